From an optimization exercise on the open Yosys and OpenROAD flow, aimed at small area and a short achievable clock period; shortcuts taken in it are not production practice. Function was checked by simulation only, so behaviour that the tests miss may differ from the original. Order is by start time. A run may have started before the one above it ended, and the first run may already hold edits. The series may have gaps, and a smaller design here may also do less where the tests do not look. Power figures rest on the tool's default switching activity, not on a simulated workload.

`flow/config.mk`:
```
export PLATFORM = sky130hd
export DESIGN_NAME = mkRouterCore
export DESIGN_NICKNAME = mkRouterCore
export VERILOG_FILES = /design/flow/design.v
export SDC_FILE = /design/flow/constraint.sdc
export NUM_CORES = 4
export LEC_CHECK = 0
export CAP_MARGIN = 40
export CORE_MARGIN = 2
export CORE_UTILIZATION = 40
export SLEW_MARGIN = 40
```
`flow/constraint.sdc`:
```
create_clock -name core_clock -period 12.0 [get_ports {CLK}]
set_input_delay 2.4000 -clock core_clock [delete_from_list [all_inputs] [get_ports {CLK}]]
set_output_delay 2.4000 -clock core_clock [all_outputs]
set_load 0.01 [all_outputs]
```
`flow/design.v`:
```
module module_gen_grant_carry(gen_grant_carry_c,
			      gen_grant_carry_r,
			      gen_grant_carry_p,
			      gen_grant_carry);
  input  gen_grant_carry_c;
  input  gen_grant_carry_r;
  input  gen_grant_carry_p;
  output [1 : 0] gen_grant_carry;
  wire [1 : 0] gen_grant_carry;
  assign gen_grant_carry =
	     { gen_grant_carry_r && (gen_grant_carry_c || gen_grant_carry_p),
	       !gen_grant_carry_r &&
	       (gen_grant_carry_c || gen_grant_carry_p) } ;
endmodule   
module module_outport_encoder(outport_encoder_vec,
			      outport_encoder);
  input  [4 : 0] outport_encoder_vec;
  output [3 : 0] outport_encoder;
  wire [3 : 0] outport_encoder;
  assign outport_encoder =
	     { outport_encoder_vec[0] || outport_encoder_vec[1] ||
	       outport_encoder_vec[2] ||
	       outport_encoder_vec[3] ||
	       outport_encoder_vec[4],
	       outport_encoder_vec[0] ?
		 3'd0 :
		 (outport_encoder_vec[1] ?
		    3'd1 :
		    (outport_encoder_vec[2] ?
		       3'd2 :
		       (outport_encoder_vec[3] ? 3'd3 : 3'd4))) } ;
endmodule   
module RegFile_1port(CLK, rst_n,
               ADDR_IN, D_IN, WE,
               ADDR_OUT, D_OUT
               );
   parameter                   data_width = 1;
   parameter                   addr_width = 1;
   parameter                   depth = 1<<addr_width;
   input                       CLK;
   input                       rst_n;
   input [addr_width - 1 : 0]  ADDR_IN;
   input [data_width - 1 : 0]  D_IN;
   input                       WE;
   input [addr_width - 1 : 0]  ADDR_OUT;
   output [data_width - 1 : 0] D_OUT;
   reg [data_width - 1 : 0]    arr[0 : depth-1];
   always@(posedge CLK)
     begin
        if (WE)
          arr[ADDR_IN] <=  D_IN;
     end  
   assign D_OUT  = arr[ADDR_OUT ];
endmodule
module mkInputVCQueues(CLK,
		       RST_N,
		       enq_fifo_in,
		       enq_data_in,
		       EN_enq,
		       deq_fifo_out,
		       EN_deq,
		       deq,
		       notEmpty,
		       notFull);
  input  CLK;
  input  RST_N;
  input  enq_fifo_in;
  input  [69 : 0] enq_data_in;
  input  EN_enq;
  input  deq_fifo_out;
  input  EN_deq;
  output [69 : 0] deq;
  output [1 : 0] notEmpty;
  output [1 : 0] notFull;
  wire [69 : 0] deq;
  wire [1 : 0] notEmpty, notFull;
  wire [2 : 0] inputVCQueues_ifc_mf_ifc_new_head_S_wget,
	       inputVCQueues_ifc_mf_ifc_new_tail_S_wget;
  wire [1 : 0] inputVCQueues_ifc_mf_ifc_rdFIFO_S_wget,
	       inputVCQueues_ifc_mf_ifc_wrFIFO_S_wget;
  reg [2 : 0] inputVCQueues_ifc_mf_ifc_heads;
  wire [2 : 0] inputVCQueues_ifc_mf_ifc_heads_S_D_IN;
  wire inputVCQueues_ifc_mf_ifc_heads_S_EN;
  reg [2 : 0] inputVCQueues_ifc_mf_ifc_heads_1;
  wire [2 : 0] inputVCQueues_ifc_mf_ifc_heads_1_S_D_IN;
  wire inputVCQueues_ifc_mf_ifc_heads_1_S_EN;
  reg inputVCQueues_ifc_mf_ifc_not_empty;
  wire inputVCQueues_ifc_mf_ifc_not_empty_S_D_IN,
       inputVCQueues_ifc_mf_ifc_not_empty_S_EN;
  reg inputVCQueues_ifc_mf_ifc_not_empty_1;
  wire inputVCQueues_ifc_mf_ifc_not_empty_1_S_D_IN,
       inputVCQueues_ifc_mf_ifc_not_empty_1_S_EN;
  reg inputVCQueues_ifc_mf_ifc_not_full;
  wire inputVCQueues_ifc_mf_ifc_not_full_S_D_IN,
       inputVCQueues_ifc_mf_ifc_not_full_S_EN;
  reg inputVCQueues_ifc_mf_ifc_not_full_1;
  wire inputVCQueues_ifc_mf_ifc_not_full_1_S_D_IN,
       inputVCQueues_ifc_mf_ifc_not_full_1_S_EN;
  reg [2 : 0] inputVCQueues_ifc_mf_ifc_tails;
  wire [2 : 0] inputVCQueues_ifc_mf_ifc_tails_S_D_IN;
  wire inputVCQueues_ifc_mf_ifc_tails_S_EN;
  reg [2 : 0] inputVCQueues_ifc_mf_ifc_tails_1;
  wire [2 : 0] inputVCQueues_ifc_mf_ifc_tails_1_S_D_IN;
  wire inputVCQueues_ifc_mf_ifc_tails_1_S_EN;
  wire [69 : 0] inputVCQueues_ifc_mf_ifc_fifoMem_S_D_IN,
		inputVCQueues_ifc_mf_ifc_fifoMem_S_D_OUT;
  wire [3 : 0] inputVCQueues_ifc_mf_ifc_fifoMem_S_ADDR_IN,
	       inputVCQueues_ifc_mf_ifc_fifoMem_S_ADDR_OUT;
  wire inputVCQueues_ifc_mf_ifc_fifoMem_S_WE;
  wire [2 : 0] fifoRdPtr__h4011,
	       fifoWrPtr__h3541,
	       x__h2438,
	       x__h3030,
	       y__h2439,
	       y__h3031;
  wire IF_deq_fifo_out_THEN_NOT_inputVCQueues_ifc_mf__ETC___d89,
       IF_enq_fifo_in_THEN_NOT_inputVCQueues_ifc_mf_i_ETC___d88,
       IF_inputVCQueues_ifc_mf_ifc_new_head_whas__8_T_ETC___d58,
       IF_inputVCQueues_ifc_mf_ifc_new_tail_whas_THEN_ETC___d36,
       NOT_inputVCQueues_ifc_mf_ifc_rdFIFO_whas__2_3__ETC___d38,
       NOT_inputVCQueues_ifc_mf_ifc_rdFIFO_whas__2_3__ETC___d41,
       NOT_inputVCQueues_ifc_mf_ifc_rdFIFO_whas__2_3__ETC___d43,
       NOT_inputVCQueues_ifc_mf_ifc_wrFIFO_whas_5_OR__ETC___d60,
       NOT_inputVCQueues_ifc_mf_ifc_wrFIFO_whas_5_OR__ETC___d63,
       NOT_inputVCQueues_ifc_mf_ifc_wrFIFO_whas_5_OR__ETC___d65,
       inputVCQueues_ifc_mf_ifc_rdFIFO_whas__2_AND_in_ETC___d52,
       inputVCQueues_ifc_mf_ifc_rdFIFO_whas__2_AND_in_ETC___d54,
       inputVCQueues_ifc_mf_ifc_wrFIFO_whas_AND_input_ETC___d30,
       inputVCQueues_ifc_mf_ifc_wrFIFO_whas_AND_input_ETC___d32;
  assign deq = inputVCQueues_ifc_mf_ifc_fifoMem_S_D_OUT ;
  assign notEmpty =
	     { inputVCQueues_ifc_mf_ifc_not_empty_1,
	       inputVCQueues_ifc_mf_ifc_not_empty } ;
  assign notFull =
	     { inputVCQueues_ifc_mf_ifc_not_full_1,
	       inputVCQueues_ifc_mf_ifc_not_full } ;
  RegFile_1port #(   32'd70,
		     32'd4) inputVCQueues_ifc_mf_ifc_fifoMem(.CLK(CLK),
									  .rst_n(RST_N),
									  .ADDR_IN(inputVCQueues_ifc_mf_ifc_fifoMem_S_ADDR_IN),
									  .ADDR_OUT(inputVCQueues_ifc_mf_ifc_fifoMem_S_ADDR_OUT),
									  .D_IN(inputVCQueues_ifc_mf_ifc_fifoMem_S_D_IN),
									  .WE(inputVCQueues_ifc_mf_ifc_fifoMem_S_WE),
									  .D_OUT(inputVCQueues_ifc_mf_ifc_fifoMem_S_D_OUT));
  assign inputVCQueues_ifc_mf_ifc_wrFIFO_S_wget = { 1'd1, enq_fifo_in } ;
  assign inputVCQueues_ifc_mf_ifc_rdFIFO_S_wget = { 1'd1, deq_fifo_out } ;
  assign inputVCQueues_ifc_mf_ifc_new_tail_S_wget = fifoWrPtr__h3541 + 3'd1 ;
  assign inputVCQueues_ifc_mf_ifc_new_head_S_wget = fifoRdPtr__h4011 + 3'd1 ;
  assign inputVCQueues_ifc_mf_ifc_heads_S_D_IN = x__h3030 ;
  assign inputVCQueues_ifc_mf_ifc_heads_S_EN =
	     EN_deq && inputVCQueues_ifc_mf_ifc_rdFIFO_S_wget[1] &&
	     !inputVCQueues_ifc_mf_ifc_rdFIFO_S_wget[0] ;
  assign inputVCQueues_ifc_mf_ifc_heads_1_S_D_IN = x__h3030 ;
  assign inputVCQueues_ifc_mf_ifc_heads_1_S_EN =
	     EN_deq && inputVCQueues_ifc_mf_ifc_rdFIFO_S_wget[1] &&
	     inputVCQueues_ifc_mf_ifc_rdFIFO_S_wget[0] ;
  assign inputVCQueues_ifc_mf_ifc_not_empty_S_D_IN =
	     inputVCQueues_ifc_mf_ifc_wrFIFO_whas_AND_input_ETC___d32 ;
  assign inputVCQueues_ifc_mf_ifc_not_empty_S_EN =
	     inputVCQueues_ifc_mf_ifc_wrFIFO_whas_AND_input_ETC___d32 ||
	     EN_deq && inputVCQueues_ifc_mf_ifc_rdFIFO_S_wget[1] &&
	     NOT_inputVCQueues_ifc_mf_ifc_wrFIFO_whas_5_OR__ETC___d63 ;
  assign inputVCQueues_ifc_mf_ifc_not_empty_1_S_D_IN =
	     inputVCQueues_ifc_mf_ifc_wrFIFO_whas_AND_input_ETC___d30 ;
  assign inputVCQueues_ifc_mf_ifc_not_empty_1_S_EN =
	     inputVCQueues_ifc_mf_ifc_wrFIFO_whas_AND_input_ETC___d30 ||
	     EN_deq && inputVCQueues_ifc_mf_ifc_rdFIFO_S_wget[1] &&
	     NOT_inputVCQueues_ifc_mf_ifc_wrFIFO_whas_5_OR__ETC___d60 ;
  assign inputVCQueues_ifc_mf_ifc_not_full_S_D_IN =
	     !EN_enq || !inputVCQueues_ifc_mf_ifc_wrFIFO_S_wget[1] ||
	     !NOT_inputVCQueues_ifc_mf_ifc_rdFIFO_whas__2_3__ETC___d41 ;
  assign inputVCQueues_ifc_mf_ifc_not_full_S_EN =
	     EN_enq && inputVCQueues_ifc_mf_ifc_wrFIFO_S_wget[1] &&
	     NOT_inputVCQueues_ifc_mf_ifc_rdFIFO_whas__2_3__ETC___d41 ||
	     inputVCQueues_ifc_mf_ifc_rdFIFO_whas__2_AND_in_ETC___d54 ;
  assign inputVCQueues_ifc_mf_ifc_not_full_1_S_D_IN =
	     !EN_enq || !inputVCQueues_ifc_mf_ifc_wrFIFO_S_wget[1] ||
	     !NOT_inputVCQueues_ifc_mf_ifc_rdFIFO_whas__2_3__ETC___d38 ;
  assign inputVCQueues_ifc_mf_ifc_not_full_1_S_EN =
	     EN_enq && inputVCQueues_ifc_mf_ifc_wrFIFO_S_wget[1] &&
	     NOT_inputVCQueues_ifc_mf_ifc_rdFIFO_whas__2_3__ETC___d38 ||
	     inputVCQueues_ifc_mf_ifc_rdFIFO_whas__2_AND_in_ETC___d52 ;
  assign inputVCQueues_ifc_mf_ifc_tails_S_D_IN = x__h2438 ;
  assign inputVCQueues_ifc_mf_ifc_tails_S_EN =
	     EN_enq && inputVCQueues_ifc_mf_ifc_wrFIFO_S_wget[1] &&
	     !inputVCQueues_ifc_mf_ifc_wrFIFO_S_wget[0] ;
  assign inputVCQueues_ifc_mf_ifc_tails_1_S_D_IN = x__h2438 ;
  assign inputVCQueues_ifc_mf_ifc_tails_1_S_EN =
	     EN_enq && inputVCQueues_ifc_mf_ifc_wrFIFO_S_wget[1] &&
	     inputVCQueues_ifc_mf_ifc_wrFIFO_S_wget[0] ;
  assign inputVCQueues_ifc_mf_ifc_fifoMem_S_ADDR_IN =
	     { enq_fifo_in, fifoWrPtr__h3541 } ;
  assign inputVCQueues_ifc_mf_ifc_fifoMem_S_ADDR_OUT =
	     { deq_fifo_out, fifoRdPtr__h4011 } ;
  assign inputVCQueues_ifc_mf_ifc_fifoMem_S_D_IN = enq_data_in ;
  assign inputVCQueues_ifc_mf_ifc_fifoMem_S_WE = EN_enq ;
  assign IF_deq_fifo_out_THEN_NOT_inputVCQueues_ifc_mf__ETC___d89 =
	     deq_fifo_out ?
	       !inputVCQueues_ifc_mf_ifc_not_empty_1 :
	       !inputVCQueues_ifc_mf_ifc_not_empty ;
  assign IF_enq_fifo_in_THEN_NOT_inputVCQueues_ifc_mf_i_ETC___d88 =
	     enq_fifo_in ?
	       !inputVCQueues_ifc_mf_ifc_not_full_1 :
	       !inputVCQueues_ifc_mf_ifc_not_full ;
  assign IF_inputVCQueues_ifc_mf_ifc_new_head_whas__8_T_ETC___d58 =
	     x__h3030 == y__h3031 ;
  assign IF_inputVCQueues_ifc_mf_ifc_new_tail_whas_THEN_ETC___d36 =
	     x__h2438 == y__h2439 ;
  assign NOT_inputVCQueues_ifc_mf_ifc_rdFIFO_whas__2_3__ETC___d38 =
	     (!EN_deq || !inputVCQueues_ifc_mf_ifc_rdFIFO_S_wget[1] ||
	      inputVCQueues_ifc_mf_ifc_wrFIFO_S_wget[0] !=
	      inputVCQueues_ifc_mf_ifc_rdFIFO_S_wget[0]) &&
	     IF_inputVCQueues_ifc_mf_ifc_new_tail_whas_THEN_ETC___d36 &&
	     inputVCQueues_ifc_mf_ifc_wrFIFO_S_wget[0] ;
  assign NOT_inputVCQueues_ifc_mf_ifc_rdFIFO_whas__2_3__ETC___d41 =
	     (!EN_deq || !inputVCQueues_ifc_mf_ifc_rdFIFO_S_wget[1] ||
	      inputVCQueues_ifc_mf_ifc_wrFIFO_S_wget[0] !=
	      inputVCQueues_ifc_mf_ifc_rdFIFO_S_wget[0]) &&
	     IF_inputVCQueues_ifc_mf_ifc_new_tail_whas_THEN_ETC___d36 &&
	     !inputVCQueues_ifc_mf_ifc_wrFIFO_S_wget[0] ;
  assign NOT_inputVCQueues_ifc_mf_ifc_rdFIFO_whas__2_3__ETC___d43 =
	     (!EN_deq || !inputVCQueues_ifc_mf_ifc_rdFIFO_S_wget[1] ||
	      inputVCQueues_ifc_mf_ifc_wrFIFO_S_wget[0] !=
	      inputVCQueues_ifc_mf_ifc_rdFIFO_S_wget[0]) &&
	     IF_inputVCQueues_ifc_mf_ifc_new_tail_whas_THEN_ETC___d36 ;
  assign NOT_inputVCQueues_ifc_mf_ifc_wrFIFO_whas_5_OR__ETC___d60 =
	     (!EN_enq || !inputVCQueues_ifc_mf_ifc_wrFIFO_S_wget[1] ||
	      inputVCQueues_ifc_mf_ifc_rdFIFO_S_wget[0] !=
	      inputVCQueues_ifc_mf_ifc_wrFIFO_S_wget[0]) &&
	     IF_inputVCQueues_ifc_mf_ifc_new_head_whas__8_T_ETC___d58 &&
	     inputVCQueues_ifc_mf_ifc_rdFIFO_S_wget[0] ;
  assign NOT_inputVCQueues_ifc_mf_ifc_wrFIFO_whas_5_OR__ETC___d63 =
	     (!EN_enq || !inputVCQueues_ifc_mf_ifc_wrFIFO_S_wget[1] ||
	      inputVCQueues_ifc_mf_ifc_rdFIFO_S_wget[0] !=
	      inputVCQueues_ifc_mf_ifc_wrFIFO_S_wget[0]) &&
	     IF_inputVCQueues_ifc_mf_ifc_new_head_whas__8_T_ETC___d58 &&
	     !inputVCQueues_ifc_mf_ifc_rdFIFO_S_wget[0] ;
  assign NOT_inputVCQueues_ifc_mf_ifc_wrFIFO_whas_5_OR__ETC___d65 =
	     (!EN_enq || !inputVCQueues_ifc_mf_ifc_wrFIFO_S_wget[1] ||
	      inputVCQueues_ifc_mf_ifc_rdFIFO_S_wget[0] !=
	      inputVCQueues_ifc_mf_ifc_wrFIFO_S_wget[0]) &&
	     IF_inputVCQueues_ifc_mf_ifc_new_head_whas__8_T_ETC___d58 ;
  assign fifoRdPtr__h4011 =
	     deq_fifo_out ?
	       inputVCQueues_ifc_mf_ifc_heads_1 :
	       inputVCQueues_ifc_mf_ifc_heads ;
  assign fifoWrPtr__h3541 =
	     enq_fifo_in ?
	       inputVCQueues_ifc_mf_ifc_tails_1 :
	       inputVCQueues_ifc_mf_ifc_tails ;
  assign inputVCQueues_ifc_mf_ifc_rdFIFO_whas__2_AND_in_ETC___d52 =
	     EN_deq && inputVCQueues_ifc_mf_ifc_rdFIFO_S_wget[1] &&
	     (!EN_enq || !inputVCQueues_ifc_mf_ifc_wrFIFO_S_wget[1] ||
	      inputVCQueues_ifc_mf_ifc_rdFIFO_S_wget[0] !=
	      inputVCQueues_ifc_mf_ifc_wrFIFO_S_wget[0]) &&
	     inputVCQueues_ifc_mf_ifc_rdFIFO_S_wget[0] ;
  assign inputVCQueues_ifc_mf_ifc_rdFIFO_whas__2_AND_in_ETC___d54 =
	     EN_deq && inputVCQueues_ifc_mf_ifc_rdFIFO_S_wget[1] &&
	     (!EN_enq || !inputVCQueues_ifc_mf_ifc_wrFIFO_S_wget[1] ||
	      inputVCQueues_ifc_mf_ifc_rdFIFO_S_wget[0] !=
	      inputVCQueues_ifc_mf_ifc_wrFIFO_S_wget[0]) &&
	     !inputVCQueues_ifc_mf_ifc_rdFIFO_S_wget[0] ;
  assign inputVCQueues_ifc_mf_ifc_wrFIFO_whas_AND_input_ETC___d30 =
	     EN_enq && inputVCQueues_ifc_mf_ifc_wrFIFO_S_wget[1] &&
	     (!EN_deq || !inputVCQueues_ifc_mf_ifc_rdFIFO_S_wget[1] ||
	      inputVCQueues_ifc_mf_ifc_wrFIFO_S_wget[0] !=
	      inputVCQueues_ifc_mf_ifc_rdFIFO_S_wget[0]) &&
	     inputVCQueues_ifc_mf_ifc_wrFIFO_S_wget[0] ;
  assign inputVCQueues_ifc_mf_ifc_wrFIFO_whas_AND_input_ETC___d32 =
	     EN_enq && inputVCQueues_ifc_mf_ifc_wrFIFO_S_wget[1] &&
	     (!EN_deq || !inputVCQueues_ifc_mf_ifc_rdFIFO_S_wget[1] ||
	      inputVCQueues_ifc_mf_ifc_wrFIFO_S_wget[0] !=
	      inputVCQueues_ifc_mf_ifc_rdFIFO_S_wget[0]) &&
	     !inputVCQueues_ifc_mf_ifc_wrFIFO_S_wget[0] ;
  assign x__h2438 = EN_enq ? inputVCQueues_ifc_mf_ifc_new_tail_S_wget : 3'd0 ;
  assign x__h3030 = EN_deq ? inputVCQueues_ifc_mf_ifc_new_head_S_wget : 3'd0 ;
  assign y__h2439 =
	     inputVCQueues_ifc_mf_ifc_wrFIFO_S_wget[0] ?
	       inputVCQueues_ifc_mf_ifc_heads_1 :
	       inputVCQueues_ifc_mf_ifc_heads ;
  assign y__h3031 =
	     inputVCQueues_ifc_mf_ifc_rdFIFO_S_wget[0] ?
	       inputVCQueues_ifc_mf_ifc_tails_1 :
	       inputVCQueues_ifc_mf_ifc_tails ;
  always@(posedge CLK)
  begin
    if (!RST_N)
      begin
        inputVCQueues_ifc_mf_ifc_heads <=  3'd0;
	inputVCQueues_ifc_mf_ifc_heads_1 <=  3'd0;
	inputVCQueues_ifc_mf_ifc_not_empty <=  1'd0;
	inputVCQueues_ifc_mf_ifc_not_empty_1 <=  1'd0;
	inputVCQueues_ifc_mf_ifc_not_full <=  1'd1;
	inputVCQueues_ifc_mf_ifc_not_full_1 <=  1'd1;
	inputVCQueues_ifc_mf_ifc_tails <=  3'd0;
	inputVCQueues_ifc_mf_ifc_tails_1 <=  3'd0;
      end
    else
      begin
        if (inputVCQueues_ifc_mf_ifc_heads_S_EN)
	  inputVCQueues_ifc_mf_ifc_heads <= 
	      inputVCQueues_ifc_mf_ifc_heads_S_D_IN;
	if (inputVCQueues_ifc_mf_ifc_heads_1_S_EN)
	  inputVCQueues_ifc_mf_ifc_heads_1 <= 
	      inputVCQueues_ifc_mf_ifc_heads_1_S_D_IN;
	if (inputVCQueues_ifc_mf_ifc_not_empty_S_EN)
	  inputVCQueues_ifc_mf_ifc_not_empty <= 
	      inputVCQueues_ifc_mf_ifc_not_empty_S_D_IN;
	if (inputVCQueues_ifc_mf_ifc_not_empty_1_S_EN)
	  inputVCQueues_ifc_mf_ifc_not_empty_1 <= 
	      inputVCQueues_ifc_mf_ifc_not_empty_1_S_D_IN;
	if (inputVCQueues_ifc_mf_ifc_not_full_S_EN)
	  inputVCQueues_ifc_mf_ifc_not_full <= 
	      inputVCQueues_ifc_mf_ifc_not_full_S_D_IN;
	if (inputVCQueues_ifc_mf_ifc_not_full_1_S_EN)
	  inputVCQueues_ifc_mf_ifc_not_full_1 <= 
	      inputVCQueues_ifc_mf_ifc_not_full_1_S_D_IN;
	if (inputVCQueues_ifc_mf_ifc_tails_S_EN)
	  inputVCQueues_ifc_mf_ifc_tails <= 
	      inputVCQueues_ifc_mf_ifc_tails_S_D_IN;
	if (inputVCQueues_ifc_mf_ifc_tails_1_S_EN)
	  inputVCQueues_ifc_mf_ifc_tails_1 <= 
	      inputVCQueues_ifc_mf_ifc_tails_1_S_D_IN;
      end
  end
  endmodule   
module mkOutPortFIFO(CLK,
		     RST_N,
		     enq_sendData,
		     EN_enq,
		     RDY_enq,
		     EN_deq,
		     RDY_deq,
		     first,
		     RDY_first,
		     notFull,
		     RDY_notFull,
		     notEmpty,
		     RDY_notEmpty,
		     count,
		     RDY_count,
		     EN_clear,
		     RDY_clear);
  input  CLK;
  input  RST_N;
  input  [2 : 0] enq_sendData;
  input  EN_enq;
  output RDY_enq;
  input  EN_deq;
  output RDY_deq;
  output [2 : 0] first;
  output RDY_first;
  output notFull;
  output RDY_notFull;
  output notEmpty;
  output RDY_notEmpty;
  output [3 : 0] count;
  output RDY_count;
  input  EN_clear;
  output RDY_clear;
  reg [2 : 0] first;
  wire [3 : 0] count;
  wire RDY_clear,
       RDY_count,
       RDY_deq,
       RDY_enq,
       RDY_first,
       RDY_notEmpty,
       RDY_notFull,
       notEmpty,
       notFull;
  reg outPortFIFO_ifc_fifo_almost_full;
  wire outPortFIFO_ifc_fifo_almost_full_S_D_IN,
       outPortFIFO_ifc_fifo_almost_full_S_EN;
  reg [63 : 0] outPortFIFO_ifc_fifo_deq_cnt;
  wire [63 : 0] outPortFIFO_ifc_fifo_deq_cnt_S_D_IN;
  wire outPortFIFO_ifc_fifo_deq_cnt_S_EN;
  reg outPortFIFO_ifc_fifo_empty;
  wire outPortFIFO_ifc_fifo_empty_S_D_IN, outPortFIFO_ifc_fifo_empty_S_EN;
  reg [63 : 0] outPortFIFO_ifc_fifo_enq_cnt;
  wire [63 : 0] outPortFIFO_ifc_fifo_enq_cnt_S_D_IN;
  wire outPortFIFO_ifc_fifo_enq_cnt_S_EN;
  reg outPortFIFO_ifc_fifo_full;
  wire outPortFIFO_ifc_fifo_full_S_D_IN, outPortFIFO_ifc_fifo_full_S_EN;
  reg [2 : 0] outPortFIFO_ifc_fifo_head;
  wire [2 : 0] outPortFIFO_ifc_fifo_head_S_D_IN;
  wire outPortFIFO_ifc_fifo_head_S_EN;
  reg [2 : 0] outPortFIFO_ifc_fifo_mem;
  wire [2 : 0] outPortFIFO_ifc_fifo_mem_S_D_IN;
  wire outPortFIFO_ifc_fifo_mem_S_EN;
  reg [2 : 0] outPortFIFO_ifc_fifo_mem_1;
  wire [2 : 0] outPortFIFO_ifc_fifo_mem_1_S_D_IN;
  wire outPortFIFO_ifc_fifo_mem_1_S_EN;
  reg [2 : 0] outPortFIFO_ifc_fifo_mem_2;
  wire [2 : 0] outPortFIFO_ifc_fifo_mem_2_S_D_IN;
  wire outPortFIFO_ifc_fifo_mem_2_S_EN;
  reg [2 : 0] outPortFIFO_ifc_fifo_mem_3;
  wire [2 : 0] outPortFIFO_ifc_fifo_mem_3_S_D_IN;
  wire outPortFIFO_ifc_fifo_mem_3_S_EN;
  reg [2 : 0] outPortFIFO_ifc_fifo_mem_4;
  wire [2 : 0] outPortFIFO_ifc_fifo_mem_4_S_D_IN;
  wire outPortFIFO_ifc_fifo_mem_4_S_EN;
  reg [2 : 0] outPortFIFO_ifc_fifo_mem_5;
  wire [2 : 0] outPortFIFO_ifc_fifo_mem_5_S_D_IN;
  wire outPortFIFO_ifc_fifo_mem_5_S_EN;
  reg [2 : 0] outPortFIFO_ifc_fifo_mem_6;
  wire [2 : 0] outPortFIFO_ifc_fifo_mem_6_S_D_IN;
  wire outPortFIFO_ifc_fifo_mem_6_S_EN;
  reg [2 : 0] outPortFIFO_ifc_fifo_mem_7;
  wire [2 : 0] outPortFIFO_ifc_fifo_mem_7_S_D_IN;
  wire outPortFIFO_ifc_fifo_mem_7_S_EN;
  reg [3 : 0] outPortFIFO_ifc_fifo_size_cnt;
  wire [3 : 0] outPortFIFO_ifc_fifo_size_cnt_S_D_IN;
  wire outPortFIFO_ifc_fifo_size_cnt_S_EN;
  reg [2 : 0] outPortFIFO_ifc_fifo_tail;
  wire [2 : 0] outPortFIFO_ifc_fifo_tail_S_D_IN;
  wire outPortFIFO_ifc_fifo_tail_S_EN;
  wire WILL_FIRE_RL_outPortFIFO_ifc_fifo_continuousAssert;
  wire [63 : 0] x__h1275, x__h2099;
  wire [3 : 0] IF_outPortFIFO_ifc_fifo_w_deq_whas_AND_outPort_ETC___d48,
	       IF_outPortFIFO_ifc_fifo_w_deq_whas_THEN_outPor_ETC___d47;
  wire [2 : 0] outPortFIFO_ifc_fifo_head_PLUS_1___d110,
	       outPortFIFO_ifc_fifo_tail_PLUS_1___d111;
  wire IF_outPortFIFO_ifc_fifo_w_deq_whas_AND_outPort_ETC___d115,
       IF_outPortFIFO_ifc_fifo_w_deq_whas_AND_outPort_ETC___d33,
       IF_outPortFIFO_ifc_fifo_w_deq_whas_AND_outPort_ETC___d41,
       IF_outPortFIFO_ifc_fifo_w_deq_whas_THEN_outPor_ETC___d32,
       IF_outPortFIFO_ifc_fifo_w_deq_whas_THEN_outPor_ETC___d40,
       IF_outPortFIFO_ifc_fifo_w_enq_whas_THEN_outPor_ETC___d23,
       IF_outPortFIFO_ifc_fifo_w_enq_whas_THEN_outPor_ETC___d31,
       outPortFIFO_ifc_fifo_empty_6_EQ_outPortFIFO_if_ETC___d82;
  assign RDY_enq = 1'd1 ;
  assign RDY_deq = 1'd1 ;
  always@(outPortFIFO_ifc_fifo_head or
	  outPortFIFO_ifc_fifo_mem_7 or
	  outPortFIFO_ifc_fifo_mem or
	  outPortFIFO_ifc_fifo_mem_1 or
	  outPortFIFO_ifc_fifo_mem_2 or
	  outPortFIFO_ifc_fifo_mem_3 or
	  outPortFIFO_ifc_fifo_mem_4 or
	  outPortFIFO_ifc_fifo_mem_5 or outPortFIFO_ifc_fifo_mem_6)
  begin
    case (outPortFIFO_ifc_fifo_head)
      3'd0: first = outPortFIFO_ifc_fifo_mem;
      3'd1: first = outPortFIFO_ifc_fifo_mem_1;
      3'd2: first = outPortFIFO_ifc_fifo_mem_2;
      3'd3: first = outPortFIFO_ifc_fifo_mem_3;
      3'd4: first = outPortFIFO_ifc_fifo_mem_4;
      3'd5: first = outPortFIFO_ifc_fifo_mem_5;
      3'd6: first = outPortFIFO_ifc_fifo_mem_6;
      3'd7: first = outPortFIFO_ifc_fifo_mem_7;
    endcase
  end
  assign RDY_first = 1'd1 ;
  assign notFull = !outPortFIFO_ifc_fifo_full ;
  assign RDY_notFull = 1'd1 ;
  assign notEmpty = !outPortFIFO_ifc_fifo_empty ;
  assign RDY_notEmpty = 1'd1 ;
  assign count = outPortFIFO_ifc_fifo_size_cnt ;
  assign RDY_count = 1'd1 ;
  assign RDY_clear = 1'd1 ;
  assign WILL_FIRE_RL_outPortFIFO_ifc_fifo_continuousAssert =
	     outPortFIFO_ifc_fifo_empty &&
	     outPortFIFO_ifc_fifo_enq_cnt != outPortFIFO_ifc_fifo_deq_cnt ;
  assign outPortFIFO_ifc_fifo_almost_full_S_D_IN =
	     !EN_clear &&
	     (IF_outPortFIFO_ifc_fifo_w_deq_whas_AND_outPort_ETC___d33 ||
	      IF_outPortFIFO_ifc_fifo_w_deq_whas_AND_outPort_ETC___d115) ;
  assign outPortFIFO_ifc_fifo_almost_full_S_EN = 1'd1 ;
  assign outPortFIFO_ifc_fifo_deq_cnt_S_D_IN = EN_clear ? 64'd0 : x__h1275 ;
  assign outPortFIFO_ifc_fifo_deq_cnt_S_EN = EN_clear || EN_deq ;
  assign outPortFIFO_ifc_fifo_empty_S_D_IN =
	     EN_clear ||
	     IF_outPortFIFO_ifc_fifo_w_deq_whas_AND_outPort_ETC___d41 ;
  assign outPortFIFO_ifc_fifo_empty_S_EN = 1'd1 ;
  assign outPortFIFO_ifc_fifo_enq_cnt_S_D_IN = EN_clear ? 64'd0 : x__h2099 ;
  assign outPortFIFO_ifc_fifo_enq_cnt_S_EN = EN_clear || EN_enq ;
  assign outPortFIFO_ifc_fifo_full_S_D_IN =
	     !EN_clear &&
	     IF_outPortFIFO_ifc_fifo_w_deq_whas_AND_outPort_ETC___d115 ;
  assign outPortFIFO_ifc_fifo_full_S_EN = 1'd1 ;
  assign outPortFIFO_ifc_fifo_head_S_D_IN =
	     EN_clear ? 3'd0 : outPortFIFO_ifc_fifo_head_PLUS_1___d110 ;
  assign outPortFIFO_ifc_fifo_head_S_EN = EN_clear || EN_deq ;
  assign outPortFIFO_ifc_fifo_mem_S_D_IN = enq_sendData ;
  assign outPortFIFO_ifc_fifo_mem_S_EN =
	     !EN_clear && EN_enq && outPortFIFO_ifc_fifo_tail == 3'd0 ;
  assign outPortFIFO_ifc_fifo_mem_1_S_D_IN = enq_sendData ;
  assign outPortFIFO_ifc_fifo_mem_1_S_EN =
	     !EN_clear && EN_enq && outPortFIFO_ifc_fifo_tail == 3'd1 ;
  assign outPortFIFO_ifc_fifo_mem_2_S_D_IN = enq_sendData ;
  assign outPortFIFO_ifc_fifo_mem_2_S_EN =
	     !EN_clear && EN_enq && outPortFIFO_ifc_fifo_tail == 3'd2 ;
  assign outPortFIFO_ifc_fifo_mem_3_S_D_IN = enq_sendData ;
  assign outPortFIFO_ifc_fifo_mem_3_S_EN =
	     !EN_clear && EN_enq && outPortFIFO_ifc_fifo_tail == 3'd3 ;
  assign outPortFIFO_ifc_fifo_mem_4_S_D_IN = enq_sendData ;
  assign outPortFIFO_ifc_fifo_mem_4_S_EN =
	     !EN_clear && EN_enq && outPortFIFO_ifc_fifo_tail == 3'd4 ;
  assign outPortFIFO_ifc_fifo_mem_5_S_D_IN = enq_sendData ;
  assign outPortFIFO_ifc_fifo_mem_5_S_EN =
	     !EN_clear && EN_enq && outPortFIFO_ifc_fifo_tail == 3'd5 ;
  assign outPortFIFO_ifc_fifo_mem_6_S_D_IN = enq_sendData ;
  assign outPortFIFO_ifc_fifo_mem_6_S_EN =
	     !EN_clear && EN_enq && outPortFIFO_ifc_fifo_tail == 3'd6 ;
  assign outPortFIFO_ifc_fifo_mem_7_S_D_IN = enq_sendData ;
  assign outPortFIFO_ifc_fifo_mem_7_S_EN =
	     !EN_clear && EN_enq && outPortFIFO_ifc_fifo_tail == 3'd7 ;
  assign outPortFIFO_ifc_fifo_size_cnt_S_D_IN =
	     EN_clear ?
	       4'd0 :
	       IF_outPortFIFO_ifc_fifo_w_deq_whas_AND_outPort_ETC___d48 ;
  assign outPortFIFO_ifc_fifo_size_cnt_S_EN = 1'd1 ;
  assign outPortFIFO_ifc_fifo_tail_S_D_IN =
	     EN_clear ? 3'd0 : outPortFIFO_ifc_fifo_tail_PLUS_1___d111 ;
  assign outPortFIFO_ifc_fifo_tail_S_EN = EN_clear || EN_enq ;
  assign IF_outPortFIFO_ifc_fifo_w_deq_whas_AND_outPort_ETC___d115 =
	     (EN_deq && EN_enq) ?
	       outPortFIFO_ifc_fifo_full :
	       !EN_deq &&
	       IF_outPortFIFO_ifc_fifo_w_enq_whas_THEN_outPor_ETC___d23 ;
  assign IF_outPortFIFO_ifc_fifo_w_deq_whas_AND_outPort_ETC___d33 =
	     (EN_deq && EN_enq) ?
	       outPortFIFO_ifc_fifo_almost_full :
	       IF_outPortFIFO_ifc_fifo_w_deq_whas_THEN_outPor_ETC___d32 ;
  assign IF_outPortFIFO_ifc_fifo_w_deq_whas_AND_outPort_ETC___d41 =
	     (EN_deq && EN_enq) ?
	       outPortFIFO_ifc_fifo_empty :
	       IF_outPortFIFO_ifc_fifo_w_deq_whas_THEN_outPor_ETC___d40 ;
  assign IF_outPortFIFO_ifc_fifo_w_deq_whas_AND_outPort_ETC___d48 =
	     (EN_deq && EN_enq) ?
	       outPortFIFO_ifc_fifo_size_cnt :
	       IF_outPortFIFO_ifc_fifo_w_deq_whas_THEN_outPor_ETC___d47 ;
  assign IF_outPortFIFO_ifc_fifo_w_deq_whas_THEN_outPor_ETC___d32 =
	     EN_deq ?
	       outPortFIFO_ifc_fifo_tail == outPortFIFO_ifc_fifo_head :
	       IF_outPortFIFO_ifc_fifo_w_enq_whas_THEN_outPor_ETC___d31 ;
  assign IF_outPortFIFO_ifc_fifo_w_deq_whas_THEN_outPor_ETC___d40 =
	     EN_deq ?
	       outPortFIFO_ifc_fifo_head_PLUS_1___d110 ==
	       outPortFIFO_ifc_fifo_tail :
	       !EN_enq && outPortFIFO_ifc_fifo_empty ;
  assign IF_outPortFIFO_ifc_fifo_w_deq_whas_THEN_outPor_ETC___d47 =
	     EN_deq ?
	       outPortFIFO_ifc_fifo_size_cnt - 4'd1 :
	       (EN_enq ?
		  outPortFIFO_ifc_fifo_size_cnt + 4'd1 :
		  outPortFIFO_ifc_fifo_size_cnt) ;
  assign IF_outPortFIFO_ifc_fifo_w_enq_whas_THEN_outPor_ETC___d23 =
	     EN_enq ?
	       outPortFIFO_ifc_fifo_tail_PLUS_1___d111 ==
	       outPortFIFO_ifc_fifo_head :
	       outPortFIFO_ifc_fifo_full ;
  assign IF_outPortFIFO_ifc_fifo_w_enq_whas_THEN_outPor_ETC___d31 =
	     EN_enq ?
	       outPortFIFO_ifc_fifo_tail + 3'd2 == outPortFIFO_ifc_fifo_head :
	       outPortFIFO_ifc_fifo_almost_full ;
  assign outPortFIFO_ifc_fifo_empty_6_EQ_outPortFIFO_if_ETC___d82 =
	     outPortFIFO_ifc_fifo_empty ==
	     (outPortFIFO_ifc_fifo_head == outPortFIFO_ifc_fifo_tail &&
	      !outPortFIFO_ifc_fifo_full) ;
  assign outPortFIFO_ifc_fifo_head_PLUS_1___d110 =
	     outPortFIFO_ifc_fifo_head + 3'd1 ;
  assign outPortFIFO_ifc_fifo_tail_PLUS_1___d111 =
	     outPortFIFO_ifc_fifo_tail + 3'd1 ;
  assign x__h1275 = outPortFIFO_ifc_fifo_deq_cnt + 64'd1 ;
  assign x__h2099 = outPortFIFO_ifc_fifo_enq_cnt + 64'd1 ;
  always@(posedge CLK)
  begin
    if (!RST_N)
      begin
        outPortFIFO_ifc_fifo_almost_full <=  1'd0;
	outPortFIFO_ifc_fifo_deq_cnt <=  64'd0;
	outPortFIFO_ifc_fifo_empty <=  1'd1;
	outPortFIFO_ifc_fifo_enq_cnt <=  64'd0;
	outPortFIFO_ifc_fifo_full <=  1'd0;
	outPortFIFO_ifc_fifo_head <=  3'd0;
	outPortFIFO_ifc_fifo_mem <=  3'd0;
	outPortFIFO_ifc_fifo_mem_1 <=  3'd0;
	outPortFIFO_ifc_fifo_mem_2 <=  3'd0;
	outPortFIFO_ifc_fifo_mem_3 <=  3'd0;
	outPortFIFO_ifc_fifo_mem_4 <=  3'd0;
	outPortFIFO_ifc_fifo_mem_5 <=  3'd0;
	outPortFIFO_ifc_fifo_mem_6 <=  3'd0;
	outPortFIFO_ifc_fifo_mem_7 <=  3'd0;
	outPortFIFO_ifc_fifo_size_cnt <=  4'd0;
	outPortFIFO_ifc_fifo_tail <=  3'd0;
      end
    else
      begin
        if (outPortFIFO_ifc_fifo_almost_full_S_EN)
	  outPortFIFO_ifc_fifo_almost_full <= 
	      outPortFIFO_ifc_fifo_almost_full_S_D_IN;
	if (outPortFIFO_ifc_fifo_deq_cnt_S_EN)
	  outPortFIFO_ifc_fifo_deq_cnt <= 
	      outPortFIFO_ifc_fifo_deq_cnt_S_D_IN;
	if (outPortFIFO_ifc_fifo_empty_S_EN)
	  outPortFIFO_ifc_fifo_empty <= 
	      outPortFIFO_ifc_fifo_empty_S_D_IN;
	if (outPortFIFO_ifc_fifo_enq_cnt_S_EN)
	  outPortFIFO_ifc_fifo_enq_cnt <= 
	      outPortFIFO_ifc_fifo_enq_cnt_S_D_IN;
	if (outPortFIFO_ifc_fifo_full_S_EN)
	  outPortFIFO_ifc_fifo_full <= 
	      outPortFIFO_ifc_fifo_full_S_D_IN;
	if (outPortFIFO_ifc_fifo_head_S_EN)
	  outPortFIFO_ifc_fifo_head <= 
	      outPortFIFO_ifc_fifo_head_S_D_IN;
	if (outPortFIFO_ifc_fifo_mem_S_EN)
	  outPortFIFO_ifc_fifo_mem <= 
	      outPortFIFO_ifc_fifo_mem_S_D_IN;
	if (outPortFIFO_ifc_fifo_mem_1_S_EN)
	  outPortFIFO_ifc_fifo_mem_1 <= 
	      outPortFIFO_ifc_fifo_mem_1_S_D_IN;
	if (outPortFIFO_ifc_fifo_mem_2_S_EN)
	  outPortFIFO_ifc_fifo_mem_2 <= 
	      outPortFIFO_ifc_fifo_mem_2_S_D_IN;
	if (outPortFIFO_ifc_fifo_mem_3_S_EN)
	  outPortFIFO_ifc_fifo_mem_3 <= 
	      outPortFIFO_ifc_fifo_mem_3_S_D_IN;
	if (outPortFIFO_ifc_fifo_mem_4_S_EN)
	  outPortFIFO_ifc_fifo_mem_4 <= 
	      outPortFIFO_ifc_fifo_mem_4_S_D_IN;
	if (outPortFIFO_ifc_fifo_mem_5_S_EN)
	  outPortFIFO_ifc_fifo_mem_5 <= 
	      outPortFIFO_ifc_fifo_mem_5_S_D_IN;
	if (outPortFIFO_ifc_fifo_mem_6_S_EN)
	  outPortFIFO_ifc_fifo_mem_6 <= 
	      outPortFIFO_ifc_fifo_mem_6_S_D_IN;
	if (outPortFIFO_ifc_fifo_mem_7_S_EN)
	  outPortFIFO_ifc_fifo_mem_7 <= 
	      outPortFIFO_ifc_fifo_mem_7_S_D_IN;
	if (outPortFIFO_ifc_fifo_size_cnt_S_EN)
	  outPortFIFO_ifc_fifo_size_cnt <= 
	      outPortFIFO_ifc_fifo_size_cnt_S_D_IN;
	if (outPortFIFO_ifc_fifo_tail_S_EN)
	  outPortFIFO_ifc_fifo_tail <= 
	      outPortFIFO_ifc_fifo_tail_S_D_IN;
      end
  end
  endmodule   
module mkRouterInputArbitersRoundRobin(CLK,
				       RST_N,
				       input_arbs_0_select_requests,
				       input_arbs_0_select,
				       EN_input_arbs_0_next,
				       input_arbs_1_select_requests,
				       input_arbs_1_select,
				       EN_input_arbs_1_next,
				       input_arbs_2_select_requests,
				       input_arbs_2_select,
				       EN_input_arbs_2_next,
				       input_arbs_3_select_requests,
				       input_arbs_3_select,
				       EN_input_arbs_3_next,
				       input_arbs_4_select_requests,
				       input_arbs_4_select,
				       EN_input_arbs_4_next);
  input  CLK;
  input  RST_N;
  input  [4 : 0] input_arbs_0_select_requests;
  output [4 : 0] input_arbs_0_select;
  input  EN_input_arbs_0_next;
  input  [4 : 0] input_arbs_1_select_requests;
  output [4 : 0] input_arbs_1_select;
  input  EN_input_arbs_1_next;
  input  [4 : 0] input_arbs_2_select_requests;
  output [4 : 0] input_arbs_2_select;
  input  EN_input_arbs_2_next;
  input  [4 : 0] input_arbs_3_select_requests;
  output [4 : 0] input_arbs_3_select;
  input  EN_input_arbs_3_next;
  input  [4 : 0] input_arbs_4_select_requests;
  output [4 : 0] input_arbs_4_select;
  input  EN_input_arbs_4_next;
  wire [4 : 0] input_arbs_0_select,
	       input_arbs_1_select,
	       input_arbs_2_select,
	       input_arbs_3_select,
	       input_arbs_4_select;
  reg [4 : 0] ias_0_token;
  wire [4 : 0] ias_0_token_S_D_IN;
  wire ias_0_token_S_EN;
  reg [4 : 0] ias_1_token;
  wire [4 : 0] ias_1_token_S_D_IN;
  wire ias_1_token_S_EN;
  reg [4 : 0] ias_2_token;
  wire [4 : 0] ias_2_token_S_D_IN;
  wire ias_2_token_S_EN;
  reg [4 : 0] ias_3_token;
  wire [4 : 0] ias_3_token_S_D_IN;
  wire ias_3_token_S_EN;
  reg [4 : 0] ias_4_token;
  wire [4 : 0] ias_4_token_S_D_IN;
  wire ias_4_token_S_EN;
  wire [1 : 0] ab__h12572,
	       ab__h12587,
	       ab__h12602,
	       ab__h12617,
	       ab__h12632,
	       ab__h14013,
	       ab__h14460,
	       ab__h14853,
	       ab__h15197,
	       ab__h15492,
	       ab__h19612,
	       ab__h19627,
	       ab__h19642,
	       ab__h19657,
	       ab__h19672,
	       ab__h21053,
	       ab__h21500,
	       ab__h21893,
	       ab__h22237,
	       ab__h22532,
	       ab__h26652,
	       ab__h26667,
	       ab__h26682,
	       ab__h26697,
	       ab__h26712,
	       ab__h28093,
	       ab__h28540,
	       ab__h28933,
	       ab__h29277,
	       ab__h29572,
	       ab__h33692,
	       ab__h33707,
	       ab__h33722,
	       ab__h33737,
	       ab__h33752,
	       ab__h35133,
	       ab__h35580,
	       ab__h35973,
	       ab__h36317,
	       ab__h36612,
	       ab__h5532,
	       ab__h5547,
	       ab__h5562,
	       ab__h5577,
	       ab__h5592,
	       ab__h6973,
	       ab__h7420,
	       ab__h7813,
	       ab__h8157,
	       ab__h8452;
  wire NOT_gen_grant_carry_00_BIT_1_01_14_AND_NOT_gen_ETC___d328,
       NOT_gen_grant_carry_00_BIT_1_01_14_AND_NOT_gen_ETC___d348,
       NOT_gen_grant_carry_0_BIT_1_1_04_AND_NOT_gen_g_ETC___d118,
       NOT_gen_grant_carry_0_BIT_1_1_04_AND_NOT_gen_g_ETC___d138,
       NOT_gen_grant_carry_0_BIT_1_1_4_AND_NOT_gen_gr_ETC___d48,
       NOT_gen_grant_carry_0_BIT_1_1_4_AND_NOT_gen_gr_ETC___d68,
       NOT_gen_grant_carry_22_BIT_1_54_60_AND_NOT_gen_ETC___d276,
       NOT_gen_grant_carry_26_BIT_1_47_51_AND_NOT_gen_ETC___d267,
       NOT_gen_grant_carry_2_BIT_1_14_20_AND_NOT_gen__ETC___d136,
       NOT_gen_grant_carry_2_BIT_1_4_0_AND_NOT_gen_gr_ETC___d66,
       NOT_gen_grant_carry_30_BIT_1_31_44_AND_NOT_gen_ETC___d258,
       NOT_gen_grant_carry_30_BIT_1_31_44_AND_NOT_gen_ETC___d278,
       NOT_gen_grant_carry_52_BIT_1_84_90_AND_NOT_gen_ETC___d206,
       NOT_gen_grant_carry_56_BIT_1_77_81_AND_NOT_gen_ETC___d197,
       NOT_gen_grant_carry_60_BIT_1_61_74_AND_NOT_gen_ETC___d188,
       NOT_gen_grant_carry_60_BIT_1_61_74_AND_NOT_gen_ETC___d208,
       NOT_gen_grant_carry_6_BIT_1_07_11_AND_NOT_gen__ETC___d127,
       NOT_gen_grant_carry_6_BIT_1_7_1_AND_NOT_gen_gr_ETC___d57,
       NOT_gen_grant_carry_92_BIT_1_24_30_AND_NOT_gen_ETC___d346,
       NOT_gen_grant_carry_96_BIT_1_17_21_AND_NOT_gen_ETC___d337,
       ab_BIT_0___h13184,
       ab_BIT_0___h13291,
       ab_BIT_0___h13398,
       ab_BIT_0___h13505,
       ab_BIT_0___h14084,
       ab_BIT_0___h14220,
       ab_BIT_0___h14613,
       ab_BIT_0___h14957,
       ab_BIT_0___h15252,
       ab_BIT_0___h20224,
       ab_BIT_0___h20331,
       ab_BIT_0___h20438,
       ab_BIT_0___h20545,
       ab_BIT_0___h21124,
       ab_BIT_0___h21260,
       ab_BIT_0___h21653,
       ab_BIT_0___h21997,
       ab_BIT_0___h22292,
       ab_BIT_0___h27264,
       ab_BIT_0___h27371,
       ab_BIT_0___h27478,
       ab_BIT_0___h27585,
       ab_BIT_0___h28164,
       ab_BIT_0___h28300,
       ab_BIT_0___h28693,
       ab_BIT_0___h29037,
       ab_BIT_0___h29332,
       ab_BIT_0___h34304,
       ab_BIT_0___h34411,
       ab_BIT_0___h34518,
       ab_BIT_0___h34625,
       ab_BIT_0___h35204,
       ab_BIT_0___h35340,
       ab_BIT_0___h35733,
       ab_BIT_0___h36077,
       ab_BIT_0___h36372,
       ab_BIT_0___h6144,
       ab_BIT_0___h6251,
       ab_BIT_0___h6358,
       ab_BIT_0___h6465,
       ab_BIT_0___h7044,
       ab_BIT_0___h7180,
       ab_BIT_0___h7573,
       ab_BIT_0___h7917,
       ab_BIT_0___h8212,
       ias_0_token_BIT_0___h6142,
       ias_0_token_BIT_1___h6249,
       ias_0_token_BIT_2___h6356,
       ias_0_token_BIT_3___h6463,
       ias_0_token_BIT_4___h6570,
       ias_1_token_BIT_0___h13182,
       ias_1_token_BIT_1___h13289,
       ias_1_token_BIT_2___h13396,
       ias_1_token_BIT_3___h13503,
       ias_1_token_BIT_4___h13610,
       ias_2_token_BIT_0___h20222,
       ias_2_token_BIT_1___h20329,
       ias_2_token_BIT_2___h20436,
       ias_2_token_BIT_3___h20543,
       ias_2_token_BIT_4___h20650,
       ias_3_token_BIT_0___h27262,
       ias_3_token_BIT_1___h27369,
       ias_3_token_BIT_2___h27476,
       ias_3_token_BIT_3___h27583,
       ias_3_token_BIT_4___h27690,
       ias_4_token_BIT_0___h34302,
       ias_4_token_BIT_1___h34409,
       ias_4_token_BIT_2___h34516,
       ias_4_token_BIT_3___h34623,
       ias_4_token_BIT_4___h34730;
  assign input_arbs_0_select =
	     { ab__h5532[1] || ab__h6973[1],
	       !ab__h5532[1] && !ab__h6973[1] &&
	       (ab__h5547[1] || ab__h7420[1]),
	       NOT_gen_grant_carry_0_BIT_1_1_4_AND_NOT_gen_gr_ETC___d48,
	       !ab__h5532[1] && !ab__h6973[1] &&
	       NOT_gen_grant_carry_6_BIT_1_7_1_AND_NOT_gen_gr_ETC___d57,
	       NOT_gen_grant_carry_0_BIT_1_1_4_AND_NOT_gen_gr_ETC___d68 } ;
  assign input_arbs_1_select =
	     { ab__h12572[1] || ab__h14013[1],
	       !ab__h12572[1] && !ab__h14013[1] &&
	       (ab__h12587[1] || ab__h14460[1]),
	       NOT_gen_grant_carry_0_BIT_1_1_04_AND_NOT_gen_g_ETC___d118,
	       !ab__h12572[1] && !ab__h14013[1] &&
	       NOT_gen_grant_carry_6_BIT_1_07_11_AND_NOT_gen__ETC___d127,
	       NOT_gen_grant_carry_0_BIT_1_1_04_AND_NOT_gen_g_ETC___d138 } ;
  assign input_arbs_2_select =
	     { ab__h19612[1] || ab__h21053[1],
	       !ab__h19612[1] && !ab__h21053[1] &&
	       (ab__h19627[1] || ab__h21500[1]),
	       NOT_gen_grant_carry_60_BIT_1_61_74_AND_NOT_gen_ETC___d188,
	       !ab__h19612[1] && !ab__h21053[1] &&
	       NOT_gen_grant_carry_56_BIT_1_77_81_AND_NOT_gen_ETC___d197,
	       NOT_gen_grant_carry_60_BIT_1_61_74_AND_NOT_gen_ETC___d208 } ;
  assign input_arbs_3_select =
	     { ab__h26652[1] || ab__h28093[1],
	       !ab__h26652[1] && !ab__h28093[1] &&
	       (ab__h26667[1] || ab__h28540[1]),
	       NOT_gen_grant_carry_30_BIT_1_31_44_AND_NOT_gen_ETC___d258,
	       !ab__h26652[1] && !ab__h28093[1] &&
	       NOT_gen_grant_carry_26_BIT_1_47_51_AND_NOT_gen_ETC___d267,
	       NOT_gen_grant_carry_30_BIT_1_31_44_AND_NOT_gen_ETC___d278 } ;
  assign input_arbs_4_select =
	     { ab__h33692[1] || ab__h35133[1],
	       !ab__h33692[1] && !ab__h35133[1] &&
	       (ab__h33707[1] || ab__h35580[1]),
	       NOT_gen_grant_carry_00_BIT_1_01_14_AND_NOT_gen_ETC___d328,
	       !ab__h33692[1] && !ab__h35133[1] &&
	       NOT_gen_grant_carry_96_BIT_1_17_21_AND_NOT_gen_ETC___d337,
	       NOT_gen_grant_carry_00_BIT_1_01_14_AND_NOT_gen_ETC___d348 } ;
  assign ias_0_token_S_D_IN = { ias_0_token[0], ias_0_token[4:1] } ;
  assign ias_0_token_S_EN = EN_input_arbs_0_next ;
  assign ias_1_token_S_D_IN = { ias_1_token[0], ias_1_token[4:1] } ;
  assign ias_1_token_S_EN = EN_input_arbs_1_next ;
  assign ias_2_token_S_D_IN = { ias_2_token[0], ias_2_token[4:1] } ;
  assign ias_2_token_S_EN = EN_input_arbs_2_next ;
  assign ias_3_token_S_D_IN = { ias_3_token[0], ias_3_token[4:1] } ;
  assign ias_3_token_S_EN = EN_input_arbs_3_next ;
  assign ias_4_token_S_D_IN = { ias_4_token[0], ias_4_token[4:1] } ;
  assign ias_4_token_S_EN = EN_input_arbs_4_next ;
  module_gen_grant_carry instance_gen_grant_carry_45(.gen_grant_carry_c(1'd0),
						     .gen_grant_carry_r(input_arbs_0_select_requests[0]),
						     .gen_grant_carry_p(ias_0_token_BIT_0___h6142),
						     .gen_grant_carry(ab__h5592));
  module_gen_grant_carry instance_gen_grant_carry_1(.gen_grant_carry_c(ab_BIT_0___h6144),
						    .gen_grant_carry_r(input_arbs_0_select_requests[1]),
						    .gen_grant_carry_p(ias_0_token_BIT_1___h6249),
						    .gen_grant_carry(ab__h5577));
  module_gen_grant_carry instance_gen_grant_carry_0(.gen_grant_carry_c(ab_BIT_0___h6251),
						    .gen_grant_carry_r(input_arbs_0_select_requests[2]),
						    .gen_grant_carry_p(ias_0_token_BIT_2___h6356),
						    .gen_grant_carry(ab__h5562));
  module_gen_grant_carry instance_gen_grant_carry_2(.gen_grant_carry_c(ab_BIT_0___h6358),
						    .gen_grant_carry_r(input_arbs_0_select_requests[3]),
						    .gen_grant_carry_p(ias_0_token_BIT_3___h6463),
						    .gen_grant_carry(ab__h5547));
  module_gen_grant_carry instance_gen_grant_carry_3(.gen_grant_carry_c(ab_BIT_0___h6465),
						    .gen_grant_carry_r(input_arbs_0_select_requests[4]),
						    .gen_grant_carry_p(ias_0_token_BIT_4___h6570),
						    .gen_grant_carry(ab__h5532));
  module_gen_grant_carry instance_gen_grant_carry_4(.gen_grant_carry_c(ab_BIT_0___h7044),
						    .gen_grant_carry_r(input_arbs_0_select_requests[0]),
						    .gen_grant_carry_p(ias_0_token_BIT_0___h6142),
						    .gen_grant_carry(ab__h8452));
  module_gen_grant_carry instance_gen_grant_carry_5(.gen_grant_carry_c(ab_BIT_0___h8212),
						    .gen_grant_carry_r(input_arbs_0_select_requests[1]),
						    .gen_grant_carry_p(ias_0_token_BIT_1___h6249),
						    .gen_grant_carry(ab__h8157));
  module_gen_grant_carry instance_gen_grant_carry_6(.gen_grant_carry_c(ab_BIT_0___h7917),
						    .gen_grant_carry_r(input_arbs_0_select_requests[2]),
						    .gen_grant_carry_p(ias_0_token_BIT_2___h6356),
						    .gen_grant_carry(ab__h7813));
  module_gen_grant_carry instance_gen_grant_carry_7(.gen_grant_carry_c(ab_BIT_0___h7573),
						    .gen_grant_carry_r(input_arbs_0_select_requests[3]),
						    .gen_grant_carry_p(ias_0_token_BIT_3___h6463),
						    .gen_grant_carry(ab__h7420));
  module_gen_grant_carry instance_gen_grant_carry_8(.gen_grant_carry_c(ab_BIT_0___h7180),
						    .gen_grant_carry_r(input_arbs_0_select_requests[4]),
						    .gen_grant_carry_p(ias_0_token_BIT_4___h6570),
						    .gen_grant_carry(ab__h6973));
  module_gen_grant_carry instance_gen_grant_carry_46(.gen_grant_carry_c(1'd0),
						     .gen_grant_carry_r(input_arbs_1_select_requests[0]),
						     .gen_grant_carry_p(ias_1_token_BIT_0___h13182),
						     .gen_grant_carry(ab__h12632));
  module_gen_grant_carry instance_gen_grant_carry_9(.gen_grant_carry_c(ab_BIT_0___h13184),
						    .gen_grant_carry_r(input_arbs_1_select_requests[1]),
						    .gen_grant_carry_p(ias_1_token_BIT_1___h13289),
						    .gen_grant_carry(ab__h12617));
  module_gen_grant_carry instance_gen_grant_carry_10(.gen_grant_carry_c(ab_BIT_0___h13291),
						     .gen_grant_carry_r(input_arbs_1_select_requests[2]),
						     .gen_grant_carry_p(ias_1_token_BIT_2___h13396),
						     .gen_grant_carry(ab__h12602));
  module_gen_grant_carry instance_gen_grant_carry_11(.gen_grant_carry_c(ab_BIT_0___h13398),
						     .gen_grant_carry_r(input_arbs_1_select_requests[3]),
						     .gen_grant_carry_p(ias_1_token_BIT_3___h13503),
						     .gen_grant_carry(ab__h12587));
  module_gen_grant_carry instance_gen_grant_carry_12(.gen_grant_carry_c(ab_BIT_0___h13505),
						     .gen_grant_carry_r(input_arbs_1_select_requests[4]),
						     .gen_grant_carry_p(ias_1_token_BIT_4___h13610),
						     .gen_grant_carry(ab__h12572));
  module_gen_grant_carry instance_gen_grant_carry_13(.gen_grant_carry_c(ab_BIT_0___h14084),
						     .gen_grant_carry_r(input_arbs_1_select_requests[0]),
						     .gen_grant_carry_p(ias_1_token_BIT_0___h13182),
						     .gen_grant_carry(ab__h15492));
  module_gen_grant_carry instance_gen_grant_carry_14(.gen_grant_carry_c(ab_BIT_0___h15252),
						     .gen_grant_carry_r(input_arbs_1_select_requests[1]),
						     .gen_grant_carry_p(ias_1_token_BIT_1___h13289),
						     .gen_grant_carry(ab__h15197));
  module_gen_grant_carry instance_gen_grant_carry_15(.gen_grant_carry_c(ab_BIT_0___h14957),
						     .gen_grant_carry_r(input_arbs_1_select_requests[2]),
						     .gen_grant_carry_p(ias_1_token_BIT_2___h13396),
						     .gen_grant_carry(ab__h14853));
  module_gen_grant_carry instance_gen_grant_carry_16(.gen_grant_carry_c(ab_BIT_0___h14613),
						     .gen_grant_carry_r(input_arbs_1_select_requests[3]),
						     .gen_grant_carry_p(ias_1_token_BIT_3___h13503),
						     .gen_grant_carry(ab__h14460));
  module_gen_grant_carry instance_gen_grant_carry_17(.gen_grant_carry_c(ab_BIT_0___h14220),
						     .gen_grant_carry_r(input_arbs_1_select_requests[4]),
						     .gen_grant_carry_p(ias_1_token_BIT_4___h13610),
						     .gen_grant_carry(ab__h14013));
  module_gen_grant_carry instance_gen_grant_carry_47(.gen_grant_carry_c(1'd0),
						     .gen_grant_carry_r(input_arbs_2_select_requests[0]),
						     .gen_grant_carry_p(ias_2_token_BIT_0___h20222),
						     .gen_grant_carry(ab__h19672));
  module_gen_grant_carry instance_gen_grant_carry_18(.gen_grant_carry_c(ab_BIT_0___h20224),
						     .gen_grant_carry_r(input_arbs_2_select_requests[1]),
						     .gen_grant_carry_p(ias_2_token_BIT_1___h20329),
						     .gen_grant_carry(ab__h19657));
  module_gen_grant_carry instance_gen_grant_carry_19(.gen_grant_carry_c(ab_BIT_0___h20331),
						     .gen_grant_carry_r(input_arbs_2_select_requests[2]),
						     .gen_grant_carry_p(ias_2_token_BIT_2___h20436),
						     .gen_grant_carry(ab__h19642));
  module_gen_grant_carry instance_gen_grant_carry_20(.gen_grant_carry_c(ab_BIT_0___h20438),
						     .gen_grant_carry_r(input_arbs_2_select_requests[3]),
						     .gen_grant_carry_p(ias_2_token_BIT_3___h20543),
						     .gen_grant_carry(ab__h19627));
  module_gen_grant_carry instance_gen_grant_carry_21(.gen_grant_carry_c(ab_BIT_0___h20545),
						     .gen_grant_carry_r(input_arbs_2_select_requests[4]),
						     .gen_grant_carry_p(ias_2_token_BIT_4___h20650),
						     .gen_grant_carry(ab__h19612));
  module_gen_grant_carry instance_gen_grant_carry_22(.gen_grant_carry_c(ab_BIT_0___h21124),
						     .gen_grant_carry_r(input_arbs_2_select_requests[0]),
						     .gen_grant_carry_p(ias_2_token_BIT_0___h20222),
						     .gen_grant_carry(ab__h22532));
  module_gen_grant_carry instance_gen_grant_carry_23(.gen_grant_carry_c(ab_BIT_0___h22292),
						     .gen_grant_carry_r(input_arbs_2_select_requests[1]),
						     .gen_grant_carry_p(ias_2_token_BIT_1___h20329),
						     .gen_grant_carry(ab__h22237));
  module_gen_grant_carry instance_gen_grant_carry_24(.gen_grant_carry_c(ab_BIT_0___h21997),
						     .gen_grant_carry_r(input_arbs_2_select_requests[2]),
						     .gen_grant_carry_p(ias_2_token_BIT_2___h20436),
						     .gen_grant_carry(ab__h21893));
  module_gen_grant_carry instance_gen_grant_carry_25(.gen_grant_carry_c(ab_BIT_0___h21653),
						     .gen_grant_carry_r(input_arbs_2_select_requests[3]),
						     .gen_grant_carry_p(ias_2_token_BIT_3___h20543),
						     .gen_grant_carry(ab__h21500));
  module_gen_grant_carry instance_gen_grant_carry_26(.gen_grant_carry_c(ab_BIT_0___h21260),
						     .gen_grant_carry_r(input_arbs_2_select_requests[4]),
						     .gen_grant_carry_p(ias_2_token_BIT_4___h20650),
						     .gen_grant_carry(ab__h21053));
  module_gen_grant_carry instance_gen_grant_carry_48(.gen_grant_carry_c(1'd0),
						     .gen_grant_carry_r(input_arbs_3_select_requests[0]),
						     .gen_grant_carry_p(ias_3_token_BIT_0___h27262),
						     .gen_grant_carry(ab__h26712));
  module_gen_grant_carry instance_gen_grant_carry_27(.gen_grant_carry_c(ab_BIT_0___h27264),
						     .gen_grant_carry_r(input_arbs_3_select_requests[1]),
						     .gen_grant_carry_p(ias_3_token_BIT_1___h27369),
						     .gen_grant_carry(ab__h26697));
  module_gen_grant_carry instance_gen_grant_carry_28(.gen_grant_carry_c(ab_BIT_0___h27371),
						     .gen_grant_carry_r(input_arbs_3_select_requests[2]),
						     .gen_grant_carry_p(ias_3_token_BIT_2___h27476),
						     .gen_grant_carry(ab__h26682));
  module_gen_grant_carry instance_gen_grant_carry_29(.gen_grant_carry_c(ab_BIT_0___h27478),
						     .gen_grant_carry_r(input_arbs_3_select_requests[3]),
						     .gen_grant_carry_p(ias_3_token_BIT_3___h27583),
						     .gen_grant_carry(ab__h26667));
  module_gen_grant_carry instance_gen_grant_carry_30(.gen_grant_carry_c(ab_BIT_0___h27585),
						     .gen_grant_carry_r(input_arbs_3_select_requests[4]),
						     .gen_grant_carry_p(ias_3_token_BIT_4___h27690),
						     .gen_grant_carry(ab__h26652));
  module_gen_grant_carry instance_gen_grant_carry_31(.gen_grant_carry_c(ab_BIT_0___h28164),
						     .gen_grant_carry_r(input_arbs_3_select_requests[0]),
						     .gen_grant_carry_p(ias_3_token_BIT_0___h27262),
						     .gen_grant_carry(ab__h29572));
  module_gen_grant_carry instance_gen_grant_carry_32(.gen_grant_carry_c(ab_BIT_0___h29332),
						     .gen_grant_carry_r(input_arbs_3_select_requests[1]),
						     .gen_grant_carry_p(ias_3_token_BIT_1___h27369),
						     .gen_grant_carry(ab__h29277));
  module_gen_grant_carry instance_gen_grant_carry_33(.gen_grant_carry_c(ab_BIT_0___h29037),
						     .gen_grant_carry_r(input_arbs_3_select_requests[2]),
						     .gen_grant_carry_p(ias_3_token_BIT_2___h27476),
						     .gen_grant_carry(ab__h28933));
  module_gen_grant_carry instance_gen_grant_carry_34(.gen_grant_carry_c(ab_BIT_0___h28693),
						     .gen_grant_carry_r(input_arbs_3_select_requests[3]),
						     .gen_grant_carry_p(ias_3_token_BIT_3___h27583),
						     .gen_grant_carry(ab__h28540));
  module_gen_grant_carry instance_gen_grant_carry_35(.gen_grant_carry_c(ab_BIT_0___h28300),
						     .gen_grant_carry_r(input_arbs_3_select_requests[4]),
						     .gen_grant_carry_p(ias_3_token_BIT_4___h27690),
						     .gen_grant_carry(ab__h28093));
  module_gen_grant_carry instance_gen_grant_carry_49(.gen_grant_carry_c(1'd0),
						     .gen_grant_carry_r(input_arbs_4_select_requests[0]),
						     .gen_grant_carry_p(ias_4_token_BIT_0___h34302),
						     .gen_grant_carry(ab__h33752));
  module_gen_grant_carry instance_gen_grant_carry_36(.gen_grant_carry_c(ab_BIT_0___h34304),
						     .gen_grant_carry_r(input_arbs_4_select_requests[1]),
						     .gen_grant_carry_p(ias_4_token_BIT_1___h34409),
						     .gen_grant_carry(ab__h33737));
  module_gen_grant_carry instance_gen_grant_carry_37(.gen_grant_carry_c(ab_BIT_0___h34411),
						     .gen_grant_carry_r(input_arbs_4_select_requests[2]),
						     .gen_grant_carry_p(ias_4_token_BIT_2___h34516),
						     .gen_grant_carry(ab__h33722));
  module_gen_grant_carry instance_gen_grant_carry_38(.gen_grant_carry_c(ab_BIT_0___h34518),
						     .gen_grant_carry_r(input_arbs_4_select_requests[3]),
						     .gen_grant_carry_p(ias_4_token_BIT_3___h34623),
						     .gen_grant_carry(ab__h33707));
  module_gen_grant_carry instance_gen_grant_carry_39(.gen_grant_carry_c(ab_BIT_0___h34625),
						     .gen_grant_carry_r(input_arbs_4_select_requests[4]),
						     .gen_grant_carry_p(ias_4_token_BIT_4___h34730),
						     .gen_grant_carry(ab__h33692));
  module_gen_grant_carry instance_gen_grant_carry_40(.gen_grant_carry_c(ab_BIT_0___h35204),
						     .gen_grant_carry_r(input_arbs_4_select_requests[0]),
						     .gen_grant_carry_p(ias_4_token_BIT_0___h34302),
						     .gen_grant_carry(ab__h36612));
  module_gen_grant_carry instance_gen_grant_carry_41(.gen_grant_carry_c(ab_BIT_0___h36372),
						     .gen_grant_carry_r(input_arbs_4_select_requests[1]),
						     .gen_grant_carry_p(ias_4_token_BIT_1___h34409),
						     .gen_grant_carry(ab__h36317));
  module_gen_grant_carry instance_gen_grant_carry_42(.gen_grant_carry_c(ab_BIT_0___h36077),
						     .gen_grant_carry_r(input_arbs_4_select_requests[2]),
						     .gen_grant_carry_p(ias_4_token_BIT_2___h34516),
						     .gen_grant_carry(ab__h35973));
  module_gen_grant_carry instance_gen_grant_carry_43(.gen_grant_carry_c(ab_BIT_0___h35733),
						     .gen_grant_carry_r(input_arbs_4_select_requests[3]),
						     .gen_grant_carry_p(ias_4_token_BIT_3___h34623),
						     .gen_grant_carry(ab__h35580));
  module_gen_grant_carry instance_gen_grant_carry_44(.gen_grant_carry_c(ab_BIT_0___h35340),
						     .gen_grant_carry_r(input_arbs_4_select_requests[4]),
						     .gen_grant_carry_p(ias_4_token_BIT_4___h34730),
						     .gen_grant_carry(ab__h35133));
  assign NOT_gen_grant_carry_00_BIT_1_01_14_AND_NOT_gen_ETC___d328 =
	     !ab__h33692[1] && !ab__h35133[1] && !ab__h33707[1] &&
	     !ab__h35580[1] &&
	     (ab__h33722[1] || ab__h35973[1]) ;
  assign NOT_gen_grant_carry_00_BIT_1_01_14_AND_NOT_gen_ETC___d348 =
	     !ab__h33692[1] && !ab__h35133[1] && !ab__h33707[1] &&
	     !ab__h35580[1] &&
	     NOT_gen_grant_carry_92_BIT_1_24_30_AND_NOT_gen_ETC___d346 ;
  assign NOT_gen_grant_carry_0_BIT_1_1_04_AND_NOT_gen_g_ETC___d118 =
	     !ab__h12572[1] && !ab__h14013[1] && !ab__h12587[1] &&
	     !ab__h14460[1] &&
	     (ab__h12602[1] || ab__h14853[1]) ;
  assign NOT_gen_grant_carry_0_BIT_1_1_04_AND_NOT_gen_g_ETC___d138 =
	     !ab__h12572[1] && !ab__h14013[1] && !ab__h12587[1] &&
	     !ab__h14460[1] &&
	     NOT_gen_grant_carry_2_BIT_1_14_20_AND_NOT_gen__ETC___d136 ;
  assign NOT_gen_grant_carry_0_BIT_1_1_4_AND_NOT_gen_gr_ETC___d48 =
	     !ab__h5532[1] && !ab__h6973[1] && !ab__h5547[1] &&
	     !ab__h7420[1] &&
	     (ab__h5562[1] || ab__h7813[1]) ;
  assign NOT_gen_grant_carry_0_BIT_1_1_4_AND_NOT_gen_gr_ETC___d68 =
	     !ab__h5532[1] && !ab__h6973[1] && !ab__h5547[1] &&
	     !ab__h7420[1] &&
	     NOT_gen_grant_carry_2_BIT_1_4_0_AND_NOT_gen_gr_ETC___d66 ;
  assign NOT_gen_grant_carry_22_BIT_1_54_60_AND_NOT_gen_ETC___d276 =
	     !ab__h26682[1] && !ab__h28933[1] && !ab__h26697[1] &&
	     !ab__h29277[1] &&
	     (ab__h26712[1] || ab__h29572[1]) ;
  assign NOT_gen_grant_carry_26_BIT_1_47_51_AND_NOT_gen_ETC___d267 =
	     !ab__h26667[1] && !ab__h28540[1] && !ab__h26682[1] &&
	     !ab__h28933[1] &&
	     (ab__h26697[1] || ab__h29277[1]) ;
  assign NOT_gen_grant_carry_2_BIT_1_14_20_AND_NOT_gen__ETC___d136 =
	     !ab__h12602[1] && !ab__h14853[1] && !ab__h12617[1] &&
	     !ab__h15197[1] &&
	     (ab__h12632[1] || ab__h15492[1]) ;
  assign NOT_gen_grant_carry_2_BIT_1_4_0_AND_NOT_gen_gr_ETC___d66 =
	     !ab__h5562[1] && !ab__h7813[1] && !ab__h5577[1] &&
	     !ab__h8157[1] &&
	     (ab__h5592[1] || ab__h8452[1]) ;
  assign NOT_gen_grant_carry_30_BIT_1_31_44_AND_NOT_gen_ETC___d258 =
	     !ab__h26652[1] && !ab__h28093[1] && !ab__h26667[1] &&
	     !ab__h28540[1] &&
	     (ab__h26682[1] || ab__h28933[1]) ;
  assign NOT_gen_grant_carry_30_BIT_1_31_44_AND_NOT_gen_ETC___d278 =
	     !ab__h26652[1] && !ab__h28093[1] && !ab__h26667[1] &&
	     !ab__h28540[1] &&
	     NOT_gen_grant_carry_22_BIT_1_54_60_AND_NOT_gen_ETC___d276 ;
  assign NOT_gen_grant_carry_52_BIT_1_84_90_AND_NOT_gen_ETC___d206 =
	     !ab__h19642[1] && !ab__h21893[1] && !ab__h19657[1] &&
	     !ab__h22237[1] &&
	     (ab__h19672[1] || ab__h22532[1]) ;
  assign NOT_gen_grant_carry_56_BIT_1_77_81_AND_NOT_gen_ETC___d197 =
	     !ab__h19627[1] && !ab__h21500[1] && !ab__h19642[1] &&
	     !ab__h21893[1] &&
	     (ab__h19657[1] || ab__h22237[1]) ;
  assign NOT_gen_grant_carry_60_BIT_1_61_74_AND_NOT_gen_ETC___d188 =
	     !ab__h19612[1] && !ab__h21053[1] && !ab__h19627[1] &&
	     !ab__h21500[1] &&
	     (ab__h19642[1] || ab__h21893[1]) ;
  assign NOT_gen_grant_carry_60_BIT_1_61_74_AND_NOT_gen_ETC___d208 =
	     !ab__h19612[1] && !ab__h21053[1] && !ab__h19627[1] &&
	     !ab__h21500[1] &&
	     NOT_gen_grant_carry_52_BIT_1_84_90_AND_NOT_gen_ETC___d206 ;
  assign NOT_gen_grant_carry_6_BIT_1_07_11_AND_NOT_gen__ETC___d127 =
	     !ab__h12587[1] && !ab__h14460[1] && !ab__h12602[1] &&
	     !ab__h14853[1] &&
	     (ab__h12617[1] || ab__h15197[1]) ;
  assign NOT_gen_grant_carry_6_BIT_1_7_1_AND_NOT_gen_gr_ETC___d57 =
	     !ab__h5547[1] && !ab__h7420[1] && !ab__h5562[1] &&
	     !ab__h7813[1] &&
	     (ab__h5577[1] || ab__h8157[1]) ;
  assign NOT_gen_grant_carry_92_BIT_1_24_30_AND_NOT_gen_ETC___d346 =
	     !ab__h33722[1] && !ab__h35973[1] && !ab__h33737[1] &&
	     !ab__h36317[1] &&
	     (ab__h33752[1] || ab__h36612[1]) ;
  assign NOT_gen_grant_carry_96_BIT_1_17_21_AND_NOT_gen_ETC___d337 =
	     !ab__h33707[1] && !ab__h35580[1] && !ab__h33722[1] &&
	     !ab__h35973[1] &&
	     (ab__h33737[1] || ab__h36317[1]) ;
  assign ab_BIT_0___h13184 = ab__h12632[0] ;
  assign ab_BIT_0___h13291 = ab__h12617[0] ;
  assign ab_BIT_0___h13398 = ab__h12602[0] ;
  assign ab_BIT_0___h13505 = ab__h12587[0] ;
  assign ab_BIT_0___h14084 = ab__h12572[0] ;
  assign ab_BIT_0___h14220 = ab__h14460[0] ;
  assign ab_BIT_0___h14613 = ab__h14853[0] ;
  assign ab_BIT_0___h14957 = ab__h15197[0] ;
  assign ab_BIT_0___h15252 = ab__h15492[0] ;
  assign ab_BIT_0___h20224 = ab__h19672[0] ;
  assign ab_BIT_0___h20331 = ab__h19657[0] ;
  assign ab_BIT_0___h20438 = ab__h19642[0] ;
  assign ab_BIT_0___h20545 = ab__h19627[0] ;
  assign ab_BIT_0___h21124 = ab__h19612[0] ;
  assign ab_BIT_0___h21260 = ab__h21500[0] ;
  assign ab_BIT_0___h21653 = ab__h21893[0] ;
  assign ab_BIT_0___h21997 = ab__h22237[0] ;
  assign ab_BIT_0___h22292 = ab__h22532[0] ;
  assign ab_BIT_0___h27264 = ab__h26712[0] ;
  assign ab_BIT_0___h27371 = ab__h26697[0] ;
  assign ab_BIT_0___h27478 = ab__h26682[0] ;
  assign ab_BIT_0___h27585 = ab__h26667[0] ;
  assign ab_BIT_0___h28164 = ab__h26652[0] ;
  assign ab_BIT_0___h28300 = ab__h28540[0] ;
  assign ab_BIT_0___h28693 = ab__h28933[0] ;
  assign ab_BIT_0___h29037 = ab__h29277[0] ;
  assign ab_BIT_0___h29332 = ab__h29572[0] ;
  assign ab_BIT_0___h34304 = ab__h33752[0] ;
  assign ab_BIT_0___h34411 = ab__h33737[0] ;
  assign ab_BIT_0___h34518 = ab__h33722[0] ;
  assign ab_BIT_0___h34625 = ab__h33707[0] ;
  assign ab_BIT_0___h35204 = ab__h33692[0] ;
  assign ab_BIT_0___h35340 = ab__h35580[0] ;
  assign ab_BIT_0___h35733 = ab__h35973[0] ;
  assign ab_BIT_0___h36077 = ab__h36317[0] ;
  assign ab_BIT_0___h36372 = ab__h36612[0] ;
  assign ab_BIT_0___h6144 = ab__h5592[0] ;
  assign ab_BIT_0___h6251 = ab__h5577[0] ;
  assign ab_BIT_0___h6358 = ab__h5562[0] ;
  assign ab_BIT_0___h6465 = ab__h5547[0] ;
  assign ab_BIT_0___h7044 = ab__h5532[0] ;
  assign ab_BIT_0___h7180 = ab__h7420[0] ;
  assign ab_BIT_0___h7573 = ab__h7813[0] ;
  assign ab_BIT_0___h7917 = ab__h8157[0] ;
  assign ab_BIT_0___h8212 = ab__h8452[0] ;
  assign ias_0_token_BIT_0___h6142 = ias_0_token[0] ;
  assign ias_0_token_BIT_1___h6249 = ias_0_token[1] ;
  assign ias_0_token_BIT_2___h6356 = ias_0_token[2] ;
  assign ias_0_token_BIT_3___h6463 = ias_0_token[3] ;
  assign ias_0_token_BIT_4___h6570 = ias_0_token[4] ;
  assign ias_1_token_BIT_0___h13182 = ias_1_token[0] ;
  assign ias_1_token_BIT_1___h13289 = ias_1_token[1] ;
  assign ias_1_token_BIT_2___h13396 = ias_1_token[2] ;
  assign ias_1_token_BIT_3___h13503 = ias_1_token[3] ;
  assign ias_1_token_BIT_4___h13610 = ias_1_token[4] ;
  assign ias_2_token_BIT_0___h20222 = ias_2_token[0] ;
  assign ias_2_token_BIT_1___h20329 = ias_2_token[1] ;
  assign ias_2_token_BIT_2___h20436 = ias_2_token[2] ;
  assign ias_2_token_BIT_3___h20543 = ias_2_token[3] ;
  assign ias_2_token_BIT_4___h20650 = ias_2_token[4] ;
  assign ias_3_token_BIT_0___h27262 = ias_3_token[0] ;
  assign ias_3_token_BIT_1___h27369 = ias_3_token[1] ;
  assign ias_3_token_BIT_2___h27476 = ias_3_token[2] ;
  assign ias_3_token_BIT_3___h27583 = ias_3_token[3] ;
  assign ias_3_token_BIT_4___h27690 = ias_3_token[4] ;
  assign ias_4_token_BIT_0___h34302 = ias_4_token[0] ;
  assign ias_4_token_BIT_1___h34409 = ias_4_token[1] ;
  assign ias_4_token_BIT_2___h34516 = ias_4_token[2] ;
  assign ias_4_token_BIT_3___h34623 = ias_4_token[3] ;
  assign ias_4_token_BIT_4___h34730 = ias_4_token[4] ;
  always@(posedge CLK)
  begin
    if (!RST_N)
      begin
        ias_0_token <=  5'd1;
	ias_1_token <=  5'd2;
	ias_2_token <=  5'd4;
	ias_3_token <=  5'd8;
	ias_4_token <=  5'd16;
      end
    else
      begin
        if (ias_0_token_S_EN)
	  ias_0_token <=  ias_0_token_S_D_IN;
	if (ias_1_token_S_EN)
	  ias_1_token <=  ias_1_token_S_D_IN;
	if (ias_2_token_S_EN)
	  ias_2_token <=  ias_2_token_S_D_IN;
	if (ias_3_token_S_EN)
	  ias_3_token <=  ias_3_token_S_D_IN;
	if (ias_4_token_S_EN)
	  ias_4_token <=  ias_4_token_S_D_IN;
      end
  end
endmodule   
module mkRouterOutputArbitersRoundRobin(CLK,
					RST_N,
					output_arbs_0_select_requests,
					output_arbs_0_select,
					EN_output_arbs_0_next,
					output_arbs_1_select_requests,
					output_arbs_1_select,
					EN_output_arbs_1_next,
					output_arbs_2_select_requests,
					output_arbs_2_select,
					EN_output_arbs_2_next,
					output_arbs_3_select_requests,
					output_arbs_3_select,
					EN_output_arbs_3_next,
					output_arbs_4_select_requests,
					output_arbs_4_select,
					EN_output_arbs_4_next);
  input  CLK;
  input  RST_N;
  input  [4 : 0] output_arbs_0_select_requests;
  output [4 : 0] output_arbs_0_select;
  input  EN_output_arbs_0_next;
  input  [4 : 0] output_arbs_1_select_requests;
  output [4 : 0] output_arbs_1_select;
  input  EN_output_arbs_1_next;
  input  [4 : 0] output_arbs_2_select_requests;
  output [4 : 0] output_arbs_2_select;
  input  EN_output_arbs_2_next;
  input  [4 : 0] output_arbs_3_select_requests;
  output [4 : 0] output_arbs_3_select;
  input  EN_output_arbs_3_next;
  input  [4 : 0] output_arbs_4_select_requests;
  output [4 : 0] output_arbs_4_select;
  input  EN_output_arbs_4_next;
  wire [4 : 0] output_arbs_0_select,
	       output_arbs_1_select,
	       output_arbs_2_select,
	       output_arbs_3_select,
	       output_arbs_4_select;
  reg [4 : 0] oas_0_token;
  wire [4 : 0] oas_0_token_S_D_IN;
  wire oas_0_token_S_EN;
  reg [4 : 0] oas_1_token;
  wire [4 : 0] oas_1_token_S_D_IN;
  wire oas_1_token_S_EN;
  reg [4 : 0] oas_2_token;
  wire [4 : 0] oas_2_token_S_D_IN;
  wire oas_2_token_S_EN;
  reg [4 : 0] oas_3_token;
  wire [4 : 0] oas_3_token_S_D_IN;
  wire oas_3_token_S_EN;
  reg [4 : 0] oas_4_token;
  wire [4 : 0] oas_4_token_S_D_IN;
  wire oas_4_token_S_EN;
  wire [1 : 0] ab__h12572,
	       ab__h12587,
	       ab__h12602,
	       ab__h12617,
	       ab__h12632,
	       ab__h14013,
	       ab__h14460,
	       ab__h14853,
	       ab__h15197,
	       ab__h15492,
	       ab__h19612,
	       ab__h19627,
	       ab__h19642,
	       ab__h19657,
	       ab__h19672,
	       ab__h21053,
	       ab__h21500,
	       ab__h21893,
	       ab__h22237,
	       ab__h22532,
	       ab__h26652,
	       ab__h26667,
	       ab__h26682,
	       ab__h26697,
	       ab__h26712,
	       ab__h28093,
	       ab__h28540,
	       ab__h28933,
	       ab__h29277,
	       ab__h29572,
	       ab__h33692,
	       ab__h33707,
	       ab__h33722,
	       ab__h33737,
	       ab__h33752,
	       ab__h35133,
	       ab__h35580,
	       ab__h35973,
	       ab__h36317,
	       ab__h36612,
	       ab__h5532,
	       ab__h5547,
	       ab__h5562,
	       ab__h5577,
	       ab__h5592,
	       ab__h6973,
	       ab__h7420,
	       ab__h7813,
	       ab__h8157,
	       ab__h8452;
  wire NOT_gen_grant_carry_00_BIT_1_01_14_AND_NOT_gen_ETC___d328,
       NOT_gen_grant_carry_00_BIT_1_01_14_AND_NOT_gen_ETC___d348,
       NOT_gen_grant_carry_0_BIT_1_1_04_AND_NOT_gen_g_ETC___d118,
       NOT_gen_grant_carry_0_BIT_1_1_04_AND_NOT_gen_g_ETC___d138,
       NOT_gen_grant_carry_0_BIT_1_1_4_AND_NOT_gen_gr_ETC___d48,
       NOT_gen_grant_carry_0_BIT_1_1_4_AND_NOT_gen_gr_ETC___d68,
       NOT_gen_grant_carry_22_BIT_1_54_60_AND_NOT_gen_ETC___d276,
       NOT_gen_grant_carry_26_BIT_1_47_51_AND_NOT_gen_ETC___d267,
       NOT_gen_grant_carry_2_BIT_1_14_20_AND_NOT_gen__ETC___d136,
       NOT_gen_grant_carry_2_BIT_1_4_0_AND_NOT_gen_gr_ETC___d66,
       NOT_gen_grant_carry_30_BIT_1_31_44_AND_NOT_gen_ETC___d258,
       NOT_gen_grant_carry_30_BIT_1_31_44_AND_NOT_gen_ETC___d278,
       NOT_gen_grant_carry_52_BIT_1_84_90_AND_NOT_gen_ETC___d206,
       NOT_gen_grant_carry_56_BIT_1_77_81_AND_NOT_gen_ETC___d197,
       NOT_gen_grant_carry_60_BIT_1_61_74_AND_NOT_gen_ETC___d188,
       NOT_gen_grant_carry_60_BIT_1_61_74_AND_NOT_gen_ETC___d208,
       NOT_gen_grant_carry_6_BIT_1_07_11_AND_NOT_gen__ETC___d127,
       NOT_gen_grant_carry_6_BIT_1_7_1_AND_NOT_gen_gr_ETC___d57,
       NOT_gen_grant_carry_92_BIT_1_24_30_AND_NOT_gen_ETC___d346,
       NOT_gen_grant_carry_96_BIT_1_17_21_AND_NOT_gen_ETC___d337,
       ab_BIT_0___h13184,
       ab_BIT_0___h13291,
       ab_BIT_0___h13398,
       ab_BIT_0___h13505,
       ab_BIT_0___h14084,
       ab_BIT_0___h14220,
       ab_BIT_0___h14613,
       ab_BIT_0___h14957,
       ab_BIT_0___h15252,
       ab_BIT_0___h20224,
       ab_BIT_0___h20331,
       ab_BIT_0___h20438,
       ab_BIT_0___h20545,
       ab_BIT_0___h21124,
       ab_BIT_0___h21260,
       ab_BIT_0___h21653,
       ab_BIT_0___h21997,
       ab_BIT_0___h22292,
       ab_BIT_0___h27264,
       ab_BIT_0___h27371,
       ab_BIT_0___h27478,
       ab_BIT_0___h27585,
       ab_BIT_0___h28164,
       ab_BIT_0___h28300,
       ab_BIT_0___h28693,
       ab_BIT_0___h29037,
       ab_BIT_0___h29332,
       ab_BIT_0___h34304,
       ab_BIT_0___h34411,
       ab_BIT_0___h34518,
       ab_BIT_0___h34625,
       ab_BIT_0___h35204,
       ab_BIT_0___h35340,
       ab_BIT_0___h35733,
       ab_BIT_0___h36077,
       ab_BIT_0___h36372,
       ab_BIT_0___h6144,
       ab_BIT_0___h6251,
       ab_BIT_0___h6358,
       ab_BIT_0___h6465,
       ab_BIT_0___h7044,
       ab_BIT_0___h7180,
       ab_BIT_0___h7573,
       ab_BIT_0___h7917,
       ab_BIT_0___h8212,
       oas_0_token_BIT_0___h6142,
       oas_0_token_BIT_1___h6249,
       oas_0_token_BIT_2___h6356,
       oas_0_token_BIT_3___h6463,
       oas_0_token_BIT_4___h6570,
       oas_1_token_BIT_0___h13182,
       oas_1_token_BIT_1___h13289,
       oas_1_token_BIT_2___h13396,
       oas_1_token_BIT_3___h13503,
       oas_1_token_BIT_4___h13610,
       oas_2_token_BIT_0___h20222,
       oas_2_token_BIT_1___h20329,
       oas_2_token_BIT_2___h20436,
       oas_2_token_BIT_3___h20543,
       oas_2_token_BIT_4___h20650,
       oas_3_token_BIT_0___h27262,
       oas_3_token_BIT_1___h27369,
       oas_3_token_BIT_2___h27476,
       oas_3_token_BIT_3___h27583,
       oas_3_token_BIT_4___h27690,
       oas_4_token_BIT_0___h34302,
       oas_4_token_BIT_1___h34409,
       oas_4_token_BIT_2___h34516,
       oas_4_token_BIT_3___h34623,
       oas_4_token_BIT_4___h34730;
  assign output_arbs_0_select =
	     { ab__h5532[1] || ab__h6973[1],
	       !ab__h5532[1] && !ab__h6973[1] &&
	       (ab__h5547[1] || ab__h7420[1]),
	       NOT_gen_grant_carry_0_BIT_1_1_4_AND_NOT_gen_gr_ETC___d48,
	       !ab__h5532[1] && !ab__h6973[1] &&
	       NOT_gen_grant_carry_6_BIT_1_7_1_AND_NOT_gen_gr_ETC___d57,
	       NOT_gen_grant_carry_0_BIT_1_1_4_AND_NOT_gen_gr_ETC___d68 } ;
  assign output_arbs_1_select =
	     { ab__h12572[1] || ab__h14013[1],
	       !ab__h12572[1] && !ab__h14013[1] &&
	       (ab__h12587[1] || ab__h14460[1]),
	       NOT_gen_grant_carry_0_BIT_1_1_04_AND_NOT_gen_g_ETC___d118,
	       !ab__h12572[1] && !ab__h14013[1] &&
	       NOT_gen_grant_carry_6_BIT_1_07_11_AND_NOT_gen__ETC___d127,
	       NOT_gen_grant_carry_0_BIT_1_1_04_AND_NOT_gen_g_ETC___d138 } ;
  assign output_arbs_2_select =
	     { ab__h19612[1] || ab__h21053[1],
	       !ab__h19612[1] && !ab__h21053[1] &&
	       (ab__h19627[1] || ab__h21500[1]),
	       NOT_gen_grant_carry_60_BIT_1_61_74_AND_NOT_gen_ETC___d188,
	       !ab__h19612[1] && !ab__h21053[1] &&
	       NOT_gen_grant_carry_56_BIT_1_77_81_AND_NOT_gen_ETC___d197,
	       NOT_gen_grant_carry_60_BIT_1_61_74_AND_NOT_gen_ETC___d208 } ;
  assign output_arbs_3_select =
	     { ab__h26652[1] || ab__h28093[1],
	       !ab__h26652[1] && !ab__h28093[1] &&
	       (ab__h26667[1] || ab__h28540[1]),
	       NOT_gen_grant_carry_30_BIT_1_31_44_AND_NOT_gen_ETC___d258,
	       !ab__h26652[1] && !ab__h28093[1] &&
	       NOT_gen_grant_carry_26_BIT_1_47_51_AND_NOT_gen_ETC___d267,
	       NOT_gen_grant_carry_30_BIT_1_31_44_AND_NOT_gen_ETC___d278 } ;
  assign output_arbs_4_select =
	     { ab__h33692[1] || ab__h35133[1],
	       !ab__h33692[1] && !ab__h35133[1] &&
	       (ab__h33707[1] || ab__h35580[1]),
	       NOT_gen_grant_carry_00_BIT_1_01_14_AND_NOT_gen_ETC___d328,
	       !ab__h33692[1] && !ab__h35133[1] &&
	       NOT_gen_grant_carry_96_BIT_1_17_21_AND_NOT_gen_ETC___d337,
	       NOT_gen_grant_carry_00_BIT_1_01_14_AND_NOT_gen_ETC___d348 } ;
  assign oas_0_token_S_D_IN = { oas_0_token[0], oas_0_token[4:1] } ;
  assign oas_0_token_S_EN = EN_output_arbs_0_next ;
  assign oas_1_token_S_D_IN = { oas_1_token[0], oas_1_token[4:1] } ;
  assign oas_1_token_S_EN = EN_output_arbs_1_next ;
  assign oas_2_token_S_D_IN = { oas_2_token[0], oas_2_token[4:1] } ;
  assign oas_2_token_S_EN = EN_output_arbs_2_next ;
  assign oas_3_token_S_D_IN = { oas_3_token[0], oas_3_token[4:1] } ;
  assign oas_3_token_S_EN = EN_output_arbs_3_next ;
  assign oas_4_token_S_D_IN = { oas_4_token[0], oas_4_token[4:1] } ;
  assign oas_4_token_S_EN = EN_output_arbs_4_next ;
  module_gen_grant_carry instance_gen_grant_carry_45(.gen_grant_carry_c(1'd0),
						     .gen_grant_carry_r(output_arbs_0_select_requests[0]),
						     .gen_grant_carry_p(oas_0_token_BIT_0___h6142),
						     .gen_grant_carry(ab__h5592));
  module_gen_grant_carry instance_gen_grant_carry_1(.gen_grant_carry_c(ab_BIT_0___h6144),
						    .gen_grant_carry_r(output_arbs_0_select_requests[1]),
						    .gen_grant_carry_p(oas_0_token_BIT_1___h6249),
						    .gen_grant_carry(ab__h5577));
  module_gen_grant_carry instance_gen_grant_carry_0(.gen_grant_carry_c(ab_BIT_0___h6251),
						    .gen_grant_carry_r(output_arbs_0_select_requests[2]),
						    .gen_grant_carry_p(oas_0_token_BIT_2___h6356),
						    .gen_grant_carry(ab__h5562));
  module_gen_grant_carry instance_gen_grant_carry_2(.gen_grant_carry_c(ab_BIT_0___h6358),
						    .gen_grant_carry_r(output_arbs_0_select_requests[3]),
						    .gen_grant_carry_p(oas_0_token_BIT_3___h6463),
						    .gen_grant_carry(ab__h5547));
  module_gen_grant_carry instance_gen_grant_carry_3(.gen_grant_carry_c(ab_BIT_0___h6465),
						    .gen_grant_carry_r(output_arbs_0_select_requests[4]),
						    .gen_grant_carry_p(oas_0_token_BIT_4___h6570),
						    .gen_grant_carry(ab__h5532));
  module_gen_grant_carry instance_gen_grant_carry_4(.gen_grant_carry_c(ab_BIT_0___h7044),
						    .gen_grant_carry_r(output_arbs_0_select_requests[0]),
						    .gen_grant_carry_p(oas_0_token_BIT_0___h6142),
						    .gen_grant_carry(ab__h8452));
  module_gen_grant_carry instance_gen_grant_carry_5(.gen_grant_carry_c(ab_BIT_0___h8212),
						    .gen_grant_carry_r(output_arbs_0_select_requests[1]),
						    .gen_grant_carry_p(oas_0_token_BIT_1___h6249),
						    .gen_grant_carry(ab__h8157));
  module_gen_grant_carry instance_gen_grant_carry_6(.gen_grant_carry_c(ab_BIT_0___h7917),
						    .gen_grant_carry_r(output_arbs_0_select_requests[2]),
						    .gen_grant_carry_p(oas_0_token_BIT_2___h6356),
						    .gen_grant_carry(ab__h7813));
  module_gen_grant_carry instance_gen_grant_carry_7(.gen_grant_carry_c(ab_BIT_0___h7573),
						    .gen_grant_carry_r(output_arbs_0_select_requests[3]),
						    .gen_grant_carry_p(oas_0_token_BIT_3___h6463),
						    .gen_grant_carry(ab__h7420));
  module_gen_grant_carry instance_gen_grant_carry_8(.gen_grant_carry_c(ab_BIT_0___h7180),
						    .gen_grant_carry_r(output_arbs_0_select_requests[4]),
						    .gen_grant_carry_p(oas_0_token_BIT_4___h6570),
						    .gen_grant_carry(ab__h6973));
  module_gen_grant_carry instance_gen_grant_carry_46(.gen_grant_carry_c(1'd0),
						     .gen_grant_carry_r(output_arbs_1_select_requests[0]),
						     .gen_grant_carry_p(oas_1_token_BIT_0___h13182),
						     .gen_grant_carry(ab__h12632));
  module_gen_grant_carry instance_gen_grant_carry_9(.gen_grant_carry_c(ab_BIT_0___h13184),
						    .gen_grant_carry_r(output_arbs_1_select_requests[1]),
						    .gen_grant_carry_p(oas_1_token_BIT_1___h13289),
						    .gen_grant_carry(ab__h12617));
  module_gen_grant_carry instance_gen_grant_carry_10(.gen_grant_carry_c(ab_BIT_0___h13291),
						     .gen_grant_carry_r(output_arbs_1_select_requests[2]),
						     .gen_grant_carry_p(oas_1_token_BIT_2___h13396),
						     .gen_grant_carry(ab__h12602));
  module_gen_grant_carry instance_gen_grant_carry_11(.gen_grant_carry_c(ab_BIT_0___h13398),
						     .gen_grant_carry_r(output_arbs_1_select_requests[3]),
						     .gen_grant_carry_p(oas_1_token_BIT_3___h13503),
						     .gen_grant_carry(ab__h12587));
  module_gen_grant_carry instance_gen_grant_carry_12(.gen_grant_carry_c(ab_BIT_0___h13505),
						     .gen_grant_carry_r(output_arbs_1_select_requests[4]),
						     .gen_grant_carry_p(oas_1_token_BIT_4___h13610),
						     .gen_grant_carry(ab__h12572));
  module_gen_grant_carry instance_gen_grant_carry_13(.gen_grant_carry_c(ab_BIT_0___h14084),
						     .gen_grant_carry_r(output_arbs_1_select_requests[0]),
						     .gen_grant_carry_p(oas_1_token_BIT_0___h13182),
						     .gen_grant_carry(ab__h15492));
  module_gen_grant_carry instance_gen_grant_carry_14(.gen_grant_carry_c(ab_BIT_0___h15252),
						     .gen_grant_carry_r(output_arbs_1_select_requests[1]),
						     .gen_grant_carry_p(oas_1_token_BIT_1___h13289),
						     .gen_grant_carry(ab__h15197));
  module_gen_grant_carry instance_gen_grant_carry_15(.gen_grant_carry_c(ab_BIT_0___h14957),
						     .gen_grant_carry_r(output_arbs_1_select_requests[2]),
						     .gen_grant_carry_p(oas_1_token_BIT_2___h13396),
						     .gen_grant_carry(ab__h14853));
  module_gen_grant_carry instance_gen_grant_carry_16(.gen_grant_carry_c(ab_BIT_0___h14613),
						     .gen_grant_carry_r(output_arbs_1_select_requests[3]),
						     .gen_grant_carry_p(oas_1_token_BIT_3___h13503),
						     .gen_grant_carry(ab__h14460));
  module_gen_grant_carry instance_gen_grant_carry_17(.gen_grant_carry_c(ab_BIT_0___h14220),
						     .gen_grant_carry_r(output_arbs_1_select_requests[4]),
						     .gen_grant_carry_p(oas_1_token_BIT_4___h13610),
						     .gen_grant_carry(ab__h14013));
  module_gen_grant_carry instance_gen_grant_carry_47(.gen_grant_carry_c(1'd0),
						     .gen_grant_carry_r(output_arbs_2_select_requests[0]),
						     .gen_grant_carry_p(oas_2_token_BIT_0___h20222),
						     .gen_grant_carry(ab__h19672));
  module_gen_grant_carry instance_gen_grant_carry_18(.gen_grant_carry_c(ab_BIT_0___h20224),
						     .gen_grant_carry_r(output_arbs_2_select_requests[1]),
						     .gen_grant_carry_p(oas_2_token_BIT_1___h20329),
						     .gen_grant_carry(ab__h19657));
  module_gen_grant_carry instance_gen_grant_carry_19(.gen_grant_carry_c(ab_BIT_0___h20331),
						     .gen_grant_carry_r(output_arbs_2_select_requests[2]),
						     .gen_grant_carry_p(oas_2_token_BIT_2___h20436),
						     .gen_grant_carry(ab__h19642));
  module_gen_grant_carry instance_gen_grant_carry_20(.gen_grant_carry_c(ab_BIT_0___h20438),
						     .gen_grant_carry_r(output_arbs_2_select_requests[3]),
						     .gen_grant_carry_p(oas_2_token_BIT_3___h20543),
						     .gen_grant_carry(ab__h19627));
  module_gen_grant_carry instance_gen_grant_carry_21(.gen_grant_carry_c(ab_BIT_0___h20545),
						     .gen_grant_carry_r(output_arbs_2_select_requests[4]),
						     .gen_grant_carry_p(oas_2_token_BIT_4___h20650),
						     .gen_grant_carry(ab__h19612));
  module_gen_grant_carry instance_gen_grant_carry_22(.gen_grant_carry_c(ab_BIT_0___h21124),
						     .gen_grant_carry_r(output_arbs_2_select_requests[0]),
						     .gen_grant_carry_p(oas_2_token_BIT_0___h20222),
						     .gen_grant_carry(ab__h22532));
  module_gen_grant_carry instance_gen_grant_carry_23(.gen_grant_carry_c(ab_BIT_0___h22292),
						     .gen_grant_carry_r(output_arbs_2_select_requests[1]),
						     .gen_grant_carry_p(oas_2_token_BIT_1___h20329),
						     .gen_grant_carry(ab__h22237));
  module_gen_grant_carry instance_gen_grant_carry_24(.gen_grant_carry_c(ab_BIT_0___h21997),
						     .gen_grant_carry_r(output_arbs_2_select_requests[2]),
						     .gen_grant_carry_p(oas_2_token_BIT_2___h20436),
						     .gen_grant_carry(ab__h21893));
  module_gen_grant_carry instance_gen_grant_carry_25(.gen_grant_carry_c(ab_BIT_0___h21653),
						     .gen_grant_carry_r(output_arbs_2_select_requests[3]),
						     .gen_grant_carry_p(oas_2_token_BIT_3___h20543),
						     .gen_grant_carry(ab__h21500));
  module_gen_grant_carry instance_gen_grant_carry_26(.gen_grant_carry_c(ab_BIT_0___h21260),
						     .gen_grant_carry_r(output_arbs_2_select_requests[4]),
						     .gen_grant_carry_p(oas_2_token_BIT_4___h20650),
						     .gen_grant_carry(ab__h21053));
  module_gen_grant_carry instance_gen_grant_carry_48(.gen_grant_carry_c(1'd0),
						     .gen_grant_carry_r(output_arbs_3_select_requests[0]),
						     .gen_grant_carry_p(oas_3_token_BIT_0___h27262),
						     .gen_grant_carry(ab__h26712));
  module_gen_grant_carry instance_gen_grant_carry_27(.gen_grant_carry_c(ab_BIT_0___h27264),
						     .gen_grant_carry_r(output_arbs_3_select_requests[1]),
						     .gen_grant_carry_p(oas_3_token_BIT_1___h27369),
						     .gen_grant_carry(ab__h26697));
  module_gen_grant_carry instance_gen_grant_carry_28(.gen_grant_carry_c(ab_BIT_0___h27371),
						     .gen_grant_carry_r(output_arbs_3_select_requests[2]),
						     .gen_grant_carry_p(oas_3_token_BIT_2___h27476),
						     .gen_grant_carry(ab__h26682));
  module_gen_grant_carry instance_gen_grant_carry_29(.gen_grant_carry_c(ab_BIT_0___h27478),
						     .gen_grant_carry_r(output_arbs_3_select_requests[3]),
						     .gen_grant_carry_p(oas_3_token_BIT_3___h27583),
						     .gen_grant_carry(ab__h26667));
  module_gen_grant_carry instance_gen_grant_carry_30(.gen_grant_carry_c(ab_BIT_0___h27585),
						     .gen_grant_carry_r(output_arbs_3_select_requests[4]),
						     .gen_grant_carry_p(oas_3_token_BIT_4___h27690),
						     .gen_grant_carry(ab__h26652));
  module_gen_grant_carry instance_gen_grant_carry_31(.gen_grant_carry_c(ab_BIT_0___h28164),
						     .gen_grant_carry_r(output_arbs_3_select_requests[0]),
						     .gen_grant_carry_p(oas_3_token_BIT_0___h27262),
						     .gen_grant_carry(ab__h29572));
  module_gen_grant_carry instance_gen_grant_carry_32(.gen_grant_carry_c(ab_BIT_0___h29332),
						     .gen_grant_carry_r(output_arbs_3_select_requests[1]),
						     .gen_grant_carry_p(oas_3_token_BIT_1___h27369),
						     .gen_grant_carry(ab__h29277));
  module_gen_grant_carry instance_gen_grant_carry_33(.gen_grant_carry_c(ab_BIT_0___h29037),
						     .gen_grant_carry_r(output_arbs_3_select_requests[2]),
						     .gen_grant_carry_p(oas_3_token_BIT_2___h27476),
						     .gen_grant_carry(ab__h28933));
  module_gen_grant_carry instance_gen_grant_carry_34(.gen_grant_carry_c(ab_BIT_0___h28693),
						     .gen_grant_carry_r(output_arbs_3_select_requests[3]),
						     .gen_grant_carry_p(oas_3_token_BIT_3___h27583),
						     .gen_grant_carry(ab__h28540));
  module_gen_grant_carry instance_gen_grant_carry_35(.gen_grant_carry_c(ab_BIT_0___h28300),
						     .gen_grant_carry_r(output_arbs_3_select_requests[4]),
						     .gen_grant_carry_p(oas_3_token_BIT_4___h27690),
						     .gen_grant_carry(ab__h28093));
  module_gen_grant_carry instance_gen_grant_carry_49(.gen_grant_carry_c(1'd0),
						     .gen_grant_carry_r(output_arbs_4_select_requests[0]),
						     .gen_grant_carry_p(oas_4_token_BIT_0___h34302),
						     .gen_grant_carry(ab__h33752));
  module_gen_grant_carry instance_gen_grant_carry_36(.gen_grant_carry_c(ab_BIT_0___h34304),
						     .gen_grant_carry_r(output_arbs_4_select_requests[1]),
						     .gen_grant_carry_p(oas_4_token_BIT_1___h34409),
						     .gen_grant_carry(ab__h33737));
  module_gen_grant_carry instance_gen_grant_carry_37(.gen_grant_carry_c(ab_BIT_0___h34411),
						     .gen_grant_carry_r(output_arbs_4_select_requests[2]),
						     .gen_grant_carry_p(oas_4_token_BIT_2___h34516),
						     .gen_grant_carry(ab__h33722));
  module_gen_grant_carry instance_gen_grant_carry_38(.gen_grant_carry_c(ab_BIT_0___h34518),
						     .gen_grant_carry_r(output_arbs_4_select_requests[3]),
						     .gen_grant_carry_p(oas_4_token_BIT_3___h34623),
						     .gen_grant_carry(ab__h33707));
  module_gen_grant_carry instance_gen_grant_carry_39(.gen_grant_carry_c(ab_BIT_0___h34625),
						     .gen_grant_carry_r(output_arbs_4_select_requests[4]),
						     .gen_grant_carry_p(oas_4_token_BIT_4___h34730),
						     .gen_grant_carry(ab__h33692));
  module_gen_grant_carry instance_gen_grant_carry_40(.gen_grant_carry_c(ab_BIT_0___h35204),
						     .gen_grant_carry_r(output_arbs_4_select_requests[0]),
						     .gen_grant_carry_p(oas_4_token_BIT_0___h34302),
						     .gen_grant_carry(ab__h36612));
  module_gen_grant_carry instance_gen_grant_carry_41(.gen_grant_carry_c(ab_BIT_0___h36372),
						     .gen_grant_carry_r(output_arbs_4_select_requests[1]),
						     .gen_grant_carry_p(oas_4_token_BIT_1___h34409),
						     .gen_grant_carry(ab__h36317));
  module_gen_grant_carry instance_gen_grant_carry_42(.gen_grant_carry_c(ab_BIT_0___h36077),
						     .gen_grant_carry_r(output_arbs_4_select_requests[2]),
						     .gen_grant_carry_p(oas_4_token_BIT_2___h34516),
						     .gen_grant_carry(ab__h35973));
  module_gen_grant_carry instance_gen_grant_carry_43(.gen_grant_carry_c(ab_BIT_0___h35733),
						     .gen_grant_carry_r(output_arbs_4_select_requests[3]),
						     .gen_grant_carry_p(oas_4_token_BIT_3___h34623),
						     .gen_grant_carry(ab__h35580));
  module_gen_grant_carry instance_gen_grant_carry_44(.gen_grant_carry_c(ab_BIT_0___h35340),
						     .gen_grant_carry_r(output_arbs_4_select_requests[4]),
						     .gen_grant_carry_p(oas_4_token_BIT_4___h34730),
						     .gen_grant_carry(ab__h35133));
  assign NOT_gen_grant_carry_00_BIT_1_01_14_AND_NOT_gen_ETC___d328 =
	     !ab__h33692[1] && !ab__h35133[1] && !ab__h33707[1] &&
	     !ab__h35580[1] &&
	     (ab__h33722[1] || ab__h35973[1]) ;
  assign NOT_gen_grant_carry_00_BIT_1_01_14_AND_NOT_gen_ETC___d348 =
	     !ab__h33692[1] && !ab__h35133[1] && !ab__h33707[1] &&
	     !ab__h35580[1] &&
	     NOT_gen_grant_carry_92_BIT_1_24_30_AND_NOT_gen_ETC___d346 ;
  assign NOT_gen_grant_carry_0_BIT_1_1_04_AND_NOT_gen_g_ETC___d118 =
	     !ab__h12572[1] && !ab__h14013[1] && !ab__h12587[1] &&
	     !ab__h14460[1] &&
	     (ab__h12602[1] || ab__h14853[1]) ;
  assign NOT_gen_grant_carry_0_BIT_1_1_04_AND_NOT_gen_g_ETC___d138 =
	     !ab__h12572[1] && !ab__h14013[1] && !ab__h12587[1] &&
	     !ab__h14460[1] &&
	     NOT_gen_grant_carry_2_BIT_1_14_20_AND_NOT_gen__ETC___d136 ;
  assign NOT_gen_grant_carry_0_BIT_1_1_4_AND_NOT_gen_gr_ETC___d48 =
	     !ab__h5532[1] && !ab__h6973[1] && !ab__h5547[1] &&
	     !ab__h7420[1] &&
	     (ab__h5562[1] || ab__h7813[1]) ;
  assign NOT_gen_grant_carry_0_BIT_1_1_4_AND_NOT_gen_gr_ETC___d68 =
	     !ab__h5532[1] && !ab__h6973[1] && !ab__h5547[1] &&
	     !ab__h7420[1] &&
	     NOT_gen_grant_carry_2_BIT_1_4_0_AND_NOT_gen_gr_ETC___d66 ;
  assign NOT_gen_grant_carry_22_BIT_1_54_60_AND_NOT_gen_ETC___d276 =
	     !ab__h26682[1] && !ab__h28933[1] && !ab__h26697[1] &&
	     !ab__h29277[1] &&
	     (ab__h26712[1] || ab__h29572[1]) ;
  assign NOT_gen_grant_carry_26_BIT_1_47_51_AND_NOT_gen_ETC___d267 =
	     !ab__h26667[1] && !ab__h28540[1] && !ab__h26682[1] &&
	     !ab__h28933[1] &&
	     (ab__h26697[1] || ab__h29277[1]) ;
  assign NOT_gen_grant_carry_2_BIT_1_14_20_AND_NOT_gen__ETC___d136 =
	     !ab__h12602[1] && !ab__h14853[1] && !ab__h12617[1] &&
	     !ab__h15197[1] &&
	     (ab__h12632[1] || ab__h15492[1]) ;
  assign NOT_gen_grant_carry_2_BIT_1_4_0_AND_NOT_gen_gr_ETC___d66 =
	     !ab__h5562[1] && !ab__h7813[1] && !ab__h5577[1] &&
	     !ab__h8157[1] &&
	     (ab__h5592[1] || ab__h8452[1]) ;
  assign NOT_gen_grant_carry_30_BIT_1_31_44_AND_NOT_gen_ETC___d258 =
	     !ab__h26652[1] && !ab__h28093[1] && !ab__h26667[1] &&
	     !ab__h28540[1] &&
	     (ab__h26682[1] || ab__h28933[1]) ;
  assign NOT_gen_grant_carry_30_BIT_1_31_44_AND_NOT_gen_ETC___d278 =
	     !ab__h26652[1] && !ab__h28093[1] && !ab__h26667[1] &&
	     !ab__h28540[1] &&
	     NOT_gen_grant_carry_22_BIT_1_54_60_AND_NOT_gen_ETC___d276 ;
  assign NOT_gen_grant_carry_52_BIT_1_84_90_AND_NOT_gen_ETC___d206 =
	     !ab__h19642[1] && !ab__h21893[1] && !ab__h19657[1] &&
	     !ab__h22237[1] &&
	     (ab__h19672[1] || ab__h22532[1]) ;
  assign NOT_gen_grant_carry_56_BIT_1_77_81_AND_NOT_gen_ETC___d197 =
	     !ab__h19627[1] && !ab__h21500[1] && !ab__h19642[1] &&
	     !ab__h21893[1] &&
	     (ab__h19657[1] || ab__h22237[1]) ;
  assign NOT_gen_grant_carry_60_BIT_1_61_74_AND_NOT_gen_ETC___d188 =
	     !ab__h19612[1] && !ab__h21053[1] && !ab__h19627[1] &&
	     !ab__h21500[1] &&
	     (ab__h19642[1] || ab__h21893[1]) ;
  assign NOT_gen_grant_carry_60_BIT_1_61_74_AND_NOT_gen_ETC___d208 =
	     !ab__h19612[1] && !ab__h21053[1] && !ab__h19627[1] &&
	     !ab__h21500[1] &&
	     NOT_gen_grant_carry_52_BIT_1_84_90_AND_NOT_gen_ETC___d206 ;
  assign NOT_gen_grant_carry_6_BIT_1_07_11_AND_NOT_gen__ETC___d127 =
	     !ab__h12587[1] && !ab__h14460[1] && !ab__h12602[1] &&
	     !ab__h14853[1] &&
	     (ab__h12617[1] || ab__h15197[1]) ;
  assign NOT_gen_grant_carry_6_BIT_1_7_1_AND_NOT_gen_gr_ETC___d57 =
	     !ab__h5547[1] && !ab__h7420[1] && !ab__h5562[1] &&
	     !ab__h7813[1] &&
	     (ab__h5577[1] || ab__h8157[1]) ;
  assign NOT_gen_grant_carry_92_BIT_1_24_30_AND_NOT_gen_ETC___d346 =
	     !ab__h33722[1] && !ab__h35973[1] && !ab__h33737[1] &&
	     !ab__h36317[1] &&
	     (ab__h33752[1] || ab__h36612[1]) ;
  assign NOT_gen_grant_carry_96_BIT_1_17_21_AND_NOT_gen_ETC___d337 =
	     !ab__h33707[1] && !ab__h35580[1] && !ab__h33722[1] &&
	     !ab__h35973[1] &&
	     (ab__h33737[1] || ab__h36317[1]) ;
  assign ab_BIT_0___h13184 = ab__h12632[0] ;
  assign ab_BIT_0___h13291 = ab__h12617[0] ;
  assign ab_BIT_0___h13398 = ab__h12602[0] ;
  assign ab_BIT_0___h13505 = ab__h12587[0] ;
  assign ab_BIT_0___h14084 = ab__h12572[0] ;
  assign ab_BIT_0___h14220 = ab__h14460[0] ;
  assign ab_BIT_0___h14613 = ab__h14853[0] ;
  assign ab_BIT_0___h14957 = ab__h15197[0] ;
  assign ab_BIT_0___h15252 = ab__h15492[0] ;
  assign ab_BIT_0___h20224 = ab__h19672[0] ;
  assign ab_BIT_0___h20331 = ab__h19657[0] ;
  assign ab_BIT_0___h20438 = ab__h19642[0] ;
  assign ab_BIT_0___h20545 = ab__h19627[0] ;
  assign ab_BIT_0___h21124 = ab__h19612[0] ;
  assign ab_BIT_0___h21260 = ab__h21500[0] ;
  assign ab_BIT_0___h21653 = ab__h21893[0] ;
  assign ab_BIT_0___h21997 = ab__h22237[0] ;
  assign ab_BIT_0___h22292 = ab__h22532[0] ;
  assign ab_BIT_0___h27264 = ab__h26712[0] ;
  assign ab_BIT_0___h27371 = ab__h26697[0] ;
  assign ab_BIT_0___h27478 = ab__h26682[0] ;
  assign ab_BIT_0___h27585 = ab__h26667[0] ;
  assign ab_BIT_0___h28164 = ab__h26652[0] ;
  assign ab_BIT_0___h28300 = ab__h28540[0] ;
  assign ab_BIT_0___h28693 = ab__h28933[0] ;
  assign ab_BIT_0___h29037 = ab__h29277[0] ;
  assign ab_BIT_0___h29332 = ab__h29572[0] ;
  assign ab_BIT_0___h34304 = ab__h33752[0] ;
  assign ab_BIT_0___h34411 = ab__h33737[0] ;
  assign ab_BIT_0___h34518 = ab__h33722[0] ;
  assign ab_BIT_0___h34625 = ab__h33707[0] ;
  assign ab_BIT_0___h35204 = ab__h33692[0] ;
  assign ab_BIT_0___h35340 = ab__h35580[0] ;
  assign ab_BIT_0___h35733 = ab__h35973[0] ;
  assign ab_BIT_0___h36077 = ab__h36317[0] ;
  assign ab_BIT_0___h36372 = ab__h36612[0] ;
  assign ab_BIT_0___h6144 = ab__h5592[0] ;
  assign ab_BIT_0___h6251 = ab__h5577[0] ;
  assign ab_BIT_0___h6358 = ab__h5562[0] ;
  assign ab_BIT_0___h6465 = ab__h5547[0] ;
  assign ab_BIT_0___h7044 = ab__h5532[0] ;
  assign ab_BIT_0___h7180 = ab__h7420[0] ;
  assign ab_BIT_0___h7573 = ab__h7813[0] ;
  assign ab_BIT_0___h7917 = ab__h8157[0] ;
  assign ab_BIT_0___h8212 = ab__h8452[0] ;
  assign oas_0_token_BIT_0___h6142 = oas_0_token[0] ;
  assign oas_0_token_BIT_1___h6249 = oas_0_token[1] ;
  assign oas_0_token_BIT_2___h6356 = oas_0_token[2] ;
  assign oas_0_token_BIT_3___h6463 = oas_0_token[3] ;
  assign oas_0_token_BIT_4___h6570 = oas_0_token[4] ;
  assign oas_1_token_BIT_0___h13182 = oas_1_token[0] ;
  assign oas_1_token_BIT_1___h13289 = oas_1_token[1] ;
  assign oas_1_token_BIT_2___h13396 = oas_1_token[2] ;
  assign oas_1_token_BIT_3___h13503 = oas_1_token[3] ;
  assign oas_1_token_BIT_4___h13610 = oas_1_token[4] ;
  assign oas_2_token_BIT_0___h20222 = oas_2_token[0] ;
  assign oas_2_token_BIT_1___h20329 = oas_2_token[1] ;
  assign oas_2_token_BIT_2___h20436 = oas_2_token[2] ;
  assign oas_2_token_BIT_3___h20543 = oas_2_token[3] ;
  assign oas_2_token_BIT_4___h20650 = oas_2_token[4] ;
  assign oas_3_token_BIT_0___h27262 = oas_3_token[0] ;
  assign oas_3_token_BIT_1___h27369 = oas_3_token[1] ;
  assign oas_3_token_BIT_2___h27476 = oas_3_token[2] ;
  assign oas_3_token_BIT_3___h27583 = oas_3_token[3] ;
  assign oas_3_token_BIT_4___h27690 = oas_3_token[4] ;
  assign oas_4_token_BIT_0___h34302 = oas_4_token[0] ;
  assign oas_4_token_BIT_1___h34409 = oas_4_token[1] ;
  assign oas_4_token_BIT_2___h34516 = oas_4_token[2] ;
  assign oas_4_token_BIT_3___h34623 = oas_4_token[3] ;
  assign oas_4_token_BIT_4___h34730 = oas_4_token[4] ;
  always@(posedge CLK)
  begin
    if (!RST_N)
      begin
        oas_0_token <=  5'd1;
	oas_1_token <=  5'd2;
	oas_2_token <=  5'd4;
	oas_3_token <=  5'd8;
	oas_4_token <=  5'd16;
      end
    else
      begin
        if (oas_0_token_S_EN)
	  oas_0_token <=  oas_0_token_S_D_IN;
	if (oas_1_token_S_EN)
	  oas_1_token <=  oas_1_token_S_D_IN;
	if (oas_2_token_S_EN)
	  oas_2_token <=  oas_2_token_S_D_IN;
	if (oas_3_token_S_EN)
	  oas_3_token <=  oas_3_token_S_D_IN;
	if (oas_4_token_S_EN)
	  oas_4_token <=  oas_4_token_S_D_IN;
      end
  end
endmodule   
module mkSepRouterAllocator(pipeline,
			    CLK,
			    RST_N,
			    allocate_alloc_input,
			    EN_allocate,
			    allocate,
			    EN_next);
  input  pipeline;
  input  CLK;
  input  RST_N;
  input  [24 : 0] allocate_alloc_input;
  input  EN_allocate;
  output [24 : 0] allocate;
  input  EN_next;
  wire [24 : 0] allocate;
  reg as_inputArbGrants_reg_0;
  wire as_inputArbGrants_reg_0_S_D_IN, as_inputArbGrants_reg_0_S_EN;
  reg as_inputArbGrants_reg_0_1;
  wire as_inputArbGrants_reg_0_1_S_D_IN, as_inputArbGrants_reg_0_1_S_EN;
  reg as_inputArbGrants_reg_0_2;
  wire as_inputArbGrants_reg_0_2_S_D_IN, as_inputArbGrants_reg_0_2_S_EN;
  reg as_inputArbGrants_reg_0_3;
  wire as_inputArbGrants_reg_0_3_S_D_IN, as_inputArbGrants_reg_0_3_S_EN;
  reg as_inputArbGrants_reg_0_4;
  wire as_inputArbGrants_reg_0_4_S_D_IN, as_inputArbGrants_reg_0_4_S_EN;
  reg as_inputArbGrants_reg_1;
  wire as_inputArbGrants_reg_1_S_D_IN, as_inputArbGrants_reg_1_S_EN;
  reg as_inputArbGrants_reg_1_1;
  wire as_inputArbGrants_reg_1_1_S_D_IN, as_inputArbGrants_reg_1_1_S_EN;
  reg as_inputArbGrants_reg_1_2;
  wire as_inputArbGrants_reg_1_2_S_D_IN, as_inputArbGrants_reg_1_2_S_EN;
  reg as_inputArbGrants_reg_1_3;
  wire as_inputArbGrants_reg_1_3_S_D_IN, as_inputArbGrants_reg_1_3_S_EN;
  reg as_inputArbGrants_reg_1_4;
  wire as_inputArbGrants_reg_1_4_S_D_IN, as_inputArbGrants_reg_1_4_S_EN;
  reg as_inputArbGrants_reg_2;
  wire as_inputArbGrants_reg_2_S_D_IN, as_inputArbGrants_reg_2_S_EN;
  reg as_inputArbGrants_reg_2_1;
  wire as_inputArbGrants_reg_2_1_S_D_IN, as_inputArbGrants_reg_2_1_S_EN;
  reg as_inputArbGrants_reg_2_2;
  wire as_inputArbGrants_reg_2_2_S_D_IN, as_inputArbGrants_reg_2_2_S_EN;
  reg as_inputArbGrants_reg_2_3;
  wire as_inputArbGrants_reg_2_3_S_D_IN, as_inputArbGrants_reg_2_3_S_EN;
  reg as_inputArbGrants_reg_2_4;
  wire as_inputArbGrants_reg_2_4_S_D_IN, as_inputArbGrants_reg_2_4_S_EN;
  reg as_inputArbGrants_reg_3;
  wire as_inputArbGrants_reg_3_S_D_IN, as_inputArbGrants_reg_3_S_EN;
  reg as_inputArbGrants_reg_3_1;
  wire as_inputArbGrants_reg_3_1_S_D_IN, as_inputArbGrants_reg_3_1_S_EN;
  reg as_inputArbGrants_reg_3_2;
  wire as_inputArbGrants_reg_3_2_S_D_IN, as_inputArbGrants_reg_3_2_S_EN;
  reg as_inputArbGrants_reg_3_3;
  wire as_inputArbGrants_reg_3_3_S_D_IN, as_inputArbGrants_reg_3_3_S_EN;
  reg as_inputArbGrants_reg_3_4;
  wire as_inputArbGrants_reg_3_4_S_D_IN, as_inputArbGrants_reg_3_4_S_EN;
  reg as_inputArbGrants_reg_4;
  wire as_inputArbGrants_reg_4_S_D_IN, as_inputArbGrants_reg_4_S_EN;
  reg as_inputArbGrants_reg_4_1;
  wire as_inputArbGrants_reg_4_1_S_D_IN, as_inputArbGrants_reg_4_1_S_EN;
  reg as_inputArbGrants_reg_4_2;
  wire as_inputArbGrants_reg_4_2_S_D_IN, as_inputArbGrants_reg_4_2_S_EN;
  reg as_inputArbGrants_reg_4_3;
  wire as_inputArbGrants_reg_4_3_S_D_IN, as_inputArbGrants_reg_4_3_S_EN;
  reg as_inputArbGrants_reg_4_4;
  wire as_inputArbGrants_reg_4_4_S_D_IN, as_inputArbGrants_reg_4_4_S_EN;
  wire [4 : 0] inputArbs_S_input_arbs_0_select,
	       inputArbs_S_input_arbs_0_select_requests,
	       inputArbs_S_input_arbs_1_select,
	       inputArbs_S_input_arbs_1_select_requests,
	       inputArbs_S_input_arbs_2_select,
	       inputArbs_S_input_arbs_2_select_requests,
	       inputArbs_S_input_arbs_3_select,
	       inputArbs_S_input_arbs_3_select_requests,
	       inputArbs_S_input_arbs_4_select,
	       inputArbs_S_input_arbs_4_select_requests;
  wire inputArbs_S_EN_input_arbs_0_next,
       inputArbs_S_EN_input_arbs_1_next,
       inputArbs_S_EN_input_arbs_2_next,
       inputArbs_S_EN_input_arbs_3_next,
       inputArbs_S_EN_input_arbs_4_next;
  wire [4 : 0] outputArbs_S_output_arbs_0_select,
	       outputArbs_S_output_arbs_0_select_requests,
	       outputArbs_S_output_arbs_1_select,
	       outputArbs_S_output_arbs_1_select_requests,
	       outputArbs_S_output_arbs_2_select,
	       outputArbs_S_output_arbs_2_select_requests,
	       outputArbs_S_output_arbs_3_select,
	       outputArbs_S_output_arbs_3_select_requests,
	       outputArbs_S_output_arbs_4_select,
	       outputArbs_S_output_arbs_4_select_requests;
  wire outputArbs_S_EN_output_arbs_0_next,
       outputArbs_S_EN_output_arbs_1_next,
       outputArbs_S_EN_output_arbs_2_next,
       outputArbs_S_EN_output_arbs_3_next,
       outputArbs_S_EN_output_arbs_4_next;
  assign allocate =
	     { outputArbs_S_output_arbs_4_select[4],
	       outputArbs_S_output_arbs_3_select[4],
	       outputArbs_S_output_arbs_2_select[4],
	       outputArbs_S_output_arbs_1_select[4],
	       outputArbs_S_output_arbs_0_select[4],
	       outputArbs_S_output_arbs_4_select[3],
	       outputArbs_S_output_arbs_3_select[3],
	       outputArbs_S_output_arbs_2_select[3],
	       outputArbs_S_output_arbs_1_select[3],
	       outputArbs_S_output_arbs_0_select[3],
	       outputArbs_S_output_arbs_4_select[2],
	       outputArbs_S_output_arbs_3_select[2],
	       outputArbs_S_output_arbs_2_select[2],
	       outputArbs_S_output_arbs_1_select[2],
	       outputArbs_S_output_arbs_0_select[2],
	       outputArbs_S_output_arbs_4_select[1],
	       outputArbs_S_output_arbs_3_select[1],
	       outputArbs_S_output_arbs_2_select[1],
	       outputArbs_S_output_arbs_1_select[1],
	       outputArbs_S_output_arbs_0_select[1],
	       outputArbs_S_output_arbs_4_select[0],
	       outputArbs_S_output_arbs_3_select[0],
	       outputArbs_S_output_arbs_2_select[0],
	       outputArbs_S_output_arbs_1_select[0],
	       outputArbs_S_output_arbs_0_select[0] } ;
  mkRouterInputArbitersRoundRobin inputArbs(.CLK(CLK),
					    .RST_N(RST_N),
					    .input_arbs_0_select_requests(inputArbs_S_input_arbs_0_select_requests),
					    .input_arbs_1_select_requests(inputArbs_S_input_arbs_1_select_requests),
					    .input_arbs_2_select_requests(inputArbs_S_input_arbs_2_select_requests),
					    .input_arbs_3_select_requests(inputArbs_S_input_arbs_3_select_requests),
					    .input_arbs_4_select_requests(inputArbs_S_input_arbs_4_select_requests),
					    .EN_input_arbs_0_next(inputArbs_S_EN_input_arbs_0_next),
					    .EN_input_arbs_1_next(inputArbs_S_EN_input_arbs_1_next),
					    .EN_input_arbs_2_next(inputArbs_S_EN_input_arbs_2_next),
					    .EN_input_arbs_3_next(inputArbs_S_EN_input_arbs_3_next),
					    .EN_input_arbs_4_next(inputArbs_S_EN_input_arbs_4_next),
					    .input_arbs_0_select(inputArbs_S_input_arbs_0_select),
					    .input_arbs_1_select(inputArbs_S_input_arbs_1_select),
					    .input_arbs_2_select(inputArbs_S_input_arbs_2_select),
					    .input_arbs_3_select(inputArbs_S_input_arbs_3_select),
					    .input_arbs_4_select(inputArbs_S_input_arbs_4_select));
  mkRouterOutputArbitersRoundRobin outputArbs(.CLK(CLK),
					      .RST_N(RST_N),
					      .output_arbs_0_select_requests(outputArbs_S_output_arbs_0_select_requests),
					      .output_arbs_1_select_requests(outputArbs_S_output_arbs_1_select_requests),
					      .output_arbs_2_select_requests(outputArbs_S_output_arbs_2_select_requests),
					      .output_arbs_3_select_requests(outputArbs_S_output_arbs_3_select_requests),
					      .output_arbs_4_select_requests(outputArbs_S_output_arbs_4_select_requests),
					      .EN_output_arbs_0_next(outputArbs_S_EN_output_arbs_0_next),
					      .EN_output_arbs_1_next(outputArbs_S_EN_output_arbs_1_next),
					      .EN_output_arbs_2_next(outputArbs_S_EN_output_arbs_2_next),
					      .EN_output_arbs_3_next(outputArbs_S_EN_output_arbs_3_next),
					      .EN_output_arbs_4_next(outputArbs_S_EN_output_arbs_4_next),
					      .output_arbs_0_select(outputArbs_S_output_arbs_0_select),
					      .output_arbs_1_select(outputArbs_S_output_arbs_1_select),
					      .output_arbs_2_select(outputArbs_S_output_arbs_2_select),
					      .output_arbs_3_select(outputArbs_S_output_arbs_3_select),
					      .output_arbs_4_select(outputArbs_S_output_arbs_4_select));
  assign as_inputArbGrants_reg_0_S_D_IN = inputArbs_S_input_arbs_0_select[0] ;
  assign as_inputArbGrants_reg_0_S_EN = EN_allocate && pipeline ;
  assign as_inputArbGrants_reg_0_1_S_D_IN = inputArbs_S_input_arbs_0_select[1] ;
  assign as_inputArbGrants_reg_0_1_S_EN = EN_allocate && pipeline ;
  assign as_inputArbGrants_reg_0_2_S_D_IN = inputArbs_S_input_arbs_0_select[2] ;
  assign as_inputArbGrants_reg_0_2_S_EN = EN_allocate && pipeline ;
  assign as_inputArbGrants_reg_0_3_S_D_IN = inputArbs_S_input_arbs_0_select[3] ;
  assign as_inputArbGrants_reg_0_3_S_EN = EN_allocate && pipeline ;
  assign as_inputArbGrants_reg_0_4_S_D_IN = inputArbs_S_input_arbs_0_select[4] ;
  assign as_inputArbGrants_reg_0_4_S_EN = EN_allocate && pipeline ;
  assign as_inputArbGrants_reg_1_S_D_IN = inputArbs_S_input_arbs_1_select[0] ;
  assign as_inputArbGrants_reg_1_S_EN = EN_allocate && pipeline ;
  assign as_inputArbGrants_reg_1_1_S_D_IN = inputArbs_S_input_arbs_1_select[1] ;
  assign as_inputArbGrants_reg_1_1_S_EN = EN_allocate && pipeline ;
  assign as_inputArbGrants_reg_1_2_S_D_IN = inputArbs_S_input_arbs_1_select[2] ;
  assign as_inputArbGrants_reg_1_2_S_EN = EN_allocate && pipeline ;
  assign as_inputArbGrants_reg_1_3_S_D_IN = inputArbs_S_input_arbs_1_select[3] ;
  assign as_inputArbGrants_reg_1_3_S_EN = EN_allocate && pipeline ;
  assign as_inputArbGrants_reg_1_4_S_D_IN = inputArbs_S_input_arbs_1_select[4] ;
  assign as_inputArbGrants_reg_1_4_S_EN = EN_allocate && pipeline ;
  assign as_inputArbGrants_reg_2_S_D_IN = inputArbs_S_input_arbs_2_select[0] ;
  assign as_inputArbGrants_reg_2_S_EN = EN_allocate && pipeline ;
  assign as_inputArbGrants_reg_2_1_S_D_IN = inputArbs_S_input_arbs_2_select[1] ;
  assign as_inputArbGrants_reg_2_1_S_EN = EN_allocate && pipeline ;
  assign as_inputArbGrants_reg_2_2_S_D_IN = inputArbs_S_input_arbs_2_select[2] ;
  assign as_inputArbGrants_reg_2_2_S_EN = EN_allocate && pipeline ;
  assign as_inputArbGrants_reg_2_3_S_D_IN = inputArbs_S_input_arbs_2_select[3] ;
  assign as_inputArbGrants_reg_2_3_S_EN = EN_allocate && pipeline ;
  assign as_inputArbGrants_reg_2_4_S_D_IN = inputArbs_S_input_arbs_2_select[4] ;
  assign as_inputArbGrants_reg_2_4_S_EN = EN_allocate && pipeline ;
  assign as_inputArbGrants_reg_3_S_D_IN = inputArbs_S_input_arbs_3_select[0] ;
  assign as_inputArbGrants_reg_3_S_EN = EN_allocate && pipeline ;
  assign as_inputArbGrants_reg_3_1_S_D_IN = inputArbs_S_input_arbs_3_select[1] ;
  assign as_inputArbGrants_reg_3_1_S_EN = EN_allocate && pipeline ;
  assign as_inputArbGrants_reg_3_2_S_D_IN = inputArbs_S_input_arbs_3_select[2] ;
  assign as_inputArbGrants_reg_3_2_S_EN = EN_allocate && pipeline ;
  assign as_inputArbGrants_reg_3_3_S_D_IN = inputArbs_S_input_arbs_3_select[3] ;
  assign as_inputArbGrants_reg_3_3_S_EN = EN_allocate && pipeline ;
  assign as_inputArbGrants_reg_3_4_S_D_IN = inputArbs_S_input_arbs_3_select[4] ;
  assign as_inputArbGrants_reg_3_4_S_EN = EN_allocate && pipeline ;
  assign as_inputArbGrants_reg_4_S_D_IN = inputArbs_S_input_arbs_4_select[0] ;
  assign as_inputArbGrants_reg_4_S_EN = EN_allocate && pipeline ;
  assign as_inputArbGrants_reg_4_1_S_D_IN = inputArbs_S_input_arbs_4_select[1] ;
  assign as_inputArbGrants_reg_4_1_S_EN = EN_allocate && pipeline ;
  assign as_inputArbGrants_reg_4_2_S_D_IN = inputArbs_S_input_arbs_4_select[2] ;
  assign as_inputArbGrants_reg_4_2_S_EN = EN_allocate && pipeline ;
  assign as_inputArbGrants_reg_4_3_S_D_IN = inputArbs_S_input_arbs_4_select[3] ;
  assign as_inputArbGrants_reg_4_3_S_EN = EN_allocate && pipeline ;
  assign as_inputArbGrants_reg_4_4_S_D_IN = inputArbs_S_input_arbs_4_select[4] ;
  assign as_inputArbGrants_reg_4_4_S_EN = EN_allocate && pipeline ;
  assign inputArbs_S_input_arbs_0_select_requests = allocate_alloc_input[4:0] ;
  assign inputArbs_S_input_arbs_1_select_requests = allocate_alloc_input[9:5] ;
  assign inputArbs_S_input_arbs_2_select_requests =
	     allocate_alloc_input[14:10] ;
  assign inputArbs_S_input_arbs_3_select_requests =
	     allocate_alloc_input[19:15] ;
  assign inputArbs_S_input_arbs_4_select_requests =
	     allocate_alloc_input[24:20] ;
  assign inputArbs_S_EN_input_arbs_0_next = EN_next ;
  assign inputArbs_S_EN_input_arbs_1_next = EN_next ;
  assign inputArbs_S_EN_input_arbs_2_next = EN_next ;
  assign inputArbs_S_EN_input_arbs_3_next = EN_next ;
  assign inputArbs_S_EN_input_arbs_4_next = EN_next ;
  assign outputArbs_S_output_arbs_0_select_requests =
	     pipeline ?
	       { as_inputArbGrants_reg_4,
		 as_inputArbGrants_reg_3,
		 as_inputArbGrants_reg_2,
		 as_inputArbGrants_reg_1,
		 as_inputArbGrants_reg_0 } :
	       { inputArbs_S_input_arbs_4_select[0],
		 inputArbs_S_input_arbs_3_select[0],
		 inputArbs_S_input_arbs_2_select[0],
		 inputArbs_S_input_arbs_1_select[0],
		 inputArbs_S_input_arbs_0_select[0] } ;
  assign outputArbs_S_output_arbs_1_select_requests =
	     pipeline ?
	       { as_inputArbGrants_reg_4_1,
		 as_inputArbGrants_reg_3_1,
		 as_inputArbGrants_reg_2_1,
		 as_inputArbGrants_reg_1_1,
		 as_inputArbGrants_reg_0_1 } :
	       { inputArbs_S_input_arbs_4_select[1],
		 inputArbs_S_input_arbs_3_select[1],
		 inputArbs_S_input_arbs_2_select[1],
		 inputArbs_S_input_arbs_1_select[1],
		 inputArbs_S_input_arbs_0_select[1] } ;
  assign outputArbs_S_output_arbs_2_select_requests =
	     pipeline ?
	       { as_inputArbGrants_reg_4_2,
		 as_inputArbGrants_reg_3_2,
		 as_inputArbGrants_reg_2_2,
		 as_inputArbGrants_reg_1_2,
		 as_inputArbGrants_reg_0_2 } :
	       { inputArbs_S_input_arbs_4_select[2],
		 inputArbs_S_input_arbs_3_select[2],
		 inputArbs_S_input_arbs_2_select[2],
		 inputArbs_S_input_arbs_1_select[2],
		 inputArbs_S_input_arbs_0_select[2] } ;
  assign outputArbs_S_output_arbs_3_select_requests =
	     pipeline ?
	       { as_inputArbGrants_reg_4_3,
		 as_inputArbGrants_reg_3_3,
		 as_inputArbGrants_reg_2_3,
		 as_inputArbGrants_reg_1_3,
		 as_inputArbGrants_reg_0_3 } :
	       { inputArbs_S_input_arbs_4_select[3],
		 inputArbs_S_input_arbs_3_select[3],
		 inputArbs_S_input_arbs_2_select[3],
		 inputArbs_S_input_arbs_1_select[3],
		 inputArbs_S_input_arbs_0_select[3] } ;
  assign outputArbs_S_output_arbs_4_select_requests =
	     pipeline ?
	       { as_inputArbGrants_reg_4_4,
		 as_inputArbGrants_reg_3_4,
		 as_inputArbGrants_reg_2_4,
		 as_inputArbGrants_reg_1_4,
		 as_inputArbGrants_reg_0_4 } :
	       { inputArbs_S_input_arbs_4_select[4],
		 inputArbs_S_input_arbs_3_select[4],
		 inputArbs_S_input_arbs_2_select[4],
		 inputArbs_S_input_arbs_1_select[4],
		 inputArbs_S_input_arbs_0_select[4] } ;
  assign outputArbs_S_EN_output_arbs_0_next = EN_next ;
  assign outputArbs_S_EN_output_arbs_1_next = EN_next ;
  assign outputArbs_S_EN_output_arbs_2_next = EN_next ;
  assign outputArbs_S_EN_output_arbs_3_next = EN_next ;
  assign outputArbs_S_EN_output_arbs_4_next = EN_next ;
  always@(posedge CLK)
  begin
    if (!RST_N)
      begin
        as_inputArbGrants_reg_0 <=  1'd0;
	as_inputArbGrants_reg_0_1 <=  1'd0;
	as_inputArbGrants_reg_0_2 <=  1'd0;
	as_inputArbGrants_reg_0_3 <=  1'd0;
	as_inputArbGrants_reg_0_4 <=  1'd0;
	as_inputArbGrants_reg_1 <=  1'd0;
	as_inputArbGrants_reg_1_1 <=  1'd0;
	as_inputArbGrants_reg_1_2 <=  1'd0;
	as_inputArbGrants_reg_1_3 <=  1'd0;
	as_inputArbGrants_reg_1_4 <=  1'd0;
	as_inputArbGrants_reg_2 <=  1'd0;
	as_inputArbGrants_reg_2_1 <=  1'd0;
	as_inputArbGrants_reg_2_2 <=  1'd0;
	as_inputArbGrants_reg_2_3 <=  1'd0;
	as_inputArbGrants_reg_2_4 <=  1'd0;
	as_inputArbGrants_reg_3 <=  1'd0;
	as_inputArbGrants_reg_3_1 <=  1'd0;
	as_inputArbGrants_reg_3_2 <=  1'd0;
	as_inputArbGrants_reg_3_3 <=  1'd0;
	as_inputArbGrants_reg_3_4 <=  1'd0;
	as_inputArbGrants_reg_4 <=  1'd0;
	as_inputArbGrants_reg_4_1 <=  1'd0;
	as_inputArbGrants_reg_4_2 <=  1'd0;
	as_inputArbGrants_reg_4_3 <=  1'd0;
	as_inputArbGrants_reg_4_4 <=  1'd0;
      end
    else
      begin
        if (as_inputArbGrants_reg_0_S_EN)
	  as_inputArbGrants_reg_0 <= 
	      as_inputArbGrants_reg_0_S_D_IN;
	if (as_inputArbGrants_reg_0_1_S_EN)
	  as_inputArbGrants_reg_0_1 <= 
	      as_inputArbGrants_reg_0_1_S_D_IN;
	if (as_inputArbGrants_reg_0_2_S_EN)
	  as_inputArbGrants_reg_0_2 <= 
	      as_inputArbGrants_reg_0_2_S_D_IN;
	if (as_inputArbGrants_reg_0_3_S_EN)
	  as_inputArbGrants_reg_0_3 <= 
	      as_inputArbGrants_reg_0_3_S_D_IN;
	if (as_inputArbGrants_reg_0_4_S_EN)
	  as_inputArbGrants_reg_0_4 <= 
	      as_inputArbGrants_reg_0_4_S_D_IN;
	if (as_inputArbGrants_reg_1_S_EN)
	  as_inputArbGrants_reg_1 <= 
	      as_inputArbGrants_reg_1_S_D_IN;
	if (as_inputArbGrants_reg_1_1_S_EN)
	  as_inputArbGrants_reg_1_1 <= 
	      as_inputArbGrants_reg_1_1_S_D_IN;
	if (as_inputArbGrants_reg_1_2_S_EN)
	  as_inputArbGrants_reg_1_2 <= 
	      as_inputArbGrants_reg_1_2_S_D_IN;
	if (as_inputArbGrants_reg_1_3_S_EN)
	  as_inputArbGrants_reg_1_3 <= 
	      as_inputArbGrants_reg_1_3_S_D_IN;
	if (as_inputArbGrants_reg_1_4_S_EN)
	  as_inputArbGrants_reg_1_4 <= 
	      as_inputArbGrants_reg_1_4_S_D_IN;
	if (as_inputArbGrants_reg_2_S_EN)
	  as_inputArbGrants_reg_2 <= 
	      as_inputArbGrants_reg_2_S_D_IN;
	if (as_inputArbGrants_reg_2_1_S_EN)
	  as_inputArbGrants_reg_2_1 <= 
	      as_inputArbGrants_reg_2_1_S_D_IN;
	if (as_inputArbGrants_reg_2_2_S_EN)
	  as_inputArbGrants_reg_2_2 <= 
	      as_inputArbGrants_reg_2_2_S_D_IN;
	if (as_inputArbGrants_reg_2_3_S_EN)
	  as_inputArbGrants_reg_2_3 <= 
	      as_inputArbGrants_reg_2_3_S_D_IN;
	if (as_inputArbGrants_reg_2_4_S_EN)
	  as_inputArbGrants_reg_2_4 <= 
	      as_inputArbGrants_reg_2_4_S_D_IN;
	if (as_inputArbGrants_reg_3_S_EN)
	  as_inputArbGrants_reg_3 <= 
	      as_inputArbGrants_reg_3_S_D_IN;
	if (as_inputArbGrants_reg_3_1_S_EN)
	  as_inputArbGrants_reg_3_1 <= 
	      as_inputArbGrants_reg_3_1_S_D_IN;
	if (as_inputArbGrants_reg_3_2_S_EN)
	  as_inputArbGrants_reg_3_2 <= 
	      as_inputArbGrants_reg_3_2_S_D_IN;
	if (as_inputArbGrants_reg_3_3_S_EN)
	  as_inputArbGrants_reg_3_3 <= 
	      as_inputArbGrants_reg_3_3_S_D_IN;
	if (as_inputArbGrants_reg_3_4_S_EN)
	  as_inputArbGrants_reg_3_4 <= 
	      as_inputArbGrants_reg_3_4_S_D_IN;
	if (as_inputArbGrants_reg_4_S_EN)
	  as_inputArbGrants_reg_4 <= 
	      as_inputArbGrants_reg_4_S_D_IN;
	if (as_inputArbGrants_reg_4_1_S_EN)
	  as_inputArbGrants_reg_4_1 <= 
	      as_inputArbGrants_reg_4_1_S_D_IN;
	if (as_inputArbGrants_reg_4_2_S_EN)
	  as_inputArbGrants_reg_4_2 <= 
	      as_inputArbGrants_reg_4_2_S_D_IN;
	if (as_inputArbGrants_reg_4_3_S_EN)
	  as_inputArbGrants_reg_4_3 <= 
	      as_inputArbGrants_reg_4_3_S_D_IN;
	if (as_inputArbGrants_reg_4_4_S_EN)
	  as_inputArbGrants_reg_4_4 <= 
	      as_inputArbGrants_reg_4_4_S_D_IN;
      end
  end
endmodule   
module mkRouterCore(CLK,
		    RST_N,
		    in_ports_0_putRoutedFlit_flit_in,
		    EN_in_ports_0_putRoutedFlit,
		    EN_in_ports_0_getCredits,
		    in_ports_0_getCredits,
		    in_ports_1_putRoutedFlit_flit_in,
		    EN_in_ports_1_putRoutedFlit,
		    EN_in_ports_1_getCredits,
		    in_ports_1_getCredits,
		    in_ports_2_putRoutedFlit_flit_in,
		    EN_in_ports_2_putRoutedFlit,
		    EN_in_ports_2_getCredits,
		    in_ports_2_getCredits,
		    in_ports_3_putRoutedFlit_flit_in,
		    EN_in_ports_3_putRoutedFlit,
		    EN_in_ports_3_getCredits,
		    in_ports_3_getCredits,
		    in_ports_4_putRoutedFlit_flit_in,
		    EN_in_ports_4_putRoutedFlit,
		    EN_in_ports_4_getCredits,
		    in_ports_4_getCredits,
		    EN_out_ports_0_getFlit,
		    out_ports_0_getFlit,
		    out_ports_0_putCredits_cr_in,
		    EN_out_ports_0_putCredits,
		    EN_out_ports_1_getFlit,
		    out_ports_1_getFlit,
		    out_ports_1_putCredits_cr_in,
		    EN_out_ports_1_putCredits,
		    EN_out_ports_2_getFlit,
		    out_ports_2_getFlit,
		    out_ports_2_putCredits_cr_in,
		    EN_out_ports_2_putCredits,
		    EN_out_ports_3_getFlit,
		    out_ports_3_getFlit,
		    out_ports_3_putCredits_cr_in,
		    EN_out_ports_3_putCredits,
		    EN_out_ports_4_getFlit,
		    out_ports_4_getFlit,
		    out_ports_4_putCredits_cr_in,
		    EN_out_ports_4_putCredits);
  input  CLK;
  input  RST_N;
  input  [73 : 0] in_ports_0_putRoutedFlit_flit_in;
  input  EN_in_ports_0_putRoutedFlit;
  input  EN_in_ports_0_getCredits;
  output [1 : 0] in_ports_0_getCredits;
  input  [73 : 0] in_ports_1_putRoutedFlit_flit_in;
  input  EN_in_ports_1_putRoutedFlit;
  input  EN_in_ports_1_getCredits;
  output [1 : 0] in_ports_1_getCredits;
  input  [73 : 0] in_ports_2_putRoutedFlit_flit_in;
  input  EN_in_ports_2_putRoutedFlit;
  input  EN_in_ports_2_getCredits;
  output [1 : 0] in_ports_2_getCredits;
  input  [73 : 0] in_ports_3_putRoutedFlit_flit_in;
  input  EN_in_ports_3_putRoutedFlit;
  input  EN_in_ports_3_getCredits;
  output [1 : 0] in_ports_3_getCredits;
  input  [73 : 0] in_ports_4_putRoutedFlit_flit_in;
  input  EN_in_ports_4_putRoutedFlit;
  input  EN_in_ports_4_getCredits;
  output [1 : 0] in_ports_4_getCredits;
  input  EN_out_ports_0_getFlit;
  output [70 : 0] out_ports_0_getFlit;
  input  [1 : 0] out_ports_0_putCredits_cr_in;
  input  EN_out_ports_0_putCredits;
  input  EN_out_ports_1_getFlit;
  output [70 : 0] out_ports_1_getFlit;
  input  [1 : 0] out_ports_1_putCredits_cr_in;
  input  EN_out_ports_1_putCredits;
  input  EN_out_ports_2_getFlit;
  output [70 : 0] out_ports_2_getFlit;
  input  [1 : 0] out_ports_2_putCredits_cr_in;
  input  EN_out_ports_2_putCredits;
  input  EN_out_ports_3_getFlit;
  output [70 : 0] out_ports_3_getFlit;
  input  [1 : 0] out_ports_3_putCredits_cr_in;
  input  EN_out_ports_3_putCredits;
  input  EN_out_ports_4_getFlit;
  output [70 : 0] out_ports_4_getFlit;
  input  [1 : 0] out_ports_4_putCredits_cr_in;
  input  EN_out_ports_4_putCredits;
  wire [70 : 0] out_ports_0_getFlit,
		out_ports_1_getFlit,
		out_ports_2_getFlit,
		out_ports_3_getFlit,
		out_ports_4_getFlit;
  wire [1 : 0] in_ports_0_getCredits,
	       in_ports_1_getCredits,
	       in_ports_2_getCredits,
	       in_ports_3_getCredits,
	       in_ports_4_getCredits;
  wire [70 : 0] hasFlitsToSend_perIn_S_wget,
		hasFlitsToSend_perIn_1_S_wget,
		hasFlitsToSend_perIn_2_S_wget,
		hasFlitsToSend_perIn_3_S_wget,
		hasFlitsToSend_perIn_4_S_wget;
  wire credits_clear_0_S_whas,
       credits_clear_0_1_S_whas,
       credits_clear_1_S_whas,
       credits_clear_1_1_S_whas,
       credits_clear_2_S_whas,
       credits_clear_2_1_S_whas,
       credits_clear_3_S_whas,
       credits_clear_3_1_S_whas,
       credits_clear_4_S_whas,
       credits_clear_4_1_S_whas,
       credits_set_0_S_whas,
       credits_set_0_1_S_whas,
       credits_set_1_S_whas,
       credits_set_1_1_S_whas,
       credits_set_2_S_whas,
       credits_set_2_1_S_whas,
       credits_set_3_S_whas,
       credits_set_3_1_S_whas,
       credits_set_4_S_whas,
       credits_set_4_1_S_whas;
  reg [1 : 0] activeVC_perIn_reg;
  wire [1 : 0] activeVC_perIn_reg_S_D_IN;
  wire activeVC_perIn_reg_S_EN;
  reg [1 : 0] activeVC_perIn_reg_1;
  wire [1 : 0] activeVC_perIn_reg_1_S_D_IN;
  wire activeVC_perIn_reg_1_S_EN;
  reg [1 : 0] activeVC_perIn_reg_2;
  wire [1 : 0] activeVC_perIn_reg_2_S_D_IN;
  wire activeVC_perIn_reg_2_S_EN;
  reg [1 : 0] activeVC_perIn_reg_3;
  wire [1 : 0] activeVC_perIn_reg_3_S_D_IN;
  wire activeVC_perIn_reg_3_S_EN;
  reg [1 : 0] activeVC_perIn_reg_4;
  wire [1 : 0] activeVC_perIn_reg_4_S_D_IN;
  wire activeVC_perIn_reg_4_S_EN;
  reg [3 : 0] credits_0;
  wire [3 : 0] credits_0_S_D_IN;
  wire credits_0_S_EN;
  reg [3 : 0] credits_0_1;
  wire [3 : 0] credits_0_1_S_D_IN;
  wire credits_0_1_S_EN;
  reg [3 : 0] credits_1;
  wire [3 : 0] credits_1_S_D_IN;
  wire credits_1_S_EN;
  reg [3 : 0] credits_1_1;
  wire [3 : 0] credits_1_1_S_D_IN;
  wire credits_1_1_S_EN;
  reg [3 : 0] credits_2;
  wire [3 : 0] credits_2_S_D_IN;
  wire credits_2_S_EN;
  reg [3 : 0] credits_2_1;
  wire [3 : 0] credits_2_1_S_D_IN;
  wire credits_2_1_S_EN;
  reg [3 : 0] credits_3;
  wire [3 : 0] credits_3_S_D_IN;
  wire credits_3_S_EN;
  reg [3 : 0] credits_3_1;
  wire [3 : 0] credits_3_1_S_D_IN;
  wire credits_3_1_S_EN;
  reg [3 : 0] credits_4;
  wire [3 : 0] credits_4_S_D_IN;
  wire credits_4_S_EN;
  reg [3 : 0] credits_4_1;
  wire [3 : 0] credits_4_1_S_D_IN;
  wire credits_4_1_S_EN;
  reg [2 : 0] inPortVL_0;
  wire [2 : 0] inPortVL_0_S_D_IN;
  wire inPortVL_0_S_EN;
  reg [2 : 0] inPortVL_0_1;
  wire [2 : 0] inPortVL_0_1_S_D_IN;
  wire inPortVL_0_1_S_EN;
  reg [2 : 0] inPortVL_1;
  wire [2 : 0] inPortVL_1_S_D_IN;
  wire inPortVL_1_S_EN;
  reg [2 : 0] inPortVL_1_1;
  wire [2 : 0] inPortVL_1_1_S_D_IN;
  wire inPortVL_1_1_S_EN;
  reg [2 : 0] inPortVL_2;
  wire [2 : 0] inPortVL_2_S_D_IN;
  wire inPortVL_2_S_EN;
  reg [2 : 0] inPortVL_2_1;
  wire [2 : 0] inPortVL_2_1_S_D_IN;
  wire inPortVL_2_1_S_EN;
  reg [2 : 0] inPortVL_3;
  wire [2 : 0] inPortVL_3_S_D_IN;
  wire inPortVL_3_S_EN;
  reg [2 : 0] inPortVL_3_1;
  wire [2 : 0] inPortVL_3_1_S_D_IN;
  wire inPortVL_3_1_S_EN;
  reg [2 : 0] inPortVL_4;
  wire [2 : 0] inPortVL_4_S_D_IN;
  wire inPortVL_4_S_EN;
  reg [2 : 0] inPortVL_4_1;
  wire [2 : 0] inPortVL_4_1_S_D_IN;
  wire inPortVL_4_1_S_EN;
  reg lockedVL_0;
  wire lockedVL_0_S_D_IN, lockedVL_0_S_EN;
  reg lockedVL_0_1;
  wire lockedVL_0_1_S_D_IN, lockedVL_0_1_S_EN;
  reg lockedVL_1;
  wire lockedVL_1_S_D_IN, lockedVL_1_S_EN;
  reg lockedVL_1_1;
  wire lockedVL_1_1_S_D_IN, lockedVL_1_1_S_EN;
  reg lockedVL_2;
  wire lockedVL_2_S_D_IN, lockedVL_2_S_EN;
  reg lockedVL_2_1;
  wire lockedVL_2_1_S_D_IN, lockedVL_2_1_S_EN;
  reg lockedVL_3;
  wire lockedVL_3_S_D_IN, lockedVL_3_S_EN;
  reg lockedVL_3_1;
  wire lockedVL_3_1_S_D_IN, lockedVL_3_1_S_EN;
  reg lockedVL_4;
  wire lockedVL_4_S_D_IN, lockedVL_4_S_EN;
  reg lockedVL_4_1;
  wire lockedVL_4_1_S_D_IN, lockedVL_4_1_S_EN;
  reg selectedIO_reg_0;
  wire selectedIO_reg_0_S_D_IN, selectedIO_reg_0_S_EN;
  reg selectedIO_reg_0_1;
  wire selectedIO_reg_0_1_S_D_IN, selectedIO_reg_0_1_S_EN;
  reg selectedIO_reg_0_2;
  wire selectedIO_reg_0_2_S_D_IN, selectedIO_reg_0_2_S_EN;
  reg selectedIO_reg_0_3;
  wire selectedIO_reg_0_3_S_D_IN, selectedIO_reg_0_3_S_EN;
  reg selectedIO_reg_0_4;
  wire selectedIO_reg_0_4_S_D_IN, selectedIO_reg_0_4_S_EN;
  reg selectedIO_reg_1;
  wire selectedIO_reg_1_S_D_IN, selectedIO_reg_1_S_EN;
  reg selectedIO_reg_1_1;
  wire selectedIO_reg_1_1_S_D_IN, selectedIO_reg_1_1_S_EN;
  reg selectedIO_reg_1_2;
  wire selectedIO_reg_1_2_S_D_IN, selectedIO_reg_1_2_S_EN;
  reg selectedIO_reg_1_3;
  wire selectedIO_reg_1_3_S_D_IN, selectedIO_reg_1_3_S_EN;
  reg selectedIO_reg_1_4;
  wire selectedIO_reg_1_4_S_D_IN, selectedIO_reg_1_4_S_EN;
  reg selectedIO_reg_2;
  wire selectedIO_reg_2_S_D_IN, selectedIO_reg_2_S_EN;
  reg selectedIO_reg_2_1;
  wire selectedIO_reg_2_1_S_D_IN, selectedIO_reg_2_1_S_EN;
  reg selectedIO_reg_2_2;
  wire selectedIO_reg_2_2_S_D_IN, selectedIO_reg_2_2_S_EN;
  reg selectedIO_reg_2_3;
  wire selectedIO_reg_2_3_S_D_IN, selectedIO_reg_2_3_S_EN;
  reg selectedIO_reg_2_4;
  wire selectedIO_reg_2_4_S_D_IN, selectedIO_reg_2_4_S_EN;
  reg selectedIO_reg_3;
  wire selectedIO_reg_3_S_D_IN, selectedIO_reg_3_S_EN;
  reg selectedIO_reg_3_1;
  wire selectedIO_reg_3_1_S_D_IN, selectedIO_reg_3_1_S_EN;
  reg selectedIO_reg_3_2;
  wire selectedIO_reg_3_2_S_D_IN, selectedIO_reg_3_2_S_EN;
  reg selectedIO_reg_3_3;
  wire selectedIO_reg_3_3_S_D_IN, selectedIO_reg_3_3_S_EN;
  reg selectedIO_reg_3_4;
  wire selectedIO_reg_3_4_S_D_IN, selectedIO_reg_3_4_S_EN;
  reg selectedIO_reg_4;
  wire selectedIO_reg_4_S_D_IN, selectedIO_reg_4_S_EN;
  reg selectedIO_reg_4_1;
  wire selectedIO_reg_4_1_S_D_IN, selectedIO_reg_4_1_S_EN;
  reg selectedIO_reg_4_2;
  wire selectedIO_reg_4_2_S_D_IN, selectedIO_reg_4_2_S_EN;
  reg selectedIO_reg_4_3;
  wire selectedIO_reg_4_3_S_D_IN, selectedIO_reg_4_3_S_EN;
  reg selectedIO_reg_4_4;
  wire selectedIO_reg_4_4_S_D_IN, selectedIO_reg_4_4_S_EN;
  wire [69 : 0] flitBuffers_S_deq, flitBuffers_S_enq_data_in;
  wire [1 : 0] flitBuffers_S_notEmpty;
  wire flitBuffers_S_EN_deq,
       flitBuffers_S_EN_enq,
       flitBuffers_S_deq_fifo_out,
       flitBuffers_S_enq_fifo_in;
  wire [69 : 0] flitBuffers_1_S_deq, flitBuffers_1_S_enq_data_in;
  wire [1 : 0] flitBuffers_1_S_notEmpty;
  wire flitBuffers_1_S_EN_deq,
       flitBuffers_1_S_EN_enq,
       flitBuffers_1_S_deq_fifo_out,
       flitBuffers_1_S_enq_fifo_in;
  wire [69 : 0] flitBuffers_2_S_deq, flitBuffers_2_S_enq_data_in;
  wire [1 : 0] flitBuffers_2_S_notEmpty;
  wire flitBuffers_2_S_EN_deq,
       flitBuffers_2_S_EN_enq,
       flitBuffers_2_S_deq_fifo_out,
       flitBuffers_2_S_enq_fifo_in;
  wire [69 : 0] flitBuffers_3_S_deq, flitBuffers_3_S_enq_data_in;
  wire [1 : 0] flitBuffers_3_S_notEmpty;
  wire flitBuffers_3_S_EN_deq,
       flitBuffers_3_S_EN_enq,
       flitBuffers_3_S_deq_fifo_out,
       flitBuffers_3_S_enq_fifo_in;
  wire [69 : 0] flitBuffers_4_S_deq, flitBuffers_4_S_enq_data_in;
  wire [1 : 0] flitBuffers_4_S_notEmpty;
  wire flitBuffers_4_S_EN_deq,
       flitBuffers_4_S_EN_enq,
       flitBuffers_4_S_deq_fifo_out,
       flitBuffers_4_S_enq_fifo_in;
  wire [2 : 0] outPortFIFOs_0_S_enq_sendData, outPortFIFOs_0_S_first;
  wire outPortFIFOs_0_S_EN_clear, outPortFIFOs_0_S_EN_deq, outPortFIFOs_0_S_EN_enq;
  wire [2 : 0] outPortFIFOs_0_1_S_enq_sendData, outPortFIFOs_0_1_S_first;
  wire outPortFIFOs_0_1_S_EN_clear,
       outPortFIFOs_0_1_S_EN_deq,
       outPortFIFOs_0_1_S_EN_enq;
  wire [2 : 0] outPortFIFOs_1_S_enq_sendData, outPortFIFOs_1_S_first;
  wire outPortFIFOs_1_S_EN_clear, outPortFIFOs_1_S_EN_deq, outPortFIFOs_1_S_EN_enq;
  wire [2 : 0] outPortFIFOs_1_1_S_enq_sendData, outPortFIFOs_1_1_S_first;
  wire outPortFIFOs_1_1_S_EN_clear,
       outPortFIFOs_1_1_S_EN_deq,
       outPortFIFOs_1_1_S_EN_enq;
  wire [2 : 0] outPortFIFOs_2_S_enq_sendData, outPortFIFOs_2_S_first;
  wire outPortFIFOs_2_S_EN_clear, outPortFIFOs_2_S_EN_deq, outPortFIFOs_2_S_EN_enq;
  wire [2 : 0] outPortFIFOs_2_1_S_enq_sendData, outPortFIFOs_2_1_S_first;
  wire outPortFIFOs_2_1_S_EN_clear,
       outPortFIFOs_2_1_S_EN_deq,
       outPortFIFOs_2_1_S_EN_enq;
  wire [2 : 0] outPortFIFOs_3_S_enq_sendData, outPortFIFOs_3_S_first;
  wire outPortFIFOs_3_S_EN_clear, outPortFIFOs_3_S_EN_deq, outPortFIFOs_3_S_EN_enq;
  wire [2 : 0] outPortFIFOs_3_1_S_enq_sendData, outPortFIFOs_3_1_S_first;
  wire outPortFIFOs_3_1_S_EN_clear,
       outPortFIFOs_3_1_S_EN_deq,
       outPortFIFOs_3_1_S_EN_enq;
  wire [2 : 0] outPortFIFOs_4_S_enq_sendData, outPortFIFOs_4_S_first;
  wire outPortFIFOs_4_S_EN_clear, outPortFIFOs_4_S_EN_deq, outPortFIFOs_4_S_EN_enq;
  wire [2 : 0] outPortFIFOs_4_1_S_enq_sendData, outPortFIFOs_4_1_S_first;
  wire outPortFIFOs_4_1_S_EN_clear,
       outPortFIFOs_4_1_S_EN_deq,
       outPortFIFOs_4_1_S_EN_enq;
  wire [24 : 0] routerAlloc_S_allocate, routerAlloc_S_allocate_alloc_input;
  wire routerAlloc_S_EN_allocate, routerAlloc_S_EN_next;
  reg [69 : 0] IF_IF_outport_encoder_00_BIT_3_01_THEN_IF_outp_ETC___d1540,
	       IF_IF_outport_encoder_00_BIT_3_01_THEN_IF_outp_ETC___d1541,
	       IF_IF_outport_encoder_00_BIT_3_01_THEN_IF_outp_ETC___d1542,
	       IF_IF_outport_encoder_00_BIT_3_01_THEN_IF_outp_ETC___d1543;
  reg [3 : 0] CASE_outPortFIFOs_0_1first_credits_4_1_0_cred_ETC__q10,
	      CASE_outPortFIFOs_0first_credits_4_0_credits__ETC__q1,
	      CASE_outPortFIFOs_1_1first_credits_4_1_0_cred_ETC__q9,
	      CASE_outPortFIFOs_1first_credits_4_0_credits__ETC__q2,
	      CASE_outPortFIFOs_2_1first_credits_4_1_0_cred_ETC__q8,
	      CASE_outPortFIFOs_2first_credits_4_0_credits__ETC__q3,
	      CASE_outPortFIFOs_3_1first_credits_4_1_0_cred_ETC__q7,
	      CASE_outPortFIFOs_3first_credits_4_0_credits__ETC__q4,
	      CASE_outPortFIFOs_4_1first_credits_4_1_0_cred_ETC__q6,
	      CASE_outPortFIFOs_4first_credits_4_0_credits__ETC__q5;
  reg CASE_active_in0337_NOT_hasFlitsToSend_perIn_4_ETC__q13,
      CASE_active_in0337_hasFlitsToSend_perIn_4wget_ETC__q14,
      CASE_active_in2080_NOT_hasFlitsToSend_perIn_4_ETC__q15,
      CASE_active_in2080_hasFlitsToSend_perIn_4wget_ETC__q16,
      CASE_active_in3823_NOT_hasFlitsToSend_perIn_4_ETC__q17,
      CASE_active_in3823_hasFlitsToSend_perIn_4wget_ETC__q18,
      CASE_active_in8594_NOT_hasFlitsToSend_perIn_4_ETC__q11,
      CASE_active_in8594_hasFlitsToSend_perIn_4wget_ETC__q12,
      IF_IF_outport_encoder_00_BIT_3_01_THEN_IF_outp_ETC___d1029,
      IF_IF_outport_encoder_00_BIT_3_01_THEN_IF_outp_ETC___d1108,
      IF_IF_outport_encoder_00_BIT_3_01_THEN_IF_outp_ETC___d1187,
      IF_IF_outport_encoder_00_BIT_3_01_THEN_IF_outp_ETC___d1562,
      IF_IF_outport_encoder_00_BIT_3_01_THEN_IF_outp_ETC___d1565,
      IF_IF_outport_encoder_00_BIT_3_01_THEN_IF_outp_ETC___d1568,
      IF_IF_outport_encoder_00_BIT_3_01_THEN_IF_outp_ETC___d1571,
      IF_IF_outport_encoder_00_BIT_3_01_THEN_IF_outp_ETC___d950;
  wire [69 : 0] IF_IF_outport_encoder_00_BIT_3_01_THEN_NOT_out_ETC___d1539,
		IF_IF_outport_encoder_00_BIT_3_01_THEN_NOT_out_ETC___d876;
  wire [4 : 0] IF_IF_outPortFIFOs_0_first__90_EQ_0_91_THEN_cr_ETC___d230,
	       IF_IF_outPortFIFOs_1_first__46_EQ_0_47_THEN_cr_ETC___d186,
	       IF_IF_outPortFIFOs_2_first__01_EQ_0_02_THEN_cr_ETC___d141,
	       IF_IF_outPortFIFOs_3_first__7_EQ_0_8_THEN_cred_ETC___d97,
	       IF_IF_outPortFIFOs_4_first_EQ_0_THEN_credits_0_ETC___d53,
	       IF_flitBuffers_1_notEmpty__44_BIT_0_45_THEN_IF_ETC___d187,
	       IF_flitBuffers_2_notEmpty__9_BIT_0_00_THEN_IF__ETC___d142,
	       IF_flitBuffers_3_notEmpty__5_BIT_0_6_THEN_IF_I_ETC___d98,
	       IF_flitBuffers_4_notEmpty_BIT_0_THEN_IF_IF_out_ETC___d54,
	       IF_flitBuffers_notEmpty__88_BIT_0_89_THEN_IF_I_ETC___d231;
  wire [3 : 0] credits_0_1_read__3_PLUS_1___d1235,
	       credits_0_read_PLUS_1___d1234,
	       credits_1_1_read__5_PLUS_1___d1237,
	       credits_1_read_PLUS_1___d1236,
	       credits_2_1_read__7_PLUS_1___d1239,
	       credits_2_read_PLUS_1___d1238,
	       credits_3_1_read__9_PLUS_1___d1241,
	       credits_3_read__1_PLUS_1___d1240,
	       credits_4_1_read__1_PLUS_1___d1243,
	       credits_4_read__3_PLUS_1___d1242,
	       outport_encoder___d1472,
	       outport_encoder___d1473,
	       outport_encoder___d1474,
	       outport_encoder___d1475,
	       outport_encoder___d1476,
	       x__h42741,
	       x__h43471,
	       x__h44414,
	       x__h45144,
	       x__h46087,
	       x__h46817,
	       x__h47760,
	       x__h48490,
	       x__h49433,
	       x__h50163;
  wire [2 : 0] IF_outport_encoder_07_BIT_3_08_THEN_IF_outport_ETC___d1230,
	       IF_outport_encoder_07_BIT_3_08_THEN_IF_outport_ETC___d1231,
	       IF_outport_encoder_07_BIT_3_08_THEN_IF_outport_ETC___d1232,
	       IF_outport_encoder_07_BIT_3_08_THEN_IF_outport_ETC___d1233,
	       IF_outport_encoder_38_BIT_3_39_THEN_IF_outport_ETC___d1226,
	       IF_outport_encoder_38_BIT_3_39_THEN_IF_outport_ETC___d1227,
	       IF_outport_encoder_38_BIT_3_39_THEN_IF_outport_ETC___d1228,
	       IF_outport_encoder_38_BIT_3_39_THEN_IF_outport_ETC___d1229,
	       IF_outport_encoder_69_BIT_3_70_THEN_IF_outport_ETC___d1222,
	       IF_outport_encoder_69_BIT_3_70_THEN_IF_outport_ETC___d1223,
	       IF_outport_encoder_69_BIT_3_70_THEN_IF_outport_ETC___d1224,
	       IF_outport_encoder_69_BIT_3_70_THEN_IF_outport_ETC___d1225,
	       active_in__h58594,
	       active_in__h60337,
	       active_in__h62080,
	       active_in__h63823;
  wire IF_IF_outport_encoder_00_BIT_3_01_THEN_NOT_out_ETC___d1559,
       IF_IF_outport_encoder_00_BIT_3_01_THEN_NOT_out_ETC___d822,
       IF_IF_outport_encoder_00_BIT_3_01_THEN_NOT_out_ETC___d823,
       IF_IF_outport_encoder_00_BIT_3_01_THEN_NOT_out_ETC___d824,
       IF_IF_outport_encoder_00_BIT_3_01_THEN_NOT_out_ETC___d840,
       IF_IF_outport_encoder_00_BIT_3_01_THEN_NOT_out_ETC___d848,
       IF_IF_outport_encoder_00_BIT_3_01_THEN_NOT_out_ETC___d858,
       IF_IF_outport_encoder_00_BIT_3_01_THEN_NOT_out_ETC___d859,
       IF_IF_outport_encoder_00_BIT_3_01_THEN_NOT_out_ETC___d860,
       IF_IF_outport_encoder_00_BIT_3_01_THEN_NOT_out_ETC___d861,
       IF_outport_encoder_00_BIT_3_01_THEN_NOT_outpor_ETC___d1409,
       IF_outport_encoder_00_BIT_3_01_THEN_NOT_outpor_ETC___d1450,
       IF_outport_encoder_00_BIT_3_01_THEN_NOT_outpor_ETC___d1451,
       IF_outport_encoder_00_BIT_3_01_THEN_NOT_outpor_ETC___d1452,
       IF_outport_encoder_00_BIT_3_01_THEN_outport_en_ETC___d1017,
       IF_outport_encoder_00_BIT_3_01_THEN_outport_en_ETC___d1023,
       IF_outport_encoder_00_BIT_3_01_THEN_outport_en_ETC___d1096,
       IF_outport_encoder_00_BIT_3_01_THEN_outport_en_ETC___d1102,
       IF_outport_encoder_00_BIT_3_01_THEN_outport_en_ETC___d1175,
       IF_outport_encoder_00_BIT_3_01_THEN_outport_en_ETC___d1181,
       IF_outport_encoder_00_BIT_3_01_THEN_outport_en_ETC___d1408,
       IF_outport_encoder_00_BIT_3_01_THEN_outport_en_ETC___d1418,
       IF_outport_encoder_00_BIT_3_01_THEN_outport_en_ETC___d1420,
       IF_outport_encoder_00_BIT_3_01_THEN_outport_en_ETC___d1422,
       IF_outport_encoder_00_BIT_3_01_THEN_outport_en_ETC___d1424,
       IF_outport_encoder_00_BIT_3_01_THEN_outport_en_ETC___d842,
       IF_outport_encoder_00_BIT_3_01_THEN_outport_en_ETC___d850,
       IF_outport_encoder_00_BIT_3_01_THEN_outport_en_ETC___d938,
       IF_outport_encoder_00_BIT_3_01_THEN_outport_en_ETC___d944,
       IF_outport_encoder_07_BIT_3_08_THEN_NOT_outpor_ETC___d1316,
       IF_outport_encoder_07_BIT_3_08_THEN_NOT_outpor_ETC___d1326,
       IF_outport_encoder_07_BIT_3_08_THEN_NOT_outpor_ETC___d1334,
       IF_outport_encoder_07_BIT_3_08_THEN_NOT_outpor_ETC___d1342,
       IF_outport_encoder_07_BIT_3_08_THEN_NOT_outpor_ETC___d1350,
       IF_outport_encoder_07_BIT_3_08_THEN_outport_en_ETC___d1497,
       IF_outport_encoder_07_BIT_3_08_THEN_outport_en_ETC___d1502,
       IF_outport_encoder_07_BIT_3_08_THEN_outport_en_ETC___d1507,
       IF_outport_encoder_07_BIT_3_08_THEN_outport_en_ETC___d1512,
       IF_outport_encoder_07_BIT_3_08_THEN_outport_en_ETC___d1517,
       IF_outport_encoder_38_BIT_3_39_THEN_NOT_outpor_ETC___d1313,
       IF_outport_encoder_38_BIT_3_39_THEN_NOT_outpor_ETC___d1324,
       IF_outport_encoder_38_BIT_3_39_THEN_NOT_outpor_ETC___d1332,
       IF_outport_encoder_38_BIT_3_39_THEN_NOT_outpor_ETC___d1340,
       IF_outport_encoder_38_BIT_3_39_THEN_NOT_outpor_ETC___d1348,
       IF_outport_encoder_38_BIT_3_39_THEN_NOT_outpor_ETC___d1484,
       IF_outport_encoder_38_BIT_3_39_THEN_NOT_outpor_ETC___d1487,
       IF_outport_encoder_38_BIT_3_39_THEN_outport_en_ETC___d1498,
       IF_outport_encoder_38_BIT_3_39_THEN_outport_en_ETC___d1503,
       IF_outport_encoder_38_BIT_3_39_THEN_outport_en_ETC___d1508,
       IF_outport_encoder_38_BIT_3_39_THEN_outport_en_ETC___d1513,
       IF_outport_encoder_38_BIT_3_39_THEN_outport_en_ETC___d1518,
       IF_outport_encoder_69_BIT_3_70_THEN_NOT_outpor_ETC___d1465,
       IF_outport_encoder_69_BIT_3_70_THEN_NOT_outpor_ETC___d1466,
       IF_outport_encoder_69_BIT_3_70_THEN_NOT_outpor_ETC___d1467,
       IF_outport_encoder_69_BIT_3_70_THEN_NOT_outpor_ETC___d1468,
       IF_outport_encoder_69_BIT_3_70_THEN_NOT_outpor_ETC___d1469,
       IF_outport_encoder_69_BIT_3_70_THEN_NOT_outpor_ETC___d1485,
       IF_outport_encoder_69_BIT_3_70_THEN_NOT_outpor_ETC___d1488,
       IF_outport_encoder_69_BIT_3_70_THEN_NOT_outpor_ETC___d1490,
       IF_outport_encoder_69_BIT_3_70_THEN_outport_en_ETC___d1499,
       IF_outport_encoder_69_BIT_3_70_THEN_outport_en_ETC___d1504,
       IF_outport_encoder_69_BIT_3_70_THEN_outport_en_ETC___d1509,
       IF_outport_encoder_69_BIT_3_70_THEN_outport_en_ETC___d1514,
       IF_outport_encoder_69_BIT_3_70_THEN_outport_en_ETC___d1519,
       NOT_IF_outPortFIFOs_0_first__90_EQ_0_91_THEN_c_ETC___d652,
       NOT_IF_outPortFIFOs_1_first__46_EQ_0_47_THEN_c_ETC___d670,
       NOT_IF_outPortFIFOs_2_first__01_EQ_0_02_THEN_c_ETC___d688,
       NOT_IF_outPortFIFOs_3_first__7_EQ_0_8_THEN_cre_ETC___d706,
       NOT_IF_outPortFIFOs_4_first_EQ_0_THEN_credits__ETC___d724,
       fifo_out__h38368,
       fifo_out__h39552,
       fifo_out__h40097,
       fifo_out__h40642,
       fifo_out__h41187,
       flitBuffers_1_notEmpty__44_BIT_0_45_AND_NOT_IF_ETC___d318,
       flitBuffers_1_notEmpty__44_BIT_1_58_AND_NOT_IF_ETC___d1527,
       flitBuffers_1_notEmpty__44_BIT_1_58_AND_NOT_IF_ETC___d173,
       flitBuffers_1_notEmpty__44_BIT_1_58_AND_NOT_IF_ETC___d175,
       flitBuffers_1_notEmpty__44_BIT_1_58_AND_NOT_IF_ETC___d177,
       flitBuffers_1_notEmpty__44_BIT_1_58_AND_NOT_IF_ETC___d180,
       flitBuffers_1_notEmpty__44_BIT_1_58_AND_NOT_IF_ETC___d182,
       flitBuffers_2_notEmpty__9_BIT_0_00_AND_NOT_IF__ETC___d349,
       flitBuffers_2_notEmpty__9_BIT_1_13_AND_NOT_IF__ETC___d128,
       flitBuffers_2_notEmpty__9_BIT_1_13_AND_NOT_IF__ETC___d130,
       flitBuffers_2_notEmpty__9_BIT_1_13_AND_NOT_IF__ETC___d132,
       flitBuffers_2_notEmpty__9_BIT_1_13_AND_NOT_IF__ETC___d135,
       flitBuffers_2_notEmpty__9_BIT_1_13_AND_NOT_IF__ETC___d137,
       flitBuffers_2_notEmpty__9_BIT_1_13_AND_NOT_IF__ETC___d1528,
       flitBuffers_3_notEmpty__5_BIT_0_6_AND_NOT_IF_o_ETC___d380,
       flitBuffers_3_notEmpty__5_BIT_1_9_AND_NOT_IF_o_ETC___d1529,
       flitBuffers_3_notEmpty__5_BIT_1_9_AND_NOT_IF_o_ETC___d84,
       flitBuffers_3_notEmpty__5_BIT_1_9_AND_NOT_IF_o_ETC___d86,
       flitBuffers_3_notEmpty__5_BIT_1_9_AND_NOT_IF_o_ETC___d88,
       flitBuffers_3_notEmpty__5_BIT_1_9_AND_NOT_IF_o_ETC___d91,
       flitBuffers_3_notEmpty__5_BIT_1_9_AND_NOT_IF_o_ETC___d93,
       flitBuffers_4_notEmpty_BIT_0_AND_NOT_IF_outPor_ETC___d411,
       flitBuffers_4_notEmpty_BIT_1_0_AND_NOT_IF_outP_ETC___d1530,
       flitBuffers_4_notEmpty_BIT_1_0_AND_NOT_IF_outP_ETC___d40,
       flitBuffers_4_notEmpty_BIT_1_0_AND_NOT_IF_outP_ETC___d42,
       flitBuffers_4_notEmpty_BIT_1_0_AND_NOT_IF_outP_ETC___d44,
       flitBuffers_4_notEmpty_BIT_1_0_AND_NOT_IF_outP_ETC___d47,
       flitBuffers_4_notEmpty_BIT_1_0_AND_NOT_IF_outP_ETC___d49,
       flitBuffers_notEmpty__88_BIT_0_89_AND_NOT_IF_o_ETC___d287,
       flitBuffers_notEmpty__88_BIT_1_02_AND_NOT_IF_o_ETC___d1526,
       flitBuffers_notEmpty__88_BIT_1_02_AND_NOT_IF_o_ETC___d217,
       flitBuffers_notEmpty__88_BIT_1_02_AND_NOT_IF_o_ETC___d219,
       flitBuffers_notEmpty__88_BIT_1_02_AND_NOT_IF_o_ETC___d221,
       flitBuffers_notEmpty__88_BIT_1_02_AND_NOT_IF_o_ETC___d224,
       flitBuffers_notEmpty__88_BIT_1_02_AND_NOT_IF_o_ETC___d226,
       outport_encoder_00_BIT_3_01_AND_IF_flitBuffers_ETC___d726,
       outport_encoder_07_BIT_3_08_AND_IF_flitBuffers_ETC___d672,
       outport_encoder_38_BIT_3_39_AND_IF_flitBuffers_ETC___d690,
       outport_encoder_69_BIT_3_70_AND_IF_flitBuffers_ETC___d708,
       outport_encoder_76_BIT_3_77_AND_IF_flitBuffers_ETC___d654;
  assign in_ports_0_getCredits =
	     { outport_encoder_76_BIT_3_77_AND_IF_flitBuffers_ETC___d654,
	       fifo_out__h38368 } ;
  assign in_ports_1_getCredits =
	     { outport_encoder_07_BIT_3_08_AND_IF_flitBuffers_ETC___d672,
	       fifo_out__h39552 } ;
  assign in_ports_2_getCredits =
	     { outport_encoder_38_BIT_3_39_AND_IF_flitBuffers_ETC___d690,
	       fifo_out__h40097 } ;
  assign in_ports_3_getCredits =
	     { outport_encoder_69_BIT_3_70_AND_IF_flitBuffers_ETC___d708,
	       fifo_out__h40642 } ;
  assign in_ports_4_getCredits =
	     { outport_encoder_00_BIT_3_01_AND_IF_flitBuffers_ETC___d726,
	       fifo_out__h41187 } ;
  assign out_ports_0_getFlit =
	     { IF_outport_encoder_00_BIT_3_01_THEN_outport_en_ETC___d1408 &&
	       IF_IF_outport_encoder_00_BIT_3_01_THEN_NOT_out_ETC___d861,
	       IF_IF_outport_encoder_00_BIT_3_01_THEN_NOT_out_ETC___d1539 } ;
  assign out_ports_1_getFlit =
	     { IF_outport_encoder_00_BIT_3_01_THEN_outport_en_ETC___d1418 &&
	       IF_IF_outport_encoder_00_BIT_3_01_THEN_IF_outp_ETC___d950,
	       IF_IF_outport_encoder_00_BIT_3_01_THEN_IF_outp_ETC___d1540 } ;
  assign out_ports_2_getFlit =
	     { IF_outport_encoder_00_BIT_3_01_THEN_outport_en_ETC___d1420 &&
	       IF_IF_outport_encoder_00_BIT_3_01_THEN_IF_outp_ETC___d1029,
	       IF_IF_outport_encoder_00_BIT_3_01_THEN_IF_outp_ETC___d1541 } ;
  assign out_ports_3_getFlit =
	     { IF_outport_encoder_00_BIT_3_01_THEN_outport_en_ETC___d1422 &&
	       IF_IF_outport_encoder_00_BIT_3_01_THEN_IF_outp_ETC___d1108,
	       IF_IF_outport_encoder_00_BIT_3_01_THEN_IF_outp_ETC___d1542 } ;
  assign out_ports_4_getFlit =
	     { IF_outport_encoder_00_BIT_3_01_THEN_outport_en_ETC___d1424 &&
	       IF_IF_outport_encoder_00_BIT_3_01_THEN_IF_outp_ETC___d1187,
	       IF_IF_outport_encoder_00_BIT_3_01_THEN_IF_outp_ETC___d1543 } ;
  mkInputVCQueues flitBuffers(.CLK(CLK),
			      .RST_N(RST_N),
			      .deq_fifo_out(flitBuffers_S_deq_fifo_out),
			      .enq_data_in(flitBuffers_S_enq_data_in),
			      .enq_fifo_in(flitBuffers_S_enq_fifo_in),
			      .EN_enq(flitBuffers_S_EN_enq),
			      .EN_deq(flitBuffers_S_EN_deq),
			      .deq(flitBuffers_S_deq),
			      .notEmpty(flitBuffers_S_notEmpty),
			      .notFull());
  mkInputVCQueues flitBuffers_1(.CLK(CLK),
				.RST_N(RST_N),
				.deq_fifo_out(flitBuffers_1_S_deq_fifo_out),
				.enq_data_in(flitBuffers_1_S_enq_data_in),
				.enq_fifo_in(flitBuffers_1_S_enq_fifo_in),
				.EN_enq(flitBuffers_1_S_EN_enq),
				.EN_deq(flitBuffers_1_S_EN_deq),
				.deq(flitBuffers_1_S_deq),
				.notEmpty(flitBuffers_1_S_notEmpty),
				.notFull());
  mkInputVCQueues flitBuffers_2(.CLK(CLK),
				.RST_N(RST_N),
				.deq_fifo_out(flitBuffers_2_S_deq_fifo_out),
				.enq_data_in(flitBuffers_2_S_enq_data_in),
				.enq_fifo_in(flitBuffers_2_S_enq_fifo_in),
				.EN_enq(flitBuffers_2_S_EN_enq),
				.EN_deq(flitBuffers_2_S_EN_deq),
				.deq(flitBuffers_2_S_deq),
				.notEmpty(flitBuffers_2_S_notEmpty),
				.notFull());
  mkInputVCQueues flitBuffers_3(.CLK(CLK),
				.RST_N(RST_N),
				.deq_fifo_out(flitBuffers_3_S_deq_fifo_out),
				.enq_data_in(flitBuffers_3_S_enq_data_in),
				.enq_fifo_in(flitBuffers_3_S_enq_fifo_in),
				.EN_enq(flitBuffers_3_S_EN_enq),
				.EN_deq(flitBuffers_3_S_EN_deq),
				.deq(flitBuffers_3_S_deq),
				.notEmpty(flitBuffers_3_S_notEmpty),
				.notFull());
  mkInputVCQueues flitBuffers_4(.CLK(CLK),
				.RST_N(RST_N),
				.deq_fifo_out(flitBuffers_4_S_deq_fifo_out),
				.enq_data_in(flitBuffers_4_S_enq_data_in),
				.enq_fifo_in(flitBuffers_4_S_enq_fifo_in),
				.EN_enq(flitBuffers_4_S_EN_enq),
				.EN_deq(flitBuffers_4_S_EN_deq),
				.deq(flitBuffers_4_S_deq),
				.notEmpty(flitBuffers_4_S_notEmpty),
				.notFull());
  mkOutPortFIFO outPortFIFOs_0(.CLK(CLK),
			       .RST_N(RST_N),
			       .enq_sendData(outPortFIFOs_0_S_enq_sendData),
			       .EN_enq(outPortFIFOs_0_S_EN_enq),
			       .EN_deq(outPortFIFOs_0_S_EN_deq),
			       .EN_clear(outPortFIFOs_0_S_EN_clear),
			       .RDY_enq(),
			       .RDY_deq(),
			       .first(outPortFIFOs_0_S_first),
			       .RDY_first(),
			       .notFull(),
			       .RDY_notFull(),
			       .notEmpty(),
			       .RDY_notEmpty(),
			       .count(),
			       .RDY_count(),
			       .RDY_clear());
  mkOutPortFIFO outPortFIFOs_0_1(.CLK(CLK),
				 .RST_N(RST_N),
				 .enq_sendData(outPortFIFOs_0_1_S_enq_sendData),
				 .EN_enq(outPortFIFOs_0_1_S_EN_enq),
				 .EN_deq(outPortFIFOs_0_1_S_EN_deq),
				 .EN_clear(outPortFIFOs_0_1_S_EN_clear),
				 .RDY_enq(),
				 .RDY_deq(),
				 .first(outPortFIFOs_0_1_S_first),
				 .RDY_first(),
				 .notFull(),
				 .RDY_notFull(),
				 .notEmpty(),
				 .RDY_notEmpty(),
				 .count(),
				 .RDY_count(),
				 .RDY_clear());
  mkOutPortFIFO outPortFIFOs_1(.CLK(CLK),
			       .RST_N(RST_N),
			       .enq_sendData(outPortFIFOs_1_S_enq_sendData),
			       .EN_enq(outPortFIFOs_1_S_EN_enq),
			       .EN_deq(outPortFIFOs_1_S_EN_deq),
			       .EN_clear(outPortFIFOs_1_S_EN_clear),
			       .RDY_enq(),
			       .RDY_deq(),
			       .first(outPortFIFOs_1_S_first),
			       .RDY_first(),
			       .notFull(),
			       .RDY_notFull(),
			       .notEmpty(),
			       .RDY_notEmpty(),
			       .count(),
			       .RDY_count(),
			       .RDY_clear());
  mkOutPortFIFO outPortFIFOs_1_1(.CLK(CLK),
				 .RST_N(RST_N),
				 .enq_sendData(outPortFIFOs_1_1_S_enq_sendData),
				 .EN_enq(outPortFIFOs_1_1_S_EN_enq),
				 .EN_deq(outPortFIFOs_1_1_S_EN_deq),
				 .EN_clear(outPortFIFOs_1_1_S_EN_clear),
				 .RDY_enq(),
				 .RDY_deq(),
				 .first(outPortFIFOs_1_1_S_first),
				 .RDY_first(),
				 .notFull(),
				 .RDY_notFull(),
				 .notEmpty(),
				 .RDY_notEmpty(),
				 .count(),
				 .RDY_count(),
				 .RDY_clear());
  mkOutPortFIFO outPortFIFOs_2(.CLK(CLK),
			       .RST_N(RST_N),
			       .enq_sendData(outPortFIFOs_2_S_enq_sendData),
			       .EN_enq(outPortFIFOs_2_S_EN_enq),
			       .EN_deq(outPortFIFOs_2_S_EN_deq),
			       .EN_clear(outPortFIFOs_2_S_EN_clear),
			       .RDY_enq(),
			       .RDY_deq(),
			       .first(outPortFIFOs_2_S_first),
			       .RDY_first(),
			       .notFull(),
			       .RDY_notFull(),
			       .notEmpty(),
			       .RDY_notEmpty(),
			       .count(),
			       .RDY_count(),
			       .RDY_clear());
  mkOutPortFIFO outPortFIFOs_2_1(.CLK(CLK),
				 .RST_N(RST_N),
				 .enq_sendData(outPortFIFOs_2_1_S_enq_sendData),
				 .EN_enq(outPortFIFOs_2_1_S_EN_enq),
				 .EN_deq(outPortFIFOs_2_1_S_EN_deq),
				 .EN_clear(outPortFIFOs_2_1_S_EN_clear),
				 .RDY_enq(),
				 .RDY_deq(),
				 .first(outPortFIFOs_2_1_S_first),
				 .RDY_first(),
				 .notFull(),
				 .RDY_notFull(),
				 .notEmpty(),
				 .RDY_notEmpty(),
				 .count(),
				 .RDY_count(),
				 .RDY_clear());
  mkOutPortFIFO outPortFIFOs_3(.CLK(CLK),
			       .RST_N(RST_N),
			       .enq_sendData(outPortFIFOs_3_S_enq_sendData),
			       .EN_enq(outPortFIFOs_3_S_EN_enq),
			       .EN_deq(outPortFIFOs_3_S_EN_deq),
			       .EN_clear(outPortFIFOs_3_S_EN_clear),
			       .RDY_enq(),
			       .RDY_deq(),
			       .first(outPortFIFOs_3_S_first),
			       .RDY_first(),
			       .notFull(),
			       .RDY_notFull(),
			       .notEmpty(),
			       .RDY_notEmpty(),
			       .count(),
			       .RDY_count(),
			       .RDY_clear());
  mkOutPortFIFO outPortFIFOs_3_1(.CLK(CLK),
				 .RST_N(RST_N),
				 .enq_sendData(outPortFIFOs_3_1_S_enq_sendData),
				 .EN_enq(outPortFIFOs_3_1_S_EN_enq),
				 .EN_deq(outPortFIFOs_3_1_S_EN_deq),
				 .EN_clear(outPortFIFOs_3_1_S_EN_clear),
				 .RDY_enq(),
				 .RDY_deq(),
				 .first(outPortFIFOs_3_1_S_first),
				 .RDY_first(),
				 .notFull(),
				 .RDY_notFull(),
				 .notEmpty(),
				 .RDY_notEmpty(),
				 .count(),
				 .RDY_count(),
				 .RDY_clear());
  mkOutPortFIFO outPortFIFOs_4(.CLK(CLK),
			       .RST_N(RST_N),
			       .enq_sendData(outPortFIFOs_4_S_enq_sendData),
			       .EN_enq(outPortFIFOs_4_S_EN_enq),
			       .EN_deq(outPortFIFOs_4_S_EN_deq),
			       .EN_clear(outPortFIFOs_4_S_EN_clear),
			       .RDY_enq(),
			       .RDY_deq(),
			       .first(outPortFIFOs_4_S_first),
			       .RDY_first(),
			       .notFull(),
			       .RDY_notFull(),
			       .notEmpty(),
			       .RDY_notEmpty(),
			       .count(),
			       .RDY_count(),
			       .RDY_clear());
  mkOutPortFIFO outPortFIFOs_4_1(.CLK(CLK),
				 .RST_N(RST_N),
				 .enq_sendData(outPortFIFOs_4_1_S_enq_sendData),
				 .EN_enq(outPortFIFOs_4_1_S_EN_enq),
				 .EN_deq(outPortFIFOs_4_1_S_EN_deq),
				 .EN_clear(outPortFIFOs_4_1_S_EN_clear),
				 .RDY_enq(),
				 .RDY_deq(),
				 .first(outPortFIFOs_4_1_S_first),
				 .RDY_first(),
				 .notFull(),
				 .RDY_notFull(),
				 .notEmpty(),
				 .RDY_notEmpty(),
				 .count(),
				 .RDY_count(),
				 .RDY_clear());
  mkSepRouterAllocator routerAlloc(.pipeline(1'd0),
				   .CLK(CLK),
				   .RST_N(RST_N),
				   .allocate_alloc_input(routerAlloc_S_allocate_alloc_input),
				   .EN_allocate(routerAlloc_S_EN_allocate),
				   .EN_next(routerAlloc_S_EN_next),
				   .allocate(routerAlloc_S_allocate));
  assign hasFlitsToSend_perIn_S_wget = { 1'd1, flitBuffers_S_deq } ;
  assign hasFlitsToSend_perIn_1_S_wget = { 1'd1, flitBuffers_1_S_deq } ;
  assign hasFlitsToSend_perIn_2_S_wget = { 1'd1, flitBuffers_2_S_deq } ;
  assign hasFlitsToSend_perIn_3_S_wget = { 1'd1, flitBuffers_3_S_deq } ;
  assign hasFlitsToSend_perIn_4_S_wget = { 1'd1, flitBuffers_4_S_deq } ;
  assign credits_set_0_S_whas =
	     EN_out_ports_0_putCredits && out_ports_0_putCredits_cr_in[1] &&
	     !out_ports_0_putCredits_cr_in[0] ;
  assign credits_set_0_1_S_whas =
	     EN_out_ports_0_putCredits && out_ports_0_putCredits_cr_in[1] &&
	     out_ports_0_putCredits_cr_in[0] ;
  assign credits_clear_0_S_whas =
	     EN_out_ports_0_getFlit &&
	     IF_outport_encoder_00_BIT_3_01_THEN_outport_en_ETC___d842 ;
  assign credits_clear_0_1_S_whas =
	     EN_out_ports_0_getFlit &&
	     IF_outport_encoder_00_BIT_3_01_THEN_outport_en_ETC___d850 ;
  assign credits_set_1_S_whas =
	     EN_out_ports_1_putCredits && out_ports_1_putCredits_cr_in[1] &&
	     !out_ports_1_putCredits_cr_in[0] ;
  assign credits_set_1_1_S_whas =
	     EN_out_ports_1_putCredits && out_ports_1_putCredits_cr_in[1] &&
	     out_ports_1_putCredits_cr_in[0] ;
  assign credits_clear_1_S_whas =
	     EN_out_ports_1_getFlit &&
	     IF_outport_encoder_00_BIT_3_01_THEN_outport_en_ETC___d938 ;
  assign credits_clear_1_1_S_whas =
	     EN_out_ports_1_getFlit &&
	     IF_outport_encoder_00_BIT_3_01_THEN_outport_en_ETC___d944 ;
  assign credits_set_2_S_whas =
	     EN_out_ports_2_putCredits && out_ports_2_putCredits_cr_in[1] &&
	     !out_ports_2_putCredits_cr_in[0] ;
  assign credits_set_2_1_S_whas =
	     EN_out_ports_2_putCredits && out_ports_2_putCredits_cr_in[1] &&
	     out_ports_2_putCredits_cr_in[0] ;
  assign credits_clear_2_S_whas =
	     EN_out_ports_2_getFlit &&
	     IF_outport_encoder_00_BIT_3_01_THEN_outport_en_ETC___d1017 ;
  assign credits_clear_2_1_S_whas =
	     EN_out_ports_2_getFlit &&
	     IF_outport_encoder_00_BIT_3_01_THEN_outport_en_ETC___d1023 ;
  assign credits_set_3_S_whas =
	     EN_out_ports_3_putCredits && out_ports_3_putCredits_cr_in[1] &&
	     !out_ports_3_putCredits_cr_in[0] ;
  assign credits_set_3_1_S_whas =
	     EN_out_ports_3_putCredits && out_ports_3_putCredits_cr_in[1] &&
	     out_ports_3_putCredits_cr_in[0] ;
  assign credits_clear_3_S_whas =
	     EN_out_ports_3_getFlit &&
	     IF_outport_encoder_00_BIT_3_01_THEN_outport_en_ETC___d1096 ;
  assign credits_clear_3_1_S_whas =
	     EN_out_ports_3_getFlit &&
	     IF_outport_encoder_00_BIT_3_01_THEN_outport_en_ETC___d1102 ;
  assign credits_set_4_S_whas =
	     EN_out_ports_4_putCredits && out_ports_4_putCredits_cr_in[1] &&
	     !out_ports_4_putCredits_cr_in[0] ;
  assign credits_set_4_1_S_whas =
	     EN_out_ports_4_putCredits && out_ports_4_putCredits_cr_in[1] &&
	     out_ports_4_putCredits_cr_in[0] ;
  assign credits_clear_4_S_whas =
	     EN_out_ports_4_getFlit &&
	     IF_outport_encoder_00_BIT_3_01_THEN_outport_en_ETC___d1175 ;
  assign credits_clear_4_1_S_whas =
	     EN_out_ports_4_getFlit &&
	     IF_outport_encoder_00_BIT_3_01_THEN_outport_en_ETC___d1181 ;
  assign activeVC_perIn_reg_S_D_IN = 2'h0 ;
  assign activeVC_perIn_reg_S_EN = 1'b0 ;
  assign activeVC_perIn_reg_1_S_D_IN = 2'h0 ;
  assign activeVC_perIn_reg_1_S_EN = 1'b0 ;
  assign activeVC_perIn_reg_2_S_D_IN = 2'h0 ;
  assign activeVC_perIn_reg_2_S_EN = 1'b0 ;
  assign activeVC_perIn_reg_3_S_D_IN = 2'h0 ;
  assign activeVC_perIn_reg_3_S_EN = 1'b0 ;
  assign activeVC_perIn_reg_4_S_D_IN = 2'h0 ;
  assign activeVC_perIn_reg_4_S_EN = 1'b0 ;
  assign credits_0_S_D_IN =
	     (credits_set_0_S_whas && !credits_clear_0_S_whas) ?
	       credits_0_read_PLUS_1___d1234 :
	       x__h42741 ;
  assign credits_0_S_EN =
	     credits_set_0_S_whas && !credits_clear_0_S_whas ||
	     !credits_set_0_S_whas && credits_clear_0_S_whas ;
  assign credits_0_1_S_D_IN =
	     (credits_set_0_1_S_whas && !credits_clear_0_1_S_whas) ?
	       credits_0_1_read__3_PLUS_1___d1235 :
	       x__h43471 ;
  assign credits_0_1_S_EN =
	     credits_set_0_1_S_whas && !credits_clear_0_1_S_whas ||
	     !credits_set_0_1_S_whas && credits_clear_0_1_S_whas ;
  assign credits_1_S_D_IN =
	     (credits_set_1_S_whas && !credits_clear_1_S_whas) ?
	       credits_1_read_PLUS_1___d1236 :
	       x__h44414 ;
  assign credits_1_S_EN =
	     credits_set_1_S_whas && !credits_clear_1_S_whas ||
	     !credits_set_1_S_whas && credits_clear_1_S_whas ;
  assign credits_1_1_S_D_IN =
	     (credits_set_1_1_S_whas && !credits_clear_1_1_S_whas) ?
	       credits_1_1_read__5_PLUS_1___d1237 :
	       x__h45144 ;
  assign credits_1_1_S_EN =
	     credits_set_1_1_S_whas && !credits_clear_1_1_S_whas ||
	     !credits_set_1_1_S_whas && credits_clear_1_1_S_whas ;
  assign credits_2_S_D_IN =
	     (credits_set_2_S_whas && !credits_clear_2_S_whas) ?
	       credits_2_read_PLUS_1___d1238 :
	       x__h46087 ;
  assign credits_2_S_EN =
	     credits_set_2_S_whas && !credits_clear_2_S_whas ||
	     !credits_set_2_S_whas && credits_clear_2_S_whas ;
  assign credits_2_1_S_D_IN =
	     (credits_set_2_1_S_whas && !credits_clear_2_1_S_whas) ?
	       credits_2_1_read__7_PLUS_1___d1239 :
	       x__h46817 ;
  assign credits_2_1_S_EN =
	     credits_set_2_1_S_whas && !credits_clear_2_1_S_whas ||
	     !credits_set_2_1_S_whas && credits_clear_2_1_S_whas ;
  assign credits_3_S_D_IN =
	     (credits_set_3_S_whas && !credits_clear_3_S_whas) ?
	       credits_3_read__1_PLUS_1___d1240 :
	       x__h47760 ;
  assign credits_3_S_EN =
	     credits_set_3_S_whas && !credits_clear_3_S_whas ||
	     !credits_set_3_S_whas && credits_clear_3_S_whas ;
  assign credits_3_1_S_D_IN =
	     (credits_set_3_1_S_whas && !credits_clear_3_1_S_whas) ?
	       credits_3_1_read__9_PLUS_1___d1241 :
	       x__h48490 ;
  assign credits_3_1_S_EN =
	     credits_set_3_1_S_whas && !credits_clear_3_1_S_whas ||
	     !credits_set_3_1_S_whas && credits_clear_3_1_S_whas ;
  assign credits_4_S_D_IN =
	     (credits_set_4_S_whas && !credits_clear_4_S_whas) ?
	       credits_4_read__3_PLUS_1___d1242 :
	       x__h49433 ;
  assign credits_4_S_EN =
	     credits_set_4_S_whas && !credits_clear_4_S_whas ||
	     !credits_set_4_S_whas && credits_clear_4_S_whas ;
  assign credits_4_1_S_D_IN =
	     (credits_set_4_1_S_whas && !credits_clear_4_1_S_whas) ?
	       credits_4_1_read__1_PLUS_1___d1243 :
	       x__h50163 ;
  assign credits_4_1_S_EN =
	     credits_set_4_1_S_whas && !credits_clear_4_1_S_whas ||
	     !credits_set_4_1_S_whas && credits_clear_4_1_S_whas ;
  assign inPortVL_0_S_D_IN = 3'h0 ;
  assign inPortVL_0_S_EN = 1'b0 ;
  assign inPortVL_0_1_S_D_IN = 3'h0 ;
  assign inPortVL_0_1_S_EN = 1'b0 ;
  assign inPortVL_1_S_D_IN = 3'h0 ;
  assign inPortVL_1_S_EN = 1'b0 ;
  assign inPortVL_1_1_S_D_IN = 3'h0 ;
  assign inPortVL_1_1_S_EN = 1'b0 ;
  assign inPortVL_2_S_D_IN = 3'h0 ;
  assign inPortVL_2_S_EN = 1'b0 ;
  assign inPortVL_2_1_S_D_IN = 3'h0 ;
  assign inPortVL_2_1_S_EN = 1'b0 ;
  assign inPortVL_3_S_D_IN = 3'h0 ;
  assign inPortVL_3_S_EN = 1'b0 ;
  assign inPortVL_3_1_S_D_IN = 3'h0 ;
  assign inPortVL_3_1_S_EN = 1'b0 ;
  assign inPortVL_4_S_D_IN = 3'h0 ;
  assign inPortVL_4_S_EN = 1'b0 ;
  assign inPortVL_4_1_S_D_IN = 3'h0 ;
  assign inPortVL_4_1_S_EN = 1'b0 ;
  assign lockedVL_0_S_D_IN = 1'b0 ;
  assign lockedVL_0_S_EN = 1'b0 ;
  assign lockedVL_0_1_S_D_IN = 1'b0 ;
  assign lockedVL_0_1_S_EN = 1'b0 ;
  assign lockedVL_1_S_D_IN = 1'b0 ;
  assign lockedVL_1_S_EN = 1'b0 ;
  assign lockedVL_1_1_S_D_IN = 1'b0 ;
  assign lockedVL_1_1_S_EN = 1'b0 ;
  assign lockedVL_2_S_D_IN = 1'b0 ;
  assign lockedVL_2_S_EN = 1'b0 ;
  assign lockedVL_2_1_S_D_IN = 1'b0 ;
  assign lockedVL_2_1_S_EN = 1'b0 ;
  assign lockedVL_3_S_D_IN = 1'b0 ;
  assign lockedVL_3_S_EN = 1'b0 ;
  assign lockedVL_3_1_S_D_IN = 1'b0 ;
  assign lockedVL_3_1_S_EN = 1'b0 ;
  assign lockedVL_4_S_D_IN = 1'b0 ;
  assign lockedVL_4_S_EN = 1'b0 ;
  assign lockedVL_4_1_S_D_IN = 1'b0 ;
  assign lockedVL_4_1_S_EN = 1'b0 ;
  assign selectedIO_reg_0_S_D_IN = 1'b0 ;
  assign selectedIO_reg_0_S_EN = 1'b0 ;
  assign selectedIO_reg_0_1_S_D_IN = 1'b0 ;
  assign selectedIO_reg_0_1_S_EN = 1'b0 ;
  assign selectedIO_reg_0_2_S_D_IN = 1'b0 ;
  assign selectedIO_reg_0_2_S_EN = 1'b0 ;
  assign selectedIO_reg_0_3_S_D_IN = 1'b0 ;
  assign selectedIO_reg_0_3_S_EN = 1'b0 ;
  assign selectedIO_reg_0_4_S_D_IN = 1'b0 ;
  assign selectedIO_reg_0_4_S_EN = 1'b0 ;
  assign selectedIO_reg_1_S_D_IN = 1'b0 ;
  assign selectedIO_reg_1_S_EN = 1'b0 ;
  assign selectedIO_reg_1_1_S_D_IN = 1'b0 ;
  assign selectedIO_reg_1_1_S_EN = 1'b0 ;
  assign selectedIO_reg_1_2_S_D_IN = 1'b0 ;
  assign selectedIO_reg_1_2_S_EN = 1'b0 ;
  assign selectedIO_reg_1_3_S_D_IN = 1'b0 ;
  assign selectedIO_reg_1_3_S_EN = 1'b0 ;
  assign selectedIO_reg_1_4_S_D_IN = 1'b0 ;
  assign selectedIO_reg_1_4_S_EN = 1'b0 ;
  assign selectedIO_reg_2_S_D_IN = 1'b0 ;
  assign selectedIO_reg_2_S_EN = 1'b0 ;
  assign selectedIO_reg_2_1_S_D_IN = 1'b0 ;
  assign selectedIO_reg_2_1_S_EN = 1'b0 ;
  assign selectedIO_reg_2_2_S_D_IN = 1'b0 ;
  assign selectedIO_reg_2_2_S_EN = 1'b0 ;
  assign selectedIO_reg_2_3_S_D_IN = 1'b0 ;
  assign selectedIO_reg_2_3_S_EN = 1'b0 ;
  assign selectedIO_reg_2_4_S_D_IN = 1'b0 ;
  assign selectedIO_reg_2_4_S_EN = 1'b0 ;
  assign selectedIO_reg_3_S_D_IN = 1'b0 ;
  assign selectedIO_reg_3_S_EN = 1'b0 ;
  assign selectedIO_reg_3_1_S_D_IN = 1'b0 ;
  assign selectedIO_reg_3_1_S_EN = 1'b0 ;
  assign selectedIO_reg_3_2_S_D_IN = 1'b0 ;
  assign selectedIO_reg_3_2_S_EN = 1'b0 ;
  assign selectedIO_reg_3_3_S_D_IN = 1'b0 ;
  assign selectedIO_reg_3_3_S_EN = 1'b0 ;
  assign selectedIO_reg_3_4_S_D_IN = 1'b0 ;
  assign selectedIO_reg_3_4_S_EN = 1'b0 ;
  assign selectedIO_reg_4_S_D_IN = 1'b0 ;
  assign selectedIO_reg_4_S_EN = 1'b0 ;
  assign selectedIO_reg_4_1_S_D_IN = 1'b0 ;
  assign selectedIO_reg_4_1_S_EN = 1'b0 ;
  assign selectedIO_reg_4_2_S_D_IN = 1'b0 ;
  assign selectedIO_reg_4_2_S_EN = 1'b0 ;
  assign selectedIO_reg_4_3_S_D_IN = 1'b0 ;
  assign selectedIO_reg_4_3_S_EN = 1'b0 ;
  assign selectedIO_reg_4_4_S_D_IN = 1'b0 ;
  assign selectedIO_reg_4_4_S_EN = 1'b0 ;
  assign flitBuffers_S_deq_fifo_out = fifo_out__h38368 ;
  assign flitBuffers_S_enq_data_in = in_ports_0_putRoutedFlit_flit_in[72:3] ;
  assign flitBuffers_S_enq_fifo_in = in_ports_0_putRoutedFlit_flit_in[67] ;
  assign flitBuffers_S_EN_enq =
	     EN_in_ports_0_putRoutedFlit &&
	     in_ports_0_putRoutedFlit_flit_in[73] ;
  assign flitBuffers_S_EN_deq = outport_encoder___d1476[3] ;
  assign flitBuffers_1_S_deq_fifo_out = fifo_out__h39552 ;
  assign flitBuffers_1_S_enq_data_in = in_ports_1_putRoutedFlit_flit_in[72:3] ;
  assign flitBuffers_1_S_enq_fifo_in = in_ports_1_putRoutedFlit_flit_in[67] ;
  assign flitBuffers_1_S_EN_enq =
	     EN_in_ports_1_putRoutedFlit &&
	     in_ports_1_putRoutedFlit_flit_in[73] ;
  assign flitBuffers_1_S_EN_deq = outport_encoder___d1475[3] ;
  assign flitBuffers_2_S_deq_fifo_out = fifo_out__h40097 ;
  assign flitBuffers_2_S_enq_data_in = in_ports_2_putRoutedFlit_flit_in[72:3] ;
  assign flitBuffers_2_S_enq_fifo_in = in_ports_2_putRoutedFlit_flit_in[67] ;
  assign flitBuffers_2_S_EN_enq =
	     EN_in_ports_2_putRoutedFlit &&
	     in_ports_2_putRoutedFlit_flit_in[73] ;
  assign flitBuffers_2_S_EN_deq = outport_encoder___d1474[3] ;
  assign flitBuffers_3_S_deq_fifo_out = fifo_out__h40642 ;
  assign flitBuffers_3_S_enq_data_in = in_ports_3_putRoutedFlit_flit_in[72:3] ;
  assign flitBuffers_3_S_enq_fifo_in = in_ports_3_putRoutedFlit_flit_in[67] ;
  assign flitBuffers_3_S_EN_enq =
	     EN_in_ports_3_putRoutedFlit &&
	     in_ports_3_putRoutedFlit_flit_in[73] ;
  assign flitBuffers_3_S_EN_deq = outport_encoder___d1473[3] ;
  assign flitBuffers_4_S_deq_fifo_out = fifo_out__h41187 ;
  assign flitBuffers_4_S_enq_data_in = in_ports_4_putRoutedFlit_flit_in[72:3] ;
  assign flitBuffers_4_S_enq_fifo_in = in_ports_4_putRoutedFlit_flit_in[67] ;
  assign flitBuffers_4_S_EN_enq =
	     EN_in_ports_4_putRoutedFlit &&
	     in_ports_4_putRoutedFlit_flit_in[73] ;
  assign flitBuffers_4_S_EN_deq = outport_encoder___d1472[3] ;
  assign outPortFIFOs_0_S_enq_sendData = in_ports_0_putRoutedFlit_flit_in[2:0] ;
  assign outPortFIFOs_0_S_EN_enq =
	     EN_in_ports_0_putRoutedFlit &&
	     in_ports_0_putRoutedFlit_flit_in[73] &&
	     !in_ports_0_putRoutedFlit_flit_in[67] ;
  assign outPortFIFOs_0_S_EN_deq =
	     outport_encoder___d1476[3] &&
	     flitBuffers_notEmpty__88_BIT_0_89_AND_NOT_IF_o_ETC___d287 ;
  assign outPortFIFOs_0_S_EN_clear = 1'b0 ;
  assign outPortFIFOs_0_1_S_enq_sendData =
	     in_ports_0_putRoutedFlit_flit_in[2:0] ;
  assign outPortFIFOs_0_1_S_EN_enq =
	     EN_in_ports_0_putRoutedFlit &&
	     in_ports_0_putRoutedFlit_flit_in[73] &&
	     in_ports_0_putRoutedFlit_flit_in[67] ;
  assign outPortFIFOs_0_1_S_EN_deq =
	     outport_encoder___d1476[3] && fifo_out__h38368 ;
  assign outPortFIFOs_0_1_S_EN_clear = 1'b0 ;
  assign outPortFIFOs_1_S_enq_sendData = in_ports_1_putRoutedFlit_flit_in[2:0] ;
  assign outPortFIFOs_1_S_EN_enq =
	     EN_in_ports_1_putRoutedFlit &&
	     in_ports_1_putRoutedFlit_flit_in[73] &&
	     !in_ports_1_putRoutedFlit_flit_in[67] ;
  assign outPortFIFOs_1_S_EN_deq =
	     outport_encoder___d1475[3] &&
	     flitBuffers_1_notEmpty__44_BIT_0_45_AND_NOT_IF_ETC___d318 ;
  assign outPortFIFOs_1_S_EN_clear = 1'b0 ;
  assign outPortFIFOs_1_1_S_enq_sendData =
	     in_ports_1_putRoutedFlit_flit_in[2:0] ;
  assign outPortFIFOs_1_1_S_EN_enq =
	     EN_in_ports_1_putRoutedFlit &&
	     in_ports_1_putRoutedFlit_flit_in[73] &&
	     in_ports_1_putRoutedFlit_flit_in[67] ;
  assign outPortFIFOs_1_1_S_EN_deq =
	     outport_encoder___d1475[3] && fifo_out__h39552 ;
  assign outPortFIFOs_1_1_S_EN_clear = 1'b0 ;
  assign outPortFIFOs_2_S_enq_sendData = in_ports_2_putRoutedFlit_flit_in[2:0] ;
  assign outPortFIFOs_2_S_EN_enq =
	     EN_in_ports_2_putRoutedFlit &&
	     in_ports_2_putRoutedFlit_flit_in[73] &&
	     !in_ports_2_putRoutedFlit_flit_in[67] ;
  assign outPortFIFOs_2_S_EN_deq =
	     outport_encoder___d1474[3] &&
	     flitBuffers_2_notEmpty__9_BIT_0_00_AND_NOT_IF__ETC___d349 ;
  assign outPortFIFOs_2_S_EN_clear = 1'b0 ;
  assign outPortFIFOs_2_1_S_enq_sendData =
	     in_ports_2_putRoutedFlit_flit_in[2:0] ;
  assign outPortFIFOs_2_1_S_EN_enq =
	     EN_in_ports_2_putRoutedFlit &&
	     in_ports_2_putRoutedFlit_flit_in[73] &&
	     in_ports_2_putRoutedFlit_flit_in[67] ;
  assign outPortFIFOs_2_1_S_EN_deq =
	     outport_encoder___d1474[3] && fifo_out__h40097 ;
  assign outPortFIFOs_2_1_S_EN_clear = 1'b0 ;
  assign outPortFIFOs_3_S_enq_sendData = in_ports_3_putRoutedFlit_flit_in[2:0] ;
  assign outPortFIFOs_3_S_EN_enq =
	     EN_in_ports_3_putRoutedFlit &&
	     in_ports_3_putRoutedFlit_flit_in[73] &&
	     !in_ports_3_putRoutedFlit_flit_in[67] ;
  assign outPortFIFOs_3_S_EN_deq =
	     outport_encoder___d1473[3] &&
	     flitBuffers_3_notEmpty__5_BIT_0_6_AND_NOT_IF_o_ETC___d380 ;
  assign outPortFIFOs_3_S_EN_clear = 1'b0 ;
  assign outPortFIFOs_3_1_S_enq_sendData =
	     in_ports_3_putRoutedFlit_flit_in[2:0] ;
  assign outPortFIFOs_3_1_S_EN_enq =
	     EN_in_ports_3_putRoutedFlit &&
	     in_ports_3_putRoutedFlit_flit_in[73] &&
	     in_ports_3_putRoutedFlit_flit_in[67] ;
  assign outPortFIFOs_3_1_S_EN_deq =
	     outport_encoder___d1473[3] && fifo_out__h40642 ;
  assign outPortFIFOs_3_1_S_EN_clear = 1'b0 ;
  assign outPortFIFOs_4_S_enq_sendData = in_ports_4_putRoutedFlit_flit_in[2:0] ;
  assign outPortFIFOs_4_S_EN_enq =
	     EN_in_ports_4_putRoutedFlit &&
	     in_ports_4_putRoutedFlit_flit_in[73] &&
	     !in_ports_4_putRoutedFlit_flit_in[67] ;
  assign outPortFIFOs_4_S_EN_deq =
	     outport_encoder___d1472[3] &&
	     flitBuffers_4_notEmpty_BIT_0_AND_NOT_IF_outPor_ETC___d411 ;
  assign outPortFIFOs_4_S_EN_clear = 1'b0 ;
  assign outPortFIFOs_4_1_S_enq_sendData =
	     in_ports_4_putRoutedFlit_flit_in[2:0] ;
  assign outPortFIFOs_4_1_S_EN_enq =
	     EN_in_ports_4_putRoutedFlit &&
	     in_ports_4_putRoutedFlit_flit_in[73] &&
	     in_ports_4_putRoutedFlit_flit_in[67] ;
  assign outPortFIFOs_4_1_S_EN_deq =
	     outport_encoder___d1472[3] && fifo_out__h41187 ;
  assign outPortFIFOs_4_1_S_EN_clear = 1'b0 ;
  assign routerAlloc_S_allocate_alloc_input =
	     { IF_flitBuffers_4_notEmpty_BIT_0_THEN_IF_IF_out_ETC___d54,
	       IF_flitBuffers_3_notEmpty__5_BIT_0_6_THEN_IF_I_ETC___d98,
	       IF_flitBuffers_2_notEmpty__9_BIT_0_00_THEN_IF__ETC___d142,
	       IF_flitBuffers_1_notEmpty__44_BIT_0_45_THEN_IF_ETC___d187,
	       IF_flitBuffers_notEmpty__88_BIT_0_89_THEN_IF_I_ETC___d231 } ;
  assign routerAlloc_S_EN_allocate = 1'd1 ;
  assign routerAlloc_S_EN_next = 1'd1 ;
  module_outport_encoder instance_outport_encoder_1(.outport_encoder_vec({ { 1'd1 &&
									     routerAlloc_S_allocate[4],
									     1'd1 &&
									     routerAlloc_S_allocate[3],
									     1'd1 &&
									     routerAlloc_S_allocate[2] },
									   1'd1 &&
									   routerAlloc_S_allocate[1],
									   1'd1 &&
									   routerAlloc_S_allocate[0] }),
						    .outport_encoder(outport_encoder___d1476));
  module_outport_encoder instance_outport_encoder_0(.outport_encoder_vec({ { 1'd1 &&
									     routerAlloc_S_allocate[9],
									     1'd1 &&
									     routerAlloc_S_allocate[8],
									     1'd1 &&
									     routerAlloc_S_allocate[7] },
									   1'd1 &&
									   routerAlloc_S_allocate[6],
									   1'd1 &&
									   routerAlloc_S_allocate[5] }),
						    .outport_encoder(outport_encoder___d1475));
  module_outport_encoder instance_outport_encoder_2(.outport_encoder_vec({ { 1'd1 &&
									     routerAlloc_S_allocate[14],
									     1'd1 &&
									     routerAlloc_S_allocate[13],
									     1'd1 &&
									     routerAlloc_S_allocate[12] },
									   1'd1 &&
									   routerAlloc_S_allocate[11],
									   1'd1 &&
									   routerAlloc_S_allocate[10] }),
						    .outport_encoder(outport_encoder___d1474));
  module_outport_encoder instance_outport_encoder_3(.outport_encoder_vec({ { 1'd1 &&
									     routerAlloc_S_allocate[19],
									     1'd1 &&
									     routerAlloc_S_allocate[18],
									     1'd1 &&
									     routerAlloc_S_allocate[17] },
									   1'd1 &&
									   routerAlloc_S_allocate[16],
									   1'd1 &&
									   routerAlloc_S_allocate[15] }),
						    .outport_encoder(outport_encoder___d1473));
  module_outport_encoder instance_outport_encoder_4(.outport_encoder_vec({ { 1'd1 &&
									     routerAlloc_S_allocate[24],
									     1'd1 &&
									     routerAlloc_S_allocate[23],
									     1'd1 &&
									     routerAlloc_S_allocate[22] },
									   1'd1 &&
									   routerAlloc_S_allocate[21],
									   1'd1 &&
									   routerAlloc_S_allocate[20] }),
						    .outport_encoder(outport_encoder___d1472));
  assign IF_IF_outPortFIFOs_0_first__90_EQ_0_91_THEN_cr_ETC___d230 =
	     (CASE_outPortFIFOs_0first_credits_4_0_credits__ETC__q1 == 4'd0) ?
	       { flitBuffers_notEmpty__88_BIT_1_02_AND_NOT_IF_o_ETC___d217,
		 flitBuffers_notEmpty__88_BIT_1_02_AND_NOT_IF_o_ETC___d219,
		 flitBuffers_notEmpty__88_BIT_1_02_AND_NOT_IF_o_ETC___d221,
		 flitBuffers_notEmpty__88_BIT_1_02_AND_NOT_IF_o_ETC___d224,
		 flitBuffers_notEmpty__88_BIT_1_02_AND_NOT_IF_o_ETC___d226 } :
	       { outPortFIFOs_0_S_first == 3'd4,
		 outPortFIFOs_0_S_first == 3'd3,
		 outPortFIFOs_0_S_first == 3'd2,
		 outPortFIFOs_0_S_first == 3'd1,
		 outPortFIFOs_0_S_first == 3'd0 } ;
  assign IF_IF_outPortFIFOs_1_first__46_EQ_0_47_THEN_cr_ETC___d186 =
	     (CASE_outPortFIFOs_1first_credits_4_0_credits__ETC__q2 == 4'd0) ?
	       { flitBuffers_1_notEmpty__44_BIT_1_58_AND_NOT_IF_ETC___d173,
		 flitBuffers_1_notEmpty__44_BIT_1_58_AND_NOT_IF_ETC___d175,
		 flitBuffers_1_notEmpty__44_BIT_1_58_AND_NOT_IF_ETC___d177,
		 flitBuffers_1_notEmpty__44_BIT_1_58_AND_NOT_IF_ETC___d180,
		 flitBuffers_1_notEmpty__44_BIT_1_58_AND_NOT_IF_ETC___d182 } :
	       { outPortFIFOs_1_S_first == 3'd4,
		 outPortFIFOs_1_S_first == 3'd3,
		 outPortFIFOs_1_S_first == 3'd2,
		 outPortFIFOs_1_S_first == 3'd1,
		 outPortFIFOs_1_S_first == 3'd0 } ;
  assign IF_IF_outPortFIFOs_2_first__01_EQ_0_02_THEN_cr_ETC___d141 =
	     (CASE_outPortFIFOs_2first_credits_4_0_credits__ETC__q3 == 4'd0) ?
	       { flitBuffers_2_notEmpty__9_BIT_1_13_AND_NOT_IF__ETC___d128,
		 flitBuffers_2_notEmpty__9_BIT_1_13_AND_NOT_IF__ETC___d130,
		 flitBuffers_2_notEmpty__9_BIT_1_13_AND_NOT_IF__ETC___d132,
		 flitBuffers_2_notEmpty__9_BIT_1_13_AND_NOT_IF__ETC___d135,
		 flitBuffers_2_notEmpty__9_BIT_1_13_AND_NOT_IF__ETC___d137 } :
	       { outPortFIFOs_2_S_first == 3'd4,
		 outPortFIFOs_2_S_first == 3'd3,
		 outPortFIFOs_2_S_first == 3'd2,
		 outPortFIFOs_2_S_first == 3'd1,
		 outPortFIFOs_2_S_first == 3'd0 } ;
  assign IF_IF_outPortFIFOs_3_first__7_EQ_0_8_THEN_cred_ETC___d97 =
	     (CASE_outPortFIFOs_3first_credits_4_0_credits__ETC__q4 == 4'd0) ?
	       { flitBuffers_3_notEmpty__5_BIT_1_9_AND_NOT_IF_o_ETC___d84,
		 flitBuffers_3_notEmpty__5_BIT_1_9_AND_NOT_IF_o_ETC___d86,
		 flitBuffers_3_notEmpty__5_BIT_1_9_AND_NOT_IF_o_ETC___d88,
		 flitBuffers_3_notEmpty__5_BIT_1_9_AND_NOT_IF_o_ETC___d91,
		 flitBuffers_3_notEmpty__5_BIT_1_9_AND_NOT_IF_o_ETC___d93 } :
	       { outPortFIFOs_3_S_first == 3'd4,
		 outPortFIFOs_3_S_first == 3'd3,
		 outPortFIFOs_3_S_first == 3'd2,
		 outPortFIFOs_3_S_first == 3'd1,
		 outPortFIFOs_3_S_first == 3'd0 } ;
  assign IF_IF_outPortFIFOs_4_first_EQ_0_THEN_credits_0_ETC___d53 =
	     (CASE_outPortFIFOs_4first_credits_4_0_credits__ETC__q5 == 4'd0) ?
	       { flitBuffers_4_notEmpty_BIT_1_0_AND_NOT_IF_outP_ETC___d40,
		 flitBuffers_4_notEmpty_BIT_1_0_AND_NOT_IF_outP_ETC___d42,
		 flitBuffers_4_notEmpty_BIT_1_0_AND_NOT_IF_outP_ETC___d44,
		 flitBuffers_4_notEmpty_BIT_1_0_AND_NOT_IF_outP_ETC___d47,
		 flitBuffers_4_notEmpty_BIT_1_0_AND_NOT_IF_outP_ETC___d49 } :
	       { outPortFIFOs_4_S_first == 3'd4,
		 outPortFIFOs_4_S_first == 3'd3,
		 outPortFIFOs_4_S_first == 3'd2,
		 outPortFIFOs_4_S_first == 3'd1,
		 outPortFIFOs_4_S_first == 3'd0 } ;
  assign IF_IF_outport_encoder_00_BIT_3_01_THEN_NOT_out_ETC___d1539 =
	     IF_outport_encoder_00_BIT_3_01_THEN_NOT_outpor_ETC___d1409 ?
	       hasFlitsToSend_perIn_S_wget[69:0] :
	       (IF_outport_encoder_00_BIT_3_01_THEN_NOT_outpor_ETC___d1450 ?
		  hasFlitsToSend_perIn_1_S_wget[69:0] :
		  IF_IF_outport_encoder_00_BIT_3_01_THEN_NOT_out_ETC___d876) ;
  assign IF_IF_outport_encoder_00_BIT_3_01_THEN_NOT_out_ETC___d1559 =
	     IF_outport_encoder_00_BIT_3_01_THEN_NOT_outpor_ETC___d1409 ?
	       !outport_encoder___d1476[3] || !hasFlitsToSend_perIn_S_wget[70] :
	       IF_IF_outport_encoder_00_BIT_3_01_THEN_NOT_out_ETC___d824 ;
  assign IF_IF_outport_encoder_00_BIT_3_01_THEN_NOT_out_ETC___d822 =
	     IF_outport_encoder_00_BIT_3_01_THEN_NOT_outpor_ETC___d1452 ?
	       !outport_encoder___d1473[3] ||
	       !hasFlitsToSend_perIn_3_S_wget[70] :
	       outport_encoder___d1472[3] &&
	       outport_encoder___d1472[2:0] == 3'd0 &&
	       !hasFlitsToSend_perIn_4_S_wget[70] ;
  assign IF_IF_outport_encoder_00_BIT_3_01_THEN_NOT_out_ETC___d823 =
	     IF_outport_encoder_00_BIT_3_01_THEN_NOT_outpor_ETC___d1451 ?
	       !outport_encoder___d1474[3] ||
	       !hasFlitsToSend_perIn_2_S_wget[70] :
	       IF_IF_outport_encoder_00_BIT_3_01_THEN_NOT_out_ETC___d822 ;
  assign IF_IF_outport_encoder_00_BIT_3_01_THEN_NOT_out_ETC___d824 =
	     IF_outport_encoder_00_BIT_3_01_THEN_NOT_outpor_ETC___d1450 ?
	       !outport_encoder___d1475[3] ||
	       !hasFlitsToSend_perIn_1_S_wget[70] :
	       IF_IF_outport_encoder_00_BIT_3_01_THEN_NOT_out_ETC___d823 ;
  assign IF_IF_outport_encoder_00_BIT_3_01_THEN_NOT_out_ETC___d840 =
	     IF_outport_encoder_00_BIT_3_01_THEN_NOT_outpor_ETC___d1450 ?
	       !hasFlitsToSend_perIn_1_S_wget[64] :
	       (IF_outport_encoder_00_BIT_3_01_THEN_NOT_outpor_ETC___d1451 ?
		  !hasFlitsToSend_perIn_2_S_wget[64] :
		  (IF_outport_encoder_00_BIT_3_01_THEN_NOT_outpor_ETC___d1452 ?
		     !hasFlitsToSend_perIn_3_S_wget[64] :
		     !hasFlitsToSend_perIn_4_S_wget[64])) ;
  assign IF_IF_outport_encoder_00_BIT_3_01_THEN_NOT_out_ETC___d848 =
	     IF_outport_encoder_00_BIT_3_01_THEN_NOT_outpor_ETC___d1450 ?
	       hasFlitsToSend_perIn_1_S_wget[64] :
	       (IF_outport_encoder_00_BIT_3_01_THEN_NOT_outpor_ETC___d1451 ?
		  hasFlitsToSend_perIn_2_S_wget[64] :
		  (IF_outport_encoder_00_BIT_3_01_THEN_NOT_outpor_ETC___d1452 ?
		     hasFlitsToSend_perIn_3_S_wget[64] :
		     hasFlitsToSend_perIn_4_S_wget[64])) ;
  assign IF_IF_outport_encoder_00_BIT_3_01_THEN_NOT_out_ETC___d858 =
	     IF_outport_encoder_00_BIT_3_01_THEN_NOT_outpor_ETC___d1452 ?
	       outport_encoder___d1473[3] && hasFlitsToSend_perIn_3_S_wget[70] :
	       !outport_encoder___d1472[3] ||
	       outport_encoder___d1472[2:0] != 3'd0 ||
	       hasFlitsToSend_perIn_4_S_wget[70] ;
  assign IF_IF_outport_encoder_00_BIT_3_01_THEN_NOT_out_ETC___d859 =
	     IF_outport_encoder_00_BIT_3_01_THEN_NOT_outpor_ETC___d1451 ?
	       outport_encoder___d1474[3] && hasFlitsToSend_perIn_2_S_wget[70] :
	       IF_IF_outport_encoder_00_BIT_3_01_THEN_NOT_out_ETC___d858 ;
  assign IF_IF_outport_encoder_00_BIT_3_01_THEN_NOT_out_ETC___d860 =
	     IF_outport_encoder_00_BIT_3_01_THEN_NOT_outpor_ETC___d1450 ?
	       outport_encoder___d1475[3] && hasFlitsToSend_perIn_1_S_wget[70] :
	       IF_IF_outport_encoder_00_BIT_3_01_THEN_NOT_out_ETC___d859 ;
  assign IF_IF_outport_encoder_00_BIT_3_01_THEN_NOT_out_ETC___d861 =
	     IF_outport_encoder_00_BIT_3_01_THEN_NOT_outpor_ETC___d1409 ?
	       outport_encoder___d1476[3] && hasFlitsToSend_perIn_S_wget[70] :
	       IF_IF_outport_encoder_00_BIT_3_01_THEN_NOT_out_ETC___d860 ;
  assign IF_IF_outport_encoder_00_BIT_3_01_THEN_NOT_out_ETC___d876 =
	     IF_outport_encoder_00_BIT_3_01_THEN_NOT_outpor_ETC___d1451 ?
	       hasFlitsToSend_perIn_2_S_wget[69:0] :
	       (IF_outport_encoder_00_BIT_3_01_THEN_NOT_outpor_ETC___d1452 ?
		  hasFlitsToSend_perIn_3_S_wget[69:0] :
		  hasFlitsToSend_perIn_4_S_wget[69:0]) ;
  assign IF_flitBuffers_1_notEmpty__44_BIT_0_45_THEN_IF_ETC___d187 =
	     flitBuffers_1_S_notEmpty[0] ?
	       IF_IF_outPortFIFOs_1_first__46_EQ_0_47_THEN_cr_ETC___d186 :
	       { flitBuffers_1_notEmpty__44_BIT_1_58_AND_NOT_IF_ETC___d173,
		 flitBuffers_1_notEmpty__44_BIT_1_58_AND_NOT_IF_ETC___d175,
		 flitBuffers_1_notEmpty__44_BIT_1_58_AND_NOT_IF_ETC___d177,
		 flitBuffers_1_notEmpty__44_BIT_1_58_AND_NOT_IF_ETC___d180,
		 flitBuffers_1_notEmpty__44_BIT_1_58_AND_NOT_IF_ETC___d182 } ;
  assign IF_flitBuffers_2_notEmpty__9_BIT_0_00_THEN_IF__ETC___d142 =
	     flitBuffers_2_S_notEmpty[0] ?
	       IF_IF_outPortFIFOs_2_first__01_EQ_0_02_THEN_cr_ETC___d141 :
	       { flitBuffers_2_notEmpty__9_BIT_1_13_AND_NOT_IF__ETC___d128,
		 flitBuffers_2_notEmpty__9_BIT_1_13_AND_NOT_IF__ETC___d130,
		 flitBuffers_2_notEmpty__9_BIT_1_13_AND_NOT_IF__ETC___d132,
		 flitBuffers_2_notEmpty__9_BIT_1_13_AND_NOT_IF__ETC___d135,
		 flitBuffers_2_notEmpty__9_BIT_1_13_AND_NOT_IF__ETC___d137 } ;
  assign IF_flitBuffers_3_notEmpty__5_BIT_0_6_THEN_IF_I_ETC___d98 =
	     flitBuffers_3_S_notEmpty[0] ?
	       IF_IF_outPortFIFOs_3_first__7_EQ_0_8_THEN_cred_ETC___d97 :
	       { flitBuffers_3_notEmpty__5_BIT_1_9_AND_NOT_IF_o_ETC___d84,
		 flitBuffers_3_notEmpty__5_BIT_1_9_AND_NOT_IF_o_ETC___d86,
		 flitBuffers_3_notEmpty__5_BIT_1_9_AND_NOT_IF_o_ETC___d88,
		 flitBuffers_3_notEmpty__5_BIT_1_9_AND_NOT_IF_o_ETC___d91,
		 flitBuffers_3_notEmpty__5_BIT_1_9_AND_NOT_IF_o_ETC___d93 } ;
  assign IF_flitBuffers_4_notEmpty_BIT_0_THEN_IF_IF_out_ETC___d54 =
	     flitBuffers_4_S_notEmpty[0] ?
	       IF_IF_outPortFIFOs_4_first_EQ_0_THEN_credits_0_ETC___d53 :
	       { flitBuffers_4_notEmpty_BIT_1_0_AND_NOT_IF_outP_ETC___d40,
		 flitBuffers_4_notEmpty_BIT_1_0_AND_NOT_IF_outP_ETC___d42,
		 flitBuffers_4_notEmpty_BIT_1_0_AND_NOT_IF_outP_ETC___d44,
		 flitBuffers_4_notEmpty_BIT_1_0_AND_NOT_IF_outP_ETC___d47,
		 flitBuffers_4_notEmpty_BIT_1_0_AND_NOT_IF_outP_ETC___d49 } ;
  assign IF_flitBuffers_notEmpty__88_BIT_0_89_THEN_IF_I_ETC___d231 =
	     flitBuffers_S_notEmpty[0] ?
	       IF_IF_outPortFIFOs_0_first__90_EQ_0_91_THEN_cr_ETC___d230 :
	       { flitBuffers_notEmpty__88_BIT_1_02_AND_NOT_IF_o_ETC___d217,
		 flitBuffers_notEmpty__88_BIT_1_02_AND_NOT_IF_o_ETC___d219,
		 flitBuffers_notEmpty__88_BIT_1_02_AND_NOT_IF_o_ETC___d221,
		 flitBuffers_notEmpty__88_BIT_1_02_AND_NOT_IF_o_ETC___d224,
		 flitBuffers_notEmpty__88_BIT_1_02_AND_NOT_IF_o_ETC___d226 } ;
  assign IF_outport_encoder_00_BIT_3_01_THEN_NOT_outpor_ETC___d1409 =
	     outport_encoder___d1472[3] ?
	       outport_encoder___d1472[2:0] != 3'd0 &&
	       IF_outport_encoder_69_BIT_3_70_THEN_NOT_outpor_ETC___d1485 :
	       IF_outport_encoder_69_BIT_3_70_THEN_NOT_outpor_ETC___d1485 ;
  assign IF_outport_encoder_00_BIT_3_01_THEN_NOT_outpor_ETC___d1450 =
	     outport_encoder___d1472[3] ?
	       outport_encoder___d1472[2:0] != 3'd0 &&
	       IF_outport_encoder_69_BIT_3_70_THEN_NOT_outpor_ETC___d1488 :
	       IF_outport_encoder_69_BIT_3_70_THEN_NOT_outpor_ETC___d1488 ;
  assign IF_outport_encoder_00_BIT_3_01_THEN_NOT_outpor_ETC___d1451 =
	     outport_encoder___d1472[3] ?
	       outport_encoder___d1472[2:0] != 3'd0 &&
	       IF_outport_encoder_69_BIT_3_70_THEN_NOT_outpor_ETC___d1490 :
	       IF_outport_encoder_69_BIT_3_70_THEN_NOT_outpor_ETC___d1490 ;
  assign IF_outport_encoder_00_BIT_3_01_THEN_NOT_outpor_ETC___d1452 =
	     outport_encoder___d1472[3] ?
	       outport_encoder___d1472[2:0] != 3'd0 &&
	       outport_encoder___d1473[3] &&
	       outport_encoder___d1473[2:0] == 3'd0 :
	       outport_encoder___d1473[3] &&
	       outport_encoder___d1473[2:0] == 3'd0 ;
  assign IF_outport_encoder_00_BIT_3_01_THEN_outport_en_ETC___d1017 =
	     IF_outport_encoder_00_BIT_3_01_THEN_outport_en_ETC___d1420 &&
	     CASE_active_in0337_NOT_hasFlitsToSend_perIn_4_ETC__q13 ;
  assign IF_outport_encoder_00_BIT_3_01_THEN_outport_en_ETC___d1023 =
	     IF_outport_encoder_00_BIT_3_01_THEN_outport_en_ETC___d1420 &&
	     CASE_active_in0337_hasFlitsToSend_perIn_4wget_ETC__q14 ;
  assign IF_outport_encoder_00_BIT_3_01_THEN_outport_en_ETC___d1096 =
	     IF_outport_encoder_00_BIT_3_01_THEN_outport_en_ETC___d1422 &&
	     CASE_active_in2080_NOT_hasFlitsToSend_perIn_4_ETC__q15 ;
  assign IF_outport_encoder_00_BIT_3_01_THEN_outport_en_ETC___d1102 =
	     IF_outport_encoder_00_BIT_3_01_THEN_outport_en_ETC___d1422 &&
	     CASE_active_in2080_hasFlitsToSend_perIn_4wget_ETC__q16 ;
  assign IF_outport_encoder_00_BIT_3_01_THEN_outport_en_ETC___d1175 =
	     IF_outport_encoder_00_BIT_3_01_THEN_outport_en_ETC___d1424 &&
	     CASE_active_in3823_NOT_hasFlitsToSend_perIn_4_ETC__q17 ;
  assign IF_outport_encoder_00_BIT_3_01_THEN_outport_en_ETC___d1181 =
	     IF_outport_encoder_00_BIT_3_01_THEN_outport_en_ETC___d1424 &&
	     CASE_active_in3823_hasFlitsToSend_perIn_4wget_ETC__q18 ;
  assign IF_outport_encoder_00_BIT_3_01_THEN_outport_en_ETC___d1408 =
	     outport_encoder___d1472[3] ?
	       outport_encoder___d1472[2:0] == 3'd0 ||
	       IF_outport_encoder_69_BIT_3_70_THEN_outport_en_ETC___d1499 :
	       IF_outport_encoder_69_BIT_3_70_THEN_outport_en_ETC___d1499 ;
  assign IF_outport_encoder_00_BIT_3_01_THEN_outport_en_ETC___d1418 =
	     outport_encoder___d1472[3] ?
	       outport_encoder___d1472[2:0] == 3'd1 ||
	       IF_outport_encoder_69_BIT_3_70_THEN_outport_en_ETC___d1504 :
	       IF_outport_encoder_69_BIT_3_70_THEN_outport_en_ETC___d1504 ;
  assign IF_outport_encoder_00_BIT_3_01_THEN_outport_en_ETC___d1420 =
	     outport_encoder___d1472[3] ?
	       outport_encoder___d1472[2:0] == 3'd2 ||
	       IF_outport_encoder_69_BIT_3_70_THEN_outport_en_ETC___d1509 :
	       IF_outport_encoder_69_BIT_3_70_THEN_outport_en_ETC___d1509 ;
  assign IF_outport_encoder_00_BIT_3_01_THEN_outport_en_ETC___d1422 =
	     outport_encoder___d1472[3] ?
	       outport_encoder___d1472[2:0] == 3'd3 ||
	       IF_outport_encoder_69_BIT_3_70_THEN_outport_en_ETC___d1514 :
	       IF_outport_encoder_69_BIT_3_70_THEN_outport_en_ETC___d1514 ;
  assign IF_outport_encoder_00_BIT_3_01_THEN_outport_en_ETC___d1424 =
	     outport_encoder___d1472[3] ?
	       outport_encoder___d1472[2:0] == 3'd4 ||
	       IF_outport_encoder_69_BIT_3_70_THEN_outport_en_ETC___d1519 :
	       IF_outport_encoder_69_BIT_3_70_THEN_outport_en_ETC___d1519 ;
  assign IF_outport_encoder_00_BIT_3_01_THEN_outport_en_ETC___d842 =
	     IF_outport_encoder_00_BIT_3_01_THEN_outport_en_ETC___d1408 &&
	     (IF_outport_encoder_00_BIT_3_01_THEN_NOT_outpor_ETC___d1409 ?
		!hasFlitsToSend_perIn_S_wget[64] :
		IF_IF_outport_encoder_00_BIT_3_01_THEN_NOT_out_ETC___d840) ;
  assign IF_outport_encoder_00_BIT_3_01_THEN_outport_en_ETC___d850 =
	     IF_outport_encoder_00_BIT_3_01_THEN_outport_en_ETC___d1408 &&
	     (IF_outport_encoder_00_BIT_3_01_THEN_NOT_outpor_ETC___d1409 ?
		hasFlitsToSend_perIn_S_wget[64] :
		IF_IF_outport_encoder_00_BIT_3_01_THEN_NOT_out_ETC___d848) ;
  assign IF_outport_encoder_00_BIT_3_01_THEN_outport_en_ETC___d938 =
	     IF_outport_encoder_00_BIT_3_01_THEN_outport_en_ETC___d1418 &&
	     CASE_active_in8594_NOT_hasFlitsToSend_perIn_4_ETC__q11 ;
  assign IF_outport_encoder_00_BIT_3_01_THEN_outport_en_ETC___d944 =
	     IF_outport_encoder_00_BIT_3_01_THEN_outport_en_ETC___d1418 &&
	     CASE_active_in8594_hasFlitsToSend_perIn_4wget_ETC__q12 ;
  assign IF_outport_encoder_07_BIT_3_08_THEN_IF_outport_ETC___d1230 =
	     outport_encoder___d1475[3] ?
	       ((outport_encoder___d1475[2:0] == 3'd1) ?
		  outport_encoder___d1475[2:0] :
		  3'd0) :
	       3'd0 ;
  assign IF_outport_encoder_07_BIT_3_08_THEN_IF_outport_ETC___d1231 =
	     outport_encoder___d1475[3] ?
	       ((outport_encoder___d1475[2:0] == 3'd2) ? 3'd1 : 3'd0) :
	       3'd0 ;
  assign IF_outport_encoder_07_BIT_3_08_THEN_IF_outport_ETC___d1232 =
	     outport_encoder___d1475[3] ?
	       ((outport_encoder___d1475[2:0] == 3'd3) ? 3'd1 : 3'd0) :
	       3'd0 ;
  assign IF_outport_encoder_07_BIT_3_08_THEN_IF_outport_ETC___d1233 =
	     outport_encoder___d1475[3] ?
	       ((outport_encoder___d1475[2:0] == 3'd4) ? 3'd1 : 3'd0) :
	       3'd0 ;
  assign IF_outport_encoder_07_BIT_3_08_THEN_NOT_outpor_ETC___d1316 =
	     outport_encoder___d1475[3] ?
	       outport_encoder___d1475[2:0] != 3'd0 &&
	       (!outport_encoder___d1476[3] ||
		outport_encoder___d1476[2:0] != 3'd0) :
	       !outport_encoder___d1476[3] ||
	       outport_encoder___d1476[2:0] != 3'd0 ;
  assign IF_outport_encoder_07_BIT_3_08_THEN_NOT_outpor_ETC___d1326 =
	     outport_encoder___d1475[3] ?
	       outport_encoder___d1475[2:0] != 3'd1 &&
	       (!outport_encoder___d1476[3] ||
		outport_encoder___d1476[2:0] != 3'd1) :
	       !outport_encoder___d1476[3] ||
	       outport_encoder___d1476[2:0] != 3'd1 ;
  assign IF_outport_encoder_07_BIT_3_08_THEN_NOT_outpor_ETC___d1334 =
	     outport_encoder___d1475[3] ?
	       outport_encoder___d1475[2:0] != 3'd2 &&
	       (!outport_encoder___d1476[3] ||
		outport_encoder___d1476[2:0] != 3'd2) :
	       !outport_encoder___d1476[3] ||
	       outport_encoder___d1476[2:0] != 3'd2 ;
  assign IF_outport_encoder_07_BIT_3_08_THEN_NOT_outpor_ETC___d1342 =
	     outport_encoder___d1475[3] ?
	       outport_encoder___d1475[2:0] != 3'd3 &&
	       (!outport_encoder___d1476[3] ||
		outport_encoder___d1476[2:0] != 3'd3) :
	       !outport_encoder___d1476[3] ||
	       outport_encoder___d1476[2:0] != 3'd3 ;
  assign IF_outport_encoder_07_BIT_3_08_THEN_NOT_outpor_ETC___d1350 =
	     outport_encoder___d1475[3] ?
	       outport_encoder___d1475[2:0] != 3'd4 &&
	       (!outport_encoder___d1476[3] ||
		outport_encoder___d1476[2:0] != 3'd4) :
	       !outport_encoder___d1476[3] ||
	       outport_encoder___d1476[2:0] != 3'd4 ;
  assign IF_outport_encoder_07_BIT_3_08_THEN_outport_en_ETC___d1497 =
	     outport_encoder___d1475[3] ?
	       outport_encoder___d1475[2:0] == 3'd0 ||
	       outport_encoder___d1476[3] &&
	       outport_encoder___d1476[2:0] == 3'd0 :
	       outport_encoder___d1476[3] &&
	       outport_encoder___d1476[2:0] == 3'd0 ;
  assign IF_outport_encoder_07_BIT_3_08_THEN_outport_en_ETC___d1502 =
	     outport_encoder___d1475[3] ?
	       outport_encoder___d1475[2:0] == 3'd1 ||
	       outport_encoder___d1476[3] &&
	       outport_encoder___d1476[2:0] == 3'd1 :
	       outport_encoder___d1476[3] &&
	       outport_encoder___d1476[2:0] == 3'd1 ;
  assign IF_outport_encoder_07_BIT_3_08_THEN_outport_en_ETC___d1507 =
	     outport_encoder___d1475[3] ?
	       outport_encoder___d1475[2:0] == 3'd2 ||
	       outport_encoder___d1476[3] &&
	       outport_encoder___d1476[2:0] == 3'd2 :
	       outport_encoder___d1476[3] &&
	       outport_encoder___d1476[2:0] == 3'd2 ;
  assign IF_outport_encoder_07_BIT_3_08_THEN_outport_en_ETC___d1512 =
	     outport_encoder___d1475[3] ?
	       outport_encoder___d1475[2:0] == 3'd3 ||
	       outport_encoder___d1476[3] &&
	       outport_encoder___d1476[2:0] == 3'd3 :
	       outport_encoder___d1476[3] &&
	       outport_encoder___d1476[2:0] == 3'd3 ;
  assign IF_outport_encoder_07_BIT_3_08_THEN_outport_en_ETC___d1517 =
	     outport_encoder___d1475[3] ?
	       outport_encoder___d1475[2:0] == 3'd4 ||
	       outport_encoder___d1476[3] &&
	       outport_encoder___d1476[2:0] == 3'd4 :
	       outport_encoder___d1476[3] &&
	       outport_encoder___d1476[2:0] == 3'd4 ;
  assign IF_outport_encoder_38_BIT_3_39_THEN_IF_outport_ETC___d1226 =
	     outport_encoder___d1474[3] ?
	       ((outport_encoder___d1474[2:0] == 3'd1) ?
		  3'd2 :
		  IF_outport_encoder_07_BIT_3_08_THEN_IF_outport_ETC___d1230) :
	       IF_outport_encoder_07_BIT_3_08_THEN_IF_outport_ETC___d1230 ;
  assign IF_outport_encoder_38_BIT_3_39_THEN_IF_outport_ETC___d1227 =
	     outport_encoder___d1474[3] ?
	       ((outport_encoder___d1474[2:0] == 3'd2) ?
		  outport_encoder___d1474[2:0] :
		  IF_outport_encoder_07_BIT_3_08_THEN_IF_outport_ETC___d1231) :
	       IF_outport_encoder_07_BIT_3_08_THEN_IF_outport_ETC___d1231 ;
  assign IF_outport_encoder_38_BIT_3_39_THEN_IF_outport_ETC___d1228 =
	     outport_encoder___d1474[3] ?
	       ((outport_encoder___d1474[2:0] == 3'd3) ?
		  3'd2 :
		  IF_outport_encoder_07_BIT_3_08_THEN_IF_outport_ETC___d1232) :
	       IF_outport_encoder_07_BIT_3_08_THEN_IF_outport_ETC___d1232 ;
  assign IF_outport_encoder_38_BIT_3_39_THEN_IF_outport_ETC___d1229 =
	     outport_encoder___d1474[3] ?
	       ((outport_encoder___d1474[2:0] == 3'd4) ?
		  3'd2 :
		  IF_outport_encoder_07_BIT_3_08_THEN_IF_outport_ETC___d1233) :
	       IF_outport_encoder_07_BIT_3_08_THEN_IF_outport_ETC___d1233 ;
  assign IF_outport_encoder_38_BIT_3_39_THEN_NOT_outpor_ETC___d1313 =
	     outport_encoder___d1474[3] ?
	       outport_encoder___d1474[2:0] != 3'd0 &&
	       IF_outport_encoder_07_BIT_3_08_THEN_NOT_outpor_ETC___d1316 :
	       IF_outport_encoder_07_BIT_3_08_THEN_NOT_outpor_ETC___d1316 ;
  assign IF_outport_encoder_38_BIT_3_39_THEN_NOT_outpor_ETC___d1324 =
	     outport_encoder___d1474[3] ?
	       outport_encoder___d1474[2:0] != 3'd1 &&
	       IF_outport_encoder_07_BIT_3_08_THEN_NOT_outpor_ETC___d1326 :
	       IF_outport_encoder_07_BIT_3_08_THEN_NOT_outpor_ETC___d1326 ;
  assign IF_outport_encoder_38_BIT_3_39_THEN_NOT_outpor_ETC___d1332 =
	     outport_encoder___d1474[3] ?
	       outport_encoder___d1474[2:0] != 3'd2 &&
	       IF_outport_encoder_07_BIT_3_08_THEN_NOT_outpor_ETC___d1334 :
	       IF_outport_encoder_07_BIT_3_08_THEN_NOT_outpor_ETC___d1334 ;
  assign IF_outport_encoder_38_BIT_3_39_THEN_NOT_outpor_ETC___d1340 =
	     outport_encoder___d1474[3] ?
	       outport_encoder___d1474[2:0] != 3'd3 &&
	       IF_outport_encoder_07_BIT_3_08_THEN_NOT_outpor_ETC___d1342 :
	       IF_outport_encoder_07_BIT_3_08_THEN_NOT_outpor_ETC___d1342 ;
  assign IF_outport_encoder_38_BIT_3_39_THEN_NOT_outpor_ETC___d1348 =
	     outport_encoder___d1474[3] ?
	       outport_encoder___d1474[2:0] != 3'd4 &&
	       IF_outport_encoder_07_BIT_3_08_THEN_NOT_outpor_ETC___d1350 :
	       IF_outport_encoder_07_BIT_3_08_THEN_NOT_outpor_ETC___d1350 ;
  assign IF_outport_encoder_38_BIT_3_39_THEN_NOT_outpor_ETC___d1484 =
	     outport_encoder___d1474[3] ?
	       outport_encoder___d1474[2:0] != 3'd0 &&
	       (!outport_encoder___d1475[3] ||
		outport_encoder___d1475[2:0] != 3'd0) :
	       !outport_encoder___d1475[3] ||
	       outport_encoder___d1475[2:0] != 3'd0 ;
  assign IF_outport_encoder_38_BIT_3_39_THEN_NOT_outpor_ETC___d1487 =
	     outport_encoder___d1474[3] ?
	       outport_encoder___d1474[2:0] != 3'd0 &&
	       outport_encoder___d1475[3] &&
	       outport_encoder___d1475[2:0] == 3'd0 :
	       outport_encoder___d1475[3] &&
	       outport_encoder___d1475[2:0] == 3'd0 ;
  assign IF_outport_encoder_38_BIT_3_39_THEN_outport_en_ETC___d1498 =
	     outport_encoder___d1474[3] ?
	       outport_encoder___d1474[2:0] == 3'd0 ||
	       IF_outport_encoder_07_BIT_3_08_THEN_outport_en_ETC___d1497 :
	       IF_outport_encoder_07_BIT_3_08_THEN_outport_en_ETC___d1497 ;
  assign IF_outport_encoder_38_BIT_3_39_THEN_outport_en_ETC___d1503 =
	     outport_encoder___d1474[3] ?
	       outport_encoder___d1474[2:0] == 3'd1 ||
	       IF_outport_encoder_07_BIT_3_08_THEN_outport_en_ETC___d1502 :
	       IF_outport_encoder_07_BIT_3_08_THEN_outport_en_ETC___d1502 ;
  assign IF_outport_encoder_38_BIT_3_39_THEN_outport_en_ETC___d1508 =
	     outport_encoder___d1474[3] ?
	       outport_encoder___d1474[2:0] == 3'd2 ||
	       IF_outport_encoder_07_BIT_3_08_THEN_outport_en_ETC___d1507 :
	       IF_outport_encoder_07_BIT_3_08_THEN_outport_en_ETC___d1507 ;
  assign IF_outport_encoder_38_BIT_3_39_THEN_outport_en_ETC___d1513 =
	     outport_encoder___d1474[3] ?
	       outport_encoder___d1474[2:0] == 3'd3 ||
	       IF_outport_encoder_07_BIT_3_08_THEN_outport_en_ETC___d1512 :
	       IF_outport_encoder_07_BIT_3_08_THEN_outport_en_ETC___d1512 ;
  assign IF_outport_encoder_38_BIT_3_39_THEN_outport_en_ETC___d1518 =
	     outport_encoder___d1474[3] ?
	       outport_encoder___d1474[2:0] == 3'd4 ||
	       IF_outport_encoder_07_BIT_3_08_THEN_outport_en_ETC___d1517 :
	       IF_outport_encoder_07_BIT_3_08_THEN_outport_en_ETC___d1517 ;
  assign IF_outport_encoder_69_BIT_3_70_THEN_IF_outport_ETC___d1222 =
	     outport_encoder___d1473[3] ?
	       ((outport_encoder___d1473[2:0] == 3'd1) ?
		  3'd3 :
		  IF_outport_encoder_38_BIT_3_39_THEN_IF_outport_ETC___d1226) :
	       IF_outport_encoder_38_BIT_3_39_THEN_IF_outport_ETC___d1226 ;
  assign IF_outport_encoder_69_BIT_3_70_THEN_IF_outport_ETC___d1223 =
	     outport_encoder___d1473[3] ?
	       ((outport_encoder___d1473[2:0] == 3'd2) ?
		  3'd3 :
		  IF_outport_encoder_38_BIT_3_39_THEN_IF_outport_ETC___d1227) :
	       IF_outport_encoder_38_BIT_3_39_THEN_IF_outport_ETC___d1227 ;
  assign IF_outport_encoder_69_BIT_3_70_THEN_IF_outport_ETC___d1224 =
	     outport_encoder___d1473[3] ?
	       ((outport_encoder___d1473[2:0] == 3'd3) ?
		  outport_encoder___d1473[2:0] :
		  IF_outport_encoder_38_BIT_3_39_THEN_IF_outport_ETC___d1228) :
	       IF_outport_encoder_38_BIT_3_39_THEN_IF_outport_ETC___d1228 ;
  assign IF_outport_encoder_69_BIT_3_70_THEN_IF_outport_ETC___d1225 =
	     outport_encoder___d1473[3] ?
	       ((outport_encoder___d1473[2:0] == 3'd4) ?
		  3'd3 :
		  IF_outport_encoder_38_BIT_3_39_THEN_IF_outport_ETC___d1229) :
	       IF_outport_encoder_38_BIT_3_39_THEN_IF_outport_ETC___d1229 ;
  assign IF_outport_encoder_69_BIT_3_70_THEN_NOT_outpor_ETC___d1465 =
	     outport_encoder___d1473[3] ?
	       outport_encoder___d1473[2:0] != 3'd0 &&
	       IF_outport_encoder_38_BIT_3_39_THEN_NOT_outpor_ETC___d1313 :
	       IF_outport_encoder_38_BIT_3_39_THEN_NOT_outpor_ETC___d1313 ;
  assign IF_outport_encoder_69_BIT_3_70_THEN_NOT_outpor_ETC___d1466 =
	     outport_encoder___d1473[3] ?
	       outport_encoder___d1473[2:0] != 3'd1 &&
	       IF_outport_encoder_38_BIT_3_39_THEN_NOT_outpor_ETC___d1324 :
	       IF_outport_encoder_38_BIT_3_39_THEN_NOT_outpor_ETC___d1324 ;
  assign IF_outport_encoder_69_BIT_3_70_THEN_NOT_outpor_ETC___d1467 =
	     outport_encoder___d1473[3] ?
	       outport_encoder___d1473[2:0] != 3'd2 &&
	       IF_outport_encoder_38_BIT_3_39_THEN_NOT_outpor_ETC___d1332 :
	       IF_outport_encoder_38_BIT_3_39_THEN_NOT_outpor_ETC___d1332 ;
  assign IF_outport_encoder_69_BIT_3_70_THEN_NOT_outpor_ETC___d1468 =
	     outport_encoder___d1473[3] ?
	       outport_encoder___d1473[2:0] != 3'd3 &&
	       IF_outport_encoder_38_BIT_3_39_THEN_NOT_outpor_ETC___d1340 :
	       IF_outport_encoder_38_BIT_3_39_THEN_NOT_outpor_ETC___d1340 ;
  assign IF_outport_encoder_69_BIT_3_70_THEN_NOT_outpor_ETC___d1469 =
	     outport_encoder___d1473[3] ?
	       outport_encoder___d1473[2:0] != 3'd4 &&
	       IF_outport_encoder_38_BIT_3_39_THEN_NOT_outpor_ETC___d1348 :
	       IF_outport_encoder_38_BIT_3_39_THEN_NOT_outpor_ETC___d1348 ;
  assign IF_outport_encoder_69_BIT_3_70_THEN_NOT_outpor_ETC___d1485 =
	     outport_encoder___d1473[3] ?
	       outport_encoder___d1473[2:0] != 3'd0 &&
	       IF_outport_encoder_38_BIT_3_39_THEN_NOT_outpor_ETC___d1484 :
	       IF_outport_encoder_38_BIT_3_39_THEN_NOT_outpor_ETC___d1484 ;
  assign IF_outport_encoder_69_BIT_3_70_THEN_NOT_outpor_ETC___d1488 =
	     outport_encoder___d1473[3] ?
	       outport_encoder___d1473[2:0] != 3'd0 &&
	       IF_outport_encoder_38_BIT_3_39_THEN_NOT_outpor_ETC___d1487 :
	       IF_outport_encoder_38_BIT_3_39_THEN_NOT_outpor_ETC___d1487 ;
  assign IF_outport_encoder_69_BIT_3_70_THEN_NOT_outpor_ETC___d1490 =
	     outport_encoder___d1473[3] ?
	       outport_encoder___d1473[2:0] != 3'd0 &&
	       outport_encoder___d1474[3] &&
	       outport_encoder___d1474[2:0] == 3'd0 :
	       outport_encoder___d1474[3] &&
	       outport_encoder___d1474[2:0] == 3'd0 ;
  assign IF_outport_encoder_69_BIT_3_70_THEN_outport_en_ETC___d1499 =
	     outport_encoder___d1473[3] ?
	       outport_encoder___d1473[2:0] == 3'd0 ||
	       IF_outport_encoder_38_BIT_3_39_THEN_outport_en_ETC___d1498 :
	       IF_outport_encoder_38_BIT_3_39_THEN_outport_en_ETC___d1498 ;
  assign IF_outport_encoder_69_BIT_3_70_THEN_outport_en_ETC___d1504 =
	     outport_encoder___d1473[3] ?
	       outport_encoder___d1473[2:0] == 3'd1 ||
	       IF_outport_encoder_38_BIT_3_39_THEN_outport_en_ETC___d1503 :
	       IF_outport_encoder_38_BIT_3_39_THEN_outport_en_ETC___d1503 ;
  assign IF_outport_encoder_69_BIT_3_70_THEN_outport_en_ETC___d1509 =
	     outport_encoder___d1473[3] ?
	       outport_encoder___d1473[2:0] == 3'd2 ||
	       IF_outport_encoder_38_BIT_3_39_THEN_outport_en_ETC___d1508 :
	       IF_outport_encoder_38_BIT_3_39_THEN_outport_en_ETC___d1508 ;
  assign IF_outport_encoder_69_BIT_3_70_THEN_outport_en_ETC___d1514 =
	     outport_encoder___d1473[3] ?
	       outport_encoder___d1473[2:0] == 3'd3 ||
	       IF_outport_encoder_38_BIT_3_39_THEN_outport_en_ETC___d1513 :
	       IF_outport_encoder_38_BIT_3_39_THEN_outport_en_ETC___d1513 ;
  assign IF_outport_encoder_69_BIT_3_70_THEN_outport_en_ETC___d1519 =
	     outport_encoder___d1473[3] ?
	       outport_encoder___d1473[2:0] == 3'd4 ||
	       IF_outport_encoder_38_BIT_3_39_THEN_outport_en_ETC___d1518 :
	       IF_outport_encoder_38_BIT_3_39_THEN_outport_en_ETC___d1518 ;
  assign NOT_IF_outPortFIFOs_0_first__90_EQ_0_91_THEN_c_ETC___d652 =
	     CASE_outPortFIFOs_0first_credits_4_0_credits__ETC__q1 != 4'd0 ||
	     flitBuffers_notEmpty__88_BIT_1_02_AND_NOT_IF_o_ETC___d1526 ;
  assign NOT_IF_outPortFIFOs_1_first__46_EQ_0_47_THEN_c_ETC___d670 =
	     CASE_outPortFIFOs_1first_credits_4_0_credits__ETC__q2 != 4'd0 ||
	     flitBuffers_1_notEmpty__44_BIT_1_58_AND_NOT_IF_ETC___d1527 ;
  assign NOT_IF_outPortFIFOs_2_first__01_EQ_0_02_THEN_c_ETC___d688 =
	     CASE_outPortFIFOs_2first_credits_4_0_credits__ETC__q3 != 4'd0 ||
	     flitBuffers_2_notEmpty__9_BIT_1_13_AND_NOT_IF__ETC___d1528 ;
  assign NOT_IF_outPortFIFOs_3_first__7_EQ_0_8_THEN_cre_ETC___d706 =
	     CASE_outPortFIFOs_3first_credits_4_0_credits__ETC__q4 != 4'd0 ||
	     flitBuffers_3_notEmpty__5_BIT_1_9_AND_NOT_IF_o_ETC___d1529 ;
  assign NOT_IF_outPortFIFOs_4_first_EQ_0_THEN_credits__ETC___d724 =
	     CASE_outPortFIFOs_4first_credits_4_0_credits__ETC__q5 != 4'd0 ||
	     flitBuffers_4_notEmpty_BIT_1_0_AND_NOT_IF_outP_ETC___d1530 ;
  assign active_in__h58594 =
	     outport_encoder___d1472[3] ?
	       ((outport_encoder___d1472[2:0] == 3'd1) ?
		  3'd4 :
		  IF_outport_encoder_69_BIT_3_70_THEN_IF_outport_ETC___d1222) :
	       IF_outport_encoder_69_BIT_3_70_THEN_IF_outport_ETC___d1222 ;
  assign active_in__h60337 =
	     outport_encoder___d1472[3] ?
	       ((outport_encoder___d1472[2:0] == 3'd2) ?
		  3'd4 :
		  IF_outport_encoder_69_BIT_3_70_THEN_IF_outport_ETC___d1223) :
	       IF_outport_encoder_69_BIT_3_70_THEN_IF_outport_ETC___d1223 ;
  assign active_in__h62080 =
	     outport_encoder___d1472[3] ?
	       ((outport_encoder___d1472[2:0] == 3'd3) ?
		  3'd4 :
		  IF_outport_encoder_69_BIT_3_70_THEN_IF_outport_ETC___d1224) :
	       IF_outport_encoder_69_BIT_3_70_THEN_IF_outport_ETC___d1224 ;
  assign active_in__h63823 =
	     outport_encoder___d1472[3] ?
	       ((outport_encoder___d1472[2:0] == 3'd4) ?
		  outport_encoder___d1472[2:0] :
		  IF_outport_encoder_69_BIT_3_70_THEN_IF_outport_ETC___d1225) :
	       IF_outport_encoder_69_BIT_3_70_THEN_IF_outport_ETC___d1225 ;
  assign credits_0_1_read__3_PLUS_1___d1235 = credits_0_1 + 4'd1 ;
  assign credits_0_read_PLUS_1___d1234 = credits_0 + 4'd1 ;
  assign credits_1_1_read__5_PLUS_1___d1237 = credits_1_1 + 4'd1 ;
  assign credits_1_read_PLUS_1___d1236 = credits_1 + 4'd1 ;
  assign credits_2_1_read__7_PLUS_1___d1239 = credits_2_1 + 4'd1 ;
  assign credits_2_read_PLUS_1___d1238 = credits_2 + 4'd1 ;
  assign credits_3_1_read__9_PLUS_1___d1241 = credits_3_1 + 4'd1 ;
  assign credits_3_read__1_PLUS_1___d1240 = credits_3 + 4'd1 ;
  assign credits_4_1_read__1_PLUS_1___d1243 = credits_4_1 + 4'd1 ;
  assign credits_4_read__3_PLUS_1___d1242 = credits_4 + 4'd1 ;
  assign fifo_out__h38368 =
	     !flitBuffers_S_notEmpty[0] ||
	     CASE_outPortFIFOs_0first_credits_4_0_credits__ETC__q1 == 4'd0 ;
  assign fifo_out__h39552 =
	     !flitBuffers_1_S_notEmpty[0] ||
	     CASE_outPortFIFOs_1first_credits_4_0_credits__ETC__q2 == 4'd0 ;
  assign fifo_out__h40097 =
	     !flitBuffers_2_S_notEmpty[0] ||
	     CASE_outPortFIFOs_2first_credits_4_0_credits__ETC__q3 == 4'd0 ;
  assign fifo_out__h40642 =
	     !flitBuffers_3_S_notEmpty[0] ||
	     CASE_outPortFIFOs_3first_credits_4_0_credits__ETC__q4 == 4'd0 ;
  assign fifo_out__h41187 =
	     !flitBuffers_4_S_notEmpty[0] ||
	     CASE_outPortFIFOs_4first_credits_4_0_credits__ETC__q5 == 4'd0 ;
  assign flitBuffers_1_notEmpty__44_BIT_0_45_AND_NOT_IF_ETC___d318 =
	     flitBuffers_1_S_notEmpty[0] &&
	     CASE_outPortFIFOs_1first_credits_4_0_credits__ETC__q2 != 4'd0 ;
  assign flitBuffers_1_notEmpty__44_BIT_1_58_AND_NOT_IF_ETC___d1527 =
	     flitBuffers_1_S_notEmpty[1] &&
	     CASE_outPortFIFOs_1_1first_credits_4_1_0_cred_ETC__q9 != 4'd0 ;
  assign flitBuffers_1_notEmpty__44_BIT_1_58_AND_NOT_IF_ETC___d173 =
	     flitBuffers_1_S_notEmpty[1] &&
	     CASE_outPortFIFOs_1_1first_credits_4_1_0_cred_ETC__q9 != 4'd0 &&
	     outPortFIFOs_1_1_S_first == 3'd4 ;
  assign flitBuffers_1_notEmpty__44_BIT_1_58_AND_NOT_IF_ETC___d175 =
	     flitBuffers_1_S_notEmpty[1] &&
	     CASE_outPortFIFOs_1_1first_credits_4_1_0_cred_ETC__q9 != 4'd0 &&
	     outPortFIFOs_1_1_S_first == 3'd3 ;
  assign flitBuffers_1_notEmpty__44_BIT_1_58_AND_NOT_IF_ETC___d177 =
	     flitBuffers_1_S_notEmpty[1] &&
	     CASE_outPortFIFOs_1_1first_credits_4_1_0_cred_ETC__q9 != 4'd0 &&
	     outPortFIFOs_1_1_S_first == 3'd2 ;
  assign flitBuffers_1_notEmpty__44_BIT_1_58_AND_NOT_IF_ETC___d180 =
	     flitBuffers_1_S_notEmpty[1] &&
	     CASE_outPortFIFOs_1_1first_credits_4_1_0_cred_ETC__q9 != 4'd0 &&
	     outPortFIFOs_1_1_S_first == 3'd1 ;
  assign flitBuffers_1_notEmpty__44_BIT_1_58_AND_NOT_IF_ETC___d182 =
	     flitBuffers_1_S_notEmpty[1] &&
	     CASE_outPortFIFOs_1_1first_credits_4_1_0_cred_ETC__q9 != 4'd0 &&
	     outPortFIFOs_1_1_S_first == 3'd0 ;
  assign flitBuffers_2_notEmpty__9_BIT_0_00_AND_NOT_IF__ETC___d349 =
	     flitBuffers_2_S_notEmpty[0] &&
	     CASE_outPortFIFOs_2first_credits_4_0_credits__ETC__q3 != 4'd0 ;
  assign flitBuffers_2_notEmpty__9_BIT_1_13_AND_NOT_IF__ETC___d128 =
	     flitBuffers_2_S_notEmpty[1] &&
	     CASE_outPortFIFOs_2_1first_credits_4_1_0_cred_ETC__q8 != 4'd0 &&
	     outPortFIFOs_2_1_S_first == 3'd4 ;
  assign flitBuffers_2_notEmpty__9_BIT_1_13_AND_NOT_IF__ETC___d130 =
	     flitBuffers_2_S_notEmpty[1] &&
	     CASE_outPortFIFOs_2_1first_credits_4_1_0_cred_ETC__q8 != 4'd0 &&
	     outPortFIFOs_2_1_S_first == 3'd3 ;
  assign flitBuffers_2_notEmpty__9_BIT_1_13_AND_NOT_IF__ETC___d132 =
	     flitBuffers_2_S_notEmpty[1] &&
	     CASE_outPortFIFOs_2_1first_credits_4_1_0_cred_ETC__q8 != 4'd0 &&
	     outPortFIFOs_2_1_S_first == 3'd2 ;
  assign flitBuffers_2_notEmpty__9_BIT_1_13_AND_NOT_IF__ETC___d135 =
	     flitBuffers_2_S_notEmpty[1] &&
	     CASE_outPortFIFOs_2_1first_credits_4_1_0_cred_ETC__q8 != 4'd0 &&
	     outPortFIFOs_2_1_S_first == 3'd1 ;
  assign flitBuffers_2_notEmpty__9_BIT_1_13_AND_NOT_IF__ETC___d137 =
	     flitBuffers_2_S_notEmpty[1] &&
	     CASE_outPortFIFOs_2_1first_credits_4_1_0_cred_ETC__q8 != 4'd0 &&
	     outPortFIFOs_2_1_S_first == 3'd0 ;
  assign flitBuffers_2_notEmpty__9_BIT_1_13_AND_NOT_IF__ETC___d1528 =
	     flitBuffers_2_S_notEmpty[1] &&
	     CASE_outPortFIFOs_2_1first_credits_4_1_0_cred_ETC__q8 != 4'd0 ;
  assign flitBuffers_3_notEmpty__5_BIT_0_6_AND_NOT_IF_o_ETC___d380 =
	     flitBuffers_3_S_notEmpty[0] &&
	     CASE_outPortFIFOs_3first_credits_4_0_credits__ETC__q4 != 4'd0 ;
  assign flitBuffers_3_notEmpty__5_BIT_1_9_AND_NOT_IF_o_ETC___d1529 =
	     flitBuffers_3_S_notEmpty[1] &&
	     CASE_outPortFIFOs_3_1first_credits_4_1_0_cred_ETC__q7 != 4'd0 ;
  assign flitBuffers_3_notEmpty__5_BIT_1_9_AND_NOT_IF_o_ETC___d84 =
	     flitBuffers_3_S_notEmpty[1] &&
	     CASE_outPortFIFOs_3_1first_credits_4_1_0_cred_ETC__q7 != 4'd0 &&
	     outPortFIFOs_3_1_S_first == 3'd4 ;
  assign flitBuffers_3_notEmpty__5_BIT_1_9_AND_NOT_IF_o_ETC___d86 =
	     flitBuffers_3_S_notEmpty[1] &&
	     CASE_outPortFIFOs_3_1first_credits_4_1_0_cred_ETC__q7 != 4'd0 &&
	     outPortFIFOs_3_1_S_first == 3'd3 ;
  assign flitBuffers_3_notEmpty__5_BIT_1_9_AND_NOT_IF_o_ETC___d88 =
	     flitBuffers_3_S_notEmpty[1] &&
	     CASE_outPortFIFOs_3_1first_credits_4_1_0_cred_ETC__q7 != 4'd0 &&
	     outPortFIFOs_3_1_S_first == 3'd2 ;
  assign flitBuffers_3_notEmpty__5_BIT_1_9_AND_NOT_IF_o_ETC___d91 =
	     flitBuffers_3_S_notEmpty[1] &&
	     CASE_outPortFIFOs_3_1first_credits_4_1_0_cred_ETC__q7 != 4'd0 &&
	     outPortFIFOs_3_1_S_first == 3'd1 ;
  assign flitBuffers_3_notEmpty__5_BIT_1_9_AND_NOT_IF_o_ETC___d93 =
	     flitBuffers_3_S_notEmpty[1] &&
	     CASE_outPortFIFOs_3_1first_credits_4_1_0_cred_ETC__q7 != 4'd0 &&
	     outPortFIFOs_3_1_S_first == 3'd0 ;
  assign flitBuffers_4_notEmpty_BIT_0_AND_NOT_IF_outPor_ETC___d411 =
	     flitBuffers_4_S_notEmpty[0] &&
	     CASE_outPortFIFOs_4first_credits_4_0_credits__ETC__q5 != 4'd0 ;
  assign flitBuffers_4_notEmpty_BIT_1_0_AND_NOT_IF_outP_ETC___d1530 =
	     flitBuffers_4_S_notEmpty[1] &&
	     CASE_outPortFIFOs_4_1first_credits_4_1_0_cred_ETC__q6 != 4'd0 ;
  assign flitBuffers_4_notEmpty_BIT_1_0_AND_NOT_IF_outP_ETC___d40 =
	     flitBuffers_4_S_notEmpty[1] &&
	     CASE_outPortFIFOs_4_1first_credits_4_1_0_cred_ETC__q6 != 4'd0 &&
	     outPortFIFOs_4_1_S_first == 3'd4 ;
  assign flitBuffers_4_notEmpty_BIT_1_0_AND_NOT_IF_outP_ETC___d42 =
	     flitBuffers_4_S_notEmpty[1] &&
	     CASE_outPortFIFOs_4_1first_credits_4_1_0_cred_ETC__q6 != 4'd0 &&
	     outPortFIFOs_4_1_S_first == 3'd3 ;
  assign flitBuffers_4_notEmpty_BIT_1_0_AND_NOT_IF_outP_ETC___d44 =
	     flitBuffers_4_S_notEmpty[1] &&
	     CASE_outPortFIFOs_4_1first_credits_4_1_0_cred_ETC__q6 != 4'd0 &&
	     outPortFIFOs_4_1_S_first == 3'd2 ;
  assign flitBuffers_4_notEmpty_BIT_1_0_AND_NOT_IF_outP_ETC___d47 =
	     flitBuffers_4_S_notEmpty[1] &&
	     CASE_outPortFIFOs_4_1first_credits_4_1_0_cred_ETC__q6 != 4'd0 &&
	     outPortFIFOs_4_1_S_first == 3'd1 ;
  assign flitBuffers_4_notEmpty_BIT_1_0_AND_NOT_IF_outP_ETC___d49 =
	     flitBuffers_4_S_notEmpty[1] &&
	     CASE_outPortFIFOs_4_1first_credits_4_1_0_cred_ETC__q6 != 4'd0 &&
	     outPortFIFOs_4_1_S_first == 3'd0 ;
  assign flitBuffers_notEmpty__88_BIT_0_89_AND_NOT_IF_o_ETC___d287 =
	     flitBuffers_S_notEmpty[0] &&
	     CASE_outPortFIFOs_0first_credits_4_0_credits__ETC__q1 != 4'd0 ;
  assign flitBuffers_notEmpty__88_BIT_1_02_AND_NOT_IF_o_ETC___d1526 =
	     flitBuffers_S_notEmpty[1] &&
	     CASE_outPortFIFOs_0_1first_credits_4_1_0_cred_ETC__q10 != 4'd0 ;
  assign flitBuffers_notEmpty__88_BIT_1_02_AND_NOT_IF_o_ETC___d217 =
	     flitBuffers_S_notEmpty[1] &&
	     CASE_outPortFIFOs_0_1first_credits_4_1_0_cred_ETC__q10 != 4'd0 &&
	     outPortFIFOs_0_1_S_first == 3'd4 ;
  assign flitBuffers_notEmpty__88_BIT_1_02_AND_NOT_IF_o_ETC___d219 =
	     flitBuffers_S_notEmpty[1] &&
	     CASE_outPortFIFOs_0_1first_credits_4_1_0_cred_ETC__q10 != 4'd0 &&
	     outPortFIFOs_0_1_S_first == 3'd3 ;
  assign flitBuffers_notEmpty__88_BIT_1_02_AND_NOT_IF_o_ETC___d221 =
	     flitBuffers_S_notEmpty[1] &&
	     CASE_outPortFIFOs_0_1first_credits_4_1_0_cred_ETC__q10 != 4'd0 &&
	     outPortFIFOs_0_1_S_first == 3'd2 ;
  assign flitBuffers_notEmpty__88_BIT_1_02_AND_NOT_IF_o_ETC___d224 =
	     flitBuffers_S_notEmpty[1] &&
	     CASE_outPortFIFOs_0_1first_credits_4_1_0_cred_ETC__q10 != 4'd0 &&
	     outPortFIFOs_0_1_S_first == 3'd1 ;
  assign flitBuffers_notEmpty__88_BIT_1_02_AND_NOT_IF_o_ETC___d226 =
	     flitBuffers_S_notEmpty[1] &&
	     CASE_outPortFIFOs_0_1first_credits_4_1_0_cred_ETC__q10 != 4'd0 &&
	     outPortFIFOs_0_1_S_first == 3'd0 ;
  assign outport_encoder_00_BIT_3_01_AND_IF_flitBuffers_ETC___d726 =
	     outport_encoder___d1472[3] &&
	     (flitBuffers_4_S_notEmpty[0] ?
		NOT_IF_outPortFIFOs_4_first_EQ_0_THEN_credits__ETC___d724 :
		flitBuffers_4_notEmpty_BIT_1_0_AND_NOT_IF_outP_ETC___d1530) ;
  assign outport_encoder_07_BIT_3_08_AND_IF_flitBuffers_ETC___d672 =
	     outport_encoder___d1475[3] &&
	     (flitBuffers_1_S_notEmpty[0] ?
		NOT_IF_outPortFIFOs_1_first__46_EQ_0_47_THEN_c_ETC___d670 :
		flitBuffers_1_notEmpty__44_BIT_1_58_AND_NOT_IF_ETC___d1527) ;
  assign outport_encoder_38_BIT_3_39_AND_IF_flitBuffers_ETC___d690 =
	     outport_encoder___d1474[3] &&
	     (flitBuffers_2_S_notEmpty[0] ?
		NOT_IF_outPortFIFOs_2_first__01_EQ_0_02_THEN_c_ETC___d688 :
		flitBuffers_2_notEmpty__9_BIT_1_13_AND_NOT_IF__ETC___d1528) ;
  assign outport_encoder_69_BIT_3_70_AND_IF_flitBuffers_ETC___d708 =
	     outport_encoder___d1473[3] &&
	     (flitBuffers_3_S_notEmpty[0] ?
		NOT_IF_outPortFIFOs_3_first__7_EQ_0_8_THEN_cre_ETC___d706 :
		flitBuffers_3_notEmpty__5_BIT_1_9_AND_NOT_IF_o_ETC___d1529) ;
  assign outport_encoder_76_BIT_3_77_AND_IF_flitBuffers_ETC___d654 =
	     outport_encoder___d1476[3] &&
	     (flitBuffers_S_notEmpty[0] ?
		NOT_IF_outPortFIFOs_0_first__90_EQ_0_91_THEN_c_ETC___d652 :
		flitBuffers_notEmpty__88_BIT_1_02_AND_NOT_IF_o_ETC___d1526) ;
  assign x__h42741 = credits_0 - 4'd1 ;
  assign x__h43471 = credits_0_1 - 4'd1 ;
  assign x__h44414 = credits_1 - 4'd1 ;
  assign x__h45144 = credits_1_1 - 4'd1 ;
  assign x__h46087 = credits_2 - 4'd1 ;
  assign x__h46817 = credits_2_1 - 4'd1 ;
  assign x__h47760 = credits_3 - 4'd1 ;
  assign x__h48490 = credits_3_1 - 4'd1 ;
  assign x__h49433 = credits_4 - 4'd1 ;
  assign x__h50163 = credits_4_1 - 4'd1 ;
  always@(outPortFIFOs_0_S_first or
	  credits_4 or credits_0 or credits_1 or credits_2 or credits_3)
  begin
    case (outPortFIFOs_0_S_first)
      3'd0: CASE_outPortFIFOs_0first_credits_4_0_credits__ETC__q1 = credits_0;
      3'd1: CASE_outPortFIFOs_0first_credits_4_0_credits__ETC__q1 = credits_1;
      3'd2: CASE_outPortFIFOs_0first_credits_4_0_credits__ETC__q1 = credits_2;
      3'd3: CASE_outPortFIFOs_0first_credits_4_0_credits__ETC__q1 = credits_3;
      default: CASE_outPortFIFOs_0first_credits_4_0_credits__ETC__q1 =
		   credits_4;
    endcase
  end
  always@(outPortFIFOs_1_S_first or
	  credits_4 or credits_0 or credits_1 or credits_2 or credits_3)
  begin
    case (outPortFIFOs_1_S_first)
      3'd0: CASE_outPortFIFOs_1first_credits_4_0_credits__ETC__q2 = credits_0;
      3'd1: CASE_outPortFIFOs_1first_credits_4_0_credits__ETC__q2 = credits_1;
      3'd2: CASE_outPortFIFOs_1first_credits_4_0_credits__ETC__q2 = credits_2;
      3'd3: CASE_outPortFIFOs_1first_credits_4_0_credits__ETC__q2 = credits_3;
      default: CASE_outPortFIFOs_1first_credits_4_0_credits__ETC__q2 =
		   credits_4;
    endcase
  end
  always@(outPortFIFOs_2_S_first or
	  credits_4 or credits_0 or credits_1 or credits_2 or credits_3)
  begin
    case (outPortFIFOs_2_S_first)
      3'd0: CASE_outPortFIFOs_2first_credits_4_0_credits__ETC__q3 = credits_0;
      3'd1: CASE_outPortFIFOs_2first_credits_4_0_credits__ETC__q3 = credits_1;
      3'd2: CASE_outPortFIFOs_2first_credits_4_0_credits__ETC__q3 = credits_2;
      3'd3: CASE_outPortFIFOs_2first_credits_4_0_credits__ETC__q3 = credits_3;
      default: CASE_outPortFIFOs_2first_credits_4_0_credits__ETC__q3 =
		   credits_4;
    endcase
  end
  always@(outPortFIFOs_3_S_first or
	  credits_4 or credits_0 or credits_1 or credits_2 or credits_3)
  begin
    case (outPortFIFOs_3_S_first)
      3'd0: CASE_outPortFIFOs_3first_credits_4_0_credits__ETC__q4 = credits_0;
      3'd1: CASE_outPortFIFOs_3first_credits_4_0_credits__ETC__q4 = credits_1;
      3'd2: CASE_outPortFIFOs_3first_credits_4_0_credits__ETC__q4 = credits_2;
      3'd3: CASE_outPortFIFOs_3first_credits_4_0_credits__ETC__q4 = credits_3;
      default: CASE_outPortFIFOs_3first_credits_4_0_credits__ETC__q4 =
		   credits_4;
    endcase
  end
  always@(outPortFIFOs_4_S_first or
	  credits_4 or credits_0 or credits_1 or credits_2 or credits_3)
  begin
    case (outPortFIFOs_4_S_first)
      3'd0: CASE_outPortFIFOs_4first_credits_4_0_credits__ETC__q5 = credits_0;
      3'd1: CASE_outPortFIFOs_4first_credits_4_0_credits__ETC__q5 = credits_1;
      3'd2: CASE_outPortFIFOs_4first_credits_4_0_credits__ETC__q5 = credits_2;
      3'd3: CASE_outPortFIFOs_4first_credits_4_0_credits__ETC__q5 = credits_3;
      default: CASE_outPortFIFOs_4first_credits_4_0_credits__ETC__q5 =
		   credits_4;
    endcase
  end
  always@(outPortFIFOs_4_1_S_first or
	  credits_4_1 or
	  credits_0_1 or credits_1_1 or credits_2_1 or credits_3_1)
  begin
    case (outPortFIFOs_4_1_S_first)
      3'd0:
	  CASE_outPortFIFOs_4_1first_credits_4_1_0_cred_ETC__q6 = credits_0_1;
      3'd1:
	  CASE_outPortFIFOs_4_1first_credits_4_1_0_cred_ETC__q6 = credits_1_1;
      3'd2:
	  CASE_outPortFIFOs_4_1first_credits_4_1_0_cred_ETC__q6 = credits_2_1;
      3'd3:
	  CASE_outPortFIFOs_4_1first_credits_4_1_0_cred_ETC__q6 = credits_3_1;
      default: CASE_outPortFIFOs_4_1first_credits_4_1_0_cred_ETC__q6 =
		   credits_4_1;
    endcase
  end
  always@(outPortFIFOs_3_1_S_first or
	  credits_4_1 or
	  credits_0_1 or credits_1_1 or credits_2_1 or credits_3_1)
  begin
    case (outPortFIFOs_3_1_S_first)
      3'd0:
	  CASE_outPortFIFOs_3_1first_credits_4_1_0_cred_ETC__q7 = credits_0_1;
      3'd1:
	  CASE_outPortFIFOs_3_1first_credits_4_1_0_cred_ETC__q7 = credits_1_1;
      3'd2:
	  CASE_outPortFIFOs_3_1first_credits_4_1_0_cred_ETC__q7 = credits_2_1;
      3'd3:
	  CASE_outPortFIFOs_3_1first_credits_4_1_0_cred_ETC__q7 = credits_3_1;
      default: CASE_outPortFIFOs_3_1first_credits_4_1_0_cred_ETC__q7 =
		   credits_4_1;
    endcase
  end
  always@(outPortFIFOs_2_1_S_first or
	  credits_4_1 or
	  credits_0_1 or credits_1_1 or credits_2_1 or credits_3_1)
  begin
    case (outPortFIFOs_2_1_S_first)
      3'd0:
	  CASE_outPortFIFOs_2_1first_credits_4_1_0_cred_ETC__q8 = credits_0_1;
      3'd1:
	  CASE_outPortFIFOs_2_1first_credits_4_1_0_cred_ETC__q8 = credits_1_1;
      3'd2:
	  CASE_outPortFIFOs_2_1first_credits_4_1_0_cred_ETC__q8 = credits_2_1;
      3'd3:
	  CASE_outPortFIFOs_2_1first_credits_4_1_0_cred_ETC__q8 = credits_3_1;
      default: CASE_outPortFIFOs_2_1first_credits_4_1_0_cred_ETC__q8 =
		   credits_4_1;
    endcase
  end
  always@(outPortFIFOs_1_1_S_first or
	  credits_4_1 or
	  credits_0_1 or credits_1_1 or credits_2_1 or credits_3_1)
  begin
    case (outPortFIFOs_1_1_S_first)
      3'd0:
	  CASE_outPortFIFOs_1_1first_credits_4_1_0_cred_ETC__q9 = credits_0_1;
      3'd1:
	  CASE_outPortFIFOs_1_1first_credits_4_1_0_cred_ETC__q9 = credits_1_1;
      3'd2:
	  CASE_outPortFIFOs_1_1first_credits_4_1_0_cred_ETC__q9 = credits_2_1;
      3'd3:
	  CASE_outPortFIFOs_1_1first_credits_4_1_0_cred_ETC__q9 = credits_3_1;
      default: CASE_outPortFIFOs_1_1first_credits_4_1_0_cred_ETC__q9 =
		   credits_4_1;
    endcase
  end
  always@(outPortFIFOs_0_1_S_first or
	  credits_4_1 or
	  credits_0_1 or credits_1_1 or credits_2_1 or credits_3_1)
  begin
    case (outPortFIFOs_0_1_S_first)
      3'd0:
	  CASE_outPortFIFOs_0_1first_credits_4_1_0_cred_ETC__q10 =
	      credits_0_1;
      3'd1:
	  CASE_outPortFIFOs_0_1first_credits_4_1_0_cred_ETC__q10 =
	      credits_1_1;
      3'd2:
	  CASE_outPortFIFOs_0_1first_credits_4_1_0_cred_ETC__q10 =
	      credits_2_1;
      3'd3:
	  CASE_outPortFIFOs_0_1first_credits_4_1_0_cred_ETC__q10 =
	      credits_3_1;
      default: CASE_outPortFIFOs_0_1first_credits_4_1_0_cred_ETC__q10 =
		   credits_4_1;
    endcase
  end
  always@(active_in__h58594 or
	  outport_encoder___d1472 or
	  hasFlitsToSend_perIn_4_S_wget or
	  outport_encoder___d1476 or
	  hasFlitsToSend_perIn_S_wget or
	  outport_encoder___d1475 or
	  hasFlitsToSend_perIn_1_S_wget or
	  outport_encoder___d1474 or
	  hasFlitsToSend_perIn_2_S_wget or
	  outport_encoder___d1473 or hasFlitsToSend_perIn_3_S_wget)
  begin
    case (active_in__h58594)
      3'd0:
	  IF_IF_outport_encoder_00_BIT_3_01_THEN_IF_outp_ETC___d950 =
	      outport_encoder___d1476[3] && hasFlitsToSend_perIn_S_wget[70];
      3'd1:
	  IF_IF_outport_encoder_00_BIT_3_01_THEN_IF_outp_ETC___d950 =
	      outport_encoder___d1475[3] && hasFlitsToSend_perIn_1_S_wget[70];
      3'd2:
	  IF_IF_outport_encoder_00_BIT_3_01_THEN_IF_outp_ETC___d950 =
	      outport_encoder___d1474[3] && hasFlitsToSend_perIn_2_S_wget[70];
      3'd3:
	  IF_IF_outport_encoder_00_BIT_3_01_THEN_IF_outp_ETC___d950 =
	      outport_encoder___d1473[3] && hasFlitsToSend_perIn_3_S_wget[70];
      default: IF_IF_outport_encoder_00_BIT_3_01_THEN_IF_outp_ETC___d950 =
		   active_in__h58594 != 3'd4 ||
		   outport_encoder___d1472[3] &&
		   hasFlitsToSend_perIn_4_S_wget[70];
    endcase
  end
  always@(active_in__h60337 or
	  outport_encoder___d1472 or
	  hasFlitsToSend_perIn_4_S_wget or
	  outport_encoder___d1476 or
	  hasFlitsToSend_perIn_S_wget or
	  outport_encoder___d1475 or
	  hasFlitsToSend_perIn_1_S_wget or
	  outport_encoder___d1474 or
	  hasFlitsToSend_perIn_2_S_wget or
	  outport_encoder___d1473 or hasFlitsToSend_perIn_3_S_wget)
  begin
    case (active_in__h60337)
      3'd0:
	  IF_IF_outport_encoder_00_BIT_3_01_THEN_IF_outp_ETC___d1029 =
	      outport_encoder___d1476[3] && hasFlitsToSend_perIn_S_wget[70];
      3'd1:
	  IF_IF_outport_encoder_00_BIT_3_01_THEN_IF_outp_ETC___d1029 =
	      outport_encoder___d1475[3] && hasFlitsToSend_perIn_1_S_wget[70];
      3'd2:
	  IF_IF_outport_encoder_00_BIT_3_01_THEN_IF_outp_ETC___d1029 =
	      outport_encoder___d1474[3] && hasFlitsToSend_perIn_2_S_wget[70];
      3'd3:
	  IF_IF_outport_encoder_00_BIT_3_01_THEN_IF_outp_ETC___d1029 =
	      outport_encoder___d1473[3] && hasFlitsToSend_perIn_3_S_wget[70];
      default: IF_IF_outport_encoder_00_BIT_3_01_THEN_IF_outp_ETC___d1029 =
		   active_in__h60337 != 3'd4 ||
		   outport_encoder___d1472[3] &&
		   hasFlitsToSend_perIn_4_S_wget[70];
    endcase
  end
  always@(active_in__h62080 or
	  outport_encoder___d1472 or
	  hasFlitsToSend_perIn_4_S_wget or
	  outport_encoder___d1476 or
	  hasFlitsToSend_perIn_S_wget or
	  outport_encoder___d1475 or
	  hasFlitsToSend_perIn_1_S_wget or
	  outport_encoder___d1474 or
	  hasFlitsToSend_perIn_2_S_wget or
	  outport_encoder___d1473 or hasFlitsToSend_perIn_3_S_wget)
  begin
    case (active_in__h62080)
      3'd0:
	  IF_IF_outport_encoder_00_BIT_3_01_THEN_IF_outp_ETC___d1108 =
	      outport_encoder___d1476[3] && hasFlitsToSend_perIn_S_wget[70];
      3'd1:
	  IF_IF_outport_encoder_00_BIT_3_01_THEN_IF_outp_ETC___d1108 =
	      outport_encoder___d1475[3] && hasFlitsToSend_perIn_1_S_wget[70];
      3'd2:
	  IF_IF_outport_encoder_00_BIT_3_01_THEN_IF_outp_ETC___d1108 =
	      outport_encoder___d1474[3] && hasFlitsToSend_perIn_2_S_wget[70];
      3'd3:
	  IF_IF_outport_encoder_00_BIT_3_01_THEN_IF_outp_ETC___d1108 =
	      outport_encoder___d1473[3] && hasFlitsToSend_perIn_3_S_wget[70];
      default: IF_IF_outport_encoder_00_BIT_3_01_THEN_IF_outp_ETC___d1108 =
		   active_in__h62080 != 3'd4 ||
		   outport_encoder___d1472[3] &&
		   hasFlitsToSend_perIn_4_S_wget[70];
    endcase
  end
  always@(active_in__h63823 or
	  outport_encoder___d1472 or
	  hasFlitsToSend_perIn_4_S_wget or
	  outport_encoder___d1476 or
	  hasFlitsToSend_perIn_S_wget or
	  outport_encoder___d1475 or
	  hasFlitsToSend_perIn_1_S_wget or
	  outport_encoder___d1474 or
	  hasFlitsToSend_perIn_2_S_wget or
	  outport_encoder___d1473 or hasFlitsToSend_perIn_3_S_wget)
  begin
    case (active_in__h63823)
      3'd0:
	  IF_IF_outport_encoder_00_BIT_3_01_THEN_IF_outp_ETC___d1187 =
	      outport_encoder___d1476[3] && hasFlitsToSend_perIn_S_wget[70];
      3'd1:
	  IF_IF_outport_encoder_00_BIT_3_01_THEN_IF_outp_ETC___d1187 =
	      outport_encoder___d1475[3] && hasFlitsToSend_perIn_1_S_wget[70];
      3'd2:
	  IF_IF_outport_encoder_00_BIT_3_01_THEN_IF_outp_ETC___d1187 =
	      outport_encoder___d1474[3] && hasFlitsToSend_perIn_2_S_wget[70];
      3'd3:
	  IF_IF_outport_encoder_00_BIT_3_01_THEN_IF_outp_ETC___d1187 =
	      outport_encoder___d1473[3] && hasFlitsToSend_perIn_3_S_wget[70];
      default: IF_IF_outport_encoder_00_BIT_3_01_THEN_IF_outp_ETC___d1187 =
		   active_in__h63823 != 3'd4 ||
		   outport_encoder___d1472[3] &&
		   hasFlitsToSend_perIn_4_S_wget[70];
    endcase
  end
  always@(active_in__h58594 or
	  hasFlitsToSend_perIn_4_S_wget or
	  hasFlitsToSend_perIn_S_wget or
	  hasFlitsToSend_perIn_1_S_wget or
	  hasFlitsToSend_perIn_2_S_wget or hasFlitsToSend_perIn_3_S_wget)
  begin
    case (active_in__h58594)
      3'd0:
	  CASE_active_in8594_NOT_hasFlitsToSend_perIn_4_ETC__q11 =
	      !hasFlitsToSend_perIn_S_wget[64];
      3'd1:
	  CASE_active_in8594_NOT_hasFlitsToSend_perIn_4_ETC__q11 =
	      !hasFlitsToSend_perIn_1_S_wget[64];
      3'd2:
	  CASE_active_in8594_NOT_hasFlitsToSend_perIn_4_ETC__q11 =
	      !hasFlitsToSend_perIn_2_S_wget[64];
      3'd3:
	  CASE_active_in8594_NOT_hasFlitsToSend_perIn_4_ETC__q11 =
	      !hasFlitsToSend_perIn_3_S_wget[64];
      default: CASE_active_in8594_NOT_hasFlitsToSend_perIn_4_ETC__q11 =
		   !hasFlitsToSend_perIn_4_S_wget[64];
    endcase
  end
  always@(active_in__h58594 or
	  hasFlitsToSend_perIn_4_S_wget or
	  hasFlitsToSend_perIn_S_wget or
	  hasFlitsToSend_perIn_1_S_wget or
	  hasFlitsToSend_perIn_2_S_wget or hasFlitsToSend_perIn_3_S_wget)
  begin
    case (active_in__h58594)
      3'd0:
	  CASE_active_in8594_hasFlitsToSend_perIn_4wget_ETC__q12 =
	      hasFlitsToSend_perIn_S_wget[64];
      3'd1:
	  CASE_active_in8594_hasFlitsToSend_perIn_4wget_ETC__q12 =
	      hasFlitsToSend_perIn_1_S_wget[64];
      3'd2:
	  CASE_active_in8594_hasFlitsToSend_perIn_4wget_ETC__q12 =
	      hasFlitsToSend_perIn_2_S_wget[64];
      3'd3:
	  CASE_active_in8594_hasFlitsToSend_perIn_4wget_ETC__q12 =
	      hasFlitsToSend_perIn_3_S_wget[64];
      3'd4:
	  CASE_active_in8594_hasFlitsToSend_perIn_4wget_ETC__q12 =
	      hasFlitsToSend_perIn_4_S_wget[64];
      default: CASE_active_in8594_hasFlitsToSend_perIn_4wget_ETC__q12 =
		   hasFlitsToSend_perIn_4_S_wget[64];
    endcase
  end
  always@(active_in__h60337 or
	  hasFlitsToSend_perIn_4_S_wget or
	  hasFlitsToSend_perIn_S_wget or
	  hasFlitsToSend_perIn_1_S_wget or
	  hasFlitsToSend_perIn_2_S_wget or hasFlitsToSend_perIn_3_S_wget)
  begin
    case (active_in__h60337)
      3'd0:
	  CASE_active_in0337_NOT_hasFlitsToSend_perIn_4_ETC__q13 =
	      !hasFlitsToSend_perIn_S_wget[64];
      3'd1:
	  CASE_active_in0337_NOT_hasFlitsToSend_perIn_4_ETC__q13 =
	      !hasFlitsToSend_perIn_1_S_wget[64];
      3'd2:
	  CASE_active_in0337_NOT_hasFlitsToSend_perIn_4_ETC__q13 =
	      !hasFlitsToSend_perIn_2_S_wget[64];
      3'd3:
	  CASE_active_in0337_NOT_hasFlitsToSend_perIn_4_ETC__q13 =
	      !hasFlitsToSend_perIn_3_S_wget[64];
      default: CASE_active_in0337_NOT_hasFlitsToSend_perIn_4_ETC__q13 =
		   !hasFlitsToSend_perIn_4_S_wget[64];
    endcase
  end
  always@(active_in__h60337 or
	  hasFlitsToSend_perIn_4_S_wget or
	  hasFlitsToSend_perIn_S_wget or
	  hasFlitsToSend_perIn_1_S_wget or
	  hasFlitsToSend_perIn_2_S_wget or hasFlitsToSend_perIn_3_S_wget)
  begin
    case (active_in__h60337)
      3'd0:
	  CASE_active_in0337_hasFlitsToSend_perIn_4wget_ETC__q14 =
	      hasFlitsToSend_perIn_S_wget[64];
      3'd1:
	  CASE_active_in0337_hasFlitsToSend_perIn_4wget_ETC__q14 =
	      hasFlitsToSend_perIn_1_S_wget[64];
      3'd2:
	  CASE_active_in0337_hasFlitsToSend_perIn_4wget_ETC__q14 =
	      hasFlitsToSend_perIn_2_S_wget[64];
      3'd3:
	  CASE_active_in0337_hasFlitsToSend_perIn_4wget_ETC__q14 =
	      hasFlitsToSend_perIn_3_S_wget[64];
      3'd4:
	  CASE_active_in0337_hasFlitsToSend_perIn_4wget_ETC__q14 =
	      hasFlitsToSend_perIn_4_S_wget[64];
      default: CASE_active_in0337_hasFlitsToSend_perIn_4wget_ETC__q14 =
		   hasFlitsToSend_perIn_4_S_wget[64];
    endcase
  end
  always@(active_in__h62080 or
	  hasFlitsToSend_perIn_4_S_wget or
	  hasFlitsToSend_perIn_S_wget or
	  hasFlitsToSend_perIn_1_S_wget or
	  hasFlitsToSend_perIn_2_S_wget or hasFlitsToSend_perIn_3_S_wget)
  begin
    case (active_in__h62080)
      3'd0:
	  CASE_active_in2080_NOT_hasFlitsToSend_perIn_4_ETC__q15 =
	      !hasFlitsToSend_perIn_S_wget[64];
      3'd1:
	  CASE_active_in2080_NOT_hasFlitsToSend_perIn_4_ETC__q15 =
	      !hasFlitsToSend_perIn_1_S_wget[64];
      3'd2:
	  CASE_active_in2080_NOT_hasFlitsToSend_perIn_4_ETC__q15 =
	      !hasFlitsToSend_perIn_2_S_wget[64];
      3'd3:
	  CASE_active_in2080_NOT_hasFlitsToSend_perIn_4_ETC__q15 =
	      !hasFlitsToSend_perIn_3_S_wget[64];
      default: CASE_active_in2080_NOT_hasFlitsToSend_perIn_4_ETC__q15 =
		   !hasFlitsToSend_perIn_4_S_wget[64];
    endcase
  end
  always@(active_in__h62080 or
	  hasFlitsToSend_perIn_4_S_wget or
	  hasFlitsToSend_perIn_S_wget or
	  hasFlitsToSend_perIn_1_S_wget or
	  hasFlitsToSend_perIn_2_S_wget or hasFlitsToSend_perIn_3_S_wget)
  begin
    case (active_in__h62080)
      3'd0:
	  CASE_active_in2080_hasFlitsToSend_perIn_4wget_ETC__q16 =
	      hasFlitsToSend_perIn_S_wget[64];
      3'd1:
	  CASE_active_in2080_hasFlitsToSend_perIn_4wget_ETC__q16 =
	      hasFlitsToSend_perIn_1_S_wget[64];
      3'd2:
	  CASE_active_in2080_hasFlitsToSend_perIn_4wget_ETC__q16 =
	      hasFlitsToSend_perIn_2_S_wget[64];
      3'd3:
	  CASE_active_in2080_hasFlitsToSend_perIn_4wget_ETC__q16 =
	      hasFlitsToSend_perIn_3_S_wget[64];
      3'd4:
	  CASE_active_in2080_hasFlitsToSend_perIn_4wget_ETC__q16 =
	      hasFlitsToSend_perIn_4_S_wget[64];
      default: CASE_active_in2080_hasFlitsToSend_perIn_4wget_ETC__q16 =
		   hasFlitsToSend_perIn_4_S_wget[64];
    endcase
  end
  always@(active_in__h63823 or
	  hasFlitsToSend_perIn_4_S_wget or
	  hasFlitsToSend_perIn_S_wget or
	  hasFlitsToSend_perIn_1_S_wget or
	  hasFlitsToSend_perIn_2_S_wget or hasFlitsToSend_perIn_3_S_wget)
  begin
    case (active_in__h63823)
      3'd0:
	  CASE_active_in3823_NOT_hasFlitsToSend_perIn_4_ETC__q17 =
	      !hasFlitsToSend_perIn_S_wget[64];
      3'd1:
	  CASE_active_in3823_NOT_hasFlitsToSend_perIn_4_ETC__q17 =
	      !hasFlitsToSend_perIn_1_S_wget[64];
      3'd2:
	  CASE_active_in3823_NOT_hasFlitsToSend_perIn_4_ETC__q17 =
	      !hasFlitsToSend_perIn_2_S_wget[64];
      3'd3:
	  CASE_active_in3823_NOT_hasFlitsToSend_perIn_4_ETC__q17 =
	      !hasFlitsToSend_perIn_3_S_wget[64];
      default: CASE_active_in3823_NOT_hasFlitsToSend_perIn_4_ETC__q17 =
		   !hasFlitsToSend_perIn_4_S_wget[64];
    endcase
  end
  always@(active_in__h63823 or
	  hasFlitsToSend_perIn_4_S_wget or
	  hasFlitsToSend_perIn_S_wget or
	  hasFlitsToSend_perIn_1_S_wget or
	  hasFlitsToSend_perIn_2_S_wget or hasFlitsToSend_perIn_3_S_wget)
  begin
    case (active_in__h63823)
      3'd0:
	  CASE_active_in3823_hasFlitsToSend_perIn_4wget_ETC__q18 =
	      hasFlitsToSend_perIn_S_wget[64];
      3'd1:
	  CASE_active_in3823_hasFlitsToSend_perIn_4wget_ETC__q18 =
	      hasFlitsToSend_perIn_1_S_wget[64];
      3'd2:
	  CASE_active_in3823_hasFlitsToSend_perIn_4wget_ETC__q18 =
	      hasFlitsToSend_perIn_2_S_wget[64];
      3'd3:
	  CASE_active_in3823_hasFlitsToSend_perIn_4wget_ETC__q18 =
	      hasFlitsToSend_perIn_3_S_wget[64];
      3'd4:
	  CASE_active_in3823_hasFlitsToSend_perIn_4wget_ETC__q18 =
	      hasFlitsToSend_perIn_4_S_wget[64];
      default: CASE_active_in3823_hasFlitsToSend_perIn_4wget_ETC__q18 =
		   hasFlitsToSend_perIn_4_S_wget[64];
    endcase
  end
  always@(active_in__h58594 or
	  outport_encoder___d1472 or
	  hasFlitsToSend_perIn_4_S_wget or
	  outport_encoder___d1476 or
	  hasFlitsToSend_perIn_S_wget or
	  outport_encoder___d1475 or
	  hasFlitsToSend_perIn_1_S_wget or
	  outport_encoder___d1474 or
	  hasFlitsToSend_perIn_2_S_wget or
	  outport_encoder___d1473 or hasFlitsToSend_perIn_3_S_wget)
  begin
    case (active_in__h58594)
      3'd0:
	  IF_IF_outport_encoder_00_BIT_3_01_THEN_IF_outp_ETC___d1562 =
	      !outport_encoder___d1476[3] || !hasFlitsToSend_perIn_S_wget[70];
      3'd1:
	  IF_IF_outport_encoder_00_BIT_3_01_THEN_IF_outp_ETC___d1562 =
	      !outport_encoder___d1475[3] || !hasFlitsToSend_perIn_1_S_wget[70];
      3'd2:
	  IF_IF_outport_encoder_00_BIT_3_01_THEN_IF_outp_ETC___d1562 =
	      !outport_encoder___d1474[3] || !hasFlitsToSend_perIn_2_S_wget[70];
      3'd3:
	  IF_IF_outport_encoder_00_BIT_3_01_THEN_IF_outp_ETC___d1562 =
	      !outport_encoder___d1473[3] || !hasFlitsToSend_perIn_3_S_wget[70];
      default: IF_IF_outport_encoder_00_BIT_3_01_THEN_IF_outp_ETC___d1562 =
		   active_in__h58594 == 3'd4 &&
		   (!outport_encoder___d1472[3] ||
		    !hasFlitsToSend_perIn_4_S_wget[70]);
    endcase
  end
  always@(active_in__h60337 or
	  outport_encoder___d1472 or
	  hasFlitsToSend_perIn_4_S_wget or
	  outport_encoder___d1476 or
	  hasFlitsToSend_perIn_S_wget or
	  outport_encoder___d1475 or
	  hasFlitsToSend_perIn_1_S_wget or
	  outport_encoder___d1474 or
	  hasFlitsToSend_perIn_2_S_wget or
	  outport_encoder___d1473 or hasFlitsToSend_perIn_3_S_wget)
  begin
    case (active_in__h60337)
      3'd0:
	  IF_IF_outport_encoder_00_BIT_3_01_THEN_IF_outp_ETC___d1565 =
	      !outport_encoder___d1476[3] || !hasFlitsToSend_perIn_S_wget[70];
      3'd1:
	  IF_IF_outport_encoder_00_BIT_3_01_THEN_IF_outp_ETC___d1565 =
	      !outport_encoder___d1475[3] || !hasFlitsToSend_perIn_1_S_wget[70];
      3'd2:
	  IF_IF_outport_encoder_00_BIT_3_01_THEN_IF_outp_ETC___d1565 =
	      !outport_encoder___d1474[3] || !hasFlitsToSend_perIn_2_S_wget[70];
      3'd3:
	  IF_IF_outport_encoder_00_BIT_3_01_THEN_IF_outp_ETC___d1565 =
	      !outport_encoder___d1473[3] || !hasFlitsToSend_perIn_3_S_wget[70];
      default: IF_IF_outport_encoder_00_BIT_3_01_THEN_IF_outp_ETC___d1565 =
		   active_in__h60337 == 3'd4 &&
		   (!outport_encoder___d1472[3] ||
		    !hasFlitsToSend_perIn_4_S_wget[70]);
    endcase
  end
  always@(active_in__h62080 or
	  outport_encoder___d1472 or
	  hasFlitsToSend_perIn_4_S_wget or
	  outport_encoder___d1476 or
	  hasFlitsToSend_perIn_S_wget or
	  outport_encoder___d1475 or
	  hasFlitsToSend_perIn_1_S_wget or
	  outport_encoder___d1474 or
	  hasFlitsToSend_perIn_2_S_wget or
	  outport_encoder___d1473 or hasFlitsToSend_perIn_3_S_wget)
  begin
    case (active_in__h62080)
      3'd0:
	  IF_IF_outport_encoder_00_BIT_3_01_THEN_IF_outp_ETC___d1568 =
	      !outport_encoder___d1476[3] || !hasFlitsToSend_perIn_S_wget[70];
      3'd1:
	  IF_IF_outport_encoder_00_BIT_3_01_THEN_IF_outp_ETC___d1568 =
	      !outport_encoder___d1475[3] || !hasFlitsToSend_perIn_1_S_wget[70];
      3'd2:
	  IF_IF_outport_encoder_00_BIT_3_01_THEN_IF_outp_ETC___d1568 =
	      !outport_encoder___d1474[3] || !hasFlitsToSend_perIn_2_S_wget[70];
      3'd3:
	  IF_IF_outport_encoder_00_BIT_3_01_THEN_IF_outp_ETC___d1568 =
	      !outport_encoder___d1473[3] || !hasFlitsToSend_perIn_3_S_wget[70];
      default: IF_IF_outport_encoder_00_BIT_3_01_THEN_IF_outp_ETC___d1568 =
		   active_in__h62080 == 3'd4 &&
		   (!outport_encoder___d1472[3] ||
		    !hasFlitsToSend_perIn_4_S_wget[70]);
    endcase
  end
  always@(active_in__h63823 or
	  outport_encoder___d1472 or
	  hasFlitsToSend_perIn_4_S_wget or
	  outport_encoder___d1476 or
	  hasFlitsToSend_perIn_S_wget or
	  outport_encoder___d1475 or
	  hasFlitsToSend_perIn_1_S_wget or
	  outport_encoder___d1474 or
	  hasFlitsToSend_perIn_2_S_wget or
	  outport_encoder___d1473 or hasFlitsToSend_perIn_3_S_wget)
  begin
    case (active_in__h63823)
      3'd0:
	  IF_IF_outport_encoder_00_BIT_3_01_THEN_IF_outp_ETC___d1571 =
	      !outport_encoder___d1476[3] || !hasFlitsToSend_perIn_S_wget[70];
      3'd1:
	  IF_IF_outport_encoder_00_BIT_3_01_THEN_IF_outp_ETC___d1571 =
	      !outport_encoder___d1475[3] || !hasFlitsToSend_perIn_1_S_wget[70];
      3'd2:
	  IF_IF_outport_encoder_00_BIT_3_01_THEN_IF_outp_ETC___d1571 =
	      !outport_encoder___d1474[3] || !hasFlitsToSend_perIn_2_S_wget[70];
      3'd3:
	  IF_IF_outport_encoder_00_BIT_3_01_THEN_IF_outp_ETC___d1571 =
	      !outport_encoder___d1473[3] || !hasFlitsToSend_perIn_3_S_wget[70];
      default: IF_IF_outport_encoder_00_BIT_3_01_THEN_IF_outp_ETC___d1571 =
		   active_in__h63823 == 3'd4 &&
		   (!outport_encoder___d1472[3] ||
		    !hasFlitsToSend_perIn_4_S_wget[70]);
    endcase
  end
  always@(active_in__h58594 or
	  hasFlitsToSend_perIn_4_S_wget or
	  hasFlitsToSend_perIn_S_wget or
	  hasFlitsToSend_perIn_1_S_wget or
	  hasFlitsToSend_perIn_2_S_wget or hasFlitsToSend_perIn_3_S_wget)
  begin
    case (active_in__h58594)
      3'd0:
	  IF_IF_outport_encoder_00_BIT_3_01_THEN_IF_outp_ETC___d1540 =
	      hasFlitsToSend_perIn_S_wget[69:0];
      3'd1:
	  IF_IF_outport_encoder_00_BIT_3_01_THEN_IF_outp_ETC___d1540 =
	      hasFlitsToSend_perIn_1_S_wget[69:0];
      3'd2:
	  IF_IF_outport_encoder_00_BIT_3_01_THEN_IF_outp_ETC___d1540 =
	      hasFlitsToSend_perIn_2_S_wget[69:0];
      3'd3:
	  IF_IF_outport_encoder_00_BIT_3_01_THEN_IF_outp_ETC___d1540 =
	      hasFlitsToSend_perIn_3_S_wget[69:0];
      3'd4:
	  IF_IF_outport_encoder_00_BIT_3_01_THEN_IF_outp_ETC___d1540 =
	      hasFlitsToSend_perIn_4_S_wget[69:0];
      default: IF_IF_outport_encoder_00_BIT_3_01_THEN_IF_outp_ETC___d1540 =
		   hasFlitsToSend_perIn_4_S_wget[69:0];
    endcase
  end
  always@(active_in__h60337 or
	  hasFlitsToSend_perIn_4_S_wget or
	  hasFlitsToSend_perIn_S_wget or
	  hasFlitsToSend_perIn_1_S_wget or
	  hasFlitsToSend_perIn_2_S_wget or hasFlitsToSend_perIn_3_S_wget)
  begin
    case (active_in__h60337)
      3'd0:
	  IF_IF_outport_encoder_00_BIT_3_01_THEN_IF_outp_ETC___d1541 =
	      hasFlitsToSend_perIn_S_wget[69:0];
      3'd1:
	  IF_IF_outport_encoder_00_BIT_3_01_THEN_IF_outp_ETC___d1541 =
	      hasFlitsToSend_perIn_1_S_wget[69:0];
      3'd2:
	  IF_IF_outport_encoder_00_BIT_3_01_THEN_IF_outp_ETC___d1541 =
	      hasFlitsToSend_perIn_2_S_wget[69:0];
      3'd3:
	  IF_IF_outport_encoder_00_BIT_3_01_THEN_IF_outp_ETC___d1541 =
	      hasFlitsToSend_perIn_3_S_wget[69:0];
      3'd4:
	  IF_IF_outport_encoder_00_BIT_3_01_THEN_IF_outp_ETC___d1541 =
	      hasFlitsToSend_perIn_4_S_wget[69:0];
      default: IF_IF_outport_encoder_00_BIT_3_01_THEN_IF_outp_ETC___d1541 =
		   hasFlitsToSend_perIn_4_S_wget[69:0];
    endcase
  end
  always@(active_in__h62080 or
	  hasFlitsToSend_perIn_4_S_wget or
	  hasFlitsToSend_perIn_S_wget or
	  hasFlitsToSend_perIn_1_S_wget or
	  hasFlitsToSend_perIn_2_S_wget or hasFlitsToSend_perIn_3_S_wget)
  begin
    case (active_in__h62080)
      3'd0:
	  IF_IF_outport_encoder_00_BIT_3_01_THEN_IF_outp_ETC___d1542 =
	      hasFlitsToSend_perIn_S_wget[69:0];
      3'd1:
	  IF_IF_outport_encoder_00_BIT_3_01_THEN_IF_outp_ETC___d1542 =
	      hasFlitsToSend_perIn_1_S_wget[69:0];
      3'd2:
	  IF_IF_outport_encoder_00_BIT_3_01_THEN_IF_outp_ETC___d1542 =
	      hasFlitsToSend_perIn_2_S_wget[69:0];
      3'd3:
	  IF_IF_outport_encoder_00_BIT_3_01_THEN_IF_outp_ETC___d1542 =
	      hasFlitsToSend_perIn_3_S_wget[69:0];
      3'd4:
	  IF_IF_outport_encoder_00_BIT_3_01_THEN_IF_outp_ETC___d1542 =
	      hasFlitsToSend_perIn_4_S_wget[69:0];
      default: IF_IF_outport_encoder_00_BIT_3_01_THEN_IF_outp_ETC___d1542 =
		   hasFlitsToSend_perIn_4_S_wget[69:0];
    endcase
  end
  always@(active_in__h63823 or
	  hasFlitsToSend_perIn_4_S_wget or
	  hasFlitsToSend_perIn_S_wget or
	  hasFlitsToSend_perIn_1_S_wget or
	  hasFlitsToSend_perIn_2_S_wget or hasFlitsToSend_perIn_3_S_wget)
  begin
    case (active_in__h63823)
      3'd0:
	  IF_IF_outport_encoder_00_BIT_3_01_THEN_IF_outp_ETC___d1543 =
	      hasFlitsToSend_perIn_S_wget[69:0];
      3'd1:
	  IF_IF_outport_encoder_00_BIT_3_01_THEN_IF_outp_ETC___d1543 =
	      hasFlitsToSend_perIn_1_S_wget[69:0];
      3'd2:
	  IF_IF_outport_encoder_00_BIT_3_01_THEN_IF_outp_ETC___d1543 =
	      hasFlitsToSend_perIn_2_S_wget[69:0];
      3'd3:
	  IF_IF_outport_encoder_00_BIT_3_01_THEN_IF_outp_ETC___d1543 =
	      hasFlitsToSend_perIn_3_S_wget[69:0];
      3'd4:
	  IF_IF_outport_encoder_00_BIT_3_01_THEN_IF_outp_ETC___d1543 =
	      hasFlitsToSend_perIn_4_S_wget[69:0];
      default: IF_IF_outport_encoder_00_BIT_3_01_THEN_IF_outp_ETC___d1543 =
		   hasFlitsToSend_perIn_4_S_wget[69:0];
    endcase
  end
  always@(posedge CLK)
  begin
    if (!RST_N)
      begin
        activeVC_perIn_reg <= 
	    { 1'd0, 1'bx    };
	activeVC_perIn_reg_1 <= 
	    { 1'd0, 1'bx    };
	activeVC_perIn_reg_2 <= 
	    { 1'd0, 1'bx    };
	activeVC_perIn_reg_3 <= 
	    { 1'd0, 1'bx    };
	activeVC_perIn_reg_4 <= 
	    { 1'd0, 1'bx    };
	credits_0 <=  4'd8;
	credits_0_1 <=  4'd8;
	credits_1 <=  4'd8;
	credits_1_1 <=  4'd8;
	credits_2 <=  4'd8;
	credits_2_1 <=  4'd8;
	credits_3 <=  4'd8;
	credits_3_1 <=  4'd8;
	credits_4 <=  4'd8;
	credits_4_1 <=  4'd8;
	inPortVL_0 <=  3'd0;
	inPortVL_0_1 <=  3'd0;
	inPortVL_1 <=  3'd0;
	inPortVL_1_1 <=  3'd0;
	inPortVL_2 <=  3'd0;
	inPortVL_2_1 <=  3'd0;
	inPortVL_3 <=  3'd0;
	inPortVL_3_1 <=  3'd0;
	inPortVL_4 <=  3'd0;
	inPortVL_4_1 <=  3'd0;
	lockedVL_0 <=  1'd0;
	lockedVL_0_1 <=  1'd0;
	lockedVL_1 <=  1'd0;
	lockedVL_1_1 <=  1'd0;
	lockedVL_2 <=  1'd0;
	lockedVL_2_1 <=  1'd0;
	lockedVL_3 <=  1'd0;
	lockedVL_3_1 <=  1'd0;
	lockedVL_4 <=  1'd0;
	lockedVL_4_1 <=  1'd0;
	selectedIO_reg_0 <=  1'd0;
	selectedIO_reg_0_1 <=  1'd0;
	selectedIO_reg_0_2 <=  1'd0;
	selectedIO_reg_0_3 <=  1'd0;
	selectedIO_reg_0_4 <=  1'd0;
	selectedIO_reg_1 <=  1'd0;
	selectedIO_reg_1_1 <=  1'd0;
	selectedIO_reg_1_2 <=  1'd0;
	selectedIO_reg_1_3 <=  1'd0;
	selectedIO_reg_1_4 <=  1'd0;
	selectedIO_reg_2 <=  1'd0;
	selectedIO_reg_2_1 <=  1'd0;
	selectedIO_reg_2_2 <=  1'd0;
	selectedIO_reg_2_3 <=  1'd0;
	selectedIO_reg_2_4 <=  1'd0;
	selectedIO_reg_3 <=  1'd0;
	selectedIO_reg_3_1 <=  1'd0;
	selectedIO_reg_3_2 <=  1'd0;
	selectedIO_reg_3_3 <=  1'd0;
	selectedIO_reg_3_4 <=  1'd0;
	selectedIO_reg_4 <=  1'd0;
	selectedIO_reg_4_1 <=  1'd0;
	selectedIO_reg_4_2 <=  1'd0;
	selectedIO_reg_4_3 <=  1'd0;
	selectedIO_reg_4_4 <=  1'd0;
      end
    else
      begin
        if (activeVC_perIn_reg_S_EN)
	  activeVC_perIn_reg <=  activeVC_perIn_reg_S_D_IN;
	if (activeVC_perIn_reg_1_S_EN)
	  activeVC_perIn_reg_1 <= 
	      activeVC_perIn_reg_1_S_D_IN;
	if (activeVC_perIn_reg_2_S_EN)
	  activeVC_perIn_reg_2 <= 
	      activeVC_perIn_reg_2_S_D_IN;
	if (activeVC_perIn_reg_3_S_EN)
	  activeVC_perIn_reg_3 <= 
	      activeVC_perIn_reg_3_S_D_IN;
	if (activeVC_perIn_reg_4_S_EN)
	  activeVC_perIn_reg_4 <= 
	      activeVC_perIn_reg_4_S_D_IN;
	if (credits_0_S_EN) credits_0 <=  credits_0_S_D_IN;
	if (credits_0_1_S_EN)
	  credits_0_1 <=  credits_0_1_S_D_IN;
	if (credits_1_S_EN) credits_1 <=  credits_1_S_D_IN;
	if (credits_1_1_S_EN)
	  credits_1_1 <=  credits_1_1_S_D_IN;
	if (credits_2_S_EN) credits_2 <=  credits_2_S_D_IN;
	if (credits_2_1_S_EN)
	  credits_2_1 <=  credits_2_1_S_D_IN;
	if (credits_3_S_EN) credits_3 <=  credits_3_S_D_IN;
	if (credits_3_1_S_EN)
	  credits_3_1 <=  credits_3_1_S_D_IN;
	if (credits_4_S_EN) credits_4 <=  credits_4_S_D_IN;
	if (credits_4_1_S_EN)
	  credits_4_1 <=  credits_4_1_S_D_IN;
	if (inPortVL_0_S_EN)
	  inPortVL_0 <=  inPortVL_0_S_D_IN;
	if (inPortVL_0_1_S_EN)
	  inPortVL_0_1 <=  inPortVL_0_1_S_D_IN;
	if (inPortVL_1_S_EN)
	  inPortVL_1 <=  inPortVL_1_S_D_IN;
	if (inPortVL_1_1_S_EN)
	  inPortVL_1_1 <=  inPortVL_1_1_S_D_IN;
	if (inPortVL_2_S_EN)
	  inPortVL_2 <=  inPortVL_2_S_D_IN;
	if (inPortVL_2_1_S_EN)
	  inPortVL_2_1 <=  inPortVL_2_1_S_D_IN;
	if (inPortVL_3_S_EN)
	  inPortVL_3 <=  inPortVL_3_S_D_IN;
	if (inPortVL_3_1_S_EN)
	  inPortVL_3_1 <=  inPortVL_3_1_S_D_IN;
	if (inPortVL_4_S_EN)
	  inPortVL_4 <=  inPortVL_4_S_D_IN;
	if (inPortVL_4_1_S_EN)
	  inPortVL_4_1 <=  inPortVL_4_1_S_D_IN;
	if (lockedVL_0_S_EN)
	  lockedVL_0 <=  lockedVL_0_S_D_IN;
	if (lockedVL_0_1_S_EN)
	  lockedVL_0_1 <=  lockedVL_0_1_S_D_IN;
	if (lockedVL_1_S_EN)
	  lockedVL_1 <=  lockedVL_1_S_D_IN;
	if (lockedVL_1_1_S_EN)
	  lockedVL_1_1 <=  lockedVL_1_1_S_D_IN;
	if (lockedVL_2_S_EN)
	  lockedVL_2 <=  lockedVL_2_S_D_IN;
	if (lockedVL_2_1_S_EN)
	  lockedVL_2_1 <=  lockedVL_2_1_S_D_IN;
	if (lockedVL_3_S_EN)
	  lockedVL_3 <=  lockedVL_3_S_D_IN;
	if (lockedVL_3_1_S_EN)
	  lockedVL_3_1 <=  lockedVL_3_1_S_D_IN;
	if (lockedVL_4_S_EN)
	  lockedVL_4 <=  lockedVL_4_S_D_IN;
	if (lockedVL_4_1_S_EN)
	  lockedVL_4_1 <=  lockedVL_4_1_S_D_IN;
	if (selectedIO_reg_0_S_EN)
	  selectedIO_reg_0 <=  selectedIO_reg_0_S_D_IN;
	if (selectedIO_reg_0_1_S_EN)
	  selectedIO_reg_0_1 <=  selectedIO_reg_0_1_S_D_IN;
	if (selectedIO_reg_0_2_S_EN)
	  selectedIO_reg_0_2 <=  selectedIO_reg_0_2_S_D_IN;
	if (selectedIO_reg_0_3_S_EN)
	  selectedIO_reg_0_3 <=  selectedIO_reg_0_3_S_D_IN;
	if (selectedIO_reg_0_4_S_EN)
	  selectedIO_reg_0_4 <=  selectedIO_reg_0_4_S_D_IN;
	if (selectedIO_reg_1_S_EN)
	  selectedIO_reg_1 <=  selectedIO_reg_1_S_D_IN;
	if (selectedIO_reg_1_1_S_EN)
	  selectedIO_reg_1_1 <=  selectedIO_reg_1_1_S_D_IN;
	if (selectedIO_reg_1_2_S_EN)
	  selectedIO_reg_1_2 <=  selectedIO_reg_1_2_S_D_IN;
	if (selectedIO_reg_1_3_S_EN)
	  selectedIO_reg_1_3 <=  selectedIO_reg_1_3_S_D_IN;
	if (selectedIO_reg_1_4_S_EN)
	  selectedIO_reg_1_4 <=  selectedIO_reg_1_4_S_D_IN;
	if (selectedIO_reg_2_S_EN)
	  selectedIO_reg_2 <=  selectedIO_reg_2_S_D_IN;
	if (selectedIO_reg_2_1_S_EN)
	  selectedIO_reg_2_1 <=  selectedIO_reg_2_1_S_D_IN;
	if (selectedIO_reg_2_2_S_EN)
	  selectedIO_reg_2_2 <=  selectedIO_reg_2_2_S_D_IN;
	if (selectedIO_reg_2_3_S_EN)
	  selectedIO_reg_2_3 <=  selectedIO_reg_2_3_S_D_IN;
	if (selectedIO_reg_2_4_S_EN)
	  selectedIO_reg_2_4 <=  selectedIO_reg_2_4_S_D_IN;
	if (selectedIO_reg_3_S_EN)
	  selectedIO_reg_3 <=  selectedIO_reg_3_S_D_IN;
	if (selectedIO_reg_3_1_S_EN)
	  selectedIO_reg_3_1 <=  selectedIO_reg_3_1_S_D_IN;
	if (selectedIO_reg_3_2_S_EN)
	  selectedIO_reg_3_2 <=  selectedIO_reg_3_2_S_D_IN;
	if (selectedIO_reg_3_3_S_EN)
	  selectedIO_reg_3_3 <=  selectedIO_reg_3_3_S_D_IN;
	if (selectedIO_reg_3_4_S_EN)
	  selectedIO_reg_3_4 <=  selectedIO_reg_3_4_S_D_IN;
	if (selectedIO_reg_4_S_EN)
	  selectedIO_reg_4 <=  selectedIO_reg_4_S_D_IN;
	if (selectedIO_reg_4_1_S_EN)
	  selectedIO_reg_4_1 <=  selectedIO_reg_4_1_S_D_IN;
	if (selectedIO_reg_4_2_S_EN)
	  selectedIO_reg_4_2 <=  selectedIO_reg_4_2_S_D_IN;
	if (selectedIO_reg_4_3_S_EN)
	  selectedIO_reg_4_3 <=  selectedIO_reg_4_3_S_D_IN;
	if (selectedIO_reg_4_4_S_EN)
	  selectedIO_reg_4_4 <=  selectedIO_reg_4_4_S_D_IN;
      end
  end
  endmodule   
```
`flow/run.sh`:
```
#!/bin/bash
# synth_recipe.tcl (not shown) runs the flow's synth.tcl, then flattens the netlist and writes it again
# the make line also repeats each setting of config.mk as NAME=value (left out here)
make -C /OpenROAD-flow-scripts/flow DESIGN_CONFIG=/design/flow/config.mk WORK_HOME=/design/flow/orfs CLKGATE_MAP_FILE= SYNTH_SCRIPT=/design/flow/synth_recipe.tcl finish
```
==> results of run 1 <==
-- cells by family after synthesis --
logic type	count (synthesis)	share of synthesized area [%]
and+or+nand+nor	5956	10.2
AOI/OAI and AO/OA	2589	7.58
buffers and inverters	1339	2.08
DFF	6060	70.4
muxes	1083	8.51
adders and majority gates	185	0.948
xor gates and xnor gates	87	0.302
-- cell usage in the layout, fill, tap and decap left out, types with 365 or more instances in the layout --
cell type / instances
a21oi_1: 422
a311oi_1: 423
a31oi_1: 365
and3_1: 572
buf_4: 475
clkbuf_16: 631
clkdlybuf4s50_1: 760
dfxtp_1: 460
edfxtp_1: 5600
mux4_2: 840
nand2_1: 3627
nand3_1: 651
nor2_1: 651
-- area by class of cell --
cell class | count | area [sq um] | share of cell area [%]
multi-input combinational | 9900 | 72200 | 24.5
sequential | 6060 | 177000 | 60.2
timing repair buffer | 1388 | 13800 | 4.69
antenna | 123 | 308 | 0.104
clock buffer | 789 | 16500 | 5.60
inverter | 141 | 592 | 0.201
tap | 8350 | 10400 | 3.55
clock inverter | 357 | 3380 | 1.15
-- layer usage --
| metal | track usage, % | vias to the layer above | part of all wire, % |
|---|---|---|---|
| met4 | 16.2 | 114 | 7.1 |
| met2 | 40.3 | 9093 | 43 |
| met3 | 9.18 | 1938 | 12 |
| li1 | - | 68573 | - |
| met1 | 35.1 | 83631 | 37 |
| met5 | 0 | - | 0.083 |
-- what timing repair did --
action	4_1_cts	5_1_grt
gates resized for setup	0	1
hold buffers	0	0
setup endpoints to repair	0	1
-- power groups by stage --
stage | clock (W) | combinational (W) | sequential [W]
6_report | 0.0189 | 0.0130 | 0.0233
5_1_grt | 0.0200 | 0.0133 | 0.0233
3_3_place_gp | 0 | 0.0123 | 0.0238
3_5_place_dp | 0 | 0.0126 | 0.0238
4_1_cts | 0.0191 | 0.0127 | 0.0233
2_1_floorplan | 0 | 0.00540 | 0.0238
-- stage by stage --
stage | power, W | instance area, sq um | util [%] | hold slack (ns) | setup WS (ns)
4_1_cts | 0.0551 | 294000 | 46.8 | 0.455 | 0.398
5_1_grt | 0.0566 | 294000 | 46.9 | 0.470 | 0.374
6_report | 0.0553 | 295000 | 46.9 | 0.451 | 0.587
2_1_floorplan | 0.0292 | 252000 | - | 0.428 | 3.04
3_5_place_dp | 0.0364 | 274000 | 43.6 | 0.447 | 1.60
3_3_place_gp | 0.0361 | 272000 | 43.3 | 0.442 | 1.59
-- flip-flops by register name, indices dropped and copies added (netlist names), 5 cells and up --
| name | flops |
|---|---|
| routerAlloc.inputArbs.ias_3_token | 5 |
| routerAlloc.inputArbs.ias_0_token | 5 |
| routerAlloc.inputArbs.ias_1_token | 5 |
| routerAlloc.outputArbs.oas_2_token | 5 |
| routerAlloc.outputArbs.oas_0_token | 5 |
| flitBuffers_3.inputVCQueues_ifc_mf_ifc_fifoMem.arr | 1120 |
| flitBuffers_4.inputVCQueues_ifc_mf_ifc_fifoMem.arr | 1120 |
| routerAlloc.inputArbs.ias_2_token | 5 |
| routerAlloc.outputArbs.oas_3_token | 5 |
| flitBuffers_1.inputVCQueues_ifc_mf_ifc_fifoMem.arr | 1120 |
| routerAlloc.outputArbs.oas_4_token | 5 |
| routerAlloc.outputArbs.oas_1_token | 5 |
| routerAlloc.inputArbs.ias_4_token | 5 |
| flitBuffers_2.inputVCQueues_ifc_mf_ifc_fifoMem.arr | 1120 |
| flitBuffers.inputVCQueues_ifc_mf_ifc_fifoMem.arr | 1120 |
-- final timing paths --
check / cells past startpoint / end
max: 18 / out_ports_0_getFlit[26]
min: 2 / outPortFIFOs_1_1.outPortFIFO_ifc_fifo_mem_2[2]
max reg2reg: 26 / credits_0[3]
min reg2reg: 2 / outPortFIFOs_1_1.outPortFIFO_ifc_fifo_mem_2[2]
-- Yosys cell counts (132+ instances only) --
master	number
a31oi_1	490
nor2_1	676
a21oi_1	430
and3_1	611
clkbuf_1	953
nand3_1	652
dfxtp_1	460
edfxtp_1	5600
inv_1	132
nand2_1	3631
a311oi_1	423
mux2i_1	163
mux4_2	840
ha_1	175
-- worst min-delay path, stage by stage, from the launching register on --
cell and delay, ns:
dfxtp_1 0.30, nand2_1 0.05, a21oi_1 0.05
==> metrics.md, run 1 <==
| Metric | Value |
|---|---|
| CTS Root Cell | clkbuf_16 |
| Worst Setup End Kind | primary output |
| Buf/Inv on CP | 3 |
| Overall Global Routing Usage | 27.3% |
| First-pass DRT Iterations | 12 |
| Die ar. | 637000 sq um |
| P_sw | 0.0172 W |
| Area Growth Syn to Fin | 16.9% |
| Cell Count, Final, Fillers Out | 27108 |
| Sw frac | 31.0% |
| Int Pwr | 0.0381 W |
| Routability congestion estimate from global placement | 0.940 |
| DR iter-0 viols | 22024 |
| Async SR Flop Fraction | 0% |
| Hold/Removal Path Class | reg2reg |
| Status | no timing/DRC/antenna violations |
| Final WL | 895000 microns |
| Syn Nets | 17886 |
| Worst-path fanout max | 46 |
| DP HPWL | 569000 microns |
| Setup CP Type | reg2out |
| P_leak | 96.1 nW |
| CP peak stage delay | 0.94 ns |
| Rows | 291 |
| DRC Markers | 0 |
| CP startpoint kind | flip-flop |
| Initial Util | 40.1% |
| Top-area cell type share of the netlist area | 66.7% |
| Via/cell ratio | 6.03 |
| Share of cells above drive strength 1 | 15.8% |
| Max VDD drop | 173 uV |
| IO Port Bufs | 761 |
| Reg-to-reg critical path startpoint | outPortFIFOs_1.outPortFIFO_ifc_fifo_head[2] |
| Worst slew pin tran | 1.14 ns |
| Cell mode on critical path | o221ai_1 |
| Vias in the first global route | 152924 |
| Area contributors post-synth | edfxtp_1, mux4_2, nand2_1, dfxtp_1, and3_1 |
| Via Count | 163349 |
| Final Hold Viols | 0 |
| CP arrival | 9.01 ns |
| Final period utilization | 95.1% |
| Power per cell area | 188 nW/um^2 |
| Yosys reg bits | 6060 |
| Pins Over Slew Limit | 0 |
| CTS Buf Count | 630 |
| Cells after synthesis | 17299 |
| Worst skew pair latency | 1.16 ns |
| Area leader, netlist | edfxtp_1 |
| Max Fclk | 87.6 MHz |
| Initial antenna violation count | 305 |
| Largest net degree at the start of global routing | 153 |
| Final layout net count | 18708 |
| Yosys warnings | 7 |
| Antenna-violating nets left | 0 |
| Clock sinks | 6060 |
| Placeable core area | 628000 sq um |
| Comb power frac | 23.5% |
| Crit-path slowest cell | o221ai_1 |
| Final setup violation count | 0 |
| Post-Place Cells | 25829 |
| Cell Chain, Critical Path | inv_1, ha_1, a22o_1, a211oi_1, or3_1, o211ai_1, a221o_4, a311oi_1, o221ai_1, a31oi_1, a32oi_1, o31a_2, a21oi_1, o311a_4, o21ai_4, buf_6, o221ai_1, clkdlybuf4s50_1 |
| H-tree depth | 6 |
| Clock Tree Buf Depth | 4 |
| Die H | 798 microns |
| Setup TNS | 0 ns |
| CP delay by family, top | compound AO/OA/AOI/OAI gates |
| Worst Setup SP | outPortFIFOs_4.outPortFIFO_ifc_fifo_head[1] |
| Flop2flop setup slack | 3.25 ns |
| Die width | 798 microns |
| Cell area after synthesis | 252000 sq um |
| Crit path time final | 11.41 ns |
| Synth cell types | 121 |
| Clock Skew | 0.103 ns |
| Register area share after synthesis | 70.4% |
| RSZ-0062 raised after global routing | no |
| Per-cell routed wire length | 33.0 microns |
| CP Data Required Time | 9.60 ns |
| Rel. slew slack | 23.5% |
| Mean post-synth cell area | 14.6 sq um |
| Max-Cap Viols | 0 |
| Clock share of power | 34.3% |
| Worst-path clk slew | 0.06 ns |
| HP Start | outPortFIFOs_1_1.outPortFIFO_ifc_fifo_mem_2[2] |
| CTS tree | built |
| Fill cells | 53849 |
| Post-CTS Setup Inserts | 0 |
| Number of flops mapped to enable cells by yosys | 5600 |
| First-pass GRT wire length | 1220000 microns |
| I/O pins | 767 |
| Ys flop type | edfxtp_1 |
| Flop pwr share | 42.2% |
| Overflow after GRT | 0 |
==> run 2: changes to the inputs <==
==> flow/design.v (replaced) <==
module mkRouterCore(CLK,
		    RST_N,
		    in_ports_0_putRoutedFlit_flit_in,
		    EN_in_ports_0_putRoutedFlit,
		    EN_in_ports_0_getCredits,
		    in_ports_0_getCredits,
		    in_ports_1_putRoutedFlit_flit_in,
		    EN_in_ports_1_putRoutedFlit,
		    EN_in_ports_1_getCredits,
		    in_ports_1_getCredits,
		    in_ports_2_putRoutedFlit_flit_in,
		    EN_in_ports_2_putRoutedFlit,
		    EN_in_ports_2_getCredits,
		    in_ports_2_getCredits,
		    in_ports_3_putRoutedFlit_flit_in,
		    EN_in_ports_3_putRoutedFlit,
		    EN_in_ports_3_getCredits,
		    in_ports_3_getCredits,
		    in_ports_4_putRoutedFlit_flit_in,
		    EN_in_ports_4_putRoutedFlit,
		    EN_in_ports_4_getCredits,
		    in_ports_4_getCredits,
		    EN_out_ports_0_getFlit,
		    out_ports_0_getFlit,
		    out_ports_0_putCredits_cr_in,
		    EN_out_ports_0_putCredits,
		    EN_out_ports_1_getFlit,
		    out_ports_1_getFlit,
		    out_ports_1_putCredits_cr_in,
		    EN_out_ports_1_putCredits,
		    EN_out_ports_2_getFlit,
		    out_ports_2_getFlit,
		    out_ports_2_putCredits_cr_in,
		    EN_out_ports_2_putCredits,
		    EN_out_ports_3_getFlit,
		    out_ports_3_getFlit,
		    out_ports_3_putCredits_cr_in,
		    EN_out_ports_3_putCredits,
		    EN_out_ports_4_getFlit,
		    out_ports_4_getFlit,
		    out_ports_4_putCredits_cr_in,
		    EN_out_ports_4_putCredits);
  input  CLK;
  input  RST_N;
  input  [73 : 0] in_ports_0_putRoutedFlit_flit_in;
  input  EN_in_ports_0_putRoutedFlit;
  input  EN_in_ports_0_getCredits;
  output [1 : 0] in_ports_0_getCredits;
  input  [73 : 0] in_ports_1_putRoutedFlit_flit_in;
  input  EN_in_ports_1_putRoutedFlit;
  input  EN_in_ports_1_getCredits;
  output [1 : 0] in_ports_1_getCredits;
  input  [73 : 0] in_ports_2_putRoutedFlit_flit_in;
  input  EN_in_ports_2_putRoutedFlit;
  input  EN_in_ports_2_getCredits;
  output [1 : 0] in_ports_2_getCredits;
  input  [73 : 0] in_ports_3_putRoutedFlit_flit_in;
  input  EN_in_ports_3_putRoutedFlit;
  input  EN_in_ports_3_getCredits;
  output [1 : 0] in_ports_3_getCredits;
  input  [73 : 0] in_ports_4_putRoutedFlit_flit_in;
  input  EN_in_ports_4_putRoutedFlit;
  input  EN_in_ports_4_getCredits;
  output [1 : 0] in_ports_4_getCredits;
  input  EN_out_ports_0_getFlit;
  output [70 : 0] out_ports_0_getFlit;
  input  [1 : 0] out_ports_0_putCredits_cr_in;
  input  EN_out_ports_0_putCredits;
  input  EN_out_ports_1_getFlit;
  output [70 : 0] out_ports_1_getFlit;
  input  [1 : 0] out_ports_1_putCredits_cr_in;
  input  EN_out_ports_1_putCredits;
  input  EN_out_ports_2_getFlit;
  output [70 : 0] out_ports_2_getFlit;
  input  [1 : 0] out_ports_2_putCredits_cr_in;
  input  EN_out_ports_2_putCredits;
  input  EN_out_ports_3_getFlit;
  output [70 : 0] out_ports_3_getFlit;
  input  [1 : 0] out_ports_3_putCredits_cr_in;
  input  EN_out_ports_3_putCredits;
  input  EN_out_ports_4_getFlit;
  output [70 : 0] out_ports_4_getFlit;
  input  [1 : 0] out_ports_4_putCredits_cr_in;
  input  EN_out_ports_4_putCredits;
  wire [73:0] fin [0:4];
  wire        en_put [0:4];
  wire [1:0]  cr_in [0:4];
  wire        en_cr [0:4];
  wire        en_gf [0:4];
  assign fin[0] = in_ports_0_putRoutedFlit_flit_in;
  assign fin[1] = in_ports_1_putRoutedFlit_flit_in;
  assign fin[2] = in_ports_2_putRoutedFlit_flit_in;
  assign fin[3] = in_ports_3_putRoutedFlit_flit_in;
  assign fin[4] = in_ports_4_putRoutedFlit_flit_in;
  assign en_put[0] = EN_in_ports_0_putRoutedFlit;
  assign en_put[1] = EN_in_ports_1_putRoutedFlit;
  assign en_put[2] = EN_in_ports_2_putRoutedFlit;
  assign en_put[3] = EN_in_ports_3_putRoutedFlit;
  assign en_put[4] = EN_in_ports_4_putRoutedFlit;
  assign cr_in[0] = out_ports_0_putCredits_cr_in;
  assign cr_in[1] = out_ports_1_putCredits_cr_in;
  assign cr_in[2] = out_ports_2_putCredits_cr_in;
  assign cr_in[3] = out_ports_3_putCredits_cr_in;
  assign cr_in[4] = out_ports_4_putCredits_cr_in;
  assign en_cr[0] = EN_out_ports_0_putCredits;
  assign en_cr[1] = EN_out_ports_1_putCredits;
  assign en_cr[2] = EN_out_ports_2_putCredits;
  assign en_cr[3] = EN_out_ports_3_putCredits;
  assign en_cr[4] = EN_out_ports_4_putCredits;
  assign en_gf[0] = EN_out_ports_0_getFlit;
  assign en_gf[1] = EN_out_ports_1_getFlit;
  assign en_gf[2] = EN_out_ports_2_getFlit;
  assign en_gf[3] = EN_out_ports_3_getFlit;
  assign en_gf[4] = EN_out_ports_4_getFlit;
  genvar p, q, s;
  reg  [4:0] tok;
  wire [4:0] tok_n = {tok[0], tok[4:1]};      
  always @(posedge CLK) tok <= RST_N ? tok_n : 5'd1;
  reg  [70:0] fout [0:4];           
  reg  [4:0]  gin;                  
  reg  [4:0]  sel;                  
  wire [70:0] fout_n [0:4];
  wire [4:0]  gin_n, sel_n;
  wire [4:0] cnz_n [0:1];           
  generate
    for (q = 0; q < 5; q = q + 1) begin : g_cr
      reg  [3:0] cred0, cred1;
      reg        nz0, nz1;          
      reg        one0, one1;        
      wire clr0 = en_gf[q] & fout[q][70] & ~fout[q][64];
      wire clr1 = en_gf[q] & fout[q][70] &  fout[q][64];
      wire set0 = en_cr[q] & cr_in[q][1] & ~cr_in[q][0];
      wire set1 = en_cr[q] & cr_in[q][1] &  cr_in[q][0];
      wire [3:0] cred0_n = (set0 & ~clr0) ? cred0 + 4'd1 : (clr0 & ~set0) ? cred0 - 4'd1 : cred0;
      wire [3:0] cred1_n = (set1 & ~clr1) ? cred1 + 4'd1 : (clr1 & ~set1) ? cred1 - 4'd1 : cred1;
      assign cnz_n[0][q] = set0 | (nz0 & ~(clr0 & one0));
      assign cnz_n[1][q] = set1 | (nz1 & ~(clr1 & one1));
      always @(posedge CLK)
        if (!RST_N) begin
          cred0 <= 4'd8; cred1 <= 4'd8;
          nz0 <= 1'b1;   nz1 <= 1'b1;
          one0 <= 1'b0;  one1 <= 1'b0;
        end else begin
          cred0 <= cred0_n; cred1 <= cred1_n;
          nz0 <= cnz_n[0][q]; nz1 <= cnz_n[1][q];
          one0 <= cred0_n == 4'd1; one1 <= cred1_n == 4'd1;
        end
    end
  endgenerate
  wire [4:0]  req_n [0:4];          
  wire [68:0] rd_n  [0:4];          
  wire [4:0]  gnt_n [0:4];          
  generate
    for (p = 0; p < 5; p = p + 1) begin : g_in
      reg [71:0] mem0 [0:7];
      reg [71:0] mem1 [0:7];
      reg [7:0]  hd0, hd1;          
      reg [7:0]  tl0, tl1;          
      reg        ne0, ne1;
      wire enq  = en_put[p] & fin[p][73];
      wire enq0 = enq & ~fin[p][67];
      wire enq1 = enq &  fin[p][67];
      wire deq0 = gin[p] & ~sel[p];
      wire deq1 = gin[p] &  sel[p];
      wire [71:0] wdata = {fin[p][72:68], fin[p][66:0]};
      wire [7:0] hd0r = {hd0[6:0], hd0[7]};
      wire [7:0] hd1r = {hd1[6:0], hd1[7]};
      wire [7:0] hd0_n = deq0 ? hd0r : hd0;
      wire [7:0] hd1_n = deq1 ? hd1r : hd1;
      wire one0 = |(hd0r & tl0);
      wire one1 = |(hd1r & tl1);
      wire emp0 = ~ne0 | (deq0 & one0);
      wire emp1 = ~ne1 | (deq1 & one1);
      wire byp0 = enq0 & emp0;
      wire byp1 = enq1 & emp1;
      wire ne0_n = enq0 | ~emp0;
      wire ne1_n = enq1 | ~emp1;
      integer j;
      always @(posedge CLK)
        for (j = 0; j < 8; j = j + 1) begin
          if (enq0 & tl0[j]) mem0[j] <= wdata;
          if (enq1 & tl1[j]) mem1[j] <= wdata;
        end
      always @(posedge CLK)
        if (!RST_N) begin
          hd0 <= 8'd1; hd1 <= 8'd1; tl0 <= 8'd1; tl1 <= 8'd1;
          ne0 <= 1'b0; ne1 <= 1'b0;
        end else begin
          hd0 <= hd0_n; hd1 <= hd1_n;
          if (enq0) tl0 <= {tl0[6:0], tl0[7]};
          if (enq1) tl1 <= {tl1[6:0], tl1[7]};
          ne0 <= ne0_n; ne1 <= ne1_n;
        end
      reg [71:0] m0, m1;
      reg [2:0]  oc0, oc1, on0, on1;    
      integer i;
      always @* begin
        m0 = 72'd0; m1 = 72'd0;
        oc0 = 3'd0; oc1 = 3'd0; on0 = 3'd0; on1 = 3'd0;
        for (i = 0; i < 8; i = i + 1) begin
          m0 = m0 | ({72{hd0_n[i]}} & mem0[i]);
          m1 = m1 | ({72{hd1_n[i]}} & mem1[i]);
          oc0 = oc0 | ({3{hd0[i]}} & mem0[i][2:0]);
          oc1 = oc1 | ({3{hd1[i]}} & mem1[i][2:0]);
          on0 = on0 | ({3{hd0r[i]}} & mem0[i][2:0]);
          on1 = on1 | ({3{hd1r[i]}} & mem1[i][2:0]);
        end
      end
      wire [2:0] os0 = deq0 ? on0 : oc0;    
      wire [2:0] os1 = deq1 ? on1 : oc1;
      wire [2:0] oi  = wdata[2:0];          
      wire [4:0] ohs0 = {os0 == 3'd4, os0 == 3'd3, os0 == 3'd2, os0 == 3'd1, os0 == 3'd0};
      wire [4:0] ohs1 = {os1 == 3'd4, os1 == 3'd3, os1 == 3'd2, os1 == 3'd1, os1 == 3'd0};
      wire [4:0] ohi  = {oi == 3'd4, oi == 3'd3, oi == 3'd2, oi == 3'd1, oi == 3'd0};
      wire [4:0] oh0 = byp0 ? ohi : ohs0;
      wire [4:0] oh1 = byp1 ? ohi : ohs1;
      wire [4:0] a0 = {5{ne0_n}} & oh0 & cnz_n[0];
      wire [4:0] a1 = {5{ne1_n}} & oh1 & cnz_n[1];
      wire e0 = |a0;
      wire e1 = |a1;
      assign sel_n[p] = ~e0;
      assign req_n[p] = a0 | ({5{~e0}} & a1);
      wire bypc = e0 ? byp0 : byp1;
      assign rd_n[p] = bypc ? wdata[71:3] : (e0 ? m0[71:3] : m1[71:3]);
      assign gin_n[p] = |gnt_n[p];
    end
  endgenerate
  generate
    for (q = 0; q < 5; q = q + 1) begin : g_oa
      wire [4:0] r = {req_n[4][q], req_n[3][q], req_n[2][q], req_n[1][q], req_n[0][q]};
      wire [4:0] t = (q == 0) ? tok_n : ((tok_n << q) | (tok_n >> (5 - q)));
      wire [4:0] g;
      for (p = 0; p < 5; p = p + 1) begin : g_p
        wire [4:0] ok;
        for (s = 0; s < 5; s = s + 1) begin : g_s
          localparam integer LEN = (p - s + 5) % 5;
          wire [9:0] rr = {r, r};
          wire [4:0] win = (rr >> s) & ((5'd1 << LEN) - 5'd1);
          assign ok[s] = t[s] & ~|win;
        end
        assign g[p] = r[p] & |ok;
      end
      assign gnt_n[0][q] = g[0];
      assign gnt_n[1][q] = g[1];
      assign gnt_n[2][q] = g[2];
      assign gnt_n[3][q] = g[3];
      assign gnt_n[4][q] = g[4];
    end
  endgenerate
  generate
    for (q = 0; q < 5; q = q + 1) begin : g_out
      wire [68:0] d = ({69{gnt_n[0][q]}} & rd_n[0]) | ({69{gnt_n[1][q]}} & rd_n[1]) |
                      ({69{gnt_n[2][q]}} & rd_n[2]) | ({69{gnt_n[3][q]}} & rd_n[3]) |
                      ({69{gnt_n[4][q]}} & rd_n[4]);
      wire vcb = (gnt_n[0][q] & sel_n[0]) | (gnt_n[1][q] & sel_n[1]) | (gnt_n[2][q] & sel_n[2]) |
                 (gnt_n[3][q] & sel_n[3]) | (gnt_n[4][q] & sel_n[4]);
      wire vld = gnt_n[0][q] | gnt_n[1][q] | gnt_n[2][q] | gnt_n[3][q] | gnt_n[4][q];
      assign fout_n[q] = {vld, d[68:64], vcb, d[63:0]};
      always @(posedge CLK) begin
        fout[q][69:0] <= fout_n[q][69:0];
        fout[q][70]   <= RST_N & fout_n[q][70];
      end
    end
  endgenerate
  always @(posedge CLK) begin
    gin <= {5{RST_N}} & gin_n;
    sel <= sel_n;
  end
  assign out_ports_0_getFlit = fout[0];
  assign out_ports_1_getFlit = fout[1];
  assign out_ports_2_getFlit = fout[2];
  assign out_ports_3_getFlit = fout[3];
  assign out_ports_4_getFlit = fout[4];
  assign in_ports_0_getCredits = {gin[0], sel[0]};
  assign in_ports_1_getCredits = {gin[1], sel[1]};
  assign in_ports_2_getCredits = {gin[2], sel[2]};
  assign in_ports_3_getCredits = {gin[3], sel[3]};
  assign in_ports_4_getCredits = {gin[4], sel[4]};
endmodule
--- a/flow/config.mk
+++ b/flow/config.mk
@@ -8,4 +8,7 @@
 export CAP_MARGIN = 40
 export CORE_MARGIN = 2
 export CORE_UTILIZATION = 40
+export CTS_CLUSTER_DIAMETER = 100
+export CTS_CLUSTER_SIZE = 24
+export SETUP_SLACK_MARGIN = 5
 export SLEW_MARGIN = 40
==> metrics.md, run 2 <==
| Metric | Value |
|---|---|
| Number of flops mapped to enable cells by yosys | 5760 (+2.9%) |
| Share of cells above drive strength 1 | 9.35% (-6.5 points) |
| Clock Skew | 0.0889 ns (-0.0145 ns) |
| Routability congestion estimate from global placement | 0.925 (-1.6%) |
| Flop2flop setup slack | 5.58 ns (+2.33 ns) |
| Most frequent cell after synthesis | edfxtp_1 |
| Worst slew pin tran | 1.03 ns (-0.117 ns) |
| First-pass GRT wire length | 1210000 microns (-0.76%) |
| Final setup violation count | 0 (unchanged) |
| RSZ-0062 raised after global routing | no |
| Die H | 781 microns (-2.2%) |
| Finished Core Util | 44.9% (-2.0 points) |
| Cells after synthesis | 14538 (-16%) |
| Placed Instance Area | 260000 sq um (-5.0%) |
| Area Growth Syn to Fin | 11.9% |
| Area contributors post-synth | edfxtp_1, a22oi_1, dfxtp_1, mux2i_1, a221oi_1 |
| Fill cells | 51780 (-3.8%) |
| Commonest non-fill, non-tap cells in the layout | edfxtp_1, a22oi_1, clkdlybuf4s50_1, dfxtp_1, nand2_1 |
| Largest net degree at the start of global routing | 75 (-51%) |
| Cell Chain, Critical Path | clkdlybuf4s50_1, nand3_1, nor2_1, a2bb2oi_1, a2111oi_2, a21oi_1, or3_1, o221ai_4, buf_4, buf_4, a22oi_1, nand2_1 |
| Die ar. | 609000 sq um (-4.3%) |
| CTS Root Cell | clkbuf_16 |
| Rows | 285 (-2.1%) |
| Footprint of the multi-input gates | 52900 sq um (-27%) |
| Final Cell Area | 270000 sq um (-8.4%) |
| Worst skew pair latency | 1.07 ns (-0.09 ns) |
| Synth cell types | 103 (-15%) |
| Critical path depth | 12 (-6) |
| Final WL | 908000 microns (+1.4%) |
| Crit-path slowest cell | clkdlybuf4s50_1 |
| Clock sinks | 6360 (+5.0%) |
| Top-area cell type share of the netlist area | 71.7% (+5.0 points) |
| Register area share after synthesis | 76.7% (+6.3 points) |
| Overall Global Routing Usage | 28.6% (+1.3 points) |
| Yosys warnings | 12 (+5) |
| Via/cell ratio | 6.45 (+7.1%) |
| Most common cell after layout, fill and taps aside | edfxtp_1 |
| Mean post-synth cell area | 16.6 sq um (+14%) |
| Final layout net count | 15481 (-17%) |
| Final Hold Viols | 0 (unchanged) |
| Status | no timing/DRC/antenna violations |
| Crit path time final | 7.04 ns (-4.37 ns) |
| R2R depth | 13 (-50%) |
| Hold/Removal Path Class | reg2reg |
| Largest registers | g_in.mem0 x2880, g_in.mem1 x2880, fout x355 |
| Setup CP Type | in2reg |
| CTS tree | built |
| Via Count | 151279 (-7.4%) |
| Worst Setup End Kind | flip-flop |
| DR iter-0 viols | 26075 (+18%) |
| Worst-path clk slew | 0.09 ns (+0.03 ns) |
| P_leak | 84.5 nW (-12%) |
| CP delay by family, top | buffers and inverters |
| Antenna-violating nets left | 0 (unchanged) |
| Area leader, netlist | edfxtp_1 |
| CP peak stage delay | 0.84 ns (-0.10 ns) |
| First-pass DRT Iterations | 15 (+3) |
| Final period utilization | 58.7% (-36 points) |
| Vias in the first global route | 139139 (-9.0%) |
| Cell mode on critical path | buf_4 |
| Post-synth top cells | edfxtp_1, a22oi_1, clkbuf_1 |
| WHS Path Cells | 2 (unchanged) |
| Power per cell area | 153 nW/um^2 (-18%) |
| Worst-path fanout max | 40 (-13%) |
| Rel. slew slack | 31.6% (+8.2 points) |
| CP arrival | 7.90 ns (-1.11 ns) |
| DP Worst Slack | 3.91 ns (+2.31 ns) |
| Async SR Flop Fraction | 0% (unchanged) |
| Syn Nets | 14960 (-16%) |
| CP startpoint kind | input port |
| Worst setup margin | 4.96 ns (+4.37 ns) |
| Overflow after GRT | 0 (unchanged) |
| Setup TNS | 0 ns (unchanged) |
| Placeable core area | 602000 sq um (-4.2%) |
| Die width | 781 microns (-2.2%) |
| Initial antenna violation count | 264 (-13%) |
| Register area | 185000 sq um (+4.3%) |
| CTS Buf Count | 308 (-51%) |
| Pins Over Slew Limit | 0 (unchanged) |
| DRC Markers | 0 (unchanged) |
| Per-cell routed wire length | 38.7 microns (+17%) |
| Clock Tree Buf Depth | 4 (unchanged) |
| Yosys reg bits | 6360 (+5.0%) |
| CP Data Required Time | 12.86 ns (+3.26 ns) |
| IO Port Bufs | 761 (unchanged) |
| Max Fclk | 142 MHz (+62%) |
| DP HPWL | 558000 microns (-2.0%) |
| Buf/Inv on CP | 3 (unchanged) |
| I/O pins | 767 (unchanged) |
| Max VDD drop | 135 uV (-22%) |
| Ys flop type | edfxtp_1 |
| Cell area after synthesis | 241000 sq um (-4.3%) |
| Max-Cap Viols | 0 (unchanged) |
| H-tree depth | 5 (-1) |
| Initial Util | 40.1% (about the same) |
-- run 2: cell count changes after synthesis, moves of 293 or more --
cell / previous run / this run
a22o_1: 50 / 433
mux4_2: 840 / 0
a31oi_1: 490 / 7
mux2i_1: 163 / 465
a22oi_1: 86 / 2533
nor2_1: 676 / 90
a221oi_1: 125 / 442
a311oi_1: 423 / 5
nand4_1: 19 / 328
nand2_1: 3631 / 534
and3_1: 611 / 21
a21oi_1: 430 / 137
-- run 2: layout make-up --
cell class                 count  share of cell area (%)
antenna                      110                   0.102
inverter                     328                   0.527
sequential                  6360                    68.5
clock inverter                37                   0.193
tap                         8036                    3.72
timing repair buffer        1193                    4.18
multi-input combinational   6868                    19.6
clock buffer                 505                    3.17
-- run 2: routing by layer --
layer / up-vias / routed length (microns) / GRT usage, %
met5: - / 1830 / 0.540
met4: 172 / 61700 / 15.9
met3: 1987 / 123000 / 10.6
met2: 10076 / 389000 / 41.8
met1: 77742 / 332000 / 36.7
li1: 61302 / - / -
-- run 2: where the power goes --
part / internal [W] / total, W / switching [W] / leakage (nW)
sequential: 0.0244 / 0.0248 / 0.000386 / 56.8
clock: 0.00502 / 0.0121 / 0.00712 / 4.33
combinational: 0.00132 / 0.00454 / 0.00322 / 23.4
total: 0.0307 / 0.0414 / 0.0107 / 84.5
-- run 2: per-stage QoR --
step / std cells / hold slack [ns] / power [W]
6_report: 23437 / 0.475 / 0.0414
3_3_place_gp: 22765 / 0.458 / 0.0295
4_1_cts: 23319 / 0.474 / 0.0413
5_1_grt: 23362 / 0.499 / 0.0423
3_5_place_dp: 22777 / 0.461 / 0.0296
2_1_floorplan: 14538 / 0.444 / 0.0266
-- run 2: kinds of logic after synthesis --
group	synth area share, %
adders and majority gates	0.104
buffers and inverters	2.15
xor gates and xnor gates	0.0762
muxes	3.17
AOI/OAI and AO/OA	14.3
DFF	76.7
and+or+nand+nor	3.57
-- run 2: worst paths after layout --
path	from	endpoint
max reg2reg	sel[3]	fout[1][30]
max	in_ports_4_putRoutedFlit_flit_in[67]	fout[1][64]
min reg2reg	g_in[2].tl0[7]	g_in[2].tl0[7]
min	g_in[2].tl0[7]	g_in[2].tl0[7]
-- run 2: worst register-to-register path, delay by kind of cell, from the launching register on --
family,cells,cell delay (ns)
compound gates,4,1.17
simple gates,2,0.90
buf+inv,4,1.64
mux,3,1.87
flops,1,0.74
-- run 2: what timing repair did --
action	CTS	global route
resized for setup	0	10
hold buffers	0	0
buffers inserted	0	4
setup endpoints to repair	0	105

-- what the ideal ports hide --
The flow's constraints put no driver on any port. The routed layouts listed below were extracted and timed again, unchanged, in two steps.
Step 1 assumes that a clkbuf_16 drives the clock port and a buf_2 every other input.
Step 2 times the ports against the registers' clock, not the clock port: input delays grow and output delays shrink by t, the midpoint of the rising clock arrivals with the driver on.
a / b / c = ideal / step 1 / step 2; a / b = the first two.
run | t (ns) | slack for setup (ns) | worst hold slack (ns) | clock arrival spread, ns | worst register clock-pin slew, ns
run 1 | 1.250 | 0.587 / 0.443 / 1.693 | 0.451 / 0.451 / 0.451 | 0.128 / 0.128 | 0.07 / 0.07
run 2 | 1.159 | 4.956 / 4.934 / 3.775 | 0.475 / 0.475 / 0.475 | 0.093 / 0.092 | 0.11 / 0.11
After both steps setup and hold are still met in every run listed. For run 2, which loses most, drivers alone change the setup slack by -0.022 ns; drivers and shift together by -1.181 ns.
